Background: an optimization exercise with open tools, aiming at a short achievable clock period and few clock cycles. Do not read the settings as production practice.
Where RTL was checked, it was by simulation tests only, not by an equivalence proof against the original.
Order is by start time. A run may have started before the one above it ended, and the first run may already hold edits.
The series may have gaps, and a smaller design here may also do less where the tests do not look.
For runs 2, 4 to 10, 12, 17 to 35, 38, 39, 41 to 43, 45 to 47, 50, 54, 55, 59 and 60, only the layout was checked, not whether the RTL still works.
Power is estimated from default activity; no workload was simulated.

[flow/design.v]
module ALU(
  input[31:0] in1,
  input[31:0] in2,
  input[3:0] cmd,
  output reg[31:0] result
);
  parameter [3:0] NOP = 4'bxxxx,
                  ADD = 4'b0000,
                  SUB = 4'b0010,
                  AND = 4'b0100,
                  OR = 4'b0101,
                  NOR = 4'b0110,
                  XOR = 4'b0111,
                  SLA = 4'b1000,
                  SLL = 4'b1000,
                  SRA = 4'b1001,
                  SRL = 4'b1010,
                  ADDI = 4'b0000,
                  SUBI = 4'b0010,
                  LD = 4'b0000,
                  ST = 4'b0000,
                  BEZ = 4'bxxxx,
                  BNE = 4'bxxxx,
                  JMP = 4'bxxxx;
always @(*) begin
  case(cmd)
   ADD: result <= in1 + in2;
   SUB: result <= in1 - in2;
   AND: result <= in1 & in2;
   OR: result <= in1 | in2;
   NOR: result <= ~(in1 | in2);
   XOR: result <= in1 ^ in2;
   SLA: result <= in1 <<< in2;
   SLL: result <= in1 << in2;
   SRA: result <= $signed(in1) >>> in2;
   SRL: result <= in1 >> in2;
   default: result <= 32'b0;
  endcase
end
endmodule
module Addr_Map(
  input[31:0] ALU_result_in,
  output[31:0] mapped_addr
);
assign mapped_addr = ALU_result_in - 32'd1024;
endmodule
module CalcJumpDest (
  input[31:0] val2,
  input[31:0] PC,
  output[31:0] Br_Addr
  );
  assign Br_Addr = val2 * 4 + PC + 4;
endmodule
module ConditionCheck(
  	input[31:0] val1,
    input[31:0] val_src2,
    input[1:0] Br_type,
    output reg Br_taken
  );
parameter [1:0] BEZ = 2'b01,
                BNE = 2'b10,
                JMP = 2'b11,
                IDLE = 2'b00;
always @(val1, val_src2, Br_type) begin
	Br_taken <= 1'b0;
	case (Br_type)
		BEZ: if(val1 == 32'b0) Br_taken <= 1'b1;
		BNE: if(val1 != val_src2) Br_taken <= 1'b1;
		JMP: Br_taken <= 1'b1;
		IDLE: Br_taken <= 1'b0;
  endcase
end
endmodule
module Control_Unit(
	input[5:0] opcode,
	output reg[3:0] Exe_Cmd,
	output reg mem_read,
	output reg mem_write,
	output reg WB_Enable,
	output reg is_immediate,
	output reg [1:0] Branch_Type
);
parameter [5:0] NOP = 6'd0,
					 ADD = 6'd1,
					 SUB = 6'd3,
					 AND = 6'd5,
					 OR = 6'd6,
					 NOR = 6'd7,
					 XOR = 6'd8,
					 SLA = 6'd9,
					 SLL = 6'd10,
					 SRA = 6'd11,
					 SRL = 6'd12,
					 ADDI = 6'd32,
					 SUBI = 6'd33,
					 LD = 6'd36,
					 ST = 6'd37,
					 BEZ = 6'd40,
					 BNE = 6'd41,
					 JMP = 6'd42;
always @(opcode) begin
	{ Exe_Cmd, mem_read, mem_write, WB_Enable, is_immediate, Branch_Type } <= 10'b0;
	case(opcode)
		NOP:  { Exe_Cmd, mem_read, mem_write, WB_Enable, is_immediate, Branch_Type } <= 10'b0000000000;
		ADD:  { Exe_Cmd, mem_read, mem_write, WB_Enable, is_immediate, Branch_Type } <= 10'b0000001000;
		SUB:  { Exe_Cmd, mem_read, mem_write, WB_Enable, is_immediate, Branch_Type } <= 10'b0010001000;
		AND:  { Exe_Cmd, mem_read, mem_write, WB_Enable, is_immediate, Branch_Type } <= 10'b0100001000;
		OR:   { Exe_Cmd, mem_read, mem_write, WB_Enable, is_immediate, Branch_Type } <= 10'b0101001000;
		NOR:  { Exe_Cmd, mem_read, mem_write, WB_Enable, is_immediate, Branch_Type } <= 10'b0110001000;
		XOR:  { Exe_Cmd, mem_read, mem_write, WB_Enable, is_immediate, Branch_Type } <= 10'b0111001000;
		SLA:  { Exe_Cmd, mem_read, mem_write, WB_Enable, is_immediate, Branch_Type } <= 10'b1000001000;
		SLL:  { Exe_Cmd, mem_read, mem_write, WB_Enable, is_immediate, Branch_Type } <= 10'b1000001000;
		SRA:  { Exe_Cmd, mem_read, mem_write, WB_Enable, is_immediate, Branch_Type } <= 10'b1001001000;
		SRL:  { Exe_Cmd, mem_read, mem_write, WB_Enable, is_immediate, Branch_Type } <= 10'b1010001000;
		ADDI: { Exe_Cmd, mem_read, mem_write, WB_Enable, is_immediate, Branch_Type } <= 10'b0000001100;
		SUBI: { Exe_Cmd, mem_read, mem_write, WB_Enable, is_immediate, Branch_Type } <= 10'b0010001100;
		LD:   { Exe_Cmd, mem_read, mem_write, WB_Enable, is_immediate, Branch_Type } <= 10'b0000101100;
		ST:   { Exe_Cmd, mem_read, mem_write, WB_Enable, is_immediate, Branch_Type } <= 10'b0000010100;
		BEZ:  { Exe_Cmd, mem_read, mem_write, WB_Enable, is_immediate, Branch_Type } <= 10'b0000000101;
		BNE:  { Exe_Cmd, mem_read, mem_write, WB_Enable, is_immediate, Branch_Type } <= 10'b0000000110;
		JMP:  { Exe_Cmd, mem_read, mem_write, WB_Enable, is_immediate, Branch_Type } <= 10'b0000000111;
	endcase
end
endmodule
module EXE_Stage(
	input clk,
	input[3:0] EXE_CMD,
	input[31:0] val1,
	input[31:0] val2,
	input[31:0] val_src2,
	input[31:0] PC,
	input[1:0] Br_type,
	input[1:0] sel1,
	input[1:0] sel2,
  input[1:0] sel3,
	input[31:0] MEM_ALU_Result,
	input[31:0] Write_Value,
	output[31:0] ALU_result,
	output[31:0] ST_val,
	output[31:0] Br_Addr,
	output Br_taken
);
wire[31:0] Val1, Val2, Src2_Val;
assign Val1 = (sel1 == 2'b00) ? val1 :
							(sel1 == 2'b01) ? MEM_ALU_Result : Write_Value;
assign Val2 = (sel2 == 2'b00) ? val2 :
 							(sel2 == 2'b01) ? MEM_ALU_Result : Write_Value;
assign Src2_Val = (sel3 == 2'b00) ? val_src2 :
									(sel3 == 2'b01) ? MEM_ALU_Result : Write_Value;
assign ST_val = Src2_Val;
ALU alu( Val1, Val2, EXE_CMD, ALU_result);
ConditionCheck CC( Val1, Src2_Val, Br_type, Br_taken);
CalcJumpDest CJD( Val2, PC, Br_Addr);
endmodule
module EXE_Stage_reg(
	input clk,
	input rst,
	input WB_en_in,
	input MEM_R_EN_in,
	input MEM_W_EN_in,
	input[31:0] PC_in,
	input[31:0] ALU_result_in,
	input[31:0] ST_val_in,
	input[4:0] Dest_in,
	input Freeze,
	output reg WB_en,
	output reg MEM_R_EN,
	output reg MEM_W_EN,
	output reg[31:0] PC,
	output reg[31:0] ALU_result,
	output reg[31:0] ST_val,
	output reg[4:0] Dest
);
always @(posedge clk, posedge rst) begin
	if(rst) begin
		WB_en <= 0;
		MEM_R_EN <= 0;
		MEM_W_EN <= 0;
		PC <= 0;
		ALU_result <= 0;
		ST_val <= 0;
		Dest <= 0;
	end
	else if (Freeze == 0) begin
		WB_en <= WB_en_in;
		MEM_R_EN <= MEM_R_EN_in;
		MEM_W_EN <= MEM_W_EN_in;
		PC <= PC_in;
		ALU_result <= ALU_result_in;
		ST_val <= ST_val_in;
		Dest <= Dest_in;
	end
end
endmodule
module Forward_Unit(
  input [4:0] src1,
  input [4:0] src2,
  input [4:0] Exe_Dest,
  input [4:0] Mem_Dest,
  input Mem_WB_EN,
  input [4:0] WB_Dest,
  input WB_WB_EN,
  input forward_en,
  input is_immediate,
  input MEM_W_EN,
  input [1:0] Branch_Type,
  output reg[1:0] sel1,
  output reg[1:0] sel2,
  output reg[1:0] sel3
);
always @ ( * ) begin
  sel1 <= 2'b00;
  sel2 <= 2'b00;
  sel3 <= 2'b00;
  if(forward_en) begin
    if((src1 == Mem_Dest && Mem_WB_EN && Mem_Dest != 0))
      sel1 <= 2'b01;
    else if (src1 == WB_Dest && WB_WB_EN && WB_Dest != 0)
      sel1 <= 2'b10;
    if (is_immediate == 0) begin
      if ((src2 == Mem_Dest && Mem_WB_EN && Mem_Dest != 0))
        sel2 <= 2'b01;
      else if ((src2 == WB_Dest && WB_WB_EN && WB_Dest != 0))
        sel2 <= 2'b10;
    end
    if((Exe_Dest == Mem_Dest && Mem_WB_EN && Mem_Dest != 0))
      sel3 <= 2'b01;
    else if (Exe_Dest == WB_Dest && WB_WB_EN && WB_Dest != 0)
      sel3 <= 2'b10;
  end
end
endmodule
module Hazard_Detection_Unit(
  input [4:0]src1,
  input [4:0]src2,
  input [4:0]Exe_Dest,
  input Exe_WB_EN,
  input [4:0]Mem_Dest,
  input Mem_WB_EN,
  input is_immediate,
  input MEM_R_EN,
  input MEM_W_EN,
  input [1:0] Branch_Type,
  input forward_en,
  output reg hazard_detected
);
always @ ( * ) begin
  hazard_detected <= 1'b0;
  if(forward_en == 1'b0) begin
    if((src1 == Exe_Dest && Exe_WB_EN && Exe_Dest != 0) || (src1 == Mem_Dest && Mem_WB_EN && Mem_Dest != 0))
      hazard_detected <= 1'b1;
    else if ((src2 == Exe_Dest && (!is_immediate || (is_immediate && (MEM_W_EN || (Branch_Type == 2'b10)))) && Exe_WB_EN && Exe_Dest != 0) || (src2 == Mem_Dest && (!is_immediate || (is_immediate && (MEM_W_EN || (Branch_Type == 2'b10)))) && Mem_WB_EN && Mem_Dest != 0))
      hazard_detected <= 1'b1;
  end
  if (((src2 == Exe_Dest && MEM_R_EN) && Exe_WB_EN && Exe_Dest != 0) || ((src2 == Mem_Dest && MEM_R_EN) && Mem_WB_EN && Mem_Dest != 0))
    hazard_detected <= 1'b1;
  if (((src1 == Exe_Dest && MEM_R_EN) && Exe_WB_EN && Exe_Dest != 0) || ((src1 == Mem_Dest && MEM_R_EN) && Mem_WB_EN && Mem_Dest != 0))
    hazard_detected <= 1'b1;
end
endmodule
module ID_Stage(
	input clk,
	input rst,
	input[31:0] Instruction,
	input WB_Write_Enable,
	input[4:0] WB_Dest,
	input[31:0] WB_Data,
	input Freeze,
	output[4:0] Dest,
	output[31:0] Reg2,
	output[31:0] Val2,
	output[31:0] Val1,
	output[3:0] EXE_CMD,
	output MEM_R_EN,
	output MEM_W_EN,
	output WB_EN,
	output[1:0] Branch_Type,
	output Is_Immediate,
	output MEM_W_EN2,
	output[1:0] Branch_Type2,
	output[4:0] src1,
	output[4:0] src2
);
wire is_immediate;
wire[31:0] reg2;
wire[31:0] sign_extended_immediate;
wire[3:0] exe_cmd;
wire mem_r_en, mem_w_en, wb_en;
wire[1:0] branch_type;
assign Val2 = is_immediate ? sign_extended_immediate : reg2;
assign Dest = is_immediate ? Instruction[20:16] : Instruction[15:11];
assign Reg2 = reg2;
assign EXE_CMD = Freeze ? 0 : exe_cmd;
assign MEM_R_EN = Freeze ? 0 : mem_r_en;
assign MEM_W_EN = Freeze ? 0 : mem_w_en;
assign WB_EN = Freeze ? 0 : wb_en;
assign Branch_Type = Freeze ? 0 : branch_type;
assign Is_Immediate = is_immediate;
assign MEM_W_EN2 = mem_w_en;
assign Branch_Type2 = branch_type;
assign src1 = Instruction[25:21];
assign src2 = Instruction[20:16];
Control_Unit cu(Instruction[31:26], exe_cmd, mem_r_en, mem_w_en, wb_en, is_immediate, branch_type);
Registers_File rf(clk, rst, Instruction[25:21], Instruction[20:16], WB_Dest, WB_Data, WB_Write_Enable, Val1, reg2);
Sign_Extend se(Instruction[15:0], sign_extended_immediate);
endmodule
module ID_Stage_reg(
	input clk,
	input rst,
	input Flush,
	input[4:0] Dest_in,
	input[31:0] Reg2_in,
	input[31:0] Val2_in,
	input[31:0] Val1_in,
	input[31:0] PC_in,
	input[3:0] EXE_CMD_in,
	input MEM_R_EN_in,
	input MEM_W_EN_in,
	input WB_EN_in,
	input[1:0] Branch_Type_in,
	input is_imm_in,
	input[4:0] src1_in,
	input[4:0] src2_in,
	input Freeze,
	output reg[4:0] Dest,
	output reg[31:0] Reg2,
	output reg[31:0] Val2,
	output reg[31:0] Val1,
	output reg[31:0] PC_out,
	output reg[3:0] EXE_CMD,
	output reg MEM_R_EN,
	output reg MEM_W_EN,
	output reg WB_EN,
	output reg[1:0] Branch_Type,
	output reg is_imm,
	output reg[4:0] src1,
	output reg[4:0] src2
);
always @(posedge clk) begin
	if (rst || Flush) begin
		Dest <= 5'b0;
		Reg2 <= 32'b0;
		Val2 <= 32'b0;
		Val1 <= 32'b0;
		PC_out <= 32'b0;
		EXE_CMD <= 4'b0;
		MEM_R_EN <= 1'b0;
		MEM_W_EN <= 1'b0;
		WB_EN <= 1'b0;
		Branch_Type <= 2'b0;
		is_imm <= 1'b0;
		src1 <= 5'b0;
		src2 <= 5'b0;
	end
	else if (Freeze == 0) begin
		Dest <= Dest_in;
		Reg2 <= Reg2_in;
		Val2 <= Val2_in;
		Val1 <= Val1_in;
		PC_out <= PC_in;
		EXE_CMD <= EXE_CMD_in;
		MEM_R_EN <= MEM_R_EN_in;
		MEM_W_EN <= MEM_W_EN_in;
		WB_EN <= WB_EN_in;
		Branch_Type <= Branch_Type_in;
		is_imm <= is_imm_in;
		src1 <= src1_in;
		src2 <= src2_in;
	end
end
endmodule
module IF_Stage(
	input clk,
	input rst,
	input Br_taken,
	input[31:0] Br_Addr,
	input Freeze,
	output[31:0] PC,
	output[31:0] Instruction,
	output[31:0] imem_addr,
	input[31:0] imem_data
);
reg[31:0] pc;
wire[31:0] pc_next;
assign pc_next = rst ? 32'b0 :
                 (Freeze == 0) ? (Br_taken ? Br_Addr : pc + 32'd4) : pc;
always @(posedge clk)begin
	pc <= pc_next;
end
assign PC = pc;
assign imem_addr = pc_next;
assign Instruction = imem_data;
endmodule
module IF_Stage_reg(
	input clk,
	input rst,
	input Flush,
	input[31:0] PC_in,
	input[31:0] Instruction_in,
	input Freeze,
	output reg[31:0] PC,
	output reg[31:0] Instruction
);
always @(posedge clk) begin
	if (rst || Flush) begin
		PC <= 32'b0;
		Instruction <= 32'b0;
	end
	else if (Freeze == 0) begin
		PC <= PC_in;
		Instruction <= Instruction_in;
	end
end
endmodule
module MEM_Stage(
  input clk,
  input rst,
  input MEM_R_EN_in,
  input MEM_W_EN_in,
  input[31:0] ALU_result_in,
  input[31:0] ST_val,
  output[31:0] Mem_read_value,
  output ready,
  input[15:0] SRAM_RDATA,
  output[17:0] SRAM_ADDR,
  output[15:0] SRAM_WDATA,
  output SRAM_WE_N
);
wire[31:0] mapped_addr;
wire[31:0] sram_address;
wire[31:0] sram_wdata;
wire[63:0] sram_rdata;
wire sram_ready, cache_hit;
Addr_Map addr_map(.ALU_result_in(ALU_result_in), .mapped_addr(mapped_addr));
cache_controller cache_ctrl(.clk(clk), .rst(rst), .address(mapped_addr), .wdata(ST_val),
                       .MEM_R_EN(MEM_R_EN_in), .MEM_W_EN(MEM_W_EN_in), .rdata(Mem_read_value),
                       .ready(ready), .cache_hit(cache_hit), .sram_address(sram_address), .sram_wdata(sram_wdata), .sram_rdata(sram_rdata),
                       .sram_ready(sram_ready));
Sram_Controller sram_controller(.clk(clk), .rst(rst), .wr_en(MEM_W_EN_in), .rd_en(MEM_R_EN_in),
                       .address(sram_address), .writeData(sram_wdata), .cache_hit(cache_hit), .readData(sram_rdata),
                       .ready(sram_ready), .SRAM_RDATA(SRAM_RDATA), .SRAM_ADDR(SRAM_ADDR),
                       .SRAM_WDATA(SRAM_WDATA), .SRAM_WE_N(SRAM_WE_N));
endmodule
module MEM_Stage_reg(
	input clk,
	input rst,
	input WB_en_in,
	input MEM_R_EN_in,
	input[31:0] ALU_result_in,
	input[31:0] Mem_read_value_in,
	input[4:0] Dest_in,
	input Freeze,
	output reg WB_en,
	output reg MEM_R_EN,
	output reg[31:0] ALU_result,
	output reg[31:0] Mem_read_value,
	output reg[4:0] Dest
);
always @(posedge clk, posedge rst) begin
	if(rst) begin
		WB_en <= 0;
		MEM_R_EN <= 0;
		ALU_result <= 0;
		Mem_read_value <= 0;
		Dest <= 0;
	end
	else if (Freeze == 0) begin
		WB_en <= WB_en_in;
		MEM_R_EN <= MEM_R_EN_in;
		ALU_result <= ALU_result_in;
		Mem_read_value <= Mem_read_value_in;
		Dest <= Dest_in;
	end
end
endmodule
module Registers_File(
	input clk,
	input rst,
	input[4:0] src1,
	input[4:0] src2,
	input[4:0] dest,
	input[31:0] Write_Val,
	input Write_EN,
	output[31:0] reg1,
	output[31:0] reg2
);
reg[31:0] register[0:31];
integer i;
assign reg1 = register[src1];
assign reg2 = register[src2];
always @(negedge clk, posedge rst) begin
	if (rst)
		for(i = 0; i < 32; i = i + 1)
			register[i] <= 32'b0;
	else if ((Write_EN == 1) & (dest != 0))
		register[dest] <= Write_Val;
end
endmodule
module Sign_Extend(
  input[15:0] a,
  output[31:0] w
);
assign w = a[15] ? {16'b1111111111111111, a} : {16'b0, a};
endmodule
module Sram_Controller(
  input clk,
  input rst,
  input wr_en,
  input rd_en,
  input[31:0] address,
  input[31:0] writeData,
  input cache_hit,
  output[63:0] readData,
  output ready,
  input[15:0] SRAM_RDATA,
  output[17:0] SRAM_ADDR,
  output[15:0] SRAM_WDATA,
  output SRAM_WE_N
  );
reg[2:0] counter;
reg[15:0] DQ;
reg[17:0] ADDR;
reg WE_N;
reg[63:0] rdata;
reg[2:0] counter_d;
reg[15:0] DQ_d;
reg[17:0] ADDR_d;
reg WE_N_d;
assign ready = (counter == 5) ? 1'b1 : 1'b0;
assign readData = (rd_en == 1) ? rdata : 0;
assign SRAM_ADDR = ADDR_d;
assign SRAM_WDATA = DQ_d;
assign SRAM_WE_N = WE_N_d;
always @(*) begin
  counter_d = counter;
  DQ_d = DQ;
  ADDR_d = ADDR;
  WE_N_d = WE_N;
  if(rst) begin
    WE_N_d = 1'b1;
    DQ_d = 16'b0;
    ADDR_d = 18'b0;
    counter_d = 3'd0 ;
  end
  if(rd_en == 1'b1 && cache_hit == 0) begin  
    if(counter == 3'd0)begin
      WE_N_d = 1'b1;
      DQ_d = 16'b0;
      ADDR_d = {address[17:3], 2'b00};
      counter_d = counter + 1;
    end
    else if(counter == 3'd1)begin
      WE_N_d = 1'b1;
      ADDR_d = {address[17:3], 2'b01};
      counter_d = counter + 1;
    end
    else if(counter == 3'd2)begin
      WE_N_d = 1'b1;
      ADDR_d = {address[17:3], 2'b10};
      counter_d = counter + 1;
    end
    else if(counter == 3'd3)begin
      WE_N_d = 1'b1;
      ADDR_d = {address[17:3], 2'b11};
      counter_d = counter + 1;
    end
    else if(counter == 3'd4)begin
      WE_N_d = 1'b1;
      counter_d = counter + 1;
    end
    else if(counter == 3'd5)begin
      WE_N_d = 1'b1;
      counter_d = 0;
    end
  end
  else if(wr_en == 1'b1 && cache_hit == 0) begin  
    if(counter == 3'd0)begin
      WE_N_d = 1'b0;
      DQ_d = writeData[15:0];  
      ADDR_d = {address[17:2], 1'b0};  
      counter_d = counter + 1;
    end
    else if(counter == 3'd1)  begin
      WE_N_d = 1'b0;
      DQ_d = writeData[31:16];  
      ADDR_d = {address[17:2], 1'b1};  
      counter_d = counter + 1;
    end
    else if(counter == 3'd2 || counter == 3'd3 || counter == 3'd4)  begin
      WE_N_d = 1'b1;
      counter_d = counter + 1;
    end
    else if(counter == 3'd5) begin
      WE_N_d = 1'b1;
      counter_d = 0;
    end
  end
end
always@(posedge clk) begin
  counter <= counter_d;
  DQ <= DQ_d;
  ADDR <= ADDR_d;
  WE_N <= WE_N_d;
  if(rd_en == 1'b1 && cache_hit == 0) begin
    if(counter == 3'd1) rdata[15:0] <= SRAM_RDATA;
    else if(counter == 3'd2) rdata[31:16] <= SRAM_RDATA;
    else if(counter == 3'd3) rdata[47:32] <= SRAM_RDATA;
    else if(counter == 3'd4) rdata[63:48] <= SRAM_RDATA;
  end
end
endmodule
module WB_Stage(
  input clk,
  input WB_en_in,
  input MEM_R_EN,
  input[31:0] ALU_result,
  input[31:0] Mem_read_value,
  input[4:0] Dest_in,
  output WB_en,
  output[31:0] Write_value,
  output[4:0] Dest
);
assign WB_en = WB_en_in;
assign Write_value = MEM_R_EN ? Mem_read_value : ALU_result;
assign Dest = Dest_in;
endmodule
module cache_controller(
  input clk,
  input rst,
  input [31:0] address,
  input [31:0] wdata,
  input MEM_R_EN,
  input MEM_W_EN,
  output [31:0] rdata,
  output ready,
  output cache_hit,
  output [31:0] sram_address,
  output [31:0] sram_wdata,
  input [63:0] sram_rdata,
  input sram_ready
);
reg[31:0] data_1h[0:63];
reg[31:0] data_1l[0:63];
reg[63:0] v_1;
reg[8:0] tag_1[0:63];
reg[31:0] data_0h[0:63];
reg[31:0] data_0l[0:63];
reg[63:0] v_0;
reg[8:0] tag_0[0:63];
reg[63:0] LRU;
wire hit, hit0, hit1;
assign hit0 = (address[17:9] == tag_0[address[8:3]]) && v_0[address[8:3]] && MEM_W_EN == 0;
assign hit1 = (address[17:9]  == tag_1[address[8:3]]) && v_1[address[8:3]]  && MEM_W_EN == 0;
assign hit = hit0 || hit1 || (MEM_R_EN == 0 && MEM_W_EN == 0);
assign ready = sram_ready || hit;
assign rdata = (hit0 && address[2] == 1) ? data_0h[address[8:3]] :
               (hit0 && address[2] == 0) ? data_0l[address[8:3]] :
               (hit1 && address[2] == 1) ? data_1h[address[8:3]] :
               (hit1 && address[2] == 0) ? data_1l[address[8:3]] :
               (address[2] == 1) ? sram_rdata[63:32] :
               sram_rdata[31:0];
assign sram_address = address;
assign sram_wdata = wdata;
assign cache_hit = hit;
integer i;
always @(posedge clk, posedge rst) begin
  if (rst) begin
  	 v_0 <= 0;
	 v_1 <= 0;
	 LRU <= 0;
  end
  else begin
    if (MEM_W_EN) begin
      if (tag_0[address[8:3]] == address[17:9] && v_0[address[8:3]] == 1)
        v_0[address[8:3]] <= 0;
      else if (tag_1[address[8:3]] == address[17:9] && v_1[address[8:3]] == 1)
        v_1[address[8:3]] <= 0;
    end
    else if (sram_ready) begin
      if (LRU[address[8:3]] == 0) begin
        v_0[address[8:3]] <= 1;
        tag_0[address[8:3]] <= address[17:9];
        data_0l[address[8:3]] <= sram_rdata[31:0];
        data_0h[address[8:3]] <= sram_rdata[63:32];
      end
      else if (LRU[address[8:3]] == 1) begin
        v_1[address[8:3]] <= 1;
        tag_1[address[8:3]] <= address[17:9];
        data_1l[address[8:3]] <= sram_rdata[31:0];
        data_1h[address[8:3]] <= sram_rdata[63:32];
      end
      LRU[address[8:3]] <= LRU[address[8:3]] + 1;
    end
  end
end
endmodule
module Mips(
	input clk,
	input rst,
	output[31:0] imem_addr,
	input[31:0] imem_data,
	output[17:0] SRAM_ADDR,
	output[15:0] SRAM_WDATA,
	input[15:0] SRAM_RDATA,
	output SRAM_WE_N
);
wire forward_en = 1'b1;
wire[31:0] pc_IF, pc_ID, pc_EXE, pc_MEM;
wire[31:0] pc_EXE1;
wire[31:0] pc_EXE2;
wire[31:0] pc_MEM1;
wire[31:0] pc_MEM2;
wire[31:0] pc_WB1;
wire[31:0] pc_WB2;
wire[31:0] instruction;
wire[31:0] instruction_out;
wire ID_WB_Write_Enable;
wire[4:0] ID_WB_Dest;
wire[31:0] ID_WB_Data;
wire[4:0] ID_Dest, EXE_Dest, MEM_Dest, WB_Dest;
wire[31:0] ID_Reg2, EXE_Reg2;
wire[31:0] ID_Val2, EXE_Val2;
wire[31:0] ID_Val1, EXE_Val1;
wire[3:0] ID_EXE_CMD, EXE_EXE_CMD;
wire ID_MEM_R_EN, EXE_MEM_R_EN, MEM_MEM_R_EN, WB_MEM_R_EN;
wire ID_MEM_W_EN, EXE_MEM_W_EN, MEM_MEM_W_EN;
wire ID_WB_EN, EXE_WB_EN, MEM_WB_EN, WB_WB_en;
wire[1:0] ID_Branch_Type, EXE_Branch_Type;
wire[31:0] EXE_ALU_result, MEM_ALU_result, WB_ALU_result;
wire[31:0] EXE_Br_Addr;
wire EXE_Br_taken;
wire[31:0] ST_val, EXE_ST_val;
wire[31:0] MEM_Mem_read_value, WB_Mem_read_value;
wire Freeze, is_immediate, is_immediate2, mem_w_en, ready;
wire[1:0] branch_type;
wire[1:0] sel1, sel2, sel3;
wire[4:0] ID_src1, ID_src2, EXE_src1, EXE_src2;
IF_Stage IF(.clk(clk), .rst(rst), .Br_taken(EXE_Br_taken) , .Br_Addr(EXE_Br_Addr), .Freeze(Freeze || ~ready),.PC(pc_IF), .Instruction(instruction),
				.imem_addr(imem_addr), .imem_data(imem_data));
IF_Stage_reg IF_reg(.clk(clk), .rst(rst), .Flush(EXE_Br_taken && ready), .PC_in(pc_IF), .Instruction_in(instruction), .Freeze(Freeze || ~ready), .PC(pc_ID), .Instruction(instruction_out));
Hazard_Detection_Unit hazard_detection(.src1(instruction_out[25:21]), .src2(instruction_out[20:16]), .Exe_Dest(EXE_Dest),
																		.Exe_WB_EN(EXE_WB_EN), .Mem_Dest(MEM_Dest), .Mem_WB_EN(MEM_WB_EN),
																		.is_immediate(is_immediate), .MEM_R_EN(EXE_MEM_R_EN), .MEM_W_EN(mem_w_en),
																		.Branch_Type(branch_type), .forward_en(forward_en), .hazard_detected(Freeze));
Forward_Unit forward_unit(.src1(EXE_src1), .src2(EXE_src2), .Exe_Dest(EXE_Dest), .Mem_Dest(MEM_Dest), .Mem_WB_EN(MEM_WB_EN),
													.WB_Dest(WB_Dest), .WB_WB_EN(WB_WB_en), .forward_en(forward_en), .is_immediate(is_immediate2),
													.MEM_W_EN(EXE_MEM_W_EN), .Branch_Type(EXE_Branch_Type),
													.sel1(sel1), .sel2(sel2), .sel3(sel3));
ID_Stage ID(.clk(clk), .rst(rst), .Instruction(instruction_out), .WB_Write_Enable(ID_WB_Write_Enable), .WB_Dest(ID_WB_Dest), .WB_Data(ID_WB_Data), .Freeze(Freeze),
				.Dest(ID_Dest), .Reg2(ID_Reg2), .Val2(ID_Val2), .Val1(ID_Val1), .EXE_CMD(ID_EXE_CMD), .MEM_R_EN(ID_MEM_R_EN), .MEM_W_EN(ID_MEM_W_EN),
				.WB_EN(ID_WB_EN), .Branch_Type(ID_Branch_Type), .Is_Immediate(is_immediate), .MEM_W_EN2(mem_w_en), .Branch_Type2(branch_type),
				.src1(ID_src1), .src2(ID_src2));
ID_Stage_reg ID_reg(.clk(clk), .rst(rst), .Flush(EXE_Br_taken && ready), .Dest_in(ID_Dest), .Reg2_in(ID_Reg2), .Val2_in(ID_Val2), .Val1_in(ID_Val1),
										.PC_in(pc_ID), .EXE_CMD_in(ID_EXE_CMD), .MEM_R_EN_in(ID_MEM_R_EN), .MEM_W_EN_in(ID_MEM_W_EN),
										.WB_EN_in(ID_WB_EN), .Branch_Type_in(ID_Branch_Type), .is_imm_in(is_immediate),
										.src1_in(ID_src1), .src2_in(ID_src2), .Freeze(~ready),
										.Dest(EXE_Dest), .Reg2(EXE_Reg2), .Val2(EXE_Val2), .Val1(EXE_Val1),
										.PC_out(pc_EXE), .EXE_CMD(EXE_EXE_CMD), .MEM_R_EN(EXE_MEM_R_EN), .MEM_W_EN(EXE_MEM_W_EN),
										.WB_EN(EXE_WB_EN), .Branch_Type(EXE_Branch_Type), .is_imm(is_immediate2), .src1(EXE_src1), .src2(EXE_src2));
EXE_Stage EXE(.clk(clk), .EXE_CMD(EXE_EXE_CMD), .val1(EXE_Val1), .val2(EXE_Val2), .val_src2(EXE_Reg2), .PC(pc_EXE),
				.Br_type(EXE_Branch_Type), .sel1(sel1), .sel2(sel2), .sel3(sel3), .MEM_ALU_Result(MEM_ALU_result), .Write_Value(ID_WB_Data),
				.ALU_result(EXE_ALU_result), .ST_val(EXE_ST_val), .Br_Addr(EXE_Br_Addr), .Br_taken(EXE_Br_taken));
EXE_Stage_reg EXE_reg(.clk(clk), .rst(rst), .WB_en_in(EXE_WB_EN),
											.MEM_R_EN_in(EXE_MEM_R_EN), .MEM_W_EN_in(EXE_MEM_W_EN),
											.PC_in(pc_EXE), .ALU_result_in(EXE_ALU_result),
											.ST_val_in(EXE_ST_val), .Dest_in(EXE_Dest), .Freeze(~ready),
											.WB_en(MEM_WB_EN),
											.MEM_R_EN(MEM_MEM_R_EN), .MEM_W_EN(MEM_MEM_W_EN), .PC(pc_MEM),
											.ALU_result(MEM_ALU_result), .ST_val(ST_val), .Dest(MEM_Dest));
MEM_Stage MEM(.clk(clk), .rst(rst), .MEM_R_EN_in(MEM_MEM_R_EN),
							.MEM_W_EN_in(MEM_MEM_W_EN), .ALU_result_in(MEM_ALU_result),
							.ST_val(ST_val), .Mem_read_value(MEM_Mem_read_value),
							.ready(ready), .SRAM_RDATA(SRAM_RDATA), .SRAM_ADDR(SRAM_ADDR),
							.SRAM_WDATA(SRAM_WDATA), .SRAM_WE_N(SRAM_WE_N));
MEM_Stage_reg MEM_reg(.clk(clk), .rst(rst), .WB_en_in(MEM_WB_EN),
										  .MEM_R_EN_in(MEM_MEM_R_EN), .ALU_result_in(MEM_ALU_result),
											.Mem_read_value_in(MEM_Mem_read_value), .Dest_in(MEM_Dest), .Freeze(~ready),
											.WB_en(WB_WB_en), .MEM_R_EN(WB_MEM_R_EN),
											.ALU_result(WB_ALU_result), .Mem_read_value(WB_Mem_read_value),
											.Dest(WB_Dest));
WB_Stage WB(.clk(clk), .WB_en_in(WB_WB_en), .MEM_R_EN(WB_MEM_R_EN),
						.ALU_result(WB_ALU_result), .Mem_read_value(WB_Mem_read_value),
						.Dest_in(WB_Dest), .WB_en(ID_WB_Write_Enable),
						.Write_value(ID_WB_Data), .Dest(ID_WB_Dest));
endmodule
[flow/run.sh]
#!/bin/bash
# synth_recipe.tcl (not shown) runs the flow's synth.tcl, then flattens the netlist and writes it again
# the make line also repeats each setting of config.mk as NAME=value (left out here)
make -C /OpenROAD-flow-scripts/flow DESIGN_CONFIG=/design/flow/config.mk WORK_HOME=/design/flow/orfs CLKGATE_MAP_FILE= SYNTH_SCRIPT=/design/flow/synth_recipe.tcl finish
[flow/config.mk]
export PLATFORM = sky130hd
export DESIGN_NAME = Mips
export DESIGN_NICKNAME = Mips
export VERILOG_FILES = /design/flow/design.v
export SDC_FILE = /design/flow/constraint.sdc
export NUM_CORES = 8
export LEC_CHECK = 0
export CAP_MARGIN = 20
export CORE_MARGIN = 2
export CORE_UTILIZATION = 40
export SLEW_MARGIN = 40
[flow/constraint.sdc]
create_clock -name core_clock -period 15.0 [get_ports {clk}]
set_input_delay 3.0000 -clock core_clock [delete_from_list [all_inputs] [get_ports {clk}]]
set_output_delay 3.0000 -clock core_clock [all_outputs]
set_load 0.01 [all_outputs]
==> results of run 1 <==
[layout make-up]
cell class | instances | area (µm²)
Antenna cell | 210 | 525.5
Clock buffer | 1445 | 30480
Clock inverter | 615 | 6703
Fill cell | 91180 | 573600
Inverter | 116 | 483.0
Multi-Input combinational cell | 14850 | 101000
Sequential cell | 11050 | 322300
Tap cell | 14130 | 17680
Timing Repair Buffer | 1455 | 16050
[critical path, cell delays in order, from the launching register on]
cell	delay, ns
dfrtp_4	0.71
inv_1	0.67
ha_2	0.67
buf_4	0.45
nand3b_1	0.36
nor2_4	0.49
buf_4	0.54
buf_4	0.56
a22oi_1	0.22
and4_1	0.31
a41oi_1	0.49
xnor2_1	0.22
nand4_1	0.12
or4b_1	0.68
buf_6	0.25
a31o_4	0.43
buf_4	0.39
or4_1	0.54
a41oi_1	0.36
clkdlybuf4s50_1	0.62
[synth_stat cells, drive strengths merged (168+ instances only)]
cell type	count	area (µm²)
nand3	551	2758
nor4	225	1444
buf	655	2783
nor3	467	2354
mux2	184	2072
ha	168	2102
edfxtp	9408	282500
a21oi	1059	5330
nand2	1609	6042
o21ai	867	4343
a221oi	464	4070
dfrtp	335	8383
and3	231	1450
a22oi	4323	32450
clkbuf	1444	5421
dfxtp	287	5746
nand4	861	5399
a22o	464	4064
nor2	1322	4972
mux2i	297	2973
dfrtn	1024	25620
[final timing paths]
check | startpoint | to | slack [ns]
max | EXE_reg.ALU_result[3] | imem_addr[24] | 1.48
min | ID.rf.register[0][2] | ID.rf.register[0][2] | 0.35
max reg2reg | MEM_reg.Dest[4] | ID.rf.register[7][16] | 3.91
min reg2reg | ID.rf.register[0][2] | ID.rf.register[0][2] | 0.35
max in group asynchronous | rst | ID.rf.register[7][13] | 3.32
min in group asynchronous | rst | MEM_reg.Dest[4] | 2.59
[sequential cells by signal (all words and copies together), names as in the netlist, 576 cells and up, named ones only]
| register | flops |
|---|---|
| MEM.cache_ctrl.data_1h | 2048 |
| ID.rf.register | 1024 |
| MEM.cache_ctrl.data_0l | 2048 |
| MEM.cache_ctrl.tag_1 | 576 |
| MEM.cache_ctrl.tag_0 | 576 |
| MEM.cache_ctrl.data_0h | 2048 |
| MEM.cache_ctrl.data_1l | 2048 |
[power groups by stage]
stage / logic [µW] / registers [µW] / clock network [µW]
6_report: 24300 / 36100 / 28800
2_1_floorplan: 11200 / 36100 / 0
3_5_place_dp: 22700 / 36700 / 0
4_1_cts: 22800 / 36100 / 28600
5_1_grt: 24200 / 36200 / 29700
3_3_place_gp: 22300 / 36600 / 0
[logic make-up after synthesis]
family | count (synthesis) | synth area share
mux | 576 | 0.01677
buf+inv | 2215 | 0.02017
flops | 11050 | 0.7524
simple gates | 5691 | 0.06401
fa+ha+maj | 170 | 0.005001
compound gates | 8225 | 0.1378
xor+xnor | 190 | 0.003885
[metal layers]
metal / global-route usage / routed length [µm] / vias to the layer above
met5: 0.0005264 / 592 / -
met4: 0.2699 / 196700 / 76
met3: 0.1382 / 359700 / 9323
met2: 0.5295 / 854400 / 36300
met1: 0.4623 / 661300 / 160100
li1: - / - / 114700
[through the flow]
step | hold slack (ns) | instance area (µm²) | util | TNS, ns | setup WS, ns
6_report | 0.3497 | 495300 | 0.4634 | 0 | 1.476
5_1_grt | 0.3639 | 494900 | 0.4630 | 0 | 1.632
4_1_cts | 0.3526 | 493900 | 0.4621 | 0 | 1.723
3_5_place_dp | 0.3510 | 456700 | 0.4273 | 0 | 2.347
3_3_place_gp | 0.3461 | 452600 | 0.4234 | 0 | 2.902
2_1_floorplan | 0.4128 | 428400 | - | -208.82 | -0.2039
==> impl_results.md, run 1 <==
* Syn. warnings at 20
* Routed Antenna Nets at 0
* Net load switching power at between 30000 and 40000 µW
* Slew @ Worst Pin at 1.078 ns
* Avg WL per Cell at 47.23 µm
* Tot Pwr at slightly below 90000 µW
* Clk pwr share at 0.322
* Depth of the worst hold-timing path at 0
* RSZ-0062 raised after global routing: no
* Critical path endpoint category: output port
* Placed insts at 41580
* Core ar. at 1069000 µm²
* Starting density of the core at 0.4007
* Initial antenna violation count at 170
* Startpoint Class: register
* Routed wire length at 2073000 µm
* Reg2reg path depth at 7
* Overall Global Routing Usage at 0.3706
* CTS H-tree lvls at 7
* Cell area after synthesis at 428300 µm²
* Port Buf Inserts at 116
* Synth async-reset ratio at 0.1229
* DR pass1 iterations at 10
* Reg power frac at 0.405
* Fin cells at 43880
* Reg clk slew, reported paths at 0.06 ns
* I/O pin cnt at 117
* CTS tree: built
* HPWL Detailed at 1123000 µm
* DIE HEIGHT at 1039 µm
* Max Buffers Root-to-Sink at 5
* Pwr dens at 180.1 nW/µm²
* Post-CTS sizing at 0
* First-pass GRT wire length at roughly 2700000 µm
* Die area at 1079000 µm²
* Commonest cells after routing, fill and taps aside: edfxtp_1 (9408), a22oi_1 (4321), nand2_1 (1593), clkbuf_16 (1162), a21oi_1 (1048)
* VDD IR-drop max at approximately 0.00022 V
* EDFF count, synth at 9408
* FF+latch count, synth at roughly 11000
* Most common cell after layout, fill and taps aside: edfxtp_1
* Syn_area_per_cell at 15.23 µm²
* Mapped Nets at 28340
* P_leak at around 0.16 µW
* Crit Path Category: register to output port
* Layout cells sized above 1 at 0.1313
* Crit path time final at around 14 ns
* # hold bufs at CTS at 0
* Max Clock Skew at between 0.15 and 0.2 ns
* Post-route clock period utilization at 0.9016
* Drt initial violations at 73470
* Drt via density at between 7 and 8
* Clock Latency Late Sink at between 1 and 1.5 ns
* Crit path DAT at 10.52 ns
* Drt drc at 0
* Final Net Count at 28850
* Post-CTS Setup Inserts at 0
* Top FF cell, synth: edfxtp_1
* Status: complete, no violations
* FP Rows at 380
* Max Fclk at between 70 and 80 MHz
* Pins Over Slew Limit at 0
* Sw frac at 0.3615
* CP Max Fanout at 46
* Final Hold Fails at 0
* Worst Hold Class: register to register
* Synth unique cells at 112
* Comb power frac at 0.273
* Max Cap Violations at 0
* Max_slew headroom at 0.2610
* Inserted Clock Buffers at 1150
* Worst EP required at 12.00 ns
* Die width at 1039 µm
* CTS Sinks at 11050
* GR Overflow Total at 0
* Syn Inst Count at 28120
* Vias at 320500
* Vias in the first global route at 289700
* Final Wtd Congestion at 0.9748
* Area Growth Syn to Fin at 15.63%
* Finish-stage setup viols at 0
* Root Buffer: clkbuf_16
* P_int at 56950 µW
* Largest net degree at the start of global routing at approximately 140
* Sequential area share after synthesis at 0.7524
Testbench counts, summed over its fixed seeds: cycles 117,590.
==> inputs of run 2 (changes only) <==
==> flow/design.v (replaced) <==
module Mips(
	input clk,
	input rst,
	output[31:0] imem_addr,
	input[31:0] imem_data,
	output[17:0] SRAM_ADDR,
	output[15:0] SRAM_WDATA,
	input[15:0] SRAM_RDATA,
	output SRAM_WE_N
);
localparam CIB = 6;               
localparam NCS = 1 << CIB;        
localparam CTB = 16 - CIB;        
localparam SBB = 2;               
localparam SBD = 1 << SBB;        
localparam [2:0] S_IDLE = 3'd0, S_DRAIN = 3'd1, S_ISSHI = 3'd2, S_CAPLO = 3'd3, S_CAPHI = 3'd4;
reg [31:0] pcf;
reg [15:0] btb_v;
reg [25:0] btb_tag [0:15];
reg [29:0] btb_tgt [0:15];
reg [1:0]  btb_ctr [0:15];
reg        v2;
reg [31:0] pc2, seq2;
reg        bh2, pt2;
reg [1:0]  bc2;
reg        vS;
reg [31:0] irS, pcS, seqS;
reg        bhS, ptS;
reg [1:0]  bcS;
reg        vD;
reg [31:0] irD, pcD, seqD;
reg        bhD, ptD;
reg [1:0]  bcD;
reg [31:0] rf [1:31];
reg        vE;
reg [31:0] A_E, B_E, T_E;
reg        aW_E, bW_E, tW_E;
reg [15:0] wE;
reg [4:0]  destE;
reg        weE, ldE, stE, bezE, bneE, jmpE, subE, specE;
reg        cAdd_E, cAnd_E, cOr_E, cNor_E, cXor_E, cSll_E, cSra_E, cSrl_E;
reg        guessE, nzE;
reg [31:0] tgtE, seqE, pcE;
reg        bhE;
reg [1:0]  bcE;
reg [2:0]  mst;
reg [15:0] lo_cap;
reg        bu_v, bu_w;
reg [3:0]  bu_i;
reg [25:0] bu_tag;
reg [29:0] bu_tgt;
reg [1:0]  bu_ctr;
reg        vW;
reg [31:0] dataW;
reg [4:0]  destW;
reg        weW, fillW;
reg [15:0] waW;
reg [NCS-1:0] cval;
reg [CTB-1:0] ctag [0:NCS-1];
reg [31:0]    cdat [0:NCS-1];
reg [15:0] sb_a [0:SBD-1];
reg [31:0] sb_d [0:SBD-1];
reg [SBB-1:0] sb_h, sb_t;
reg [SBB:0]   sb_n;
reg        sb_ph;
reg [17:0] sa;
reg [15:0] sw;
reg        swe_n;
assign imem_addr = pcf;
assign SRAM_ADDR = sa;
assign SRAM_WDATA = sw;
assign SRAM_WE_N = swe_n;
wire [3:0]  fi = pcf[5:2];
wire        bhit = btb_v[fi] && (btb_tag[fi] == pcf[31:6]);
wire [1:0]  bctr = btb_ctr[fi];
wire        bpt = bhit && bctr[1];
wire [31:0] pcf4 = pcf + 32'd4;
wire [31:0] npc = bpt ? {btb_tgt[fi], 2'b00} : pcf4;
wire [5:0] opD = irD[31:26];
wire [4:0] rsD = irD[25:21];
wire [4:0] rtD = irD[20:16];
wire [4:0] rdD = irD[15:11];
wire [31:0] sxD = {{16{irD[15]}}, irD[15:0]};
wire isRD   = (opD == 6'd1) || (opD == 6'd3) || (opD == 6'd5) || (opD == 6'd6) || (opD == 6'd7) ||
              (opD == 6'd8) || (opD == 6'd9) || (opD == 6'd10) || (opD == 6'd11) || (opD == 6'd12);
wire isAddiD = (opD == 6'd32);
wire isSubiD = (opD == 6'd33);
wire isLdD  = (opD == 6'd36);
wire isStD  = (opD == 6'd37);
wire isBezD = (opD == 6'd40);
wire isBneD = (opD == 6'd41);
wire isJmpD = (opD == 6'd42);
wire useB_D = isRD | isBneD;
wire [4:0] destD = isRD ? rdD : rtD;
wire weD = (isRD | isAddiD | isSubiD | isLdD) && (destD != 5'd0);
wire [31:0] tgtD = seqD + {sxD[29:0], 2'b00};
wire [31:0] rfA = (rsD == 5'd0) ? 32'd0 : (vW && weW && destW == rsD) ? dataW : rf[rsD];
wire [31:0] rfB = (rtD == 5'd0) ? 32'd0 : (vW && weW && destW == rtD) ? dataW : rf[rtD];
wire [17:0] ofsD = sxD[17:0] - 18'd1024;
wire [17:0] eaD = rfA[17:0] + ofsD;
wire [15:0] wD = eaD[17:2];
wire hazD = vE && weE && (isLdD || isStD) && rsD == destE;
wire rdD_fire = vD && !ptD && (isJmpD || ((isBezD || isBneD) && irD[15] && !bhD));
wire fAW = vE && weE && destE == rsD;
wire fBW = vE && weE && destE == rtD;
wire [31:0] Af = aW_E ? dataW : A_E;
wire [31:0] Bf = bW_E ? dataW : B_E;
wire [31:0] Tf = tW_E ? dataW : T_E;
wire [31:0] sumE = Af + (subE ? ~Bf : Bf) + {31'd0, subE};
wire big = |Bf[31:5];
wire [4:0] sh = Bf[4:0];
wire [31:0] sllE = big ? 32'd0 : (Af << sh);
wire [31:0] srE = $signed({cSra_E & Af[31], Af}) >>> (big ? 6'd32 : {1'b0, sh});
wire [31:0] aluE = ({32{cAdd_E}} & sumE) |
                   ({32{cAnd_E}} & (Af & Bf)) |
                   ({32{cOr_E}}  & (Af | Bf)) |
                   ({32{cNor_E}} & ~(Af | Bf)) |
                   ({32{cXor_E}} & (Af ^ Bf)) |
                   ({32{cSll_E}} & sllE) |
                   ({32{cSra_E | cSrl_E}} & srE);
wire takenE = jmpE | (bezE & (Af == 32'd0)) | (bneE & (Af != Bf));
wire mispE = vE && (bezE || bneE) && nzE && (takenE != guessE);
wire [31:0] redirE = takenE ? tgtE : seqE;
wire ldEv = vE && ldE;
wire stEv = vE && stE;
wire [CIB-1:0] ciE = wE[CIB-1:0];
wire [CTB-1:0] ctE = wE[15:CIB];
wire chit = cval[ciE] && (ctag[ciE] == ctE);
wire [31:0] cdE = cdat[ciE];
wire sb_full = (sb_n == SBD);
wire sb_empty = (sb_n == 0);
reg sbmatch;
integer k;
always @(*) begin
	sbmatch = 1'b0;
	for (k = 0; k < SBD; k = k + 1)
		if (((k - sb_h) & (SBD - 1)) < sb_n && sb_a[k] == wE) sbmatch = 1'b1;
end
wire ld_done = (mst == S_IDLE && chit) || (mst == S_CAPHI);
wire stallE = (ldEv && !ld_done) || (stEv && sb_full);
wire advE = !stallE;
reg [2:0] mst_n;
reg p_lo, p_hi;
always @(*) begin
	mst_n = mst;
	p_lo = 1'b0;
	p_hi = 1'b0;
	case (mst)
		S_IDLE: if (ldEv && !chit) begin
			if (sbmatch) mst_n = S_DRAIN;
			else if (specE) begin p_hi = 1'b1; mst_n = S_CAPLO; end
			else begin p_lo = 1'b1; mst_n = S_ISSHI; end
		end
		S_DRAIN: if (sb_empty) begin p_lo = 1'b1; mst_n = S_ISSHI; end
		S_ISSHI: begin p_hi = 1'b1; mst_n = S_CAPLO; end
		S_CAPLO: mst_n = S_CAPHI;
		S_CAPHI: mst_n = S_IDLE;
		default: mst_n = S_IDLE;
	endcase
end
wire accD = !vD || (advE && !hazD);
wire fetch_ok = accD || (!vS && !v2);
wire goD = vD && advE && !hazD && !mispE;    
wire spec_go = vD && isLdD && advE && !hazD;
wire sb_go = !(p_lo || p_hi || spec_go) && !sb_empty;
wire sb_deq = sb_go && sb_ph;
wire sb_enq = stEv && !sb_full;
integer i;
always @(posedge clk or posedge rst) begin
	if (rst) begin
		pcf <= 32'd0;
		v2 <= 1'b0;
		vS <= 1'b0;
		vD <= 1'b0;
		ptD <= 1'b0;
	end else begin
		if (mispE) begin
			pcf <= redirE;
			v2 <= 1'b0;
		end else if (rdD_fire) begin
			pcf <= tgtD;
			v2 <= 1'b0;
		end else if (fetch_ok) begin
			pcf <= npc;
			v2 <= 1'b1;
		end else
			v2 <= 1'b0;
		if (mispE || rdD_fire)
			vS <= 1'b0;
		else if (accD)
			vS <= vS & v2;
		else if (v2)
			vS <= 1'b1;
		if (mispE)
			vD <= 1'b0;
		else if (accD) begin
			if (rdD_fire)
				vD <= 1'b0;
			else if (vS) begin
				vD <= 1'b1;
				ptD <= ptS;
			end else begin
				vD <= v2;
				ptD <= pt2;
			end
		end else if (rdD_fire)
			ptD <= 1'b1;
	end
end
always @(posedge clk) begin
	if (fetch_ok) begin
		pc2 <= pcf;
		seq2 <= pcf4;
		bh2 <= bhit;
		bc2 <= bctr;
		pt2 <= bpt;
	end
	if (accD) begin
		if (vS) begin
			irS <= imem_data; pcS <= pc2; seqS <= seq2; bhS <= bh2; bcS <= bc2; ptS <= pt2;
		end
	end else if (v2) begin
		irS <= imem_data; pcS <= pc2; seqS <= seq2; bhS <= bh2; bcS <= bc2; ptS <= pt2;
	end
	if (accD) begin
		if (vS) begin
			irD <= irS; pcD <= pcS; seqD <= seqS; bhD <= bhS; bcD <= bcS;
		end else begin
			irD <= imem_data; pcD <= pc2; seqD <= seq2; bhD <= bh2; bcD <= bc2;
		end
	end
end
always @(posedge clk or posedge rst) begin
	if (rst)
		btb_v <= 16'd0;
	else if (bu_v && bu_w)
		btb_v[bu_i] <= 1'b1;
end
always @(posedge clk) begin
	if (bu_v && bu_w) begin
		btb_tag[bu_i] <= bu_tag;
		btb_tgt[bu_i] <= bu_tgt;
		btb_ctr[bu_i] <= bu_ctr;
	end
end
always @(posedge clk or posedge rst) begin
	if (rst)
		bu_v <= 1'b0;
	else
		bu_v <= vE && (bezE || bneE || jmpE) && advE;
end
always @(posedge clk) begin
	bu_i <= pcE[5:2];
	bu_tag <= pcE[31:6];
	bu_tgt <= tgtE[31:2];
	bu_w <= bhE || takenE;
	bu_ctr <= !bhE ? 2'd2 :
	          takenE ? ((bcE == 2'd3) ? 2'd3 : bcE + 2'd1) :
	                   ((bcE == 2'd0) ? 2'd0 : bcE - 2'd1);
end
always @(posedge clk or posedge rst) begin
	if (rst) begin
		for (i = 1; i < 32; i = i + 1)
			rf[i] <= 32'd0;
	end else if (vW && weW)
		rf[destW] <= dataW;
end
always @(posedge clk or posedge rst) begin
	if (rst) begin
		vE <= 1'b0;
		mst <= S_IDLE;
	end else begin
		if (advE) vE <= goD;
		mst <= mst_n;
	end
end
always @(posedge clk) begin
	if (advE) begin
		A_E <= rfA;
		B_E <= useB_D ? rfB : sxD;
		T_E <= rfB;
		aW_E <= fAW;
		bW_E <= useB_D && fBW;
		tW_E <= fBW;
		wE <= wD;
		destE <= destD;
		weE <= weD;
		ldE <= isLdD;
		stE <= isStD;
		specE <= spec_go;
		bezE <= isBezD;
		bneE <= isBneD;
		jmpE <= isJmpD;
		subE <= (opD == 6'd3) || isSubiD;
		cAdd_E <= (opD == 6'd1) || (opD == 6'd3) || isAddiD || isSubiD;
		cAnd_E <= (opD == 6'd5);
		cOr_E <= (opD == 6'd6);
		cNor_E <= (opD == 6'd7);
		cXor_E <= (opD == 6'd8);
		cSll_E <= (opD == 6'd9) || (opD == 6'd10);
		cSra_E <= (opD == 6'd11);
		cSrl_E <= (opD == 6'd12);
		guessE <= ptD || rdD_fire;
		nzE <= (irD[15:0] != 16'd0);
		tgtE <= tgtD;
		seqE <= seqD;
		pcE <= pcD;
		bhE <= bhD;
		bcE <= bcD;
	end else begin
		A_E <= Af; aW_E <= 1'b0;
		B_E <= Bf; bW_E <= 1'b0;
		T_E <= Tf; tW_E <= 1'b0;
		if (mispE) guessE <= takenE;
	end
	if (mst == S_CAPLO) lo_cap <= SRAM_RDATA;
end
always @(posedge clk or posedge rst) begin
	if (rst)
		vW <= 1'b0;
	else
		vW <= vE && advE;
end
always @(posedge clk) begin
	dataW <= (mst == S_CAPHI) ? {SRAM_RDATA, lo_cap} : ldE ? cdE : aluE;
	destW <= destE;
	weW <= weE;
	fillW <= ldEv && (mst == S_CAPHI);
	waW <= wE;
end
always @(posedge clk or posedge rst) begin
	if (rst)
		cval <= {NCS{1'b0}};
	else begin
		if (fillW) cval[waW[CIB-1:0]] <= 1'b1;
		if (sb_enq) cval[ciE] <= 1'b1;
	end
end
always @(posedge clk) begin
	if (fillW) begin
		ctag[waW[CIB-1:0]] <= waW[15:CIB];
		cdat[waW[CIB-1:0]] <= dataW;
	end
	if (sb_enq) begin
		ctag[ciE] <= ctE;
		cdat[ciE] <= Tf;
	end
end
always @(posedge clk or posedge rst) begin
	if (rst) begin
		sb_h <= {SBB{1'b0}};
		sb_t <= {SBB{1'b0}};
		sb_n <= {(SBB+1){1'b0}};
		sb_ph <= 1'b0;
		swe_n <= 1'b1;
		sa <= 18'd0;
	end else begin
		if (sb_enq) sb_t <= sb_t + 1'b1;
		if (sb_deq) sb_h <= sb_h + 1'b1;
		sb_n <= sb_n + {{SBB{1'b0}}, sb_enq} - {{SBB{1'b0}}, sb_deq};
		if (sb_go) sb_ph <= ~sb_ph;
		swe_n <= !sb_go;
		if (p_lo) sa <= {1'b0, wE, 1'b0};
		else if (p_hi) sa <= {1'b0, wE, 1'b1};
		else if (spec_go) sa <= {1'b0, wD, 1'b0};
		else if (sb_go) sa <= {1'b0, sb_a[sb_h], sb_ph};
	end
end
always @(posedge clk) begin
	if (sb_enq) begin
		sb_a[sb_t] <= wE;
		sb_d[sb_t] <= Tf;
	end
	if (sb_go) sw <= sb_ph ? sb_d[sb_h][31:16] : sb_d[sb_h][15:0];
end
endmodule
==> flow/flow/run.sh (new file) <==
#!/bin/bash
# Standard ORFS layout, with timing repair aimed well below the 15 ns clock:
# repair_timing keeps working until setup slack reaches SETUP_SLACK_MARGIN.
export SETUP_SLACK_MARGIN=10
bash standard.sh > standard.log 2>&1
==> flow/standard.sh (new file) <==
#!/bin/bash
# synth_recipe.tcl (not shown) runs the flow's synth.tcl, then flattens the netlist and writes it again
# the make line also repeats each setting of config.mk as NAME=value (left out here)
make -C /OpenROAD-flow-scripts/flow DESIGN_CONFIG=/design/flow/config.mk WORK_HOME=/design/flow/orfs CLKGATE_MAP_FILE= SYNTH_SCRIPT=/design/flow/synth_recipe.tcl "${@:-finish}"
--- a/flow/config.mk
+++ b/flow/config.mk
@@ -5,6 +5,7 @@
 export SDC_FILE = /design/flow/constraint.sdc
 export NUM_CORES = 8
 export LEC_CHECK = 0
+export ABC_CLOCK_PERIOD_IN_PS = 4500
 export CAP_MARGIN = 20
 export CORE_MARGIN = 2
 export CORE_UTILIZATION = 40
removed: flow/run.sh
==> run 2 against run 1 <==
  * Cell count is 35% lower
  * Power is 27% lower
  * Critical path depth is 3 higher
  * Via count is 42% lower
  * Sequential share of layout area is 13 points lower
  * Register-to-register slack better by 5.7 ns
  * Cell area is 38% lower
  * Wire length is 51% lower
  * Worst hold slack worse by 0.019 ns
  * Synthesized area is 38% lower
  * Critical path type is now register to register
  * Highest routed layer unchanged
==> impl_results.md, run 2 <==
* Seq. cell area at 160400 µm² (-50%)
* Clk pwr share at 0.226 (-0.096)
* RSZ-0062 raised after global routing: yes
* Crit path time final at 5.354 ns (-8.170 ns)
* Max_slew headroom at 0.3124 (+0.05142)
* Core ar. at 658800 µm² (-38%)
* CTS H-tree lvls at 6 (-1)
* Pins Over Slew Limit at 0 (unchanged)
* Met3 Use GR at 0.07903 (-0.05915)
* Mapped Nets at 19880 (-30%)
* Max Fclk at 186.8 MHz (+150%)
* CTS Sinks at 5598 (-49%)
* FP Rows at 298 (-22%)
* Routed Antenna Nets at 0 (unchanged)
* Net load switching power at 25110 µW (-22%)
* Sequential area share after synthesis at 0.6051 (-0.1473)
* Most frequent cell after synthesis: edfxtp_1
* Setup TNS at 0 ns (unchanged)
* Depth of the worst hold-timing path at 0 (unchanged)
* Number of flip-flops under the largest register name at 2048
* Max Buffers Root-to-Sink at 4 (-1)
* Status: complete, no violations
* Cell area after synthesis at 264700 µm² (-38%)
* Synth async-reset ratio at 0.2036 (+0.08070)
* First-pass GRT wire length at 1399000 µm (-48%)
* DIE HEIGHT at 817.5 µm (-21%)
* Startpoint Class: register
* Layout cells sized above 1 at 0.2834 (+0.1521)
* Share of the synthesized area in the top cell type at 0.4804 (-0.1791)
* Finish-stage setup viols at 0 (unchanged)
* CP Max Fanout at 6 (-87%)
* GR Overflow Total at 0 (unchanged)
* Most common cell after layout, fill and taps aside: edfxtp_1
* VDD IR-drop max at 0.0001938 V (-9.9%)
* Pwr dens at 213.3 nW/µm² (+18%)
* Registers with the most flip-flops: cdat (2048), rf (992), ctag (640)
* Crit path DAT at 6.18 ns (-4.34 ns)
* HPWL Detailed at 576300 µm (-49%)
* Port Buf Inserts at 115 (-0.86%)
* Max Clock Skew at 0.08509 ns (-0.1013 ns)
* CP Capture Point: pcE[21]
* Syn Inst Count at 19660 (-30%)
* Syn. warnings at 2 (-90%)
* I/O pin cnt at 117 (unchanged)
* Overall Global Routing Usage at 0.2916 (-0.07900)
* Post-route clock period utilization at 0.3569 (-0.5447)
* Critical path endpoint category: register
* Clock Latency Late Sink at 1.14 ns (-0.17 ns)
* Final Wtd Congestion at 0.9604 (-1.5%)
* Area Growth Syn to Fin at 15.66% (about the same)
* Vias at 185800 (-42%)
* Drt drc at 0 (unchanged)
* Drt via density at 6.503 (-11%)
* DR pass1 iterations at 12 (+2)
* Max Cap Violations at 0 (unchanged)
* Die area at 668300 µm² (-38%)
* Comb. pwr at 26700 µW (+9.9%)
* Synth unique cells at 95 (-15%)
* Commonest cells post-synth: edfxtp_1 (4235), nor2_1 (1779), mux2_2 (1754)
* Top cells by area, synth: edfxtp_1 (48%), dfrtp_1 (11%), mux4_2 (10%), mux2_2 (7.5%), a21oi_1 (3.0%)
* Filler instances at 56670 (-38%)
* Final hold slack at 0.3311 ns (-0.01861 ns)
* RR Endpoint: pcE[21]
* Crit-path max cell delay at 0.55 ns (-0.16 ns)
* Most Used Layer, Global Route: met2
* Largest Register: cdat
* Slew @ Worst Pin at 1.022 ns (-0.05572 ns)
* Top pwr grp: combinational logic
* Avg WL per Cell at 35.53 µm (-25%)
* Reg power frac at 0.365 (-0.040)
* Vias in the first global route at 176700 (-39%)
[run 2: worst max-delay path: cells and delay by family (launching register included)]
| family | cells | cell delay [ns] |
|---|---|---|
| AND/OR/NAND/NOR | 6 | 1.52 |
| multiplexers | 2 | 1.03 |
| buffers and inverters | 13 | 1.82 |
| flip-flops | 1 | 0.44 |
| AO/OA/AOI/OAI | 1 | 0.17 |
[run 2: kinds of logic after synthesis]
family,Yosys count,synth area share
simple gates,3916,0.06257
buf+inv,2293,0.03355
mux,3253,0.1868
other cells,1,0.00001417
flops,5598,0.6051
fa+ha+maj,170,0.008111
xor+xnor,259,0.008570
compound gates,4169,0.09531
[run 2: area by class of cell]
cell class	count	area share
clock inverters	259	0.008325
repair inverters	3	0.00007765
repair buffers	1186	0.04776
diodes	30	0.0002452
multi-input cells	11770	0.3276
clock buffers	812	0.05381
well taps	8700	0.03556
inverters	203	0.002697
flip-flops and latches	5598	0.5239
[run 2: metrics by stage]
step	power [µW]	cell area, µm²	std cells	setup WS [ns]	utilization
global route	67390	306100	28540	9.597	0.4646
detailed placement	46880	277800	27040	6.559	0.4216
floorplan	37810	264800	19660	-3.736	-
CTS	63450	302300	28370	9.656	0.4589
global placement	46350	276100	26990	6.625	0.4191
finish	65300	306100	28560	9.646	0.4647
[run 2: what timing repair did]
item / in CTS / in global routing
endpoints found under the setup margin: 896 / 981
pin swaps: 65 / 103
cloned: 69 / 39
resized for setup: 653 / 375
endpoints found under the hold margin: 0 / 0
buffers inserted: 190 / 98
[run 2: routing by layer]
layer	share of wire	vias to the layer above
met3	0.13	3133
met5	0.00023	-
met2	0.44	13730
met1	0.37	94410
met4	0.061	34
li1	-	74450
==> run 3: too many edits to list; what changed since run 2 <==
flow/design.v: 376 -> 488 lines; modules unchanged: 0
  Mips: edited, 376 -> 488 lines, not shown
==> flow/flow/run.sh (replaced) <==
#!/bin/bash
# Standard ORFS layout (standard.sh), with timing repair aimed well
# below the 15 ns clock: repair_timing keeps working until the setup slack
# reaches SETUP_SLACK_MARGIN (10.5 ns, i.e. a 4.5 ns clock).
export SETUP_SLACK_MARGIN=10.5
bash standard.sh > standard.log 2>&1
==> run 3 against run 2 <==
  * Sequential share of layout area decreased by 0.55 points
  * Critical path type unchanged
  * Via count increased by 18%
  * Register-to-register slack got worse by 0.36 ns
  * Clock power increased by 7%
  * Synthesized cell count increased by 6.7%
  * Utilization increased by 2.0 points
  * Still clean on timing, DRC and antenna
  * Wire length increased by 29%
  * Power increased by 1.6%
==> impl_results.md, run 3 <==
* Status: complete, no violations
* RR Endpoint: cdE[13]
* Drt drc at 0 (unchanged)
* Placed cell areas at 290100 µm² (+4.4%)
* Top cells by area, synth: edfxtp_1 (58%), mux4_2 (6.3%), a21oi_1 (3.9%), mux2_2 (3.5%), dfxtp_1 (3.2%)
* Vias in the first global route at 196800 (+11%)
* Routed Antenna Nets at 0 (unchanged)
* Crit path time final at 5.717 ns (+0.3627 ns)
* Most common cell after layout, fill and taps aside: edfxtp_1
* Final Wtd Congestion at 0.9932 (+3.4%)
* Commonest cells post-synth: edfxtp_1 (5276), nor2_1 (2166), a21oi_1 (2129)
* Post-route cell area at 332000 µm² (+8.4%)
* Number of flip-flops under the largest register name at 2048 (unchanged)
* Port Buf Inserts at 115 (unchanged)
* Layout cells sized above 1 at 0.2613 (-0.02215)
* Critical path endpoint category: register
* Setup Slack @ Placement at 7.643 ns (+1.084 ns)
* Met3 wire length at 227500 µm (+77%)
* CTS Sinks at 5898 (+5.4%)
* Placed insts at 28890 (+6.8%)
* Avg WL per Cell at 42.08 µm (+18%)
* VDD IR-drop max at 0.0001690 V (-13%)
* Max_slew headroom at 0.2767 (-0.03571)
* CP Max Fanout at 7 (+1)
* Max Buffers Root-to-Sink at 4 (unchanged)
* DRT met1 WL at 432700 µm (+16%)
* Drt via density at 7.046 (+8.4%)
* Startpoint Class: register
* WP buf/inv at 7 (-6)
* DR pass1 iterations at 22 (+10)
* Largest Register: cdatF
* Area Growth Syn to Fin at 21.03%
* Tot Pwr at 66340 µW (+1.6%)
* Most frequent cell after synthesis: edfxtp_1
* Max Clock Skew at 0.1313 ns (+0.04625 ns)
* GR Overflow Total at 0 (unchanged)
* Finish-stage setup viols at 0 (unchanged)
* Core ar. at 684300 µm² (+3.9%)
* RSZ-0062 raised after global routing: yes
* CTS H-tree lvls at 6 (unchanged)
* Synth unique cells at 110 (+16%)
* Die area at 692400 µm² (+3.6%)
* Pins Over Slew Limit at 0 (unchanged)
* Synth async-reset ratio at 0.03069 (-0.1730)
* Fin cells at 31180 (+9.2%)
* Levels on crit path at 18 (-18%)
* Registers with the most flip-flops: cdatF (2048), rf (992), ctagF (640)
* Share of the synthesized area in the top cell type at 0.5776 (+0.09717)
* Crit path DAT at 6.72 ns (+0.54 ns)
* Clock Latency Late Sink at 1.19 ns (+0.05 ns)
* FP Rows at 304 (+2.0%)
* Layout Utilization at 0.4851 (+0.02047)
* Routed length on met2 at 519200 µm (+15%)
* Min setup slack post-route at 9.283 ns (-0.3627 ns)
* Most Used Layer, Global Route: met2
* Depth of the worst hold-timing path at 0 (unchanged)
* HPWL Detailed at 709300 µm (+23%)
* Crit-path max cell delay at 0.89 ns (+0.34 ns)
* Max Fclk at 174.9 MHz (-6.3%)
* Post-route clock period utilization at 0.3811 (+0.02418)
* Worst EP required at between 15 and 20 ns
* Cell area after synthesis at 274300 µm² (+3.6%)
* DIE HEIGHT at 832.1 µm (+1.8%)
* I/O pin cnt at 117 (unchanged)
* Overall Global Routing Usage at 0.3582 (+0.06656)
* Slew @ Worst Pin at 1.084 ns (+0.06183 ns)
* Syn Inst Count at 20980 (+6.7%)
* Mapped Nets at 21250 (+6.9%)
* First-pass GRT wire length at 1711000 µm (+22%)
* Max Used Layer: met5
* Sequential area share after synthesis at 0.6263 (+0.02123)
[run 3: how the worst min path moves through the flow]
stage,from,endpoint
2_1_floorplan,pcE[2],bu_i[0]
3_3_place_gp,pcE[19],bu_tag[13]
3_5_place_dp,pcE[13],bu_tag[7]
6_report,pcE[2],bu_i[0]
5_1_grt,pcE[31],bu_tag[25]
4_1_cts,pcE[26],bu_tag[20]
[run 3: layout make-up]
| type | count | area [µm²] |
|---|---|---|
| antenna | 153 | 382.9 |
| clock buffer | 826 | 16970 |
| clock inverter | 309 | 3259 |
| fill | 58130 | 352300 |
| inverter | 250 | 1060 |
| multi-input combinational | 12770 | 102800 |
| sequential | 5898 | 172100 |
| tap | 9027 | 11290 |
| timing repair buffer | 1941 | 24120 |
| timing repair inverter | 3 | 26.28 |
[run 3: report_power, final]
part           internal, µW  switching [µW]  total (µW)
Clock                  8770            6930       15700
Combinational          9270           18300       27600
Sequential            21100            1960       23100
Total                 39200           27200       66300
[run 3: cells by family (layout without fill, tap and decap cells)]
logic type | count (synthesis) | in the layout | share of synthesized area
AO/OA/AOI/OAI | 5242 | 5242 | 0.1208
XOR/XNOR | 345 | 345 | 0.01132
adder cells (fa/ha/maj) | 224 | 224 | 0.01031
buffers and inverters | 2335 | 3329 | 0.03338
flip-flops | 5898 | 5898 | 0.6263
multiplexers | 2356 | 2356 | 0.1251
other | 1 | 154 | 0.00001367
AND/OR/NAND/NOR | 4580 | 4603 | 0.07273
[run 3: repair_timing]
action                                  in CTS  in global routing
pin swaps                                  397                359
endpoints found under the setup margin    3960               1427
resized for setup                         1880                593
setup buffers                              585                240
gates cloned                               116                 34
Testbench counts for the RTL of run 3, summed over its fixed seeds: cycles 66,883.
==> inputs of run 4 (changes only) <==
--- a/flow/design.v
+++ b/flow/design.v
@@ -8,7 +8,7 @@
 	input[15:0] SRAM_RDATA,
 	output SRAM_WE_N
 );
-localparam CIB = 6;               
+localparam CIB = 4;               
 localparam NCS = 1 << CIB;        
 localparam CTB = 16 - CIB;        
 localparam SBB = 2;               
@@ -26,16 +26,19 @@
 reg [1:0]  bc2;
 reg        vS;
 reg [31:0] irS, pcS, seqS;
+reg [9:0]  pdS;
 reg [31:0] opA_S, opB_S;
 reg        bWA_S, bWB_S;
 reg        bhS, ptS;
 reg [1:0]  bcS;
 reg        vD;
 reg [31:0] irD, pcD, seqD;
+reg [9:0]  pdD;
 reg        bhD, ptD;
 reg [1:0]  bcD;
 reg [31:0] opA_D, opB_D;
 reg        bWA_D, bWB_D;   
+reg        eA_r, eB_r;     
 reg [31:0] rf [1:31];
 reg [31:1] rfv;           
 reg        vE;
@@ -60,6 +63,13 @@
 reg [15:0] lbW;
 reg [15:0] lo_cap;
 reg [31:0] dataL;
+localparam PFK = 15;
+reg        pfV;
+reg [3:0]  pfCnt;
+reg [15:0] pfW, pfFA;
+reg        pf_s1, pf_s2, pf_s3, pfDataV, pfCancel;
+reg [15:0] pf_lo;
+reg [31:0] pfData;
 reg        bu_v, bu_w;
 reg [3:0]  bu_i;
 reg [25:0] bu_tag;
@@ -90,6 +100,24 @@
 wire        bpt = bhit && bctr[1];
 wire [31:0] pcf4 = pcf + 32'd4;
 wire [31:0] npc = bpt ? {btb_tgt[fi], 2'b00} : pcf4;
+function [9:0] predec(input [31:0] w);
+	reg [5:0] op;
+	begin
+		op = w[31:26];
+		predec[0] = (op == 6'd1) || (op == 6'd3) || (op == 6'd5) || (op == 6'd6) || (op == 6'd7) ||
+		            (op == 6'd8) || (op == 6'd9) || (op == 6'd10) || (op == 6'd11) || (op == 6'd12);
+		predec[1] = (op == 6'd32);
+		predec[2] = (op == 6'd33);
+		predec[3] = (op == 6'd36);
+		predec[4] = (op == 6'd37);
+		predec[5] = (op == 6'd40);
+		predec[6] = (op == 6'd41);
+		predec[7] = (op == 6'd42);
+		predec[8] = (w[15:0] != 16'd0);
+		predec[9] = (w[25:21] == w[20:16]);
+	end
+endfunction
+wire [9:0] pdN = predec(imem_data);
 wire [4:0] rsN = imem_data[25:21];
 wire [4:0] rtN = imem_data[20:16];
 wire [4:0] rsS = irS[25:21];
@@ -111,15 +139,16 @@
 wire [4:0] rtD = irD[20:16];
 wire [4:0] rdD = irD[15:11];
 wire [31:0] sxD = {{16{irD[15]}}, irD[15:0]};
-wire isRD   = (opD == 6'd1) || (opD == 6'd3) || (opD == 6'd5) || (opD == 6'd6) || (opD == 6'd7) ||
-              (opD == 6'd8) || (opD == 6'd9) || (opD == 6'd10) || (opD == 6'd11) || (opD == 6'd12);
-wire isAddiD = (opD == 6'd32);
-wire isSubiD = (opD == 6'd33);
-wire isLdD  = (opD == 6'd36);
-wire isStD  = (opD == 6'd37);
-wire isBezD = (opD == 6'd40);
-wire isBneD = (opD == 6'd41);
-wire isJmpD = (opD == 6'd42);
+wire isRD    = pdD[0];
+wire isAddiD = pdD[1];
+wire isSubiD = pdD[2];
+wire isLdD   = pdD[3];
+wire isStD   = pdD[4];
+wire isBezD  = pdD[5];
+wire isBneD  = pdD[6];
+wire isJmpD  = pdD[7];
+wire nzD     = pdD[8];      
+wire sameD   = pdD[9];      
 wire useA_D = isRD | isAddiD | isSubiD | isBezD | isBneD;    
 wire useB_D = isRD | isBneD;                                 
 wire [4:0] destD = isRD ? rdD : rtD;
@@ -178,7 +207,15 @@
 wire wn_we = e2w || (lbToW && lbWe);
 wire [4:0] wn_dest = e2w ? destE : lbDest;
 wire cbyS = st_wr && ciE == ciD;
-wire cbyF = fillW && waW[CIB-1:0] == ciD;
+wire fill_we = fillW || pfDataV;
+wire [15:0] fill_a = fillW ? waW : pfFA;
+wire [31:0] fill_d = fillW ? dataW : pfData;
+wire cbyF = fill_we && fill_a[CIB-1:0] == ciD;
+wire [CIB-1:0] pI = rfA[CIB+1:2] ^ sxD[CIB+1:2];
+wire [CIB-1:0] gI = rfA[CIB+1:2] & sxD[CIB+1:2];
+wire c2I = (rfA[1] & sxD[1]) | ((rfA[1] ^ sxD[1]) & rfA[0] & sxD[0]);
+reg [NCS-1:0] selD;
+reg [CIB-1:0] jv, cyI;
 reg           crvR;
 reg [CTB-1:0] crtR;
 reg [31:0]    crdR;
@@ -188,19 +225,35 @@
 	crtR = {CTB{1'b0}};
 	crdR = 32'd0;
 	for (j = 0; j < NCS; j = j + 1) begin
-		crvR = crvR | ((ciD == j) & cval[j]);
-		crtR = crtR | ({CTB{ciD == j}} & ctagF[j*CTB +: CTB]);
-		crdR = crdR | ({32{ciD == j}} & cdatF[j*32 +: 32]);
+		jv = j;
+		cyI = gI | (pI & ~jv);
+		selD[j] = ((pI ^ jv) == {cyI[CIB-2:0], c2I});
+		crvR = crvR | (selD[j] & cval[j]);
+		crtR = crtR | ({CTB{selD[j]}} & ctagF[j*CTB +: CTB]);
+		crdR = crdR | ({32{selD[j]}} & cdatF[j*32 +: 32]);
 	end
 end
 wire          crvD = cbyS | cbyF | crvR;
-wire [CTB-1:0] crtD = cbyS ? ctE : cbyF ? waW[15:CIB] : crtR;
-wire [31:0]   crdD = cbyS ? Tf : cbyF ? dataW : crdR;
+wire [CTB-1:0] crtD = cbyS ? ctE : cbyF ? fill_a[15:CIB] : crtR;
+wire [31:0]   crdD = cbyS ? Tf : cbyF ? fill_d : crdR;
 wire p_hi = (mst == S_ISSHI);
 wire p_new = ldAlloc;
 wire spec_go;
 wire sb_go = !(p_hi || p_new || spec_go) && !sb_empty;
 wire sb_deq = sb_go && sb_ph;
+wire pf_free = !(p_hi || p_new || spec_go || sb_go);
+reg pfSbMatch;
+always @(*) begin
+	pfSbMatch = 1'b0;
+	for (k = 0; k < SBD; k = k + 1)
+		if (((k - sb_h) & (SBD - 1)) < sb_n && sb_a[k] == pfW) pfSbMatch = 1'b1;
+end
+wire pf_idle = !pf_s1 && !pf_s2 && !pf_s3 && !pfDataV;
+wire pf_try = pfV && pfCnt != 4'd0 && pf_idle;
+wire pf_lo_go = pf_try && !pfSbMatch && pf_free;
+wire pf_skip = pf_try && pfSbMatch;
+wire pf_hi_go = pf_s1 && pf_free;
+wire pf_kill = st_wr && wE == pfFA;      
 wire sb_enq = st_wr;
 reg [1:0] mst_n;
 always @(*) begin
@@ -213,16 +266,48 @@
 	if (ldAlloc) mst_n = specE ? S_CAPLO : S_ISSHI;
 end
 wire accD = !vD || (advE && !hazD);
-wire fetch_ok = accD || (!vS && !v2);
+wire fetch_ok = !rst && (accD || (!vS && !v2));
 wire goD = vD && advE && !hazD && !mispE;    
+wire brD = (isBezD || isBneD) && nzD;
+wire bneSame = isBneD && sameD;                       
+wire eA = eA_r;                  
+wire eB = eB_r && isBneD;        
+wire useE = (eA || eB) && !bneSame;
+wire lbHazB = lbV && lbWe && (rsD == lbDest || (isBneD && rtD == lbDest));
+wire eAdd = cAdd_E;
+wire eLog = cAnd_E | cOr_E | cNor_E | cXor_E;
+wire eLd = ldE && chit;
+wire [31:0] xD = isBezD ? 32'd0 : (eA ? rfB : rfA);   
+wire [31:0] bxE = subE ? ~Bf : Bf;
+wire [31:0] ppE = Af ^ bxE;
+wire [31:0] ggE = Af & bxE;
+wire [31:0] cyE = ggE | (ppE & ~xD);
+wire eqAdd = ((ppE ^ xD) == {cyE[30:0], subE});
+wire [31:0] logE = ({32{cAnd_E}} & (Af & Bf)) | ({32{cOr_E}} & (Af | Bf)) |
+                   ({32{cNor_E}} & ~(Af | Bf)) | ({32{cXor_E}} & (Af ^ Bf));
+wire eqLog = (logE == xD);
+wire eqLd = (cdE == xD);
+wire eqE = eAdd ? eqAdd : eLog ? eqLog : eqLd;
+wire eqR = isBezD ? (rfA == 32'd0) : (rfA == rfB);
+wire eqD = bneSame | (useE ? eqE : eqR);
+wire takenD = isBezD ? eqD : !eqD;
+wire resD = brD && goD && !lbHazB && (!useE || eAdd || eLog || eLd);
+wire mispD = resD && (takenD != ptD);
 assign spec_go = vD && isLdD && !hazD && advE && !p_hi && !p_new;
-wire [31:0] pcf_n = mispE ? redirE : rdF_fire ? tgtF : fetch_ok ? npc : pcf;
+wire [31:0] pcf_n = mispE ? redirE : mispD ? (takenD ? tgtD : seqD) : rdF_fire ? tgtF : fetch_ok ? npc : pcf;
 integer i;
+always @(posedge clk)
+	ia_q <= pcf_n;
+wire [4:0] rsNew = vS ? rsS : rsN;
+wire [4:0] rtNew = vS ? rtS : rtN;
 always @(posedge clk) begin
-	if (rst)
-		ia_q <= 32'd0;
-	else
-		ia_q <= pcf_n;
+	if (advE) begin
+		eA_r <= goD && weD && destD == rsNew;
+		eB_r <= goD && weD && destD == rtNew;
+	end else if (accD) begin
+		eA_r <= vE && weE && destE == rsNew;
+		eB_r <= vE && weE && destE == rtNew;
+	end
 end
 always @(posedge clk or posedge rst) begin
 	if (rst) begin
@@ -233,8 +318,8 @@
 		ptD <= 1'b0;
 	end else begin
 		pcf <= pcf_n;
-		v2 <= !mispE && !rdF_fire && fetch_ok;
-		if (mispE)
+		v2 <= !mispE && !mispD && !rdF_fire && fetch_ok;
+		if (mispE || mispD)
 			vS <= 1'b0;
 		else if (accD)
 			vS <= vS & v2;
@@ -243,7 +328,9 @@
 		if (mispE)
 			vD <= 1'b0;
 		else if (accD) begin
-			if (vS) begin
+			if (mispD)
+				vD <= 1'b0;
+			else if (vS) begin
 				vD <= 1'b1;
 				ptD <= ptS;
 			end else begin
@@ -262,7 +349,7 @@
 		pt2 <= bpt;
 	end
 	if ((accD && vS) || (!accD && v2)) begin
-		irS <= imem_data; pcS <= pc2; seqS <= seq2; bhS <= bh2; bcS <= bc2; ptS <= ptF;
+		irS <= imem_data; pdS <= pdN; pcS <= pc2; seqS <= seq2; bhS <= bh2; bcS <= bc2; ptS <= ptF;
 		opA_S <= rdA_N;
 		opB_S <= rdB_N;
 		bWA_S <= wn_we && wn_dest == rsN;
@@ -291,9 +378,9 @@
 	end
 	if (accD) begin
 		if (vS) begin
-			irD <= irS; pcD <= pcS; seqD <= seqS; bhD <= bhS; bcD <= bcS;
+			irD <= irS; pdD <= pdS; pcD <= pcS; seqD <= seqS; bhD <= bhS; bcD <= bcS;
 		end else begin
-			irD <= imem_data; pcD <= pc2; seqD <= seq2; bhD <= bh2; bcD <= bc2;
+			irD <= imem_data; pdD <= pdN; pcD <= pc2; seqD <= seq2; bhD <= bh2; bcD <= bc2;
 		end
 	end
 end
@@ -373,8 +460,8 @@
 		cSll_E <= (opD == 6'd9) || (opD == 6'd10);
 		cSra_E <= (opD == 6'd11);
 		cSrl_E <= (opD == 6'd12);
-		guessE <= ptD;
-		nzE <= (irD[15:0] != 16'd0);
+		guessE <= resD ? takenD : ptD;
+		nzE <= nzD;
 		tgtE <= tgtD;
 		seqE <= seqD;
 		pcE <= pcD;
@@ -440,10 +527,44 @@
 	waW <= lbW;
 end
 always @(posedge clk or posedge rst) begin
+	if (rst) begin
+		pfV <= 1'b0;
+		pf_s1 <= 1'b0;
+		pf_s2 <= 1'b0;
+		pf_s3 <= 1'b0;
+		pfDataV <= 1'b0;
+	end else begin
+		if (ldAlloc) pfV <= 1'b1;
+		pf_s1 <= pf_lo_go;
+		pf_s2 <= pf_hi_go;
+		pf_s3 <= pf_s2;
+		if (pf_s3)
+			pfDataV <= !pfCancel && !pf_kill;
+		else if (!fillW || pf_kill)
+			pfDataV <= 1'b0;
+	end
+end
+always @(posedge clk) begin
+	if (ldAlloc) begin
+		pfW <= wE + 16'd1;
+		pfCnt <= PFK;
+	end else if (pf_hi_go || pf_skip) begin
+		pfW <= pfW + 16'd1;
+		pfCnt <= pfCnt - 4'd1;
+	end
+	if (pf_lo_go) begin
+		pfFA <= pfW;
+		pfCancel <= 1'b0;
+	end else if (pf_kill)
+		pfCancel <= 1'b1;
+	if (pf_s2) pf_lo <= SRAM_RDATA;
+	if (pf_s3) pfData <= {SRAM_RDATA, pf_lo};
+end
+always @(posedge clk or posedge rst) begin
 	if (rst)
 		cval <= {NCS{1'b0}};
 	else begin
-		if (fillW) cval[waW[CIB-1:0]] <= 1'b1;
+		if (fill_we) cval[fill_a[CIB-1:0]] <= 1'b1;
 		if (sb_enq) cval[ciE] <= 1'b1;
 	end
 end
@@ -452,9 +573,9 @@
 		if (sb_enq && ciE == j) begin
 			ctagF[j*CTB +: CTB] <= ctE;
 			cdatF[j*32 +: 32] <= Tf;
-		end else if (fillW && waW[CIB-1:0] == j) begin
-			ctagF[j*CTB +: CTB] <= waW[15:CIB];
-			cdatF[j*32 +: 32] <= dataW;
+		end else if (fill_we && fill_a[CIB-1:0] == j) begin
+			ctagF[j*CTB +: CTB] <= fill_a[15:CIB];
+			cdatF[j*32 +: 32] <= fill_d;
 		end
 	end
 end
@@ -476,6 +597,8 @@
 		else if (p_new) sa <= {1'b0, wE, specE};
 		else if (spec_go) sa <= {1'b0, wD, 1'b0};
 		else if (sb_go) sa <= {1'b0, sb_a[sb_h], sb_ph};
+		else if (pf_lo_go) sa <= {1'b0, pfW, 1'b0};
+		else if (pf_hi_go) sa <= {1'b0, pfFA, 1'b1};
 	end
 end
 always @(posedge clk) begin
==> flow/flow/run.sh (replaced) <==
#!/bin/bash
# Standard ORFS layout (standard.sh), with timing repair aimed well
# below the 15 ns clock: repair_timing keeps working until the setup slack
# reaches SETUP_SLACK_MARGIN (10.6 ns below the 15 ns clock).
export SETUP_SLACK_MARGIN=10.6
bash standard.sh > standard.log 2>&1
==> run 4 against run 3 <==
  * Flip-flop and latch count down 1918
  * Clock skew shrank 0.0044 ns
  * Critical path type unchanged
  * Wire length decreased by 47%
  * Maximum frequency up 18%
  * Largest cell class unchanged
  * Critical path depth is 1 lower
  * Global-route usage down 7.2 points
  * Utilization decreased by 0.90 points
  * Combinational power shrank 73%
  * Non-clock buffer count decreased by 1014
  * Largest power group is now registers
  * Via count is 41% lower
==> impl_results.md, run 4 <==
* Max Used Layer: met5
* Crit-path max cell delay at 0.45 ns (-0.44 ns)
* Multi-input combinational area share at 0.3272 (+0.01763)
* CP Max Fanout at 11 (+4)
* Finish-stage setup viols at 0 (unchanged)
* Area Growth Syn to Fin at 18.68%
* Synth async-reset ratio at 0.03467 (+0.003985)
* DIE HEIGHT at 688.4 µm (-17%)
* Largest family of logic cells by synthesized area: multiplexers
* Port Buf Inserts at 115 (unchanged)
* Clock Latency Late Sink at 1.09 ns (-0.10 ns)
* Num sequential at 3980 (-33%)
* Registers with the most flip-flops: rf (992), cdatF (512), btb_tgt (480)
* Comb power frac at 0.228 (-0.188)
* VDD IR-drop max at 0.0002096 V (+24%)
* Core ar. at 467000 µm² (-32%)
* Setup Slack @ Placement at 7.109 ns (-0.5345 ns)
* Most Used Layer, Global Route: met2
* Clk pwr share at 0.329 (+0.092)
* Pins Over Slew Limit at 0 (unchanged)
* Commonest cells post-synth: edfxtp_1 (3394), nor2_1 (1352), a21oi_1 (1183)
* Number of flip-flops under the largest register name at 992 (-52%)
* Slew @ Worst Pin at 0.9700 ns (-0.1139 ns)
* Buffers excl. clock at 927 (-52%)
* Met3 wire length at 78630 µm (-65%)
* TAP cells at 6198 (-31%)
* DR pass1 iterations at 8 (-64%)
* Top cell category: registers
* Reg power frac at 0.443 (+0.095)
* Multi-input logic area at 72760 µm² (-29%)
* Xor and xnor fraction of the mapped netlist area at 0.02822 (+0.01690)
* Largest Register: rf
* Avg WL per Cell at 34.20 µm (-19%)
* Layout clock buffer count at 557 (-33%)
* Status: complete, no violations
* HPWL Detailed at 403400 µm (-43%)
* Most common cell after layout, fill and taps aside: edfxtp_1
* CTS Sinks at 3980 (-33%)
* Routed length on met2 at 313500 µm (-40%)
* FP Rows at 251 (-17%)
* Sequential area share after synthesis at 0.6103 (-0.01604)
* Max Buffers Root-to-Sink at 4 (unchanged)
* Max Fclk at 206.1 MHz (+18%)
* Seq area share at 0.5153 (-0.003047)
* Seq. cell area at 114600 µm² (-33%)
* Critical path endpoint category: register
* Synth unique cells at 97 (-12%)
* Vias in the first global route at 123400 (-37%)
* Crit path DAT at 5.68 ns (-1.04 ns)
[run 4: cell types whose count changed after synthesis, sizes merged, moves of 99 or more]
| cell | before | now |
|---|---|---|
| a22oi | 763 | 324 |
| nor2 | 2166 | 1352 |
| a222oi | 144 | 2 |
| edfxtp | 5276 | 3394 |
| a21oi | 2129 | 1184 |
| buf | 676 | 276 |
| clkbuf | 1409 | 770 |
| o21ai | 854 | 372 |
| nand3 | 249 | 150 |
| xnor2 | 180 | 324 |
| xor2 | 159 | 277 |
| mux2 | 843 | 191 |
| nand4 | 212 | 108 |
| nand2 | 1229 | 532 |
[run 4: repair_timing]
action	CTS	global route
pin swaps	164	72
setup endpoints to repair	937	606
gates resized for setup	1324	238
hold endpoints to repair	0	0
cloned	92	10
buffers inserted	221	61
[run 4: how the worst min path moves through the flow]
stage | from | end | slack [ns] | depth (start not counted)
finish | pcE[27] | bu_tag[21] | 0.33 | 0
global route | pcE[26] | bu_tag[20] | 0.34 | 0
CTS | pcE[27] | bu_tag[21] | 0.33 | 0
detailed placement | pcE[19] | bu_tag[13] | 0.33 | 0
global placement | pcE[19] | bu_tag[13] | 0.33 | 0
floorplan | pcE[2] | bu_i[0] | 0.32 | 0
[run 4: through the flow]
step | utilization | power (µW) | instance area, µm² | std cells
final | 0.4762 | 32630 | 222400 | 20430
after global routing | 0.4761 | 33490 | 222300 | 20410
after CTS | 0.4721 | 32360 | 220500 | 20340
after detailed placement | 0.4231 | 20930 | 197600 | 19240
after global placement | 0.4216 | 20850 | 196900 | 19230
after floorplan | - | 17970 | 188300 | 13540
[run 4: power by group through the flow]
stage	clock network, µW	logic (µW)	registers, µW
floorplan	0	3840	14100
global placement	0	6180	14700
detailed placement	0	6240	14700
CTS	10800	7130	14400
global route	11200	7760	14500
finish	10700	7430	14500
==> inputs of run 5 (changes only) <==
==> flow/flow/run.sh (replaced) <==
#!/bin/bash
# Standard ORFS layout (standard.sh), with timing repair aimed well
# below the 15 ns clock: repair_timing keeps working until the setup slack
# reaches SETUP_SLACK_MARGIN (10.2 ns below the 15 ns clock).
export SETUP_SLACK_MARGIN=10.2
bash standard.sh > standard.log 2>&1
==> run 5 against run 4 <==
  * Still clean
  * Sequential power is essentially flat
  * Die area did not move
  * Global-route usage shrank 0.65 points
  * Setup slack lost 0.044 ns
  * Synthesized cell count stayed put
  * Highest routed layer unchanged
==> impl_results.md, run 5 <==
* VDD IR-drop max at 0.0001380 V (-34%)
* Startpoint Class: register
* Critical path endpoint category: register
* Fin cells at 20320 (-0.55%)
* FF+latch count, synth at 3980
* Max Fclk at 204.2 MHz (-0.90%)
* Max Cap Violations at 0
* FP Rows at 251 (unchanged)
* Pins Over Slew Limit at 0 (unchanged)
* CP Max Fanout at 8 (-3)
* Most common cell after layout, fill and taps aside: edfxtp_1
* P_leak at approximately 0.076 µW
* Top FF cell, synth: edfxtp_1
* Vias in the first global route at 122300 (-0.87%)
* Clock Latency Late Sink at 1.07 ns (-0.02 ns)
* DR pass1 iterations at 7 (-1)
* Port Buf Inserts at 115 (unchanged)
* Root Buffer: clkbuf_16
* Layout cells sized above 1 at 0.2180
* Final Hold Fails at 0
* Avg WL per Cell at 33.87 µm (-0.95%)
* RSZ-0062 raised after global routing: yes
* Mapped Nets at 13850
* Setup Slack @ Placement at 7.003 ns (-0.1052 ns)
* Finish-stage setup viols at 0 (unchanged)
* Largest Register: rf
* Max Buffers Root-to-Sink at 4 (unchanged)
* CTS Sinks at 3980 (unchanged)
* EDFF count, synth at 3394
* HPWL Detailed at 410500 µm (+1.8%)
* Commonest cells post-synth: edfxtp_1 (3394), nor2_1 (1352), a21oi_1 (1183)
* Share of the synthesized area in the top cell type at 0.5440
* Number of flip-flops under the largest register name at 992 (unchanged)
* Reg clk slew, reported paths at approximately 0.06 ns
* Crit-path max cell delay at 0.46 ns (about the same)
* Post-CTS Setup Inserts at 93 (-58%)
* Commonest cells after routing, fill and taps aside: edfxtp_1 (3394), nor2_1 (1300), a21oi_1 (1170), mux4_2 (856), mux2i_1 (628)
* Top cells by area, synth: edfxtp_1 (54%), mux4_2 (10%), dfxtp_1 (4.8%), mux2i_1 (3.9%), a21oi_1 (3.2%)
* Pwr dens at 146.9 nW/µm²
* Placed insts at 19250 (+0.068%)
* Core ar. at 467000 µm² (unchanged)
* Sequential area share after synthesis at 0.6103 (unchanged)
* GR Overflow Total at 0
* Die area at 473900 µm²
* Drt via density at 6.331
* Post-route cell area at 218900 µm² (-1.6%)
* Placed cell areas at 198000 µm² (+0.18%)
* Status: complete, no violations
* Post-CTS sizing at 639 (-52%)
* Area Growth Syn to Fin at 16.81%
* CP max stage cell: edfxtp_1
* Layout Utilization at 0.4687 (-0.007494)
* Post-route clock period utilization at 0.3265
* I/O pin cnt at around 120
* DIE HEIGHT at 688.4 µm (unchanged)
* Registers with the most flip-flops: rf (992), cdatF (512), btb_tgt (480)
* Crit Path Category: register to register
* Max Clock Skew at 0.1224 ns
* Synth unique cells at 97 (unchanged)
* Slew @ Worst Pin at 0.9483 ns (-0.02169 ns)
* Delay-heaviest family, CP: compound AO/OA/AOI/OAI gates
* Overall Global Routing Usage at 0.2799
* Tot Pwr at 32140 µW (-1.5%)
* WP buf/inv at 4
* Largest net degree at the start of global routing at 90
* Initial antenna violation count at between 50 and 60
* Synth async-reset ratio at 0.03467 (unchanged)
* Final hold slack at 0.3406 ns
* Crit path DAT at 5.81 ns (+0.13 ns)
* Setup TNS at 0 ns
* Worst Hold Class: register to register
run 5: cell counts after synthesis:
Identical to the previous run, type by type.
run 5: power breakdown:
| group | internal, µW | switching (µW) |
|---|---|---|
| registers | 13400 | 962 |
| clock network | 6060 | 4620 |
| logic | 2600 | 4530 |
run 5: logic make-up (layout without fill, tap and decap cells):
logic type / Yosys count / in the layout / synth area share
and+or+nand+nor: 2779 / 2786 / 0.06596
AOI/OAI and AO/OA: 2772 / 2772 / 0.09404
xor gates and xnor gates: 602 / 602 / 0.02822
buffers and inverters: 1357 / 1914 / 0.02870
other: 1 / 20 / 0.00002001
adders and majority gates: 260 / 260 / 0.01887
DFF: 3980 / 3980 / 0.6103
muxes: 1785 / 1787 / 0.1539
run 5: layer usage:
metal,vias to the layer above,track usage,share of wire
met2,8339,0.4346,0.45
met5,-,0,0.00011
met4,12,0.1314,0.055
li1,52810,-,-
met1,65870,0.3789,0.38
met3,1601,0.05592,0.11
run 5: cell type report:
class,count,area [µm²]
well taps,6198,7755
clock buffers,568,11460
fillers,40270,248100
inverters,311,1272
repair buffers,821,9533
flip-flops and latches,3980,114500
multi-input cells,8208,71720
diodes,19,47.55
clock inverters,214,2565
run 5: final timing paths:
check / slack [ns] / from / cells past startpoint / to
setup / recovery: 10.10 / eA_r / 17 / ia_q[29]
hold / removal: 0.34 / pcE[22] / 0 / bu_tag[16]
setup reg to reg: 10.10 / eA_r / 17 / ia_q[29]
hold reg to reg: 0.34 / pcE[22] / 0 / bu_tag[16]
max in group asynchronous: 10.37 / rst / 5 / sb_h[1]
min in group asynchronous: 2.63 / rst / 2 / pcf[31]
==> inputs of run 6 (changes only) <==
--- a/flow/design.v
+++ b/flow/design.v
@@ -28,7 +28,7 @@
 reg [31:0] irS, pcS, seqS;
 reg [9:0]  pdS;
 reg [31:0] opA_S, opB_S;
-reg        bWA_S, bWB_S;
+reg        bWA_S, bWB_S, bW2A_S, bW2B_S;
 reg        bhS, ptS;
 reg [1:0]  bcS;
 reg        vD;
@@ -38,6 +38,7 @@
 reg [1:0]  bcD;
 reg [31:0] opA_D, opB_D;
 reg        bWA_D, bWB_D;   
+reg        bW2A_D, bW2B_D;  
 reg        eA_r, eB_r;     
 reg [31:0] rf [1:31];
 reg [31:1] rfv;           
@@ -76,7 +77,7 @@
 reg [29:0] bu_tgt;
 reg [1:0]  bu_ctr;
 reg        weW, fillW;
-reg [31:0] dataW;
+reg [31:0] dataW, dataW2;
 reg [4:0]  destW;
 reg [15:0] waW;
 reg [NCS-1:0]     cval;
@@ -122,10 +123,12 @@
 wire [4:0] rtN = imem_data[20:16];
 wire [4:0] rsS = irS[25:21];
 wire [4:0] rtS = irS[20:16];
-wire [31:0] rfA_S = bWA_S ? dataW : opA_S;
-wire [31:0] rfB_S = bWB_S ? dataW : opB_S;
-wire [31:0] rdA_N = (rsN == 5'd0) ? 32'd0 : (weW && destW == rsN) ? dataW : rfv[rsN] ? rf[rsN] : 32'd0;
-wire [31:0] rdB_N = (rtN == 5'd0) ? 32'd0 : (weW && destW == rtN) ? dataW : rfv[rtN] ? rf[rtN] : 32'd0;
+wire [31:0] rfA_S = bWA_S ? dataW : bW2A_S ? dataW2 : opA_S;
+wire [31:0] rfB_S = bWB_S ? dataW : bW2B_S ? dataW2 : opB_S;
+wire [31:0] rdA_N = (rsN != 5'd0 && rfv[rsN]) ? rf[rsN] : 32'd0;
+wire [31:0] rdB_N = (rtN != 5'd0 && rfv[rtN]) ? rf[rtN] : 32'd0;
+wire bW2A_N = weW && destW == rsN && rsN != 5'd0;
+wire bW2B_N = weW && destW == rtN && rtN != 5'd0;
 wire [5:0] opF = imem_data[31:26];
 wire isBezF = (opF == 6'd40);
 wire isBneF = (opF == 6'd41);
@@ -154,8 +157,8 @@
 wire [4:0] destD = isRD ? rdD : rtD;
 wire weD = (isRD | isAddiD | isSubiD | isLdD) && (destD != 5'd0);
 wire [31:0] tgtD = seqD + {sxD[29:0], 2'b00};
-wire [31:0] rfA = bWA_D ? dataW : opA_D;
-wire [31:0] rfB = bWB_D ? dataW : opB_D;
+wire [31:0] rfA = bWA_D ? dataW : bW2A_D ? dataW2 : opA_D;
+wire [31:0] rfB = bWB_D ? dataW : bW2B_D ? dataW2 : opB_D;
 wire [17:0] ofsD = sxD[17:0] - 18'd1024;
 wire [17:0] eaD = rfA[17:0] + ofsD;
 wire [15:0] wD = eaD[17:2];
@@ -277,24 +280,32 @@
 wire eAdd = cAdd_E;
 wire eLog = cAnd_E | cOr_E | cNor_E | cXor_E;
 wire eLd = ldE && chit;
-wire [31:0] xD = isBezD ? 32'd0 : (eA ? rfB : rfA);   
 wire [31:0] bxE = subE ? ~Bf : Bf;
 wire [31:0] ppE = Af ^ bxE;
 wire [31:0] ggE = Af & bxE;
-wire [31:0] cyE = ggE | (ppE & ~xD);
-wire eqAdd = ((ppE ^ xD) == {cyE[30:0], subE});
 wire [31:0] logE = ({32{cAnd_E}} & (Af & Bf)) | ({32{cOr_E}} & (Af | Bf)) |
                    ({32{cNor_E}} & ~(Af | Bf)) | ({32{cXor_E}} & (Af ^ Bf));
-wire eqLog = (logE == xD);
-wire eqLd = (cdE == xD);
-wire eqE = eAdd ? eqAdd : eLog ? eqLog : eqLd;
+function eqRes(input [31:0] x, input [31:0] pp, input [31:0] gg, input sub,
+               input [31:0] lg, input [31:0] ld, input isAdd, input isLog);
+	reg [31:0] cy;
+	begin
+		cy = gg | (pp & ~x);
+		eqRes = isAdd ? ((pp ^ x) == {cy[30:0], sub}) :
+		        isLog ? (lg == x) : (ld == x);
+	end
+endfunction
+wire eqE_0 = eqRes(32'd0, ppE, ggE, subE, logE, cdE, eAdd, eLog);
+wire eqE_A = eqRes(rfA, ppE, ggE, subE, logE, cdE, eAdd, eLog);
+wire eqE_B = eqRes(rfB, ppE, ggE, subE, logE, cdE, eAdd, eLog);
+wire eqE = isBezD ? eqE_0 : eA ? eqE_B : eqE_A;
 wire eqR = isBezD ? (rfA == 32'd0) : (rfA == rfB);
 wire eqD = bneSame | (useE ? eqE : eqR);
 wire takenD = isBezD ? eqD : !eqD;
 wire resD = brD && goD && !lbHazB && (!useE || eAdd || eLog || eLd);
 wire mispD = resD && (takenD != ptD);
 assign spec_go = vD && isLdD && !hazD && advE && !p_hi && !p_new;
-wire [31:0] pcf_n = mispE ? redirE : mispD ? (takenD ? tgtD : seqD) : rdF_fire ? tgtF : fetch_ok ? npc : pcf;
+wire [31:0] pcf_n = mispD ? (ptD ? seqD : tgtD) :
+                    mispE ? redirE : rdF_fire ? tgtF : fetch_ok ? npc : pcf;
 integer i;
 always @(posedge clk)
 	ia_q <= pcf_n;
@@ -354,27 +365,37 @@
 		opB_S <= rdB_N;
 		bWA_S <= wn_we && wn_dest == rsN;
 		bWB_S <= wn_we && wn_dest == rtN;
+		bW2A_S <= bW2A_N;
+		bW2B_S <= bW2B_N;
 	end else begin
 		opA_S <= rfA_S;
 		opB_S <= rfB_S;
 		bWA_S <= wn_we && wn_dest == rsS;
 		bWB_S <= wn_we && wn_dest == rtS;
+		bW2A_S <= 1'b0;
+		bW2B_S <= 1'b0;
 	end
 	if (accD && vS) begin
 		opA_D <= rfA_S;
 		opB_D <= rfB_S;
 		bWA_D <= wn_we && wn_dest == rsS;
 		bWB_D <= wn_we && wn_dest == rtS;
+		bW2A_D <= 1'b0;
+		bW2B_D <= 1'b0;
 	end else if (accD) begin
 		opA_D <= rdA_N;
 		opB_D <= rdB_N;
 		bWA_D <= wn_we && wn_dest == rsN;
 		bWB_D <= wn_we && wn_dest == rtN;
+		bW2A_D <= bW2A_N;
+		bW2B_D <= bW2B_N;
 	end else begin
 		opA_D <= rfA;
 		opB_D <= rfB;
 		bWA_D <= wn_we && wn_dest == rsD;
 		bWB_D <= wn_we && wn_dest == rtD;
+		bW2A_D <= 1'b0;
+		bW2B_D <= 1'b0;
 	end
 	if (accD) begin
 		if (vS) begin
@@ -524,6 +545,7 @@
 always @(posedge clk) begin
 	dataW <= e2w ? (ldE ? cdE : aluE) : lbRdy ? dataL : {SRAM_RDATA, lo_cap};
 	destW <= wn_dest;
+	dataW2 <= dataW;
 	waW <= lbW;
 end
 always @(posedge clk or posedge rst) begin
@@ -554,7 +576,7 @@
 	end
 	if (pf_lo_go) begin
 		pfFA <= pfW;
-		pfCancel <= 1'b0;
+		pfCancel <= st_wr && wE == pfW;
 	end else if (pf_kill)
 		pfCancel <= 1'b1;
 	if (pf_s2) pf_lo <= SRAM_RDATA;
==> flow/flow/run.sh (replaced) <==
#!/bin/bash
# Standard ORFS layout (standard.sh), with timing repair aimed well
# below the 15 ns clock: repair_timing keeps working until the setup slack
# reaches SETUP_SLACK_MARGIN (10.6 ns below the 15 ns clock).
export SETUP_SLACK_MARGIN=10.6
bash standard.sh > standard.log 2>&1
==> run 6 against run 5 <==
  * Synthesized area up 0.97%
  * Worst hold slack worse by 0.0024 ns
  * Via count grew 2.5%
  * Critical path type unchanged
  * Power grew 3.3%
  * Clock skew up 0.0051 ns
  * Largest cell class unchanged
  * Maximum frequency shrank 1.4%
  * Critical path depth rose by 3
  * Clock power barely moved
  * Non-clock buffer count increased by 276
  * First-iteration DRC count rose by 5.5%
  * Synthesized cell count grew 1.1%
  * Cell area increased by 3.8%
==> impl_results.md, run 6 <==
* Status: complete, no violations
* Initial antenna violation count at 44 (-14%)
* Synth async-reset ratio at 0.03436 (-0.0003108)
* Worst Hold Class: register to register
* Number of flip-flops under the largest register name at 992 (unchanged)
* Layout Utilization at 0.4824 (+0.01372)
* Commonest cells after routing, fill and taps aside: edfxtp_1 (3395), nor2_1 (1101), a21oi_1 (1087), mux4_2 (804), nand2_1 (679)
* HPWL Detailed at 433600 µm (+5.6%)
* Reg2reg path depth at 20 (+3)
* Share of the synthesized area in the top cell type at 0.5389 (-0.005062)
* Mapped Nets at 14060 (+1.5%)
* Avg WL per Cell at 35.46 µm (+4.7%)
* Met3 Use GR at 0.06621 (+0.01029)
* Setup Slack @ Placement at 7.345 ns (+0.3420 ns)
* Core ar. at 471100 µm² (+0.87%)
* FF-to-FF Start: aW_E
* Max Buffers Root-to-Sink at 4 (unchanged)
* DR pass1 iterations at 8 (+1)
* CP max stage cell: nor4_1
* RR Endpoint: pcf[21]
* Max Used Layer: met5
* Pins Over Slew Limit at 0 (unchanged)
* Area Growth Syn to Fin at 20.12%
* Tot Pwr at 33210 µW (+3.3%)
* Drt via density at 6.337 (about the same)
* Finish-stage setup viols at 0 (unchanged)
* Max Cap Violations at 0 (unchanged)
* I/O pin cnt at 117 (unchanged)
* Crit path launch: aW_E
* Placed insts at 19500 (+1.3%)
* Commonest cells post-synth: edfxtp_1 (3395), nor2_1 (1162), a21oi_1 (1152)
* FP Rows at 252 (+0.40%)
* Die area at 478500 µm² (+0.96%)
* Top cells by area, synth: edfxtp_1 (54%), mux4_2 (9.6%), dfxtp_1 (5.1%), mux2i_1 (3.9%), a21oi_1 (3.0%)
* Largest net degree at the start of global routing at 89 (-1.1%)
* Startpoint Class: register
* Routed length on met2 at 329600 µm (+5.8%)
* Post-CTS Setup Inserts at 248 (+170%)
* Fin cells at 20810 (+2.4%)
* Setup TNS at 0 ns (unchanged)
* Most common cell after layout, fill and taps aside: edfxtp_1
* Registers with the most flip-flops: rf (992), cdatF (512), btb_tgt (480)
* Max Fclk at 201.4 MHz (-1.4%)
* FF-to-FF setup slack at 10.04 ns (-0.07 ns)
* GR Util met1 at 0.3997 (+0.02087)
* Clock Latency Late Sink at 1.08 ns (about the same)
* Crit Path Category: register to register
* FF+latch count, synth at 4016 (+0.90%)
* Placed cell areas at 200300 µm² (+1.2%)
run 6: cell types whose count changed in the layout (fill, tap and decap cells not counted), sizes merged, moves of 42 or more:
cell / before / now
nand2: 534 / 703
nor2b: 78 / 27
nand3: 150 / 247
nor3: 227 / 154
mux4: 856 / 804
mux2: 193 / 332
nor2: 1352 / 1163
nand4: 108 / 150
xnor2: 324 / 435
o21ai: 372 / 448
buf: 683 / 1000
run 6: how the worst min path moves through the flow:
stage	startpoint	to	slack, ns
4_1_cts	pcE[7]	bu_tag[1]	0.33
6_report	pcE[4]	bu_i[2]	0.34
3_5_place_dp	pcE[29]	bu_tag[23]	0.33
5_1_grt	pcE[9]	bu_tag[3]	0.34
2_1_floorplan	pcE[2]	bu_i[0]	0.32
3_3_place_gp	pcE[29]	bu_tag[23]	0.33
run 6: power by group:
part	total (µW)	internal (µW)	switching, µW
registers	14600	13500	1110
clock network	10800	6120	4670
logic	7790	3020	4770
run 6: layout make-up:
cell class / count / area, µm²
tap: 6223 / 7786
clock inverter: 209 / 2345
clock buffer: 588 / 11820
inverter: 265 / 1157
fill: 40360 / 243800
sequential: 4016 / 115300
timing repair buffer: 1097 / 13860
antenna: 16 / 40.04
timing repair inverter: 4 / 35.03
multi-input combinational: 8387 / 74870
run 6: critical path, delay by kind of cell, from the launching register on:
kind | cells | cell delay, ns
flops | 1 | 0.39
simple gates | 5 | 1.29
compound gates | 3 | 0.80
mux | 3 | 0.89
fa+ha+maj | 1 | 0.18
buf+inv | 8 | 1.37
run 6: logic make-up after synthesis:
kind of cell             synth area share
adder cells (fa/ha/maj)           0.02394
multiplexers                       0.1546
buffers and inverters             0.02638
AO/OA/AOI/OAI                     0.08869
flip-flops                         0.6083
XOR/XNOR                          0.03296
AND/OR/NAND/NOR                   0.06513
other                          0.00001982
==> inputs of run 7 (changes only) <==
--- a/flow/config.mk
+++ b/flow/config.mk
@@ -9,4 +9,6 @@
 export CAP_MARGIN = 20
 export CORE_MARGIN = 2
 export CORE_UTILIZATION = 40
+export CTS_CLUSTER_DIAMETER = 60
+export CTS_CLUSTER_SIZE = 24
 export SLEW_MARGIN = 40
==> run 7 against run 6 <==
  * Cell area decreased by 0.43%
  * Critical path depth is 2 lower
  * Combinational power about the same
  * First-iteration DRC count increased by 0.83%
  * Global-route usage fell by 0.052 points
  * Flip-flop and latch count did not move
  * Critical path type unchanged
  * Via count decreased by 0.42%
  * Still clean
  * Setup slack improved by 0.0039 ns
==> impl_results.md, run 7 <==
* Drt via density at 6.340 (about the same)
* Startpoint Class: register
* Number of flip-flops under the largest register name at 992 (unchanged)
* DR pass1 iterations at 6 (-2)
* Comb power frac at 0.239 (+0.004)
* Largest net degree at the start of global routing at 89 (unchanged)
* Post-CTS Setup Inserts at 244 (-1.6%)
* Clock Latency Late Sink at 1.09 ns (about the same)
* CP max stage cell: nor4_2
* Placed insts at 19500 (unchanged)
* Reg power frac at 0.447 (+0.006)
* Largest Register: rf
* Inserted Clock Buffers at 365
* Finish-stage setup viols at 0 (unchanged)
* Commonest cells post-synth: edfxtp_1 (3395), nor2_1 (1162), a21oi_1 (1152)
* Layout Utilization at 0.4803 (-0.002090)
* Final Wtd Congestion at roughly 1
* Net load switching power at 10960 µW (+3.9%)
* P_int at 21720 µW (-4.1%)
* Max Cap Violations at 0 (unchanged)
* Commonest cells after routing, fill and taps aside: edfxtp_1 (3395), nor2_1 (1099), a21oi_1 (1090), mux4_2 (804), nand2_1 (683)
* WP buf/inv at 5 (-3)
* CTS tree: built
* Starting density of the core at 0.4016
* Top cells by area, synth: edfxtp_1 (54%), mux4_2 (9.6%), dfxtp_1 (5.1%), mux2i_1 (3.9%), a21oi_1 (3.0%)
* Max Fclk at 201.6 MHz (about the same)
* Registers with the most flip-flops: rf (992), cdatF (512), btb_tgt (480)
* RR Endpoint: ia_q[31]
* Mapped Nets at 14060 (unchanged)
* Die area at 478500 µm² (unchanged)
* Setup Slack @ Placement at 7.345 ns (unchanged)
* Reg2reg path depth at 18 (-10%)
* P_leak at slightly below 0.08 µW
* FF+latch count, synth at 4016 (unchanged)
* Reg clk slew, reported paths at 0.08 ns
* Worst Hold Class: register to register
* HPWL Detailed at 433600 µm (unchanged)
* Sw frac at 0.3354 (+0.01779)
* VDD IR-drop max at 0.0001253 V
* Share of the synthesized area in the top cell type at 0.5389 (unchanged)
* Avg WL per Cell at 35.57 µm (+0.30%)
* FP Rows at 252 (unchanged)
* Clk pwr share at 0.314 (-0.011)
* # hold bufs at CTS at 0
* Synth async-reset ratio at 0.03436 (unchanged)
* Crit Path Category: register to register
* Most common cell after layout, fill and taps aside: edfxtp_1
* Max Buffers Root-to-Sink at 4 (unchanged)
* Initial antenna violation count at 51 (+16%)
* Syn_area_per_cell at 13.82 µm²
* Hold-critical path endpoint: bu_tag[1]
* Core ar. at 471100 µm² (unchanged)
* CTS H-tree lvls at 5
* Top FF cell, synth: edfxtp_1
* Setup TNS at 0 ns (unchanged)
* Delay-heaviest family, CP: compound AO/OA/AOI/OAI gates
* Fin cells at 20710 (-0.47%)
* Overall Global Routing Usage at 0.2953
* Hold_sp: pcE[7]
* Syn Inst Count at 13690
* Area Growth Syn to Fin at 19.60%
* Pins Over Slew Limit at 0 (unchanged)
* FF-to-FF setup slack at 10.04 ns (about the same)
* Most frequent cell after synthesis: edfxtp_1
* I/O pin cnt at 117 (unchanged)
* Status: complete, no violations
* Crit-path max cell delay at about 0.46 ns
* Levels on crit path at 18 (-10%)
* FF-to-FF Start: dataW[5]
* Crit path launch: dataW[5]
* Post-route clock period utilization at 0.3307
-- run 7: routing by layer --
| layer | global-route usage | wire (µm) | vias up |
|---|---|---|---|
| li1 | - | - | 53690 |
| met1 | 0.3996 | 280900 | 67180 |
| met2 | 0.4521 | 326900 | 8559 |
| met3 | 0.06650 | 85260 | 1824 |
| met4 | 0.1401 | 43340 | 32 |
| met5 | 0.0007001 | 215 | - |
-- run 7: layout make-up --
cell class,instances,area [µm²]
antenna,19,47.55
clock buffer,389,9350
clock inverter,300,3895
fill,40480,244800
inverter,265,1176
multi-input combinational,8387,74570
sequential,4016,115300
tap,6223,7786
timing repair buffer,1104,14080
timing repair inverter,4,35.03
-- run 7: cells by family (layout without fill, tap and decap cells) --
family / count (synthesis) / count (layout) / synth area share
buffers and inverters: 1286 / 2062 / 0.02638
AO/OA/AOI/OAI: 2707 / 2708 / 0.08869
other: 1 / 20 / 0.00001982
multiplexers: 1874 / 1874 / 0.1546
XOR/XNOR: 712 / 712 / 0.03296
adder cells (fa/ha/maj): 321 / 321 / 0.02394
AND/OR/NAND/NOR: 2771 / 2771 / 0.06513
flip-flops: 4016 / 4016 / 0.6083
-- run 7: power groups by stage --
stage          Clock (µW)  Sequential (µW)  Combinational (µW)
6_report            10300            14600                7800
5_1_grt             10800            14700                8100
4_1_cts             10400            14600                7380
3_5_place_dp            0            14800                6590
3_3_place_gp            0            14800                6560
2_1_floorplan           0            14300                3890
-- run 7: stage by stage --
stage / hold WS [ns] / instance area, µm² / power (µW)
6_report: 0.3101 / 226200 / 32680
5_1_grt: 0.3171 / 226200 / 33520
4_1_cts: 0.3054 / 222500 / 32300
3_5_place_dp: 0.3269 / 200300 / 21380
3_3_place_gp: 0.3259 / 199700 / 21340
2_1_floorplan: 0.3233 / 190500 / 18190
==> inputs of run 8 (changes only) <==
==> flow/config.mk (replaced) <==
export PLATFORM = sky130hd
export DESIGN_NAME = Mips
export DESIGN_NICKNAME = Mips
export VERILOG_FILES = /design/flow/design.v
export SDC_FILE = /design/flow/constraint.sdc
export NUM_CORES = 8
export LEC_CHECK = 0
export ABC_CLOCK_PERIOD_IN_PS = 3000
export CAP_MARGIN = 20
export CORE_MARGIN = 2
export CORE_UTILIZATION = 40
export SLEW_MARGIN = 40
==> run 8 against run 7 <==
  * Largest cell class unchanged
  * Still clean
  * Cell area up 0.43%
  * Non-clock buffer count down 7
  * Cell count up 0.47%
  * Wire length up 0.17%
  * Flip-flop and latch count unchanged
  * Setup slack worse by 0.0039 ns
  * Sequential power about the same
  * Clock-buffer cell count up 199
  * First-iteration DRC count down 0.82%
  * Register-to-register slack about the same
==> impl_results.md, run 8 <==
* Inserted Clock Buffers at 427 (+17%)
* FF-to-FF Start: aW_E
* DIE HEIGHT at 691.7 µm
* Clock Latency Late Sink at 1.08 ns (about the same)
* Hold-critical path endpoint: bu_i[2]
* Placed insts at 19500 (unchanged)
* Simple-gate portion of the synthesized area at 0.06513 (unchanged)
* FF+latch count, synth at 4016 (unchanged)
* Setup TNS at 0 ns (unchanged)
* Overall Global Routing Usage at 0.2958 (+0.0005174)
* I/O pin cnt at 117 (unchanged)
* Drt via density at 6.337 (about the same)
* Mapped Nets at 14060 (unchanged)
* Levels on crit path at 20 (+2)
* CTS H-tree lvls at 5 (unchanged)
* Largest net degree at the start of global routing at 89 (unchanged)
* Largest Register: rf
* Layout Utilization at 0.4824 (+0.002090)
* Crit path launch: aW_E
* Setup Slack @ Placement at 7.345 ns (unchanged)
* FF-to-FF setup slack at 10.04 ns (about the same)
* Commonest cells post-synth: edfxtp_1 (3395), nor2_1 (1162), a21oi_1 (1152)
* Max Cap Violations at 0 (unchanged)
* Post-synthesis mux area share at 0.1546 (unchanged)
* Routed wire length at 737800 µm
* Largest family of logic cells by synthesized area: multiplexers
* EDFF count, synth at 3395
* Worst Hold Class: register to register
* RR Endpoint: pcf[21]
* Post-synthesis compound-gate area fraction at 0.08869 (unchanged)
* FP Rows at 252 (unchanged)
* # hold bufs at CTS at 0 (unchanged)
* Die area at 478500 µm² (unchanged)
* Max Fclk at 201.4 MHz (about the same)
* Final hold slack at 0.3382 ns (+0.02812 ns)
* Starting density of the core at 0.4016 (unchanged)
* Core ar. at 471100 µm² (unchanged)
* Post-route cell area at 227200 µm² (+0.43%)
* Share of the synthesized area in the top cell type at 0.5389 (unchanged)
* Status: complete, no violations
* Max Buffers Root-to-Sink at 4 (unchanged)
* Area Growth Syn to Fin at 20.12%
* Placed cell areas at 200300 µm² (unchanged)
* Xor and xnor fraction of the mapped netlist area at 0.03296 (unchanged)
* HPWL Detailed at 433600 µm (unchanged)
* Reg clk slew, reported paths at 0.07 ns (about the same)
* Finish-stage setup viols at 0 (unchanged)
* Final Wtd Congestion at 1.018 (unchanged)
* CP max stage cell: nor4_1
* Hold_sp: pcE[4]
* Delay-heaviest family, CP: buffers and inverters
* Top cells by area, synth: edfxtp_1 (54%), mux4_2 (9.6%), dfxtp_1 (5.1%), mux2i_1 (3.9%), a21oi_1 (3.0%)
* Die width at between 600 and 700 µm
* DR pass1 iterations at 8 (+2)
* Startpoint Class: register
* VDD IR-drop max at 0.0001294 V (+3.2%)
* Post-Synth Adder-Cell Area at 0.02394 (unchanged)
* Avg WL per Cell at 35.46 µm (-0.30%)
* Reg2reg path depth at 20 (+2)
* Syn Inst Count at 13690 (unchanged)
* Initial antenna violation count at 44 (-14%)
* Most common cell after layout, fill and taps aside: edfxtp_1
* Syn_area_per_cell at 13.82 µm² (unchanged)
* Most frequent cell after synthesis: edfxtp_1
* P_leak at 0.07987 µW (+0.62%)
* Pins Over Slew Limit at 0 (unchanged)
* Post-route clock period utilization at 0.3310 (about the same)
* Synth async-reset ratio at 0.03436 (unchanged)
* Top FF cell, synth: edfxtp_1
* Crit-path max cell delay at 0.42 ns (-0.04 ns)
* Tot Pwr at 33210 µW (+1.6%)
==> run 8: cell count changes in the layout (fill, tap and decap cells not counted), moves of 22 or more <==
cell       before  now
clkinv_4       30    8
clkinv_1       19   69
inv_12         25    1
clkbuf_8        2   47
clkinv_8       56    4
clkinv_2       22   58
inv_6          61   21
clkbuf_1       17  111
inv_8          38    1
clkbuf_16     401  454
==> run 8: per-layer routing <==
metal	global-route usage	routed length, µm	vias up
met3	0.06621	84380	1862
met4	0.1371	43000	24
met5	0	264	-
met2	0.4554	329600	8613
met1	0.3997	280600	67540
li1	-	-	53800
==> run 8: logic make-up (layout without fill, tap and decap cells) <==
family                     count (synthesis)  in the layout
DFF                                     4016           4016
and+or+nand+nor                         2771           2771
AOI/OAI and AO/OA                       2707           2708
muxes                                   1874           1874
buffers and inverters                   1286           2163
xor gates and xnor gates                 712            712
adders and majority gates                321            321
other                                      1             17
==> run 8: where the power goes <==
| group | internal (µW) | total, µW | switching (µW) |
|---|---|---|---|
| combinational | 3020 | 7790 | 4770 |
| sequential | 13500 | 14600 | 1110 |
| clock | 6120 | 10800 | 4670 |
==> run 8: cell type report <==
class / count / area, µm² / share of cell area
timing repair buffer: 1097 / 13860 / 0.06099
antenna: 16 / 40.04 / 0.0001762
tap: 6223 / 7786 / 0.03427
multi-input combinational: 8387 / 74870 / 0.3295
inverter: 265 / 1157 / 0.005093
clock inverter: 209 / 2345 / 0.01032
clock buffer: 588 / 11820 / 0.05203
sequential: 4016 / 115300 / 0.5075
timing repair inverter: 4 / 35.03 / 0.0001542
==> run 8: what timing repair did <==
item                                    4_1_cts  5_1_grt
endpoints found under the setup margin      986      587
pin swaps                                    78      127
cloned                                       92       26
setup buffers                               248      119
gates resized for setup                    1374      393
==> inputs of run 9 (changes only) <==
==> flow/design.v: back to that of run 4 <==
==> run 9 against run 8 <==
  * Still clean on timing, DRC and antenna
  * Clock-buffer cell count shrank 31
  * Sequential share of layout area grew 0.78 points
  * Maximum frequency grew 2.3%
  * Power shrank 1.8%
  * Global-route usage shrank 0.94 points
  * Synthesized cell count shrank 1.1%
  * Worst hold slack lost 0.011 ns
  * Wire length shrank 5.3%
  * Non-clock buffer count shrank 170
  * Die area shrank 0.95%
  * Combinational power shrank 4.6%
  * Synthesized area shrank 0.96%
  * Critical path type unchanged
  * Largest cell class unchanged
  * Largest power group unchanged
==> impl_results.md, run 9 <==
* Top FF cell, synth: edfxtp_1
* Max Cap Violations at 0 (unchanged)
* Crit path launch: aW_E
* Largest net degree at the start of global routing at 95 (+6.7%)
* Syn_area_per_cell at 13.84 µm² (+0.15%)
* FP Rows at 251 (-0.40%)
* Die area at 473900 µm² (-0.95%)
* Synth async-reset ratio at 0.03467 (+0.0003108)
* Avg WL per Cell at 34.20 µm (-3.6%)
* Final Wtd Congestion at 1.038 (+2.0%)
* RR Endpoint: ia_q[29]
* Starting density of the core at 0.4012 (about the same)
* DR pass1 iterations at 8 (unchanged)
* Net load switching power at 10250 µW (-2.8%)
* Core ar. at 467000 µm² (-0.86%)
* Post-CTS Setup Inserts at 221 (-11%)
* Reg2reg path depth at 17 (-15%)
* Reg clk slew, reported paths at 0.06 ns (about the same)
* Drt via density at 6.345 (+0.13%)
* Startpoint Class: register
* Comb power frac at 0.228 (-0.007)
* DIE HEIGHT at 688.4 µm (-0.48%)
* Overall Global Routing Usage at 0.2864 (-0.009405)
* Routed wire length at 698700 µm (-5.3%)
* VDD IR-drop max at 0.0002096 V (+62%)
* Worst Hold Class: register to register
* P_leak at 0.07732 µW (-3.2%)
* Status: complete, no violations
* Placed insts at 19240 (-1.3%)
* Initial antenna violation count at 33 (-25%)
* Pins Over Slew Limit at 0 (unchanged)
* Mapped Nets at 13850 (-1.5%)
* Clock Latency Late Sink at 1.09 ns (about the same)
* Inserted Clock Buffers at 415 (-2.8%)
* EDFF count, synth at 3394 (-0.029%)
* Levels on crit path at 17 (-15%)
* Clock net power at 10700 µW (about the same)
* Commonest cells post-synth: edfxtp_1 (3394), nor2_1 (1352), a21oi_1 (1183)
* Tot Pwr at 32630 µW (-1.8%)
* # hold bufs at CTS at 0 (unchanged)
* FF+latch count, synth at 3980 (-0.90%)
* Die width at 688.4 µm (-0.48%)
* Layout Utilization at 0.4762 (-0.006228)
* Reg power frac at 0.443 (+0.002)
* Share of the synthesized area in the top cell type at 0.5440 (+0.005062)
* Most frequent cell after synthesis: edfxtp_1
* CP max stage cell: dfxtp_4
* P_int at 22380 µW (-1.3%)
* Max Buffers Root-to-Sink at 4 (unchanged)
==> run 9: worst min-delay path by stage <==
| stage | startpoint | endpoint | slack (ns) | depth (start not counted) |
|---|---|---|---|---|
| floorplan | pcE[2] | bu_i[0] | 0.32 | 0 |
| CTS | pcE[27] | bu_tag[21] | 0.33 | 0 |
| finish | pcE[27] | bu_tag[21] | 0.33 | 0 |
| global placement | pcE[19] | bu_tag[13] | 0.33 | 0 |
| global route | pcE[26] | bu_tag[20] | 0.34 | 0 |
| detailed placement | pcE[19] | bu_tag[13] | 0.33 | 0 |
==> run 9: routing by layer <==
layer,track usage,share of wire,up-vias
met5,0.007347,0.0012,-
met4,0.1481,0.062,28
met3,0.06555,0.11,1826
met2,0.4417,0.45,8492
met1,0.3786,0.38,66250
li1,-,-,53050
==> run 9: layout make-up <==
cell class | instances | area (µm²) | area share
Sequential cell | 3980 | 114600 | 0.5153
Multi-Input combinational cell | 8208 | 72760 | 0.3272
Tap cell | 6198 | 7755 | 0.03488
Clock inverter | 230 | 2644 | 0.01189
Clock buffer | 557 | 11460 | 0.05154
Inverter | 311 | 1297 | 0.005835
Timing Repair Buffer | 927 | 11800 | 0.05307
Antenna cell | 21 | 52.55 | 0.0002363
==> run 9: kinds of logic (layout without fill, tap and decap cells) <==
| family | count (synthesis) | in the layout | synth area share |
|---|---|---|---|
| flops | 3980 | 3980 | 0.6103 |
| simple gates | 2779 | 2785 | 0.06596 |
| compound gates | 2772 | 2772 | 0.09404 |
| mux | 1785 | 1788 | 0.1539 |
| buf+inv | 1357 | 2025 | 0.02870 |
| xor+xnor | 602 | 602 | 0.02822 |
| fa+ha+maj | 260 | 260 | 0.01887 |
| other cells | 1 | 22 | 0.00002001 |
==> inputs of run 10 (changes only) <==
--- a/flow/design.v
+++ b/flow/design.v
@@ -28,7 +28,7 @@
 reg [31:0] irS, pcS, seqS;
 reg [9:0]  pdS;
 reg [31:0] opA_S, opB_S;
-reg        bWA_S, bWB_S;
+reg        bWA_S, bWB_S, bW2A_S, bW2B_S;
 reg        bhS, ptS;
 reg [1:0]  bcS;
 reg        vD;
@@ -38,6 +38,7 @@
 reg [1:0]  bcD;
 reg [31:0] opA_D, opB_D;
 reg        bWA_D, bWB_D;   
+reg        bW2A_D, bW2B_D;  
 reg        eA_r, eB_r;     
 reg [31:0] rf [1:31];
 reg [31:1] rfv;           
@@ -76,7 +77,7 @@
 reg [29:0] bu_tgt;
 reg [1:0]  bu_ctr;
 reg        weW, fillW;
-reg [31:0] dataW;
+reg [31:0] dataW, dataW2;
 reg [4:0]  destW;
 reg [15:0] waW;
 reg [NCS-1:0]     cval;
@@ -122,10 +123,12 @@
 wire [4:0] rtN = imem_data[20:16];
 wire [4:0] rsS = irS[25:21];
 wire [4:0] rtS = irS[20:16];
-wire [31:0] rfA_S = bWA_S ? dataW : opA_S;
-wire [31:0] rfB_S = bWB_S ? dataW : opB_S;
-wire [31:0] rdA_N = (rsN == 5'd0) ? 32'd0 : (weW && destW == rsN) ? dataW : rfv[rsN] ? rf[rsN] : 32'd0;
-wire [31:0] rdB_N = (rtN == 5'd0) ? 32'd0 : (weW && destW == rtN) ? dataW : rfv[rtN] ? rf[rtN] : 32'd0;
+wire [31:0] rfA_S = bWA_S ? dataW : bW2A_S ? dataW2 : opA_S;
+wire [31:0] rfB_S = bWB_S ? dataW : bW2B_S ? dataW2 : opB_S;
+wire [31:0] rdA_N = (rsN != 5'd0 && rfv[rsN]) ? rf[rsN] : 32'd0;
+wire [31:0] rdB_N = (rtN != 5'd0 && rfv[rtN]) ? rf[rtN] : 32'd0;
+wire bW2A_N = weW && destW == rsN && rsN != 5'd0;
+wire bW2B_N = weW && destW == rtN && rtN != 5'd0;
 wire [5:0] opF = imem_data[31:26];
 wire isBezF = (opF == 6'd40);
 wire isBneF = (opF == 6'd41);
@@ -154,8 +157,8 @@
 wire [4:0] destD = isRD ? rdD : rtD;
 wire weD = (isRD | isAddiD | isSubiD | isLdD) && (destD != 5'd0);
 wire [31:0] tgtD = seqD + {sxD[29:0], 2'b00};
-wire [31:0] rfA = bWA_D ? dataW : opA_D;
-wire [31:0] rfB = bWB_D ? dataW : opB_D;
+wire [31:0] rfA = bWA_D ? dataW : bW2A_D ? dataW2 : opA_D;
+wire [31:0] rfB = bWB_D ? dataW : bW2B_D ? dataW2 : opB_D;
 wire [17:0] ofsD = sxD[17:0] - 18'd1024;
 wire [17:0] eaD = rfA[17:0] + ofsD;
 wire [15:0] wD = eaD[17:2];
@@ -354,27 +357,37 @@
 		opB_S <= rdB_N;
 		bWA_S <= wn_we && wn_dest == rsN;
 		bWB_S <= wn_we && wn_dest == rtN;
+		bW2A_S <= bW2A_N;
+		bW2B_S <= bW2B_N;
 	end else begin
 		opA_S <= rfA_S;
 		opB_S <= rfB_S;
 		bWA_S <= wn_we && wn_dest == rsS;
 		bWB_S <= wn_we && wn_dest == rtS;
+		bW2A_S <= 1'b0;
+		bW2B_S <= 1'b0;
 	end
 	if (accD && vS) begin
 		opA_D <= rfA_S;
 		opB_D <= rfB_S;
 		bWA_D <= wn_we && wn_dest == rsS;
 		bWB_D <= wn_we && wn_dest == rtS;
+		bW2A_D <= 1'b0;
+		bW2B_D <= 1'b0;
 	end else if (accD) begin
 		opA_D <= rdA_N;
 		opB_D <= rdB_N;
 		bWA_D <= wn_we && wn_dest == rsN;
 		bWB_D <= wn_we && wn_dest == rtN;
+		bW2A_D <= bW2A_N;
+		bW2B_D <= bW2B_N;
 	end else begin
 		opA_D <= rfA;
 		opB_D <= rfB;
 		bWA_D <= wn_we && wn_dest == rsD;
 		bWB_D <= wn_we && wn_dest == rtD;
+		bW2A_D <= 1'b0;
+		bW2B_D <= 1'b0;
 	end
 	if (accD) begin
 		if (vS) begin
@@ -524,6 +537,7 @@
 always @(posedge clk) begin
 	dataW <= e2w ? (ldE ? cdE : aluE) : lbRdy ? dataL : {SRAM_RDATA, lo_cap};
 	destW <= wn_dest;
+	dataW2 <= dataW;
 	waW <= lbW;
 end
 always @(posedge clk or posedge rst) begin
@@ -554,7 +568,7 @@
 	end
 	if (pf_lo_go) begin
 		pfFA <= pfW;
-		pfCancel <= 1'b0;
+		pfCancel <= st_wr && wE == pfW;
 	end else if (pf_kill)
 		pfCancel <= 1'b1;
 	if (pf_s2) pf_lo <= SRAM_RDATA;
--- a/flow/config.mk
+++ b/flow/config.mk
@@ -5,7 +5,6 @@
 export SDC_FILE = /design/flow/constraint.sdc
 export NUM_CORES = 8
 export LEC_CHECK = 0
-export ABC_CLOCK_PERIOD_IN_PS = 3000
 export CAP_MARGIN = 20
 export CORE_MARGIN = 2
 export CORE_UTILIZATION = 40
==> run 10 against run 9 <==
  * Still clean on timing, DRC and antenna
  * Critical path depth unchanged
  * Wire length up 4.3%
  * Clock power about the same
  * Flip-flop and latch count up 36
  * Combinational power down 9.2%
  * Synthesized cell count up 1.2%
  * Register-to-register slack worse by 0.05 ns
  * Sequential power about the same
  * First-iteration DRC count up 4.2%
  * Cell count up 2.5%
  * Synthesized area up 0.57%
  * Critical path type is now input port to register
  * Largest cell class unchanged
  * Highest routed layer unchanged
==> impl_results.md, run 10 <==
* Max Cap Violations at 0 (unchanged)
* Worst Hold Class: register to register
* Share of the synthesized area in the top cell type at 0.5410 (-0.002922)
* Pwr dens at between 100 and 150 nW/µm²
* Commonest cells after routing, fill and taps aside: edfxtp_1 (3395), nor2_1 (1168), a21oi_1 (1128), mux4_2 (765), mux2i_1 (709)
* Number of flip-flops under the largest register name at 992
* Setup TNS at 0 ns
* P_leak at 0.07987 µW (+3.3%)
* DIE HEIGHT at 690.3 µm (+0.28%)
* Met3 Use GR at 0.07278 (+0.007235)
* Vias at between 100k and 150k
* Starting density of the core at 0.4008 (about the same)
* GR Overflow Total at 0
* Initial antenna violation count at 48 (+45%)
* Inserted Clock Buffers at 421 (+1.4%)
* Routed wire length at 728500 µm (+4.3%)
* Post-CTS Setup Inserts at 377 (+71%)
* Critical path endpoint category: register
* Max Buffers Root-to-Sink at 4 (unchanged)
* Commonest cells post-synth: edfxtp_1 (3395), nor2_1 (1257), a21oi_1 (1177)
* Startpoint Class: input port
* FF+latch count, synth at 4016 (+0.90%)
* Layout Utilization at 0.4855 (+0.009376)
* Pins Over Slew Limit at 0 (unchanged)
* Top FF cell, synth: edfxtp_1
* Synth async-reset ratio at 0.03436 (-0.0003108)
* Mapped Nets at 14000 (+1.1%)
* Fin cells at 20950
* M2 GR Usage at 0.4361 (-0.005601)
* WP buf/inv at 4
* Root Buffer: clkbuf_16
* Drt initial violations at between 20000 and 25000
* VDD IR-drop max at 0.0001218 V (-42%)
* Die width at 690.3 µm (+0.28%)
* Depth of the worst hold-timing path at 0 (unchanged)
* Levels on crit path at 17 (unchanged)
* Placed insts at 19520 (+1.5%)
* Max Fclk at 195.2 MHz
* Core ar. at 470100 µm² (+0.67%)
* Tot Pwr at 31690 µW (-2.9%)
* EDFF count, synth at 3395 (+0.029%)
* Clock Latency Late Sink at 1.04 ns (-0.05 ns)
* Status: complete, no violations
* Most common cell after layout, fill and taps aside: edfxtp_1
* GR Util met1 at 0.4060 (+0.02739)
* Min setup slack post-route at 9.877 ns
* CP max stage cell: a221o_1
* Area leader, netlist: edfxtp_1
* Overall Global Routing Usage at 0.2940 (+0.007590)
* Final Net Count at around 15000
* # hold bufs at CTS at 0 (unchanged)
* Die area at 476600 µm² (+0.57%)
* Largest net degree at the start of global routing at 89 (-6.3%)
* Setup Slack @ Placement at 7.082 ns
* Post-route clock period utilization at 0.3415
* Most frequent cell after synthesis: edfxtp_1
* Reg2reg path depth at 14 (-3)
* DR pass1 iterations at 6 (-2)
* Most Used Layer, Global Route: met2
* Reg clk slew, reported paths at 0.06 ns (about the same)
* FP Rows at 252 (+0.40%)
* Avg WL per Cell at 34.78 µm (+1.7%)
* Final Wtd Congestion at 0.9899 (-4.7%)
* Layout cells sized above 1 at 0.2592
* Syn_area_per_cell at 13.76 µm² (-0.58%)
* Sequential area share after synthesis at 0.6107
* Post-route cell area at 228300 µm²
* Max Clock Skew at 0.07218 ns
* Final Hold Fails at 0
* Drt via density at 6.360 (+0.23%)
* Delay-heaviest family, CP: compound AO/OA/AOI/OAI gates
run 10: cell count changes after synthesis, moves of 80 or more:
cell and delta:
nand2_1 +198, a22oi_1 -160, mux2i_1 +115, nor2_1 -95, mux4_2 -91, mux2_2 +81
nor3_1 -80
run 10: logic make-up (layout without fill, tap and decap cells):
kind of cell / count (synthesis) / after routing / synth area share
DFF: 4016 / 4016 / 0.6107
xor gates and xnor gates: 624 / 624 / 0.02912
muxes: 1918 / 1918 / 0.1549
other: 1 / 29 / 0.00001990
AOI/OAI and AO/OA: 2806 / 2808 / 0.09425
adders and majority gates: 260 / 260 / 0.01874
buffers and inverters: 1262 / 2255 / 0.02646
and+or+nand+nor: 2806 / 2812 / 0.06584
run 10: power by group:
part	internal [µW]	total [µW]	switching, µW
Clock	6040	10700	4630
Sequential	13300	14300	1010
Combinational	2630	6750	4110
Total	21900	31700	9750
run 10: worst paths after layout:
| check | startpoint | endpoint | slack [ns] |
|---|---|---|---|
| setup / recovery | imem_data[0] | pcf[22] | 9.88 |
| hold / removal | pcE[4] | bu_i[2] | 0.34 |
| setup reg to reg | pcf[3] | pcf[30] | 10.10 |
| hold reg to reg | pcE[4] | bu_i[2] | 0.34 |
| max in group asynchronous | rst | sb_h[0] | 10.82 |
| min in group asynchronous | rst | weW | 3.03 |
run 10: final cells by class:
type / count / area [µm²]
fill: 39980 / 241900
sequential: 4016 / 115300
multi-input combinational: 8423 / 74910
timing repair buffer: 1174 / 14910
clock buffer: 578 / 11710
tap: 6223 / 7786
clock inverter: 212 / 2267
inverter: 285 / 1209
antenna: 28 / 70.07
timing repair inverter: 6 / 63.81
run 10: metal layers:
layer	part of all wire	vias up
li1	-	54250
met1	0.38	67810
met2	0.43	9246
met3	0.13	1884
met4	0.057	26
met5	0.00029	-
==> inputs of run 11 (changes only) <==
--- a/flow/design.v
+++ b/flow/design.v
@@ -19,23 +19,23 @@
 reg [15:0] btb_v;
 reg [25:0] btb_tag [0:15];
 reg [29:0] btb_tgt [0:15];
-reg [1:0]  btb_ctr [0:15];
+reg [2:0]  btb_ctr [0:15];
 reg        v2;
 reg [31:0] pc2, seq2;
 reg        bh2, pt2;
-reg [1:0]  bc2;
+reg [2:0]  bc2;
 reg        vS;
 reg [31:0] irS, pcS, seqS;
 reg [9:0]  pdS;
 reg [31:0] opA_S, opB_S;
 reg        bWA_S, bWB_S, bW2A_S, bW2B_S;
 reg        bhS, ptS;
-reg [1:0]  bcS;
+reg [2:0]  bcS;
 reg        vD;
 reg [31:0] irD, pcD, seqD;
 reg [9:0]  pdD;
 reg        bhD, ptD;
-reg [1:0]  bcD;
+reg [2:0]  bcD;
 reg [31:0] opA_D, opB_D;
 reg        bWA_D, bWB_D;   
 reg        bW2A_D, bW2B_D;  
@@ -57,7 +57,7 @@
 reg        guessE, nzE;
 reg [31:0] tgtE, seqE, pcE;
 reg        bhE;
-reg [1:0]  bcE;
+reg [2:0]  bcE;
 reg [1:0]  mst;
 reg        lbV, lbWe, lbFill, lbRdy;
 reg [4:0]  lbDest;
@@ -75,7 +75,7 @@
 reg [3:0]  bu_i;
 reg [25:0] bu_tag;
 reg [29:0] bu_tgt;
-reg [1:0]  bu_ctr;
+reg [2:0]  bu_ctr;
 reg        weW, fillW;
 reg [31:0] dataW, dataW2;
 reg [4:0]  destW;
@@ -97,8 +97,8 @@
 assign SRAM_WE_N = swe_n;
 wire [3:0]  fi = pcf[5:2];
 wire        bhit = btb_v[fi] && (btb_tag[fi] == pcf[31:6]);
-wire [1:0]  bctr = btb_ctr[fi];
-wire        bpt = bhit && bctr[1];
+wire [2:0]  bctr = btb_ctr[fi];
+wire        bpt = bhit && bctr[2];
 wire [31:0] pcf4 = pcf + 32'd4;
 wire [31:0] npc = bpt ? {btb_tgt[fi], 2'b00} : pcf4;
 function [9:0] predec(input [31:0] w);
@@ -297,7 +297,8 @@
 wire resD = brD && goD && !lbHazB && (!useE || eAdd || eLog || eLd);
 wire mispD = resD && (takenD != ptD);
 assign spec_go = vD && isLdD && !hazD && advE && !p_hi && !p_new;
-wire [31:0] pcf_n = mispE ? redirE : mispD ? (takenD ? tgtD : seqD) : rdF_fire ? tgtF : fetch_ok ? npc : pcf;
+wire [31:0] pcf_n = mispD ? (ptD ? seqD : tgtD) :
+                    mispE ? redirE : rdF_fire ? tgtF : fetch_ok ? npc : pcf;
 integer i;
 always @(posedge clk)
 	ia_q <= pcf_n;
@@ -421,9 +422,9 @@
 	bu_tag <= pcE[31:6];
 	bu_tgt <= tgtE[31:2];
 	bu_w <= bhE || takenE;
-	bu_ctr <= !bhE ? 2'd2 :
-	          takenE ? ((bcE == 2'd3) ? 2'd3 : bcE + 2'd1) :
-	                   ((bcE == 2'd0) ? 2'd0 : bcE - 2'd1);
+	bu_ctr <= !bhE ? 3'd6 :
+	          takenE ? ((bcE == 3'd7) ? 3'd7 : bcE + 3'd1) :
+	                   ((bcE == 3'd0) ? 3'd0 : bcE - 3'd1);
 end
 always @(posedge clk or posedge rst) begin
 	if (rst)
==> run 11 against run 10 <==
  * Clock power hardly changed
  * Sequential power is 3% higher
  * First-iteration DRC count is 9.5% lower
  * Critical path depth is 4 higher
  * Setup slack better by 0.24 ns
  * Worst hold slack better by 0.0021 ns
  * Combinational power is 6.5% higher
  * Synthesized area is 0.28% lower
  * Flip-flop and latch count is 21 higher
  * Highest routed layer unchanged
==> impl_results.md, run 11 <==
* Routed wire length at 685300 µm (-5.9%)
* Simple-gate portion of the synthesized area at 0.06157 (-0.004263)
* Reg2reg path depth at 21 (+7)
* P_leak at 0.07922 µW (-0.81%)
* Startpoint Class: register
* Post-Synth Adder-Cell Area at 0.01902 (+0.0002792)
* Depth of the worst hold-timing path at 0 (unchanged)
* Starting density of the core at 0.4018 (+0.001006)
* Max Buffers Root-to-Sink at 4 (unchanged)
* Max Clock Skew at 0.09675 ns (+0.02456 ns)
* Number of flip-flops under the largest register name at 992 (unchanged)
* Vias at 128700 (-3.4%)
* Non-clock inverter count at 265 (-8.9%)
* Delay-heaviest family, CP: simple AND/OR/NAND/NOR gates
* VDD IR-drop max at 0.0001073 V (-12%)
* # hold bufs at CTS at 0 (unchanged)
* Hold_sp: pcE[2]
* Diodes inserted at 37 (+32%)
* Final Hold Fails at 0 (unchanged)
* RR Endpoint: pcf[31]
* Final Wtd Congestion at 0.9661 (-2.4%)
* Status: complete, no violations
* Top FF cell, synth: edfxtp_1
* FF+latch count, synth at 4037 (+0.52%)
* EDFF count, synth at 3415 (+0.59%)
* Commonest cells after routing, fill and taps aside: edfxtp_1 (3415), nor2_1 (1159), a21oi_1 (1155), mux4_2 (846), nand2_1 (599)
* DIE HEIGHT at 689.4 µm (-0.14%)
* Inserted Clock Buffers at 427 (+1.4%)
* Syn_area_per_cell at 14.00 µm² (+1.7%)
* Crit path launch: bW_E
* Post-route clock period utilization at 0.3256 (-0.01592)
* Layout Utilization at 0.4833 (-0.002233)
* CP max stage cell: nor4_4
* Worst Hold Class: register to register
* Clock Latency Late Sink at 1.04 ns (about the same)
* Die width at 689.4 µm (-0.14%)
* Multi-input combinational area share at 0.3237 (-0.004449)
* Avg WL per Cell at 33.43 µm (-3.9%)
* Synth async-reset ratio at 0.03418 (-0.0001787)
* Pwr dens at 144.7 nW/µm² (+4.2%)
* Seq area share at 0.5130 (+0.007688)
* Signal buffers share of area at 0.06014 (-0.005195)
* Max Fclk at 204.7 MHz (+4.9%)
* Clk cell area share at 0.06321 (+0.001989)
* Layout clock buffer count at 596 (+3.1%)
* Max Cap Violations at 0 (unchanged)
* WP buf/inv at 7 (+3)
* Commonest cells post-synth: edfxtp_1 (3415), a21oi_1 (1228), nor2_1 (1198)
* Num sequential at 4037 (+0.52%)
run 11: how the worst max path moves through the flow:
| stage | endpoint | slack, ns | depth (start not counted) |
|---|---|---|---|
| 2_1_floorplan | pcf[31] | 8.58 | 9 |
| 3_3_place_gp | opB_D[18] | 7.85 | 9 |
| 3_5_place_dp | opA_D[13] | 7.98 | 9 |
| 4_1_cts | SRAM_WE_N | 10.17 | 1 |
| 5_1_grt | pcf[29] | 10.19 | 16 |
| 6_report | pcf[31] | 10.12 | 21 |
run 11: logic make-up after synthesis:
logic type,Yosys count
flip-flops,4037
buffers and inverters,1277
AO/OA/AOI/OAI,2810
XOR/XNOR,618
AND/OR/NAND/NOR,2612
multiplexers,1807
adder cells (fa/ha/maj),263
other,1
run 11: per-stage QoR:
step	setup slack (ns)	power (µW)	area [µm²]	cells
after CTS	10.17	32260	221700	20320
after floorplan	8.579	18020	188900	13430
final	10.12	32710	226000	20500
after detailed placement	7.982	20820	198100	19160
after global routing	10.19	33610	225900	20470
after global placement	7.846	20770	197400	19140
run 11: report_power, final:
| part | switching [µW] | total [µW] | internal, µW |
|---|---|---|---|
| combinational | 4340 | 7190 | 2850 |
| clock | 4610 | 10900 | 6240 |
| sequential | 1130 | 14700 | 13500 |
| total | 10100 | 32700 | 22600 |
run 11: repair_timing:
item / in CTS / in global routing
setup buffers: 266 / 109
resized for setup: 1379 / 492
hold endpoints to repair: 0 / 0
cloned: 88 / 32
endpoints found under the setup margin: 1040 / 788
pin swaps: 111 / 159
run 11: per-layer routing:
metal	vias up	track usage	wire, µm
met5	-	0	65
met4	10	0.1335	40340
met3	1760	0.05673	75190
met2	8121	0.4259	306300
met1	65720	0.3763	263400
li1	53080	-	-
Testbench counts for the RTL of run 11, summed over its fixed seeds: cycles 63,511.
==> inputs of run 12 (changes only) <==
--- a/flow/design.v
+++ b/flow/design.v
@@ -135,7 +135,13 @@
 wire stTakenF = imem_data[15] || (isBezF && rsN == 5'd0) || (isBneF && rsN != rtN);
 wire rdF_fire = v2 && !pt2 && ((opF == 6'd42) ||
                 ((isBezF || isBneF) && stTakenF && !bh2 && imem_data[15:0] != 16'd0));
-wire [31:0] tgtF = seq2 + {{14{imem_data[15]}}, imem_data[15:0], 2'b00};
+wire [16:0] tgtF_lo = {1'b0, seq2[17:2]} + {1'b0, imem_data[15:0]};
+wire [13:0] upF = seq2[31:18];
+wire [13:0] upF_p1 = upF + 14'd1;
+wire [13:0] upF_m1 = upF - 14'd1;
+wire [13:0] tgtF_hi = (tgtF_lo[16] && !imem_data[15]) ? upF_p1 :
+                      (!tgtF_lo[16] && imem_data[15]) ? upF_m1 : upF;
+wire [31:0] tgtF = {tgtF_hi, tgtF_lo[15:0], 2'b00};
 wire ptF = pt2 || rdF_fire;
 wire [5:0] opD = irD[31:26];
 wire [4:0] rsD = irD[25:21];
==> run 12 against run 11 <==
  * Global-route usage is 0.63 points higher
  * Register-to-register slack improved by 0.03 ns
  * Highest routed layer unchanged
  * Largest power group unchanged
  * Still clean on timing, DRC and antenna
  * Cell area fell by 0.64%
==> impl_results.md, run 12 <==
* Status: complete, no violations
* Routed Antenna Nets at 0
* WP buf/inv at 8 (+1)
* Depth of the worst hold-timing path at 0 (unchanged)
* DRT met1 WL at 271600 µm (+3.1%)
* Top cells by area, synth: edfxtp_1 (54%), mux4_2 (9.4%), dfxtp_1 (5.1%), mux2i_1 (4.4%), a21oi_1 (3.0%)
* Vias in the first global route at about 120k
* Comb power frac at 0.373 (+0.153)
* Inserted Clock Buffers at 421 (-1.4%)
* Max Fclk at 196.2 MHz (-4.2%)
* CTS H-tree lvls at 5
* EDFF count, synth at 3415 (unchanged)
* Post-route clock period utilization at 0.3398 (+0.01420)
* Comb. pwr at 16200 µW (+130%)
* Commonest cells after routing, fill and taps aside: edfxtp_1 (3415), nor2_1 (1186), a21oi_1 (1111), mux4_2 (786), mux2i_1 (707)
* Commonest cells post-synth: edfxtp_1 (3415), nor2_1 (1249), a21oi_1 (1150)
* Post-CTS sizing at 1413 (+2.5%)
* Hold_sp: pcE[28]
* # hold bufs at CTS at 0 (unchanged)
* Syn_area_per_cell at 13.88 µm² (-0.80%)
* Vias at 130300 (+1.3%)
* Max Clock Skew at 0.07814 ns (-0.01861 ns)
* Top pwr grp: registers
* M2 GR Usage at 0.4281 (+0.002244)
* FF+latch count, synth at 4037 (unchanged)
* Sequential area share after synthesis at 0.6111
* Max Cap Violations at 0 (unchanged)
* P_leak at 0.07679 µW (-3.1%)
* CP Max Fanout at 6
* Most Used Layer, Global Route: met2
* HPWL Detailed at 411500 µm
* DIE HEIGHT at 692.0 µm (+0.37%)
* Clock Latency Late Sink at 1.03 ns (about the same)
* Synth async-reset ratio at 0.03418 (unchanged)
* Avg WL per Cell at 34.08 µm (+2.0%)
* FF-to-FF Start: bW_E
* Routed wire length at 701000 µm (+2.3%)
* Routed length on met2 at 308200 µm (+0.61%)
* Net load switching power at 16580 µW (+65%)
* Max Used Layer: met5
* Startpoint Class: input port
* Fin cells at 20570 (+0.32%)
* Clk pwr share at 0.246 (-0.086)
* Max_slew headroom at 0.3475
* Crit path launch: imem_data[22]
* CP max stage cell: mux4_2
* Placed insts at 19400 (+1.2%)
* Top FF cell, synth: edfxtp_1
* GR Util met1 at 0.3912 (+0.01491)
* Die width at 692.0 µm (+0.37%)
* Starting density of the core at 0.4019 (about the same)
* P_int at 26880 µW (+19%)
* Most frequent cell after synthesis: edfxtp_1
* Pwr dens at 193.5 nW/µm² (+34%)
* P_seq at 16600 µW (+13%)
* VDD IR-drop max at 0.0001415 V (+32%)
* Final Wtd Congestion at 0.9959 (+3.1%)
* Met3 Use GR at 0.06180 (+0.005074)
* Reg power frac at 0.381 (-0.067)
* Met3 wire length at 81470 µm (+8.4%)
* Number of flip-flops under the largest register name at 992 (unchanged)
* Final Hold Fails at 0 (unchanged)
* Sw frac at 0.3816 (+0.07351)
* Reg clk slew, reported paths at 0.06 ns
* RR Endpoint: pcf[27]
* Worst Hold Class: register to register
* Final Net Count at 14260
* Post-CTS Setup Inserts at 233 (-12%)
* Delay-heaviest family, CP: buffers and inverters
* Reg2reg path depth at 20 (-4.8%)
* Clock net power at 10700 µW (about the same)
==> run 12: cell types whose count changed after synthesis, moves of 51 or more <==
cell	change
a21oi_1	-78
buf_2	+64
mux2_2	+66
mux2i_1	+108
mux4_2	-60
nor2_1	+51
nor3_1	-73
==> run 12: metrics by stage <==
stage / setup WS (ns) / hold WS [ns] / util / cell area (µm²) / power (µW)
2_1_floorplan: 8.279 / 0.3233 / - / 190300 / 24430
3_3_place_gp: 6.958 / 0.3254 / 0.4216 / 198600 / 30190
3_5_place_dp: 7.152 / 0.3269 / 0.4233 / 199400 / 30330
4_1_cts: 10.03 / 0.3336 / 0.4717 / 222200 / 42550
5_1_grt: 9.800 / 0.3359 / 0.4766 / 224500 / 44790
6_report: 9.903 / 0.3301 / 0.4767 / 224500 / 43460
==> run 12: cell families (layout without fill, tap and decap cells) <==
group	Yosys count	in the layout	synth area share
compound gates	2825	2825	0.09498
xor+xnor	606	606	0.02804
fa+ha+maj	250	250	0.01803
buf+inv	1314	2006	0.02855
flops	4037	4037	0.6111
mux	1919	1919	0.1558
other cells	1	17	0.00001981
simple gates	2683	2684	0.06342
==> run 12: how the worst max path moves through the flow <==
stage	to	slack, ns	depth (start not counted)
finish	opA_S[19]	9.90	18
global route	opA_D[5]	9.80	19
CTS	opA_D[26]	10.03	18
detailed placement	opB_D[10]	7.15	12
global placement	opB_D[15]	6.96	12
floorplan	pcf[2]	8.28	8
==> run 12: final cells by class <==
class | instances | area [µm²]
clock buffers | 562 | 11570
clock inverters | 227 | 2436
inverters | 284 | 1217
repair buffers | 929 | 11760
fillers | 40500 | 246500
multi-input cells | 8285 | 73720
repair inverters | 4 | 35.03
flip-flops and latches | 4037 | 116000
diodes | 16 | 40.04
well taps | 6223 | 7786
==> inputs of run 13 (changes only) <==
--- a/flow/design.v
+++ b/flow/design.v
@@ -135,13 +135,7 @@
 wire stTakenF = imem_data[15] || (isBezF && rsN == 5'd0) || (isBneF && rsN != rtN);
 wire rdF_fire = v2 && !pt2 && ((opF == 6'd42) ||
                 ((isBezF || isBneF) && stTakenF && !bh2 && imem_data[15:0] != 16'd0));
-wire [16:0] tgtF_lo = {1'b0, seq2[17:2]} + {1'b0, imem_data[15:0]};
-wire [13:0] upF = seq2[31:18];
-wire [13:0] upF_p1 = upF + 14'd1;
-wire [13:0] upF_m1 = upF - 14'd1;
-wire [13:0] tgtF_hi = (tgtF_lo[16] && !imem_data[15]) ? upF_p1 :
-                      (!tgtF_lo[16] && imem_data[15]) ? upF_m1 : upF;
-wire [31:0] tgtF = {tgtF_hi, tgtF_lo[15:0], 2'b00};
+wire [31:0] tgtF = seq2 + {{14{imem_data[15]}}, imem_data[15:0], 2'b00};
 wire ptF = pt2 || rdF_fire;
 wire [5:0] opD = irD[31:26];
 wire [4:0] rsD = irD[25:21];
==> flow/flow/run.sh (replaced) <==
#!/bin/bash
# Standard ORFS layout (standard.sh), with timing repair aimed well
# below the 15 ns clock: repair_timing keeps working until the setup slack
# reaches SETUP_SLACK_MARGIN (10.8 ns below the 15 ns clock).
export SETUP_SLACK_MARGIN=10.8
bash standard.sh > standard.log 2>&1
==> run 13 against run 12 <==
  * Still clean on timing, DRC and antenna
  * Largest power group unchanged
  * Via count up 0.21%
  * Critical path type is now register to register
  * Maximum frequency up 6.8%
  * Critical endpoint is now ia_q[30]
  * Cell count about the same
==> impl_results.md, run 13 <==
* Final Wtd Congestion at 0.9774 (-1.9%)
* Filler instances at 39130 (-3.4%)
* Post-CTS sizing at 1503 (+6.4%)
* Most frequent cell after synthesis: edfxtp_1
* Most common cell after layout, fill and taps aside: edfxtp_1
* Top cells by area, synth: edfxtp_1 (55%), mux4_2 (10%), dfxtp_1 (5.2%), mux2i_1 (3.8%), a21oi_1 (3.3%)
* Post-synthesis mux area share at 0.1548 (-0.001020)
* P_leak at 0.08039 µW (+4.7%)
* Worst Hold Class: register to register
* Post-route cell area at 229100 µm² (+2.0%)
* Layout cells sized above 1 at 0.2754
* Worst EP required at 15.93 ns
* Pins Over Slew Limit at 0
* Sequential area share after synthesis at 0.6157 (+0.004590)
* Max Clock Skew at 0.1248 ns (+0.04663 ns)
* DIE HEIGHT at 689.4 µm (-0.37%)
* Fin cells at 20560 (-0.024%)
* Clock Latency Late Sink at 1.06 ns (+0.03 ns)
* Final hold slack at 0.3365 ns (+0.006390 ns)
* Max Fclk at 209.6 MHz (+6.8%)
* Largest net degree at the start of global routing at between 100 and 150
* WP buf/inv at 6 (-2)
* Post-route clock period utilization at 0.3180 (-0.02178)
* # hold bufs at CTS at 0 (unchanged)
* Top FF cell, synth: edfxtp_1
* Vias in the first global route at 122700 (-1.0%)
* HPWL Detailed at 390900 µm (-5.0%)
* Synth async-reset ratio at 0.03418 (unchanged)
* Max_slew headroom at 0.3701 (+0.02262)
* VDD IR-drop max at 0.0001128 V (-20%)
* Reg clk slew, reported paths at 0.06 ns (about the same)
* RSZ-0062 raised after global routing: yes
* Post-Synth Adder-Cell Area at 0.01902 (+0.0009878)
* Min setup slack post-route at 10.23 ns (+0.3267 ns)
* Placed cell areas at 198200 µm² (-0.58%)
* CP Max Fanout at 14 (+8)
* Port Buf Inserts at 115
* Commonest cells after routing, fill and taps aside: edfxtp_1 (3415), nor2_1 (1155), a21oi_1 (1140), mux4_2 (848), mux2i_1 (583)
* Placed insts at 19160 (-1.2%)
* Tot Pwr at 33000 µW (-24%)
* Delay-heaviest family, CP: simple AND/OR/NAND/NOR gates
* Syn_area_per_cell at 14.00 µm² (+0.81%)
* Max Cap Violations at 0 (unchanged)
* Die width at 689.4 µm (-0.37%)
* Setup Slack @ Placement at 7.573 ns (+0.4205 ns)
* Synth unique cells at between 90 and 100
* Pwr dens at 144.0 nW/µm² (-26%)
* CTS H-tree lvls at 5 (unchanged)
* Vias at 130600 (+0.21%)
* Number of flip-flops under the largest register name at 992 (unchanged)
* CP max stage cell: or4_4
* Drt drc at 0
* Routed Antenna Nets at 0 (unchanged)
* Largest family of logic cells by synthesized area: multiplexers
* Area Growth Syn to Fin at 21.95%
* Xor and xnor fraction of the mapped netlist area at 0.02888 (+0.0008432)
* Commonest cells post-synth: edfxtp_1 (3415), a21oi_1 (1228), nor2_1 (1198)
* Initial antenna violation count at 41
* Final Net Count at 14290 (+0.16%)
* Post-synthesis compound-gate area fraction at 0.09366 (-0.001318)
* Avg WL per Cell at 34.38 µm (+0.87%)
* Starting density of the core at 0.4018 (about the same)
* Simple-gate portion of the synthesized area at 0.06157 (-0.001841)
* Status: complete, no violations
* Post-CTS Setup Inserts at 287 (+23%)
* CTS tree: built
* Final Hold Fails at 0 (unchanged)
* Inserted Clock Buffers at 423 (+0.48%)
* FF+latch count, synth at 4037 (unchanged)
* Layout Utilization at 0.4900 (+0.01334)
* Startpoint Class: register
## run 13: cell types whose count changed in the layout (fill, tap and decap cells not counted), sizes merged, moves of 26 or more
cell	previous run	this run
a211oi	113	75
mux2	297	231
nor3	99	164
mux2i	832	724
nor2	1249	1198
a21oi	1151	1229
clkbuf	572	622
buf	847	1014
o22ai	66	40
a21o	47	75
mux4	790	852
## run 13: area by class of cell
| class | count | area [µm²] | share of cell area |
|---|---|---|---|
| sequential | 4037 | 115900 | 0.5059 |
| clock inverter | 216 | 2296 | 0.01002 |
| clock buffer | 584 | 11850 | 0.05173 |
| timing repair buffer | 1130 | 15180 | 0.06626 |
| tap | 6198 | 7755 | 0.03384 |
| antenna | 16 | 40.04 | 0.0001747 |
| inverter | 262 | 1132 | 0.004942 |
| multi-input combinational | 8116 | 74930 | 0.3270 |
| timing repair inverter | 3 | 33.78 | 0.0001474 |
## run 13: path summary, 6_finish.rpt
check | to | startpoint | cells past startpoint
max in group asynchronous | pcf[2] | rst | 4
worst min-delay path | bu_tag[24] | pcE[30] | 0
worst min register to register | bu_tag[24] | pcE[30] | 0
worst max-delay path | ia_q[30] | bW2A_D | 18
min in group asynchronous | cval[14] | rst | 3
worst max register to register | ia_q[30] | bW2A_D | 18
## run 13: where the power goes
| part | switching (µW) | total (µW) | internal, µW |
|---|---|---|---|
| clock network | 4620 | 10800 | 6170 |
| registers | 1090 | 14600 | 13500 |
| logic | 4570 | 7590 | 3020 |
## run 13: layer usage
metal  global-route usage  wire, µm
met5                    0        82
met4               0.1443     43710
met3              0.05796     81340
met2               0.4382    315400
met1               0.3860    266400
Testbench counts for the RTL of run 13, summed over its fixed seeds: cycles 63,511.
==> inputs of run 14 (changes only) <==
==> flow/flow/run.sh (replaced) <==
#!/bin/bash
# Standard ORFS layout (standard.sh), with timing repair aimed well
# below the 15 ns clock: repair_timing keeps working until the setup slack
# reaches SETUP_SLACK_MARGIN (10.6 ns below the 15 ns clock).
export SETUP_SLACK_MARGIN=10.6
bash standard.sh > standard.log 2>&1
--- a/flow/config.mk
+++ b/flow/config.mk
@@ -7,5 +7,5 @@
 export LEC_CHECK = 0
 export CAP_MARGIN = 20
 export CORE_MARGIN = 2
-export CORE_UTILIZATION = 40
+export CORE_UTILIZATION = 45
 export SLEW_MARGIN = 40
==> run 14 against run 13 <==
  * Still clean
  * Clock-buffer cell count down 7
  * First-iteration DRC count rose by 0.19%
  * Via count up 1.3%
  * Power grew 0.65%
  * Non-clock buffer count decreased by 3
  * Wire length increased by 5.3%
  * Combinational power rose by 3.4%
  * Cell area decreased by 0.85%
  * Critical path type is now input port to register
  * Highest routed layer unchanged
==> impl_results.md, run 14 <==
* Status: complete, no violations
* Crit path launch: imem_data[0]
* Hold-critical path endpoint: bu_tag[17]
* Number of flip-flops under the largest register name at 992 (unchanged)
* Post-route clock period utilization at 0.3207 (+0.002660)
* Drt drc at 0 (unchanged)
* Area Growth Syn to Fin at 20.92%
* Depth of the worst hold-timing path at 0 (unchanged)
* Delay-heaviest family, CP: compound AO/OA/AOI/OAI gates
* RR Endpoint: pcf[18]
* Synth unique cells at 94 (unchanged)
* Port Buf Inserts at 115 (unchanged)
* P_leak at 0.07972 µW (-0.84%)
* Layout cells sized above 1 at 0.2723 (-0.003118)
* Vias at 132300 (+1.3%)
* DIE HEIGHT at 650.2 µm (-5.7%)
* Worst Hold Class: register to register
* Final Hold Fails at 0 (unchanged)
* Die width at 650.2 µm (-5.7%)
* Setup Slack @ Placement at 7.636 ns (+0.06320 ns)
* Routed Antenna Nets at 0 (unchanged)
* Post-CTS sizing at 1597 (+6.3%)
* Max Clock Skew at 0.08260 ns (-0.04217 ns)
* Min setup slack post-route at 10.19 ns (-0.03990 ns)
* Syn_area_per_cell at 14.00 µm² (unchanged)
* Initial antenna violation count at 45 (+9.8%)
* Layout Utilization at 0.5457 (+0.05571)
* FF+latch count, synth at 4037 (unchanged)
* Most frequent cell after synthesis: edfxtp_1
* Reg clk slew, reported paths at 0.06 ns (about the same)
* Reg2reg path depth at 16 (-2)
* # hold bufs at CTS at 0 (unchanged)
* Worst EP required at 15.85 ns (-0.08 ns)
* Vias in the first global route at 125700 (+2.4%)
* Top FF cell, synth: edfxtp_1
* Levels on crit path at 15 (-3)
* Synth async-reset ratio at 0.03418 (unchanged)
* Final Net Count at 14290 (unchanged)
* Starting density of the core at 0.4513 (+0.04950)
* Pwr dens at 146.2 nW/µm² (+1.5%)
* CP Capture Point: pcf[22]
* Max_slew headroom at 0.3485 (-0.02159)
* Max Cap Violations at 0 (unchanged)
* Hold_sp: pcE[23]
* FF-to-FF Start: aW_E
* Pins Over Slew Limit at 0 (unchanged)
* Clock Latency Late Sink at 1.04 ns (-0.02 ns)
* Final Wtd Congestion at 1.002 (+2.5%)
* Avg WL per Cell at 37.49 µm (+9.1%)
* Largest net degree at the start of global routing at 138 (-6.8%)
* RSZ-0062 raised after global routing: yes
* WP buf/inv at 2 (-4)
* Max Fclk at 207.9 MHz (-0.83%)
* CTS tree: built
* Commonest cells post-synth: edfxtp_1 (3415), a21oi_1 (1228), nor2_1 (1198)
* Placed cell areas at 197500 µm² (-0.36%)
* Most common cell after layout, fill and taps aside: edfxtp_1
* Finish-stage setup viols at 0
* Tot Pwr at 33220 µW (+0.65%)
* Commonest cells after routing, fill and taps aside: edfxtp_1 (3415), nor2_1 (1157), a21oi_1 (1116), mux4_2 (848), nand2_1 (591)
* Fin cells at 19860 (-3.4%)
* Inserted Clock Buffers at 427 (+0.95%)
* VDD IR-drop max at 0.0001094 V (-3.0%)
* CP max stage cell: o31a_1
* Final hold slack at 0.3391 ns (+0.002544 ns)
* Sequential area share after synthesis at 0.6157 (unchanged)
* CTS H-tree lvls at 5 (unchanged)
* Placed insts at 18450 (-3.7%)
* Post-CTS Setup Inserts at 282 (-1.7%)
* CP Max Fanout at 2 (-12)
* Top cells by area, synth: edfxtp_1 (55%), mux4_2 (10%), dfxtp_1 (5.2%), mux2i_1 (3.8%), a21oi_1 (3.3%)
## run 14: cell types whose count changed in the layout (fill, tap and decap cells not counted), sizes merged, moves of 2 or more
cell	delta
dlygate4sd2	+4
inv	-16
buf	+14
bufinv	+2
dlymetal6s2s	-3
bufbuf	-5
diode	+9
clkinv	+4
clkinvlp	+7
clkbuf	-19
## run 14: logic make-up (layout without fill, tap and decap cells)
kind of cell / Yosys count / count (layout) / share of synthesized area
buffers and inverters: 1277 / 2182 / 0.02631
AO/OA/AOI/OAI: 2810 / 2810 / 0.09366
adder cells (fa/ha/maj): 263 / 263 / 0.01902
AND/OR/NAND/NOR: 2612 / 2618 / 0.06157
multiplexers: 1807 / 1807 / 0.1548
other: 1 / 26 / 0.00001996
XOR/XNOR: 618 / 618 / 0.02888
flip-flops: 4037 / 4037 / 0.6157
## run 14: area by class of cell
cell class                 instances  area [µm²]
fill                           33170      189100
sequential                      4037      115900
multi-input combinational       8117       74910
timing repair buffer            1127       14230
clock buffer                     577       11860
tap                             5497        6878
clock inverter                   215        2135
inverter                         262        1182
antenna                           25       62.56
timing repair inverter             1       30.03
## run 14: where the power goes
| part | internal (µW) | switching (µW) | leakage, µW |
|---|---|---|---|
| Clock | 6180 | 4550 | 0.00682 |
| Combinational | 3020 | 4830 | 0.0359 |
| Sequential | 13500 | 1100 | 0.0370 |
## run 14: layer usage
layer / vias up / share of wire / track usage
met5: - / 0.000082 / 0
met4: 10 / 0.073 / 0.1957
met3: 2135 / 0.11 / 0.07181
met2: 9274 / 0.45 / 0.5210
met1: 67660 / 0.37 / 0.4482
li1: 53240 / - / -
==> inputs of run 15 (changes only) <==
==> flow/flow/run.sh (replaced) <==
#!/bin/bash
# Standard ORFS layout (standard.sh), with timing repair aimed well
# below the 15 ns clock: repair_timing keeps working until the setup slack
# reaches SETUP_SLACK_MARGIN (10.8 ns below the 15 ns clock).
export SETUP_SLACK_MARGIN=10.8
bash standard.sh > standard.log 2>&1
--- a/flow/config.mk
+++ b/flow/config.mk
@@ -7,5 +7,7 @@
 export LEC_CHECK = 0
 export CAP_MARGIN = 20
 export CORE_MARGIN = 2
-export CORE_UTILIZATION = 45
+export CORE_UTILIZATION = 40
+export CTS_CLUSTER_DIAMETER = 60
+export CTS_CLUSTER_SIZE = 24
 export SLEW_MARGIN = 40
==> run 15 against run 14 <==
  * Synthesized area is the same
  * Sequential power about the same
  * Die area up 12%
  * Cell count is 3.0% higher
  * Clock skew decreased by 0.0020 ns
  * Sequential share of layout area about the same
  * Global-route usage fell by 5.5 points
  * Largest power group unchanged
  * Clock-buffer cell count is 216 lower
  * Highest routed layer unchanged
  * Synthesized cell count unchanged
  * Clock power fell by 8%
  * Largest cell class unchanged
  * Flip-flop and latch count unchanged
  * First-iteration DRC count down 0.52%
==> impl_results.md, run 15 <==
* RSZ-0062 raised after global routing: yes
* Layout cells sized above 1 at 0.2745 (+0.002142)
* Initial antenna violation count at 41 (-8.9%)
* Layout clock buffer count at 361 (-37%)
* P_leak at 0.07953 µW (-0.24%)
* Final Wtd Congestion at 0.9774 (-2.4%)
* FF+latch count, synth at 4037 (unchanged)
* Post-route clock period utilization at 0.3306 (+0.009907)
* Clock Latency Late Sink at 1.02 ns (-0.02 ns)
* Vias at 130300 (-1.6%)
* Placed cell areas at 198200 µm² (+0.36%)
* Synth unique cells at 94 (unchanged)
* Inserted Clock Buffers at 333 (-22%)
* Final Net Count at 14270 (-0.091%)
* Top FF cell, synth: edfxtp_1
* Reg2reg path depth at 24 (+8)
* FF-to-FF Start: bW_E
* Area Growth Syn to Fin at 21.02% (about the same)
* Sequential area share after synthesis at 0.6157 (unchanged)
* CTS tree: built
* CP Capture Point: ia_q[19]
* P_seq at 14600 µW (about the same)
* Diodes inserted at 12 (-52%)
* Routed Antenna Nets at 0 (unchanged)
* CP Max Fanout at 7 (+5)
* Finish-stage setup viols at 0 (unchanged)
* Most common cell after layout, fill and taps aside: edfxtp_1
* Max Cap Violations at 0 (unchanged)
* Pins Over Slew Limit at 0 (unchanged)
* Crit path launch: bW_E
* Met3 wire length at 82390 µm (+0.76%)
* Reg clk slew, reported paths at 0.09 ns (+0.03 ns)
* Vias in the first global route at 121800 (-3.0%)
* Hold_sp: pcE[27]
* Final Hold Fails at 0 (unchanged)
* Sw frac at 0.3295 (+0.01409)
* DIE HEIGHT at 689.4 µm (+6.0%)
* Clock net power at 9880 µW (-8%)
* Port Buf Inserts at 115 (unchanged)
* Multi-In Gates at 8118 (+0.012%)
* Die width at 689.4 µm (+6.0%)
* Max Used Layer: met5
* Net load switching power at 10560 µW (+0.77%)
* Drt drc at 0 (unchanged)
* Routed length on met2 at 313000 µm (-6.3%)
* Status: complete, no violations
* Non-clock inverter count at 265 (+0.76%)
* Top cell category: registers
* Num sequential at 4037 (unchanged)
## run 15: stage by stage
stage / util / worst slack (ns) / power, µW
floorplan: - / 8.579 / 18030
global placement: 0.4223 / 7.117 / 20780
detailed placement: 0.4239 / 7.573 / 20850
CTS: 0.4754 / 10.27 / 31560
global route: 0.4862 / 10.10 / 32900
finish: 0.4863 / 10.04 / 32040
## run 15: cells by family (layout without fill, tap and decap cells)
kind of cell | count (synthesis) | count (layout) | synth area share
compound gates | 2810 | 2810 | 0.09366
xor+xnor | 618 | 618 | 0.02888
fa+ha+maj | 263 | 263 | 0.01902
buf+inv | 1277 | 2091 | 0.02631
flops | 4037 | 4037 | 0.6157
mux | 1807 | 1807 | 0.1548
other cells | 1 | 13 | 0.00001996
simple gates | 2612 | 2619 | 0.06157
## run 15: repair_timing
| item | 4_1_cts | 5_1_grt |
|---|---|---|
| gates cloned | 110 | 29 |
| pin swaps | 155 | 151 |
| gates resized for setup | 1612 | 531 |
| setup endpoints to repair | 1306 | 888 |
| setup buffers | 336 | 183 |
## run 15: worst max-delay path: stages, from the launching register on
cell and delay (ns):
dfxtp_4 0.35, buf_6 0.12, buf_12 0.12, buf_6 0.11, buf_16 0.16, mux2i_4 0.29
buf_12 0.17, inv_16 0.03, ha_4 0.14, a22oi_2 0.22, nand2_2 0.12, a21oi_4 0.17
xnor2_2 0.10, nor4_4 0.71, and4_1 0.31, and4b_1 0.25, a2bb2oi_4 0.17, buf_12 0.15
xnor3_1 0.26, nand2_4 0.11, buf_12 0.13, buf_8 0.11, buf_16 0.14, buf_12 0.15
mux2i_4 0.24
## run 15: per-layer routing
metal / global-route usage / up-vias
met5: 0 / -
met4: 0.1394 / 20
met3: 0.06065 / 1908
met2: 0.4349 / 8780
met1: 0.3854 / 66360
li1: - / 53190
==> inputs of run 16 (changes only) <==
==> flow/flow/run.sh (replaced) <==
#!/bin/bash
# Standard ORFS layout (standard.sh), with timing repair aimed well
# below the 15 ns clock: repair_timing keeps working until the setup slack
# reaches SETUP_SLACK_MARGIN (11.0 ns below the 15 ns clock).
export SETUP_SLACK_MARGIN=11.0
bash standard.sh > standard.log 2>&1
--- a/flow/config.mk
+++ b/flow/config.mk
@@ -8,6 +8,4 @@
 export CAP_MARGIN = 20
 export CORE_MARGIN = 2
 export CORE_UTILIZATION = 40
-export CTS_CLUSTER_DIAMETER = 60
-export CTS_CLUSTER_SIZE = 24
 export SLEW_MARGIN = 40
==> run 16 against run 15 <==
  * Non-clock buffer count increased by 159
  * Setup slack improved by 0.18 ns
  * Synthesized cell count unchanged
  * Register-to-register slack improved by 0.27 ns
  * Wire length increased by 1.0%
  * Clock skew increased by 0.0049 ns
  * Synthesized area unchanged
  * Highest routed layer unchanged
==> impl_results.md, run 16 <==
* CTS tree: built
* Avg WL per Cell at 34.28 µm
* Levels on crit path at 13 (-46%)
* Most common cell after layout, fill and taps aside: edfxtp_1
* Vias at 132300 (+1.6%)
* Post-CTS sizing at 1813 (+12%)
* Top FF cell, synth: edfxtp_1
* Tot Pwr at 33280 µW (+3.9%)
* Initial antenna violation count at 26 (-37%)
* Area leader, netlist: edfxtp_1
* Status: complete, no violations
* Clock net power at 10800 µW (+9%)
* Post-CTS Setup Inserts at 443 (+32%)
* Die width at 689.4 µm (unchanged)
* Inserted Clock Buffers at 423 (+27%)
* CP Max Fanout at 4 (-3)
* Net load switching power at 10390 µW (-1.6%)
* Crit path DAT at 5.65 ns
* CP max stage cell: dlygate4sd2_1
* P_leak at 0.08170 µW (+2.7%)
* Drt drc at 0 (unchanged)
* Port Buf Inserts at 115 (unchanged)
* Area Growth Syn to Fin at 23.84%
* Pins Over Slew Limit at 0 (unchanged)
* WP buf/inv at 1 (-10)
* Final Wtd Congestion at 0.9851 (+0.79%)
* Synth unique cells at 94 (unchanged)
* Delay-heaviest family, CP: compound AO/OA/AOI/OAI gates
* Xor and xnor fraction of the mapped netlist area at 0.02888 (unchanged)
* Reg2reg path depth at 21 (-13%)
* Final Hold Fails at 0 (unchanged)
* Post-synthesis compound-gate area fraction at 0.09366 (unchanged)
* RSZ-0062 raised after global routing: yes
* Post-route clock period utilization at 0.3184 (-0.01221)
* Reg power frac at 0.438
* Layout cells sized above 1 at 0.2945 (+0.02002)
* Finish-stage setup viols at 0 (unchanged)
* Max Cap Violations at 0 (unchanged)
* Sw frac at 0.3121 (-0.01740)
* Vias in the first global route at 124500 (+2.2%)
* DIE HEIGHT at 689.4 µm (unchanged)
* FF-to-FF setup slack at 10.31 ns
* Die area at 475200 µm²
* Post-synthesis mux area share at 0.1548 (unchanged)
* P_seq at 14600 µW (about the same)
* Crit-path max cell delay at 0.46 ns (-0.25 ns)
* Post-Synth Adder-Cell Area at 0.01902 (unchanged)
* Reg clk slew, reported paths at 0.06 ns (-0.03 ns)
* Sequential area share after synthesis at 0.6157 (unchanged)
==> run 16: cell count changes in the layout (fill, tap and decap cells not counted), sizes merged, moves of 3 or more <==
| cell | before | now |
|---|---|---|
| nand2 | 635 | 638 |
| clkinvlp | 18 | 27 |
| bufbuf | 55 | 41 |
| bufinv | 24 | 40 |
| clkbuf | 390 | 588 |
| buf | 1095 | 1273 |
| nand3 | 112 | 119 |
| clkinv | 100 | 162 |
| inv | 383 | 262 |
==> run 16: final timing paths <==
| path | to | from |
|---|---|---|
| hold / removal | bu_tag[24] | pcE[30] |
| min in group asynchronous | sb_ph | rst |
| max in group asynchronous | sb_h[0] | rst |
| setup / recovery | pcf[22] | imem_data[7] |
| setup reg to reg | pcf[29] | aW_E |
| hold reg to reg | bu_tag[24] | pcE[30] |
==> run 16: stage by stage <==
step | hold WS [ns] | cell area [µm²] | cells | setup slack (ns) | util
finish | 0.3327 | 232700 | 20800 | 10.22 | 0.4976
global route | 0.3405 | 232700 | 20790 | 10.13 | 0.4976
CTS | 0.3346 | 226400 | 20520 | 10.19 | 0.4842
detailed placement | 0.3269 | 198400 | 19160 | 7.346 | 0.4242
global placement | 0.3236 | 197600 | 19140 | 7.283 | 0.4226
floorplan | 0.3233 | 189300 | 13430 | 8.579 | -
==> run 16: layout make-up <==
class,count,area share
diodes,13,0.0001398
flip-flops and latches,4037,0.4982
well taps,6198,0.03333
repair inverters,4,0.0001613
clock buffers,564,0.05028
clock inverters,225,0.01033
inverters,262,0.004963
multi-input cells,8129,0.3260
repair buffers,1364,0.07659
==> run 16: metal layers <==
layer,global-route usage,up-vias,share of wire
met1,0.3876,67560,0.37
met2,0.4404,9017,0.45
met5,0,-,0.000094
met3,0.06438,1955,0.12
met4,0.1419,10,0.061
li1,-,53760,-
==> inputs of run 17 (changes only) <==
--- a/flow/design.v
+++ b/flow/design.v
@@ -20,6 +20,8 @@
 reg [25:0] btb_tag [0:15];
 reg [29:0] btb_tgt [0:15];
 reg [2:0]  btb_ctr [0:15];
+reg [7:0]  btb_dif [0:15];
+reg [15:0] btb_xn;
 reg        v2;
 reg [31:0] pc2, seq2;
 reg        bh2, pt2;
@@ -76,6 +78,8 @@
 reg [25:0] bu_tag;
 reg [29:0] bu_tgt;
 reg [2:0]  bu_ctr;
+reg [7:0]  bu_dif;
+reg        bu_tk, bu_hit, bu_bne;
 reg        weW, fillW;
 reg [31:0] dataW, dataW2;
 reg [4:0]  destW;
@@ -98,7 +102,7 @@
 wire [3:0]  fi = pcf[5:2];
 wire        bhit = btb_v[fi] && (btb_tag[fi] == pcf[31:6]);
 wire [2:0]  bctr = btb_ctr[fi];
-wire        bpt = bhit && bctr[2];
+wire        bpt = bhit && bctr[2] && !btb_xn[fi];
 wire [31:0] pcf4 = pcf + 32'd4;
 wire [31:0] npc = bpt ? {btb_tgt[fi], 2'b00} : pcf4;
 function [9:0] predec(input [31:0] w);
@@ -404,11 +408,20 @@
 	else if (bu_v && bu_w)
 		btb_v[bu_i] <= 1'b1;
 end
+wire [7:0] bu_dif0 = btb_dif[bu_i];
+wire [7:0] bu_next = {bu_dif[6:0], 1'b0} - bu_dif0;    
+always @(posedge clk or posedge rst) begin
+	if (rst)
+		btb_xn <= 16'd0;
+	else if (bu_v && bu_w)
+		btb_xn[bu_i] <= bu_tk && bu_hit && bu_bne && bu_next == 8'd0 && bu_dif != bu_dif0;
+end
 always @(posedge clk) begin
 	if (bu_v && bu_w) begin
 		btb_tag[bu_i] <= bu_tag;
 		btb_tgt[bu_i] <= bu_tgt;
 		btb_ctr[bu_i] <= bu_ctr;
+		btb_dif[bu_i] <= bu_dif;
 	end
 end
 always @(posedge clk or posedge rst) begin
@@ -422,6 +435,10 @@
 	bu_tag <= pcE[31:6];
 	bu_tgt <= tgtE[31:2];
 	bu_w <= bhE || takenE;
+	bu_dif <= Af[7:0] - Bf[7:0];
+	bu_tk <= takenE;
+	bu_hit <= bhE;
+	bu_bne <= bneE;
 	bu_ctr <= !bhE ? 3'd6 :
 	          takenE ? ((bcE == 3'd7) ? 3'd7 : bcE + 3'd1) :
 	                   ((bcE == 3'd0) ? 3'd0 : bcE - 3'd1);
==> flow/flow/run.sh (replaced) <==
#!/bin/bash
# Standard ORFS layout (standard.sh), with timing repair aimed well
# below the 15 ns clock: repair_timing keeps working until the setup slack
# reaches SETUP_SLACK_MARGIN (10.8 ns below the 15 ns clock).
export SETUP_SLACK_MARGIN=10.8
bash standard.sh > standard.log 2>&1
==> run 17 against run 16 <==
  * Maximum frequency fell by 2.7%
  * Sequential power rose by 5%
  * First-iteration DRC count increased by 0.81%
  * Wire length increased by 0.29%
  * Power increased by 4.2%
  * Global-route usage down 1.1 points
  * Via count grew 0.46%
==> impl_results.md, run 17 <==
* Status: complete, no violations
* Layout cells sized above 1 at 0.2568 (-0.03766)
* Port Buf Inserts at 115 (unchanged)
* RSZ-0062 raised after global routing: yes
* Top FF cell, synth: edfxtp_1
* Largest family of logic cells by synthesized area: multiplexers
* CP max stage cell: o41a_1
* Post-synthesis mux area share at 0.1587 (+0.003926)
* DIE HEIGHT at 703.6 µm (+2.1%)
* Cell area after synthesis at 195800 µm²
* Post-synthesis compound-gate area fraction at 0.08949 (-0.004173)
* CP Max Fanout at 4 (unchanged)
* Inserted Clock Buffers at 437 (+3.3%)
* Max Cap Violations at 0 (unchanged)
* Starting density of the core at 0.4021
* Drt via density at 6.266
* Commonest cells post-synth: edfxtp_1 (3543), nor2_1 (1333), a21oi_1 (1210)
* Clock Latency Late Sink at 1.05 ns
* Area Growth Syn to Fin at 19.66%
* Drt drc at 0 (unchanged)
* Initial antenna violation count at 43 (+65%)
* Xor and xnor fraction of the mapped netlist area at 0.02801 (-0.0008710)
* Share of the synthesized area in the top cell type at 0.5435
* Finish-stage setup viols at 0 (unchanged)
* Most common cell after layout, fill and taps aside: edfxtp_1
* Overall Global Routing Usage at 0.2765
* Final Hold Fails at 0 (unchanged)
* Crit-path max cell delay at 0.44 ns (-0.02 ns)
* Crit path DAT at 5.77 ns (+0.12 ns)
* Delay-heaviest family, CP: compound AO/OA/AOI/OAI gates
* Core ar. at slightly below 500000 µm²
* Vias at 132900 (+0.46%)
* Post-route clock period utilization at 0.3273 (+0.008913)
* Mapped Nets at 14300
* Pins Over Slew Limit at 0 (unchanged)
* Post-CTS Setup Inserts at 213 (-52%)
* FF+latch count, synth at 4192
* # hold bufs at CTS at 0
* Die width at 703.6 µm (+2.1%)
* Area leader, netlist: edfxtp_1
* Synth async-reset ratio at 0.03674
* Largest net degree at the start of global routing at 132
* DR pass1 iterations at 6
* Max_slew headroom at 0.2996
* Post-Synth Adder-Cell Area at 0.01907 (+0.00005513)
* Max Fclk at 203.7 MHz
* Reg clk slew, reported paths at 0.06 ns (about the same)
* Startpoint Class: input port
* Syn Inst Count at 13970
* Crit path time final at 4.909 ns
* Synth unique cells at 104 (+11%)
* Max Clock Skew at approximately 0.12 ns
* Registers with the most flip-flops: rf (992), cdatF (512), btb_tgt (480)
* CP dominant cell by count: a211o_1
* CTS tree: built
* Avg WL per Cell at 33.71 µm (-1.7%)
* Routed wire length at between 700000 and 800000 µm
* Sequential area share after synthesis at 0.6138 (-0.001897)
* Worst EP required at between 15 and 20 ns
* Setup Slack @ Placement at 7.798 ns (+0.4517 ns)
* Worst Hold Class: register to register
* Most frequent cell after synthesis: edfxtp_1
* WP buf/inv at 1 (unchanged)
* Die area at 495000 µm² (+4.2%)
* Final Wtd Congestion at 0.9588 (-2.7%)
* Vias in the first global route at 126400 (+1.6%)
* Pwr dens at around 150 nW/µm²
* P_leak at 0.08065 µW (-1.3%)
* Min setup slack post-route at 10.09 ns (-0.1337 ns)
* Final Net Count at 14680
* Post-CTS sizing at 1456 (-20%)
run 17: final timing paths:
check / startpoint / to / slack (ns) / depth (start not counted)
max: imem_data[1] / pcf[31] / 10.09 / 13
min: pcE[24] / bu_tag[18] / 0.33 / 0
max reg2reg: bW_E / pcf[15] / 10.27 / 20
min reg2reg: pcE[24] / bu_tag[18] / 0.33 / 0
max in group asynchronous: rst / sa[12] / 11.08 / 4
min in group asynchronous: rst / pcf[6] / 2.64 / 2
run 17: final cells by class:
| type | count | area (µm²) |
|---|---|---|
| repair buffers | 975 | 13070 |
| well taps | 6450 | 8070 |
| diodes | 21 | 52.55 |
| flip-flops and latches | 4192 | 120400 |
| inverters | 295 | 1197 |
| clock inverters | 252 | 2596 |
| multi-input cells | 8447 | 76790 |
| repair inverters | 3 | 25.02 |
| clock buffers | 578 | 12030 |
| fillers | 41420 | 252600 |
run 17: stage by stage:
step                instances  power, µW  hold WS, ns  utilization  instance area (µm²)
floorplan               13970      19150       0.3233            -               197200
global placement        19870      22200       0.3240       0.4220               205400
detailed placement      19890      22280       0.3269       0.4236               206200
CTS                     21020      34090       0.3393       0.4726               230100
global route            21190      35660       0.3408       0.4810               234200
finish                  21210      34680       0.3337       0.4811               234200
run 17: power by group:
part,switching (µW),internal (µW),leakage [µW]
registers,1330,14100,0.0382
logic,4920,3250,0.0353
clock network,4820,6250,0.00713
run 17: per-layer routing:
metal | share of wire | GRT usage | vias to the layer above
met4 | 0.055 | 0.1217 | 18
met5 | 0.00018 | 0 | -
li1 | - | - | 54880
met1 | 0.39 | 0.3789 | 67670
met3 | 0.11 | 0.05653 | 1744
met2 | 0.45 | 0.4268 | 8605
==> inputs of run 18 (changes only) <==
--- a/flow/design.v
+++ b/flow/design.v
@@ -139,7 +139,13 @@
 wire stTakenF = imem_data[15] || (isBezF && rsN == 5'd0) || (isBneF && rsN != rtN);
 wire rdF_fire = v2 && !pt2 && ((opF == 6'd42) ||
                 ((isBezF || isBneF) && stTakenF && !bh2 && imem_data[15:0] != 16'd0));
-wire [31:0] tgtF = seq2 + {{14{imem_data[15]}}, imem_data[15:0], 2'b00};
+wire [16:0] tgtF_lo = {1'b0, seq2[17:2]} + {1'b0, imem_data[15:0]};
+wire [13:0] upF = seq2[31:18];
+wire [13:0] upF_p1 = upF + 14'd1;
+wire [13:0] upF_m1 = upF - 14'd1;
+wire [13:0] tgtF_hi = (tgtF_lo[16] && !imem_data[15]) ? upF_p1 :
+                      (!tgtF_lo[16] && imem_data[15]) ? upF_m1 : upF;
+wire [31:0] tgtF = {tgtF_hi, tgtF_lo[15:0], 2'b00};
 wire ptF = pt2 || rdF_fire;
 wire [5:0] opD = irD[31:26];
 wire [4:0] rsD = irD[25:21];
==> run 18 against run 17 <==
  * The layout now fails its checks (max-capacitance violations, max-slew violations)
  * Cell count about the same
  * Flip-flop and latch count unchanged
  * Worst hold slack better by 0.0025 ns
  * Sequential power about the same
  * Synthesized area down 0.21%
  * Utilization about the same
  * Setup slack better by 0.052 ns
  * Die area down 0.21%
  * Critical path depth up 3
==> impl_results.md, run 18 <==
* WP buf/inv at 3 (+2)
* FF+latch count, synth at 4192 (unchanged)
* Layout cells sized above 1 at 0.2599 (+0.003086)
* Layout Utilization at 0.4809 (about the same)
* Post-route clock period utilization at 0.3239 (-0.003447)
* Fin cells at 21220 (+0.0094%)
* Largest net degree at the start of global routing at 86 (-35%)
* GR Util met1 at 0.3911 (+0.01220)
* Failing layout criteria: max-capacitance violations, max-slew violations
* Sequential area share after synthesis at 0.6151 (+0.001309)
* Max Fclk at 205.9 MHz (+1.1%)
* Delay-heaviest family, CP: compound AO/OA/AOI/OAI gates
* Final Net Count at 14650 (-0.16%)
* Vias in the first global route at 126700 (+0.20%)
* Reg clk slew, reported paths at 0.06 ns (about the same)
* P_int at 23530 µW (-0.35%)
* CP Max Fanout at 6 (+2)
* Mapped Nets at 14210 (-0.61%)
* Routed wire length at 720000 µm (+0.70%)
* Crit-path max cell delay at 0.36 ns (-0.08 ns)
* Comb power frac at 0.234 (about the same)
* Cell area after synthesis at 195300 µm² (-0.21%)
* Port Buf Inserts at 115 (unchanged)
* Top FF cell, synth: edfxtp_1
* Net load switching power at 10930 µW (-1.3%)
* Pins Over Slew Limit at 7 (+7)
* CTS tree: built
* Drt drc at 0 (unchanged)
* DR pass1 iterations at 9 (+3)
* RSZ-0062 raised after global routing: yes
* Core ar. at 486200 µm² (-0.13%)
* Reg power frac at 0.444 (about the same)
* Final Wtd Congestion at 0.9507 (-0.84%)
* Initial antenna violation count at 67 (+56%)
* Vias at 133400 (+0.38%)
* Share of the synthesized area in the top cell type at 0.5447 (+0.001159)
* Max Clock Skew at 0.1284 ns (+0.01007 ns)
* Starting density of the core at 0.4017 (about the same)
* Sw frac at 0.3172 (-0.002014)
* Synth async-reset ratio at 0.03674 (unchanged)
* Filler instances at 41350 (-0.17%)
* Post-synthesis compound-gate area fraction at 0.08462 (-0.004869)
* Pwr dens at 147.4 nW/µm² (-0.47%)
* Die area at 493900 µm² (-0.21%)
* Clk pwr share at 0.323 (+0.004)
* Post-CTS Setup Inserts at 292 (+37%)
* Xor and xnor fraction of the mapped netlist area at 0.02740 (-0.0006128)
* Max Cap Violations at 1 (+1)
* Tot Pwr at 34460 µW (-0.64%)
* Post-route cell area at 233800 µm² (-0.17%)
* CP max stage cell: a221oi_4
* Inserted Clock Buffers at 435 (-0.46%)
* Min setup slack post-route at 10.14 ns (+0.05170 ns)
* Most Used Layer, Global Route: met2
* # hold bufs at CTS at 0 (unchanged)
* Area leader, netlist: edfxtp_1
* Die width at 702.8 µm (-0.11%)
* M2 GR Usage at 0.4208 (-0.005997)
* Final hold slack at 0.3362 ns (+0.002520 ns)
* Setup Slack @ Placement at 7.466 ns (-0.3316 ns)
* Worst Hold Class: register to register
* Met3 wire length at 85900 µm (+5.4%)
* Crit path time final at 4.858 ns (-0.05170 ns)
* Placed cell areas at 206700 µm² (+0.23%)
* Avg WL per Cell at 33.94 µm (+0.69%)
* Finish-stage setup viols at 0 (unchanged)
* Commonest cells post-synth: edfxtp_1 (3543), nor2_1 (1301), a21oi_1 (1177)
* Routed length on met2 at 316200 µm (-0.84%)
* Placed insts at 19850 (-0.19%)
* Status: complete, but fails checks
* Crit path DAT at 5.73 ns (-0.04 ns)
[run 18: cell count changes after synthesis, moves of 24 or more]
cell | previous run | this run
a22oi_1 | 108 | 193
nand2_1 | 633 | 708
o211ai_1 | 146 | 91
a22o_1 | 172 | 120
a221oi_1 | 212 | 161
xor2_1 | 277 | 229
nor3b_1 | 11 | 50
o21ai_0 | 419 | 380
buf_1 | 166 | 201
a21oi_1 | 1210 | 1177
xnor2_1 | 349 | 382
nor2_1 | 1333 | 1301
mux4_2 | 899 | 929
mux2_2 | 278 | 254
[run 18: path summary, 6_finish.rpt]
kind / from / end / slack [ns] / cells after the start
worst max-delay path: imem_data[0] / pcf[31] / 10.14 / 16
worst min-delay path: pcE[4] / bu_i[2] / 0.34 / 0
worst max register to register: dataW[21] / ia_q[22] / 10.23 / 17
worst min register to register: pcE[4] / bu_i[2] / 0.34 / 0
max in group asynchronous: rst / pf_s2 / 11.12 / 4
min in group asynchronous: rst / rfv[12] / 2.57 / 3
[run 18: area by class of cell]
cell class              count  area, µm²  area share
flip-flops and latches   4192     120400      0.5150
multi-input cells        8382      76440      0.3269
repair buffers           1040      13140     0.05619
clock buffers             577      11850     0.05067
well taps                6450       8070     0.03451
clock inverters           239       2629     0.01124
inverters                 285       1164    0.004976
diodes                     48      120.1   0.0005137
repair inverters            2      17.52  0.00007491
[run 18: power groups by stage]
stage	logic [µW]	clock network (µW)	registers, µW
floorplan	4080	0	14800
global placement	6490	0	15500
detailed placement	6550	0	15500
CTS	7530	11200	15200
global route	8390	11700	15300
finish	8060	11100	15300
==> inputs of run 19 (changes only) <==
==> flow/flow/run.sh (replaced) <==
#!/bin/bash
# Standard ORFS layout (standard.sh), with timing repair aimed well
# below the 15 ns clock: repair_timing keeps working until the setup slack
# reaches SETUP_SLACK_MARGIN (10.6 ns below the 15 ns clock).
export SETUP_SLACK_MARGIN=10.6
bash standard.sh > standard.log 2>&1
==> run 19 against run 18 <==
  * The run now finishes clean
  * Via count decreased by 1.3%
  * Utilization decreased by 0.24 points
  * Sequential share of layout area increased by 0.26 points
  * Maximum frequency about the same
  * First-iteration DRC count decreased by 8.0%
  * Wire length decreased by 2.4%
  * Register-to-register slack got worse by 0.03 ns
  * Synthesized cell count unchanged
==> impl_results.md, run 19 <==
* Synth async-reset ratio at 0.03674 (unchanged)
* WP buf/inv at 4 (+1)
* Inserted Clock Buffers at 439 (+0.92%)
* Reg2reg path depth at 14 (-3)
* Reg power frac at 0.447 (+0.003)
* Depth of the worst hold-timing path at 0 (unchanged)
* FF-to-FF Start: pcf[3]
* Most Used Layer, Global Route: met2
* Crit path DAT at 5.80 ns (+0.07 ns)
* Post-route clock period utilization at 0.3239 (unchanged)
* Final Wtd Congestion at 0.9569 (+0.65%)
* Max Clock Skew at 0.08404 ns (-0.04440 ns)
* Hold-critical path endpoint: bu_tag[6]
* Max Fclk at 205.9 MHz (about the same)
* Met3 wire length at 79160 µm (-7.8%)
* Port Buf Inserts at 115 (unchanged)
* Final hold slack at 0.3334 ns (-0.002790 ns)
* Layout Utilization at 0.4785 (-0.002427)
* CTS tree: built
* Finish-stage setup viols at 0 (unchanged)
* Clock net power at 11300 µW (about the same)
* Die width at 702.8 µm (unchanged)
* Vias in the first global route at 125100 (-1.3%)
* Starting density of the core at 0.4017 (unchanged)
* Vias at 131700 (-1.3%)
* Layout cells sized above 1 at 0.2495 (-0.01043)
* Net load switching power at 10700 µW (-2.1%)
* Reg clk slew, reported paths at 0.06 ns (about the same)
* Initial antenna violation count at 53 (-21%)
* Routed wire length at 703000 µm (-2.4%)
* Commonest cells post-synth: edfxtp_1 (3543), nor2_1 (1301), a21oi_1 (1177)
* Hold_sp: pcE[12]
* Routed length on met2 at 313000 µm (-1.0%)
* Sw frac at 0.3124 (-0.004827)
* Core ar. at 486200 µm² (unchanged)
* RSZ-0062 raised after global routing: yes
* FF+latch count, synth at 4192 (unchanged)
* Multi-input logic area at 75610 µm² (-1.1%)
* Clk pwr share at 0.329 (+0.006)
* Max Cap Violations at 0 (-1)
* Pwr dens at 147.3 nW/µm² (about the same)
* CP max stage cell: fa_2
* Die area at 493900 µm² (unchanged)
* P_int at 23560 µW (+0.14%)
* Crit-path max cell delay at 0.36 ns (about the same)
* Delay-heaviest family, CP: compound AO/OA/AOI/OAI gates
* Seq. cell area at 120400 µm² (about the same)
* Status: complete, no violations
* Filler instances at 41370 (+0.039%)
* Number of flip-flops under the largest register name at ~990
* Setup Slack @ Placement at 7.537 ns (+0.07146 ns)
* Comb. pwr at 7670 µW (-4.8%)
* FF-to-FF setup slack at 10.20 ns (-0.03 ns)
* Area leader, netlist: edfxtp_1
* Share of the synthesized area in the top cell type at 0.5447 (unchanged)
* Avg WL per Cell at 33.31 µm (-1.9%)
* Crit path time final at 4.858 ns (unchanged)
* Mapped Nets at 14210 (unchanged)
* P_seq at 15300 µW (about the same)
* Top FF cell, synth: edfxtp_1
* Sequential area share after synthesis at 0.6151 (unchanged)
* Worst Hold Class: register to register
* Min setup slack post-route at 10.14 ns (unchanged)
* RR Endpoint: pcf[31]
* M2 GR Usage at 0.4169 (-0.003858)
* CP Max Fanout at 7 (+1)
* Drt drc at 0 (unchanged)
* Top pwr grp: registers
* Cell area after synthesis at 195300 µm² (unchanged)
* Comb power frac at 0.224 (-0.010)
* Largest net degree at the start of global routing at 73 (-15%)
## run 19: changes by cell type in the layout (fill, tap and decap cells not counted), sizes merged, moves of 4 or more
cell / change
clkinv: -6
clkdlybuf4s15: -6
clkbuf: +16
buf: -91
dlygate4sd2: +7
inv: -5
diode: -21
bufinv: +4
## run 19: cell families (layout without fill, tap and decap cells)
family	Yosys count	count (layout)	synth area share
AOI/OAI and AO/OA	2653	2653	0.08462
xor gates and xnor gates	611	611	0.02740
adders and majority gates	264	264	0.01841
buffers and inverters	1324	2060	0.02601
DFF	4192	4192	0.6151
muxes	1975	1975	0.1626
other	1	28	0.00001920
and+or+nand+nor	2875	2875	0.06582
## run 19: layout make-up
type	count	share of cell area
clock buffers	587	0.05179
well taps	6450	0.03469
multi-input cells	8379	0.3250
repair inverters	3	0.0001129
diodes	27	0.0002904
flip-flops and latches	4192	0.5175
clock inverters	229	0.01163
inverters	285	0.005103
repair buffers	956	0.05389
## run 19: what timing repair did
item	in CTS	in global routing
hold buffers	0	0
endpoints found under the setup margin	903	504
gates resized for setup	1166	414
buffers inserted	168	132
gates cloned	76	33
pin swaps	55	96
## run 19: stage by stage
stage,cells,cell area (µm²),power (µW)
finish,21110,232700,34260
global route,21100,232600,35200
CTS,20910,228600,33770
detailed placement,19850,206600,21960
global placement,19830,205700,21870
floorplan,13900,197000,18870
## run 19: worst max-delay path by stage
stage               endpoint          start  cells past startpoint  slack, ns
3_5_place_dp       opB_D[24]  imem_data[16]                      9       7.54
6_report            ia_q[21]   imem_data[0]                     17      10.14
4_1_cts             ia_q[31]   imem_data[0]                     16      10.22
5_1_grt             ia_q[22]   imem_data[0]                     18       9.99
2_1_floorplan  btb_ctr[6][0]        bu_i[2]                      4       8.49
3_3_place_gp       opA_D[23]  imem_data[21]                     10       7.20
==> inputs of run 20 (changes only) <==
--- a/flow/design.v
+++ b/flow/design.v
@@ -30,6 +30,7 @@
 reg [31:0] irS, pcS, seqS;
 reg [9:0]  pdS;
 reg [31:0] opA_S, opB_S;
+reg        srcF_S;         
 reg        bWA_S, bWB_S, bW2A_S, bW2B_S;
 reg        bhS, ptS;
 reg [2:0]  bcS;
@@ -39,6 +40,8 @@
 reg        bhD, ptD;
 reg [2:0]  bcD;
 reg [31:0] opA_D, opB_D;
+reg        srcF_D;         
+reg [31:0] opA_F, opB_F;   
 reg        bWA_D, bWB_D;   
 reg        bW2A_D, bW2B_D;  
 reg        eA_r, eB_r;     
@@ -127,8 +130,8 @@
 wire [4:0] rtN = imem_data[20:16];
 wire [4:0] rsS = irS[25:21];
 wire [4:0] rtS = irS[20:16];
-wire [31:0] rfA_S = bWA_S ? dataW : bW2A_S ? dataW2 : opA_S;
-wire [31:0] rfB_S = bWB_S ? dataW : bW2B_S ? dataW2 : opB_S;
+wire [31:0] rfA_S = bWA_S ? dataW : bW2A_S ? dataW2 : srcF_S ? opA_F : opA_S;
+wire [31:0] rfB_S = bWB_S ? dataW : bW2B_S ? dataW2 : srcF_S ? opB_F : opB_S;
 wire [31:0] rdA_N = (rsN != 5'd0 && rfv[rsN]) ? rf[rsN] : 32'd0;
 wire [31:0] rdB_N = (rtN != 5'd0 && rfv[rtN]) ? rf[rtN] : 32'd0;
 wire bW2A_N = weW && destW == rsN && rsN != 5'd0;
@@ -167,8 +170,8 @@
 wire [4:0] destD = isRD ? rdD : rtD;
 wire weD = (isRD | isAddiD | isSubiD | isLdD) && (destD != 5'd0);
 wire [31:0] tgtD = seqD + {sxD[29:0], 2'b00};
-wire [31:0] rfA = bWA_D ? dataW : bW2A_D ? dataW2 : opA_D;
-wire [31:0] rfB = bWB_D ? dataW : bW2B_D ? dataW2 : opB_D;
+wire [31:0] rfA = bWA_D ? dataW : bW2A_D ? dataW2 : srcF_D ? opA_F : opA_D;
+wire [31:0] rfB = bWB_D ? dataW : bW2B_D ? dataW2 : srcF_D ? opB_F : opB_D;
 wire [17:0] ofsD = sxD[17:0] - 18'd1024;
 wire [17:0] eaD = rfA[17:0] + ofsD;
 wire [15:0] wD = eaD[17:2];
@@ -362,17 +365,19 @@
 		bc2 <= bctr;
 		pt2 <= bpt;
 	end
+	opA_F <= rdA_N;
+	opB_F <= rdB_N;
+	opA_S <= rfA_S;
+	opB_S <= rfB_S;
 	if ((accD && vS) || (!accD && v2)) begin
 		irS <= imem_data; pdS <= pdN; pcS <= pc2; seqS <= seq2; bhS <= bh2; bcS <= bc2; ptS <= ptF;
-		opA_S <= rdA_N;
-		opB_S <= rdB_N;
+		srcF_S <= 1'b1;
 		bWA_S <= wn_we && wn_dest == rsN;
 		bWB_S <= wn_we && wn_dest == rtN;
 		bW2A_S <= bW2A_N;
 		bW2B_S <= bW2B_N;
 	end else begin
-		opA_S <= rfA_S;
-		opB_S <= rfB_S;
+		srcF_S <= 1'b0;
 		bWA_S <= wn_we && wn_dest == rsS;
 		bWB_S <= wn_we && wn_dest == rtS;
 		bW2A_S <= 1'b0;
@@ -381,13 +386,13 @@
 	if (accD && vS) begin
 		opA_D <= rfA_S;
 		opB_D <= rfB_S;
+		srcF_D <= 1'b0;
 		bWA_D <= wn_we && wn_dest == rsS;
 		bWB_D <= wn_we && wn_dest == rtS;
 		bW2A_D <= 1'b0;
 		bW2B_D <= 1'b0;
 	end else if (accD) begin
-		opA_D <= rdA_N;
-		opB_D <= rdB_N;
+		srcF_D <= 1'b1;
 		bWA_D <= wn_we && wn_dest == rsN;
 		bWB_D <= wn_we && wn_dest == rtN;
 		bW2A_D <= bW2A_N;
@@ -395,6 +400,7 @@
 	end else begin
 		opA_D <= rfA;
 		opB_D <= rfB;
+		srcF_D <= 1'b0;
 		bWA_D <= wn_we && wn_dest == rsD;
 		bWB_D <= wn_we && wn_dest == rtD;
 		bW2A_D <= 1'b0;
==> run 20 against run 19 <==
  * Utilization shrank 0.33 points
  * Power is 1.0% higher
  * Worst hold slack better by 0.0054 ns
  * Die area is 1.7% higher
  * Synthesized area rose by 1.7%
  * Critical endpoint is now pcf[30]
==> impl_results.md, run 20 <==
* Sw frac at 0.3147 (+0.002311)
* Core ar. at 494200 µm² (+1.6%)
* Crit path time final at 4.932 ns (+0.07460 ns)
* # hold bufs at CTS at 0 (unchanged)
* Filler instances at 42610 (+3.0%)
* Routed wire length at 731400 µm (+4.0%)
* Max Cap Violations at 0 (unchanged)
* Status: complete, no violations
* I/O pin cnt at 117
* Net load switching power at 10890 µW (+1.8%)
* Crit-path max cell delay at 0.38 ns (+0.02 ns)
* Cell area after synthesis at 198700 µm² (+1.7%)
* Post-synthesis compound-gate area fraction at 0.09336 (+0.008735)
* Clk pwr share at 0.330 (about the same)
* Avg WL per Cell at 33.48 µm (+0.51%)
* Placed insts at 20600 (+3.7%)
* CP Max Fanout at 5 (-2)
* Number of flip-flops under the largest register name at 992 (unchanged)
* P_int at 23720 µW (+0.66%)
* Commonest cells post-synth: edfxtp_1 (3607), nor2_1 (1548), a21oi_1 (1362)
* Simple-gate portion of the synthesized area at 0.06609 (+0.0002678)
* Max Fclk at 202.7 MHz (-1.5%)
* Post-route cell area at 234900 µm² (+0.95%)
* Top FF cell, synth: edfxtp_1
* Finish-stage setup viols at 0 (unchanged)
* Starting density of the core at 0.4020 (about the same)
* Pwr dens at 147.3 nW/µm² (about the same)
* Max Clock Skew at 0.1482 ns (+0.06411 ns)
* Inserted Clock Buffers at 445 (+1.4%)
* Setup Slack @ Placement at 7.984 ns (+0.4463 ns)
* CTS tree: built
* Drt drc at 0 (unchanged)
* Fin cells at 21850 (+3.5%)
* Routed length on met2 at 324600 µm (+3.7%)
* Largest net degree at the start of global routing at 72 (-1.4%)
* Vias at 137200 (+4.2%)
* Layout cells sized above 1 at 0.2326 (-0.01692)
* M2 GR Usage at 0.4283 (+0.01138)
* Largest family of logic cells by synthesized area: multiplexers
* Area leader, netlist: edfxtp_1
* Post-Synth Adder-Cell Area at 0.01810 (-0.0003108)
* Sequential area share after synthesis at 0.6146 (about the same)
* Final Wtd Congestion at 1.035 (+8.2%)
* Commonest cells after routing, fill and taps aside: edfxtp_1 (3607), nor2_1 (1452), a21oi_1 (1310), mux4_2 (795), mux2i_1 (761)
* RSZ-0062 raised after global routing: yes
* Placed cell areas at 209900 µm² (+1.6%)
* Drt via density at 6.278
* Max Buffers Root-to-Sink at 4
* Tot Pwr at 34610 µW (+1.0%)
* Port Buf Inserts at 115 (unchanged)
* Post-route clock period utilization at 0.3288 (+0.004973)
* Share of the synthesized area in the top cell type at 0.5451 (about the same)
* Layout Utilization at 0.4753 (-0.003254)
* Initial antenna violation count at 39 (-26%)
* CP max stage cell: or3_4
* Crit path DAT at 5.83 ns (+0.03 ns)
* Comb power frac at 0.222 (-0.002)
* Reg clk slew, reported paths at 0.06 ns (about the same)
* Mapped Nets at 14760 (+3.8%)
* Post-synthesis mux area share at 0.1537 (-0.008942)
* Min setup slack post-route at 10.07 ns (-0.07460 ns)
* Worst Hold Class: register to register
* FF+latch count, synth at 4258 (+1.6%)
* Synth async-reset ratio at 0.03617 (-0.0005694)
* Met3 Use GR at 0.05432
* Met3 wire length at 82970 µm (+4.8%)
* Synth unique cells at 98
* Die area at 502400 µm² (+1.7%)
* Reg power frac at 0.447 (about the same)
* Xor and xnor fraction of the mapped netlist area at 0.02753 (+0.0001357)
* Final hold slack at 0.3388 ns (+0.005393 ns)
[run 20: power by group through the flow]
stage | sequential (µW) | combinational [µW] | clock, µW
final | 15500 | 7690 | 11400
after global placement | 15700 | 6720 | 0
after global routing | 15500 | 8020 | 12000
after floorplan | 15200 | 4010 | 0
after CTS | 15400 | 7260 | 11500
after detailed placement | 15700 | 6780 | 0
[run 20: repair_timing]
item                        CTS  global route
hold endpoints to repair      0             0
gates resized for setup    1135           365
cloned                       54            24
pin swaps                   109            83
setup buffers               166           145
setup endpoints to repair   994           492
[run 20: worst max-delay path: cells and delay by family]
| kind | cells | cell delay [ns] |
|---|---|---|
| simple gates | 2 | 0.43 |
| xor+xnor | 1 | 0.12 |
| fa+ha+maj | 2 | 0.38 |
| mux | 1 | 0.23 |
| compound gates | 7 | 1.49 |
| buf+inv | 2 | 0.16 |
[run 20: layout make-up]
type	count	area [µm²]	share of cell area
Clock buffer	648	12820	0.05457
Sequential cell	4258	122300	0.5209
Tap cell	6630	8295	0.03532
Timing Repair inverter	3	33.78	0.0001438
Multi-Input combinational cell	8833	76620	0.3262
Clock inverter	191	2238	0.009530
Inverter	307	1310	0.005577
Antenna cell	17	42.54	0.0001811
Timing Repair Buffer	961	11180	0.04761
[run 20: final timing paths]
check | start | to | slack [ns] | depth (start not counted)
min | pcE[17] | bu_tag[11] | 0.34 | 0
min reg2reg | pcE[17] | bu_tag[11] | 0.34 | 0
max | imem_data[0] | pcf[30] | 10.07 | 15
min in group asynchronous | rst | pcf[16] | 2.58 | 2
max in group asynchronous | rst | pf_s3 | 10.86 | 5
max reg2reg | srcF_D | pcf[12] | 10.09 | 20
==> inputs of run 21 (changes only) <==
==> flow/flow/run.sh (replaced) <==
#!/bin/bash
# Standard ORFS layout (standard.sh), with timing repair aimed well
# below the 15 ns clock: repair_timing keeps working until the setup slack
# reaches SETUP_SLACK_MARGIN (10.8 ns below the 15 ns clock).
export SETUP_SLACK_MARGIN=10.8
bash standard.sh > standard.log 2>&1
==> run 21 against run 20 <==
  * Power increased by 0.64%
  * Critical path type is now register to register
  * Still clean on timing, DRC and antenna
  * Highest routed layer unchanged
  * Cell area increased by 1.7%
  * Critical path depth increased by 4
  * Worst hold slack got worse by 0.0046 ns
==> impl_results.md, run 21 <==
* Status: complete, no violations
* Die area at 502400 µm² (unchanged)
* Pins Over Slew Limit at 0
* Synth async-reset ratio at 0.03617 (unchanged)
* Cell area after synthesis at 198700 µm² (unchanged)
* Mapped Nets at 14760 (unchanged)
* Crit path DAT at 5.92 ns (+0.09 ns)
* Reg clk slew, reported paths at 0.07 ns (about the same)
* Reg power frac at 0.443 (-0.004)
* I/O pin cnt at 117 (unchanged)
* RSZ-0062 raised after global routing: yes
* Depth of the worst hold-timing path at 0 (unchanged)
* Pwr dens at 145.8 nW/µm² (-1.0%)
* Max Cap Violations at 0 (unchanged)
* Syn_area_per_cell at 13.76 µm²
* Post-route cell area at 238900 µm² (+1.7%)
* Drt drc at 0 (unchanged)
* Port Buf Inserts at 115 (unchanged)
* Avg WL per Cell at 34.04 µm (+1.7%)
* EDFF count, synth at 3607
* P_int at 23780 µW (+0.29%)
* Routed wire length at 751200 µm (+2.7%)
* Top cells by area, synth: edfxtp_1 (55%), mux4_2 (9.0%), dfxtp_1 (5.0%), mux2i_1 (4.5%), a21oi_1 (3.4%)
* Vias in the first global route at 130500
* Fin cells at 22070 (+0.99%)
* Commonest cells after routing, fill and taps aside: edfxtp_1 (3607), nor2_1 (1434), a21oi_1 (1297), mux4_2 (795), mux2i_1 (746)
* Largest net degree at the start of global routing at 92 (+28%)
* Tot Pwr at 34830 µW (+0.64%)
* Commonest cells post-synth: edfxtp_1 (3607), nor2_1 (1548), a21oi_1 (1362)
* Share of the synthesized area in the top cell type at 0.5451 (unchanged)
* Core ar. at 494200 µm² (unchanged)
* Max Buffers Root-to-Sink at 4 (unchanged)
* Placed insts at 20630 (+0.17%)
* Initial antenna violation count at 40 (+2.6%)
* Post-route clock period utilization at 0.3353 (+0.006466)
* Final Wtd Congestion at 1.004 (-3.0%)
* Startpoint Class: register
* Layout Utilization at 0.4833 (+0.008055)
* Sw frac at 0.3171 (+0.002409)
* Starting density of the core at 0.4020 (unchanged)
* Worst Hold Class: register to register
* Area leader, netlist: edfxtp_1
* RR Endpoint: pcf[13]
* Crit path time final at 5.029 ns (+0.09699 ns)
* Min setup slack post-route at 9.971 ns (-0.09699 ns)
* Drt via density at 6.291 (+0.19%)
* Crit path launch: aW_E
* FP Rows at 258
* FF-to-FF Start: aW_E
* Number of flip-flops under the largest register name at 992 (unchanged)
* Setup Slack @ Placement at 7.591 ns (-0.3925 ns)
* Layout cells sized above 1 at 0.2508 (+0.01823)
* Net load switching power at 11040 µW (+1.4%)
* Placed cell areas at 210200 µm² (+0.16%)
* Final hold slack at 0.3342 ns (-0.004586 ns)
* Inserted Clock Buffers at 445 (unchanged)
* Clk pwr share at 0.327 (-0.003)
* # hold bufs at CTS at 0 (unchanged)
* Max Fclk at 198.8 MHz (-1.9%)
* Hold-critical path endpoint: bu_tag[14]
* CP Capture Point: pcf[13]
* Synth unique cells at 98 (unchanged)
* Top FF cell, synth: edfxtp_1
* Sequential area share after synthesis at 0.6146 (unchanged)
* Max Clock Skew at 0.1628 ns (+0.01460 ns)
* CP Max Fanout at 8 (+3)
* FF-to-FF setup slack at 9.97 ns (-0.12 ns)
* Reg2reg path depth at 19 (-5.0%)
* FF+latch count, synth at 4258 (unchanged)
* Hold_sp: pcE[20]
* CTS tree: built
[run 21: cell counts after synthesis]
Identical to the previous run, type by type.
[run 21: power groups by stage]
stage               Clock, µW  Combinational (µW)  Sequential [µW]
floorplan                   0                4030            15200
global placement            0                6790            15600
detailed placement          0                6860            15600
CTS                     11500                7490            15400
global route            11900                8350            15500
finish                  11400                8030            15400
[run 21: area by class of cell]
type                       instances  area [µm²]
timing repair buffer            1170       14530
clock buffer                     603       12360
fill                           42110      255400
tap                             6630        8295
sequential                      4258      122300
timing repair inverter             1       16.27
clock inverter                   244        2616
antenna                           19       47.55
multi-input combinational       8833       77390
inverter                         307        1274
[run 21: critical path, stage by stage (launching register included)]
cell	delay, ns
dfxtp_4	0.37
buf_12	0.12
buf_4	0.14
mux2i_1	0.18
buf_4	0.26
inv_1	0.29
ha_1	0.28
a22oi_1	0.14
nand2_1	0.21
a21oi_2	0.36
xor2_1	0.31
nand4_1	0.19
nor4_4	0.41
a31oi_4	0.24
or3_4	0.40
a21oi_4	0.18
buf_12	0.14
buf_12	0.10
buf_16	0.16
mux2_4	0.32
[run 21: timing repair]
item                                    in CTS  in global routing
gates cloned                                79                 49
buffers inserted                           256                177
pin swaps                                  139                147
resized for setup                         1320                482
endpoints found under the setup margin    1080                819
[run 21: cells by family after synthesis]
logic type      share of synthesized area
simple gates                      0.06609
mux                                0.1537
buf+inv                           0.02663
compound gates                    0.09336
flops                              0.6146
xor+xnor                          0.02753
fa+ha+maj                         0.01810
other cells                    0.00001887
[run 21: per-layer routing]
| metal | track usage | part of all wire |
|---|---|---|
| met1 | 0.3801 | 0.38 |
| met2 | 0.4411 | 0.45 |
| met3 | 0.06048 | 0.11 |
| met4 | 0.1364 | 0.061 |
| met5 | 0 | 0.000081 |
==> inputs of run 22 (changes only) <==
--- a/flow/design.v
+++ b/flow/design.v
@@ -140,15 +140,16 @@
 wire isBezF = (opF == 6'd40);
 wire isBneF = (opF == 6'd41);
 wire stTakenF = imem_data[15] || (isBezF && rsN == 5'd0) || (isBneF && rsN != rtN);
-wire rdF_fire = v2 && !pt2 && ((opF == 6'd42) ||
+wire shortF = (imem_data[15:7] == 9'h000) || (imem_data[15:7] == 9'h1FF);
+wire rdF_fire = v2 && !pt2 && shortF && ((opF == 6'd42) ||
                 ((isBezF || isBneF) && stTakenF && !bh2 && imem_data[15:0] != 16'd0));
-wire [16:0] tgtF_lo = {1'b0, seq2[17:2]} + {1'b0, imem_data[15:0]};
-wire [13:0] upF = seq2[31:18];
-wire [13:0] upF_p1 = upF + 14'd1;
-wire [13:0] upF_m1 = upF - 14'd1;
-wire [13:0] tgtF_hi = (tgtF_lo[16] && !imem_data[15]) ? upF_p1 :
-                      (!tgtF_lo[16] && imem_data[15]) ? upF_m1 : upF;
-wire [31:0] tgtF = {tgtF_hi, tgtF_lo[15:0], 2'b00};
+wire [8:0]  tgtF_lo = {1'b0, seq2[9:2]} + {1'b0, imem_data[7:0]};
+wire [21:0] upF = seq2[31:10];
+wire [21:0] upF_p1 = upF + 22'd1;
+wire [21:0] upF_m1 = upF - 22'd1;
+wire [21:0] tgtF_hi = (tgtF_lo[8] && !imem_data[15]) ? upF_p1 :
+                      (!tgtF_lo[8] && imem_data[15]) ? upF_m1 : upF;
+wire [31:0] tgtF = {tgtF_hi, tgtF_lo[7:0], 2'b00};
 wire ptF = pt2 || rdF_fire;
 wire [5:0] opD = irD[31:26];
 wire [4:0] rsD = irD[25:21];
@@ -306,8 +307,9 @@
 wire eqE = eAdd ? eqAdd : eLog ? eqLog : eqLd;
 wire eqR = isBezD ? (rfA == 32'd0) : (rfA == rfB);
 wire eqD = bneSame | (useE ? eqE : eqR);
-wire takenD = isBezD ? eqD : !eqD;
-wire resD = brD && goD && !lbHazB && (!useE || eAdd || eLog || eLd);
+wire takenD = isJmpD | (isBezD ? eqD : !eqD);
+wire resD = goD && ((brD && !lbHazB && (!useE || eAdd || eLog || eLd)) ||
+                    isJmpD);    
 wire mispD = resD && (takenD != ptD);
 assign spec_go = vD && isLdD && !hazD && advE && !p_hi && !p_new;
 wire [31:0] pcf_n = mispD ? (ptD ? seqD : tgtD) :
==> flow/flow/run.sh (replaced) <==
#!/bin/bash
# Standard ORFS layout (standard.sh), with timing repair aimed well
# below the 15 ns clock: repair_timing keeps working until the setup slack
# reaches SETUP_SLACK_MARGIN (10.6 ns below the 15 ns clock).
export SETUP_SLACK_MARGIN=10.6
bash standard.sh > standard.log 2>&1
==> run 22 against run 21 <==
  * Synthesized cell count shrank 0.67%
  * Via count shrank 0.63%
  * Flip-flop and latch count unchanged
  * Cell count is 1.0% lower
  * Die area down 0.42%
  * Critical path type unchanged
  * Critical endpoint is now ia_q[17]
  * Largest cell class unchanged
  * Largest power group is now combinational logic
==> impl_results.md, run 22 <==
* Final Wtd Congestion at 1.007 (+0.28%)
* Die area at 500300 µm² (-0.42%)
* Top FF cell, synth: edfxtp_1
* DRT met1 WL at 287600 µm (+1.8%)
* Status: complete, no violations
* GR Util met1 at 0.3896 (+0.009502)
* Number of flip-flops under the largest register name at 992 (unchanged)
* Avg WL per Cell at 34.51 µm (+1.4%)
* CP max stage cell: or4_4
* Post-CTS Setup Inserts at 297 (+16%)
* CP dominant cell by count: buf_12
* Worst path cell trace: buf_12 > buf_4 > mux2i_4 > inv_1 > ha_1 > a22oi_1 > nand2_1 > a21o_1 > xnor2_1 > or4_1 > o211ai_1 > o2111a_1 > a31oi_4 > or4_4 > a21oi_2 > nand3b_1 > buf_12 > buf_16 > buf_12 > mux2i_4
* Post-route clock period utilization at 0.3534 (+0.01811)
* FF-to-FF setup slack at 9.70 ns (-0.27 ns)
* Post-Synth Adder-Cell Area at 0.01772 (-0.0003795)
* Pins Over Slew Limit at 0 (unchanged)
* Reg2reg path depth at 20 (+1)
* Share of the synthesized area in the top cell type at 0.5474 (+0.002282)
* Routed length on met2 at 339100 µm (+0.75%)
* Pwr dens at 202.4 nW/µm² (+39%)
* Filler instances at 42050 (-0.15%)
* RSZ-0062 raised after global routing: yes
* FP Rows at 258 (unchanged)
* Reg power frac at 0.357 (-0.086)
* FF+latch count, synth at 4258 (unchanged)
* Syn_area_per_cell at 13.79 µm² (+0.26%)
* RR Endpoint: ia_q[17]
* Synth unique cells at 90 (-8.2%)
* Routed wire length at 753400 µm (+0.30%)
* Cell area after synthesis at 197900 µm² (-0.42%)
* Max Cap Violations at 0 (unchanged)
* Post-CTS sizing at 1362 (+3.2%)
* Worst Hold Class: register to register
* Area leader, netlist: edfxtp_1
* Largest net degree at the start of global routing at 110 (+20%)
* Commonest cells after routing, fill and taps aside: edfxtp_1 (3607), nor2_1 (1457), a21oi_1 (1263), mux4_2 (849), mux2i_1 (647)
* Largest family of logic cells by synthesized area: multiplexers
* Startpoint Class: register
* Delay-heaviest family, CP: compound AO/OA/AOI/OAI gates
* FF-to-FF Start: aW_E
* Placed insts at 20380 (-1.2%)
* Met3 wire length at 81980 µm (-4.4%)
* CP Max Fanout at 8 (unchanged)
* Clk pwr share at 0.234 (-0.093)
* Post-synthesis compound-gate area fraction at 0.09151 (-0.001848)
* Xor and xnor fraction of the mapped netlist area at 0.02793 (+0.0003998)
* Reg clk slew, reported paths at 0.06 ns (about the same)
* Vias in the first global route at 130400 (-0.091%)
* Commonest cells post-synth: edfxtp_1 (3607), nor2_1 (1557), a21oi_1 (1329)
-- run 22: power by group through the flow --
| stage | logic [µW] | registers (µW) | clock network (µW) |
|---|---|---|---|
| global route | 20300 | 17300 | 11800 |
| CTS | 18300 | 17100 | 11300 |
| global placement | 15600 | 17300 | 0 |
| detailed placement | 15700 | 17300 | 0 |
| floorplan | 9490 | 16600 | 0 |
| finish | 19700 | 17200 | 11200 |
-- run 22: cell type report --
cell class,count,area [µm²],share of cell area
Timing Repair Buffer,1151,14820,0.06240
Clock inverter,193,2082,0.008768
Sequential cell,4258,122400,0.5153
Antenna cell,42,105.1,0.0004426
Clock buffer,656,12580,0.05299
Tap cell,6500,8133,0.03425
Multi-Input combinational cell,8755,76240,0.3211
Inverter,278,1132,0.004769
Timing Repair inverter,1,5.005,0.00002108
-- run 22: per-stage QoR --
| stage | area, µm² | hold WS (ns) | utilization | total power (µW) | setup WS [ns] |
|---|---|---|---|---|---|
| floorplan | 199200 | 0.3233 | - | 26090 | 8.579 |
| global placement | 207900 | 0.3234 | 0.4216 | 32900 | 7.738 |
| detailed placement | 208800 | 0.3269 | 0.4233 | 33000 | 7.717 |
| CTS | 233500 | 0.3381 | 0.4735 | 46680 | 9.838 |
| global route | 237400 | 0.3479 | 0.4813 | 49330 | 9.734 |
| finish | 237400 | 0.3362 | 0.4814 | 48070 | 9.699 |
-- run 22: worst max-delay path by stage --
stage	from	to	cells past startpoint
2_1_floorplan	sb_h[1]	bcS[0]	16
3_3_place_gp	imem_data[23]	opA_F[24]	10
3_5_place_dp	imem_data[23]	opA_F[10]	10
4_1_cts	aW_E	ia_q[12]	17
5_1_grt	bW_E	pcf[7]	18
6_report	aW_E	ia_q[17]	20
==> inputs of run 23 (changes only) <==
==> flow/flow/run.sh (replaced) <==
#!/bin/bash
# Standard ORFS layout (standard.sh), with timing repair aimed well
# below the 15 ns clock: repair_timing keeps working until the setup slack
# reaches SETUP_SLACK_MARGIN (10.8 ns below the 15 ns clock).
export SETUP_SLACK_MARGIN=10.8
bash standard.sh > standard.log 2>&1
==> run 23 against run 22 <==
  * Still clean on timing, DRC and antenna
  * Critical path depth increased by 1
  * Die area unchanged
  * Combinational power about the same
  * Power increased by 0.87%
  * Global-route usage increased by 0.21 points
  * Wire length increased by 1.0%
  * Critical path type unchanged
==> impl_results.md, run 23 <==
* RR Endpoint: ia_q[10]
* Drt initial violations at 21420
* Crit path time final at 5.274 ns
* Top FF cell, synth: edfxtp_1
* Max Cap Violations at 0 (unchanged)
* I/O pin cnt at 117
* Inserted Clock Buffers at around 440
* Synth async-reset ratio at 0.03617
* Vias in the first global route at 131000 (+0.42%)
* Simple-gate portion of the synthesized area at 0.06931
* CTS Sinks at roughly 4300
* Crit path launch: srcF_D
* CP max stage cell: fa_1
* Syn_area_per_cell at 13.79 µm² (unchanged)
* Routed wire length at 761300 µm (+1.0%)
* Number of flip-flops under the largest register name at 992 (unchanged)
* Multi-input logic area at 76610 µm² (+0.48%)
* Share of the synthesized area in the top cell type at 0.5474 (unchanged)
* Reg power frac at 0.356 (about the same)
* Max Fclk at approximately 190 MHz
* Commonest cells after routing, fill and taps aside: edfxtp_1 (3607), nor2_1 (1424), a21oi_1 (1242), mux4_2 (849), mux2i_1 (647)
* Commonest cells post-synth: edfxtp_1 (3607), nor2_1 (1557), a21oi_1 (1329)
* Post-route cell area at 240000 µm² (+1.1%)
* Max Clock Skew at 0.1563 ns
* Layout Utilization at 0.4865 (+0.005106)
* P_leak at 0.08491 µW
* Status: complete, no violations
* Critical path endpoint category: register
* Die area at 500300 µm² (unchanged)
* Seq. cell area at 122400 µm² (about the same)
* Final Wtd Congestion at 0.9880 (-1.9%)
* RSZ-0062 raised after global routing: yes
* Root Buffer: clkbuf_16
* Xor and xnor fraction of the mapped netlist area at 0.02793 (unchanged)
* Post-route clock period utilization at 0.3516 (-0.001783)
* Tot Pwr at 48490 µW (+0.87%)
* Area leader, netlist: edfxtp_1
* Placed cell areas at 208900 µm² (about the same)
* Reg2reg path depth at 21 (+5.0%)
* Startpoint Class: register
* Sw frac at 0.3917
* Crit-path max cell delay at 0.57 ns
* Levels on crit path at 21 (+5.0%)
* Initial antenna violation count at between 60 and 70
* Delay-heaviest family, CP: simple AND/OR/NAND/NOR gates
* FF-to-FF setup slack at 9.73 ns (+0.03 ns)
* Drt drc at 0
* FF+latch count, synth at 4258 (unchanged)
* Pwr dens at 202.1 nW/µm² (-0.19%)
* Worst path cell trace: buf_6 > buf_16 > mux2i_1 > nor2_1 > a21oi_2 > a211oi_2 > buf_4 > fa_1 > xor2_1 > nand4_1 > nor4_2 > nand2_1 > o21ai_2 > a31oi_4 > or4_4 > a21oi_2 > nand3b_1 > buf_12 > buf_12 > buf_16 > mux2i_4
* Post-Synth Adder-Cell Area at 0.01772 (unchanged)
* CP Capture Point: ia_q[10]
* Avg WL per Cell at 34.71 µm (+0.58%)
* FP Rows at 258 (unchanged)
* Cell area after synthesis at 197900 µm² (unchanged)
* Clk pwr share at 0.233 (about the same)
* Synth unique cells at 90 (unchanged)
* CTS H-tree lvls at 5
* Hold-critical path endpoint: bcE[2]
* Final hold slack at 0.2882 ns (-0.04794 ns)
* Largest net degree at the start of global routing at 94 (-15%)
* Sequential area share after synthesis at 0.6172
* FF-to-FF Start: srcF_D
* Syn Inst Count at 14350
* CP Max Fanout at 13 (+5)
* Post-synthesis compound-gate area fraction at 0.09151 (unchanged)
* Filler instances at 41900 (-0.35%)
* Reg clk slew, reported paths at 0.06 ns (about the same)
* Largest family of logic cells by synthesized area: multiplexers
* Pins Over Slew Limit at 0 (unchanged)
* Worst Hold Class: register to register
## run 23: cell types whose count changed in the layout (fill, tap and decap cells not counted), sizes merged, moves of 5 or more
cell	previous run	this run
buf	1048	1144
clkbuf	683	634
bufinv	31	36
clkdlybuf4s50	23	18
clkinvlp	24	31
clkdlybuf4s15	3	8
clkinv	135	175
inv	282	271
bufbuf	39	50
## run 23: power by group through the flow
stage	registers (µW)	logic [µW]	clock network, µW
2_1_floorplan	16600	9510	0
4_1_cts	17200	18400	11400
5_1_grt	17400	20600	11800
3_5_place_dp	17400	15600	0
6_report	17200	19900	11300
3_3_place_gp	17400	15500	0
## run 23: metal layers
metal | global-route usage | up-vias | wire length [µm]
li1 | - | 56690 | -
met1 | 0.3886 | 70980 | 288300
met2 | 0.4488 | 9175 | 340100
met3 | 0.06674 | 2164 | 85860
met4 | 0.1473 | 34 | 46820
met5 | 0 | - | 220
## run 23: area by class of cell
cell class / count / share of cell area
Antenna cell: 46 / 0.0004797
Tap cell: 6500 / 0.03389
Clock inverter: 231 / 0.01081
Sequential cell: 4258 / 0.5100
Multi-Input combinational cell: 8754 / 0.3192
Clock buffer: 609 / 0.05119
Timing Repair Buffer: 1255 / 0.06924
Timing Repair inverter: 4 / 0.0001356
Inverter: 278 / 0.005005
## run 23: stage by stage
stage                     setup slack (ns)  cells
after floorplan                      8.579  14350
after global placement               7.431  20360
after detailed placement             7.765  20390
after CTS                            9.959  21680
after global routing                 9.767  21910
final                                9.726  21940
## run 23: repair_timing
item,4_1_cts,5_1_grt
hold buffers,0,0
pin swaps,205,212
resized for setup,1566,459
setup buffers,321,178
gates cloned,123,30
setup endpoints to repair,1245,759
==> inputs of run 24 (changes only) <==
==> flow/flow/run.sh (replaced) <==
#!/bin/bash
# Standard ORFS layout (standard.sh) with two changes to timing repair:
#  - repair_timing keeps working until the setup slack reaches
#    SETUP_SLACK_MARGIN (10.6 ns below the 15 ns clock);
#  - resizing may pick any drive strength of a cell, not only one of the
#    same width (MATCH_CELL_FOOTPRINT=0; the platform default is 1).
export SETUP_SLACK_MARGIN=10.6
bash standard.sh MATCH_CELL_FOOTPRINT=0 finish > standard.log 2>&1
==> run 24 against run 23 <==
  * Setup slack improved by 0.23 ns
  * Still clean on timing, DRC and antenna
  * Clock power about the same
  * Largest power group unchanged
  * Utilization fell by 0.91 points
  * Highest routed layer unchanged
==> impl_results.md, run 24 <==
* Crit path time final at 5.043 ns (-0.2317 ns)
* CTS Sinks at 4258 (unchanged)
* Max Clock Skew at 0.1419 ns (-0.01442 ns)
* Critical path endpoint category: register
* Status: complete, no violations
* Commonest cells post-synth: edfxtp_1 (3607), nor2_1 (1557), a21oi_1 (1329)
* DRT met1 WL at 288300 µm (about the same)
* Routed length on met2 at 334600 µm (-1.6%)
* CP max stage cell: fa_1
* Final Wtd Congestion at 1.006 (+1.8%)
* Layout clock buffer count at 601 (-1.3%)
* Largest net degree at the start of global routing at 149 (+59%)
* Syn Inst Count at 14350 (unchanged)
* Seq area share at 0.5196 (+0.009615)
* Multi-input combinational area share at 0.3205 (+0.001226)
* Syn_area_per_cell at 13.79 µm² (unchanged)
* Max Fclk at 198.3 MHz (+4.6%)
* Startpoint Class: register
* Fin cells at 21730 (-0.92%)
* Clk cell area share at 0.06338 (+0.001371)
* GR Util met1 at 0.3919 (+0.003338)
* FF+latch count, synth at 4258 (unchanged)
* Area leader, netlist: edfxtp_1
* Reg power frac at 0.362 (+0.006)
* Pins Over Slew Limit at 0 (unchanged)
* Avg WL per Cell at 34.35 µm (-1.0%)
* Initial antenna violation count at 43 (-36%)
* Max Used Layer: met5
* Reg clk slew, reported paths at 0.07 ns (about the same)
* Synth unique cells at 90 (unchanged)
* Sequential area share after synthesis at 0.6172 (unchanged)
* Synth async-reset ratio at 0.03617 (unchanged)
* Inserted Clock Buffers at 444 (+0.23%)
* Final hold slack at 0.3405 ns (+0.05227 ns)
* Post-route clock period utilization at 0.3362 (-0.01545)
* Commonest cells after routing, fill and taps aside: edfxtp_1 (3607), nor2_1 (1456), a21oi_1 (1239), mux4_2 (849), mux2i_1 (649)
* Routed wire length at 746600 µm (-1.9%)
* Non-clock inverter count at 281 (-0.35%)
* CP Max Fanout at 35 (+22)
* Top cell category: registers
* Buffers excl. clock at 1079 (-14%)
* I/O pin cnt at 117 (unchanged)
* Filler instances at 42470 (+1.3%)
* FP Rows at 258 (unchanged)
* Top FF cell, synth: edfxtp_1
* Multi-In Gates at 8758 (+0.046%)
* Worst Hold Class: register to register
* Multi-input logic area at 75460 µm² (-1.5%)
* Number of flip-flops under the largest register name at 992 (unchanged)
## run 24: changes by cell type in the layout (fill, tap and decap cells not counted), moves of 25 or more
cell       previous run  this run
buf_4               603       539
buf_6               212       167
buf_16              126        49
a221oi_2            112        21
diode_2              46        21
a221oi_1             75       170
bufbuf_16            50         0
buf_12              150       118
clkbuf_16           471       553
nor2_1             1424      1456
## run 24: timing repair
action,4_1_cts,5_1_grt
setup endpoints to repair,1116,870
setup buffers,253,110
cloned,91,37
resized for setup,1213,388
hold buffers,0,0
pin swaps,108,80
## run 24: worst paths after layout
kind                         from       end  cells after the start
max in group asynchronous     rst    sa[14]                      5
setup reg to reg            bWA_D  ia_q[24]                     21
hold reg to reg            pcE[3]   bu_i[1]                      0
hold / removal             pcE[3]   bu_i[1]                      0
setup / recovery            bWA_D  ia_q[24]                     21
min in group asynchronous     rst   pcf[22]                      2
## run 24: cell families (layout without fill, tap and decap cells)
| group | after synthesis | count (layout) | share of synthesized area |
|---|---|---|---|
| flops | 4258 | 4258 | 0.6172 |
| simple gates | 3088 | 3096 | 0.06931 |
| compound gates | 2911 | 2911 | 0.09151 |
| mux | 1862 | 1862 | 0.1495 |
| buf+inv | 1337 | 2197 | 0.02682 |
| xor+xnor | 631 | 631 | 0.02793 |
| fa+ha+maj | 257 | 257 | 0.01772 |
| other cells | 1 | 22 | 0.00001895 |
## run 24: power by group through the flow
stage / Sequential [µW] / Combinational [µW] / Clock [µW]
6_report: 17100 / 18900 / 11300
5_1_grt: 17300 / 19600 / 11900
4_1_cts: 17100 / 17600 / 11400
3_5_place_dp: 17300 / 15700 / 0
3_3_place_gp: 17300 / 15600 / 0
2_1_floorplan: 16600 / 9510 / 0
==> inputs of run 25 (changes only) <==
==> flow/flow/run.sh (replaced) <==
#!/bin/bash
# Standard ORFS layout (standard.sh) with two changes to timing repair:
#  - repair_timing keeps working until the setup slack reaches
#    SETUP_SLACK_MARGIN (10.8 ns below the 15 ns clock);
#  - resizing may pick any drive strength of a cell, not only one of the
#    same width (MATCH_CELL_FOOTPRINT=0; the platform default is 1).
export SETUP_SLACK_MARGIN=10.8
bash standard.sh MATCH_CELL_FOOTPRINT=0 finish > standard.log 2>&1
==> run 25 against run 24 <==
  * Still clean on timing, DRC and antenna
  * Sequential power is essentially flat
  * Sequential share of layout area is 1.5 points lower
  * Cell area increased by 3.0%
  * Clock-buffer cell count up 14
  * Cell count is 1.5% higher
  * Die area did not move
  * Wire length increased by 2.3%
  * Critical path type unchanged
==> impl_results.md, run 25 <==
* Commonest cells after routing, fill and taps aside: edfxtp_1 (3607), nor2_1 (1386), a21oi_1 (1176), mux4_2 (849), mux2i_1 (643)
* VDD IR-drop max at 0.0001489 V
* Startpoint Class: register
* Pins Over Slew Limit at 0 (unchanged)
* # hold bufs at CTS at 0 (unchanged)
* Routed wire length at 763900 µm (+2.3%)
* Worst EP required at about 16 ns
* Top cell category: registers
* Status: complete, no violations
* Starting density of the core at 0.4011
* Layout Utilization at 0.4918
* FP Rows at 258 (unchanged)
* Post-route clock period utilization at 0.3536 (+0.01743)
* Number of flip-flops under the largest register name at 992 (unchanged)
* Avg WL per Cell at 34.63 µm (+0.81%)
* CTS H-tree lvls at 5
* CTS Sinks at 4258 (unchanged)
* Filler instances at 41450 (-2.4%)
* Max Buffers Root-to-Sink at 4
* Clk cell area share at 0.06305 (-0.0003283)
* Drt initial violations at 21030
* Crit Path Category: register to register
* Mapped Nets at 14650
* Vias at between 100k and 150k
* Reg clk slew, reported paths at 0.07 ns (about the same)
* Post-CTS Setup Inserts at 385 (+52%)
* Signal buffers share of area at 0.07335
* Crit path DAT at 6.32 ns
* Drt via density at 6.312
* Layout clock buffer count at 615 (+2.3%)
* Syn Inst Count at 14350 (unchanged)
* Multi-input combinational area share at 0.3203 (about the same)
* I/O pin cnt at 117 (unchanged)
* Inserted Clock Buffers at 444 (unchanged)
* Final Net Count at 15440
* DR pass1 iterations at 6
* Post-CTS sizing at 1501 (+24%)
* Top FF cell, synth: edfxtp_1
* Buffers excl. clock at 1389 (+29%)
* CP Max Fanout at 12 (-66%)
* Die width at 707.3 µm
* Seq area share at 0.5043 (-0.01529)
* EDFF count, synth at roughly 3600
* Sequential area share after synthesis at 0.6172 (unchanged)
* Multi-input logic area at 77700 µm² (+3.0%)
* Crit path time final at 5.304 ns (+0.2614 ns)
* Final hold slack at 0.2598 ns (-0.08072 ns)
* Clock Latency Late Sink at 1.12 ns
* Commonest cells post-synth: edfxtp_1 (3607), nor2_1 (1557), a21oi_1 (1329)
* Max Fclk at 188.5 MHz (-4.9%)
* GR Overflow Total at 0
* Core ar. at 493300 µm²
* Placed insts at between 20000 and 25000
* Max Clock Skew at 0.1946 ns (+0.05271 ns)
* Critical path endpoint category: register
* Num sequential at around 4300
* Syn_area_per_cell at 13.79 µm² (unchanged)
* Finish-stage setup viols at 0
* Final Wtd Congestion at 0.9895 (-1.6%)
* P_leak at 0.08600 µW
* Area leader, netlist: edfxtp_1
* Synth unique cells at 90 (unchanged)
* Largest net degree at the start of global routing at 74 (-50%)
* Worst Hold Class: register to register
* FF+latch count, synth at 4258 (unchanged)
* Fin cells at 22060 (+1.5%)
* Share of the synthesized area in the top cell type at 0.5474
* Synth async-reset ratio at 0.03617 (unchanged)
* Initial antenna violation count at 43 (unchanged)
* Non-clock inverter count at 284 (+1.1%)
* Multi-In Gates at 8760 (+0.023%)
[run 25: logic make-up after synthesis]
| group | Yosys count | synth area share |
|---|---|---|
| flip-flops | 4258 | 0.6172 |
| AND/OR/NAND/NOR | 3088 | 0.06931 |
| AO/OA/AOI/OAI | 2911 | 0.09151 |
| multiplexers | 1862 | 0.1495 |
| buffers and inverters | 1337 | 0.02682 |
| XOR/XNOR | 631 | 0.02793 |
| adder cells (fa/ha/maj) | 257 | 0.01772 |
| other | 1 | 0.00001895 |
[run 25: worst max-delay path: stages, from the launching register on]
cell	delay (ns)
dfxtp_4	0.52
buf_6	0.15
clkbuf_16	0.18
mux2_2	0.39
mux2_2	0.32
mux2i_2	0.63
o22a_1	0.20
o21ai_0	0.10
nor4_1	0.36
nand4_1	0.26
o31a_1	0.53
or4_4	0.57
a21oi_2	0.12
nand3b_1	0.13
buf_6	0.14
buf_12	0.15
clkbuf_16	0.23
mux2i_4	0.25
[run 25: worst paths after layout]
path / slack [ns] / to / startpoint / cells after the start
min in group asynchronous: 2.36 / pcf[3] / rst / 2
max reg2reg: 9.70 / pcf[4] / srcF_D / 17
min reg2reg: 0.26 / bu_tag[17] / pcE[23] / 0
max in group asynchronous: 10.93 / sb_h[0] / rst / 4
max: 9.70 / pcf[4] / srcF_D / 17
min: 0.26 / bu_tag[17] / pcE[23] / 0
[run 25: metal layers]
layer	global-route usage	vias to the layer above	part of all wire
li1	-	56960	-
met1	0.3880	71070	0.38
met2	0.4462	9203	0.45
met3	0.06869	1977	0.12
met4	0.1406	24	0.059
met5	0	-	0.00020
[run 25: report_power, final]
part	internal, µW	switching, µW
sequential	15500	1740
clock	6570	4950
combinational	7740	12400
==> inputs of run 26 (changes only) <==
--- a/flow/design.v
+++ b/flow/design.v
@@ -307,13 +307,13 @@
 wire eqE = eAdd ? eqAdd : eLog ? eqLog : eqLd;
 wire eqR = isBezD ? (rfA == 32'd0) : (rfA == rfB);
 wire eqD = bneSame | (useE ? eqE : eqR);
-wire takenD = isJmpD | (isBezD ? eqD : !eqD);
-wire resD = goD && ((brD && !lbHazB && (!useE || eAdd || eLog || eLd)) ||
-                    isJmpD);    
+wire takenD = isBezD ? eqD : !eqD;
+wire resD = brD && goD && !lbHazB && (!useE || eAdd || eLog || eLd);
+wire rdD_fire = vD && isJmpD && !ptD;
 wire mispD = resD && (takenD != ptD);
 assign spec_go = vD && isLdD && !hazD && advE && !p_hi && !p_new;
 wire [31:0] pcf_n = mispD ? (ptD ? seqD : tgtD) :
-                    mispE ? redirE : rdF_fire ? tgtF : fetch_ok ? npc : pcf;
+                    mispE ? redirE : rdD_fire ? tgtD : rdF_fire ? tgtF : fetch_ok ? npc : pcf;
 integer i;
 always @(posedge clk)
 	ia_q <= pcf_n;
@@ -337,8 +337,8 @@
 		ptD <= 1'b0;
 	end else begin
 		pcf <= pcf_n;
-		v2 <= !mispE && !mispD && !rdF_fire && fetch_ok;
-		if (mispE || mispD)
+		v2 <= !mispE && !mispD && !rdD_fire && !rdF_fire && fetch_ok;
+		if (mispE || mispD || rdD_fire)
 			vS <= 1'b0;
 		else if (accD)
 			vS <= vS & v2;
@@ -347,7 +347,7 @@
 		if (mispE)
 			vD <= 1'b0;
 		else if (accD) begin
-			if (mispD)
+			if (mispD || rdD_fire)
 				vD <= 1'b0;
 			else if (vS) begin
 				vD <= 1'b1;
@@ -356,7 +356,8 @@
 				vD <= v2;
 				ptD <= ptF;
 			end
-		end
+		end else if (rdD_fire)
+			ptD <= 1'b1;
 	end
 end
 always @(posedge clk) begin
==> flow/flow/run.sh (replaced) <==
#!/bin/bash
# Standard ORFS layout (standard.sh), with timing repair aimed well
# below the 15 ns clock: repair_timing keeps working until the setup slack
# reaches SETUP_SLACK_MARGIN (10.6 ns below the 15 ns clock).
export SETUP_SLACK_MARGIN=10.6
bash standard.sh > standard.log 2>&1
==> run 26 against run 25 <==
  * Still clean on timing, DRC and antenna
  * Sequential share of layout area grew 1.0 points
  * Clock power is essentially flat
  * Combinational power shrank 56%
  * Via count grew 0.17%
  * Clock skew shrank 0.024 ns
  * Cell count is essentially flat
  * Maximum frequency grew 5.5%
  * Power shrank 27%
  * Utilization shrank 1.3 points
  * Die area grew 0.91%
  * Critical path type unchanged
  * Largest power group is now registers
  * Highest routed layer unchanged
==> impl_results.md, run 26 <==
* Delay-heaviest family, CP: compound AO/OA/AOI/OAI gates
* P_leak at 0.08339 µW (-3.0%)
* Reg power frac at 0.428 (+0.076)
* Top pwr grp: registers
* Number of flip-flops under the largest register name at 992 (unchanged)
* Comb power frac at 0.246 (-0.167)
* Simple-gate portion of the synthesized area at 0.06953 (+0.0002283)
* Largest net degree at the start of global routing at 170 (+130%)
* Core ar. at 497400 µm² (+0.85%)
* EDFF count, synth at 3607 (unchanged)
* Synth async-reset ratio at 0.03617 (unchanged)
* Reg clk slew, reported paths at 0.06 ns (about the same)
* Vias at 139500 (+0.17%)
* Filler instances at 42670 (+3.0%)
* Pins Over Slew Limit at 0 (unchanged)
* Crit-path max cell delay at 0.79 ns (+0.16 ns)
* CP Max Fanout at 7 (-5)
* Sequential area share after synthesis at 0.6116 (-0.005612)
* Startpoint Class: register
* Mapped Nets at 14800 (+1.0%)
* Max Buffers Root-to-Sink at 4 (unchanged)
* Syn_area_per_cell at 13.78 µm² (-0.13%)
* Routed wire length at 763900 µm (about the same)
* CP max stage cell: o21a_1
* P_seq at 15300 µW (-11%)
* VDD IR-drop max at 0.0001433 V (-3.8%)
* Worst Hold Class: register to register
* Share of the synthesized area in the top cell type at 0.5424 (-0.004977)
* Final hold slack at 0.3244 ns (+0.06457 ns)
* # hold bufs at CTS at 0 (unchanged)
* Post-route clock period utilization at 0.3351 (-0.01847)
* Initial antenna violation count at 58 (+35%)
* Status: complete, no violations
* Post-synthesis mux area share at 0.1528 (+0.003259)
* Layout Utilization at 0.4783 (-0.01346)
* Final Net Count at 15260 (-1.2%)
* DR pass1 iterations at 8 (+2)
* Max Fclk at 198.9 MHz (+5.5%)
* Inserted Clock Buffers at 447 (+0.68%)
* Crit Path Category: register to register
* CTS Sinks at 4258 (unchanged)
* Clock net power at 11700 µW (about the same)
* Drt initial violations at 20460 (-2.7%)
* Largest family of logic cells by synthesized area: multiplexers
* Avg WL per Cell at 34.66 µm (about the same)
* P_int at 24350 µW (-18%)
* Clock Latency Late Sink at 1.10 ns (-0.02 ns)
* Synth unique cells at 115 (+28%)
* Area leader, netlist: edfxtp_1
==> run 26: changes by cell type in the layout (fill, tap and decap cells not counted), moves of 56 or more <==
| cell | delta |
|---|---|
| a21oi_1 | +93 |
| a21oi_2 | -95 |
| a221oi_2 | -63 |
| a22oi_1 | +100 |
| buf_12 | -62 |
| buf_4 | -80 |
| buf_6 | -95 |
| clkbuf_16 | -116 |
| inv_1 | +56 |
| mux2i_1 | +102 |
| nand2_1 | -109 |
| o21ai_1 | -72 |
==> run 26: final cells by class <==
class,count,area share
multi-input combinational,8851,0.3251
timing repair inverter,2,0.00005785
inverter,336,0.005916
timing repair buffer,1060,0.05456
clock buffer,598,0.05148
clock inverter,247,0.01324
antenna,31,0.0003260
tap,6655,0.03500
sequential,4258,0.5143
==> run 26: final timing paths <==
check	start	to	slack [ns]	depth (start not counted)
setup / recovery	srcF_D	ia_q[6]	9.97	17
hold / removal	tgtE[28]	bu_tgt[26]	0.32	0
setup reg to reg	srcF_D	ia_q[6]	9.97	17
hold reg to reg	tgtE[28]	bu_tgt[26]	0.32	0
max in group asynchronous	rst	pcf[4]	10.79	4
min in group asynchronous	rst	pf_s3	2.51	2
==> run 26: stage by stage <==
step	instance area, µm²	std cells
final	237900	22040
after global routing	237900	22010
after CTS	235100	21880
after detailed placement	210500	20670
after global placement	209700	20650
after floorplan	200900	14500
==> run 26: metal layers <==
metal / up-vias / wire length (µm) / GRT usage
met5: - / 234 / 0
met4: 38 / 45760 / 0.1414
met3: 1967 / 91570 / 0.07435
met2: 9311 / 335800 / 0.4409
met1: 71090 / 290500 / 0.3893
li1: 57060 / - / -
==> run 26: timing repair <==
action | in CTS | in global routing
resized for setup | 1380 | 237
buffers inserted | 286 | 94
cloned | 76 | 30
setup endpoints to repair | 1093 | 373
pin swaps | 133 | 102
==> inputs of run 27 (changes only) <==
==> flow/flow/run.sh (replaced) <==
#!/bin/bash
# Standard ORFS layout (standard.sh) with two changes to timing repair:
#  - repair_timing keeps working until the setup slack reaches
#    SETUP_SLACK_MARGIN (10.6 ns below the 15 ns clock);
#  - resizing may pick any drive strength of a cell, not only one of the
#    same width (MATCH_CELL_FOOTPRINT=0; the platform default is 1).
export SETUP_SLACK_MARGIN=10.6
bash standard.sh MATCH_CELL_FOOTPRINT=0 finish > standard.log 2>&1
==> run 27 against run 26 <==
  * Clock skew fell by 0.060 ns
  * Largest power group unchanged
  * Cell count grew 0.29%
  * Setup slack improved by 0.029 ns
  * Power is 0.62% lower
  * Non-clock buffer count grew 65
  * Clock power about the same
  * Sequential share of layout area is essentially flat
  * Combinational power shrank 0.8%
  * Largest cell class unchanged
  * Synthesized area is the same
==> impl_results.md, run 27 <==
* Status: complete, no violations
* Synth async-reset ratio at 0.03617 (unchanged)
* Avg WL per Cell at 35.24 µm (+1.7%)
* Clock Latency Late Sink at 1.08 ns (-0.02 ns)
* Drt initial violations at 21100 (+3.1%)
* Reg2reg path depth at 19 (+2)
* FF-to-FF setup slack at 10.00 ns (+0.03 ns)
* Filler instances at 42550 (-0.28%)
* Post-route clock period utilization at 0.3332 (-0.001912)
* Multi-input combinational area share at 0.3237 (-0.001431)
* Drt via density at 6.346
* Number of flip-flops under the largest register name at 992 (unchanged)
* Met3 Use GR at 0.07574 (+0.001383)
* Routed wire length at 779000 µm (+2.0%)
* P_int at 24100 µW (-1.1%)
* FF-to-FF Start: eA_r
* Diodes inserted at 29 (-6.5%)
* Routed length on met2 at 342000 µm (+1.9%)
* Comb power frac at 0.246 (about the same)
* Area leader, netlist: edfxtp_1
* TAP cells at 6655 (unchanged)
* Hold-critical path endpoint: bu_i[1]
* Placed cell areas at 210900 µm² (+0.19%)
* Multi-In Gates at 8851 (unchanged)
* Inserted Clock Buffers at 447 (unchanged)
* DR pass1 iterations at 8 (unchanged)
* Max Fclk at 200.1 MHz (+0.57%)
* Most Used Layer, Global Route: met2
* Worst Hold Class: register to register
* Top cell category: registers
* Placed insts at 20690 (+0.11%)
* Non-clock inverter count at 338 (unchanged)
* Max Buffers Root-to-Sink at 4 (unchanged)
* Core ar. at 497400 µm² (unchanged)
* Max Used Layer: met5
* DRT met1 WL at 295400 µm (+1.7%)
* CTS Sinks at 4258 (unchanged)
* VDD IR-drop max at 0.0001283 V (-10%)
* Signal buffers share of area at 0.05749 (+0.002929)
* # hold bufs at CTS at 0 (unchanged)
* Seq area share at 0.5142 (about the same)
* Reg clk slew, reported paths at 0.07 ns (about the same)
* Sequential area share after synthesis at 0.6116 (unchanged)
* Depth of the worst hold-timing path at 0 (unchanged)
* Syn_area_per_cell at 13.78 µm² (unchanged)
* Hold_sp: pcE[3]
* Fin cells at 22100 (+0.29%)
* Final Hold Fails at 0
* Final hold slack at 0.3405 ns (+0.01613 ns)
* Layout clock buffer count at 641 (+7.2%)
* Layout Utilization at 0.4784 (about the same)
* Crit Path Category: register to register
* Pins Over Slew Limit at 0 (unchanged)
* CP Max Fanout at 10 (+3)
* Max Cap Violations at 0
* Share of the synthesized area in the top cell type at 0.5424 (unchanged)
* Initial antenna violation count at 59 (+1.7%)
* Routed Antenna Nets at 0
* Post-route cell area at 238000 µm² (about the same)
* Buffers excl. clock at 1125 (+6.1%)
* Synth unique cells at 115 (unchanged)
* Clk cell area share at 0.06353 (-0.001185)
* Final Net Count at 15330 (+0.43%)
* EDFF count, synth at 3607 (unchanged)
* Vias at 140300 (+0.58%)
* Reg power frac at 0.431 (+0.003)
* Startpoint Class: register
* GR Util met1 at 0.3945 (+0.005157)
* Num sequential at 4258 (unchanged)
* Mapped Nets at 14800 (unchanged)
* Largest net degree at the start of global routing at 142 (-16%)
run 27: worst max path at each step:
stage,start,to,slack [ns]
after floorplan,imem_data[0],pcf[27],9.45
after global placement,imem_data[16],opB_F[24],7.19
after detailed placement,sb_h[1],pcS[13],7.68
after CTS,imem_data[0],ia_q[27],10.18
after global routing,eA_r,pcf[14],9.93
final,eA_r,ia_q[15],10.00
run 27: worst max-delay path, cell delays in order, from the launching register on:
cell,delay (ns)
edfxtp_1,0.44
buf_6,0.18
buf_4,0.17
clkbuf_16,0.19
nor2_1,0.35
a221o_1,0.39
nor2_1,0.12
fa_1,0.62
xor2_2,0.22
nand4_1,0.23
nor4_2,0.33
a21oi_1,0.10
inv_1,0.13
a21oi_4,0.06
o211ai_4,0.26
buf_12,0.17
mux2i_4,0.27
buf_12,0.16
buf_12,0.15
mux2_4,0.31
run 27: what timing repair did:
item | 4_1_cts | 5_1_grt
resized for setup | 1162 | 391
gates cloned | 72 | 47
setup buffers | 240 | 170
setup endpoints to repair | 1064 | 383
pin swaps | 96 | 157
run 27: cell families (layout without fill, tap and decap cells):
group | Yosys count | in the layout | share of synthesized area
AOI/OAI and AO/OA | 2967 | 2967 | 0.09356
xor gates and xnor gates | 614 | 614 | 0.02697
adders and majority gates | 256 | 256 | 0.01751
buffers and inverters | 1397 | 2310 | 0.02807
DFF | 4258 | 4258 | 0.6116
muxes | 1963 | 1963 | 0.1528
other | 1 | 30 | 0.00001878
and+or+nand+nor | 3039 | 3050 | 0.06953
run 27: power by group through the flow:
stage / clock network (µW) / logic (µW) / registers (µW)
after CTS: 11600 / 8200 / 15300
after floorplan: 0 / 4520 / 15000
after global routing: 12000 / 9060 / 15400
after detailed placement: 0 / 7450 / 15500
after global placement: 0 / 7410 / 15500
final: 11500 / 8740 / 15300
==> inputs of run 28 (changes only) <==
--- a/flow/design.v
+++ b/flow/design.v
@@ -49,7 +49,6 @@
 reg [31:1] rfv;           
 reg        vE;
 reg [31:0] A_E, B_E, T_E;
-reg        aW_E, bW_E, tW_E;
 reg [4:0]  rsE, rtE;
 reg        uA_E, uB_E, uT_E;
 reg [15:0] wE;
@@ -179,9 +178,9 @@
 wire [CIB-1:0] ciD = wD[CIB-1:0];
 wire hazD = (isLdD || isStD) &&
             ((vE && weE && rsD == destE) || (lbV && lbWe && rsD == lbDest));
-wire [31:0] Af = aW_E ? dataW : A_E;
-wire [31:0] Bf = bW_E ? dataW : B_E;
-wire [31:0] Tf = tW_E ? dataW : T_E;
+wire [31:0] Af = A_E;
+wire [31:0] Bf = B_E;
+wire [31:0] Tf = T_E;
 wire [31:0] sumE = Af + (subE ? ~Bf : Bf) + {31'd0, subE};
 wire big = |Bf[31:5];
 wire [4:0] sh = Bf[4:0];
@@ -223,6 +222,7 @@
 wire lbToW = lbV && (lbRdy || capNow) && !e2w;
 wire wn_we = e2w || (lbToW && lbWe);
 wire [4:0] wn_dest = e2w ? destE : lbDest;
+wire [31:0] wn_data = e2w ? (ldE ? cdE : aluE) : lbRdy ? dataL : {SRAM_RDATA, lo_cap};
 wire cbyS = st_wr && ciE == ciD;
 wire fill_we = fillW || pfDataV;
 wire [15:0] fill_a = fillW ? waW : pfFA;
@@ -476,12 +476,9 @@
 end
 always @(posedge clk) begin
 	if (advE) begin
-		A_E <= rfA;
-		B_E <= useB_D ? rfB : sxD;
-		T_E <= rfB;
-		aW_E <= wn_we && wn_dest == rsD;
-		bW_E <= useB_D && wn_we && wn_dest == rtD;
-		tW_E <= wn_we && wn_dest == rtD;
+		A_E <= (wn_we && wn_dest == rsD) ? wn_data : rfA;
+		B_E <= !useB_D ? sxD : (wn_we && wn_dest == rtD) ? wn_data : rfB;
+		T_E <= (wn_we && wn_dest == rtD) ? wn_data : rfB;
 		rsE <= rsD;
 		rtE <= rtD;
 		uA_E <= useA_D;
@@ -514,12 +511,9 @@
 		bhE <= bhD;
 		bcE <= bcD;
 	end else begin
-		A_E <= Af;
-		B_E <= Bf;
-		T_E <= Tf;
-		aW_E <= wn_we && wn_dest == rsE;
-		bW_E <= uB_E && wn_we && wn_dest == rtE;
-		tW_E <= wn_we && wn_dest == rtE;
+		if (wn_we && wn_dest == rsE) A_E <= wn_data;
+		if (uB_E && wn_we && wn_dest == rtE) B_E <= wn_data;
+		if (wn_we && wn_dest == rtE) T_E <= wn_data;
 		specE <= 1'b0;
 		heldMiss <= ldMiss;
 		if (mispE) guessE <= takenE;
@@ -568,7 +562,7 @@
 	end
 end
 always @(posedge clk) begin
-	dataW <= e2w ? (ldE ? cdE : aluE) : lbRdy ? dataL : {SRAM_RDATA, lo_cap};
+	dataW <= wn_data;
 	destW <= wn_dest;
 	dataW2 <= dataW;
 	waW <= lbW;
==> run 28 against run 27 <==
  * Via count is 0.84% lower
  * Utilization rose by 0.19 points
  * Clock skew is 0.0027 ns lower
  * Cell count fell by 0.91%
  * Maximum frequency hardly changed
  * Non-clock buffer count up 70
  * Sequential share of layout area up 0.50 points
  * Critical path type unchanged
  * Highest routed layer unchanged
==> impl_results.md, run 28 <==
* Met3 wire length at 88250 µm
* Simple-gate portion of the synthesized area at 0.06626 (-0.003271)
* Syn_area_per_cell at 13.93 µm² (+1.1%)
* Crit-path max cell delay at 0.72 ns (+0.10 ns)
* Mapped Nets at 14570 (-1.5%)
* CP Max Fanout at 14 (+4)
* Sw frac at 0.3194
* I/O pin cnt at 117
* Levels on crit path at 16 (-3)
* Drt initial violations at 22080 (+4.7%)
* Avg WL per Cell at 35.27 µm (about the same)
* Post-synthesis compound-gate area fraction at 0.09483 (+0.001271)
* CTS Sinks at 4255 (-0.070%)
* Final Hold Fails at 0 (unchanged)
* Post-CTS Setup Inserts at 299 (+25%)
* Seq area share at 0.5191 (+0.004990)
* DRT met1 WL at 299700 µm (+1.5%)
* Drt via density at 6.351 (about the same)
* Share of the synthesized area in the top cell type at 0.5593 (+0.01687)
* # hold bufs at CTS at 0 (unchanged)
* Worst path cell trace: buf_6 > clkbuf_16 > mux2_2 > mux2i_1 > o21ai_1 > xor2_1 > nor4_1 > o211ai_1 > nor4bb_1 > o21a_1 > a211oi_4 > buf_12 > clkbuf_16 > a21o_4 > a222oi_1 > o31a_1
* Post-route clock period utilization at 0.3329 (about the same)
* Reg power frac at 0.446 (+0.015)
* Routed length on met2 at 338400 µm (-1.1%)
* Core ar. at 494200 µm² (-0.65%)
* Area leader, netlist: edfxtp_1
* Depth of the worst hold-timing path at 0 (unchanged)
* Post-Synth Adder-Cell Area at 0.01758 (+0.00007647)
* Clock Latency Late Sink at 1.09 ns (about the same)
* Non-clock inverter count at 338 (unchanged)
* Worst Hold Class: register to register
* DR pass1 iterations at 8 (unchanged)
* Vias at 139100 (-0.84%)
* WP buf/inv at 4 (-3)
* Pins Over Slew Limit at 0 (unchanged)
* Delay-heaviest family, CP: compound AO/OA/AOI/OAI gates
* CP max stage cell: o21ai_1
* TAP cells at 6630 (-0.38%)
* Multi-input combinational area share at 0.3171 (-0.006589)
* Largest family of logic cells by synthesized area: multiplexers
* Max Buffers Root-to-Sink at 4 (unchanged)
* Post-route cell area at 237400 µm² (-0.24%)
* Clk cell area share at 0.06273 (-0.0008041)
* EDFF count, synth at 3703 (+2.7%)
* Final Net Count at 15150 (-1.1%)
* Post-synthesis mux area share at 0.1466 (-0.006149)
* Startpoint Class: register
* VDD IR-drop max at 0.0001106 V (-14%)
* Initial antenna violation count at 47 (-20%)
* Overall Global Routing Usage at 0.2932
* Top cell category: registers
* Crit Path Category: register to register
* Max Fclk at 200.2 MHz (about the same)
* Comb power frac at 0.228 (-0.018)
* Diodes inserted at 31 (+6.9%)
* Xor and xnor fraction of the mapped netlist area at 0.02811 (+0.001137)
* Synth async-reset ratio at 0.03619 (about the same)
* Reg clk slew, reported paths at 0.06 ns (about the same)
* Signal buffers share of area at 0.05987 (+0.002385)
* Placed cell areas at 209300 µm² (-0.76%)
* Sequential area share after synthesis at 0.6188 (+0.007202)
* Number of flip-flops under the largest register name at 992 (unchanged)
* Status: complete, no violations
* Multi-In Gates at 8614 (-2.7%)
* Multi-input logic area at 75290 µm²
* Max Used Layer: met5
* Largest net degree at the start of global routing at 108 (-24%)
* Post-CTS sizing at 1313 (+13%)
* Max Cap Violations at 0 (unchanged)
* Buffers excl. clock at 1195 (+6.2%)
* Filler instances at 42310 (-0.56%)
==> run 28: cell count changes after synthesis, moves of 59 or more <==
cell / before / now
dfxtp_1: 497 / 398
edfxtp_1: 3607 / 3703
mux2i_1: 853 / 751
a21oi_1: 1319 / 1155
nor2_1: 1512 / 1340
o21ai_0: 358 / 417
==> run 28: power by group through the flow <==
stage          clock network (µW)  registers [µW]  logic (µW)
2_1_floorplan                   0           15200        3910
3_3_place_gp                    0           15700        6690
3_5_place_dp                    0           15700        6760
4_1_cts                     11400           15500        7390
5_1_grt                     11900           15600        8220
6_report                    11300           15500        7940
==> run 28: routing by layer <==
| layer | track usage | vias up |
|---|---|---|
| met5 | 0 | - |
| met2 | 0.4403 | 9503 |
| met4 | 0.1366 | 22 |
| met3 | 0.05870 | 1985 |
| li1 | - | 56450 |
| met1 | 0.4099 | 71130 |
==> run 28: worst paths after layout <==
path | start | to
max | srcF_D | ia_q[13]
min | pcE[6] | bu_tag[0]
max reg2reg | srcF_D | ia_q[13]
min reg2reg | pcE[6] | bu_tag[0]
max in group asynchronous | rst | rfv[22]
min in group asynchronous | rst | pcf[28]
==> run 28: stage by stage <==
| stage | util | cells | hold WS [ns] | worst slack, ns | total power (µW) |
|---|---|---|---|---|---|
| after global placement | 0.4219 | 20380 | 0.3245 | 6.607 | 22430 |
| after global routing | 0.4802 | 21880 | 0.3451 | 9.950 | 35650 |
| after floorplan | - | 14270 | 0.3233 | 7.922 | 19090 |
| after detailed placement | 0.4235 | 20400 | 0.3268 | 7.100 | 22490 |
| final | 0.4804 | 21900 | 0.3364 | 10.01 | 34770 |
| after CTS | 0.4704 | 21620 | 0.3378 | 10.02 | 34280 |
==> inputs of run 29 (changes only) <==
==> flow/flow/run.sh (replaced) <==
#!/bin/bash
# Standard ORFS layout (standard.sh), with timing repair aimed well
# below the 15 ns clock: repair_timing keeps working until the setup slack
# reaches SETUP_SLACK_MARGIN (10.6 ns below the 15 ns clock).
export SETUP_SLACK_MARGIN=10.6
bash standard.sh > standard.log 2>&1
==> run 29 against run 28 <==
  * Power increased by 0.25%
  * Largest cell class unchanged
  * Die area unchanged
  * Clock-buffer cell count up 9
  * Via count down 0.26%
  * Critical endpoint unchanged
  * Still clean on timing, DRC and antenna
  * Sequential power is essentially flat
  * Cell area shrank 0.48%
  * Critical path type unchanged
  * Maximum frequency shrank 5.6%
  * Flip-flop and latch count unchanged
  * Clock power about the same
  * Cell count down 0.53%
==> impl_results.md, run 29 <==
* Share of the synthesized area in the top cell type at 0.5593 (unchanged)
* Worst Hold Class: register to register
* Initial antenna violation count at 51 (+8.5%)
* Crit-path max cell delay at 0.69 ns (-0.03 ns)
* Min setup slack post-route at 9.712 ns (-0.2941 ns)
* WP buf/inv at 4 (unchanged)
* Layout Utilization at 0.4781 (-0.002304)
* Max Fclk at 189.1 MHz (-5.6%)
* VDD IR-drop max at 0.0001389 V (+26%)
* Final hold slack at 0.3386 ns (+0.002168 ns)
* Reg clk slew, reported paths at 0.06 ns (about the same)
* Worst path cell trace: buf_12 > clkinvlp_4 > ha_1 > nor4_4 > nand4_1 > o21a_1 > nor3_4 > buf_12 > xnor2_1 > and3_1 > buf_6 > nor2_1 > a21o_4 > a222oi_1 > o31a_1
* Drt via density at 6.368 (+0.27%)
* Die area at approximately 500000 µm²
* Mapped Nets at 14570 (unchanged)
* FF-to-FF Start: A_E[26]
* Area leader, netlist: edfxtp_1
* Final Hold Fails at 0 (unchanged)
* Synth async-reset ratio at 0.03619 (unchanged)
* Core ar. at 494200 µm² (unchanged)
* Sequential area share after synthesis at 0.6188 (unchanged)
* Post-route clock period utilization at 0.3525 (+0.01960)
* Placed insts at 20410 (+0.015%)
* Number of flip-flops under the largest register name at 992 (unchanged)
* CP Max Fanout at 29 (+15)
* Crit path launch: A_E[26]
* Status: complete, no violations
* Area Growth Syn to Fin at 18.84%
* Largest net degree at the start of global routing at 112 (+3.7%)
* Fin cells at 21790 (-0.53%)
* Post-CTS Setup Inserts at 270 (-9.7%)
* Final Net Count at 15040 (-0.73%)
* Placed cell areas at 209400 µm² (about the same)
* # hold bufs at CTS at 0 (unchanged)
* Max Cap Violations at 0 (unchanged)
* Syn_area_per_cell at 13.93 µm² (unchanged)
* Post-CTS sizing at 1283 (-2.3%)
* Crit Path Category: register to register
* Tot Pwr at 34860 µW (+0.25%)
* Delay-heaviest family, CP: simple AND/OR/NAND/NOR gates
* Drt initial violations at 21410 (-3.0%)
* Clock Latency Late Sink at 1.06 ns (-0.03 ns)
* Max Buffers Root-to-Sink at 4 (unchanged)
* CP dominant cell by count: buf_12
* DR pass1 iterations at 9 (+1)
* Vias at 138700 (-0.26%)
* Startpoint Class: register
* Overall Global Routing Usage at 0.2873 (-0.005868)
* Post-route cell area at 236300 µm² (-0.48%)
run 29: cell counts after synthesis:
Identical to the previous run, type by type.
run 29: final cells by class:
class / count / area [µm²]
clock buffer: 604 / 12540
multi-input combinational: 8617 / 74970
inverter: 338 / 1388
tap: 6630 / 8295
antenna: 18 / 45.04
timing repair buffer: 1078 / 12930
timing repair inverter: 1 / 5.005
clock inverter: 244 / 2841
fill: 42300 / 257900
sequential: 4255 / 123200
run 29: worst paths after layout:
kind,cells after the start,endpoint
max in group asynchronous,4,fillW
min,0,bu_tag[0]
min in group asynchronous,2,sb_h[0]
max reg2reg,15,ia_q[13]
max,15,ia_q[13]
min reg2reg,0,bu_tag[0]
run 29: kinds of logic (layout without fill, tap and decap cells):
| group | Yosys count | after routing | share of synthesized area |
|---|---|---|---|
| adder cells (fa/ha/maj) | 256 | 256 | 0.01758 |
| XOR/XNOR | 638 | 638 | 0.02811 |
| buffers and inverters | 1411 | 2265 | 0.02780 |
| multiplexers | 1869 | 1876 | 0.1466 |
| other | 1 | 19 | 0.00001886 |
| AND/OR/NAND/NOR | 2875 | 2882 | 0.06626 |
| AO/OA/AOI/OAI | 2963 | 2964 | 0.09483 |
| flip-flops | 4255 | 4255 | 0.6188 |
run 29: where the power goes:
group | leakage (µW) | switching (µW) | internal (µW)
sequential | 0.0393 | 1230 | 14300
combinational | 0.0370 | 4850 | 2840
clock | 0.00749 | 4940 | 6670
total | 0.0838 | 11000 | 23800
run 29: layer usage:
layer / global-route usage / vias to the layer above / wire length, µm / share of wire
met2: 0.4338 / 9539 / 331200 / 0.44
met1: 0.3965 / 70930 / 291100 / 0.39
met3: 0.06805 / 2000 / 88960 / 0.12
li1: - / 56210 / - / -
met4: 0.1240 / 38 / 40190 / 0.053
met5: 0.001634 / - / 397 / 0.00053
==> inputs of run 30 (changes only) <==
--- a/flow/design.v
+++ b/flow/design.v
@@ -294,7 +294,7 @@
 wire eAdd = cAdd_E;
 wire eLog = cAnd_E | cOr_E | cNor_E | cXor_E;
 wire eLd = ldE && chit;
-wire [31:0] xD = isBezD ? 32'd0 : (eA ? rfB : rfA);   
+wire [31:0] xD = eA ? rfB : rfA;    
 wire [31:0] bxE = subE ? ~Bf : Bf;
 wire [31:0] ppE = Af ^ bxE;
 wire [31:0] ggE = Af & bxE;
@@ -304,7 +304,10 @@
                    ({32{cNor_E}} & ~(Af | Bf)) | ({32{cXor_E}} & (Af ^ Bf));
 wire eqLog = (logE == xD);
 wire eqLd = (cdE == xD);
-wire eqE = eAdd ? eqAdd : eLog ? eqLog : eqLd;
+wire eqE_x = eAdd ? eqAdd : eLog ? eqLog : eqLd;
+wire eqAdd0 = (ppE == {ggE[30:0], subE});
+wire eqE_0 = eAdd ? eqAdd0 : eLog ? (logE == 32'd0) : (cdE == 32'd0);
+wire eqE = isBezD ? eqE_0 : eqE_x;
 wire eqR = isBezD ? (rfA == 32'd0) : (rfA == rfB);
 wire eqD = bneSame | (useE ? eqE : eqR);
 wire takenD = isBezD ? eqD : !eqD;
==> run 30 against run 29 <==
  * Setup slack improved by 0.43 ns
  * Critical path depth is 14 lower
  * Utilization shrank 0.12 points
  * Critical path type is now register to output port
  * Global-route usage hardly changed
  * Register-to-register slack better by 0.56 ns
  * Synthesized cell count fell by 0.50%
  * Synthesized area grew 0.46%
  * First-iteration DRC count fell by 0.61%
  * Critical endpoint is now SRAM_WE_N
  * Maximum frequency increased by 8.8%
==> impl_results.md, run 30 <==
* Max Fclk at 205.7 MHz (+8.8%)
* Area leader, netlist: edfxtp_1
* Post-route clock period utilization at 0.3240 (-0.02850)
* Crit path time final at 4.860 ns
* Tot Pwr at 33800 µW (-3.0%)
* CP Max Fanout at 1 (-97%)
* Hold-critical path endpoint: waW[13]
* Top cells by area, synth: edfxtp_1 (56%), mux4_2 (9.2%), dfxtp_1 (4.0%), mux2i_1 (3.7%), a21oi_1 (2.8%)
* Final Net Count at 15010 (-0.21%)
* Most frequent cell after synthesis: edfxtp_1
* Worst path cell trace: buf_6
* Finish-stage setup viols at 0
* Area Growth Syn to Fin at 18.76% (about the same)
* Max Buffers Root-to-Sink at 4 (unchanged)
* RR Endpoint: pcf[21]
* Syn_area_per_cell at 14.07 µm² (+0.97%)
* Crit path DAT at roughly 1.9 ns
* Post-CTS Setup Inserts at 259 (-4.1%)
* FP Rows at between 200 and 300
* Crit path launch: swe_n
* Share of the synthesized area in the top cell type at 0.5567 (-0.002579)
* FF-to-FF Start: A_E[29]
* Drt initial violations at 21280 (-0.61%)
* Filler instances at 42600 (+0.72%)
* Overall Global Routing Usage at 0.2868 (-0.0004903)
* Final Wtd Congestion at between 1 and 1.5
* DR pass1 iterations at 8 (-1)
* Synth async-reset ratio at 0.03619 (unchanged)
* Registers with the most flip-flops: rf (992), cdatF (512), btb_tgt (480)
* M2 GR Usage at 0.4353 (+0.001448)
* Initial antenna violation count at 50 (-2.0%)
* Drt drc at 0
* Setup TNS at 0 ns
* Post-CTS sizing at 1247 (-2.8%)
* Fin cells at 21750 (-0.15%)
* Startpoint Class: register
* DIE HEIGHT at about 710 µm
* VDD IR-drop max at 0.0001197 V (-14%)
* CP Capture Point: SRAM_WE_N
* Status: complete, no violations
* Drt via density at 6.336 (-0.50%)
* Met3 Use GR at 0.06724 (-0.0008075)
* Crit-path max cell delay at 0.64 ns (-0.05 ns)
* Max Cap Violations at 0 (unchanged)
* First-pass GRT wire length at 1031000 µm
* Depth of the worst hold-timing path at 0 (unchanged)
* Die area at 505000 µm² (+0.46%)
* Avg WL per Cell at 34.73 µm
* Final Hold Fails at 0 (unchanged)
* Core ar. at 497400 µm² (+0.65%)
* Largest net degree at the start of global routing at 66 (-41%)
* CTS Sinks at 4255
* Reg2reg path depth at 13 (-2)
* GR Util met1 at 0.3898 (-0.006688)
* Clock Latency Late Sink at 1.11 ns (+0.05 ns)
* Delay-heaviest family, CP: flip-flops
* Sequential area share after synthesis at 0.6159 (-0.002853)
* Final hold slack at 0.3186 ns (-0.01997 ns)
* Number of flip-flops under the largest register name at 992 (unchanged)
* Levels on crit path at 1 (-14)
* Mapped Nets at 14530 (-0.29%)
* Commonest cells post-synth: edfxtp_1 (3703), nor2_1 (1291), a21oi_1 (1113)
* # hold bufs at CTS at 0 (unchanged)
* Max Clock Skew at 0.1419 ns
* Worst Hold Class: register to register
* Crit Path Category: register to output port
* Vias at 137800 (-0.65%)
* Placed insts at 20350 (-0.29%)
* WP buf/inv at 1 (-3)
* Most Used Layer, Global Route: met2
* Reg clk slew, reported paths at 0.06 ns (about the same)
==> run 30: cell count changes after synthesis, moves of 48 or more <==
cell      previous run  this run
a221oi_1           172       227
a22oi_1            285       193
clkbuf_1           766       828
o22ai_1            152       104
nor2_1            1340      1291
a22o_1             110       169
==> run 30: stage by stage <==
stage	utilization	setup WS [ns]	instance area (µm²)
3_5_place_dp	0.4228	7.646	210300
3_3_place_gp	0.4215	7.506	209600
2_1_floorplan	-	8.296	200900
6_report	0.4768	10.14	237200
5_1_grt	0.4768	10.12	237200
4_1_cts	0.4683	10.03	233000
==> run 30: kinds of logic after synthesis <==
family,Yosys count,synth area share
flops,4255,0.6159
compound gates,2961,0.09705
simple gates,2803,0.06401
mux,1858,0.1462
buf+inv,1397,0.02839
xor+xnor,637,0.02797
fa+ha+maj,285,0.02041
other cells,1,0.00001878
==> run 30: area by class of cell <==
cell class	instances	area, µm²	share of cell area
repair buffers	1108	12750	0.05375
clock inverters	235	2700	0.01138
flip-flops and latches	4255	123300	0.5197
clock buffers	608	12450	0.05247
inverters	302	1244	0.005243
repair inverters	1	5.005	0.00002110
diodes	24	60.06	0.0002532
multi-input cells	8564	76400	0.3221
well taps	6655	8327	0.03510
==> run 30: routing by layer <==
layer / wire length (µm) / vias up / share of wire
met5: 139 / - / 0.00018
met4: 43540 / 22 / 0.058
met3: 89250 / 1903 / 0.12
met2: 334400 / 9387 / 0.44
met1: 288100 / 70300 / 0.38
li1: - / 56210 / -
==> run 30: power breakdown <==
group	switching [µW]	internal (µW)	leakage (µW)	total [µW]
clock network	4920	6550	0.00736	11500
logic	4430	2650	0.0369	7080
registers	1160	14100	0.0393	15200
==> inputs of run 31 (changes only) <==
==> flow/flow/run.sh (replaced) <==
#!/bin/bash
# Standard ORFS layout (standard.sh) with two changes to timing repair:
#  - repair_timing keeps working until the setup slack reaches
#    SETUP_SLACK_MARGIN (10.6 ns below the 15 ns clock);
#  - resizing may pick any drive strength of a cell, not only one of the
#    same width (MATCH_CELL_FOOTPRINT=0; the platform default is 1).
export SETUP_SLACK_MARGIN=10.6
bash standard.sh MATCH_CELL_FOOTPRINT=0 finish > standard.log 2>&1
==> run 31 against run 30 <==
  * Maximum frequency shrank 0.70%
  * Sequential power is essentially flat
  * Clock power is essentially flat
  * Cell area shrank 0.22%
  * Utilization shrank 0.10 points
  * Setup slack lost 0.034 ns
  * Power grew 0.35%
  * Die area is the same
  * Via count shrank 0.84%
  * Global-route usage shrank 0.11 points
==> impl_results.md, run 31 <==
* Met3 Use GR at 0.05811 (-0.009139)
* Overall Global Routing Usage at 0.2857 (-0.001053)
* Clock Latency Late Sink at 1.09 ns (-0.02 ns)
* Startpoint Class: register
* Share of the synthesized area in the top cell type at 0.5567 (unchanged)
* Final Net Count at 14960 (-0.33%)
* Delay-heaviest family, CP: compound AO/OA/AOI/OAI gates
* Worst path cell trace: buf_12 > buf_12 > buf_6 > mux2_2 > o22a_1 > o221a_4 > fa_2 > xor2_2 > nand4_1 > nor4_2 > nand2_1 > o21ai_1 > a31oi_1 > a221oi_2 > buf_6 > mux2_8 > buf_4 > a211oi_4 > a31oi_4
* Number of flip-flops under the largest register name at 992 (unchanged)
* Simple-gate portion of the synthesized area at 0.06401 (unchanged)
* Crit-path max cell delay at 0.61 ns (-0.03 ns)
* WP buf/inv at 5 (+4)
* Commonest cells post-synth: edfxtp_1 (3703), nor2_1 (1291), a21oi_1 (1113)
* Post-route clock period utilization at 0.3263 (+0.002267)
* Syn_area_per_cell at 14.07 µm² (unchanged)
* Area leader, netlist: edfxtp_1
* Post-synthesis mux area share at 0.1462 (unchanged)
* Crit Path Category: register to register
* DIE HEIGHT at 710.6 µm (unchanged)
* P_int at 23370 µW (+0.35%)
* Comb power frac at 0.206 (-0.004)
* GR Util met1 at 0.3962 (+0.006377)
* # hold bufs at CTS at 0 (unchanged)
* Crit path launch: srcF_D
* Synth async-reset ratio at 0.03619 (unchanged)
* Largest family of logic cells by synthesized area: multiplexers
* Max Buffers Root-to-Sink at 4 (unchanged)
* DR pass1 iterations at 9 (+1)
* Tot Pwr at 33920 µW (+0.35%)
* Net load switching power at 10550 µW (+0.37%)
* Area Growth Syn to Fin at 18.50%
* Mapped Nets at 14530 (unchanged)
* FF-to-FF Start: srcF_D
* Final Wtd Congestion at 1.015 (+0.44%)
* Drt via density at 6.298 (-0.60%)
* First-pass GRT wire length at 1027000 µm (-0.37%)
* Hold-critical path endpoint: bu_tag[4]
* Top cells by area, synth: edfxtp_1 (56%), mux4_2 (9.2%), dfxtp_1 (4.0%), mux2i_1 (3.7%), a21oi_1 (2.8%)
* Finish-stage setup viols at 0 (unchanged)
* Setup Slack @ Placement at 7.684 ns (+0.03793 ns)
* Xor and xnor fraction of the mapped netlist area at 0.02797 (unchanged)
* Most Used Layer, Global Route: met2
* Depth of the worst hold-timing path at 0 (unchanged)
* Post-CTS sizing at 1243 (-0.32%)
* Status: complete, no violations
* Vias at 136700 (-0.84%)
* Post-Synth Adder-Cell Area at 0.02041 (unchanged)
* Drt drc at 0 (unchanged)
* Sw frac at 0.3110 (about the same)
-- run 31: layer usage --
layer | vias up | share of wire
li1 | 56140 | -
met1 | 69810 | 0.39
met2 | 8928 | 0.44
met3 | 1778 | 0.11
met4 | 14 | 0.058
met5 | - | 0.00011
-- run 31: power groups by stage --
| stage | Clock [µW] | Combinational (µW) | Sequential [µW] |
|---|---|---|---|
| CTS | 11800 | 6610 | 15200 |
| finish | 11700 | 6990 | 15200 |
| detailed placement | 0 | 6120 | 15400 |
| global route | 12300 | 7270 | 15300 |
| global placement | 0 | 6050 | 15400 |
| floorplan | 0 | 3610 | 14900 |
-- run 31: worst reg2reg max path, stage by stage (launching register included) --
cell      delay, ns
dfxtp_4        0.38
buf_12         0.13
buf_12         0.11
buf_6          0.14
mux2_2         0.38
o22a_1         0.26
o221a_4        0.15
fa_2           0.61
xor2_2         0.26
nand4_1        0.20
nor4_2         0.36
nand2_1        0.09
o21ai_1        0.12
a31oi_1        0.08
a221oi_2       0.28
buf_6          0.25
mux2_8         0.49
buf_4          0.17
a211oi_4       0.18
a31oi_4        0.07
-- run 31: final cells by class --
| cell class | count | area [µm²] |
|---|---|---|
| Fill cell | 42550 | 260800 |
| Sequential cell | 4255 | 123300 |
| Multi-Input combinational cell | 8562 | 76060 |
| Clock buffer | 574 | 12240 |
| Timing Repair Buffer | 1055 | 12150 |
| Tap cell | 6655 | 8327 |
| Clock inverter | 277 | 3332 |
| Inverter | 302 | 1252 |
| Antenna cell | 18 | 45.04 |
| Timing Repair inverter | 2 | 15.01 |
-- run 31: stage by stage --
stage,std cells,area (µm²)
after floorplan,14200,200700
after global placement,20330,209700
after detailed placement,20370,210700
after CTS,21520,233400
after global routing,21690,236600
final,21700,236700
==> inputs of run 32 (changes only) <==
==> flow/flow/run.sh (replaced) <==
#!/bin/bash
# Standard ORFS layout (standard.sh), with timing repair aimed well
# below the 15 ns clock: repair_timing keeps working until the setup slack
# reaches SETUP_SLACK_MARGIN (10.8 ns below the 15 ns clock).
export SETUP_SLACK_MARGIN=10.8
bash standard.sh > standard.log 2>&1
==> run 32 against run 31 <==
  * Clock-buffer cell count rose by 47
  * Largest power group unchanged
  * Maximum frequency shrank 0.35%
  * Critical path depth decreased by 18
  * First-iteration DRC count rose by 10%
  * Global-route usage increased by 0.60 points
==> impl_results.md, run 32 <==
* Delay-heaviest family, CP: flip-flops
* Vias at 139900 (+2.3%)
* Worst path cell trace: buf_6
* CTS Sinks at 4255
* Crit path launch: swe_n
* Layout Utilization at 0.4848
* Depth of the worst hold-timing path at 0 (unchanged)
* Synth async-reset ratio at 0.03619 (unchanged)
* Seq. cell area at 123300 µm² (about the same)
* Drt via density at 6.389 (+1.4%)
* Initial antenna violation count at 54
* CP max stage cell: dfstp_2
* Registers with the most flip-flops: rf (992), cdatF (512), btb_tgt (480)
* Most frequent cell after synthesis: edfxtp_1
* Routed Antenna Nets at 0
* Area leader, netlist: edfxtp_1
* Inserted Clock Buffers at 443
* Reg clk slew, reported paths at about 0.060 ns
* Most common cell after layout, fill and taps aside: edfxtp_1
* Commonest cells post-synth: edfxtp_1 (3703), nor2_1 (1291), a21oi_1 (1113)
* Status: complete, no violations
* Max Fclk at 203.6 MHz
* Overall Global Routing Usage at 0.2918 (+0.006033)
* Crit-path max cell delay at 0.71 ns (+0.10 ns)
* Syn Inst Count at around 14000
* Multi-input logic area at 78140 µm² (+2.7%)
* Commonest cells after routing, fill and taps aside: edfxtp_1 (3703), nor2_1 (1187), a21oi_1 (1053), mux4_2 (816), mux2i_1 (688)
* GR Overflow Total at 0
* Share of the synthesized area in the top cell type at 0.5567 (unchanged)
* Comb power frac at 0.219 (+0.013)
* HPWL Detailed at between 400000 and 500000 µm
* Syn. warnings at 1
* Drt drc at 0 (unchanged)
* Setup Slack @ Placement at 7.705 ns (+0.02045 ns)
* Fin cells at 21890 (+0.88%)
* Final Net Count at 15160 (+1.3%)
* CTS H-tree lvls at 5
* Post-CTS sizing at 1493 (+20%)
* # hold bufs at CTS at 0 (unchanged)
* WP buf/inv at 1 (-4)
* Finish-stage setup viols at 0 (unchanged)
* FF-to-FF Start: subE
* Mapped Nets at 14530 (unchanged)
* Number of flip-flops under the largest register name at 992 (unchanged)
* Post-route cell area at 241100 µm² (+1.9%)
* Startpoint Class: register
* FP Rows at 259
* Core ar. at between 400000 and 500000 µm²
* Reg power frac at 0.448
* FF+latch count, synth at 4255
* First-pass GRT wire length at 1046000 µm (+1.9%)
* Net load switching power at 10670 µW (+1.2%)
* Filler instances at 42140 (-0.96%)
* Top cells by area, synth: edfxtp_1 (56%), mux4_2 (9.2%), dfxtp_1 (4.0%), mux2i_1 (3.7%), a21oi_1 (2.8%)
* Crit Path Category: register to output port
* DR pass1 iterations at 9 (unchanged)
* Area Growth Syn to Fin at 20.73%
* Placed cell areas at 210600 µm² (about the same)
* Tot Pwr at 33890 µW (about the same)
* Sw frac at 0.3150 (+0.003932)
* DIE HEIGHT at 710.6 µm (unchanged)
* Cell area after synthesis at between 150000 and 200000 µm²
* Syn_area_per_cell at 14.07 µm² (unchanged)
* Clock Latency Late Sink at 1.09 ns (about the same)
* Die area at approximately 500000 µm²
* Post-route clock period utilization at 0.3274 (+0.001133)
* P_int at 23210 µW (-0.66%)
* Max Buffers Root-to-Sink at 4 (unchanged)
* Placed insts at 20360 (-0.039%)
* Worst Hold Class: register to register
* Final Wtd Congestion at 1.016 (about the same)
==> run 32: final cells by class <==
cell class,count,share of cell area
Timing Repair inverter,1,0.00002075
Sequential cell,4255,0.5112
Clock buffer,621,0.05123
Multi-Input combinational cell,8564,0.3240
Tap cell,6655,0.03453
Clock inverter,220,0.01004
Antenna cell,19,0.0001972
Timing Repair Buffer,1253,0.06360
Inverter,302,0.005173
==> run 32: worst paths after layout <==
path / to / slack [ns]
worst min-delay path: waW[4] / 0.31
worst max register to register: pcf[19] / 10.21
min in group asynchronous: pcf[5] / 2.51
worst max-delay path: SRAM_WE_N / 10.09
worst min register to register: waW[4] / 0.31
max in group asynchronous: sb_h[1] / 11.03
==> run 32: power groups by stage <==
stage / Clock (µW) / Sequential [µW] / Combinational, µW
2_1_floorplan: 0 / 14900 / 3620
3_3_place_gp: 0 / 15400 / 6100
3_5_place_dp: 0 / 15400 / 6170
4_1_cts: 11400 / 15100 / 6820
5_1_grt: 11800 / 15200 / 7670
6_report: 11300 / 15200 / 7430
==> run 32: per-layer routing <==
layer | global-route usage | wire length (µm) | vias up
met5 | 0 | 87 | -
met4 | 0.1450 | 51040 | 14
met3 | 0.06276 | 91610 | 2188
met2 | 0.4428 | 342500 | 9731
met1 | 0.3977 | 294100 | 71420
li1 | - | - | 56520
==> run 32: cell families (layout without fill, tap and decap cells) <==
logic type / Yosys count / in the layout / synth area share
simple gates: 2803 / 2813 / 0.06401
other cells: 1 / 20 / 0.00001878
fa+ha+maj: 285 / 285 / 0.02041
compound gates: 2961 / 2963 / 0.09705
buf+inv: 1397 / 2397 / 0.02839
xor+xnor: 637 / 637 / 0.02797
flops: 4255 / 4255 / 0.6159
mux: 1858 / 1865 / 0.1462
==> inputs of run 33 (changes only) <==
--- a/flow/design.v
+++ b/flow/design.v
@@ -315,8 +315,15 @@
 wire rdD_fire = vD && isJmpD && !ptD;
 wire mispD = resD && (takenD != ptD);
 assign spec_go = vD && isLdD && !hazD && advE && !p_hi && !p_new;
-wire [31:0] pcf_n = mispD ? (ptD ? seqD : tgtD) :
-                    mispE ? redirE : rdD_fire ? tgtD : rdF_fire ? tgtF : fetch_ok ? npc : pcf;
+wire s_mD = mispD;
+wire s_mE = mispE;
+wire s_rD = rdD_fire && !mispE;
+wire s_rF = rdF_fire && !mispE && !mispD && !rdD_fire;
+wire s_nx = fetch_ok && !mispE && !mispD && !rdD_fire && !rdF_fire;
+wire s_hd = !(s_mD || s_mE || s_rD || s_rF || s_nx);
+wire [31:0] pcf_n = ({32{s_mD}} & (ptD ? seqD : tgtD)) | ({32{s_mE}} & redirE) |
+                    ({32{s_rD}} & tgtD) | ({32{s_rF}} & tgtF) |
+                    ({32{s_nx}} & npc) | ({32{s_hd}} & pcf);
 integer i;
 always @(posedge clk)
 	ia_q <= pcf_n;
@@ -629,23 +636,22 @@
 		sb_t <= {SBB{1'b0}};
 		sb_n <= {(SBB+1){1'b0}};
 		sb_ph <= 1'b0;
-		swe_n <= 1'b1;
-		sa <= 18'd0;
 	end else begin
 		if (sb_enq) sb_t <= sb_t + 1'b1;
 		if (sb_deq) sb_h <= sb_h + 1'b1;
 		sb_n <= sb_n + {{SBB{1'b0}}, sb_enq} - {{SBB{1'b0}}, sb_deq};
 		if (sb_go) sb_ph <= ~sb_ph;
-		swe_n <= !sb_go;
-		if (p_hi) sa <= {1'b0, lbW, 1'b1};
-		else if (p_new) sa <= {1'b0, wE, specE};
-		else if (spec_go) sa <= {1'b0, wD, 1'b0};
-		else if (sb_go) sa <= {1'b0, sb_a[sb_h], sb_ph};
-		else if (pf_lo_go) sa <= {1'b0, pfW, 1'b0};
-		else if (pf_hi_go) sa <= {1'b0, pfFA, 1'b1};
 	end
 end
 always @(posedge clk) begin
+	swe_n <= rst || !sb_go;
+	sa <= p_hi ? {1'b0, lbW, 1'b1} :
+	      p_new ? {1'b0, wE, specE} :
+	      spec_go ? {1'b0, wD, 1'b0} :
+	      sb_go ? {1'b0, sb_a[sb_h], sb_ph} :
+	      pf_lo_go ? {1'b0, pfW, 1'b0} : {1'b0, pfFA, 1'b1};
+end
+always @(posedge clk) begin
 	if (sb_enq) begin
 		sb_a[sb_t] <= wE;
 		sb_d[sb_t] <= Tf;
==> flow/flow/run.sh (replaced) <==
#!/bin/bash
# Standard ORFS layout (standard.sh), with timing repair aimed well
# below the 15 ns clock: repair_timing keeps working until the setup slack
# reaches SETUP_SLACK_MARGIN (10.6 ns below the 15 ns clock).
export SETUP_SLACK_MARGIN=10.6
bash standard.sh > standard.log 2>&1
==> run 33 against run 32 <==
  * Critical path depth grew 16
  * Combinational power rose by 0.5%
  * Non-clock buffer count down 266
  * Via count down 4.5%
  * Cell count fell by 3.3%
  * Largest power group unchanged
  * Worst hold slack improved by 0.027 ns
  * Critical path type is now input port to register
==> impl_results.md, run 33 <==
* Setup Slack @ Placement at 7.304 ns (-0.4012 ns)
* Reg power frac at 0.450 (+0.002)
* Sw frac at 0.3111 (-0.003892)
* Finish-stage setup viols at 0 (unchanged)
* FF-to-FF Start: srcF_D
* Layout Utilization at 0.4766 (-0.008196)
* Min setup slack post-route at 9.547 ns
* P_leak at around 0.082 µW
* Share of the synthesized area in the top cell type at 0.5622 (+0.005466)
* FP Rows at 258 (-0.39%)
* VDD IR-drop max at 0.0001244 V
* Initial antenna violation count at 60 (+11%)
* Syn_area_per_cell at 14.29 µm² (+1.6%)
* Final Net Count at 14570 (-3.9%)
* Worst Hold Class: register to register
* Placed insts at 19870 (-2.4%)
* Fin cells at 21170 (-3.3%)
* Final Wtd Congestion at 1.013 (-0.31%)
* Registers with the most flip-flops: rf (992), cdatF (512), btb_tgt (480)
* Most common cell after layout, fill and taps aside: edfxtp_1
* First-pass GRT wire length at 997300 µm (-4.7%)
* P_int at 23920 µW (+3.0%)
* M2 GR Usage at 0.4274 (-0.01535)
* Top cells by area, synth: edfxtp_1 (56%), mux4_2 (11%), dfxtp_1 (4.2%), mux2i_1 (2.8%), a21oi_1 (2.8%)
* Post-CTS sizing at 1099 (-26%)
* Depth of the worst hold-timing path at 0 (unchanged)
* Mapped Nets at 14170 (-2.5%)
* Cell area after synthesis at 197800 µm² (-0.97%)
* CTS H-tree lvls at 5 (unchanged)
* CTS Sinks at 4255 (unchanged)
* Comb power frac at 0.215 (-0.004)
* Syn Inst Count at 13840 (-2.5%)
* CP Capture Point: pcf[28]
* Met3 Use GR at 0.06227 (-0.0004930)
* Final hold slack at about 0.34 ns
* GR Util met1 at 0.3904 (-0.007288)
* Commonest cells post-synth: edfxtp_1 (3703), nor2_1 (1256), a21oi_1 (1107)
* RR Endpoint: pcf[22]
* Hold_sp: pcE[16]
* DR pass1 iterations at 6 (-3)
* HPWL Detailed at 437400 µm (-2.2%)
* # hold bufs at CTS at 0 (unchanged)
* Drt drc at 0 (unchanged)
* Drt via density at 6.311 (-1.2%)
* Clock Latency Late Sink at 1.13 ns (+0.04 ns)
* DIE HEIGHT at 707.2 µm (-0.48%)
* Syn. warnings at 1 (unchanged)
* Number of flip-flops under the largest register name at 992 (unchanged)
* Max Clock Skew at 0.1729 ns
* Core ar. at 493300 µm² (-0.84%)
* Inserted Clock Buffers at 450 (+1.6%)
* Routed Antenna Nets at 0 (unchanged)
* Vias at 133600 (-4.5%)
* Max Fclk at 183.4 MHz (-9.9%)
* Most frequent cell after synthesis: edfxtp_1
* Net load switching power at 10800 µW (+1.2%)
* Hold-critical path endpoint: bu_tag[10]
* Post-route clock period utilization at 0.3635 (+0.03609)
* Status: complete, no violations
* Reg clk slew, reported paths at 0.06 ns (about the same)
* Area leader, netlist: edfxtp_1
* FF-to-FF setup slack at 9.93 ns (-0.28 ns)
* Commonest cells after routing, fill and taps aside: edfxtp_1 (3703), nor2_1 (1179), a21oi_1 (1079), mux4_2 (942), nand2_1 (546)
* Max Buffers Root-to-Sink at 4 (unchanged)
* Crit path launch: imem_data[0]
* Die area at 500100 µm² (-0.97%)
* Synth async-reset ratio at 0.03196 (-0.004230)
* Overall Global Routing Usage at 0.2798 (-0.01201)
* FF+latch count, synth at 4255 (unchanged)
* Post-route cell area at 235100 µm² (-2.5%)
* Crit Path Category: input port to register
## run 33: worst max-delay path: stages
cell and delay [ns]:
buf_8 0.10, ha_4 0.16, fa_2 0.39, a21o_1 0.19
a21oi_2 0.21, o21bai_4 0.10, a2111oi_4 0.28, buf_4 0.20
buf_6 0.11, o2111ai_4 0.14, or4_4 0.54, or4_4 0.45
o21ai_4 0.08, xnor2_2 0.14, o32ai_2 0.09, a21oi_1 0.12
nand3_1 0.11
## run 33: per-layer routing
metal	up-vias	share of wire
met5	-	0.00045
met4	28	0.046
met3	1527	0.11
met2	8440	0.45
met1	69060	0.39
li1	54560	-
## run 33: power by group through the flow
stage	Sequential [µW]	Clock, µW	Combinational [µW]
after floorplan	15200	0	3810
after global placement	15900	0	6370
after detailed placement	15800	0	6470
after CTS	15600	11700	7010
after global routing	15700	12200	7760
final	15600	11600	7470
## run 33: logic make-up (layout without fill, tap and decap cells)
family,after synthesis,count (layout),share of synthesized area
other,1,34,0.00001896
muxes,1798,1798,0.1525
xor gates and xnor gates,636,636,0.02816
DFF,4255,4255,0.6215
adders and majority gates,285,285,0.02061
and+or+nand+nor,2755,2756,0.06315
buffers and inverters,1385,2183,0.02677
AOI/OAI and AO/OA,2722,2723,0.08726
## run 33: area by class of cell
class                           count  area (µm²)  share of cell area
Clock buffer                      602       12590             0.05354
Timing Repair inverter              2       17.52          0.00007452
Tap cell                         6500        8133             0.03460
Timing Repair Buffer              987       12300             0.05233
Clock inverter                    252        2899             0.01233
Multi-Input combinational cell   8199       74530              0.3171
Inverter                          340        1375            0.005850
Sequential cell                  4255      123100              0.5238
Antenna cell                       33       82.58           0.0003513
==> inputs of run 34 (changes only) <==
==> flow/flow/run.sh (replaced) <==
#!/bin/bash
# Standard ORFS layout (standard.sh), with timing repair aimed well
# below the 15 ns clock: repair_timing keeps working until the setup slack
# reaches SETUP_SLACK_MARGIN (10.8 ns below the 15 ns clock).
export SETUP_SLACK_MARGIN=10.8
bash standard.sh > standard.log 2>&1
==> run 34 against run 33 <==
  * Still clean
  * Synthesized area is the same
  * Clock-buffer cell count grew 14
  * Via count grew 3.3%
  * Power grew 1.0%
  * Non-clock buffer count grew 403
  * Worst hold slack lost 0.0069 ns
  * Register-to-register slack lost 0.13 ns
  * Clock power is essentially flat
  * First-iteration DRC count grew 11%
  * Sequential share of layout area shrank 1.7 points
  * Wire length grew 5.9%
  * Utilization grew 1.6 points
  * Critical endpoint is now pcf[26]
  * Largest power group unchanged
  * Highest routed layer unchanged
==> impl_results.md, run 34 <==
* Depth of the worst hold-timing path at 0 (unchanged)
* Commonest cells after routing, fill and taps aside: edfxtp_1 (3703), nor2_1 (1150), a21oi_1 (1035), mux4_2 (942), buf_4 (662)
* Max Used Layer: met5
* Top cells by area, synth: edfxtp_1 (56%), mux4_2 (11%), dfxtp_1 (4.2%), mux2i_1 (2.8%), a21oi_1 (2.8%)
* Syn. warnings at 1 (unchanged)
* Post-route clock period utilization at 0.3536 (-0.009911)
* Routed length on met2 at 343300 µm (+4.6%)
* Mapped Nets at 14170 (unchanged)
* Max Fclk at 188.5 MHz (+2.8%)
* Crit Path Category: input port to register
* Reg clk slew, reported paths at 0.07 ns (about the same)
* Status: complete, no violations
* DIE HEIGHT at 707.2 µm (unchanged)
* Max Buffers Root-to-Sink at 4 (unchanged)
* Routed Antenna Nets at 0 (unchanged)
* Syn_area_per_cell at 14.29 µm² (unchanged)
* GR Util met1 at 0.4005 (+0.01015)
* Final hold slack at 0.3302 ns (-0.006895 ns)
* Die area at 500100 µm² (unchanged)
* Levels on crit path at 14 (-3)
* Number of flip-flops under the largest register name at 992 (unchanged)
* Drt via density at 6.405 (+1.5%)
* P_int at 24050 µW (+0.56%)
* First-pass GRT wire length at 1037000 µm (+4.0%)
* Delay-heaviest family, CP: compound AO/OA/AOI/OAI gates
* Area leader, netlist: edfxtp_1
* Sw frac at 0.3142 (+0.003167)
* WP buf/inv at 1 (-2)
* Reg power frac at 0.444 (-0.006)
* Top pwr grp: registers
* CTS Sinks at 4255 (unchanged)
* Core ar. at 493300 µm² (unchanged)
* FF+latch count, synth at 4255 (unchanged)
* Commonest cells post-synth: edfxtp_1 (3703), nor2_1 (1256), a21oi_1 (1107)
* Initial antenna violation count at 42 (-30%)
* P_leak at 0.08518 µW (+3.6%)
* Min setup slack post-route at 9.696 ns (+0.1487 ns)
* Drt drc at 0 (unchanged)
* Max Clock Skew at 0.1018 ns (-0.07116 ns)
* Final Net Count at 14980 (+2.8%)
* P_seq at 15600 µW (about the same)
* Layout Utilization at 0.4924 (+0.01586)
* Clock net power at 11300 µW (about the same)
* Finish-stage setup viols at 0 (unchanged)
* Worst path cell trace: buf_8 > ha_4 > fa_2 > a21o_1 > a21oi_2 > o21bai_2 > a2111oi_4 > o2111ai_2 > or4_4 > or3_4 > o21ai_2 > xnor2_1 > o21ai_1 > a2111o_1
* M2 GR Usage at 0.4463 (+0.01886)
* Comb power frac at 0.235 (+0.020)
* Final Wtd Congestion at 1.002 (-1.1%)
* Syn Inst Count at 13840 (unchanged)
==> run 34: changes by cell type in the layout (fill, tap and decap cells not counted), moves of 43 or more <==
cell / change
mux2i_1: -63
buf_4: +177
a21oi_1: -44
buf_6: +111
buf_16: +46
a221oi_1: -48
o21ai_0: -48
a221oi_2: +43
buf_12: +61
==> run 34: cell type report <==
type,count,area (µm²),area share
sequential,4255,123100,0.5070
multi-input combinational,8209,77180,0.3177
timing repair buffer,1390,18160,0.07479
clock buffer,616,12490,0.05142
tap,6500,8133,0.03348
clock inverter,226,2266,0.009329
inverter,340,1439,0.005924
antenna,19,47.55,0.0001957
timing repair inverter,2,27.53,0.0001133
==> run 34: worst reg2reg max path, delay by kind of cell (launching register included) <==
kind | cells | cell delay, ns
AOI/OAI and AO/OA | 6 | 1.75
xor gates and xnor gates | 1 | 0.12
adders and majority gates | 1 | 0.41
buffers and inverters | 5 | 0.75
DFF | 1 | 0.64
muxes | 1 | 0.28
and+or+nand+nor | 4 | 1.13
==> run 34: worst paths after layout <==
path / slack, ns / from / end
setup / recovery: 9.70 / imem_data[0] / pcf[26]
hold / removal: 0.33 / pcE[15] / bu_tag[9]
setup reg to reg: 9.80 / B_E[5] / ia_q[17]
hold reg to reg: 0.33 / pcE[15] / bu_tag[9]
max in group asynchronous: 10.99 / rst / vS
min in group asynchronous: 2.80 / rst / cval[4]
==> run 34: cell families after synthesis <==
kind of cell             count (synthesis)
AO/OA/AOI/OAI                         2722
XOR/XNOR                               636
adder cells (fa/ha/maj)                285
buffers and inverters                 1385
flip-flops                            4255
multiplexers                          1798
other                                    1
AND/OR/NAND/NOR                       2755
==> run 34: what timing repair did <==
action	in CTS	in global routing
setup endpoints to repair	1625	810
gates cloned	117	56
pin swaps	215	334
resized for setup	1575	743
setup buffers	375	270
hold buffers	0	0
==> inputs of run 35 (changes only) <==
--- a/flow/design.v
+++ b/flow/design.v
@@ -24,6 +24,7 @@
 reg [15:0] btb_xn;
 reg        v2;
 reg [31:0] pc2, seq2;
+reg [21:0] seq2_p1, seq2_m1;    
 reg        bh2, pt2;
 reg [2:0]  bc2;
 reg        vS;
@@ -144,8 +145,8 @@
                 ((isBezF || isBneF) && stTakenF && !bh2 && imem_data[15:0] != 16'd0));
 wire [8:0]  tgtF_lo = {1'b0, seq2[9:2]} + {1'b0, imem_data[7:0]};
 wire [21:0] upF = seq2[31:10];
-wire [21:0] upF_p1 = upF + 22'd1;
-wire [21:0] upF_m1 = upF - 22'd1;
+wire [21:0] upF_p1 = seq2_p1;
+wire [21:0] upF_m1 = seq2_m1;
 wire [21:0] tgtF_hi = (tgtF_lo[8] && !imem_data[15]) ? upF_p1 :
                       (!tgtF_lo[8] && imem_data[15]) ? upF_m1 : upF;
 wire [31:0] tgtF = {tgtF_hi, tgtF_lo[7:0], 2'b00};
@@ -295,18 +296,25 @@
 wire eLog = cAnd_E | cOr_E | cNor_E | cXor_E;
 wire eLd = ldE && chit;
 wire [31:0] xD = eA ? rfB : rfA;    
-wire [31:0] bxE = subE ? ~Bf : Bf;
-wire [31:0] ppE = Af ^ bxE;
-wire [31:0] ggE = Af & bxE;
-wire [31:0] cyE = ggE | (ppE & ~xD);
-wire eqAdd = ((ppE ^ xD) == {cyE[30:0], subE});
-wire [31:0] logE = ({32{cAnd_E}} & (Af & Bf)) | ({32{cOr_E}} & (Af | Bf)) |
-                   ({32{cNor_E}} & ~(Af | Bf)) | ({32{cXor_E}} & (Af ^ Bf));
-wire eqLog = (logE == xD);
-wire eqLd = (cdE == xD);
-wire eqE_x = eAdd ? eqAdd : eLog ? eqLog : eqLd;
-wire eqAdd0 = (ppE == {ggE[30:0], subE});
-wire eqE_0 = eAdd ? eqAdd0 : eLog ? (logE == 32'd0) : (cdE == 32'd0);
+function sumEq(input [31:0] a, input [31:0] b, input cin, input [31:0] x);
+	reg [31:0] p, cy;
+	begin
+		p = a ^ b;
+		cy = (a & b) | (p & ~x);
+		sumEq = ((p ^ x) == {cy[30:0], cin});
+	end
+endfunction
+wire [31:0] andE = Af & Bf;
+wire [31:0] orE = Af | Bf;
+wire [31:0] xorE = Af ^ Bf;
+wire eqAddX = sumEq(Af, Bf, 1'b0, xD);
+wire eqSubX = sumEq(Af, ~Bf, 1'b1, xD);
+wire eqAdd0 = sumEq(Af, Bf, 1'b0, 32'd0);
+wire eqSub0 = sumEq(Af, ~Bf, 1'b1, 32'd0);
+wire eqLogX = cAnd_E ? (andE == xD) : cOr_E ? (orE == xD) : cNor_E ? (orE == ~xD) : (xorE == xD);
+wire eqLog0 = cAnd_E ? (andE == 32'd0) : cOr_E ? (orE == 32'd0) : cNor_E ? (&orE) : (xorE == 32'd0);
+wire eqE_x = eAdd ? (subE ? eqSubX : eqAddX) : eLog ? eqLogX : (cdE == xD);
+wire eqE_0 = eAdd ? (subE ? eqSub0 : eqAdd0) : eLog ? eqLog0 : (cdE == 32'd0);
 wire eqE = isBezD ? eqE_0 : eqE_x;
 wire eqR = isBezD ? (rfA == 32'd0) : (rfA == rfB);
 wire eqD = bneSame | (useE ? eqE : eqR);
@@ -315,15 +323,8 @@
 wire rdD_fire = vD && isJmpD && !ptD;
 wire mispD = resD && (takenD != ptD);
 assign spec_go = vD && isLdD && !hazD && advE && !p_hi && !p_new;
-wire s_mD = mispD;
-wire s_mE = mispE;
-wire s_rD = rdD_fire && !mispE;
-wire s_rF = rdF_fire && !mispE && !mispD && !rdD_fire;
-wire s_nx = fetch_ok && !mispE && !mispD && !rdD_fire && !rdF_fire;
-wire s_hd = !(s_mD || s_mE || s_rD || s_rF || s_nx);
-wire [31:0] pcf_n = ({32{s_mD}} & (ptD ? seqD : tgtD)) | ({32{s_mE}} & redirE) |
-                    ({32{s_rD}} & tgtD) | ({32{s_rF}} & tgtF) |
-                    ({32{s_nx}} & npc) | ({32{s_hd}} & pcf);
+wire [31:0] pcf_n = mispD ? (ptD ? seqD : tgtD) :
+                    mispE ? redirE : rdD_fire ? tgtD : rdF_fire ? tgtF : fetch_ok ? npc : pcf;
 integer i;
 always @(posedge clk)
 	ia_q <= pcf_n;
@@ -374,6 +375,8 @@
 	if (fetch_ok) begin
 		pc2 <= pcf;
 		seq2 <= pcf4;
+		seq2_p1 <= pcf4[31:10] + 22'd1;
+		seq2_m1 <= pcf4[31:10] - 22'd1;
 		bh2 <= bhit;
 		bc2 <= bctr;
 		pt2 <= bpt;
==> flow/flow/run.sh (replaced) <==
#!/bin/bash
# Standard ORFS layout (standard.sh), with timing repair aimed well
# below the 15 ns clock: repair_timing keeps working until the setup slack
# reaches SETUP_SLACK_MARGIN (10.6 ns below the 15 ns clock).
export SETUP_SLACK_MARGIN=10.6
bash standard.sh > standard.log 2>&1
==> run 35 against run 34 <==
  * Non-clock buffer count is 297 lower
  * Via count is 0.11% lower
  * Register-to-register slack lost 0.17 ns
  * Critical path depth increased by 8
==> impl_results.md, run 35 <==
* Overall Global Routing Usage at 0.2870
* Final Wtd Congestion at 0.9702 (-3.2%)
* RR Endpoint: ia_q[19]
* Root Buffer: clkbuf_16
* Comb power frac at 0.229 (-0.006)
* Crit path launch: srcF_D
* Final Net Count at 15030 (+0.35%)
* P_int at 24140 µW (+0.38%)
* Max Clock Skew at 0.1152 ns (+0.01346 ns)
* Critical path endpoint category: register
* Inserted Clock Buffers at 449
* RSZ-0062 raised after global routing: yes
* Levels on crit path at 22 (+8)
* Sw frac at 0.3148 (+0.0005537)
* Worst Hold Class: register to register
* Net load switching power at 11090 µW
* Final hold slack at 0.3381 ns (+0.007900 ns)
* Clock net power at 11400 µW (about the same)
* Crit Path Category: register to register
* Synth async-reset ratio at 0.03164
* Reg clk slew, reported paths at 0.06 ns (about the same)
* P_seq at 15700 µW (about the same)
* Synth unique cells at 116
* Worst EP required at roughly 16 ns
* Die area at 509400 µm² (+1.9%)
* Area leader, netlist: edfxtp_1
* Core ar. at 501600 µm² (+1.7%)
* Placed cell areas at 213000 µm²
* Mapped Nets at 14530 (+2.5%)
* CTS Sinks at 4298 (+1.0%)
* Tot Pwr at between 30000 and 40000 µW
* Worst path cell trace: buf_12 > buf_4 > mux2i_1 > nand2_1 > o21ai_2 > buf_6 > inv_1 > fa_2 > xnor2_1 > nor4_2 > nand4_1 > nor4_2 > a221oi_1 > o211a_1 > or4_4 > and4b_4 > nor2_4 > buf_12 > buf_4 > buf_16 > o311ai_1 > o21ai_1
* Routed Antenna Nets at 0 (unchanged)
* Top pwr grp: registers
* Syn_area_per_cell at 14.23 µm² (-0.48%)
* CP Capture Point: ia_q[19]
* CTS tree: built
* Routed wire length at 769100 µm
* Cell area after synthesis at 201500 µm²
* Max Cap Violations at 0
* Top cells by area, synth: edfxtp_1 (56%), mux4_2 (10%), dfxtp_1 (4.1%), mux2i_1 (2.9%), a21oi_1 (2.8%)
* FF-to-FF Start: srcF_D
* Largest net degree at the start of global routing at 111
* FF+latch count, synth at 4298 (+1.0%)
* Setup TNS at 0 ns
* Finish-stage setup viols at 0 (unchanged)
* DIE HEIGHT at 713.8 µm (+0.93%)
* Xor and xnor fraction of the mapped netlist area at 0.03463
* CP Max Fanout at 7
* FF-to-FF setup slack at 9.63 ns (-0.17 ns)
* Drt drc at 0 (unchanged)
* Delay-heaviest family, CP: simple AND/OR/NAND/NOR gates
* Max Fclk at 186.1 MHz (-1.3%)
* Startpoint Class: register
* Number of flip-flops under the largest register name at 992 (unchanged)
* P_leak at 0.08321 µW (-2.3%)
* First-pass GRT wire length at 1038000 µm (about the same)
* Syn. warnings at 1 (unchanged)
* Vias at 137900
* Max Buffers Root-to-Sink at 4 (unchanged)
* Status: complete, no violations
* Commonest cells post-synth: edfxtp_1 (3746), nor2_1 (1276), a21oi_1 (1136)
* Syn Inst Count at 14170 (+2.4%)
* Initial antenna violation count at 38 (-9.5%)
* DR pass1 iterations at 7
* Crit-path max cell delay at approximately 0.63 ns
* Post-route clock period utilization at 0.3582 (+0.004613)
* Reg power frac at 0.447 (+0.003)
* Drt via density at 6.337 (-1.1%)
* WP buf/inv at 7 (+6)
* Commonest cells after routing, fill and taps aside: edfxtp_1 (3746), nor2_1 (1206), a21oi_1 (1084), mux4_2 (901), buf_4 (617)
## run 35: cell types whose count changed after synthesis, sizes merged, moves of 35 or more
| cell | change |
|---|---|
| a22oi | -151 |
| xnor2 | +129 |
| a221oi | +105 |
| a22o | +80 |
| buf | +69 |
| inv | -67 |
| clkbuf | -61 |
| nor4 | +49 |
| edfxtp | +43 |
| mux4 | -41 |
| nor3 | +35 |
## run 35: cell type report
type	instances	area [µm²]
Timing Repair Buffer	1093	12770
Timing Repair inverter	3	33.78
Clock buffer	623	12510
Antenna cell	18	45.04
Tap cell	6681	8359
Clock inverter	228	2530
Multi-Input combinational cell	8541	76240
Sequential cell	4298	124400
Inverter	278	1144
Fill cell	43090	263600
## run 35: worst min-delay path by stage
stage | start | end | slack (ns) | cells past startpoint
after floorplan | pcE[2] | bu_i[0] | 0.32 | 0
after global placement | pcE[26] | bu_tag[20] | 0.33 | 0
after detailed placement | pcE[7] | bu_tag[1] | 0.33 | 0
after CTS | lbW[12] | waW[12] | 0.34 | 0
after global routing | pcE[27] | bu_tag[21] | 0.35 | 0
final | pcE[7] | bu_tag[1] | 0.34 | 0
## run 35: through the flow
stage	instances	util	worst slack, ns
final	21760	0.4746	9.627
after global routing	21750	0.4745	9.616
after CTS	21520	0.4656	9.657
after detailed placement	20440	0.4246	7.742
after global placement	20410	0.4229	7.489
after floorplan	14170	-	9.509
## run 35: layer usage
layer | track usage | share of wire | wire [µm]
met1 | 0.3806 | 0.37 | 286700
met2 | 0.4496 | 0.45 | 346700
met3 | 0.06182 | 0.11 | 87250
met4 | 0.1393 | 0.063 | 48310
met5 | 0 | 0.00032 | 248
## run 35: what timing repair did
item,4_1_cts,5_1_grt
buffers inserted,187,159
resized for setup,905,396
hold buffers,0,0
cloned,49,51
setup endpoints to repair,1204,750
pin swaps,74,117
==> inputs of run 36 (changes only) <==
--- a/flow/design.v
+++ b/flow/design.v
@@ -296,25 +296,18 @@
 wire eLog = cAnd_E | cOr_E | cNor_E | cXor_E;
 wire eLd = ldE && chit;
 wire [31:0] xD = eA ? rfB : rfA;    
-function sumEq(input [31:0] a, input [31:0] b, input cin, input [31:0] x);
-	reg [31:0] p, cy;
-	begin
-		p = a ^ b;
-		cy = (a & b) | (p & ~x);
-		sumEq = ((p ^ x) == {cy[30:0], cin});
-	end
-endfunction
-wire [31:0] andE = Af & Bf;
-wire [31:0] orE = Af | Bf;
-wire [31:0] xorE = Af ^ Bf;
-wire eqAddX = sumEq(Af, Bf, 1'b0, xD);
-wire eqSubX = sumEq(Af, ~Bf, 1'b1, xD);
-wire eqAdd0 = sumEq(Af, Bf, 1'b0, 32'd0);
-wire eqSub0 = sumEq(Af, ~Bf, 1'b1, 32'd0);
-wire eqLogX = cAnd_E ? (andE == xD) : cOr_E ? (orE == xD) : cNor_E ? (orE == ~xD) : (xorE == xD);
-wire eqLog0 = cAnd_E ? (andE == 32'd0) : cOr_E ? (orE == 32'd0) : cNor_E ? (&orE) : (xorE == 32'd0);
-wire eqE_x = eAdd ? (subE ? eqSubX : eqAddX) : eLog ? eqLogX : (cdE == xD);
-wire eqE_0 = eAdd ? (subE ? eqSub0 : eqAdd0) : eLog ? eqLog0 : (cdE == 32'd0);
+wire [31:0] bxE = subE ? ~Bf : Bf;
+wire [31:0] ppE = Af ^ bxE;
+wire [31:0] ggE = Af & bxE;
+wire [31:0] cyE = ggE | (ppE & ~xD);
+wire eqAdd = ((ppE ^ xD) == {cyE[30:0], subE});
+wire [31:0] logE = ({32{cAnd_E}} & (Af & Bf)) | ({32{cOr_E}} & (Af | Bf)) |
+                   ({32{cNor_E}} & ~(Af | Bf)) | ({32{cXor_E}} & (Af ^ Bf));
+wire eqLog = (logE == xD);
+wire eqLd = (cdE == xD);
+wire eqE_x = eAdd ? eqAdd : eLog ? eqLog : eqLd;
+wire eqAdd0 = (ppE == {ggE[30:0], subE});
+wire eqE_0 = eAdd ? eqAdd0 : eLog ? (logE == 32'd0) : (cdE == 32'd0);
 wire eqE = isBezD ? eqE_0 : eqE_x;
 wire eqR = isBezD ? (rfA == 32'd0) : (rfA == rfB);
 wire eqD = bneSame | (useE ? eqE : eqR);
==> run 36 against run 35 <==
  * Synthesized cell count is 0.70% higher
  * Global-route usage increased by 0.27 points
  * Cell area increased by 0.96%
  * Die area shrank 0.20%
  * Clock-buffer cell count decreased by 21
  * Worst hold slack about the same
  * Flip-flop and latch count is the same
  * Setup slack improved by 0.61 ns
  * Sequential power is essentially flat
  * Register-to-register slack better by 0.61 ns
  * Synthesized area down 0.20%
  * Highest routed layer unchanged
==> impl_results.md, run 36 <==
* Post-route clock period utilization at 0.3176 (-0.04065)
* Max Clock Skew at 0.1244 ns (+0.009204 ns)
* # hold bufs at CTS at 0 (unchanged)
* Met3 wire length at 86370 µm (-1.0%)
* FF+latch count, synth at 4298 (unchanged)
* Final Net Count at 15160 (+0.84%)
* Layout Utilization at 0.4797 (+0.005169)
* DIE HEIGHT at 713.0 µm (about the same)
* Commonest cells after routing, fill and taps aside: edfxtp_1 (3746), nor2_1 (1320), a21oi_1 (1155), mux4_2 (866), mux2i_1 (689)
* Final hold slack at 0.3381 ns (-0.00008400 ns)
* Max Cap Violations at 0 (unchanged)
* Routed length on met2 at 338600 µm (-2.3%)
* First-pass GRT wire length at 1048000 µm (+1.0%)
* Mapped Nets at 14600 (+0.47%)
* Critical path endpoint category: register
* RSZ-0062 raised after global routing: yes
* Inserted Clock Buffers at 443 (-1.3%)
* CTS Sinks at 4298 (unchanged)
* Crit-path max cell delay at 0.46 ns (-0.17 ns)
* Placed insts at 20470 (+0.16%)
* Crit Path Category: register to register
* Worst EP required at 15.98 ns (+0.03 ns)
* Core ar. at 501000 µm² (-0.13%)
* Max Fclk at 209.9 MHz (+13%)
* Overall Global Routing Usage at 0.2897 (+0.002722)
* Syn. warnings at 1 (unchanged)
* DRT met1 WL at 297900 µm (+3.9%)
* Status: complete, no violations
* Syn Inst Count at 14260 (+0.70%)
* Routed Antenna Nets at 0 (unchanged)
* Routed wire length at 768100 µm (-0.13%)
* Max Used Layer: met5
* Delay-heaviest family, CP: simple AND/OR/NAND/NOR gates
* P_leak at 0.08471 µW (+1.8%)
* Setup TNS at 0 ns (unchanged)
* Largest net degree at the start of global routing at 96 (-14%)
* Finish-stage setup viols at 0 (unchanged)
* Tot Pwr at 35610 µW (+1.1%)
* Final Wtd Congestion at 0.9980 (+2.9%)
* Synth async-reset ratio at 0.03164 (unchanged)
* CP Max Fanout at 17 (+10)
* Multi-input logic area at 76650 µm² (+0.54%)
* Filler instances at 42720 (-0.86%)
* Worst path cell trace: buf_4 > buf_12 > xor2_4 > ha_1 > fa_1 > nor4_4 > nand3_1 > nor4_2 > o31ai_2 > nor4_1 > nand4_1 > buf_6 > a211oi_4 > or2_4 > buf_12 > buf_12 > mux2i_2
* CTS tree: built
* Syn_area_per_cell at 14.10 µm² (-0.89%)
* Root Buffer: clkbuf_16
* WP buf/inv at 5 (-2)
* Min setup slack post-route at 10.24 ns (+0.6097 ns)
## run 36: cell count changes after synthesis, moves of 63 or more
cell / delta
a21oi_1: +90
a22oi_1: +140
nor2_1: +125
buf_1: -63
xor2_1: -93
a22o_1: -63
mux2i_1: +176
## run 36: cell families (layout without fill, tap and decap cells)
logic type / Yosys count / after routing / synth area share
other: 1 / 31 / 0.00001865
buffers and inverters: 1394 / 2342 / 0.02845
AND/OR/NAND/NOR: 2913 / 2916 / 0.06564
adder cells (fa/ha/maj): 286 / 286 / 0.02033
multiplexers: 1926 / 1926 / 0.1520
XOR/XNOR: 660 / 660 / 0.02875
flip-flops: 4298 / 4298 / 0.6177
AO/OA/AOI/OAI: 2786 / 2786 / 0.08714
## run 36: path summary, 6_finish.rpt
kind,startpoint,end,slack (ns),depth (start not counted)
max in group asynchronous,rst,weW,11.04,6
worst min register to register,pcE[8],bu_tag[2],0.34,0
worst min-delay path,pcE[8],bu_tag[2],0.34,0
worst max-delay path,subE,ia_q[6],10.24,17
worst max register to register,subE,ia_q[6],10.24,17
min in group asynchronous,rst,pcf[20],2.48,3
## run 36: power breakdown
group          switching (µW)  internal (µW)  total, µW
Combinational            5230           3290       8520
Clock                    4920           6310      11200
Sequential               1300          14600      15900
Total                   11400          24200      35600
## run 36: timing repair
action	4_1_cts	5_1_grt
buffers inserted	292	167
pin swaps	137	109
setup endpoints to repair	1933	1030
cloned	89	34
resized for setup	1392	338
## run 36: area by class of cell
cell class | instances | area share
multi-input combinational | 8575 | 0.3189
clock buffer | 602 | 0.05105
tap | 6681 | 0.03478
inverter | 331 | 0.005664
sequential | 4298 | 0.5179
timing repair buffer | 1169 | 0.06103
timing repair inverter | 4 | 0.0001302
antenna | 30 | 0.0003124
clock inverter | 236 | 0.01017
Testbench counts for the RTL of run 36, summed over its fixed seeds: cycles 62,400.
==> inputs of run 37 (changes only) <==
==> flow/flow/run.sh (replaced) <==
#!/bin/bash
# Standard ORFS layout (standard.sh) with two changes to timing repair:
#  - repair_timing keeps working until the setup slack reaches
#    SETUP_SLACK_MARGIN (10.6 ns below the 15 ns clock);
#  - resizing may pick any drive strength of a cell, not only one of the
#    same width (MATCH_CELL_FOOTPRINT=0; the platform default is 1).
export SETUP_SLACK_MARGIN=10.6
bash standard.sh MATCH_CELL_FOOTPRINT=0 finish > standard.log 2>&1
==> run 37 against run 36 <==
  * Setup slack got worse by 0.030 ns
  * Die area is the same
  * Power grew 1.3%
  * Cell area grew 0.60%
  * Still clean on timing, DRC and antenna
  * Clock power barely moved
  * Wire length increased by 2.3%
  * Sequential share of layout area down 0.31 points
  * Global-route usage is 0.75 points higher
  * Register-to-register slack is essentially flat
  * Combinational power grew 2%
==> impl_results.md, run 37 <==
* Status: complete, no violations
* Core ar. at 501000 µm² (unchanged)
* CP Max Fanout at 6 (-11)
* Worst EP required at 15.94 ns (-0.04 ns)
* First-pass GRT wire length at 1068000 µm (+1.9%)
* Root Buffer: clkbuf_16
* Tot Pwr at 36090 µW (+1.3%)
* Post-CTS sizing at 1514 (+8.8%)
* Inserted Clock Buffers at 448 (+1.1%)
* Sw frac at 0.3222 (+0.0006757)
* Post-route clock period utilization at 0.3196 (+0.001987)
* Layout Utilization at 0.4826 (+0.002890)
* Worst path cell trace: buf_8 > ha_4 > inv_2 > fa_2 > nor2b_1 > o21ai_1 > a21boi_1 > o21ai_1 > nand2_1 > a31oi_4 > buf_6 > clkbuf_16 > buf_12 > mux2i_1 > a21oi_1 > a221o_1 > a21oi_2 > mux2i_1
* DIE HEIGHT at 713.0 µm (unchanged)
* CTS tree: built
* Finish-stage setup viols at 0 (unchanged)
* CTS H-tree lvls at 5
* Net load switching power at 11630 µW (+1.6%)
* Crit-path max cell delay at 0.34 ns (-0.12 ns)
* Critical path endpoint category: register
* Final hold slack at 0.3136 ns (-0.02448 ns)
* CTS Sinks at 4298 (unchanged)
* # hold bufs at CTS at 0 (unchanged)
* Largest Register: rf
* Final Wtd Congestion at 0.9954 (-0.26%)
* Routed wire length at 786100 µm (+2.3%)
* Delay-heaviest family, CP: compound AO/OA/AOI/OAI gates
* Min setup slack post-route at 10.21 ns (-0.02980 ns)
* Placed insts at 20460 (-0.059%)
* Largest net degree at the start of global routing at 104 (+8.3%)
* Syn. warnings at 1 (unchanged)
* Comb power frac at 0.240 (about the same)
* Final Net Count at 15210 (+0.37%)
* Synth async-reset ratio at 0.03164 (unchanged)
* Max Fclk at 208.6 MHz (-0.62%)
* WP buf/inv at 5 (unchanged)
* Routed Antenna Nets at 0 (unchanged)
* Layout cells sized above 1 at 0.2620
* P_int at 24460 µW (+1.2%)
* Top FF cell, synth: edfxtp_1
* Syn Inst Count at 14260 (unchanged)
* Fin cells at 21980
* Mapped Nets at 14600 (unchanged)
* Clk pwr share at 0.320 (+0.005)
* RSZ-0062 raised after global routing: yes
* Overall Global Routing Usage at 0.2971 (+0.007451)
* Max Clock Skew at 0.1389 ns (+0.01447 ns)
* Crit Path Category: input port to register
* Setup TNS at 0 ns (unchanged)
## run 37: worst paths after layout
kind / startpoint / to / slack [ns] / cells past startpoint
min in group asynchronous: rst / pcf[4] / 2.51 / 3
setup / recovery: imem_data[0] / pcf[16] / 10.21 / 18
max in group asynchronous: rst / pf_s3 / 11.14 / 5
hold / removal: pcE[31] / bu_tag[25] / 0.31 / 0
setup reg to reg: subE / pcf[27] / 10.23 / 18
hold reg to reg: pcE[31] / bu_tag[25] / 0.31 / 0
## run 37: power by group through the flow
stage	Sequential [µW]	Clock [µW]	Combinational [µW]
after global placement	16100	0	6990
after CTS	15800	11600	8120
after detailed placement	16100	0	7040
after floorplan	15400	0	4260
final	15900	11500	8670
after global routing	15900	12100	8970
## run 37: cell families after synthesis
group | after synthesis | share of synthesized area
adder cells (fa/ha/maj) | 286 | 0.02033
AND/OR/NAND/NOR | 2913 | 0.06564
flip-flops | 4298 | 0.6177
multiplexers | 1926 | 0.1520
XOR/XNOR | 660 | 0.02875
AO/OA/AOI/OAI | 2786 | 0.08714
other | 1 | 0.00001865
buffers and inverters | 1394 | 0.02845
## run 37: per-layer routing
| metal | wire, µm | GRT usage | up-vias |
|---|---|---|---|
| met1 | 299200 | 0.4053 | 71080 |
| met5 | 190 | 0 | - |
| li1 | - | - | 56440 |
| met2 | 343600 | 0.4440 | 9553 |
| met4 | 49770 | 0.1535 | 32 |
| met3 | 93370 | 0.06978 | 2038 |
## run 37: cell type report
class / count / area (µm²)
inverters: 331 / 1381
fillers: 42630 / 259200
multi-input cells: 8586 / 77530
clock inverters: 206 / 2487
diodes: 23 / 57.56
well taps: 6681 / 8359
flip-flops and latches: 4298 / 124500
repair inverters: 2 / 22.52
clock buffers: 641 / 12760
repair buffers: 1211 / 14720
==> inputs of run 38 (changes only) <==
--- a/flow/design.v
+++ b/flow/design.v
@@ -223,7 +223,14 @@
 wire lbToW = lbV && (lbRdy || capNow) && !e2w;
 wire wn_we = e2w || (lbToW && lbWe);
 wire [4:0] wn_dest = e2w ? destE : lbDest;
-wire [31:0] wn_data = e2w ? (ldE ? cdE : aluE) : lbRdy ? dataL : {SRAM_RDATA, lo_cap};
+wire [31:0] resE = ldE ? cdE : aluE;
+wire [31:0] lbData = lbRdy ? dataL : {SRAM_RDATA, lo_cap};
+wire [31:0] wn_data = e2w ? resE : lbData;
+wire lbToW_a = lbV && (lbRdy || capNow) && !(vE && weE && !ldMiss);
+wire fA_E = eA_r && !ldMiss;
+wire fB_E = eB_r && !ldMiss;
+wire fA_L = lbToW_a && lbWe && lbDest == rsD;
+wire fB_L = lbToW_a && lbWe && lbDest == rtD;
 wire cbyS = st_wr && ciE == ciD;
 wire fill_we = fillW || pfDataV;
 wire [15:0] fill_a = fillW ? waW : pfFA;
@@ -296,18 +303,25 @@
 wire eLog = cAnd_E | cOr_E | cNor_E | cXor_E;
 wire eLd = ldE && chit;
 wire [31:0] xD = eA ? rfB : rfA;    
-wire [31:0] bxE = subE ? ~Bf : Bf;
-wire [31:0] ppE = Af ^ bxE;
-wire [31:0] ggE = Af & bxE;
-wire [31:0] cyE = ggE | (ppE & ~xD);
-wire eqAdd = ((ppE ^ xD) == {cyE[30:0], subE});
-wire [31:0] logE = ({32{cAnd_E}} & (Af & Bf)) | ({32{cOr_E}} & (Af | Bf)) |
-                   ({32{cNor_E}} & ~(Af | Bf)) | ({32{cXor_E}} & (Af ^ Bf));
-wire eqLog = (logE == xD);
-wire eqLd = (cdE == xD);
-wire eqE_x = eAdd ? eqAdd : eLog ? eqLog : eqLd;
-wire eqAdd0 = (ppE == {ggE[30:0], subE});
-wire eqE_0 = eAdd ? eqAdd0 : eLog ? (logE == 32'd0) : (cdE == 32'd0);
+function sumEq(input [31:0] a, input [31:0] b, input cin, input [31:0] x);
+	reg [31:0] p, cy;
+	begin
+		p = a ^ b;
+		cy = (a & b) | (p & ~x);
+		sumEq = ((p ^ x) == {cy[30:0], cin});
+	end
+endfunction
+wire [31:0] andE = Af & Bf;
+wire [31:0] orE = Af | Bf;
+wire [31:0] xorE = Af ^ Bf;
+wire eqAddX = sumEq(Af, Bf, 1'b0, xD);
+wire eqSubX = sumEq(Af, ~Bf, 1'b1, xD);
+wire eqAdd0 = sumEq(Af, Bf, 1'b0, 32'd0);
+wire eqSub0 = sumEq(Af, ~Bf, 1'b1, 32'd0);
+wire eqLogX = cAnd_E ? (andE == xD) : cOr_E ? (orE == xD) : cNor_E ? (orE == ~xD) : (xorE == xD);
+wire eqLog0 = cAnd_E ? (andE == 32'd0) : cOr_E ? (orE == 32'd0) : cNor_E ? (&orE) : (xorE == 32'd0);
+wire eqE_x = eAdd ? (subE ? eqSubX : eqAddX) : eLog ? eqLogX : (cdE == xD);
+wire eqE_0 = eAdd ? (subE ? eqSub0 : eqAdd0) : eLog ? eqLog0 : (cdE == 32'd0);
 wire eqE = isBezD ? eqE_0 : eqE_x;
 wire eqR = isBezD ? (rfA == 32'd0) : (rfA == rfB);
 wire eqD = bneSame | (useE ? eqE : eqR);
@@ -482,9 +496,9 @@
 end
 always @(posedge clk) begin
 	if (advE) begin
-		A_E <= (wn_we && wn_dest == rsD) ? wn_data : rfA;
-		B_E <= !useB_D ? sxD : (wn_we && wn_dest == rtD) ? wn_data : rfB;
-		T_E <= (wn_we && wn_dest == rtD) ? wn_data : rfB;
+		A_E <= fA_E ? resE : fA_L ? lbData : rfA;
+		B_E <= !useB_D ? sxD : fB_E ? resE : fB_L ? lbData : rfB;
+		T_E <= fB_E ? resE : fB_L ? lbData : rfB;
 		rsE <= rsD;
 		rtE <= rtD;
 		uA_E <= useA_D;
==> flow/flow/run.sh (replaced) <==
#!/bin/bash
# Standard ORFS layout (standard.sh), with timing repair aimed well
# below the 15 ns clock: repair_timing keeps working until the setup slack
# reaches SETUP_SLACK_MARGIN (10.6 ns below the 15 ns clock).
export SETUP_SLACK_MARGIN=10.6
bash standard.sh > standard.log 2>&1
==> run 38 against run 37 <==
  * Still clean on timing, DRC and antenna
  * Sequential power about the same
  * Clock-buffer cell count up 18
  * Largest power group unchanged
  * Setup slack lost 0.60 ns
  * Critical path type is now register to register
  * Via count grew 4.6%
==> impl_results.md, run 38 <==
* Multi-input logic area at 81350 µm² (+4.9%)
* Top cell category: registers
* Largest net degree at the start of global routing at 100 (-3.8%)
* Largest Register: rf
* Synth async-reset ratio at 0.03164 (unchanged)
* Critical path endpoint category: register
* Non-clock inverter count at 328 (-1.5%)
* TAP cells at 6757 (+1.1%)
* Reg2reg path depth at 20 (+2)
* Layout cells sized above 1 at 0.2541 (-0.007912)
* Worst EP required at 15.89 ns (-0.05 ns)
* Tot Pwr at 36290 µW (+0.57%)
* Placed cell areas at between 200000 and 250000 µm²
* CTS tree: built
* Inserted Clock Buffers at 448 (unchanged)
* Num sequential at 4298 (unchanged)
* Setup TNS at 0 ns (unchanged)
* Syn Inst Count at 14930 (+4.7%)
* Die width at slightly above 700 µm
* Routed Antenna Nets at 0 (unchanged)
* Layout clock buffer count at 659 (+2.8%)
* Routed wire length at 814900 µm (+3.7%)
* Multi-In Gates at 9173 (+6.8%)
* Post-CTS sizing at 1216 (-20%)
* Hold_sp: pcE[12]
* Number of flip-flops under the largest register name at about 1000
* Clk cell area share at 0.06188 (-0.001165)
* Post-route clock period utilization at 0.3596 (+0.04002)
* GR Util met1 at 0.4037 (-0.001553)
* CTS Sinks at 4298 (unchanged)
* First-pass GRT wire length at 1104000 µm (+3.4%)
* Mapped Nets at 15300 (+4.8%)
* Depth of the worst hold-timing path at 0 (unchanged)
* RR Endpoint: ia_q[27]
* Finish-stage setup viols at 0 (unchanged)
* Multi-input combinational area share at 0.3316 (+0.01091)
* CTS H-tree lvls at 5 (unchanged)
* Area leader, netlist: edfxtp_1
* FF-to-FF Start: srcF_D
* Root Buffer: clkbuf_16
* Placed insts at 21190 (+3.6%)
* M2 GR Usage at 0.4541 (+0.01005)
* Filler instances at 43850 (+2.9%)
* Buffers excl. clock at 1202 (-0.74%)
* Signal buffers share of area at 0.05845 (-0.002424)
* Crit Path Category: register to register
* Routed length on met2 at 358600 µm (+4.4%)
* Status: complete, no violations
* Drt initial violations at 23090
* Diodes inserted at 41 (+78%)
* Core ar. at 512400 µm² (+2.3%)
* CP Max Fanout at 8 (+2)
* Max Clock Skew at 0.1215 ns (-0.01745 ns)
* # hold bufs at CTS at 0 (unchanged)
* Syn. warnings at 1 (unchanged)
* Fin cells at 22650 (+3.1%)
* Layout Utilization at 0.4789 (-0.003723)
* Final Net Count at 15820 (+4.0%)
* Final Wtd Congestion at 1.016 (+2.1%)
* Hold-critical path endpoint: bu_tag[6]
* Seq area share at 0.5072 (-0.007618)
* Seq. cell area at 124400 µm² (about the same)
* Overall Global Routing Usage at 0.3003 (+0.003198)
* Most Used Layer, Global Route: met2
* Max Fclk at 185.4 MHz (-11%)
* Max Used Layer: met5
* RSZ-0062 raised after global routing: yes
* Min setup slack post-route at 9.606 ns (-0.6003 ns)
* DIE HEIGHT at 720.6 µm (+1.1%)
* Final hold slack at 0.3389 ns (+0.02531 ns)
* Met3 Use GR at 0.08021 (+0.01043)
## run 38: cell count changes after synthesis, moves of 40 or more
cell,delta
xor2_1,+85
clkbuf_1,+73
nor2_1,+48
mux2i_1,-90
buf_2,-40
o22ai_1,+43
mux2_2,-64
nor3_1,+44
nand2_1,+78
mux4_2,+46
buf_1,+68
nor4_1,+62
## run 38: worst max-delay path, stage by stage (launching register included)
cell and delay, ns:
dfxtp_4 0.45, buf_16 0.17, buf_12 0.12, mux2i_2 0.49, and2_1 0.27, nor3_1 0.08, buf_4 0.18, fa_2 0.63
xor2_2 0.30, nand4_1 0.19, nor4_2 0.36, nand4_1 0.14, o2bb2ai_2 0.17, or4b_4 0.16, nand3b_1 0.14, a311oi_4 0.39
a2111oi_4 0.10, buf_4 0.17, a21oi_2 0.25, nor2_1 0.10, a311oi_2 0.32
## run 38: worst max-delay path by stage
stage                        from        end  slack (ns)  cells past startpoint
floorplan                 sb_h[0]     bcS[0]        8.21                     19
global placement    imem_data[16]  opB_F[20]        7.33                      8
detailed placement  imem_data[16]    pcf[30]        7.82                     14
CTS                       B_E[27]    pcf[26]        9.74                     18
global route                 eA_r    pcf[21]        9.60                     22
finish                     srcF_D   ia_q[27]        9.61                     20
## run 38: where the power goes
group          switching, µW  internal, µW
combinational           5470          3340
sequential              1400         14600
clock                   4930          6590
total                  11800         24500
## run 38: logic make-up (layout without fill, tap and decap cells)
kind of cell             after synthesis  in the layout  synth area share
flip-flops                          4298           4298            0.6048
AND/OR/NAND/NOR                     3270           3272           0.07355
AO/OA/AOI/OAI                       3007           3008           0.09386
multiplexers                        1810           1811            0.1453
buffers and inverters               1464           2382           0.02792
XOR/XNOR                             764            764           0.03271
adder cells (fa/ha/maj)              317            317           0.02187
other                                  1             42        0.00001826
==> inputs of run 39 (changes only) <==
--- a/flow/design.v
+++ b/flow/design.v
@@ -303,25 +303,18 @@
 wire eLog = cAnd_E | cOr_E | cNor_E | cXor_E;
 wire eLd = ldE && chit;
 wire [31:0] xD = eA ? rfB : rfA;    
-function sumEq(input [31:0] a, input [31:0] b, input cin, input [31:0] x);
-	reg [31:0] p, cy;
-	begin
-		p = a ^ b;
-		cy = (a & b) | (p & ~x);
-		sumEq = ((p ^ x) == {cy[30:0], cin});
-	end
-endfunction
-wire [31:0] andE = Af & Bf;
-wire [31:0] orE = Af | Bf;
-wire [31:0] xorE = Af ^ Bf;
-wire eqAddX = sumEq(Af, Bf, 1'b0, xD);
-wire eqSubX = sumEq(Af, ~Bf, 1'b1, xD);
-wire eqAdd0 = sumEq(Af, Bf, 1'b0, 32'd0);
-wire eqSub0 = sumEq(Af, ~Bf, 1'b1, 32'd0);
-wire eqLogX = cAnd_E ? (andE == xD) : cOr_E ? (orE == xD) : cNor_E ? (orE == ~xD) : (xorE == xD);
-wire eqLog0 = cAnd_E ? (andE == 32'd0) : cOr_E ? (orE == 32'd0) : cNor_E ? (&orE) : (xorE == 32'd0);
-wire eqE_x = eAdd ? (subE ? eqSubX : eqAddX) : eLog ? eqLogX : (cdE == xD);
-wire eqE_0 = eAdd ? (subE ? eqSub0 : eqAdd0) : eLog ? eqLog0 : (cdE == 32'd0);
+wire [31:0] bxE = subE ? ~Bf : Bf;
+wire [31:0] ppE = Af ^ bxE;
+wire [31:0] ggE = Af & bxE;
+wire [31:0] cyE = ggE | (ppE & ~xD);
+wire eqAdd = ((ppE ^ xD) == {cyE[30:0], subE});
+wire [31:0] logE = ({32{cAnd_E}} & (Af & Bf)) | ({32{cOr_E}} & (Af | Bf)) |
+                   ({32{cNor_E}} & ~(Af | Bf)) | ({32{cXor_E}} & (Af ^ Bf));
+wire eqLog = (logE == xD);
+wire eqLd = (cdE == xD);
+wire eqE_x = eAdd ? eqAdd : eLog ? eqLog : eqLd;
+wire eqAdd0 = (ppE == {ggE[30:0], subE});
+wire eqE_0 = eAdd ? eqAdd0 : eLog ? (logE == 32'd0) : (cdE == 32'd0);
 wire eqE = isBezD ? eqE_0 : eqE_x;
 wire eqR = isBezD ? (rfA == 32'd0) : (rfA == rfB);
 wire eqD = bneSame | (useE ? eqE : eqR);
==> run 39 against run 38 <==
  * Still clean
  * Utilization up 0.14 points
  * Maximum frequency up 8.0%
  * Cell count down 1.5%
  * Cell area down 1.1%
  * Critical path depth down 2
  * Critical path type is now input port to register
  * Largest cell class unchanged
==> impl_results.md, run 39 <==
* Status: complete, no violations
* Placed insts at 20850 (-1.6%)
* Num sequential at 4298 (unchanged)
* DIE HEIGHT at 716.0 µm (-0.63%)
* Routed wire length at 797500 µm (-2.1%)
* Post-route cell area at 242600 µm²
* Depth of the worst hold-timing path at 0 (unchanged)
* Final Wtd Congestion at 1.026 (+0.94%)
* Buffers excl. clock at 1199 (-0.25%)
* Hold-critical path endpoint: bu_tag[6]
* Registers with the most flip-flops: rf (992), cdatF (512), btb_tgt (480)
* Crit Path Category: input port to register
* Mapped Nets at 14970 (-2.2%)
* Root Buffer: clkbuf_16
* Placed cell areas at 214100 µm² (-1.2%)
* Multi-input combinational area share at 0.3229 (-0.008662)
* Drt via density at 6.371
* Port Buf Inserts at 115
* Max Clock Skew at 0.1237 ns (+0.002256 ns)
* First-pass GRT wire length at 1077000 µm (-2.4%)
* # hold bufs at CTS at 0 (unchanged)
* Top cell category: registers
* Clk cell area share at 0.06340 (+0.001523)
* RR Endpoint: pcf[30]
* Seq. cell area at 124500 µm² (about the same)
* Largest net degree at the start of global routing at 90 (-10%)
* Diodes inserted at 34 (-17%)
* Core ar. at 505200 µm² (-1.4%)
* Reg clk slew, reported paths at 0.06 ns
* Overall Global Routing Usage at 0.2975 (-0.002841)
* Reg2reg path depth at 14 (-30%)
* CTS tree: built
* Layout cells sized above 1 at 0.2489 (-0.005224)
* Syn. warnings at 1 (unchanged)
* Largest Register: rf
* Max Fclk at 200.3 MHz (+8.0%)
* Multi-input logic area at 78340 µm² (-3.7%)
* Die width at 716.0 µm (-0.63%)
* Signal buffers share of area at 0.05953 (+0.001082)
* Layout Utilization at 0.4803 (+0.001373)
* Setup TNS at 0 ns (unchanged)
* Filler instances at 42980 (-2.0%)
* TAP cells at 6706 (-0.75%)
* Layout clock buffer count at 583 (-12%)
* Max_slew headroom at 0.3033
* Final Net Count at 15510 (-2.0%)
* Finish-stage setup viols at 0 (unchanged)
* RSZ-0062 raised after global routing: yes
* Synth async-reset ratio at 0.03164 (unchanged)
* Number of flip-flops under the largest register name at 992 (unchanged)
* GR Overflow Total at 0
* Fin cells at 22310 (-1.5%)
* Min setup slack post-route at 10.01 ns (+0.4015 ns)
* CP Capture Point: ia_q[26]
* Final hold slack at 0.3262 ns (-0.01272 ns)
* Syn Inst Count at 14630 (-2.0%)
* Inserted Clock Buffers at 446 (-0.45%)
* CTS H-tree lvls at 5 (unchanged)
* Tot Pwr at 49920 µW (+38%)
* Non-clock inverter count at 354 (+7.9%)
* Critical path endpoint category: register
* Post-route clock period utilization at 0.3328 (-0.02677)
* Area leader, netlist: edfxtp_1
* Multi-In Gates at 8875 (-3.2%)
* Routed Antenna Nets at 0 (unchanged)
* FF-to-FF Start: A_E[27]
* Crit path launch: imem_data[21]
* Seq area share at 0.5130 (+0.005853)
* CP Max Fanout at 6 (-2)
* Hold_sp: pcE[12]
* Worst EP required at 15.92 ns (+0.03 ns)
-- run 39: cell types whose count changed after synthesis, sizes merged, moves of 30 or more --
cell	delta
mux2i	+128
xnor2	-94
mux4	-62
nand4	-60
a22o	+59
nor4	-51
mux2	+46
o21bai	-46
o21ai	+45
nand2	-44
nor2	-39
a22oi	-33
ha	-30
-- run 39: metal layers --
metal | part of all wire | vias up | wire length, µm | global-route usage
met2 | 0.44 | 9846 | 349600 | 0.4481
met1 | 0.38 | 72330 | 303100 | 0.4029
li1 | - | 57820 | - | -
met3 | 0.12 | 2126 | 93520 | 0.07071
met5 | 0.00017 | - | 138 | 0
met4 | 0.064 | 22 | 51130 | 0.1505
-- run 39: cells by family (layout without fill, tap and decap cells) --
group	count (synthesis)	count (layout)	synth area share
compound gates	2971	2972	0.09373
simple gates	3043	3052	0.06806
flops	4298	4298	0.6126
buf+inv	1469	2398	0.02868
mux	1922	1922	0.1490
other cells	1	35	0.00001849
xor+xnor	643	643	0.02777
fa+ha+maj	285	285	0.02010
-- run 39: power breakdown --
part           total, µW  internal [µW]  switching, µW
clock network      11700           6780           4930
registers          17900          15700           2160
logic              20300           7490          12800
-- run 39: critical path, cell delays in order --
cell      delay [ns]
buf_16          0.13
clkinv_8        0.05
ha_4            0.11
nor3b_4         0.18
nor2b_4         0.23
nand2_2         0.09
a311oi_4        0.60
buf_4           0.25
o221ai_4        0.11
buf_12          0.16
buf_12          0.13
buf_12          0.12
nand2_8         0.09
buf_4           0.12
buf_6           0.10
buf_6           0.10
o22ai_2         0.07
mux2i_1         0.24
-- run 39: repair_timing --
action	in CTS	in global routing
pin swaps	132	162
gates resized for setup	1274	433
endpoints found under the setup margin	1447	897
setup buffers	244	216
cloned	66	41
==> inputs of run 40 (changes only) <==
--- a/flow/design.v
+++ b/flow/design.v
@@ -223,14 +223,7 @@
 wire lbToW = lbV && (lbRdy || capNow) && !e2w;
 wire wn_we = e2w || (lbToW && lbWe);
 wire [4:0] wn_dest = e2w ? destE : lbDest;
-wire [31:0] resE = ldE ? cdE : aluE;
-wire [31:0] lbData = lbRdy ? dataL : {SRAM_RDATA, lo_cap};
-wire [31:0] wn_data = e2w ? resE : lbData;
-wire lbToW_a = lbV && (lbRdy || capNow) && !(vE && weE && !ldMiss);
-wire fA_E = eA_r && !ldMiss;
-wire fB_E = eB_r && !ldMiss;
-wire fA_L = lbToW_a && lbWe && lbDest == rsD;
-wire fB_L = lbToW_a && lbWe && lbDest == rtD;
+wire [31:0] wn_data = e2w ? (ldE ? cdE : aluE) : lbRdy ? dataL : {SRAM_RDATA, lo_cap};
 wire cbyS = st_wr && ciE == ciD;
 wire fill_we = fillW || pfDataV;
 wire [15:0] fill_a = fillW ? waW : pfFA;
@@ -489,9 +482,9 @@
 end
 always @(posedge clk) begin
 	if (advE) begin
-		A_E <= fA_E ? resE : fA_L ? lbData : rfA;
-		B_E <= !useB_D ? sxD : fB_E ? resE : fB_L ? lbData : rfB;
-		T_E <= fB_E ? resE : fB_L ? lbData : rfB;
+		A_E <= (wn_we && wn_dest == rsD) ? wn_data : rfA;
+		B_E <= !useB_D ? sxD : (wn_we && wn_dest == rtD) ? wn_data : rfB;
+		T_E <= (wn_we && wn_dest == rtD) ? wn_data : rfB;
 		rsE <= rsD;
 		rtE <= rtD;
 		uA_E <= useA_D;
==> flow/flow/run.sh (replaced) <==
#!/bin/bash
# Standard ORFS layout (standard.sh), with timing repair aimed well
# below the 15 ns clock: repair_timing keeps working until the setup slack
# reaches SETUP_SLACK_MARGIN (10.8 ns below the 15 ns clock).
export SETUP_SLACK_MARGIN=10.8
bash standard.sh > standard.log 2>&1
==> run 40 against run 39 <==
  * Via count fell by 0.94%
  * Synthesized cell count fell by 2.5%
  * Cell count fell by 1.1%
  * Largest power group is now registers
==> impl_results.md, run 40 <==
* Depth of the worst hold-timing path at 0 (unchanged)
* Simple-gate portion of the synthesized area at 0.06564 (-0.002419)
* Hold_sp: pcE[13]
* EDFF count, synth at approximately 3700
* Routed Antenna Nets at 0 (unchanged)
* CP Max Fanout at 8 (+2)
* Inserted Clock Buffers at 445 (-0.22%)
* Clock net power at 11400 µW (about the same)
* Max Clock Skew at 0.1278 ns (+0.004045 ns)
* Crit Path Category: register to register
* RSZ-0062 raised after global routing: yes
* Delay-heaviest family, CP: simple AND/OR/NAND/NOR gates
* Port Buf Inserts at 115 (unchanged)
* Net load switching power at 11740 µW (-41%)
* Top pwr grp: registers
* Status: complete, no violations
* Largest Register: rf
* Clock Latency Late Sink at 1.13 ns
* GR Overflow Total at 0 (unchanged)
* Post-synthesis mux area share at 0.1520 (+0.002929)
* Worst path cell trace: buf_12 > buf_12 > buf_16 > mux2_2 > mux2i_1 > nor2_1 > a21oi_1 > o211ai_1 > or4_1 > nor4_2 > nand4_1 > a31o_4 > and4_4 > or2_4 > buf_12 > buf_12 > buf_16 > mux2i_4
* Final Net Count at 15300 (-1.3%)
* Levels on crit path at 18 (unchanged)
* CP Capture Point: pcf[2]
* Seq. cell area at 124500 µm² (about the same)
* Post-route clock period utilization at 0.3305 (-0.002320)
* Post-synthesis compound-gate area fraction at 0.08714 (-0.006592)
* Sw frac at 0.3241 (-0.07486)
* P_seq at 16000 µW (-11%)
* Final Wtd Congestion at 1.007 (-1.8%)
* CP dominant cell by count: buf_12
* Finish-stage setup viols at 0 (unchanged)
* Xor and xnor fraction of the mapped netlist area at 0.02875 (+0.0009720)
* RR Endpoint: pcf[2]
* # hold bufs at CTS at 0 (unchanged)
* Max Fclk at 201.7 MHz (+0.70%)
* Multi-input logic area at 78650 µm² (+0.39%)
* Comb power frac at 0.245 (-0.162)
* First-pass GRT wire length at 1071000 µm (-0.56%)
* Layout cells sized above 1 at 0.2766 (+0.02778)
* Registers with the most flip-flops: rf (992), cdatF (512), btb_tgt (480)
* Reg clk slew, reported paths at 0.06 ns (about the same)
* CP max stage cell: or4_1
* CTS H-tree lvls at 5 (unchanged)
* Critical path endpoint category: register
* WP buf/inv at 6 (-3)
* Layout Utilization at 0.4893 (+0.008998)
* Overall Global Routing Usage at 0.2978 (about the same)
* Max_slew headroom at 0.3430 (+0.03969)
* Mapped Nets at 14600 (-2.5%)
* Syn. warnings at 1 (unchanged)
* CTS tree: built
* Number of flip-flops under the largest register name at 992 (unchanged)
* Routed wire length at 788400 µm (-1.1%)
* Area leader, netlist: edfxtp_1
* Largest family of logic cells by synthesized area: multiplexers
* Filler instances at 42290 (-1.6%)
* Reg2reg path depth at 18 (+4)
* Max Used Layer: met5
* Met3 wire length at 95680 µm (+2.3%)
* Root Buffer: clkbuf_16
* Comb. pwr at 8860 µW (-56%)
* Synth async-reset ratio at 0.03164 (unchanged)
* Reg power frac at 0.441 (+0.082)
* Crit path launch: srcF_D
* Die width at 713.0 µm (-0.41%)
* Hold-critical path endpoint: bu_tag[7]
* Setup TNS at 0 ns (unchanged)
* P_int at 24490 µW (-18%)
* Worst EP required at 15.98 ns (+0.06 ns)
* Routed length on met2 at 346500 µm (-0.88%)
## run 40: metrics by stage
step	setup slack [ns]	hold WS (ns)	cell area, µm²	total power, µW	std cells
after global placement	7.525	0.3246	210900	23090	20440
after global routing	10.12	0.3395	245100	37090	22050
after floorplan	8.196	0.3233	202500	19710	14260
final	10.04	0.3333	245100	36230	22070
after CTS	10.30	0.3380	240600	35560	21880
after detailed placement	7.529	0.3259	211900	23150	20470
## run 40: per-layer routing
metal | vias up | global-route usage
met2 | 9828 | 0.4490
met3 | 2380 | 0.07520
met5 | - | 0
met1 | 71900 | 0.3965
met4 | 40 | 0.1600
li1 | 56660 | -
## run 40: final cells by class
| cell class | instances | area share |
|---|---|---|
| sequential | 4298 | 0.5079 |
| tap | 6681 | 0.03410 |
| timing repair buffer | 1299 | 0.07027 |
| inverter | 331 | 0.005666 |
| timing repair inverter | 4 | 0.0001378 |
| clock buffer | 565 | 0.04838 |
| antenna | 22 | 0.0002246 |
| multi-input combinational | 8586 | 0.3209 |
| clock inverter | 280 | 0.01245 |
## run 40: what timing repair did
item                                    4_1_cts  5_1_grt
buffers inserted                            428      128
endpoints found under the setup margin     2291      923
pin swaps                                   225      205
resized for setup                          1749      539
cloned                                      136       25
## run 40: worst reg2reg max path, cell delays in order (launching register included)
cell and delay [ns]:
dfxtp_4 0.42, buf_12 0.17, buf_12 0.15, buf_16 0.14
mux2_2 0.38, mux2i_1 0.33, nor2_1 0.16, a21oi_1 0.26
o211ai_1 0.12, or4_1 0.55, nor4_2 0.20, nand4_1 0.39
a31o_4 0.46, and4_4 0.22, or2_4 0.26, buf_12 0.16
buf_12 0.14, buf_16 0.15, mux2i_4 0.18
Testbench counts for the RTL of run 40, summed over its fixed seeds: cycles 62,400.
==> inputs of run 41 (changes only) <==
--- a/flow/design.v
+++ b/flow/design.v
@@ -15,7 +15,6 @@
 localparam SBD = 1 << SBB;        
 localparam [1:0] S_IDLE = 2'd0, S_ISSHI = 2'd1, S_CAPLO = 2'd2, S_CAPHI = 2'd3;
 reg [31:0] pcf;
-reg [31:0] ia_q;          
 reg [15:0] btb_v;
 reg [25:0] btb_tag [0:15];
 reg [29:0] btb_tgt [0:15];
@@ -98,7 +97,7 @@
 reg [17:0] sa;
 reg [15:0] sw;
 reg        swe_n;
-assign imem_addr = ia_q;
+assign imem_addr = pcf;
 assign SRAM_ADDR = sa;
 assign SRAM_WDATA = sw;
 assign SRAM_WE_N = swe_n;
@@ -319,8 +318,6 @@
 wire [31:0] pcf_n = mispD ? (ptD ? seqD : tgtD) :
                     mispE ? redirE : rdD_fire ? tgtD : rdF_fire ? tgtF : fetch_ok ? npc : pcf;
 integer i;
-always @(posedge clk)
-	ia_q <= pcf_n;
 wire [4:0] rsNew = vS ? rsS : rsN;
 wire [4:0] rtNew = vS ? rtS : rtN;
 always @(posedge clk) begin
==> flow/flow/run.sh (replaced) <==
#!/bin/bash
# Standard ORFS layout (standard.sh), with timing repair aimed well
# below the 15 ns clock: repair_timing keeps working until the setup slack
# reaches SETUP_SLACK_MARGIN (10.6 ns below the 15 ns clock).
export SETUP_SLACK_MARGIN=10.6
bash standard.sh > standard.log 2>&1
==> run 41 against run 40 <==
  * Flip-flop and latch count down 32
  * Critical endpoint is now pcf[21]
  * Synthesized cell count increased by 0.22%
  * Sequential share of layout area grew 0.33 points
==> impl_results.md, run 41 <==
* Final Wtd Congestion at 1.031 (+2.3%)
* GR Overflow Total at 0 (unchanged)
* Setup Slack @ Placement at 6.950 ns (-0.5786 ns)
* Max_slew headroom at 0.3591 (+0.01607)
* Number of flip-flops under the largest register name at 992 (unchanged)
* CP max stage cell: fa_2
* Seq. cell area at 123700 µm² (-0.61%)
* Crit path time final at 4.997 ns
* Largest Register: rf
* Crit Path Category: input port to register
* Max Fclk at 200.1 MHz (-0.79%)
* Largest family of logic cells by synthesized area: multiplexers
* Port Buf Inserts at 115 (unchanged)
* RR Endpoint: pcf[26]
* Syn. warnings at 1 (unchanged)
* CP Max Fanout at 4 (-4)
* RSZ-0062 raised after global routing: yes
* Root Buffer: clkbuf_16
* Max Buffers Root-to-Sink at 4
* Simple-gate portion of the synthesized area at 0.06589 (+0.0002442)
* Layout cells sized above 1 at 0.2598 (-0.01687)
* CTS tree: built
* CTS H-tree lvls at 5 (unchanged)
* Area leader, netlist: edfxtp_1
* Pins Over Slew Limit at 0
* Synth async-reset ratio at 0.03188 (+0.0002374)
* Critical path endpoint category: register
* Multi-input logic area at 77390 µm² (-1.6%)
* Die width at 712.4 µm (about the same)
* Depth of the worst hold-timing path at 0 (unchanged)
* Xor and xnor fraction of the mapped netlist area at 0.02849 (-0.0002558)
* Post-CTS Setup Inserts at 340 (-21%)
* Crit path launch: imem_data[0]
* EDFF count, synth at 3746 (unchanged)
* Inserted Clock Buffers at 455 (+2.2%)
* Hold-critical path endpoint: bu_tag[13]
* Syn_area_per_cell at 14.04 µm²
* Final Net Count at 15290 (-0.059%)
* Pwr dens at 153.0 nW/µm²
* FP Rows at 260
* Overall Global Routing Usage at 0.2921 (-0.005676)
* Finish-stage setup viols at 0 (unchanged)
* Routed wire length at 773900 µm (-1.8%)
* Filler instances at 42250 (-0.085%)
* Post-CTS sizing at 1406 (-20%)
* Final Hold Fails at 0
* WP buf/inv at 5 (-1)
* Min setup slack post-route at 10.00 ns (-0.03970 ns)
* Status: complete, no violations
* Layout Utilization at 0.4834 (-0.005822)
* Hold_sp: pcE[19]
* First-pass GRT wire length at 1055000 µm (-1.5%)
* # hold bufs at CTS at 0 (unchanged)
* Post-synthesis mux area share at 0.1477 (-0.004269)
* Placed insts at 20520 (+0.25%)
* Worst path cell trace: buf_12 > ha_4 > inv_2 > fa_2 > nor2b_2 > o21ai_2 > a21boi_2 > o21ai_2 > a21o_4 > buf_12 > buf_16 > buf_4 > and3_1 > a211oi_1 > a311o_1 > a31oi_2 > o221ai_1 > o21a_1 > o31ai_2
* Reg2reg path depth at 17 (-1)
* Post-route clock period utilization at 0.3331 (+0.002647)
* Mapped Nets at 14630 (+0.21%)
* Max Clock Skew at 0.08586 ns (-0.04190 ns)
* Clock Latency Late Sink at 1.08 ns (-0.05 ns)
* Worst EP required at 15.95 ns (-0.03 ns)
* Fin cells at 22070 (+0.018%)
* Post-synthesis compound-gate area fraction at 0.09332 (+0.006184)
* Routed Antenna Nets at 0 (unchanged)
* Drt initial violations at approximately 21000
* Setup TNS at 0 ns (unchanged)
* Reg clk slew, reported paths at 0.06 ns (about the same)
* Registers with the most flip-flops: rf (992), cdatF (512), btb_tgt (480)
* Delay-heaviest family, CP: compound AO/OA/AOI/OAI gates
* Levels on crit path at 19 (+1)
==> run 41: cell types whose count changed in the layout (fill, tap and decap cells not counted), moves of 44 or more <==
| cell | before | now |
|---|---|---|
| a21oi_2 | 91 | 36 |
| a221oi_1 | 100 | 162 |
| a22o_1 | 108 | 190 |
| a22oi_1 | 243 | 75 |
| buf_12 | 167 | 123 |
| nand2_1 | 515 | 591 |
| nor2_4 | 128 | 72 |
| xnor2_1 | 332 | 288 |
| xor2_1 | 250 | 316 |
==> run 41: per-stage QoR <==
| stage | hold slack [ns] | area (µm²) | power [µW] |
|---|---|---|---|
| 2_1_floorplan | 0.3233 | 201700 | 19920 |
| 3_3_place_gp | 0.3232 | 210900 | 23430 |
| 3_5_place_dp | 0.3269 | 211900 | 23530 |
| 4_1_cts | 0.3023 | 237200 | 36340 |
| 5_1_grt | 0.3070 | 242000 | 37960 |
| 6_report | 0.3051 | 242000 | 37030 |
==> run 41: final cells by class <==
cell class	instances	area share
flip-flops and latches	4266	0.5112
multi-input cells	8589	0.3197
repair buffers	1275	0.06397
clock buffers	628	0.05246
well taps	6681	0.03454
clock inverters	233	0.01163
inverters	368	0.006115
diodes	29	0.0002998
repair inverters	1	0.00003619
==> run 41: routing by layer <==
metal / share of wire / GRT usage / up-vias
met3: 0.12 / 0.06938 / 2111
li1: - / - / 56840
met4: 0.063 / 0.1483 / 32
met1: 0.38 / 0.3966 / 71360
met2: 0.44 / 0.4388 / 9519
met5: 0.00025 / 0 / -
==> run 41: where the power goes <==
group / switching (µW) / internal, µW
Clock: 4940 / 6830
Combinational: 5970 / 3780
Sequential: 1060 / 14400
==> inputs of run 42 (changes only) <==
--- a/flow/design.v
+++ b/flow/design.v
@@ -15,6 +15,7 @@
 localparam SBD = 1 << SBB;        
 localparam [1:0] S_IDLE = 2'd0, S_ISSHI = 2'd1, S_CAPLO = 2'd2, S_CAPHI = 2'd3;
 reg [31:0] pcf;
+reg [31:0] ia_q;          
 reg [15:0] btb_v;
 reg [25:0] btb_tag [0:15];
 reg [29:0] btb_tgt [0:15];
@@ -43,6 +44,8 @@
 reg        srcF_D;         
 reg [31:0] opA_F, opB_F;   
 reg        bWA_D, bWB_D;   
+reg        mrd;            
+reg [31:0] mrdTgt;
 reg        bW2A_D, bW2B_D;  
 reg        eA_r, eB_r;     
 reg [31:0] rf [1:31];
@@ -97,7 +100,7 @@
 reg [17:0] sa;
 reg [15:0] sw;
 reg        swe_n;
-assign imem_addr = pcf;
+assign imem_addr = ia_q;
 assign SRAM_ADDR = sa;
 assign SRAM_WDATA = sw;
 assign SRAM_WE_N = swe_n;
@@ -284,7 +287,7 @@
 end
 wire accD = !vD || (advE && !hazD);
 wire fetch_ok = !rst && (accD || (!vS && !v2));
-wire goD = vD && advE && !hazD && !mispE;    
+wire goD = vD && advE && !hazD && !mispE && !mrd;    
 wire brD = (isBezD || isBneD) && nzD;
 wire bneSame = isBneD && sameD;                       
 wire eA = eA_r;                  
@@ -305,19 +308,22 @@
 wire eqLog = (logE == xD);
 wire eqLd = (cdE == xD);
 wire eqE_x = eAdd ? eqAdd : eLog ? eqLog : eqLd;
-wire eqAdd0 = (ppE == {ggE[30:0], subE});
+wire [31:0] cyE0 = ggE | ppE;
+wire eqAdd0 = (ppE == {cyE0[30:0], subE});
 wire eqE_0 = eAdd ? eqAdd0 : eLog ? (logE == 32'd0) : (cdE == 32'd0);
 wire eqE = isBezD ? eqE_0 : eqE_x;
 wire eqR = isBezD ? (rfA == 32'd0) : (rfA == rfB);
 wire eqD = bneSame | (useE ? eqE : eqR);
 wire takenD = isBezD ? eqD : !eqD;
 wire resD = brD && goD && !lbHazB && (!useE || eAdd || eLog || eLd);
-wire rdD_fire = vD && isJmpD && !ptD;
+wire rdD_fire = vD && isJmpD && !ptD && !mrd;
 wire mispD = resD && (takenD != ptD);
-assign spec_go = vD && isLdD && !hazD && advE && !p_hi && !p_new;
-wire [31:0] pcf_n = mispD ? (ptD ? seqD : tgtD) :
-                    mispE ? redirE : rdD_fire ? tgtD : rdF_fire ? tgtF : fetch_ok ? npc : pcf;
+assign spec_go = vD && isLdD && !hazD && advE && !mrd && !p_hi && !p_new;
+wire [31:0] pcf_n = mispE ? redirE : mrd ? mrdTgt :
+                    rdD_fire ? tgtD : rdF_fire ? tgtF : fetch_ok ? npc : pcf;
 integer i;
+always @(posedge clk)
+	ia_q <= pcf_n;
 wire [4:0] rsNew = vS ? rsS : rsN;
 wire [4:0] rtNew = vS ? rtS : rtN;
 always @(posedge clk) begin
@@ -332,23 +338,25 @@
 always @(posedge clk or posedge rst) begin
 	if (rst) begin
 		pcf <= 32'd0;
+		mrd <= 1'b0;
 		v2 <= 1'b0;
 		vS <= 1'b0;
 		vD <= 1'b0;
 		ptD <= 1'b0;
 	end else begin
 		pcf <= pcf_n;
-		v2 <= !mispE && !mispD && !rdD_fire && !rdF_fire && fetch_ok;
-		if (mispE || mispD || rdD_fire)
+		mrd <= mispD;
+		v2 <= !mispE && !mrd && !rdD_fire && !rdF_fire && fetch_ok;
+		if (mispE || mrd || rdD_fire)
 			vS <= 1'b0;
 		else if (accD)
 			vS <= vS & v2;
 		else if (v2)
 			vS <= 1'b1;
-		if (mispE)
+		if (mispE || mrd)
 			vD <= 1'b0;
 		else if (accD) begin
-			if (mispD || rdD_fire)
+			if (rdD_fire)
 				vD <= 1'b0;
 			else if (vS) begin
 				vD <= 1'b1;
@@ -362,6 +370,7 @@
 	end
 end
 always @(posedge clk) begin
+	mrdTgt <= ptD ? seqD : tgtD;
 	if (fetch_ok) begin
 		pc2 <= pcf;
 		seq2 <= pcf4;
==> run 42 against run 41 <==
  * Still clean on timing, DRC and antenna
  * Sequential power barely moved
  * Cell count is 2.4% lower
  * Maximum frequency increased by 5.6%
  * Utilization fell by 1.0 points
  * Wire length down 7.2%
  * Sequential share of layout area increased by 2.0 points
  * Power shrank 5.4%
  * Critical endpoint is now pcf[8]
==> impl_results.md, run 42 <==
* Status: complete, no violations
* Share of the synthesized area in the top cell type at 0.5632
* Routed Antenna Nets at 0 (unchanged)
* Max Buffers Root-to-Sink at 4 (unchanged)
* EDFF count, synth at 3746 (unchanged)
* # hold bufs at CTS at 0 (unchanged)
* Reg2reg path depth at 14 (-3)
* Mapped Nets at 14440 (-1.3%)
* Hold-critical path endpoint: waW[8]
* Syn. warnings at 1 (unchanged)
* Drt initial violations at 19580 (-8.0%)
* CP max stage cell: nor4_4
* Post-CTS sizing at 1085 (-23%)
* Root Buffer: clkbuf_16
* Port Buf Inserts at 115 (unchanged)
* Pwr dens at 148.8 nW/µm² (-2.8%)
* Simple-gate portion of the synthesized area at 0.06488 (-0.001005)
* Max_slew headroom at 0.3014 (-0.05762)
* Post-synthesis compound-gate area fraction at 0.08578 (-0.007543)
* DIE HEIGHT at just over 700 µm
* Overall Global Routing Usage at 0.2732 (-0.01895)
* Area leader, netlist: edfxtp_1
* Inserted Clock Buffers at 447 (-1.8%)
* Crit Path Category: input port to register
* Largest family of logic cells by synthesized area: multiplexers
* Critical path endpoint category: register
* Largest Register: rf
* Avg WL per Cell at 33.33 µm
* RSZ-0062 raised after global routing: yes
* Final Wtd Congestion at 0.9965 (-3.3%)
* Routed wire length at 718100 µm (-7.2%)
* Xor and xnor fraction of the mapped netlist area at 0.02997 (+0.001479)
* Most frequent cell after synthesis: edfxtp_1
* First-pass GRT wire length at 987100 µm (-6.5%)
* FP Rows at 259 (-0.38%)
* Clock Latency Late Sink at 1.05 ns (-0.03 ns)
* Synth async-reset ratio at 0.03163 (-0.0002476)
* Pins Over Slew Limit at 0 (unchanged)
* Post-synthesis mux area share at 0.1480 (+0.0003011)
* Final hold slack at 0.3335 ns (+0.02832 ns)
* Syn Inst Count at 14100
* Max Cap Violations at 0
* Die width at 710.6 µm (-0.25%)
* CTS Sinks at 4331
* Post-route clock period utilization at 0.3156 (-0.01758)
* Worst EP required at 15.95 ns (about the same)
* Final Net Count at 14820 (-3.1%)
* RR Endpoint: pcf[30]
* Max Fclk at 211.3 MHz (+5.6%)
* Syn_area_per_cell at 14.16 µm² (+0.85%)
* Crit path time final at 4.733 ns (-0.2637 ns)
* CTS tree: built
* Setup TNS at 0 ns (unchanged)
* Depth of the worst hold-timing path at 0 (unchanged)
* Final Hold Fails at 0 (unchanged)
* Crit path launch: imem_data[15]
* Crit-path max cell delay at roughly 0.63 ns
* Max Clock Skew at 0.08372 ns (-0.002149 ns)
* Number of flip-flops under the largest register name at 992 (unchanged)
* Finish-stage setup viols at 0 (unchanged)
* Post-CTS Setup Inserts at 161 (-53%)
* Worst path cell trace: buf_12 > buf_12 > nor4_4 > nand4_1 > and3b_2 > o221ai_4 > buf_6 > buf_12 > buf_16 > nor3b_2 > a21oi_1 > o311ai_1 > a22oi_1
* Worst Hold Class: register to register
* CTS H-tree lvls at 5 (unchanged)
* Reg clk slew, reported paths at 0.07 ns (about the same)
* GR Overflow Total at 0 (unchanged)
* Layout cells sized above 1 at 0.2341 (-0.02567)
* Area Growth Syn to Fin at 17.90%
* Filler instances at 42660 (+0.97%)
* Hold_sp: lbW[8]
* CP Max Fanout at 6 (+2)
run 42: final cells by class:
| cell class | count | area, µm² | share of cell area |
|---|---|---|---|
| Antenna cell | 5 | 12.51 | 0.00005314 |
| Inverter | 315 | 1292 | 0.005489 |
| Tap cell | 6655 | 8327 | 0.03536 |
| Multi-Input combinational cell | 8430 | 73940 | 0.3140 |
| Timing Repair inverter | 4 | 31.28 | 0.0001328 |
| Sequential cell | 4331 | 125100 | 0.5312 |
| Clock buffer | 602 | 12690 | 0.05390 |
| Timing Repair Buffer | 957 | 11460 | 0.04865 |
| Clock inverter | 244 | 2643 | 0.01122 |
run 42: routing by layer:
layer  share of wire  vias up  global-route usage
li1                -    55280                   -
met1            0.40    68890              0.3852
met2            0.45     8276              0.4170
met3            0.11     1604             0.05422
met4           0.048       20              0.1065
met5         0.00018        -                   0
run 42: stage by stage:
stage          instances  instance area (µm²)  total power [µW]  setup slack [ns]    util
6_report           21540               235500             35040             10.27  0.4734
2_1_floorplan      14100               200800             19260             8.430       -
5_1_grt            21540               235500             36010             10.20  0.4734
3_5_place_dp       20330               211000             22510             8.197  0.4242
4_1_cts            21390               231900             34650             10.35  0.4662
3_3_place_gp       20300               210100             22440             8.019  0.4223
run 42: power by group:
group | switching, µW | total (µW) | internal [µW] | leakage [µW]
Sequential | 1020 | 15500 | 14500 | 0.0400
Combinational | 4920 | 7870 | 2950 | 0.0350
Clock | 4920 | 11700 | 6730 | 0.00755
run 42: critical path, delay by kind of cell:
| kind | cells | cell delay, ns |
|---|---|---|
| AO/OA/AOI/OAI | 4 | 0.77 |
| AND/OR/NAND/NOR | 4 | 1.24 |
| buffers and inverters | 5 | 0.67 |
==> inputs of run 43 (changes only) <==
--- a/flow/design.v
+++ b/flow/design.v
@@ -143,8 +143,9 @@
 wire isBneF = (opF == 6'd41);
 wire stTakenF = imem_data[15] || (isBezF && rsN == 5'd0) || (isBneF && rsN != rtN);
 wire shortF = (imem_data[15:7] == 9'h000) || (imem_data[15:7] == 9'h1FF);
+wire nzShortF = (|imem_data[7:0]) || imem_data[15];
 wire rdF_fire = v2 && !pt2 && shortF && ((opF == 6'd42) ||
-                ((isBezF || isBneF) && stTakenF && !bh2 && imem_data[15:0] != 16'd0));
+                ((isBezF || isBneF) && stTakenF && !bh2 && nzShortF));
 wire [8:0]  tgtF_lo = {1'b0, seq2[9:2]} + {1'b0, imem_data[7:0]};
 wire [21:0] upF = seq2[31:10];
 wire [21:0] upF_p1 = seq2_p1;
@@ -319,8 +320,9 @@
 wire rdD_fire = vD && isJmpD && !ptD && !mrd;
 wire mispD = resD && (takenD != ptD);
 assign spec_go = vD && isLdD && !hazD && advE && !mrd && !p_hi && !p_new;
-wire [31:0] pcf_n = mispE ? redirE : mrd ? mrdTgt :
-                    rdD_fire ? tgtD : rdF_fire ? tgtF : fetch_ok ? npc : pcf;
+wire rdF_eff = rdF_fire && !mispE && !mrd && !rdD_fire;
+wire [31:0] pcf_n = rdF_eff ? tgtF :
+                    mispE ? redirE : mrd ? mrdTgt : rdD_fire ? tgtD : fetch_ok ? npc : pcf;
 integer i;
 always @(posedge clk)
 	ia_q <= pcf_n;
==> run 43 against run 42 <==
  * Clock-buffer cell count up 39
  * Sequential power hardly changed
  * Wire length rose by 4.2%
  * Cell count increased by 1.7%
  * Power up 1.8%
  * Largest cell class unchanged
  * Combinational power increased by 4.6%
  * Still clean on timing, DRC and antenna
  * Setup slack improved by 0.10 ns
  * Worst hold slack lost 0.045 ns
  * First-iteration DRC count shrank 4.6%
==> impl_results.md, run 43 <==
* Reg2reg path depth at 15 (+1)
* P_int at 24520 µW (+1.4%)
* Root Buffer: clkbuf_16
* Layout cells sized above 1 at 0.2318 (-0.002316)
* Most frequent cell after synthesis: edfxtp_1
* CP Max Fanout at 4 (-2)
* Max Fclk at 215.9 MHz (+2.2%)
* WP buf/inv at 3 (-2)
* Area Growth Syn to Fin at 17.52%
* Min setup slack post-route at 10.37 ns (+0.1022 ns)
* RSZ-0062 raised after global routing: yes
* GR Overflow Total at 0 (unchanged)
* Status: complete, no violations
* Post-route cell area at 237200 µm² (+0.75%)
* Share of the synthesized area in the top cell type at 0.5572 (-0.005962)
* Syn Inst Count at 14420 (+2.2%)
* Syn_area_per_cell at 14.00 µm² (-1.1%)
* Simple-gate portion of the synthesized area at 0.06871 (+0.003825)
* Setup TNS at 0 ns (unchanged)
* Post-synthesis mux area share at 0.1495 (+0.001489)
* Max_slew headroom at 0.3306 (+0.02914)
* # hold bufs at CTS at 0 (unchanged)
* Reg clk slew, reported paths at 0.06 ns (about the same)
* Critical path endpoint category: register
* Tot Pwr at 35660 µW (+1.8%)
* Mapped Nets at 14750 (+2.2%)
* Post-CTS Setup Inserts at 157 (-2.5%)
* Clock Latency Late Sink at 1.08 ns (+0.03 ns)
* Multi-input logic area at 74980 µm² (+1.4%)
* Setup Slack @ Placement at 7.683 ns (-0.5143 ns)
* Fin cells at 21920 (+1.7%)
* Depth of the worst hold-timing path at 0 (unchanged)
* Crit path time final at 4.631 ns (-0.1022 ns)
* Filler instances at 43130 (+1.1%)
* Overall Global Routing Usage at 0.2809 (+0.007717)
* Hold-critical path endpoint: bu_tag[2]
* Synth async-reset ratio at 0.03163 (unchanged)
* Seq. cell area at 125100 µm² (about the same)
* First-pass GRT wire length at 1022000 µm (+3.5%)
* Final Hold Fails at 0 (unchanged)
* CP max stage cell: o32a_1
* Post-CTS sizing at 1063 (-2.0%)
* Reg power frac at 0.443 (about the same)
* Finish-stage setup viols at 0 (unchanged)
* Routed wire length at 748200 µm (+4.2%)
* Delay-heaviest family, CP: compound AO/OA/AOI/OAI gates
* Hold_sp: pcE[8]
* Post-route clock period utilization at 0.3087 (-0.006813)
* Largest Register: rf
[run 43: worst max path at each step]
stage / depth (start not counted) / from / endpoint / slack, ns
final: 15 / imem_data[0] / pcf[30] / 10.37
after global routing: 15 / irD[0] / pcf[30] / 10.27
after CTS: 1 / ia_q[25] / imem_addr[25] / 10.36
after detailed placement: 8 / imem_data[21] / opA_F[18] / 7.68
after global placement: 8 / imem_data[21] / opA_F[29] / 7.44
after floorplan: 17 / imem_data[21] / pcf[14] / 9.12
[run 43: worst register-to-register path: stages (launching register included)]
cell and delay, ns:
edfxtp_1 0.32, buf_4 0.31, ha_1 0.34, inv_1 0.08, fa_1 0.41, nor2b_1 0.18, o2111ai_1 0.18, a31oi_1 0.58
a21oi_2 0.24, o21ai_0 0.44, o41ai_2 0.19, or4b_2 0.22, o311ai_0 0.15, buf_4 0.20, a221o_1 0.30, o32a_1 0.37
[run 43: final cells by class]
cell class | count | area share
antenna | 34 | 0.0003586
clock buffer | 641 | 0.05392
clock inverter | 226 | 0.01073
inverter | 333 | 0.005849
multi-input combinational | 8679 | 0.3160
sequential | 4331 | 0.5274
tap | 6681 | 0.03524
timing repair buffer | 988 | 0.05041
timing repair inverter | 2 | 0.00007384
[run 43: metal layers]
metal  vias up  global-route usage  wire length (µm)
li1      56420                   -                 -
met1     69950              0.3686            284200
met2      8151              0.4465            343900
met3      1786             0.06170             77890
met4        26              0.1290             41610
met5         -                   0               525
[run 43: power by group through the flow]
stage	Combinational [µW]	Sequential (µW)	Clock, µW
floorplan	4360	15500	0
global placement	7060	16000	0
detailed placement	7140	16000	0
CTS	7870	15800	11700
global route	8570	15900	12200
finish	8230	15800	11600
==> inputs of run 44 (changes only) <==
--- a/flow/design.v
+++ b/flow/design.v
@@ -44,8 +44,6 @@
 reg        srcF_D;         
 reg [31:0] opA_F, opB_F;   
 reg        bWA_D, bWB_D;   
-reg        mrd;            
-reg [31:0] mrdTgt;
 reg        bW2A_D, bW2B_D;  
 reg        eA_r, eB_r;     
 reg [31:0] rf [1:31];
@@ -143,9 +141,8 @@
 wire isBneF = (opF == 6'd41);
 wire stTakenF = imem_data[15] || (isBezF && rsN == 5'd0) || (isBneF && rsN != rtN);
 wire shortF = (imem_data[15:7] == 9'h000) || (imem_data[15:7] == 9'h1FF);
-wire nzShortF = (|imem_data[7:0]) || imem_data[15];
 wire rdF_fire = v2 && !pt2 && shortF && ((opF == 6'd42) ||
-                ((isBezF || isBneF) && stTakenF && !bh2 && nzShortF));
+                ((isBezF || isBneF) && stTakenF && !bh2 && imem_data[15:0] != 16'd0));
 wire [8:0]  tgtF_lo = {1'b0, seq2[9:2]} + {1'b0, imem_data[7:0]};
 wire [21:0] upF = seq2[31:10];
 wire [21:0] upF_p1 = seq2_p1;
@@ -288,7 +285,7 @@
 end
 wire accD = !vD || (advE && !hazD);
 wire fetch_ok = !rst && (accD || (!vS && !v2));
-wire goD = vD && advE && !hazD && !mispE && !mrd;    
+wire goD = vD && advE && !hazD && !mispE;    
 wire brD = (isBezD || isBneD) && nzD;
 wire bneSame = isBneD && sameD;                       
 wire eA = eA_r;                  
@@ -317,12 +314,11 @@
 wire eqD = bneSame | (useE ? eqE : eqR);
 wire takenD = isBezD ? eqD : !eqD;
 wire resD = brD && goD && !lbHazB && (!useE || eAdd || eLog || eLd);
-wire rdD_fire = vD && isJmpD && !ptD && !mrd;
+wire rdD_fire = vD && isJmpD && !ptD;
 wire mispD = resD && (takenD != ptD);
-assign spec_go = vD && isLdD && !hazD && advE && !mrd && !p_hi && !p_new;
-wire rdF_eff = rdF_fire && !mispE && !mrd && !rdD_fire;
-wire [31:0] pcf_n = rdF_eff ? tgtF :
-                    mispE ? redirE : mrd ? mrdTgt : rdD_fire ? tgtD : fetch_ok ? npc : pcf;
+assign spec_go = vD && isLdD && !hazD && advE && !p_hi && !p_new;
+wire [31:0] pcf_n = mispD ? (ptD ? seqD : tgtD) :
+                    mispE ? redirE : rdD_fire ? tgtD : rdF_fire ? tgtF : fetch_ok ? npc : pcf;
 integer i;
 always @(posedge clk)
 	ia_q <= pcf_n;
@@ -340,25 +336,23 @@
 always @(posedge clk or posedge rst) begin
 	if (rst) begin
 		pcf <= 32'd0;
-		mrd <= 1'b0;
 		v2 <= 1'b0;
 		vS <= 1'b0;
 		vD <= 1'b0;
 		ptD <= 1'b0;
 	end else begin
 		pcf <= pcf_n;
-		mrd <= mispD;
-		v2 <= !mispE && !mrd && !rdD_fire && !rdF_fire && fetch_ok;
-		if (mispE || mrd || rdD_fire)
+		v2 <= !mispE && !mispD && !rdD_fire && !rdF_fire && fetch_ok;
+		if (mispE || mispD || rdD_fire)
 			vS <= 1'b0;
 		else if (accD)
 			vS <= vS & v2;
 		else if (v2)
 			vS <= 1'b1;
-		if (mispE || mrd)
+		if (mispE)
 			vD <= 1'b0;
 		else if (accD) begin
-			if (rdD_fire)
+			if (mispD || rdD_fire)
 				vD <= 1'b0;
 			else if (vS) begin
 				vD <= 1'b1;
@@ -372,7 +366,6 @@
 	end
 end
 always @(posedge clk) begin
-	mrdTgt <= ptD ? seqD : tgtD;
 	if (fetch_ok) begin
 		pc2 <= pcf;
 		seq2 <= pcf4;
==> run 44 against run 43 <==
  * Still clean on timing, DRC and antenna
  * Register-to-register slack got worse by 0.03 ns
  * Flip-flop and latch count decreased by 33
  * Critical path depth increased by 1
  * Synthesized area increased by 0.14%
  * First-iteration DRC count increased by 14%
  * Worst hold slack improved by 0.044 ns
  * Power increased by 2.5%
  * Largest power group unchanged
==> impl_results.md, run 44 <==
* Status: complete, no violations
* Largest net degree at the start of global routing at 85
* Max Used Layer: met5
* Crit path time final at 4.692 ns (+0.06080 ns)
* Layout cells sized above 1 at 0.2470 (+0.01521)
* Crit path launch: imem_data[0]
* DRT met1 WL at 303600 µm (+6.8%)
* Largest Register: rf
* Reg2reg path depth at 18 (+3)
* Most common cell after layout, fill and taps aside: edfxtp_1
* Max Fclk at 213.1 MHz (-1.3%)
* Depth of the worst hold-timing path at 0 (unchanged)
* CTS Sinks at 4298
* P_leak at 0.08438 µW
* Area Growth Syn to Fin at 18.79%
* Syn Inst Count at 14540 (+0.81%)
* Routed wire length at 779400 µm (+4.2%)
* Synth async-reset ratio at 0.03164 (about the same)
* Delay-heaviest family, CP: compound AO/OA/AOI/OAI gates
* First-pass GRT wire length at 1061000 µm (+3.9%)
* Setup TNS at 0 ns (unchanged)
* Critical path endpoint category: register
* Setup Slack @ Placement at 7.757 ns (+0.07406 ns)
* Reg power frac at 0.431 (-0.012)
* Mapped Nets at 14870 (+0.80%)
* Most frequent cell after synthesis: edfxtp_1
* Routed length on met2 at 340000 µm (-1.1%)
* Hold-critical path endpoint: bu_tag[6]
* Levels on crit path at 16 (+1)
* Max Buffers Root-to-Sink at 4
* Worst path cell trace: buf_8 > ha_4 > inv_2 > fa_2 > nor2b_1 > o21ai_2 > a21boi_2 > o21ai_4 > a21o_4 > nand2_4 > buf_4 > a211oi_2 > a31oi_1 > a221oi_2 > o21ai_1 > mux2_4
* Syn_area_per_cell at 13.91 µm² (-0.67%)
* Reg clk slew, reported paths at 0.06 ns (about the same)
* Hold_sp: pcE[12]
* Met3 Use GR at 0.07150 (+0.009796)
* Met3 wire length at 93930 µm (+21%)
* Max_slew headroom at 0.3539 (+0.02335)
* P_int at 24580 µW (+0.23%)
* CP Max Fanout at 9 (+5)
* RSZ-0062 raised after global routing: yes
* Share of the synthesized area in the top cell type at 0.5565 (-0.0007657)
* Clock Latency Late Sink at 1.09 ns (about the same)
* CP max stage cell: a21o_4
* Min setup slack post-route at 10.31 ns (-0.06080 ns)
* Most Used Layer, Global Route: met2
* Finish-stage setup viols at 0 (unchanged)
* GR Util met1 at 0.4056 (+0.03691)
* Post-route clock period utilization at 0.3128 (+0.004053)
* Fin cells at 22110 (+0.89%)
* GR Overflow Total at 0 (unchanged)
* Root Buffer: clkbuf_16
* Worst EP required at approximately 16 ns
* Max Cap Violations at 0
* FF-to-FF Start: A_E[24]
* CP Capture Point: pcf[14]
* Starting density of the core at 0.4009
* Registers with the most flip-flops: rf (992), cdatF (512), btb_tgt (480)
* Max Clock Skew at around 0.13 ns
* # hold bufs at CTS at 0 (unchanged)
* Tot Pwr at 36530 µW (+2.5%)
* DR pass1 iterations at 7
* CTS tree: built
* Overall Global Routing Usage at 0.2926 (+0.01169)
* WP buf/inv at 3 (unchanged)
* VDD IR-drop max at 0.0001152 V
* M2 GR Usage at 0.4372 (-0.009370)
* Post-route cell area at 240100 µm² (+1.2%)
* Final Hold Fails at 0 (unchanged)
* Worst Hold Class: register to register
* Cell area after synthesis at a little over 200000 µm²
* Sw frac at 0.3272
run 44: cell count changes in the layout (fill, tap and decap cells not counted), moves of 36 or more:
| cell | delta |
|---|---|
| a21oi_1 | +66 |
| a221oi_1 | +95 |
| a22o_1 | +165 |
| a22oi_1 | -295 |
| buf_4 | +44 |
| buf_6 | +47 |
| mux2_2 | -36 |
| mux2i_1 | -92 |
| nand2_1 | -121 |
| xnor2_1 | -147 |
| xor2_1 | +116 |
run 44: area by class of cell:
type / instances / area, µm²
Timing Repair Buffer: 1069 / 12830
Sequential cell: 4298 / 124400
Clock buffer: 652 / 12900
Timing Repair inverter: 1 / 11.26
Inverter: 377 / 1584
Clock inverter: 201 / 2193
Fill cell: 43350 / 264100
Antenna cell: 35 / 87.58
Multi-Input combinational cell: 8771 / 77680
Tap cell: 6706 / 8391
run 44: logic make-up (layout without fill, tap and decap cells):
| logic type | after synthesis | in the layout | share of synthesized area |
|---|---|---|---|
| other cells | 1 | 36 | 0.00001855 |
| mux | 1826 | 1826 | 0.1438 |
| buf+inv | 1481 | 2300 | 0.02933 |
| xor+xnor | 648 | 648 | 0.02808 |
| fa+ha+maj | 289 | 289 | 0.01931 |
| compound gates | 3053 | 3055 | 0.09858 |
| flops | 4298 | 4298 | 0.6145 |
| simple gates | 2939 | 2952 | 0.06642 |
run 44: repair_timing:
item                        CTS  global route
resized for setup          1262           364
cloned                       75            31
pin swaps                   157            93
setup endpoints to repair  1544           654
buffers inserted            242           132
run 44: power by group through the flow:
stage	logic (µW)	registers, µW	clock network (µW)
3_3_place_gp	7780	16000	0
6_report	9330	15800	11400
2_1_floorplan	4820	15400	0
3_5_place_dp	7850	16000	0
5_1_grt	9700	15800	12000
4_1_cts	8820	15700	11500
Testbench counts for the RTL of run 44, summed over its fixed seeds: cycles 62,400.
==> inputs of run 45 (changes only) <==
--- a/flow/design.v
+++ b/flow/design.v
@@ -141,8 +141,9 @@
 wire isBneF = (opF == 6'd41);
 wire stTakenF = imem_data[15] || (isBezF && rsN == 5'd0) || (isBneF && rsN != rtN);
 wire shortF = (imem_data[15:7] == 9'h000) || (imem_data[15:7] == 9'h1FF);
+wire nzShortF = (|imem_data[7:0]) || imem_data[15];
 wire rdF_fire = v2 && !pt2 && shortF && ((opF == 6'd42) ||
-                ((isBezF || isBneF) && stTakenF && !bh2 && imem_data[15:0] != 16'd0));
+                ((isBezF || isBneF) && stTakenF && !bh2 && nzShortF));
 wire [8:0]  tgtF_lo = {1'b0, seq2[9:2]} + {1'b0, imem_data[7:0]};
 wire [21:0] upF = seq2[31:10];
 wire [21:0] upF_p1 = seq2_p1;
@@ -317,8 +318,9 @@
 wire rdD_fire = vD && isJmpD && !ptD;
 wire mispD = resD && (takenD != ptD);
 assign spec_go = vD && isLdD && !hazD && advE && !p_hi && !p_new;
-wire [31:0] pcf_n = mispD ? (ptD ? seqD : tgtD) :
-                    mispE ? redirE : rdD_fire ? tgtD : rdF_fire ? tgtF : fetch_ok ? npc : pcf;
+wire rdF_eff = rdF_fire && !mispE && !mispD && !rdD_fire;
+wire [31:0] pcf_n = rdF_eff ? tgtF : mispD ? (ptD ? seqD : tgtD) :
+                    mispE ? redirE : rdD_fire ? tgtD : fetch_ok ? npc : pcf;
 integer i;
 always @(posedge clk)
 	ia_q <= pcf_n;
==> run 45 against run 44 <==
  * Still clean on timing, DRC and antenna
  * Global-route usage is 0.31 points lower
  * Wire length shrank 0.84%
  * Non-clock buffer count up 80
  * Die area about the same
  * Flip-flop and latch count did not move
  * Clock power increased by 4%
  * Critical path depth unchanged
  * Synthesized area barely moved
  * Synthesized cell count decreased by 1.5%
  * Worst hold slack better by 0.0081 ns
  * Maximum frequency fell by 4.4%
  * Highest routed layer unchanged
==> impl_results.md, run 45 <==
* Final Hold Fails at 0 (unchanged)
* P_seq at 15700 µW (about the same)
* CTS tree: built
* Post-route clock period utilization at 0.3271 (+0.01430)
* Max Buffers Root-to-Sink at 4 (unchanged)
* Hold-critical path endpoint: waW[10]
* Hold_sp: lbW[10]
* Max_slew headroom at 0.3416 (-0.01232)
* Post-Synth Adder-Cell Area at 0.01929 (-0.00001958)
* Worst Hold Class: register to register
* Crit path time final at 4.906 ns (+0.2145 ns)
* Crit path launch: cAnd_E
* FF-to-FF Start: cAnd_E
* Reg power frac at 0.444 (+0.013)
* First-pass GRT wire length at 1049000 µm (-1.2%)
* VDD IR-drop max at 0.0001287 V (+12%)
* Xor and xnor fraction of the mapped netlist area at 0.02793 (-0.0001479)
* Seq. cell area at 124400 µm² (about the same)
* Post-synthesis compound-gate area fraction at 0.08878 (-0.009804)
* Max Clock Skew at 0.1050 ns (-0.02966 ns)
* Root Buffer: clkbuf_16
* RSZ-0062 raised after global routing: yes
* Multi-input logic area at 77640 µm² (about the same)
* Diodes inserted at 28 (-20%)
* Non-clock inverter count at 388 (+2.6%)
* Worst EP required at 15.94 ns (-0.03 ns)
* DRT met1 WL at 298000 µm (-1.8%)
* Commonest cells after routing, fill and taps aside: edfxtp_1 (3746), nor2_1 (1183), a21oi_1 (1044), mux4_2 (950), buf_4 (602)
* Layout clock buffer count at 609 (-6.6%)
* P_leak at 0.08537 µW (+1.2%)
* Largest Register: rf
* Post-synthesis mux area share at 0.1533 (+0.009535)
* Status: complete, no violations
* TAP cells at 6681 (-0.37%)
* GR Overflow Total at 0 (unchanged)
* Reg2reg path depth at 16 (-2)
* CP Max Fanout at 43 (+34)
* Core ar. at 502300 µm²
* Clock net power at 11900 µW (+4%)
* Reg clk slew, reported paths at 0.06 ns (about the same)
* Finish-stage setup viols at 0 (unchanged)
* Syn_area_per_cell at 14.11 µm² (+1.5%)
* Share of the synthesized area in the top cell type at 0.5570 (about the same)
* GR Util met1 at 0.4000 (-0.005555)
* Max Fclk at 203.8 MHz (-4.4%)
* Met3 wire length at 93700 µm (-0.25%)
* Critical path endpoint category: register
* Seq area share at 0.5138 (-0.004412)
* Overall Global Routing Usage at 0.2895 (-0.003117)
* Sw frac at 0.3108 (-0.01641)
* CP Capture Point: ia_q[6]
* Layout cells sized above 1 at 0.2653 (+0.01829)
* Starting density of the core at 0.4021 (+0.001176)
* Area leader, netlist: edfxtp_1
* Simple-gate portion of the synthesized area at 0.06678 (+0.0003579)
* Met3 Use GR at 0.06990 (-0.001600)
* Most frequent cell after synthesis: edfxtp_1
* Area Growth Syn to Fin at 19.92%
* M2 GR Usage at 0.4368 (about the same)
* Largest family of logic cells by synthesized area: multiplexers
* Depth of the worst hold-timing path at 0 (unchanged)
* Multi-input combinational area share at 0.3206 (-0.002922)
* Most common cell after layout, fill and taps aside: edfxtp_1
* Comb. pwr at 7780 µW (-17%)
* Max Used Layer: met5
* Top cell category: registers
* Filler instances at 42720 (-1.5%)
* Cell area after synthesis at 202000 µm² (about the same)
* Mapped Nets at 14650 (-1.5%)
* Syn Inst Count at 14310 (-1.5%)
* Top pwr grp: registers
## run 45: changes by cell type in the layout (fill, tap and decap cells not counted), moves of 91 or more
cell      before   now
a22oi_1      136   274
mux4_2       830   950
a221oi_1     207    93
a22o_1       184    79
mux2i_1      632   538
a21oi_1     1135  1044
## run 45: worst max-delay path, cell delays in order, from the launching register on
cell	delay, ns
edfxtp_1	0.43
buf_12	0.19
or4_1	0.57
buf_8	0.19
buf_12	0.19
o21ai_0	0.47
xor2_1	0.33
o2111ai_1	0.22
nor4_1	0.37
a31oi_2	0.17
a211oi_4	0.22
buf_12	0.17
mux2i_4	0.28
buf_12	0.16
buf_16	0.13
or4b_4	0.48
o221ai_4	0.08
## run 45: what timing repair did
| item | 4_1_cts | 5_1_grt |
|---|---|---|
| gates resized for setup | 1413 | 455 |
| hold endpoints to repair | 0 | 0 |
| endpoints found under the setup margin | 1713 | 654 |
| hold buffers | 0 | 0 |
| pin swaps | 145 | 142 |
| buffers inserted | 273 | 193 |
| cloned | 87 | 31 |
## run 45: through the flow
| stage | hold slack, ns | instances | cell area, µm² | power, µW | worst slack, ns |
|---|---|---|---|---|---|
| final | 0.3397 | 21940 | 242200 | 35320 | 10.09 |
| after global placement | 0.3240 | 20440 | 211700 | 22420 | 7.792 |
| after global routing | 0.3480 | 21920 | 242100 | 36170 | 10.10 |
| after CTS | 0.3346 | 21660 | 237300 | 34870 | 10.32 |
| after detailed placement | 0.3269 | 20460 | 212400 | 22460 | 7.761 |
| after floorplan | 0.3233 | 14310 | 203000 | 19300 | 9.441 |
==> inputs of run 46 (changes only) <==
--- a/flow/design.v
+++ b/flow/design.v
@@ -24,7 +24,7 @@
 reg [15:0] btb_xn;
 reg        v2;
 reg [31:0] pc2, seq2;
-reg [21:0] seq2_p1, seq2_m1;    
+reg [23:0] seq2_p1, seq2_m1;    
 reg        bh2, pt2;
 reg [2:0]  bc2;
 reg        vS;
@@ -140,17 +140,17 @@
 wire isBezF = (opF == 6'd40);
 wire isBneF = (opF == 6'd41);
 wire stTakenF = imem_data[15] || (isBezF && rsN == 5'd0) || (isBneF && rsN != rtN);
-wire shortF = (imem_data[15:7] == 9'h000) || (imem_data[15:7] == 9'h1FF);
-wire nzShortF = (|imem_data[7:0]) || imem_data[15];
+wire shortF = (imem_data[15:5] == 11'h000) || (imem_data[15:5] == 11'h7FF);
+wire nzShortF = (|imem_data[5:0]) || imem_data[15];
 wire rdF_fire = v2 && !pt2 && shortF && ((opF == 6'd42) ||
                 ((isBezF || isBneF) && stTakenF && !bh2 && nzShortF));
-wire [8:0]  tgtF_lo = {1'b0, seq2[9:2]} + {1'b0, imem_data[7:0]};
-wire [21:0] upF = seq2[31:10];
-wire [21:0] upF_p1 = seq2_p1;
-wire [21:0] upF_m1 = seq2_m1;
-wire [21:0] tgtF_hi = (tgtF_lo[8] && !imem_data[15]) ? upF_p1 :
-                      (!tgtF_lo[8] && imem_data[15]) ? upF_m1 : upF;
-wire [31:0] tgtF = {tgtF_hi, tgtF_lo[7:0], 2'b00};
+wire [6:0]  tgtF_lo = {1'b0, seq2[7:2]} + {1'b0, imem_data[5:0]};
+wire [23:0] upF = seq2[31:8];
+wire [23:0] upF_p1 = seq2_p1;
+wire [23:0] upF_m1 = seq2_m1;
+wire [23:0] tgtF_hi = (tgtF_lo[6] && !imem_data[15]) ? upF_p1 :
+                      (!tgtF_lo[6] && imem_data[15]) ? upF_m1 : upF;
+wire [31:0] tgtF = {tgtF_hi, tgtF_lo[5:0], 2'b00};
 wire ptF = pt2 || rdF_fire;
 wire [5:0] opD = irD[31:26];
 wire [4:0] rsD = irD[25:21];
@@ -371,8 +371,8 @@
 	if (fetch_ok) begin
 		pc2 <= pcf;
 		seq2 <= pcf4;
-		seq2_p1 <= pcf4[31:10] + 22'd1;
-		seq2_m1 <= pcf4[31:10] - 22'd1;
+		seq2_p1 <= pcf4[31:8] + 24'd1;
+		seq2_m1 <= pcf4[31:8] - 24'd1;
 		bh2 <= bhit;
 		bc2 <= bctr;
 		pt2 <= bpt;
==> run 46 against run 45 <==
  * Critical path depth rose by 3
  * Non-clock buffer count up 48
  * Register-to-register slack worse by 0.24 ns
  * Clock-buffer cell count rose by 3
  * Wire length rose by 2.2%
  * Critical endpoint is now ia_q[2]
==> impl_results.md, run 46 <==
* FF-to-FF Start: subE
* Delay-heaviest family, CP: simple AND/OR/NAND/NOR gates
* Hold-critical path endpoint: bu_i[1]
* Largest Register: rf
* Root Buffer: clkbuf_16
* Overall Global Routing Usage at 0.2927 (+0.003258)
* Post-CTS sizing at 1390 (-1.6%)
* Top pwr grp: registers
* Cell area after synthesis at 203000 µm² (+0.49%)
* Crit-path max cell delay at 0.64 ns (+0.07 ns)
* Comb. pwr at 8110 µW (+4.2%)
* Post-route cell area at 243400 µm² (+0.52%)
* Hold_sp: pcE[3]
* Syn_area_per_cell at 13.88 µm² (-1.6%)
* Largest family of logic cells by synthesized area: multiplexers
* Area leader, netlist: edfxtp_1
* Depth of the worst hold-timing path at 0 (unchanged)
* Commonest cells after routing, fill and taps aside: edfxtp_1 (3750), nor2_1 (1309), a21oi_1 (1143), mux4_2 (945), nand2_1 (677)
* First-pass GRT wire length at 1064000 µm (+1.5%)
* Final Hold Fails at 0 (unchanged)
* Crit path time final at 5.150 ns (+0.2435 ns)
* RSZ-0062 raised after global routing: yes
* Met3 Use GR at 0.08367 (+0.01377)
* Worst path cell trace: buf_12 > xor2_1 > inv_1 > ha_1 > xnor2_1 > nor4_1 > nand4_1 > nor4_1 > a21oi_1 > o31ai_1 > nand3_2 > and2_4 > a21oi_4 > o311ai_4 > buf_4 > buf_6 > buf_12 > buf_16 > o21a_1
* Post-synthesis mux area share at 0.1483 (-0.005001)
* Status: complete, no violations
* Worst Hold Class: register to register
* Worst EP required at 15.92 ns (-0.02 ns)
* # hold bufs at CTS at 0 (unchanged)
* WP buf/inv at 6 (unchanged)
* Post-Synth Adder-Cell Area at 0.01895 (-0.0003414)
* Most frequent cell after synthesis: edfxtp_1
* Max Clock Skew at 0.1282 ns (+0.02325 ns)
* Xor and xnor fraction of the mapped netlist area at 0.02852 (+0.0005964)
* Clock net power at 11400 µW (-4%)
* Reg2reg path depth at 19 (+3)
* CTS tree: built
* Area Growth Syn to Fin at 19.95% (about the same)
* P_leak at 0.08545 µW (about the same)
* P_seq at 15300 µW (-3%)
* Layout cells sized above 1 at 0.2512 (-0.01409)
* Post-route clock period utilization at 0.3433 (+0.01623)
* M2 GR Usage at 0.4292 (-0.007545)
* Reg clk slew, reported paths at 0.06 ns (about the same)
* Simple-gate portion of the synthesized area at 0.07175 (+0.004974)
* Share of the synthesized area in the top cell type at 0.5548 (-0.002145)
* Reg power frac at 0.439 (-0.005)
* VDD IR-drop max at 0.0001314 V (+2.1%)
* Max Fclk at 194.2 MHz (-4.7%)
[run 46: cell count changes after synthesis, moves of 24 or more]
| cell | change |
|---|---|
| a21oi_1 | +107 |
| a221oi_1 | +30 |
| a22oi_1 | -41 |
| buf_1 | +55 |
| clkbuf_1 | -24 |
| mux2_2 | -78 |
| nand2_1 | +156 |
| nor2_1 | +127 |
| nor4_1 | -27 |
| o22ai_1 | -71 |
| xnor2_1 | +124 |
| xor2_1 | -107 |
[run 46: how the worst max path moves through the flow]
stage,from,endpoint,slack (ns),cells after the start
after floorplan,sb_h[0],bcS[0],8.51,19
after global placement,rst,pcf[24],7.42,11
after detailed placement,rst,pcf[24],7.63,11
after CTS,srcF_D,pcf[5],10.11,22
after global routing,srcF_D,ia_q[2],9.78,23
final,subE,ia_q[2],9.85,19
[run 46: layout make-up]
class                           instances  area [µm²]
Antenna cell                           49       122.6
Fill cell                           42880      261700
Sequential cell                      4302      124600
Clock inverter                        226        2537
Timing Repair inverter                  2       17.52
Timing Repair Buffer                 1197       15500
Tap cell                             6706        8391
Inverter                              378        1599
Multi-Input combinational cell       8845       78410
Clock buffer                          612       12290
[run 46: per-stage QoR]
step	utilization	hold WS [ns]	setup WS, ns	instances	power (µW)
after floorplan	-	0.3233	8.505	14620	19090
final	0.4819	0.3394	9.850	22320	34720
after global placement	0.4214	0.3244	7.425	20770	21970
after detailed placement	0.4231	0.3268	7.628	20810	22020
after CTS	0.4732	0.3392	10.11	22060	34150
after global routing	0.4817	0.3459	9.781	22280	35530
[run 46: layer usage]
metal,vias to the layer above,part of all wire
met1,73020,0.38
met2,10620,0.43
met3,2241,0.14
li1,57670,-
met4,36,0.062
met5,-,0.00036
==> inputs of run 47 (changes only) <==
--- a/flow/design.v
+++ b/flow/design.v
@@ -44,6 +44,8 @@
 reg        srcF_D;         
 reg [31:0] opA_F, opB_F;   
 reg        bWA_D, bWB_D;   
+reg        mrd;            
+reg [31:0] mrdTgt;
 reg        bW2A_D, bW2B_D;  
 reg        eA_r, eB_r;     
 reg [31:0] rf [1:31];
@@ -286,7 +288,7 @@
 end
 wire accD = !vD || (advE && !hazD);
 wire fetch_ok = !rst && (accD || (!vS && !v2));
-wire goD = vD && advE && !hazD && !mispE;    
+wire goD = vD && advE && !hazD && !mispE && !mrd;    
 wire brD = (isBezD || isBneD) && nzD;
 wire bneSame = isBneD && sameD;                       
 wire eA = eA_r;                  
@@ -315,12 +317,12 @@
 wire eqD = bneSame | (useE ? eqE : eqR);
 wire takenD = isBezD ? eqD : !eqD;
 wire resD = brD && goD && !lbHazB && (!useE || eAdd || eLog || eLd);
-wire rdD_fire = vD && isJmpD && !ptD;
+wire rdD_fire = vD && isJmpD && !ptD && !mrd;
 wire mispD = resD && (takenD != ptD);
-assign spec_go = vD && isLdD && !hazD && advE && !p_hi && !p_new;
-wire rdF_eff = rdF_fire && !mispE && !mispD && !rdD_fire;
-wire [31:0] pcf_n = rdF_eff ? tgtF : mispD ? (ptD ? seqD : tgtD) :
-                    mispE ? redirE : rdD_fire ? tgtD : fetch_ok ? npc : pcf;
+assign spec_go = vD && isLdD && !hazD && advE && !mrd && !p_hi && !p_new;
+wire rdF_eff = rdF_fire && !mispE && !mrd && !rdD_fire;
+wire [31:0] pcf_n = rdF_eff ? tgtF :
+                    mispE ? redirE : mrd ? mrdTgt : rdD_fire ? tgtD : fetch_ok ? npc : pcf;
 integer i;
 always @(posedge clk)
 	ia_q <= pcf_n;
@@ -338,23 +340,25 @@
 always @(posedge clk or posedge rst) begin
 	if (rst) begin
 		pcf <= 32'd0;
+		mrd <= 1'b0;
 		v2 <= 1'b0;
 		vS <= 1'b0;
 		vD <= 1'b0;
 		ptD <= 1'b0;
 	end else begin
 		pcf <= pcf_n;
-		v2 <= !mispE && !mispD && !rdD_fire && !rdF_fire && fetch_ok;
-		if (mispE || mispD || rdD_fire)
+		mrd <= mispD;
+		v2 <= !mispE && !mrd && !rdD_fire && !rdF_fire && fetch_ok;
+		if (mispE || mrd || rdD_fire)
 			vS <= 1'b0;
 		else if (accD)
 			vS <= vS & v2;
 		else if (v2)
 			vS <= 1'b1;
-		if (mispE)
+		if (mispE || mrd)
 			vD <= 1'b0;
 		else if (accD) begin
-			if (mispD || rdD_fire)
+			if (rdD_fire)
 				vD <= 1'b0;
 			else if (vS) begin
 				vD <= 1'b1;
@@ -368,6 +372,7 @@
 	end
 end
 always @(posedge clk) begin
+	mrdTgt <= ptD ? seqD : tgtD;
 	if (fetch_ok) begin
 		pc2 <= pcf;
 		seq2 <= pcf4;
==> run 47 against run 46 <==
  * Cell area fell by 3.0%
  * Global-route usage decreased by 1.5 points
  * Die area down 0.93%
  * Sequential power is 16% higher
  * Setup slack improved by 0.51 ns
  * Worst hold slack better by 0.0016 ns
  * Critical endpoint is now imem_addr[25]
  * Sequential share of layout area is 1.8 points higher
==> impl_results.md, run 47 <==
* Final Net Count at 14980
* Levels on crit path at 1 (-18)
* Seq. cell area at 125200 µm² (+0.52%)
* Routed length on met2 at 338500 µm (+0.70%)
* Max Clock Skew at 0.1044 ns (-0.02384 ns)
* Filler instances at 43040 (+0.38%)
* Area leader, netlist: edfxtp_1
* Multi-In Gates at 8580 (-3.0%)
* Multi-input combinational area share at 0.3172 (-0.004832)
* Met3 wire length at 78300 µm (-27%)
* M2 GR Usage at 0.4413 (+0.01207)
* First-pass GRT wire length at 1009000 µm (-5.2%)
* Crit path time final at 4.636 ns (-0.5138 ns)
* Overall Global Routing Usage at 0.2779 (-0.01481)
* Worst path cell trace: buf_6
* Pwr dens at around 200 nW/µm²
* Max Cap Violations at 0
* Most Used Layer, Global Route: met2
* Diodes inserted at 24 (-51%)
* TAP cells at 6681 (-0.37%)
* Reg2reg path depth at 17 (-2)
* Max Fclk at 215.7 MHz (+11%)
* Layout clock buffer count at 630 (+2.9%)
* FF-to-FF Start: A_E[21]
* Num sequential at 4335 (+0.77%)
* Worst Hold Class: register to register
* Crit-path max cell delay at 0.46 ns (-0.18 ns)
* Non-clock inverter count at 308 (-19%)
* CP Capture Point: imem_addr[25]
* Multi-input logic area at 74950 µm² (-4.4%)
* Seq area share at 0.5300 (+0.01831)
* Cell area after synthesis at 201100 µm² (-0.93%)
* Registers with the most flip-flops: rf (992), cdatF (512), btb_tgt (480)
* P_seq at 17700 µW (+16%)
* # hold bufs at CTS at 0 (unchanged)
* Clock Latency Late Sink at 1.07 ns
* Area Growth Syn to Fin at 17.50%
* FF-to-FF setup slack at 10.45 ns
* Commonest cells after routing, fill and taps aside: edfxtp_1 (3750), nor2_1 (1301), a21oi_1 (1106), mux4_2 (916), nand2_1 (684)
* Comb. pwr at 18200 µW (+120%)
* Clk cell area share at 0.06142 (+0.0005198)
* Post-route cell area at 236300 µm² (-3.0%)
* Signal buffers share of area at 0.04986 (-0.01382)
* CTS tree: built
* Delay-heaviest family, CP: flip-flops
* Syn_area_per_cell at 14.08 µm² (+1.5%)
* Final Hold Fails at 0 (unchanged)
* CTS H-tree lvls at 5
* VDD IR-drop max at 0.0001656 V (+26%)
* Layout cells sized above 1 at 0.2374 (-0.01376)
* Buffers excl. clock at 977 (-18%)
* Tot Pwr at 47030 µW (+35%)
* Reg power frac at 0.376 (-0.063)
* Max Used Layer: met5
* WP buf/inv at 1 (-5)
* Top cell category: registers
* Worst EP required at 12.00 ns (-3.92 ns)
* Root Buffer: clkbuf_16
* Largest Register: rf
* DRT met1 WL at 276900 µm (-6.5%)
* Crit path launch: ia_q[25]
* Top pwr grp: combinational logic
* Status: complete, no violations
* Reg clk slew, reported paths at 0.06 ns (about the same)
* Post-route clock period utilization at 0.3091 (-0.03425)
* Met3 Use GR at 0.06095 (-0.02272)
* Share of the synthesized area in the top cell type at 0.5601 (+0.005234)
* RSZ-0062 raised after global routing: yes
* P_leak at 0.08241 µW (-3.6%)
* CP max stage cell: dfxtp_4
* Finish-stage setup viols at 0
==> run 47: changes by cell type after synthesis, sizes merged, moves of 52 or more <==
cell	change
a21oi	-61
nand3	+52
mux2	+66
xor2	+118
xnor2	-112
inv	-77
nand4	-59
==> run 47: how the worst min path moves through the flow <==
stage / from / endpoint / slack [ns] / depth (start not counted)
2_1_floorplan: pcE[2] / bu_i[0] / 0.32 / 0
4_1_cts: pcE[13] / bu_tag[7] / 0.34 / 0
3_5_place_dp: pcE[25] / bu_tag[19] / 0.33 / 0
3_3_place_gp: pcE[16] / bu_tag[10] / 0.33 / 0
5_1_grt: pcE[21] / bu_tag[15] / 0.35 / 0
6_report: pcE[4] / bu_i[2] / 0.34 / 0
==> run 47: cells by family (layout without fill, tap and decap cells) <==
group,Yosys count,in the layout,synth area share
AOI/OAI and AO/OA,2720,2723,0.08478
xor gates and xnor gates,667,667,0.02909
DFF,4335,4335,0.6217
muxes,1839,1839,0.1505
buffers and inverters,1369,2125,0.02699
adders and majority gates,284,284,0.01913
and+or+nand+nor,3061,3066,0.06777
other,1,25,0.00001865
==> run 47: repair_timing <==
action,CTS,global route
cloned,54,27
pin swaps,71,132
setup buffers,172,120
endpoints found under the setup margin,1708,944
resized for setup,1084,414
==> run 47: per-stage QoR <==
stage / hold slack (ns) / util / instances / setup WS, ns
6_report: 0.3409 / 0.4716 / 21750 / 10.36
5_1_grt: 0.3494 / 0.4715 / 21730 / 10.33
3_3_place_gp: 0.3259 / 0.4214 / 20460 / 7.131
2_1_floorplan: 0.3233 / - / 14280 / 8.129
4_1_cts: 0.3405 / 0.4647 / 21570 / 10.28
3_5_place_dp: 0.3269 / 0.4236 / 20500 / 7.205
==> inputs of run 48 (changes only) <==
==> flow/design.v: back to that of run 44 <==
--- a/flow/config.mk
+++ b/flow/config.mk
@@ -7,5 +7,5 @@
 export LEC_CHECK = 0
 export CAP_MARGIN = 20
 export CORE_MARGIN = 2
-export CORE_UTILIZATION = 40
+export CORE_UTILIZATION = 45
 export SLEW_MARGIN = 40
==> run 48 against run 47 <==
  * Sequential share of layout area decreased by 0.76 points
  * Maximum frequency decreased by 3.1%
  * Power decreased by 22%
  * Clock-buffer cell count decreased by 22
  * Register-to-register slack got worse by 0.10 ns
==> impl_results.md, run 48 <==
* FF-to-FF setup slack at 10.35 ns (-0.10 ns)
* Cell area after synthesis at 202100 µm² (+0.54%)
* Reg power frac at 0.432 (+0.056)
* P_leak at 0.08394 µW (+1.9%)
* Registers with the most flip-flops: rf (992), cdatF (512), btb_tgt (480)
* CP Capture Point: pcf[14]
* Largest Register: rf
* Reg clk slew, reported paths at 0.06 ns (about the same)
* Area Growth Syn to Fin at 17.90%
* Crit path launch: imem_data[2]
* DRT met1 WL at 298700 µm (+7.9%)
* Hold-critical path endpoint: bu_tag[8]
* Crit Path Category: input port to register
* Levels on crit path at 14 (+13)
* GR Overflow Total at 0
* Hold_sp: pcE[14]
* Status: complete, no violations
* Met3 wire length at 92210 µm (+18%)
* Final Hold Fails at 0 (unchanged)
* Core ar. at between 400000 and 500000 µm²
* M2 GR Usage at 0.4949 (+0.05358)
* Clock Latency Late Sink at 1.06 ns (about the same)
* Depth of the worst hold-timing path at 0 (unchanged)
* P_seq at 15900 µW (-10%)
* Worst Hold Class: register to register
* Max Clock Skew at 0.1013 ns (-0.003049 ns)
* CTS tree: built
* P_int at 24760 µW
* Worst path cell trace: clkdlybuf4s15_2 > ha_4 > nor2b_2 > o21ai_2 > a21boi_2 > o21ai_4 > a21o_4 > buf_4 > nand2_4 > nand2_1 > a31oi_1 > a221oi_2 > o21ai_1 > mux2_4
* Pwr dens at 154.5 nW/µm² (-22%)
* Commonest cells after routing, fill and taps aside: edfxtp_1 (3746), nor2_1 (1220), a21oi_1 (1111), mux4_2 (830), mux2i_1 (656)
* Area leader, netlist: edfxtp_1
* Final Net Count at 15290 (+2.1%)
* Number of flip-flops under the largest register name at roughly 990
* Most Used Layer, Global Route: met2
* RSZ-0062 raised after global routing: yes
* First-pass GRT wire length at 1066000 µm (+5.6%)
* Comb power frac at 0.251
* Startpoint Class: input port
* CP max stage cell: a21o_4
* Root Buffer: clkbuf_16
* VDD IR-drop max at 0.0001141 V (-31%)
* Met3 Use GR at 0.07414 (+0.01318)
* Finish-stage setup viols at 0 (unchanged)
* Worst EP required at 15.87 ns (+3.87 ns)
* Post-route clock period utilization at 0.3191 (+0.01000)
* Initial antenna violation count at 64
* FP Rows at 246
* WP buf/inv at 2 (+1)
* CTS H-tree lvls at 5 (unchanged)
* Clk pwr share at 0.317
* Crit path time final at 4.786 ns (+0.1500 ns)
* Layout cells sized above 1 at 0.2478 (+0.01038)
* Drt initial violations at 21720
* Routed length on met2 at 341400 µm (+0.85%)
* Reg2reg path depth at 15 (-2)
* Max Cap Violations at 0 (unchanged)
* Comb. pwr at 9230 µW (-49%)
* Max Fclk at 208.9 MHz (-3.1%)
* Syn_area_per_cell at 13.91 µm² (-1.3%)
* Top pwr grp: registers
* Critical path endpoint category: register
* FF-to-FF Start: pcf[3]
* Crit-path max cell delay at 0.33 ns (-0.13 ns)
* Delay-heaviest family, CP: compound AO/OA/AOI/OAI gates
* Overall Global Routing Usage at 0.3330 (+0.05512)
* Final Wtd Congestion at 1.027
* Max Used Layer: met5
* Synth unique cells at roughly 110
* Tot Pwr at 36830 µW (-22%)
* Share of the synthesized area in the top cell type at 0.5565 (-0.003596)
## run 48: cell type report
type | count | area [µm²] | area share
Antenna cell | 53 | 132.6 | 0.0005565
Clock buffer | 608 | 12580 | 0.05277
Clock inverter | 243 | 2796 | 0.01173
Inverter | 377 | 1605 | 0.006736
Multi-Input combinational cell | 8769 | 77340 | 0.3245
Sequential cell | 4298 | 124500 | 0.5224
Tap cell | 5952 | 7447 | 0.03125
Timing Repair Buffer | 1053 | 11910 | 0.04997
Timing Repair inverter | 2 | 15.01 | 0.00006300
## run 48: through the flow
step | hold WS [ns] | cells | utilization | setup WS, ns | instance area, µm²
6_report | 0.3209 | 21360 | 0.5318 | 10.21 | 238300
5_1_grt | 0.3425 | 21320 | 0.5316 | 10.14 | 238200
4_1_cts | 0.3417 | 21110 | 0.5224 | 10.30 | 234100
3_5_place_dp | 0.3269 | 19990 | 0.4739 | 7.731 | 212400
3_3_place_gp | 0.3237 | 19960 | 0.4719 | 7.730 | 211500
2_1_floorplan | 0.3233 | 14540 | - | 9.372 | 203400
## run 48: cell families after synthesis
family / Yosys count / synth area share
compound gates: 3053 / 0.09858
simple gates: 2939 / 0.06642
xor+xnor: 648 / 0.02808
buf+inv: 1481 / 0.02933
fa+ha+maj: 289 / 0.01931
mux: 1826 / 0.1438
other cells: 1 / 0.00001855
flops: 4298 / 0.6145
## run 48: what timing repair did
| action | in CTS | in global routing |
|---|---|---|
| setup buffers | 224 | 150 |
| hold buffers | 0 | 0 |
| gates cloned | 43 | 19 |
| gates resized for setup | 1175 | 428 |
| pin swaps | 113 | 124 |
| setup endpoints to repair | 1706 | 893 |
Testbench counts for the RTL of run 48, summed over its fixed seeds: cycles 62,400.
==> inputs of run 49 (changes only) <==
==> flow/flow/run.sh (replaced) <==
#!/bin/bash
# Standard ORFS layout (standard.sh), with timing repair aimed well
# below the 15 ns clock: repair_timing keeps working until the setup slack
# reaches SETUP_SLACK_MARGIN (11.0 ns below the 15 ns clock).
export SETUP_SLACK_MARGIN=11.0
bash standard.sh > standard.log 2>&1
--- a/flow/config.mk
+++ b/flow/config.mk
@@ -7,5 +7,5 @@
 export LEC_CHECK = 0
 export CAP_MARGIN = 20
 export CORE_MARGIN = 2
-export CORE_UTILIZATION = 45
+export CORE_UTILIZATION = 40
 export SLEW_MARGIN = 40
==> run 49 against run 48 <==
  * Still clean
  * Flip-flop and latch count stayed put
  * Synthesized cell count unchanged
  * Clock-buffer cell count shrank 43
  * Cell area increased by 5.0%
  * Die area increased by 12%
  * Via count up 3.8%
  * Largest cell class unchanged
==> impl_results.md, run 49 <==
* Status: complete, no violations
* Post-Synth Adder-Cell Area at 0.01931 (unchanged)
* Setup Slack @ Placement at 7.647 ns (-0.08422 ns)
* DR pass1 iterations at 9
* Max Fclk at 211.5 MHz (+1.2%)
* Area Growth Syn to Fin at 23.82%
* Largest family of logic cells by synthesized area: multiplexers
* Overall Global Routing Usage at 0.3093 (-0.02374)
* Tot Pwr at 37790 µW (+2.6%)
* Layout Utilization at 0.4964 (-0.03538)
* GR Overflow Total at 0 (unchanged)
* Root Buffer: clkbuf_16
* Worst Hold Class: register to register
* VDD IR-drop max at 0.0001308 V (+15%)
* Worst EP required at 12.00 ns (-3.87 ns)
* Comb power frac at 0.275 (+0.024)
* Synth unique cells at 113 (unchanged)
* Post-route clock period utilization at 0.3152 (-0.003867)
* Max Used Layer: met5
* Core ar. at 504200 µm² (+13%)
* FP Rows at 261 (+6.1%)
* Share of the synthesized area in the top cell type at 0.5565 (unchanged)
* Routed length on met2 at 360200 µm (+5.5%)
* Largest Register: rf
* Simple-gate portion of the synthesized area at 0.06642 (unchanged)
* Sequential area share after synthesis at 0.6145
* Registers with the most flip-flops: rf (992), cdatF (512), btb_tgt (480)
* Finish-stage setup viols at 0 (unchanged)
* Final Hold Fails at 0 (unchanged)
* Number of flip-flops under the largest register name at 992 (unchanged)
* Worst path cell trace: buf_6
* Layout cells sized above 1 at 0.3005 (+0.05265)
* Final Net Count at 15750 (+3.0%)
* DRT met1 WL at 304400 µm (+1.9%)
* Starting density of the core at 0.4009
* Crit Path Category: register to output port
* Reg power frac at 0.419 (-0.013)
* # hold bufs at CTS at 0 (unchanged)
* Placed cell areas at 213200 µm² (+0.39%)
* Vias in the first global route at about 140k
* CP max stage cell: dfxtp_4
* Crit-path max cell delay at 0.47 ns (+0.14 ns)
* Post-synthesis mux area share at 0.1438 (unchanged)
* Min setup slack post-route at 10.27 ns (+0.05800 ns)
* Reg clk slew, reported paths at 0.07 ns (about the same)
* Avg WL per Cell at 36.68 µm
* Cell area after synthesis at 202100 µm² (unchanged)
* Startpoint Class: register
* Most Used Layer, Global Route: met2
* P_leak at 0.08839 µW (+5.3%)
* Clk pwr share at 0.306 (-0.011)
* Final hold slack at 0.2810 ns (-0.03991 ns)
* Fin cells at 22540 (+5.6%)
* Xor and xnor fraction of the mapped netlist area at 0.02808 (unchanged)
* Initial antenna violation count at 73 (+14%)
* P_int at 25180 µW (+1.7%)
* Final Wtd Congestion at 1.025 (-0.24%)
* Met3 wire length at 101900 µm (+10%)
* Critical path endpoint category: output port
* First-pass GRT wire length at 1114000 µm (+4.5%)
* Delay-heaviest family, CP: flip-flops
* Max Cap Violations at 0 (unchanged)
* Post-route cell area at 250300 µm² (+5.0%)
* Drt initial violations at 23070 (+6.2%)
* WP buf/inv at 1 (-1)
* Commonest cells after routing, fill and taps aside: edfxtp_1 (3746), nor2_1 (1184), a21oi_1 (1073), mux4_2 (830), buf_4 (787)
* Area leader, netlist: edfxtp_1
* CTS tree: built
* Clock Latency Late Sink at 1.11 ns (+0.05 ns)
* Met3 Use GR at 0.07586 (+0.001722)
* M2 GR Usage at 0.4648 (-0.03009)
-- run 49: cell counts after synthesis --
Identical to the previous run, type by type.
-- run 49: what timing repair did --
action / in CTS / in global routing
gates resized for setup: 2002 / 712
endpoints found under the setup margin: 2520 / 1323
gates cloned: 151 / 37
setup buffers: 516 / 233
pin swaps: 325 / 370
hold endpoints to repair: 0 / 0
-- run 49: power groups by stage --
| stage | clock [µW] | sequential (µW) | combinational (µW) |
|---|---|---|---|
| after floorplan | 0 | 15400 | 4850 |
| after global placement | 0 | 16000 | 7940 |
| after detailed placement | 0 | 16000 | 7990 |
| after CTS | 11600 | 15800 | 9530 |
| after global routing | 12100 | 15900 | 10700 |
| final | 11500 | 15800 | 10400 |
-- run 49: path summary, 6_finish.rpt --
| kind | start | to | slack (ns) | cells past startpoint |
|---|---|---|---|---|
| min in group asynchronous | rst | pcf[24] | 2.67 | 3 |
| max reg2reg | pcf[2] | ia_q[24] | 10.46 | 16 |
| max | ia_q[27] | imem_addr[27] | 10.27 | 1 |
| min | lbW[11] | waW[11] | 0.28 | 0 |
| min reg2reg | lbW[11] | waW[11] | 0.28 | 0 |
| max in group asynchronous | rst | weW | 11.41 | 4 |
-- run 49: final cells by class --
cell class | instances | area [µm²] | share of cell area
Timing Repair Buffer | 1505 | 19120 | 0.07637
Clock inverter | 273 | 3029 | 0.01210
Timing Repair inverter | 6 | 48.80 | 0.0001950
Multi-Input combinational cell | 8778 | 81550 | 0.3258
Inverter | 377 | 1613 | 0.006443
Antenna cell | 35 | 87.58 | 0.0003499
Clock buffer | 565 | 12000 | 0.04793
Sequential cell | 4298 | 124500 | 0.4973
Tap cell | 6706 | 8391 | 0.03352
==> inputs of run 50 (changes only) <==
==> flow/design.v: back to that of run 47 <==
==> flow/flow/run.sh (replaced) <==
#!/bin/bash
# Standard ORFS layout (standard.sh), with timing repair aimed well
# below the 15 ns clock: repair_timing keeps working until the setup slack
# reaches SETUP_SLACK_MARGIN (10.8 ns below the 15 ns clock).
export SETUP_SLACK_MARGIN=10.8
bash standard.sh > standard.log 2>&1
==> run 50 against run 49 <==
  * Via count down 5.0%
  * First-iteration DRC count down 9.2%
  * Combinational power up 85%
  * Clock skew down 0.041 ns
  * Maximum frequency down 2.9%
  * Cell count down 2.1%
  * Clock-buffer cell count up 72
  * Non-clock buffer count down 247
  * Power up 28%
  * Critical endpoint is now A_E[21]
  * Largest power group is now combinational logic
==> impl_results.md, run 50 <==
* Reg power frac at 0.367 (-0.052)
* Tot Pwr at 48550 µW (+28%)
* Max Cap Violations at 0 (unchanged)
* Layout Utilization at 0.4845 (-0.01189)
* P_leak at 0.08534 µW (-3.5%)
* Finish-stage setup viols at 0 (unchanged)
* Crit-path max cell delay at 0.62 ns (+0.15 ns)
* Max Fclk at 205.3 MHz (-2.9%)
* DRT met1 WL at 276600 µm (-9.1%)
* Hold_sp: pcE[25]
* Post-route clock period utilization at 0.3247 (+0.009473)
* Delay-heaviest family, CP: simple AND/OR/NAND/NOR gates
* CP Capture Point: A_E[21]
* Clock Latency Late Sink at 1.06 ns (-0.05 ns)
* Initial antenna violation count at 45 (-38%)
* Vias in the first global route at 130400 (-4.2%)
* Clock net power at 11600 µW (about the same)
* Registers with the most flip-flops: rf (992), cdatF (512), btb_tgt (480)
* Number of flip-flops under the largest register name at 992 (unchanged)
* Area Growth Syn to Fin at 20.73%
* Largest Register: rf
* Max Used Layer: met5
* Final Net Count at 15280 (-3.0%)
* Crit Path Category: register to register
* Synth unique cells at 98 (-13%)
* First-pass GRT wire length at 1027000 µm (-7.8%)
* Root Buffer: clkbuf_16
* Commonest cells after routing, fill and taps aside: edfxtp_1 (3750), nor2_1 (1233), a21oi_1 (1086), mux4_2 (916), nand2_1 (646)
* Startpoint Class: register
* GR Overflow Total at 0 (unchanged)
* Starting density of the core at 0.4013 (+0.0004245)
* Status: complete, no violations
* Most Used Layer, Global Route: met2
* DR pass1 iterations at 13 (+4)
* Met3 wire length at 87670 µm (-14%)
* Routed length on met2 at 343700 µm (-4.6%)
* P_seq at 17800 µW (+13%)
* Hold-critical path endpoint: bu_tag[19]
* CTS Sinks at 4335
* Share of the synthesized area in the top cell type at 0.5601 (+0.003596)
* Worst path cell trace: buf_12 > xor2_4 > nor4_4 > nand4_1 > buf_6 > nand2_4 > or3b_4 > buf_6 > buf_6 > mux2i_4 > buf_6 > a222oi_1 > nand2_2 > nand2_8 > buf_12 > buf_16 > mux2_4
* Overall Global Routing Usage at 0.2837 (-0.02555)
* CP max stage cell: nand4_1
* FP Rows at 260 (-0.38%)
* Final hold slack at 0.3262 ns (+0.04518 ns)
* Comb. pwr at 19200 µW (+85%)
* Top pwr grp: combinational logic
* Levels on crit path at 17 (+16)
* Reg2reg path depth at 17 (+1)
* Depth of the worst hold-timing path at 0 (unchanged)
* Final Hold Fails at 0 (unchanged)
* Fin cells at 22060 (-2.1%)
* WP buf/inv at 7 (+6)
* Core ar. at 501000 µm² (-0.64%)
* Comb power frac at 0.395 (+0.120)
* RR Endpoint: A_E[21]
* FF-to-FF Start: wE[8]
* Worst Hold Class: register to register
* Area leader, netlist: edfxtp_1
* Met3 Use GR at 0.06903 (-0.006828)
* FF-to-FF setup slack at 10.13 ns (-0.33 ns)
* Cell area after synthesis at 201100 µm² (-0.54%)
* Sequential area share after synthesis at 0.6217 (+0.007220)
* Crit path launch: wE[8]
* Final Wtd Congestion at 0.9909 (-3.3%)
* Critical path endpoint category: register
* Clk pwr share at 0.238 (-0.068)
* Worst EP required at 15.79 ns (+3.79 ns)
* P_int at 29840 µW (+19%)
* Layout cells sized above 1 at 0.2683 (-0.03221)
* Drt initial violations at 20950 (-9.2%)
run 50: cell count changes after synthesis, sizes merged, moves of 32 or more:
cell,delta
a221oi,-111
a22oi,+129
inv,-72
mux4,+86
a21oi,-54
o21ai,-47
nand4,-36
a22o,-94
buf,-52
mux2i,-82
nor2,+58
nand3,+85
dfxtp,+32
nand2,+86
run 50: cell type report:
type                            instances  area (µm²)  share of cell area
Sequential cell                      4335      125200              0.5159
Multi-Input combinational cell       8582       76410              0.3148
Timing Repair Buffer                 1258       16120             0.06643
Clock buffer                          637       12910             0.05320
Tap cell                             6681        8359             0.03444
Clock inverter                        227        2262            0.009319
Inverter                              305        1277            0.005263
Timing Repair inverter                  7       93.84           0.0003866
Antenna cell                           30       75.07           0.0003093
run 50: per-stage QoR:
step	setup WS (ns)	area (µm²)
after CTS	10.31	237400
after floorplan	8.129	202000
after detailed placement	8.221	212000
after global routing	10.22	242700
after global placement	7.390	211100
final	10.13	242700
run 50: kinds of logic (layout without fill, tap and decap cells):
kind of cell / after synthesis / count (layout) / share of synthesized area
AOI/OAI and AO/OA: 2720 / 2723 / 0.08478
xor gates and xnor gates: 667 / 667 / 0.02909
adders and majority gates: 284 / 284 / 0.01913
buffers and inverters: 1369 / 2434 / 0.02699
DFF: 4335 / 4335 / 0.6217
muxes: 1839 / 1839 / 0.1505
other: 1 / 31 / 0.00001865
and+or+nand+nor: 3061 / 3068 / 0.06777
run 50: repair_timing:
item,4_1_cts,5_1_grt
pin swaps,193,164
buffers inserted,322,188
endpoints found under the hold margin,0,0
gates cloned,106,56
setup endpoints to repair,2128,1601
resized for setup,1495,558
==> inputs of run 51 (changes only) <==
==> flow/design.v: back to that of run 44 <==
==> run 51 against run 50 <==
  * Cell area increased by 1.4%
  * Global-route usage rose by 1.9 points
  * Die area grew 0.54%
  * Utilization is 0.38 points higher
  * Clock skew rose by 0.031 ns
  * Synthesized area grew 0.54%
  * Clock power is essentially flat
  * Worst hold slack got worse by 0.014 ns
  * Cell count increased by 1.3%
  * Register-to-register slack improved by 0.24 ns
  * Sequential share of layout area fell by 1.0 points
  * Still clean
  * Non-clock buffer count is 54 higher
==> impl_results.md, run 51 <==
* RR Endpoint: pcf[27]
* Initial antenna violation count at 57 (+27%)
* Xor and xnor fraction of the mapped netlist area at 0.02808 (-0.001016)
* CP max stage cell: dfxtp_4
* Depth of the worst hold-timing path at 0 (unchanged)
* Status: complete, no violations
* Post-synthesis mux area share at 0.1438 (-0.006749)
* Startpoint Class: register
* Post-Synth Adder-Cell Area at 0.01931 (+0.0001822)
* Post-route cell area at 246200 µm² (+1.4%)
* Finish-stage setup viols at 0 (unchanged)
* Max Fclk at 212.7 MHz (+3.6%)
* Layout cells sized above 1 at 0.2837 (+0.01546)
* P_leak at 0.08682 µW (+1.7%)
* GR Overflow Total at 0 (unchanged)
* Routed Antenna Nets at 0
* Registers with the most flip-flops: rf (992), cdatF (512), btb_tgt (480)
* Layout Utilization at 0.4883 (+0.003797)
* Largest family of logic cells by synthesized area: multiplexers
* Crit path launch: ia_q[27]
* Final Hold Fails at 0 (unchanged)
* VDD IR-drop max at 0.0001406 V
* WP buf/inv at 1 (-6)
* Drt initial violations at 22980 (+9.7%)
* # hold bufs at CTS at 0
* Cell area after synthesis at 202100 µm² (+0.54%)
* Crit Path Category: register to output port
* FP Rows at 261 (+0.38%)
* Largest Register: rf
* Drt via density at 6.432
* Vias in the first global route at 133400 (+2.3%)
* Delay-heaviest family, CP: flip-flops
* Hold_sp: lbW[7]
* Core ar. at 504200 µm² (+0.65%)
* Final Wtd Congestion at 1.016 (+2.6%)
* Commonest cells after routing, fill and taps aside: edfxtp_1 (3746), nor2_1 (1186), a21oi_1 (1093), mux4_2 (830), buf_4 (691)
* Number of flip-flops under the largest register name at 992 (unchanged)
* Crit-path max cell delay at 0.47 ns (-0.15 ns)
* Share of the synthesized area in the top cell type at 0.5565 (-0.003596)
* Simple-gate portion of the synthesized area at 0.06642 (-0.001347)
* Fin cells at 22340 (+1.3%)
* Post-synthesis compound-gate area fraction at 0.09858 (+0.01381)
* Worst path cell trace: buf_6
* Overall Global Routing Usage at 0.3030 (+0.01927)
* Synth unique cells at 113 (+15%)
* DR pass1 iterations at 9 (-4)
* CTS tree: built
* Top FF cell, synth: edfxtp_1
* Port Buf Inserts at approximately 120
* Placed cell areas at 213300 µm² (+0.64%)
* CTS Sinks at 4298 (-0.85%)
* Root Buffer: clkbuf_16
* Starting density of the core at 0.4009 (-0.0004245)
* Final Net Count at 15550 (+1.8%)
* Reg2reg path depth at 14 (-3)
* Hold-critical path endpoint: waW[7]
* Worst Hold Class: register to register
* Sequential area share after synthesis at 0.6145 (-0.007220)
* First-pass GRT wire length at 1091000 µm (+6.2%)
* Area Growth Syn to Fin at 21.80%
* Post-route clock period utilization at 0.3134 (-0.01125)
* Critical path endpoint category: output port
* Area leader, netlist: edfxtp_1
* CTS H-tree lvls at 5
* Clock Latency Late Sink at 1.09 ns (+0.03 ns)
* FF-to-FF Start: cOr_E
* Worst EP required at 12.00 ns (-3.79 ns)
* Max_slew headroom at 0.2893
* EDFF count, synth at 3746
* FF-to-FF setup slack at 10.37 ns (+0.24 ns)
* Max Cap Violations at 0 (unchanged)
[run 51: cell type report]
cell class	instances	area, µm²	share of cell area
diodes	28	70.07	0.0002846
clock buffers	629	12430	0.05050
clock inverters	208	2252	0.009147
inverters	377	1627	0.006606
multi-input cells	8777	80520	0.3270
flip-flops and latches	4298	124500	0.5055
well taps	6706	8391	0.03408
repair buffers	1312	16410	0.06664
repair inverters	6	51.30	0.0002083
[run 51: how the worst max path moves through the flow]
stage,to,cells after the start,slack [ns]
floorplan,opA_F[1],16,9.37
global placement,opA_F[29],8,7.40
detailed placement,opB_F[16],8,7.51
CTS,imem_addr[27],1,10.21
global route,imem_addr[27],1,10.24
finish,imem_addr[27],1,10.30
[run 51: repair_timing]
action / 4_1_cts / 5_1_grt
gates resized for setup: 1733 / 739
pin swaps: 228 / 296
setup endpoints to repair: 1895 / 1417
gates cloned: 122 / 36
buffers inserted: 380 / 193
[run 51: through the flow]
stage	total power (µW)	setup slack (ns)	hold WS, ns
finish	37140	10.30	0.3127
CTS	36310	10.21	0.3082
floorplan	20210	9.367	0.3233
global route	38000	10.24	0.3268
detailed placement	23970	7.514	0.3269
global placement	23910	7.403	0.3243
[run 51: where the power goes]
group / internal, µW / switching [µW]
Combinational: 3910 / 6130
Clock: 6350 / 4910
Sequential: 14500 / 1330
[run 51: per-layer routing]
metal  vias to the layer above  part of all wire  track usage
met5                         -           0.00037            0
met4                        48             0.070       0.1628
met3                      2279              0.12      0.07270
met2                     10320              0.44       0.4550
met1                     73270              0.37       0.4074
li1                      57790                 -            -
[run 51: logic make-up (layout without fill, tap and decap cells)]
family          after synthesis  in the layout
buf+inv                    1481           2532
mux                        1826           1826
fa+ha+maj                   289            289
flops                      4298           4298
other cells                   1             29
simple gates               2939           2956
xor+xnor                    648            648
compound gates             3053           3057
Testbench counts for the RTL of run 51, summed over its fixed seeds: cycles 62,400.
==> inputs of run 52 (changes only) <==
--- a/flow/design.v
+++ b/flow/design.v
@@ -24,7 +24,6 @@
 reg [15:0] btb_xn;
 reg        v2;
 reg [31:0] pc2, seq2;
-reg [21:0] seq2_p1, seq2_m1;    
 reg        bh2, pt2;
 reg [2:0]  bc2;
 reg        vS;
@@ -33,12 +32,12 @@
 reg [31:0] opA_S, opB_S;
 reg        srcF_S;         
 reg        bWA_S, bWB_S, bW2A_S, bW2B_S;
-reg        bhS, ptS;
+reg        bhS, ptS, rdfS;
 reg [2:0]  bcS;
 reg        vD;
 reg [31:0] irD, pcD, seqD;
 reg [9:0]  pdD;
-reg        bhD, ptD;
+reg        bhD, ptD, rdfD;    
 reg [2:0]  bcD;
 reg [31:0] opA_D, opB_D;
 reg        srcF_D;         
@@ -141,15 +140,11 @@
 wire isBneF = (opF == 6'd41);
 wire stTakenF = imem_data[15] || (isBezF && rsN == 5'd0) || (isBneF && rsN != rtN);
 wire shortF = (imem_data[15:7] == 9'h000) || (imem_data[15:7] == 9'h1FF);
+wire nzShortF = (|imem_data[7:0]) || imem_data[15];
 wire rdF_fire = v2 && !pt2 && shortF && ((opF == 6'd42) ||
-                ((isBezF || isBneF) && stTakenF && !bh2 && imem_data[15:0] != 16'd0));
-wire [8:0]  tgtF_lo = {1'b0, seq2[9:2]} + {1'b0, imem_data[7:0]};
-wire [21:0] upF = seq2[31:10];
-wire [21:0] upF_p1 = seq2_p1;
-wire [21:0] upF_m1 = seq2_m1;
-wire [21:0] tgtF_hi = (tgtF_lo[8] && !imem_data[15]) ? upF_p1 :
-                      (!tgtF_lo[8] && imem_data[15]) ? upF_m1 : upF;
-wire [31:0] tgtF = {tgtF_hi, tgtF_lo[7:0], 2'b00};
+                ((isBezF || isBneF) && stTakenF && !bh2 && nzShortF));
+wire [7:0]  tgtF_lo = seq2[9:2] + imem_data[7:0];
+wire [31:0] tgtF = {seq2[31:10], tgtF_lo, 2'b00};
 wire ptF = pt2 || rdF_fire;
 wire [5:0] opD = irD[31:26];
 wire [4:0] rsD = irD[25:21];
@@ -315,10 +310,12 @@
 wire takenD = isBezD ? eqD : !eqD;
 wire resD = brD && goD && !lbHazB && (!useE || eAdd || eLog || eLd);
 wire rdD_fire = vD && isJmpD && !ptD;
+wire tfix = vD && rdfD && (tgtD[31:10] != seqD[31:10]);
+wire rdD_any = rdD_fire || tfix;
 wire mispD = resD && (takenD != ptD);
 assign spec_go = vD && isLdD && !hazD && advE && !p_hi && !p_new;
 wire [31:0] pcf_n = mispD ? (ptD ? seqD : tgtD) :
-                    mispE ? redirE : rdD_fire ? tgtD : rdF_fire ? tgtF : fetch_ok ? npc : pcf;
+                    mispE ? redirE : rdD_any ? tgtD : rdF_fire ? tgtF : fetch_ok ? npc : pcf;
 integer i;
 always @(posedge clk)
 	ia_q <= pcf_n;
@@ -340,10 +337,11 @@
 		vS <= 1'b0;
 		vD <= 1'b0;
 		ptD <= 1'b0;
+		rdfD <= 1'b0;
 	end else begin
 		pcf <= pcf_n;
-		v2 <= !mispE && !mispD && !rdD_fire && !rdF_fire && fetch_ok;
-		if (mispE || mispD || rdD_fire)
+		v2 <= !mispE && !mispD && !rdD_any && !rdF_fire && fetch_ok;
+		if (mispE || mispD || rdD_any)
 			vS <= 1'b0;
 		else if (accD)
 			vS <= vS & v2;
@@ -352,25 +350,29 @@
 		if (mispE)
 			vD <= 1'b0;
 		else if (accD) begin
-			if (mispD || rdD_fire)
+			if (mispD || rdD_any)
 				vD <= 1'b0;
 			else if (vS) begin
 				vD <= 1'b1;
 				ptD <= ptS;
+				rdfD <= rdfS;
 			end else begin
 				vD <= v2;
 				ptD <= ptF;
+				rdfD <= rdF_fire;
 			end
-		end else if (rdD_fire)
-			ptD <= 1'b1;
+		end else begin
+			if (rdD_fire)
+				ptD <= 1'b1;
+			if (tfix)
+				rdfD <= 1'b0;
+		end
 	end
 end
 always @(posedge clk) begin
 	if (fetch_ok) begin
 		pc2 <= pcf;
 		seq2 <= pcf4;
-		seq2_p1 <= pcf4[31:10] + 22'd1;
-		seq2_m1 <= pcf4[31:10] - 22'd1;
 		bh2 <= bhit;
 		bc2 <= bctr;
 		pt2 <= bpt;
@@ -380,7 +382,7 @@
 	opA_S <= rfA_S;
 	opB_S <= rfB_S;
 	if ((accD && vS) || (!accD && v2)) begin
-		irS <= imem_data; pdS <= pdN; pcS <= pc2; seqS <= seq2; bhS <= bh2; bcS <= bc2; ptS <= ptF;
+		irS <= imem_data; pdS <= pdN; pcS <= pc2; seqS <= seq2; bhS <= bh2; bcS <= bc2; ptS <= ptF; rdfS <= rdF_fire;
 		srcF_S <= 1'b1;
 		bWA_S <= wn_we && wn_dest == rsN;
 		bWB_S <= wn_we && wn_dest == rtN;
==> run 52 against run 51 <==
  * Still clean on timing, DRC and antenna
  * Clock skew down 0.013 ns
  * Non-clock buffer count grew 80
  * Utilization grew 0.31 points
  * Power down 0.95%
  * Maximum frequency down 0.11%
  * Critical endpoint is now ia_q[5]
  * Highest routed layer unchanged
==> impl_results.md, run 52 <==
* Worst path cell trace: buf_8 > nor3_1 > nand2_1 > o211a_4 > fa_1 > xor2_1 > nand4_1 > nor3_2 > nand4_1 > o21ai_1 > a32o_2 > buf_6 > nor2_4 > a21o_4 > buf_12 > a221o_1
* Cell area after synthesis at 200300 µm² (-0.90%)
* P_int at 24800 µW (about the same)
* Tot Pwr at 36780 µW (-0.95%)
* Final hold slack at 0.3389 ns (+0.02621 ns)
* Post-synthesis compound-gate area fraction at 0.09169 (-0.006896)
* Max Cap Violations at 0 (unchanged)
* CTS Sinks at 4257 (-0.95%)
* Max Fclk at 212.5 MHz (-0.11%)
* FP Rows at 259 (-0.77%)
* Min setup slack post-route at 10.29 ns (-0.005300 ns)
* Met3 wire length at 96500 µm (-2.0%)
* Finish-stage setup viols at 0 (unchanged)
* Status: complete, no violations
* CTS tree: built
* Commonest cells after routing, fill and taps aside: edfxtp_1 (3704), nor2_1 (1216), a21oi_1 (1084), mux4_2 (908), buf_4 (709)
* Max Clock Skew at 0.1036 ns
* Final Wtd Congestion at 1.015 (about the same)
* Crit-path max cell delay at 0.72 ns (+0.25 ns)
* Crit Path Category: register to register
* EDFF count, synth at 3704 (-1.1%)
* Post-synthesis mux area share at 0.1524 (+0.008627)
* Post-CTS Setup Inserts at 302 (-21%)
* Placed insts at 20480
* Sw frac at 0.3259 (-0.007048)
* Largest Register: rf
* Comb power frac at 0.256 (-0.014)
* VDD IR-drop max at 0.0001203 V (-14%)
* Worst Hold Class: register to register
* Largest family of logic cells by synthesized area: multiplexers
* Routed Antenna Nets at 0 (unchanged)
* Synth unique cells at 110 (-2.7%)
* Final Hold Fails at 0 (unchanged)
* Vias in the first global route at 132000 (-1.1%)
* Post-Synth Adder-Cell Area at 0.01925 (-0.00006257)
* Clock Latency Late Sink at 1.10 ns (about the same)
* Port Buf Inserts at 115 (unchanged)
* Clk pwr share at 0.318 (+0.015)
* Area Growth Syn to Fin at 22.19%
* Setup TNS at 0 ns
* CTS H-tree lvls at 5 (unchanged)
* Sequential area share after synthesis at 0.6139 (about the same)
* Routed length on met2 at 351900 µm (-0.45%)
* # hold bufs at CTS at 0 (unchanged)
* Delay-heaviest family, CP: simple AND/OR/NAND/NOR gates
* Drt initial violations at 23070 (+0.41%)
* Core ar. at 498100 µm² (-1.2%)
* Reg power frac at 0.425 (about the same)
* P_leak at 0.08680 µW (about the same)
* Placed cell areas at 211300 µm² (-0.94%)
* Number of flip-flops under the largest register name at 992 (unchanged)
* Net load switching power at 11990 µW (-3.0%)
* WP buf/inv at 3 (+2)
* Simple-gate portion of the synthesized area at 0.06598 (-0.0004357)
* Max Used Layer: met5
* Root Buffer: clkbuf_16
* DRT met1 WL at 306500 µm (+1.4%)
* Critical path endpoint category: register
* CP max stage cell: nor3_1
* Overall Global Routing Usage at 0.2976 (-0.005440)
* GR Overflow Total at 0 (unchanged)
* Drt via density at 6.394 (-0.60%)
* Max_slew headroom at 0.3455 (+0.05622)
* Startpoint Class: register
* Post-CTS sizing at 1433 (-17%)
* Layout cells sized above 1 at 0.2801 (-0.003602)
* Top FF cell, synth: edfxtp_1
* Setup Slack @ Placement at 7.949 ns (+0.4347 ns)
* Share of the synthesized area in the top cell type at 0.5552 (-0.001260)
* DR pass1 iterations at 16 (+7)
* Initial antenna violation count at 63 (+11%)
==> run 52: final cells by class <==
class                   instances  area, µm²  area share
clock buffers                 616      12560     0.05132
flip-flops and latches       4257     123200      0.5033
well taps                    6655       8327     0.03402
repair buffers               1392      17670     0.07218
inverters                     380       1618    0.006609
repair inverters                2      20.02  0.00008178
multi-input cells            8583      78450      0.3205
clock inverters               235       2850     0.01164
diodes                         32      80.08   0.0003271
==> run 52: worst paths after layout <==
kind	to	slack, ns	cells after the start	from
setup / recovery	ia_q[5]	10.29	16	bWA_D
hold / removal	bu_tag[18]	0.34	0	pcE[24]
setup reg to reg	ia_q[5]	10.29	16	bWA_D
hold reg to reg	bu_tag[18]	0.34	0	pcE[24]
max in group asynchronous	pcf[4]	11.10	5	rst
min in group asynchronous	btb_v[9]	2.36	3	rst
==> run 52: power by group through the flow <==
stage	clock network, µW	registers, µW	logic [µW]
2_1_floorplan	0	15300	4450
3_3_place_gp	0	15900	7420
3_5_place_dp	0	15900	7550
4_1_cts	11800	15600	8530
5_1_grt	12200	15700	9720
6_report	11700	15600	9430
==> run 52: per-layer routing <==
| metal | track usage | vias to the layer above |
|---|---|---|
| met2 | 0.4507 | 9984 |
| met3 | 0.06944 | 2077 |
| met4 | 0.1308 | 38 |
| met1 | 0.4098 | 72550 |
| met5 | 0 | - |
| li1 | - | 56990 |
==> run 52: logic make-up (layout without fill, tap and decap cells) <==
group	after synthesis	after routing
adder cells (fa/ha/maj)	285	285
buffers and inverters	1464	2625
AO/OA/AOI/OAI	2877	2878
multiplexers	1879	1879
XOR/XNOR	635	635
AND/OR/NAND/NOR	2899	2905
other	1	33
flip-flops	4257	4257
Testbench counts for the RTL of run 52, summed over its fixed seeds: cycles 62,410.
==> inputs of run 53 (changes only) <==
==> flow/flow/run.sh (replaced) <==
#!/bin/bash
# Standard ORFS layout (standard.sh), with timing repair aimed well
# below the 15 ns clock: repair_timing keeps working until the setup slack
# reaches SETUP_SLACK_MARGIN (10.6 ns below the 15 ns clock).
export SETUP_SLACK_MARGIN=10.6
bash standard.sh > standard.log 2>&1
==> run 53 against run 52 <==
  * Still clean
  * First-iteration DRC count is 12% lower
  * Synthesized area stayed put
  * Cell count is 1.4% lower
  * Utilization is 1.1 points lower
  * Cell area is 2.3% lower
  * Combinational power is 5.8% lower
  * Clock skew hardly changed
  * Worst hold slack worse by 0.0031 ns
==> impl_results.md, run 53 <==
* Status: complete, no violations
* Cell area after synthesis at 200300 µm² (unchanged)
* Post-synthesis compound-gate area fraction at 0.09169 (unchanged)
* Vias in the first global route at 129500 (-1.9%)
* Simple-gate portion of the synthesized area at 0.06598 (unchanged)
* Root Buffer: clkbuf_16
* Overall Global Routing Usage at 0.2855 (-0.01208)
* Drt initial violations at 20240 (-12%)
* CTS Sinks at 4257 (unchanged)
* CP max stage cell: dfxtp_4
* CTS H-tree lvls at 5 (unchanged)
* Post-route clock period utilization at 0.3102
* Share of the synthesized area in the top cell type at 0.5552 (unchanged)
* Avg WL per Cell at between 30 and 40 µm
* Syn Inst Count at 14300
* Clock Latency Late Sink at 1.07 ns (-0.03 ns)
* Area Growth Syn to Fin at 19.36%
* Number of flip-flops under the largest register name at 992 (unchanged)
* Synth unique cells at 110 (unchanged)
* DR pass1 iterations at 7 (-9)
* Core ar. at 498100 µm² (unchanged)
* Sequential area share after synthesis at 0.6139 (unchanged)
* Hold_sp: pcE[22]
* Post-Synth Adder-Cell Area at 0.01925 (unchanged)
* Critical path endpoint category: output port
* CTS tree: built
* Initial antenna violation count at 70 (+11%)
* Max Clock Skew at 0.1038 ns (+0.0001830 ns)
* Layout cells sized above 1 at 0.2558 (-0.02435)
* FF+latch count, synth at 4257
* Top cells by area, synth: edfxtp_1 (56%), mux4_2 (10%), dfxtp_1 (4.2%), mux2i_1 (3.5%), a21oi_1 (2.9%)
* Crit path launch: ia_q[9]
* EDFF count, synth at 3704 (unchanged)
* Final Hold Fails at 0 (unchanged)
* Delay-heaviest family, CP: flip-flops
* Drt via density at 6.305 (-1.4%)
* Xor and xnor fraction of the mapped netlist area at 0.02790
* Top FF cell, synth: edfxtp_1
* Tot Pwr at 36140 µW (-1.8%)
* # hold bufs at CTS at 0 (unchanged)
* P_leak at 0.08412 µW (-3.1%)
* Post-route cell area at 239100 µm²
* Largest Register: rf
* Most common cell after layout, fill and taps aside: edfxtp_1
* Crit-path max cell delay at 0.45 ns (-0.27 ns)
* Startpoint Class: register
* Crit path DAT at 1.65 ns
* FP Rows at 259 (unchanged)
* Final Wtd Congestion at 1.043 (+2.8%)
* WP buf/inv at 1 (-2)
* VDD IR-drop max at 0.0001277 V (+6.2%)
* Synth async-reset ratio at 0.03218
* Crit Path Category: register to output port
* Post-synthesis mux area share at 0.1524 (unchanged)
* GR Overflow Total at 0 (unchanged)
* Worst Hold Class: register to register
* Routed Antenna Nets at 0 (unchanged)
* Max_slew headroom at 0.3325 (-0.01300)
* Drt drc at 0
* FF-to-FF Start: pcf[5]
* Largest family of logic cells by synthesized area: multiplexers
* Max Cap Violations at 0 (unchanged)
* Worst path cell trace: buf_6
* Finish-stage setup viols at 0 (unchanged)
* Die width at 711.7 µm
* Commonest cells after routing, fill and taps aside: edfxtp_1 (3704), nor2_1 (1220), a21oi_1 (1094), mux4_2 (908), mux2i_1 (637)
* Placed cell areas at 210900 µm² (-0.18%)
* RSZ-0062 raised after global routing: yes
* Port Buf Inserts at 115 (unchanged)
* Setup TNS at 0 ns (unchanged)
* Max Fclk at 214.9 MHz (+1.2%)
==> run 53: cell counts after synthesis <==
Identical to the previous run, type by type.
==> run 53: final cells by class <==
cell class,count,area [µm²],area share
clock buffers,616,12510,0.05232
inverters,380,1672,0.006991
diodes,29,72.57,0.0003035
clock inverters,227,2775,0.01161
flip-flops and latches,4257,123200,0.5153
repair buffers,1096,13220,0.05528
well taps,6655,8327,0.03482
repair inverters,6,57.56,0.0002407
multi-input cells,8584,77280,0.3232
==> run 53: through the flow <==
step                      hold slack, ns  std cells  utilization  worst slack (ns)
after floorplan                   0.3233      14300            -             8.553
after global placement            0.3247      20430       0.4222             7.668
after detailed placement          0.3293      20460       0.4235             7.680
after CTS                         0.3289      21630       0.4709             10.27
after global routing              0.3401      21820       0.4799             10.32
final                             0.3358      21850       0.4801             10.35
==> run 53: timing repair <==
action,in CTS,in global routing
setup endpoints to repair,1508,598
buffers inserted,252,158
gates resized for setup,1305,531
pin swaps,135,140
gates cloned,72,28
==> run 53: path summary, 6_finish.rpt <==
| kind | to | slack (ns) | cells after the start |
|---|---|---|---|
| hold reg to reg | bu_tag[16] | 0.34 | 0 |
| setup / recovery | imem_addr[9] | 10.35 | 1 |
| setup reg to reg | pcf[31] | 10.43 | 13 |
| min in group asynchronous | btb_v[15] | 2.32 | 3 |
| max in group asynchronous | pcf[2] | 11.21 | 5 |
| hold / removal | bu_tag[16] | 0.34 | 0 |
==> run 53: routing by layer <==
metal  track usage  wire [µm]
met1        0.3916     292400
met2        0.4334     334300
met3       0.06813      89000
met4        0.1247      40420
met5             0        283
==> run 53: where the power goes <==
part / switching (µW) / internal (µW) / total, µW / leakage (µW)
clock network: 4890 / 6690 / 11600 / 0.00743
registers: 1280 / 14400 / 15700 / 0.0392
logic: 5450 / 3440 / 8880 / 0.0375
==> inputs of run 54 (changes only) <==
--- a/flow/design.v
+++ b/flow/design.v
@@ -102,9 +102,17 @@
 assign SRAM_WDATA = sw;
 assign SRAM_WE_N = swe_n;
 wire [3:0]  fi = pcf[5:2];
-wire        bhit = btb_v[fi] && (btb_tag[fi] == pcf[31:6]);
+reg [15:0] bhitE, bptE;
+integer bi;
+always @(*) begin
+	for (bi = 0; bi < 16; bi = bi + 1) begin
+		bhitE[bi] = btb_v[bi] && (btb_tag[bi] == pcf[31:6]);
+		bptE[bi] = bhitE[bi] && btb_ctr[bi][2] && !btb_xn[bi];
+	end
+end
+wire        bhit = bhitE[fi];
 wire [2:0]  bctr = btb_ctr[fi];
-wire        bpt = bhit && bctr[2] && !btb_xn[fi];
+wire        bpt = bptE[fi];
 wire [31:0] pcf4 = pcf + 32'd4;
 wire [31:0] npc = bpt ? {btb_tgt[fi], 2'b00} : pcf4;
 function [9:0] predec(input [31:0] w);
==> run 54 against run 53 <==
  * Clock skew decreased by 0.0015 ns
  * Cell count increased by 0.54%
  * Critical path depth increased by 15
  * Clock power about the same
  * Cell area decreased by 0.54%
  * Register-to-register slack got worse by 0.35 ns
  * Combinational power increased by 35%
==> impl_results.md, run 54 <==
* Synth async-reset ratio at 0.03218 (unchanged)
* Post-Synth Adder-Cell Area at 0.01913 (-0.0001214)
* DR pass1 iterations at 8 (+1)
* CTS tree: built
* Crit-path max cell delay at 0.53 ns (+0.08 ns)
* Commonest cells after routing, fill and taps aside: edfxtp_1 (3704), nor2_1 (1274), a21oi_1 (1111), mux4_2 (825), xnor2_1 (675)
* Max Fclk at 203.1 MHz (-5.5%)
* Max Cap Violations at 0 (unchanged)
* Status: complete, no violations
* Synth unique cells at 101 (-8.2%)
* Number of flip-flops under the largest register name at 992 (unchanged)
* Clock net power at 11400 µW (about the same)
* Root Buffer: clkbuf_16
* Die width at 711.9 µm (about the same)
* Delay-heaviest family, CP: buffers and inverters
* VDD IR-drop max at 0.0001138 V (-11%)
* Crit path launch: subE
* P_int at 25710 µW (+4.9%)
* Hold_sp: pcE[21]
* Initial antenna violation count at 66 (-5.7%)
* Finish-stage setup viols at 0 (unchanged)
* Largest Register: rf
* Largest family of logic cells by synthesized area: multiplexers
* Top FF cell, synth: edfxtp_1
* Net load switching power at 13980 µW (+20%)
* P_leak at 0.08297 µW (-1.4%)
* Crit Path Category: register to register
* Share of the synthesized area in the top cell type at 0.5549 (about the same)
* Final hold slack at 0.3337 ns (-0.002141 ns)
* Clock Latency Late Sink at 1.07 ns (about the same)
* P_seq at 16300 µW (+4%)
* Sequential area share after synthesis at 0.6136 (about the same)
* Simple-gate portion of the synthesized area at 0.06925 (+0.003265)
* Max Clock Skew at 0.1023 ns (-0.001486 ns)
* Most common cell after layout, fill and taps aside: edfxtp_1
* Crit path DAT at 5.91 ns (+4.26 ns)
* Sw frac at 0.3522 (+0.03072)
* CTS H-tree lvls at 5 (unchanged)
* CP max stage cell: ha_1
* Final Hold Fails at 0 (unchanged)
* Depth of the worst hold-timing path at 0 (unchanged)
* RSZ-0062 raised after global routing: yes
* Drt via density at 6.285 (-0.31%)
* Max_slew headroom at 0.3571 (+0.02459)
* Final Wtd Congestion at 1.029 (-1.4%)
* Top cells by area, synth: edfxtp_1 (55%), mux4_2 (9.3%), dfxtp_1 (4.2%), xnor2_1 (3.0%), a21oi_1 (2.9%)
* Port Buf Inserts at 115 (unchanged)
* Reg2reg path depth at 16 (+3)
* GR Overflow Total at 0 (unchanged)
* Xor and xnor fraction of the mapped netlist area at 0.04678 (+0.01888)
* Core ar. at 498400 µm² (about the same)
* Syn Inst Count at 14490 (+1.4%)
* Drt drc at 0 (unchanged)
* WP buf/inv at 5 (+4)
* Setup Slack @ Placement at 7.514 ns (-0.1668 ns)
* Post-synthesis mux area share at 0.1357 (-0.01667)
* Top pwr grp: registers
* RR Endpoint: ia_q[23]
* FP Rows at 259 (unchanged)
* Overall Global Routing Usage at 0.2912 (+0.005691)
* Area Growth Syn to Fin at 18.66%
* Routed Antenna Nets at 0 (unchanged)
* FF-to-FF Start: subE
* Cell area after synthesis at 200400 µm² (about the same)
* Critical path endpoint category: register
* FF+latch count, synth at 4257 (unchanged)
* Clk pwr share at 0.288 (-0.033)
* Multi-input logic area at 77480 µm² (+0.26%)
* EDFF count, synth at 3704 (unchanged)
* Drt initial violations at 21250 (+5.0%)
* Avg WL per Cell at 34.88 µm (+0.77%)
==> run 54: cell type report <==
type	instances	share of cell area
Multi-Input combinational cell	8828	0.3258
Sequential cell	4257	0.5181
Clock buffer	610	0.05251
Timing Repair inverter	1	0.00008418
Antenna cell	29	0.0003051
Tap cell	6655	0.03501
Clock inverter	238	0.01071
Inverter	308	0.005414
Timing Repair Buffer	1043	0.05212
==> run 54: worst max path at each step <==
| stage | to | cells after the start |
|---|---|---|
| global route | pcf[1] | 19 |
| CTS | pcf[0] | 18 |
| finish | ia_q[23] | 16 |
| detailed placement | pcf[23] | 16 |
| global placement | pcf[23] | 16 |
| floorplan | opA_F[10] | 13 |
==> run 54: through the flow <==
step	instance area [µm²]	util	std cells	total power (µW)
after floorplan	201700	-	14490	21990
after global placement	210900	0.4231	20630	26850
after detailed placement	212000	0.4254	20670	26930
after CTS	234800	0.4711	21800	39080
after global routing	237800	0.4770	21940	40760
final	237800	0.4772	21970	39690
==> run 54: logic make-up (layout without fill, tap and decap cells) <==
kind of cell | after synthesis | in the layout
flip-flops | 4257 | 4257
AND/OR/NAND/NOR | 3030 | 3033
AO/OA/AOI/OAI | 2797 | 2798
multiplexers | 1652 | 1652
buffers and inverters | 1411 | 2200
XOR/XNOR | 1061 | 1061
adder cells (fa/ha/maj) | 283 | 283
other | 1 | 30
==> run 54: routing by layer <==
layer,vias up,global-route usage,routed length (µm)
li1,56520,-,-
met1,70800,0.4121,307100
met2,8903,0.4283,330600
met3,1818,0.06525,86410
met4,38,0.1327,41980
met5,-,0,232
==> run 54: timing repair <==
action                     4_1_cts  5_1_grt
setup endpoints to repair     1767      639
buffers inserted               233      104
cloned                          55       14
resized for setup             1325      323
pin swaps                      113       88
==> inputs of run 55 (changes only) <==
==> flow/flow/run.sh (replaced) <==
#!/bin/bash
# Standard ORFS layout (standard.sh), with timing repair aimed well
# below the 15 ns clock: repair_timing keeps working until the setup slack
# reaches SETUP_SLACK_MARGIN (10.8 ns below the 15 ns clock).
export SETUP_SLACK_MARGIN=10.8
bash standard.sh > standard.log 2>&1
==> run 55 against run 54 <==
  * Still clean
  * Clock-buffer cell count decreased by 9
  * Critical path depth increased by 1
  * Cell area increased by 3.5%
  * Clock power increased by 4%
  * Synthesized area unchanged
  * Wire length increased by 3.1%
  * Non-clock buffer count increased by 299
  * Register-to-register slack improved by 0.05 ns
  * Synthesized cell count unchanged
  * Worst hold slack got worse by 0.0096 ns
  * Largest power group unchanged
==> impl_results.md, run 55 <==
* Overall Global Routing Usage at 0.2981 (+0.006901)
* Top cells by area, synth: edfxtp_1 (55%), mux4_2 (9.3%), dfxtp_1 (4.2%), xnor2_1 (3.0%), a21oi_1 (2.9%)
* Largest family of logic cells by synthesized area: multiplexers
* Syn_area_per_cell at between 10 and 15 µm²
* Max Clock Skew at 0.1257 ns (+0.02341 ns)
* Final hold slack at 0.3241 ns (-0.009631 ns)
* CTS tree: built
* Crit path launch: srcF_D
* Initial antenna violation count at 80 (+21%)
* Max Buffers Root-to-Sink at 4
* Layout Utilization at 0.4939 (+0.01672)
* Commonest cells after routing, fill and taps aside: edfxtp_1 (3704), nor2_1 (1227), a21oi_1 (1073), mux4_2 (825), buf_4 (679)
* Delay-heaviest family, CP: compound AO/OA/AOI/OAI gates
* Most common cell after layout, fill and taps aside: edfxtp_1
* FF-to-FF Start: srcF_D
* Levels on crit path at 17 (+1)
* Setup Slack @ Placement at 7.667 ns (+0.1534 ns)
* P_int at 26520 µW (+3.2%)
* Xor and xnor fraction of the mapped netlist area at 0.04678 (unchanged)
* Synth async-reset ratio at 0.03218 (unchanged)
* Placed insts at 20670 (-0.0048%)
* Largest Register: rf
* Slew @ Worst Pin at roughly 0.95 ns
* CTS H-tree lvls at 5 (unchanged)
* CP Capture Point: pcf[23]
* Final Wtd Congestion at 1.030 (+0.12%)
* Routed Antenna Nets at 0 (unchanged)
* Top pwr grp: registers
* Drt via density at 6.349 (+1.0%)
* Placed cell areas at 212200 µm² (about the same)
* WP buf/inv at 5 (unchanged)
* Die width at 711.9 µm (unchanged)
* Clock net power at 11900 µW (+4%)
* Status: complete, no violations
* FF+latch count, synth at 4257 (unchanged)
* Post-Synth Adder-Cell Area at 0.01913 (unchanged)
* Number of flip-flops under the largest register name at 992 (unchanged)
* Avg WL per Cell at 35.45 µm (+1.6%)
* FP Rows at 259 (unchanged)
* Post-synthesis mux area share at 0.1357 (unchanged)
* RR Endpoint: pcf[23]
* Reg2reg path depth at 17 (+1)
* Port Buf Inserts at 115 (unchanged)
* P_leak at 0.08630 µW (+4.0%)
* Max Fclk at 205.2 MHz (+1.0%)
* VDD IR-drop max at 0.0001201 V (+5.5%)
* Synth unique cells at 101 (unchanged)
* Drt drc at 0 (unchanged)
* Tot Pwr at 40940 µW (+3.2%)
* Max Cap Violations at 0 (unchanged)
* Critical path endpoint category: register
* Simple-gate portion of the synthesized area at 0.06925 (unchanged)
* Multi-input logic area at 80260 µm² (+3.6%)
* Area leader, netlist: edfxtp_1
* RSZ-0062 raised after global routing: yes
* GR Overflow Total at 0 (unchanged)
* Crit-path max cell delay at 0.52 ns (about the same)
* Crit Path Category: register to register
* Area Growth Syn to Fin at 22.82%
* Final Hold Fails at 0 (unchanged)
* EDFF count, synth at 3704 (unchanged)
* DR pass1 iterations at 8 (unchanged)
* Core ar. at 498400 µm² (unchanged)
* P_seq at 16400 µW (about the same)
* Pins Over Slew Limit at 0
* Sw frac at 0.3523 (about the same)
* Syn Inst Count at 14490 (unchanged)
* Post-route cell area at 246200 µm² (+3.5%)
* Cell area after synthesis at 200400 µm² (unchanged)
* Share of the synthesized area in the top cell type at 0.5549 (unchanged)
* Clk pwr share at 0.290 (+0.002)
==> run 55: cell count changes in the layout (fill, tap and decap cells not counted), sizes merged, moves of 2 or more <==
cell and change:
buf +278, bufbuf +17, bufinv +15, clkinvlp +9, nand3 +7, dlygate4sd2 -5, inv -5, clkinv +3
diode +3, dlymetal6s2s -3, clkbuf +2
==> run 55: cell type report <==
type                       count  share of cell area
tap                         6655             0.03383
timing repair buffer        1342             0.06952
clock buffer                 601             0.05098
multi-input combinational   8838              0.3260
antenna                       32           0.0003253
sequential                  4257              0.5007
inverter                     308            0.005413
clock inverter               260             0.01310
timing repair inverter         1          0.00008133
==> run 55: worst min path at each step <==
stage,startpoint,endpoint,cells past startpoint
finish,pcE[12],bu_tag[6],0
CTS,pcE[13],bu_tag[7],0
global placement,pcE[14],bu_tag[8],0
detailed placement,pcE[16],bu_tag[10],0
floorplan,pcE[2],bu_i[0],0
global route,pcE[13],bu_tag[7],0
==> run 55: layer usage <==
| layer | routed length (µm) | track usage | vias up | share of wire |
|---|---|---|---|---|
| met5 | 384 | 0 | - | 0.00049 |
| met1 | 306200 | 0.4105 | 72140 | 0.39 |
| met3 | 97610 | 0.07646 | 2123 | 0.12 |
| met2 | 341100 | 0.4406 | 10040 | 0.43 |
| li1 | - | - | 57190 | - |
| met4 | 45020 | 0.1433 | 50 | 0.057 |
==> run 55: what timing repair did <==
item / 4_1_cts / 5_1_grt
cloned: 113 / 21
hold endpoints to repair: 0 / 0
hold buffers: 0 / 0
buffers inserted: 387 / 193
resized for setup: 1789 / 630
setup endpoints to repair: 2030 / 662
pin swaps: 229 / 259
==> inputs of run 56 (changes only) <==
--- a/flow/design.v
+++ b/flow/design.v
@@ -102,17 +102,9 @@
 assign SRAM_WDATA = sw;
 assign SRAM_WE_N = swe_n;
 wire [3:0]  fi = pcf[5:2];
-reg [15:0] bhitE, bptE;
-integer bi;
-always @(*) begin
-	for (bi = 0; bi < 16; bi = bi + 1) begin
-		bhitE[bi] = btb_v[bi] && (btb_tag[bi] == pcf[31:6]);
-		bptE[bi] = bhitE[bi] && btb_ctr[bi][2] && !btb_xn[bi];
-	end
-end
-wire        bhit = bhitE[fi];
+wire        bhit = btb_v[fi] && (btb_tag[fi] == pcf[31:6]);
 wire [2:0]  bctr = btb_ctr[fi];
-wire        bpt = bptE[fi];
+wire        bpt = bhit && bctr[2] && !btb_xn[fi];
 wire [31:0] pcf4 = pcf + 32'd4;
 wire [31:0] npc = bpt ? {btb_tgt[fi], 2'b00} : pcf4;
 function [9:0] predec(input [31:0] w);
==> flow/flow/run.sh (replaced) <==
#!/bin/bash
# Standard ORFS layout (standard.sh), with timing repair aimed well
# below the 15 ns clock: repair_timing keeps working until the setup slack
# reaches SETUP_SLACK_MARGIN (10.7 ns below the 15 ns clock).
export SETUP_SLACK_MARGIN=10.7
bash standard.sh > standard.log 2>&1
==> run 56 against run 55 <==
  * Still clean on timing, DRC and antenna
  * Combinational power down 28%
  * First-iteration DRC count shrank 4.4%
  * Cell count decreased by 1.6%
  * Utilization down 1.1 points
  * Sequential power shrank 4%
  * Power is 12% lower
  * Flip-flop and latch count did not move
  * Critical path depth fell by 16
  * Synthesized area barely moved
  * Synthesized cell count is 1.3% lower
  * Via count is 1.7% lower
  * Clock-buffer cell count increased by 31
  * Highest routed layer unchanged
==> impl_results.md, run 56 <==
* CTS H-tree lvls at 5 (unchanged)
* Slew @ Worst Pin at 0.9423 ns (-0.01085 ns)
* Most common cell after layout, fill and taps aside: edfxtp_1
* Drt via density at 6.339 (-0.17%)
* Share of the synthesized area in the top cell type at 0.5552 (about the same)
* Max Cap Violations at 0 (unchanged)
* Initial antenna violation count at 63 (-21%)
* Top cells by area, synth: edfxtp_1 (56%), mux4_2 (10%), dfxtp_1 (4.2%), mux2i_1 (3.5%), a21oi_1 (2.9%)
* Area leader, netlist: edfxtp_1
* Sequential area share after synthesis at 0.6139
* Status: complete, no violations
* Number of flip-flops under the largest register name at 992 (unchanged)
* Vias at 139100
* FF+latch count, synth at 4257 (unchanged)
* Critical path endpoint category: output port
* Post-route cell area at 240700 µm² (-2.2%)
* GR Overflow Total at 0 (unchanged)
* Syn_area_per_cell at 14.01 µm² (+1.3%)
* Layout Utilization at 0.4833 (-0.01058)
* Max_slew headroom at 0.3660
* CP max stage cell: dfxtp_4
* Tot Pwr at 36150 µW (-12%)
* Placed insts at 20440 (-1.1%)
* CTS tree: built
* Root Buffer: clkbuf_16
* Routed Antenna Nets at 0 (unchanged)
* P_int at 24350 µW (-8.2%)
* Drt drc at 0 (unchanged)
* Final hold slack at 0.3336 ns (+0.009577 ns)
* Port Buf Inserts at 115 (unchanged)
* Max Clock Skew at 0.1313 ns (+0.005600 ns)
* Max Buffers Root-to-Sink at 4 (unchanged)
* # hold bufs at CTS at 0 (unchanged)
* Min setup slack post-route at between 10 and 15 ns
* Setup Slack @ Placement at 7.590 ns (-0.07730 ns)
* P_leak at 0.08488 µW (-1.6%)
* Delay-heaviest family, CP: flip-flops
* Clk pwr share at 0.315 (+0.025)
* Synth async-reset ratio at 0.03218 (unchanged)
* Area Growth Syn to Fin at 20.16%
* Commonest cells after routing, fill and taps aside: edfxtp_1 (3704), nor2_1 (1219), a21oi_1 (1086), mux4_2 (908), buf_4 (639)
* VDD IR-drop max at 0.0001255 V (+4.5%)
* HPWL Detailed at between 400000 and 500000 µm
* Crit path DAT at 1.68 ns
* Starting density of the core at 0.4022
* Pwr dens at 150.2 nW/µm²
* Vias in the first global route at 129600
* Largest Register: rf
* Layout cells sized above 1 at 0.2616
* RSZ-0062 raised after global routing: yes
* Final Hold Fails at 0 (unchanged)
* Sw frac at 0.3264 (-0.02584)
* Die area at 506500 µm²
* Cell area after synthesis at 200300 µm² (about the same)
* Synth unique cells at 110 (+8.9%)
* Avg WL per Cell at 35.42 µm (about the same)
* Max Fclk at 213.7 MHz (+4.1%)
* Placed cell areas at 210900 µm² (-0.60%)
* Syn Inst Count at 14300 (-1.3%)
* DR pass1 iterations at 6 (-2)
* Core ar. at 498100 µm² (about the same)
* FP Rows at 259 (unchanged)
* WP buf/inv at 1 (-4)
* EDFF count, synth at 3704 (unchanged)
* Pins Over Slew Limit at 0 (unchanged)
* Crit Path Category: register to output port
* Crit-path max cell delay at 0.45 ns (-0.07 ns)
* Crit path time final at 4.680 ns
* Final Wtd Congestion at 1.013 (-1.7%)
* Die width at 711.7 µm (about the same)
* Overall Global Routing Usage at 0.2908 (-0.007229)
-- run 56: power by group through the flow --
stage          combinational [µW]  sequential (µW)  clock [µW]
2_1_floorplan                4450            15300           0
3_3_place_gp                 7430            15900           0
3_5_place_dp                 7480            15900           0
4_1_cts                      8390            15700       11500
5_1_grt                      9430            15700       11900
6_report                     9100            15700       11400
-- run 56: timing repair --
action	CTS	global route
cloned	85	47
gates resized for setup	1364	606
buffers inserted	250	234
endpoints found under the setup margin	1457	590
pin swaps	93	168
-- run 56: per-layer routing --
layer,wire length (µm),share of wire,GRT usage
met1,302400,0.39,0.4058
met2,342900,0.44,0.4424
met3,90590,0.12,0.06376
met4,40990,0.053,0.1175
met5,592,0.00076,0
-- run 56: worst paths after layout --
| kind | to | depth (start not counted) | start | slack (ns) |
|---|---|---|---|---|
| min reg2reg | bu_tag[15] | 0 | pcE[21] | 0.33 |
| min in group asynchronous | btb_xn[4] | 3 | rst | 2.44 |
| max | imem_addr[2] | 1 | ia_q[2] | 10.32 |
| max reg2reg | ia_q[20] | 19 | eA_r | 10.41 |
| max in group asynchronous | weW | 5 | rst | 11.11 |
| min | bu_tag[15] | 0 | pcE[21] | 0.33 |
-- run 56: kinds of logic after synthesis --
group | synth area share
buffers and inverters | 0.02889
AOI/OAI and AO/OA | 0.09169
xor gates and xnor gates | 0.02790
DFF | 0.6139
and+or+nand+nor | 0.06598
adders and majority gates | 0.01925
other | 0.00001872
muxes | 0.1524
-- run 56: area by class of cell --
class	count	area (µm²)
antenna	34	85.08
inverter	380	1649
multi-input combinational	8581	77460
sequential	4257	123200
timing repair buffer	1193	15010
clock inverter	212	2441
timing repair inverter	4	40.04
tap	6655	8327
fill	42360	257400
clock buffer	632	12510
Testbench counts for the RTL of run 56, summed over its fixed seeds: cycles 62,410.
==> inputs of run 57 (changes only) <==
==> flow/flow/run.sh (replaced) <==
#!/bin/bash
# Standard ORFS layout (standard.sh) with two changes to timing repair:
#  - repair_timing keeps working until the setup slack reaches
#    SETUP_SLACK_MARGIN (10.7 ns below the 15 ns clock);
#  - resizing may pick any drive strength of a cell, not only one of the
#    same width (MATCH_CELL_FOOTPRINT=0; the platform default is 1).
export SETUP_SLACK_MARGIN=10.7
bash standard.sh MATCH_CELL_FOOTPRINT=0 finish > standard.log 2>&1
==> run 57 against run 56 <==
  * Still clean on timing, DRC and antenna
  * First-iteration DRC count fell by 1.2%
  * Flip-flop and latch count did not move
  * Critical path depth rose by 15
  * Sequential share of layout area up 0.065 points
  * Cell count grew 0.12%
  * Cell area shrank 0.12%
  * Via count up 0.43%
  * Utilization decreased by 0.057 points
  * Sequential power about the same
  * Die area stayed put
  * Maximum frequency fell by 0.44%
  * Largest cell class unchanged
==> impl_results.md, run 57 <==
* Status: complete, no violations
* Drt via density at 6.358 (+0.30%)
* Delay-heaviest family, CP: compound AO/OA/AOI/OAI gates
* Max Cap Violations at 0 (unchanged)
* # hold bufs at CTS at 0 (unchanged)
* Crit Path Category: register to register
* Core ar. at 498100 µm² (unchanged)
* WP buf/inv at 5 (+4)
* Root Buffer: clkbuf_16
* Synth unique cells at 110 (unchanged)
* Die area at 506500 µm² (unchanged)
* Max Buffers Root-to-Sink at 4 (unchanged)
* Initial antenna violation count at 70 (+11%)
* Routed Antenna Nets at 0 (unchanged)
* Max Clock Skew at 0.1028 ns (-0.02854 ns)
* HPWL Detailed at 463700 µm (+0.22%)
* Reg2reg path depth at 16 (-3)
* Slew @ Worst Pin at 0.9761 ns (+0.03385 ns)
* Vias at 139700 (+0.43%)
* RSZ-0062 raised after global routing: yes
* VDD IR-drop max at 0.0001203 V (-4.2%)
* Port Buf Inserts at 115 (unchanged)
* Max_slew headroom at 0.3472 (-0.01879)
* Avg WL per Cell at 35.48 µm (+0.15%)
* Largest Register: rf
* Syn Inst Count at 14300 (unchanged)
* FP Rows at 259 (unchanged)
* CTS H-tree lvls at 5 (unchanged)
* Setup Slack @ Placement at 7.209 ns (-0.3810 ns)
* FF-to-FF Start: A_E[30]
* Max Fclk at 212.7 MHz (-0.44%)
* Final Wtd Congestion at 0.9972 (-1.5%)
* Top cells by area, synth: edfxtp_1 (56%), mux4_2 (10%), dfxtp_1 (4.2%), mux2i_1 (3.5%), a21oi_1 (2.9%)
* Share of the synthesized area in the top cell type at 0.5552 (unchanged)
* Cell area after synthesis at 200300 µm² (unchanged)
* GR Overflow Total at 0 (unchanged)
* CTS tree: built
* Placed cell areas at 211300 µm² (+0.18%)
* FF-to-FF setup slack at 10.30 ns (-0.11 ns)
* Vias in the first global route at 130600 (+0.79%)
* Starting density of the core at 0.4022 (unchanged)
* Drt drc at 0 (unchanged)
* Crit path time final at 4.701 ns (+0.02050 ns)
* Layout Utilization at 0.4827 (-0.0005700)
* Min setup slack post-route at 10.30 ns (-0.02050 ns)
* DR pass1 iterations at 7 (+1)
* Commonest cells after routing, fill and taps aside: edfxtp_1 (3704), nor2_1 (1221), a21oi_1 (1094), mux4_2 (908), buf_4 (649)
* Syn_area_per_cell at 14.01 µm² (unchanged)
* Crit-path max cell delay at 0.48 ns (+0.03 ns)
run 57: cell counts after synthesis:
Identical to the previous run, type by type.
run 57: worst max-delay path by stage:
| stage | cells past startpoint | startpoint | end |
|---|---|---|---|
| detailed placement | 9 | imem_data[21] | opA_F[21] |
| global placement | 9 | imem_data[21] | opA_F[21] |
| floorplan | 10 | rst | pcf[29] |
| CTS | 1 | ia_q[9] | imem_addr[9] |
| global route | 1 | ia_q[3] | imem_addr[3] |
| finish | 16 | A_E[30] | pcf[20] |
run 57: area by class of cell:
class,count,area (µm²)
Tap cell,6655,8327
Clock buffer,612,12410
Multi-Input combinational cell,8580,77180
Timing Repair inverter,5,52.55
Clock inverter,220,2426
Antenna cell,34,85.08
Sequential cell,4257,123200
Timing Repair Buffer,1232,15090
Inverter,380,1657
Fill cell,42560,257600
run 57: cells by family after synthesis:
logic type | synth area share
compound gates | 0.09169
buf+inv | 0.02889
flops | 0.6139
mux | 0.1524
other cells | 0.00001872
xor+xnor | 0.02790
fa+ha+maj | 0.01925
simple gates | 0.06598
run 57: power by group:
group	switching [µW]	internal, µW
Clock	4930	6370
Sequential	1270	14400
Combinational	5550	3450
Total	11700	24200
run 57: per-layer routing:
| layer | GRT usage | vias to the layer above | share of wire |
|---|---|---|---|
| met5 | 0 | - | 0.00036 |
| met1 | 0.4074 | 71720 | 0.39 |
| met4 | 0.1254 | 40 | 0.053 |
| li1 | - | 56610 | - |
| met2 | 0.4512 | 9507 | 0.45 |
| met3 | 0.05956 | 1841 | 0.11 |
run 57: repair_timing:
action	4_1_cts	5_1_grt
gates cloned	101	35
pin swaps	97	148
setup endpoints to repair	1573	780
resized for setup	1399	552
buffers inserted	259	216
endpoints found under the hold margin	0	0
==> inputs of run 58 (changes only) <==
==> flow/flow/run.sh (replaced) <==
#!/bin/bash
# Standard ORFS layout (standard.sh), with timing repair aimed well
# below the 15 ns clock: repair_timing keeps working until the setup slack
# reaches SETUP_SLACK_MARGIN (10.7 ns below the 15 ns clock).
export SETUP_SLACK_MARGIN=10.7
bash standard.sh > standard.log 2>&1
--- a/flow/config.mk
+++ b/flow/config.mk
@@ -8,4 +8,5 @@
 export CAP_MARGIN = 20
 export CORE_MARGIN = 2
 export CORE_UTILIZATION = 40
+export PLACE_DENSITY = 0.65
 export SLEW_MARGIN = 40
==> run 58 against run 57 <==
  * Utilization fell by 0.29 points
  * Clock power about the same
  * Highest routed layer unchanged
  * Synthesized area is the same
  * Setup slack worse by 0.065 ns
==> impl_results.md, run 58 <==
* CTS H-tree lvls at 5 (unchanged)
* Post-synthesis compound-gate area fraction at 0.09169 (unchanged)
* Vias in the first global route at 131300 (+0.53%)
* Routed wire length at 755800 µm
* Post-synthesis mux area share at 0.1524 (unchanged)
* Simple-gate portion of the synthesized area at 0.06598 (unchanged)
* HPWL Detailed at 451300 µm (-2.7%)
* Commonest cells after routing, fill and taps aside: edfxtp_1 (3704), nor2_1 (1241), a21oi_1 (1089), mux4_2 (908), mux2i_1 (627)
* DRT met1 WL at 282000 µm (-6.9%)
* Drt drc at 0 (unchanged)
* Most Used Layer, Global Route: met2
* GR Overflow Total at 0 (unchanged)
* FF+latch count, synth at around 4300
* Comb. pwr at 8800 µW (-2%)
* Post-CTS sizing at 1275 (-8.9%)
* Synth unique cells at 110 (unchanged)
* Max Used Layer: met5
* DR pass1 iterations at 9 (+2)
* Net load switching power at 11570 µW (-1.4%)
* Top pwr grp: registers
* GR Util met1 at 0.3803 (-0.02716)
* Top cells by area, synth: edfxtp_1 (56%), mux4_2 (10%), dfxtp_1 (4.2%), mux2i_1 (3.5%), a21oi_1 (2.9%)
* P_int at 24310 µW (+0.38%)
* Max_slew headroom at 0.09034 (-0.2569)
* Status: complete, no violations
* Layout Utilization at 0.4798 (-0.002914)
* Placed cell areas at 211100 µm² (about the same)
* Share of the synthesized area in the top cell type at 0.5552 (unchanged)
* Die area at 506500 µm² (unchanged)
* Routed length on met2 at 332900 µm (-4.1%)
* Slew @ Worst Pin at 1.362 ns (+0.3856 ns)
* Syn Inst Count at 14300 (unchanged)
* Port Buf Inserts at 115 (unchanged)
* Post-Synth Adder-Cell Area at 0.01925 (unchanged)
* Crit Path Category: register to register
* Root Buffer: clkbuf_16
* Largest family of logic cells by synthesized area: multiplexers
* Drt via density at 6.363 (about the same)
* Area leader, netlist: edfxtp_1
* Initial antenna violation count at 65 (-7.1%)
* Drt initial violations at 21600
* Met3 wire length at 96630 µm (+9.5%)
* Routed Antenna Nets at 0 (unchanged)
* Met3 Use GR at 0.07586 (+0.01629)
* Xor and xnor fraction of the mapped netlist area at 0.02790 (unchanged)
* Cell area after synthesis at 200300 µm² (unchanged)
* P_seq at 15700 µW (about the same)
* RSZ-0062 raised after global routing: yes
* Comb power frac at 0.245 (-0.005)
* Vias at 139100 (-0.42%)
* Largest Register: rf
* Max Cap Violations at 0 (unchanged)
* Final Wtd Congestion at 1.023 (+2.6%)
* Reg power frac at 0.436 (about the same)
* M2 GR Usage at 0.4305 (-0.02070)
* Max Buffers Root-to-Sink at 4 (unchanged)
* Crit path time final at 4.766 ns (+0.06490 ns)
* # hold bufs at CTS at 0 (unchanged)
* CTS tree: built
* Core ar. at 498100 µm² (unchanged)
* Clk pwr share at 0.318 (+0.004)
* Clock net power at 11400 µW (about the same)
* Mapped Nets at 14630
* Max Fclk at 209.8 MHz (-1.4%)
* FP Rows at 259 (unchanged)
* Sw frac at 0.3225 (-0.004016)
* Starting density of the core at 0.4022 (unchanged)
* Avg WL per Cell at 34.57 µm (-2.6%)
* Setup Slack @ Placement at 7.840 ns (+0.6316 ns)
* Post-CTS Setup Inserts at 232 (-10%)
* Max Clock Skew at 0.1004 ns (-0.002406 ns)
==> run 58: cell types whose count changed in the layout (fill, tap and decap cells not counted), sizes merged, moves of 10 or more <==
cell and change:
buf -74, bufbuf +44, bufinv +21, clkbuf -122, dlygate4sd2 +14, dlymetal6s2s -15, inv +10
==> run 58: path summary, 6_finish.rpt <==
kind	from	end	slack, ns	cells past startpoint
max in group asynchronous	rst	sb_h[1]	10.93	5
min in group asynchronous	rst	pcf[19]	2.64	3
worst min register to register	pcE[5]	bu_i[3]	0.33	0
worst min-delay path	pcE[5]	bu_i[3]	0.33	0
worst max register to register	srcF_D	pcf[23]	10.23	18
worst max-delay path	srcF_D	pcf[23]	10.23	18
==> run 58: critical path, stage by stage, from the launching register on <==
cell and delay [ns]:
dfxtp_4 0.40, buf_6 0.13, buf_16 0.14, buf_12 0.15, buf_4 0.12, mux2_1 0.39, mux2_2 0.30, nor2_2 0.33
o22ai_1 0.14, o31a_1 0.26, a211oi_1 0.63, nand4_1 0.31, o21ai_4 0.24, buf_12 0.15, nor2_4 0.06, a21o_4 0.25
buf_12 0.15, clkbuf_16 0.17, a221o_1 0.34
==> run 58: layout make-up <==
cell class	count	area, µm²
fillers	42240	259100
flip-flops and latches	4257	123200
multi-input cells	8580	76820
repair buffers	1116	13900
clock buffers	578	11900
well taps	6655	8327
clock inverters	252	3077
inverters	380	1607
diodes	40	100.1
repair inverters	5	51.30
==> run 58: logic make-up (layout without fill, tap and decap cells) <==
kind of cell	Yosys count	in the layout
compound gates	2877	2878
xor+xnor	635	635
fa+ha+maj	285	285
buf+inv	1464	2331
flops	4257	4257
mux	1879	1879
other cells	1	41
simple gates	2899	2902
==> inputs of run 59 (changes only) <==
--- a/flow/design.v
+++ b/flow/design.v
@@ -290,17 +290,16 @@
 wire eAdd = cAdd_E;
 wire eLog = cAnd_E | cOr_E | cNor_E | cXor_E;
 wire eLd = ldE && chit;
-wire [31:0] xD = eA ? rfB : rfA;    
 wire [31:0] bxE = subE ? ~Bf : Bf;
 wire [31:0] ppE = Af ^ bxE;
 wire [31:0] ggE = Af & bxE;
-wire [31:0] cyE = ggE | (ppE & ~xD);
-wire eqAdd = ((ppE ^ xD) == {cyE[30:0], subE});
+wire [31:0] cyA = ggE | (ppE & ~rfA);
+wire [31:0] cyB = ggE | (ppE & ~rfB);
 wire [31:0] logE = ({32{cAnd_E}} & (Af & Bf)) | ({32{cOr_E}} & (Af | Bf)) |
                    ({32{cNor_E}} & ~(Af | Bf)) | ({32{cXor_E}} & (Af ^ Bf));
-wire eqLog = (logE == xD);
-wire eqLd = (cdE == xD);
-wire eqE_x = eAdd ? eqAdd : eLog ? eqLog : eqLd;
+wire eqE_A = eAdd ? ((ppE ^ rfA) == {cyA[30:0], subE}) : eLog ? (logE == rfA) : (cdE == rfA);
+wire eqE_B = eAdd ? ((ppE ^ rfB) == {cyB[30:0], subE}) : eLog ? (logE == rfB) : (cdE == rfB);
+wire eqE_x = eA ? eqE_B : eqE_A;
 wire [31:0] cyE0 = ggE | ppE;
 wire eqAdd0 = (ppE == {cyE0[30:0], subE});
 wire eqE_0 = eAdd ? eqAdd0 : eLog ? (logE == 32'd0) : (cdE == 32'd0);
==> flow/flow/run.sh (replaced) <==
#!/bin/bash
# Standard ORFS layout (standard.sh), with timing repair aimed well
# below the 15 ns clock: repair_timing keeps working until the setup slack
# reaches SETUP_SLACK_MARGIN (10.6 ns below the 15 ns clock).
export SETUP_SLACK_MARGIN=10.6
bash standard.sh > standard.log 2>&1
--- a/flow/config.mk
+++ b/flow/config.mk
@@ -8,5 +8,4 @@
 export CAP_MARGIN = 20
 export CORE_MARGIN = 2
 export CORE_UTILIZATION = 40
-export PLACE_DENSITY = 0.65
 export SLEW_MARGIN = 40
==> run 59 against run 58 <==
  * Still clean on timing, DRC and antenna
  * Power fell by 2.1%
  * Utilization fell by 0.14 points
  * Cell count rose by 0.45%
  * First-iteration DRC count rose by 5.8%
  * Clock-buffer cell count rose by 48
  * Critical path depth rose by 1
  * Setup slack got worse by 0.33 ns
  * Die area rose by 0.61%
  * Global-route usage rose by 0.82 points
  * Flip-flop and latch count did not move
  * Cell area rose by 0.41%
  * Critical endpoint is now ia_q[28]
  * Largest power group unchanged
  * Highest routed layer unchanged
==> impl_results.md, run 59 <==
* Largest family of logic cells by synthesized area: multiplexers
* CTS H-tree lvls at 5 (unchanged)
* Root Buffer: clkbuf_16
* P_int at 23880 µW (-1.8%)
* Simple-gate portion of the synthesized area at 0.07056 (+0.004573)
* FF+latch count, synth at 4257 (unchanged)
* Clk pwr share at 0.323 (+0.005)
* Crit path time final at 5.094 ns (+0.3280 ns)
* Port Buf Inserts at 115 (unchanged)
* FP Rows at 260 (+0.39%)
* Seq. cell area at 123200 µm² (about the same)
* Crit Path Category: register to register
* Top cells by area, synth: edfxtp_1 (55%), mux4_2 (10%), dfxtp_1 (4.1%), mux2i_1 (3.0%), a21oi_1 (2.5%)
* Max Cap Violations at 0 (unchanged)
* Vias at 140000 (+0.62%)
* # hold bufs at CTS at 0 (unchanged)
* Max_slew headroom at 0.1424 (+0.05207)
* Delay-heaviest family, CP: simple AND/OR/NAND/NOR gates
* CP max stage cell: or3b_4
* Synth unique cells at 103 (-6.4%)
* Cell area after synthesis at 201600 µm² (+0.61%)
* Status: complete, no violations
* Starting density of the core at 0.4018 (-0.0004142)
* Comb power frac at 0.238 (-0.007)
* Mapped Nets at 14720 (+0.60%)
* First-pass GRT wire length at about 1100000 µm
* Crit-path max cell delay at 0.50 ns (-0.13 ns)
* Vias in the first global route at 130900 (-0.37%)
* Sw frac at 0.3203 (-0.002155)
* Largest Register: rf
* Drt drc at 0 (unchanged)
* Initial antenna violation count at 51 (-22%)
* CP dominant cell by count: buf_12
* Post-CTS Setup Inserts at 271 (+17%)
* CTS tree: built
* DR pass1 iterations at 8 (-1)
* Drt via density at 6.374 (+0.17%)
* HPWL Detailed at 465200 µm (+3.1%)
* Final Wtd Congestion at 1.028 (+0.48%)
* Routed wire length at 780000 µm (+3.2%)
* Post-synthesis compound-gate area fraction at 0.08996 (-0.001728)
* Post-CTS sizing at 1264 (-0.86%)
* Syn Inst Count at 14350 (+0.40%)
* Post-synthesis mux area share at 0.1491 (-0.003250)
* WP buf/inv at 6 (-1)
* Multi-input logic area at 78250 µm² (+1.9%)
* RSZ-0062 raised after global routing: yes
* Avg WL per Cell at 35.52 µm (+2.7%)
* GR Overflow Total at 0 (unchanged)
==> run 59: metal layers <==
layer / vias to the layer above / track usage / share of wire
met1: 71650 / 0.4070 / 0.38
met4: 34 / 0.1295 / 0.055
li1: 56700 / - / -
met3: 1832 / 0.06110 / 0.12
met5: - / 0 / 0.00030
met2: 9759 / 0.4416 / 0.44
==> run 59: through the flow <==
stage,hold WS (ns),util,area (µm²),setup slack (ns)
after floorplan,0.3233,-,202400,9.219
after global placement,0.3238,0.4218,211600,6.773
after detailed placement,0.3269,0.4237,212600,7.060
after CTS,0.3153,0.4699,235700,10.08
after global routing,0.3379,0.4783,239900,9.895
final,0.3169,0.4784,240000,9.906
==> run 59: power by group through the flow <==
stage / combinational (µW) / sequential, µW / clock [µW]
3_5_place_dp: 7140 / 15600 / 0
3_3_place_gp: 7070 / 15600 / 0
6_report: 8370 / 15400 / 11400
4_1_cts: 7860 / 15400 / 11400
5_1_grt: 8670 / 15400 / 11900
2_1_floorplan: 4270 / 15100 / 0
==> run 59: final timing paths <==
check / end / cells past startpoint / start
min: waW[11] / 0 / lbW[11]
min in group asynchronous: weW / 3 / rst
max: ia_q[28] / 19 / bW2A_D
max in group asynchronous: btb_v[8] / 5 / rst
max reg2reg: ia_q[28] / 19 / bW2A_D
min reg2reg: waW[11] / 0 / lbW[11]
==> run 59: area by class of cell <==
class                           count  area share
Clock buffer                      626     0.05236
Timing Repair Buffer             1112     0.05648
Multi-Input combinational cell   8688      0.3261
Inverter                          351    0.006361
Clock inverter                    219     0.01010
Timing Repair inverter              4   0.0001877
Sequential cell                  4257      0.5134
Tap cell                         6681     0.03483
Antenna cell                       23   0.0002398
==> inputs of run 60 (changes only) <==
==> flow/flow/run.sh (replaced) <==
#!/bin/bash
# Standard ORFS layout (standard.sh), with timing repair aimed well
# below the 15 ns clock: repair_timing keeps working until the setup slack
# reaches SETUP_SLACK_MARGIN (10.7 ns below the 15 ns clock).
export SETUP_SLACK_MARGIN=10.7
bash standard.sh > standard.log 2>&1
==> run 60 against run 59 <==
  * Still clean
  * Clock-buffer cell count grew 1
  * Setup slack lost 0.14 ns
  * Critical path depth shrank 4
  * Global-route usage grew 0.49 points
  * First-iteration DRC count shrank 3.7%
  * Sequential power is essentially flat
  * Worst hold slack gained 0.016 ns
  * Wire length grew 0.84%
  * Via count grew 0.72%
  * Non-clock buffer count grew 130
  * Utilization grew 0.79 points
  * Maximum frequency shrank 2.6%
  * Critical endpoint is now ia_q[4]
  * Largest power group unchanged
  * Highest routed layer unchanged
==> impl_results.md, run 60 <==
* Post-route cell area at 243900 µm² (+1.6%)
* Drt via density at 6.379 (about the same)
* Fin cells at 22100
* Min setup slack post-route at 9.768 ns (-0.1380 ns)
* Drt initial violations at 22020
* Port Buf Inserts at 115 (unchanged)
* Routed wire length at 786600 µm (+0.84%)
* # hold bufs at CTS at 0 (unchanged)
* Critical path endpoint category: register
* Layout cells sized above 1 at 0.2736
* DR pass1 iterations at 8 (unchanged)
* Top cells by area, synth: edfxtp_1 (55%), mux4_2 (10%), dfxtp_1 (4.1%), mux2i_1 (3.0%), a21oi_1 (2.5%)
* Root Buffer: clkbuf_16
* Setup TNS at 0 ns
* Die width at 713.8 µm
* Synth async-reset ratio at 0.03218
* FF+latch count, synth at 4257 (unchanged)
* Initial antenna violation count at 58 (+14%)
* Drt drc at 0 (unchanged)
* Commonest cells after routing, fill and taps aside: edfxtp_1 (3704), nor2_1 (1108), a21oi_1 (995), mux4_2 (908), buf_4 (609)
* Status: complete, no violations
* WP buf/inv at 3 (-3)
* Clock Latency Late Sink at 1.06 ns
* Max Buffers Root-to-Sink at 4
* Cell area after synthesis at 201600 µm² (unchanged)
* Final Wtd Congestion at 1.021 (-0.71%)
* GR Overflow Total at 0 (unchanged)
* Registers with the most flip-flops: rf (992), cdatF (512), btb_tgt (480)
* CP max stage cell: o22ai_1
* Share of the synthesized area in the top cell type at 0.5518
* Vias in the first global route at 131600 (+0.57%)
* Filler instances at between 40000 and 50000
* Vias at 141000 (+0.72%)
* First-pass GRT wire length at 1068000 µm (+1.4%)
* Finish-stage setup viols at 0
* Setup Slack @ Placement at 6.895 ns (-0.1641 ns)
* Largest Register: rf
* Final hold slack at 0.3326 ns (+0.01576 ns)
* Most common cell after layout, fill and taps aside: edfxtp_1
* Avg WL per Cell at 35.59 µm (+0.20%)
* CTS H-tree lvls at 5 (unchanged)
* Synth unique cells at 103 (unchanged)
* Final Hold Fails at 0
* Post-route clock period utilization at 0.3488
* Commonest cells post-synth: edfxtp_1 (3704), nor2_1 (1247), a21oi_1 (1022)
* Placed cell areas at 212500 µm² (about the same)
* Delay-heaviest family, CP: compound AO/OA/AOI/OAI gates
* Max Cap Violations at 0 (unchanged)
* FP Rows at 260 (unchanged)
* I/O pin cnt at 117
* Largest net degree at the start of global routing at 92
* Tot Pwr at ~36000 µW
* Crit path time final at 5.232 ns (+0.1380 ns)
* Max_slew headroom at 0.05408 (-0.08833)
* Starting density of the core at 0.4018 (unchanged)
* Mapped Nets at 14720 (unchanged)
* Syn_area_per_cell at roughly 14 µm²
* CP Max Fanout at 7
* Crit-path max cell delay at 0.55 ns (+0.05 ns)
* HPWL Detailed at 463900 µm (-0.27%)
* Routed Antenna Nets at 0
* CTS tree: built
* Max Fclk at 191.1 MHz
* Syn Inst Count at 14350 (unchanged)
* FF-to-FF setup slack at about 9.8 ns
* Max Clock Skew at 0.09554 ns
* Reg clk slew, reported paths at 0.06 ns
* Crit Path Category: register to register
* RSZ-0062 raised after global routing: yes
* Layout Utilization at 0.4862 (+0.007854)
* Area leader, netlist: edfxtp_1
run 60: changes by cell type in the layout (fill, tap and decap cells not counted), sizes merged, moves of 5 or more:
cell	previous run	this run
buf	997	1133
bufinv	31	42
clkinvlp	50	41
dlygate4sd2	17	10
dlymetal6s2s	0	5
run 60: final timing paths:
kind	from	to	cells past startpoint
setup / recovery	A_E[29]	ia_q[4]	15
max in group asynchronous	rst	btb_v[3]	5
setup reg to reg	A_E[29]	ia_q[4]	15
hold reg to reg	pcE[10]	bu_tag[4]	0
hold / removal	pcE[10]	bu_tag[4]	0
min in group asynchronous	rst	rfv[25]	2
run 60: cells by family after synthesis:
family / synth area share
xor gates and xnor gates: 0.03048
other: 0.00001861
AOI/OAI and AO/OA: 0.08996
and+or+nand+nor: 0.07056
DFF: 0.6102
buffers and inverters: 0.02751
adders and majority gates: 0.02216
muxes: 0.1491
run 60: cell type report:
class,count,area (µm²),area share
sequential,4257,123200,0.5051
multi-input combinational,8692,79680,0.3267
timing repair buffer,1242,15860,0.06504
clock buffer,627,12630,0.05177
tap,6681,8359,0.03427
clock inverter,224,2626,0.01077
inverter,351,1485,0.006089
antenna,26,65.06,0.0002667
timing repair inverter,2,16.27,0.00006669
run 60: per-layer routing:
metal	share of wire	global-route usage
met1	0.38	0.4070
met2	0.44	0.4457
met3	0.12	0.07125
met4	0.059	0.1403
met5	0.00033	0
run 60: timing repair:
action | CTS | global route
buffers inserted | 353 | 166
endpoints found under the hold margin | 0 | 0
pin swaps | 192 | 229
endpoints found under the setup margin | 1831 | 1332
gates cloned | 107 | 29
resized for setup | 1642 | 586
run 60: report_power, final:
group          switching, µW  internal, µW  total (µW)
clock                   4910          6630       11500
sequential              1200         14200       15400
combinational           5270          3380        8650
==> inputs of run 61 (changes only) <==
--- a/flow/design.v
+++ b/flow/design.v
@@ -290,16 +290,17 @@
 wire eAdd = cAdd_E;
 wire eLog = cAnd_E | cOr_E | cNor_E | cXor_E;
 wire eLd = ldE && chit;
+wire [31:0] xD = eA ? rfB : rfA;    
 wire [31:0] bxE = subE ? ~Bf : Bf;
 wire [31:0] ppE = Af ^ bxE;
 wire [31:0] ggE = Af & bxE;
-wire [31:0] cyA = ggE | (ppE & ~rfA);
-wire [31:0] cyB = ggE | (ppE & ~rfB);
+wire [31:0] cyE = ggE | (ppE & ~xD);
+wire eqAdd = ((ppE ^ xD) == {cyE[30:0], subE});
 wire [31:0] logE = ({32{cAnd_E}} & (Af & Bf)) | ({32{cOr_E}} & (Af | Bf)) |
                    ({32{cNor_E}} & ~(Af | Bf)) | ({32{cXor_E}} & (Af ^ Bf));
-wire eqE_A = eAdd ? ((ppE ^ rfA) == {cyA[30:0], subE}) : eLog ? (logE == rfA) : (cdE == rfA);
-wire eqE_B = eAdd ? ((ppE ^ rfB) == {cyB[30:0], subE}) : eLog ? (logE == rfB) : (cdE == rfB);
-wire eqE_x = eA ? eqE_B : eqE_A;
+wire eqLog = (logE == xD);
+wire eqLd = (cdE == xD);
+wire eqE_x = eAdd ? eqAdd : eLog ? eqLog : eqLd;
 wire [31:0] cyE0 = ggE | ppE;
 wire eqAdd0 = (ppE == {cyE0[30:0], subE});
 wire eqE_0 = eAdd ? eqAdd0 : eLog ? (logE == 32'd0) : (cdE == 32'd0);
==> flow/flow/run.sh (replaced) <==
#!/bin/bash
# Standard ORFS layout (standard.sh), with timing repair aimed well
# below the 15 ns clock: repair_timing keeps working until the setup slack
# reaches SETUP_SLACK_MARGIN (10.75 ns below the 15 ns clock).
export SETUP_SLACK_MARGIN=10.75
bash standard.sh > standard.log 2>&1
==> run 61 against run 60 <==
  * Still clean on timing, DRC and antenna
  * Global-route usage is 0.43 points lower
  * Synthesized cell count is 0.40% lower
  * Worst hold slack worse by 0.0050 ns
  * Wire length is 0.67% lower
  * Critical path depth is 2 higher
  * Power is 1.1% higher
  * Cell count is 0.71% lower
  * Setup slack better by 0.42 ns
  * Sequential power hardly changed
  * Register-to-register slack better by 0.42 ns
  * First-iteration DRC count is 0.54% higher
  * Highest routed layer unchanged
==> impl_results.md, run 61 <==
* Status: complete, no violations
* Max Cap Violations at 0 (unchanged)
* Net load switching power at 11720 µW (+3.0%)
* Crit path launch: srcF_D
* Synth async-reset ratio at 0.03218 (unchanged)
* P_int at 24300 µW (+0.24%)
* P_seq at 15700 µW (about the same)
* Synth unique cells at 110 (+6.8%)
* Final Hold Fails at 0 (unchanged)
* Layout cells sized above 1 at 0.2618 (-0.01176)
* Vias in the first global route at 130500 (-0.85%)
* Routed wire length at 781300 µm (-0.67%)
* Die width at 711.7 µm (-0.30%)
* Critical path endpoint category: register
* FP Rows at 259 (-0.38%)
* Drt drc at 0 (unchanged)
* Most Used Layer, Global Route: met2
* Avg WL per Cell at 35.60 µm (about the same)
* Clock Latency Late Sink at 1.07 ns (about the same)
* Registers with the most flip-flops: rf (992), cdatF (512), btb_tgt (480)
* Clk pwr share at 0.313 (-0.011)
* CTS H-tree lvls at 5 (unchanged)
* Non-clock inverter count at 382 (+8.2%)
* First-pass GRT wire length at 1054000 µm (-1.3%)
* Root Buffer: clkbuf_16
* Max_slew headroom at 0.3325 (+0.2784)
* CP Capture Point: ia_q[6]
* Hold-critical path endpoint: bu_i[3]
* Comb. pwr at 9030 µW (+4.4%)
* Final Wtd Congestion at 1.020 (about the same)
* TAP cells at 6655 (-0.39%)
* Initial antenna violation count at 84 (+45%)
* CP Max Fanout at 9 (+2)
* Share of the synthesized area in the top cell type at 0.5552 (+0.003360)
* Sw frac at 0.3254 (+0.005827)
* CP max stage cell: nor4bb_1
* Starting density of the core at 0.4022 (+0.0004142)
* Filler instances at 42350 (-0.58%)
* Multi-input combinational area share at 0.3223 (-0.004385)
* Cell area after synthesis at 200300 µm² (-0.61%)
* Finish-stage setup viols at 0 (unchanged)
* Drt via density at 6.370 (-0.14%)
* Seq. cell area at 123200 µm² (about the same)
* Syn_area_per_cell at 14.01 µm² (-0.21%)
* Max Clock Skew at 0.09224 ns (-0.003294 ns)
* Num sequential at 4257 (unchanged)
* Met3 wire length at 92540 µm (-3.0%)
* Port Buf Inserts at 115 (unchanged)
* HPWL Detailed at 461100 µm (-0.61%)
[run 61: changes by cell type after synthesis, sizes merged, moves of 61 or more]
cell / previous run / this run
nor2b: 156 / 91
nand2: 645 / 575
a22oi: 244 / 183
nor2: 1249 / 1357
mux2i: 603 / 709
a21oi: 1022 / 1146
[run 61: per-stage QoR]
step / cells / cell area (µm²) / util / worst slack (ns) / total power (µW)
after detailed placement: 20480 / 211300 / 0.4241 / 7.265 / 23320
after global placement: 20440 / 210300 / 0.4223 / 7.226 / 23250
final: 21940 / 240700 / 0.4833 / 10.19 / 36020
after global routing: 21910 / 240600 / 0.4831 / 10.17 / 36900
after CTS: 21660 / 235300 / 0.4724 / 10.29 / 35300
after floorplan: 14300 / 201200 / - / 8.553 / 19720
[run 61: what timing repair did]
action | CTS | global route
gates resized for setup | 1393 | 589
pin swaps | 112 | 232
setup endpoints to repair | 1757 | 834
gates cloned | 90 | 42
setup buffers | 242 | 194
endpoints found under the hold margin | 0 | 0
[run 61: worst register-to-register path, cell delays in order, from the launching register on]
cell and delay, ns:
dfxtp_4 0.36, buf_12 0.15, buf_8 0.13, mux2_2 0.37
mux2i_2 0.36, and2_1 0.43, a2bb2oi_1 0.19, nor4bb_1 0.59
a41oi_1 0.35, nand3_1 0.26, o21ai_4 0.09, buf_12 0.15
o211a_4 0.25, buf_6 0.12, a21o_4 0.23, buf_6 0.13
buf_12 0.14, a221o_1 0.38
[run 61: logic make-up after synthesis]
kind of cell | count (synthesis) | synth area share
flip-flops | 4257 | 0.6139
AND/OR/NAND/NOR | 2899 | 0.06598
AO/OA/AOI/OAI | 2877 | 0.09169
multiplexers | 1879 | 0.1524
buffers and inverters | 1464 | 0.02889
XOR/XNOR | 635 | 0.02790
adder cells (fa/ha/maj) | 285 | 0.01925
other | 1 | 0.00001872
Testbench counts for the RTL of run 61, summed over its fixed seeds: cycles 62,410.
==> inputs of run 62 (changes only) <==
==> flow/flow/run.sh (replaced) <==
#!/bin/bash
# Standard ORFS layout (standard.sh), with timing repair aimed well
# below the 15 ns clock: repair_timing keeps working until the setup slack
# reaches SETUP_SLACK_MARGIN (10.7 ns below the 15 ns clock).
export SETUP_SLACK_MARGIN=10.7
bash standard.sh > standard.log 2>&1
--- a/flow/config.mk
+++ b/flow/config.mk
@@ -7,5 +7,5 @@
 export LEC_CHECK = 0
 export CAP_MARGIN = 20
 export CORE_MARGIN = 2
-export CORE_UTILIZATION = 40
+export CORE_UTILIZATION = 42
 export SLEW_MARGIN = 40
==> run 62 against run 61 <==
  * The layout now fails its checks (max-capacitance violations, max-slew violations)
  * Combinational power rose by 2.7%
  * Global-route usage rose by 2.0 points
  * Maximum frequency rose by 2.3%
  * Utilization rose by 2.4 points
  * Setup slack improved by 0.11 ns
  * Worst hold slack improved by 0.013 ns
  * Cell area rose by 0.11%
  * Critical path depth fell by 4
  * Critical path type is now input port to register
  * Largest cell class unchanged
==> impl_results.md, run 62 <==
* FF-to-FF Start: srcF_D
* Layout Utilization at 0.5075 (+0.02422)
* Pins Over Slew Limit at 7
* Placed insts at 20050 (-2.1%)
* Port Buf Inserts at 115 (unchanged)
* Placed cell areas at 210700 µm² (-0.27%)
* Status: complete, but fails checks
* TAP cells at 6247 (-6.1%)
* Vias in the first global route at 130500 (-0.025%)
* Critical path endpoint category: register
* Crit path launch: imem_data[4]
* Simple-gate portion of the synthesized area at 0.06598 (unchanged)
* CP Max Fanout at 6 (-3)
* Filler instances at 39500 (-6.7%)
* Initial antenna violation count at 62 (-26%)
* Layout clock buffer count at 616
* Largest family of logic cells by synthesized area: multiplexers
* Xor and xnor fraction of the mapped netlist area at 0.02790 (unchanged)
* Number of flip-flops under the largest register name at ~990
* Syn Inst Count at 14300
* Die width at 694.6 µm (-2.4%)
* FP Rows at 253 (-2.3%)
* Layout cells sized above 1 at 0.2654 (+0.003535)
* CP max stage cell: or4_4
* Hold_sp: pcE[4]
* Max Clock Skew at 0.1132 ns (+0.02097 ns)
* HPWL Detailed at 465100 µm (+0.86%)
* I/O pin cnt at 117
* Routed wire length at 782100 µm (about the same)
* Post-synthesis mux area share at 0.1524 (unchanged)
* Tot Pwr at 36210 µW (+0.54%)
* Root Buffer: clkbuf_16
* Hold-critical path endpoint: bu_i[2]
* Post-Synth Adder-Cell Area at 0.01925 (unchanged)
* Non-clock inverter count at 385 (+0.79%)
* Share of the synthesized area in the top cell type at 0.5552 (unchanged)
* Post-synthesis compound-gate area fraction at 0.09169 (unchanged)
* Starting density of the core at 0.4219 (+0.01970)
* Avg WL per Cell at 36.27 µm (+1.9%)
* Max_slew headroom at -0.008144 (-0.3407)
* Final Wtd Congestion at 1.010 (-0.97%)
* Commonest cells after routing, fill and taps aside: edfxtp_1 (3704), nor2_1 (1252), a21oi_1 (1078), mux4_2 (908), buf_4 (665)
* Fin cells at 21560 (-1.7%)
* Setup Slack @ Placement at 7.465 ns (+0.1994 ns)
* Finish-stage setup viols at 0 (unchanged)
* Clock Latency Late Sink at 1.07 ns (about the same)
* Startpoint Class: input port
* Post-route cell area at 241000 µm² (+0.11%)
* Registers with the most flip-flops: rf (992), cdatF (512), btb_tgt (480)
* Drt drc at 0 (unchanged)
* Area Growth Syn to Fin at 20.28%
* Cell area after synthesis at 200300 µm² (unchanged)
* First-pass GRT wire length at 1062000 µm (+0.75%)
* P_leak at roughly 0.085 µW
* CTS H-tree lvls at 5 (unchanged)
* Max Cap Violations at 1 (+1)
* Core ar. at between 400000 and 500000 µm²
* Seq. cell area at 123200 µm² (about the same)
* EDFF count, synth at 3704
* Most frequent cell after synthesis: edfxtp_1
* Multi-input combinational area share at 0.3229 (+0.0005882)
* WP buf/inv at 5
* Min setup slack post-route at 10.30 ns (+0.1094 ns)
* Synth async-reset ratio at 0.03218 (unchanged)
* CP dominant cell by count: buf_12
* Final Hold Fails at 0 (unchanged)
* Num sequential at 4257 (unchanged)
* Drt via density at 6.465 (+1.5%)
* Syn_area_per_cell at 14.01 µm² (unchanged)
* Failing layout criteria: max-capacitance violations, max-slew violations
* Synth unique cells at 110 (unchanged)
-- run 62: cell count changes in the layout (fill, tap and decap cells not counted), sizes merged, moves of 12 or more --
| cell | delta |
|---|---|
| clkbuf | -50 |
| buf | +49 |
| bufbuf | +16 |
| clkinv | +14 |
| diode | -12 |
-- run 62: worst reg2reg max path, stage by stage (launching register included) --
cell     delay (ns)
dfxtp_4        0.40
buf_6          0.12
buf_12         0.13
buf_16         0.16
buf_12         0.16
mux2i_4        0.31
a21oi_4        0.11
buf_4          0.15
a22oi_1        0.33
o22ai_1        0.14
or4_1          0.58
nor4_2         0.34
nand4_1        0.19
o21ai_4        0.19
buf_12         0.15
buf_4          0.12
nor2_4         0.05
a21o_4         0.27
buf_6          0.16
buf_16         0.15
a221o_1        0.34
-- run 62: kinds of logic after synthesis --
logic type,after synthesis
simple gates,2899
buf+inv,1464
xor+xnor,635
mux,1879
flops,4257
fa+ha+maj,285
compound gates,2877
other cells,1
-- run 62: how the worst max path moves through the flow --
stage | to
floorplan | pcf[29]
global placement | opB_F[25]
detailed placement | opB_F[30]
CTS | imem_addr[3]
global route | ia_q[12]
finish | ia_q[12]
-- run 62: per-layer routing --
metal,global-route usage,vias up,share of wire
met2,0.4680,9382,0.44
met3,0.06738,1840,0.12
met1,0.4403,71490,0.39
met4,0.1313,36,0.054
li1,-,56650,-
met5,0,-,0.00033
-- run 62: report_power, final --
| part | switching, µW | internal, µW |
|---|---|---|
| clock network | 4910 | 6360 |
| registers | 1290 | 14400 |
| logic | 5630 | 3630 |
| total | 11800 | 24400 |
-- run 62: repair_timing --
action,CTS,global route
resized for setup,1637,370
cloned,110,20
setup endpoints to repair,1743,844
setup buffers,355,157
pin swaps,170,173
hold buffers,0,0
==> inputs of run 63 (changes only) <==
--- a/flow/config.mk
+++ b/flow/config.mk
@@ -7,5 +7,7 @@
 export LEC_CHECK = 0
 export CAP_MARGIN = 20
 export CORE_MARGIN = 2
-export CORE_UTILIZATION = 42
+export CORE_UTILIZATION = 40
+export CTS_CLUSTER_DIAMETER = 80
+export CTS_CLUSTER_SIZE = 20
 export SLEW_MARGIN = 40
==> run 63 against run 62 <==
  * Register-to-register slack got worse by 0.06 ns
  * Now clean on timing, DRC and antenna
  * First-iteration DRC count fell by 12%
  * Clock skew fell by 0.043 ns
  * Sequential share of layout area rose by 1.7 points
  * Clock power fell by 28%
  * Cell area fell by 3.2%
==> impl_results.md, run 63 <==
* Syn. warnings at 1
* Max_slew headroom at 0.3650 (+0.3732)
* Synth async-reset ratio at 0.03218 (unchanged)
* Core ar. at 498100 µm² (+4.9%)
* Drt drc at 0 (unchanged)
* Syn Inst Count at 14300 (unchanged)
* EDFF count, synth at 3704 (unchanged)
* Root Buffer: clkbuf_16
* CTS H-tree lvls at 5 (unchanged)
* Layout cells sized above 1 at 0.2415 (-0.02388)
* Post-CTS sizing at 1442 (-12%)
* Starting density of the core at 0.4022 (-0.01970)
* Sw frac at 0.3404 (+0.01376)
* Die width at 711.7 µm (+2.5%)
* Clock net power at 8090 µW (-28%)
* Final Hold Fails at 0 (unchanged)
* WP buf/inv at 5 (unchanged)
* Net load switching power at 11130 µW (-5.9%)
* Share of the synthesized area in the top cell type at 0.5552 (unchanged)
* # hold bufs at CTS at 0 (unchanged)
* CP Max Fanout at 11 (+5)
* Avg WL per Cell at 35.51 µm (-2.1%)
* Comb power frac at 0.274 (+0.018)
* P_int at 21560 µW (-12%)
* Startpoint Class: register
* Comb. pwr at 8950 µW (-3.5%)
* Pins Over Slew Limit at 0 (-7)
* Number of flip-flops under the largest register name at 992 (unchanged)
* Max Clock Skew at 0.07021 ns (-0.04300 ns)
* FF+latch count, synth at between 4000 and 5000
* P_seq at 15700 µW (about the same)
* Routed wire length at 764300 µm (-2.3%)
* Clock Latency Late Sink at 1.01 ns (-0.06 ns)
* Most frequent cell after synthesis: edfxtp_1
* Finish-stage setup viols at 0 (unchanged)
* Critical path endpoint category: register
* Vias in the first global route at 128100 (-1.8%)
* CP max stage cell: a2111o_1
* Crit path launch: A_E[2]
* HPWL Detailed at 462700 µm (-0.51%)
* Filler instances at 43030 (+9.0%)
* Top pwr grp: registers
* Port Buf Inserts at 115 (unchanged)
* Syn_area_per_cell at 14.01 µm² (unchanged)
* Drt via density at 6.360 (-1.6%)
* Initial antenna violation count at 61 (-1.6%)
* Layout Utilization at 0.4683 (-0.03919)
* Registers with the most flip-flops: rf (992), cdatF (512), btb_tgt (480)
* Cell area after synthesis at 200300 µm² (unchanged)
* DR pass1 iterations at 9
* Crit path time final at 4.709 ns
* FF-to-FF Start: A_E[2]
* Synth unique cells at 110 (unchanged)
* Crit Path Category: register to register
* Seq. cell area at 123200 µm² (about the same)
* First-pass GRT wire length at 1041000 µm (-2.0%)
* Post-CTS Setup Inserts at 294 (-17%)
* Reg power frac at 0.479 (+0.046)
* Commonest cells after routing, fill and taps aside: edfxtp_1 (3704), nor2_1 (1222), a21oi_1 (1086), mux4_2 (908), mux2i_1 (615)
* I/O pin cnt at 117 (unchanged)
* CP dominant cell by count: buf_4
* FP Rows at 259 (+2.4%)
* Max Fclk at 212.4 MHz
* Final Wtd Congestion at 1.013 (+0.26%)
* Area Growth Syn to Fin at 16.43%
* Mapped Nets at 14630
* Hold_sp: pcE[21]
* Status: complete, no violations
* Max Cap Violations at 0 (-1)
* Worst path cell trace: buf_4 > inv_1 > ha_1 > nor4_2 > nand3_1 > a2111o_1 > nor4_4 > o31ai_4 > nand3_2 > o21ai_4 > buf_12 > o211a_4 > buf_4 > a21o_4 > clkbuf_16 > a221o_1
* Clk pwr share at 0.247 (-0.064)
## run 63: cell counts after synthesis
No cell type changed its count.
## run 63: stage by stage
step	setup WS, ns	instances	cell area (µm²)	total power, µW
3_3_place_gp	7.401	20420	210200	23360
3_5_place_dp	7.590	20440	210900	23410
6_report	10.29	21520	233300	32690
5_1_grt	10.26	21490	233200	33580
4_1_cts	10.34	21320	229300	32160
2_1_floorplan	8.553	14300	201200	19720
## run 63: cells by family after synthesis
| group | after synthesis | share of synthesized area |
|---|---|---|
| multiplexers | 1879 | 0.1524 |
| other | 1 | 0.00001872 |
| AO/OA/AOI/OAI | 2877 | 0.09169 |
| XOR/XNOR | 635 | 0.02790 |
| adder cells (fa/ha/maj) | 285 | 0.01925 |
| buffers and inverters | 1464 | 0.02889 |
| flip-flops | 4257 | 0.6139 |
| AND/OR/NAND/NOR | 2899 | 0.06598 |
## run 63: per-layer routing
metal / GRT usage / up-vias / part of all wire
met2: 0.4426 / 8788 / 0.45
met3: 0.06022 / 1564 / 0.11
li1: - / 55930 / -
met1: 0.4057 / 70560 / 0.39
met5: 0 / - / 0.00054
met4: 0.1110 / 34 / 0.048
## run 63: cell type report
type,count,area share
Clock inverter,75,0.004431
Timing Repair inverter,3,0.0001126
Antenna cell,33,0.0003540
Multi-Input combinational cell,8580,0.3316
Inverter,380,0.006882
Sequential cell,4257,0.5282
Timing Repair Buffer,1110,0.05948
Tap cell,6655,0.03570
Clock buffer,428,0.03323
## run 63: final timing paths
path | cells after the start | end | slack (ns)
max in group asynchronous | 5 | vS | 10.97
hold reg to reg | 0 | bu_tag[15] | 0.34
min in group asynchronous | 3 | btb_xn[4] | 2.51
setup / recovery | 16 | pcf[22] | 10.29
setup reg to reg | 16 | pcf[22] | 10.29
hold / removal | 0 | bu_tag[15] | 0.34
==> inputs of run 64 (changes only) <==
--- a/flow/config.mk
+++ b/flow/config.mk
@@ -8,6 +8,5 @@
 export CAP_MARGIN = 20
 export CORE_MARGIN = 2
 export CORE_UTILIZATION = 40
-export CTS_CLUSTER_DIAMETER = 80
-export CTS_CLUSTER_SIZE = 20
+export GPL_ROUTABILITY_DRIVEN = 0
 export SLEW_MARGIN = 40
==> run 64 against run 63 <==
  * Sequential power about the same
  * Via count increased by 1.4%
  * Setup slack gained 0.050 ns
  * Wire length is 2.6% lower
  * Worst hold slack lost 0.012 ns
  * Still clean on timing, DRC and antenna
  * Non-clock buffer count fell by 8
  * Critical path type is now register to output port
  * Synthesized cell count unchanged
==> impl_results.md, run 64 <==
* FP Rows at 259 (unchanged)
* Clk cell area share at 0.06255 (+0.02489)
* Levels on crit path at 1 (-15)
* Synth async-reset ratio at 0.03218 (unchanged)
* FF-to-FF Start: A_E[28]
* Crit path launch: ia_q[19]
* I/O pin cnt at 117 (unchanged)
* Non-clock inverter count at 383 (unchanged)
* Clock Latency Late Sink at 1.10 ns (+0.09 ns)
* Synth unique cells at 110 (unchanged)
* Post-synthesis mux area share at 0.1524 (unchanged)
* # hold bufs at CTS at 0 (unchanged)
* Vias in the first global route at 130400 (+1.8%)
* Pins Over Slew Limit at 0 (unchanged)
* Layout clock buffer count at 631 (+47%)
* CTS H-tree lvls at 5 (unchanged)
* Drt drc at 0 (unchanged)
* Avg WL per Cell at 34.07 µm (-4.1%)
* Critical path endpoint category: output port
* Max Clock Skew at 0.1368 ns (+0.06662 ns)
* Startpoint Class: register
* Routed length on met2 at 318100 µm (-6.7%)
* Initial antenna violation count at 58 (-4.9%)
* Xor and xnor fraction of the mapped netlist area at 0.02790 (unchanged)
* Reg2reg path depth at 16 (unchanged)
* FF+latch count, synth at 4257 (unchanged)
* Core ar. at 498100 µm² (unchanged)
* Status: complete, no violations
* Port Buf Inserts at 115 (unchanged)
* Max Fclk at 214.6 MHz (+1.1%)
* Max_slew headroom at 0.2034 (-0.1616)
* Final Hold Fails at 0 (unchanged)
* HPWL Detailed at 434700 µm (-6.1%)
* Most Used Layer, Global Route: met2
* CP Max Fanout at 1 (-10)
* Top cell category: registers
* Syn. warnings at 1 (unchanged)
* Num sequential at 4257 (unchanged)
* Post-Synth Adder-Cell Area at 0.01925 (unchanged)
* DR pass1 iterations at 15 (+6)
* M2 GR Usage at 0.4113 (-0.03135)
* Syn_area_per_cell at 14.01 µm² (unchanged)
* Largest family of logic cells by synthesized area: multiplexers
* Mapped Nets at 14630 (unchanged)
* RR Endpoint: ia_q[5]
* Registers with the most flip-flops: rf (992), cdatF (512), btb_tgt (480)
* Post-synthesis compound-gate area fraction at 0.09169 (unchanged)
* Seq area share at 0.5153 (-0.01291)
* Seq. cell area at 123200 µm² (about the same)
* Finish-stage setup viols at 0 (unchanged)
* WP buf/inv at 1 (-4)
* Number of flip-flops under the largest register name at 992 (unchanged)
* Routed wire length at 744700 µm (-2.6%)
* Drt via density at 6.353 (-0.12%)
* Max Used Layer: met5
* Area Growth Syn to Fin at 19.35%
* Cell area after synthesis at 200300 µm² (unchanged)
* Commonest cells after routing, fill and taps aside: edfxtp_1 (3704), nor2_1 (1222), a21oi_1 (1088), mux4_2 (908), mux2i_1 (625)
* Share of the synthesized area in the top cell type at 0.5552 (unchanged)
* Crit Path Category: register to output port
* Syn Inst Count at 14300 (unchanged)
* Multi-input combinational area share at 0.3227 (-0.008886)
* Worst path cell trace: buf_6
* Crit path time final at 4.659 ns (-0.04970 ns)
* Most frequent cell after synthesis: edfxtp_1
* Post-CTS sizing at 1380 (-4.3%)
* Starting density of the core at 0.4022 (unchanged)
* Max Cap Violations at 0 (unchanged)
* Post-CTS Setup Inserts at 280 (-4.8%)
* FF-to-FF setup slack at 10.41 ns (+0.12 ns)
* Buffers excl. clock at 1102 (-0.72%)
## run 64: changes by cell type in the layout (fill, tap and decap cells not counted), moves of 17 or more
| cell | delta |
|---|---|
| clkbuf_8 | +64 |
| clkbuf_1 | -18 |
| clkinv_1 | +46 |
| clkbuf_16 | +155 |
| bufinv_16 | +30 |
| mux2i_2 | -17 |
| clkinv_2 | +70 |
## run 64: logic make-up after synthesis
| family | after synthesis |
|---|---|
| xor gates and xnor gates | 635 |
| AOI/OAI and AO/OA | 2877 |
| muxes | 1879 |
| buffers and inverters | 1464 |
| other | 1 |
| adders and majority gates | 285 |
| and+or+nand+nor | 2899 |
| DFF | 4257 |
## run 64: per-stage QoR
| stage | util | instance area (µm²) | hold slack, ns | setup WS (ns) |
|---|---|---|---|---|
| 3_5_place_dp | 0.4232 | 210800 | 0.3269 | 7.293 |
| 2_1_floorplan | - | 201200 | 0.3233 | 8.553 |
| 3_3_place_gp | 0.4216 | 210000 | 0.3260 | 7.010 |
| 4_1_cts | 0.4718 | 235000 | 0.3406 | 10.30 |
| 5_1_grt | 0.4799 | 239000 | 0.3420 | 10.31 |
| 6_report | 0.4800 | 239100 | 0.3287 | 10.34 |
## run 64: worst min path at each step
stage / startpoint / end / slack [ns] / cells after the start
floorplan: pcE[2] / bu_i[0] / 0.32 / 0
global placement: pcE[16] / bu_tag[10] / 0.33 / 0
detailed placement: pcE[18] / bu_tag[12] / 0.33 / 0
global route: pcE[12] / bu_tag[6] / 0.34 / 0
CTS: pcE[12] / bu_tag[6] / 0.34 / 0
finish: pcE[28] / bu_tag[22] / 0.33 / 0
## run 64: report_power, final
part	leakage [µW]	switching, µW	total, µW	internal (µW)
registers	0.0392	1290	15700	14400
clock network	0.00727	4890	11300	6430
logic	0.0377	5420	8870	3450

re-timing with driven ports:
The flow's constraints put no driver on any port. The routed layouts listed below were extracted and timed again, unchanged, in two steps. Step 1: set_driving_cell puts a clkbuf_16 on clk and a buf_2 on each other input, an assumption about the parent block. Step 2 adds t to the input delays and takes it off the output delays; t is the mean of the earliest and latest rising clock arrival at the registers after step 1. Input paths then give back, and output paths get back, about the clock's delay inside the block. Slacks: ideal / step 1 / step 2; pairs: ideal / step 1.
| run | t, ns | setup slack, ns | worst setup path after step 2 | pins driven straight from the clock port |
|---|---|---|---|---|
| run 2 | 1.223 | 9.646 / 9.646 / 9.265 | input, reset recovery | 1 |
| run 3 | 1.242 | 9.283 / 9.283 / 8.655 | input to register | 1 |
| run 4 | 1.141 | 10.147 / 9.965 / 8.824 | input to register | 1 |
| run 5 | 1.131 | 10.103 / 9.886 / 8.755 | input to register | 1 |
| run 6 | 1.147 | 10.035 / 10.035 / 9.001 | input to register | 1 |
| run 7 | 1.151 | 10.039 / 10.039 / 9.026 | input to register | 1 |
| run 8 | 1.147 | 10.035 / 10.035 / 9.001 | input to register | 1 |
| run 9 | 1.141 | 10.147 / 9.965 / 8.824 | input to register | 1 |
| run 10 | 1.123 | 9.877 / 9.950 / 8.828 | input to register | 1 |
| run 11 | 1.111 | 10.116 / 10.115 / 9.073 | input to register | 1 |
| run 12 | 1.097 | 9.903 / 9.774 / 8.677 | input to register | 1 |
| run 13 | 1.120 | 10.230 / 10.114 / 9.047 | input to register | 1 |
| run 14 | 1.115 | 10.190 / 10.145 / 9.060 | input to register | 1 |
| run 15 | 1.109 | 10.041 / 10.041 / 9.051 | input to register | 1 |
| run 16 | 1.128 | 10.224 / 10.171 / 9.048 | input to register | 1 |
| run 17 | 1.108 | 10.090 / 9.964 / 8.856 | input to register | 1 |
| run 18 | 1.133 | 10.142 / 10.022 / 8.889 | input to register | 1 |
| run 19 | 1.109 | 10.142 / 10.153 / 9.045 | input to register | 1 |
| run 20 | 1.155 | 10.068 / 10.093 / 8.998 | input to register | 1 |
| run 21 | 1.188 | 9.971 / 9.971 / 8.871 | input to register | 1 |
| run 22 | 1.171 | 9.699 / 9.699 / 8.574 | input to register | 1 |
| run 23 | 1.169 | 9.726 / 9.726 / 8.767 | input to register | 1 |
| run 24 | 1.139 | 9.957 / 9.957 / 8.973 | input to register | 1 |
| run 25 | 1.155 | 9.696 / 9.696 / 8.828 | input to register | 1 |
| run 26 | 1.138 | 9.973 / 9.973 / 9.034 | input to register | 1 |
| run 27 | 1.151 | 10.002 / 10.002 / 9.038 | input to register | 1 |
| run 28 | 1.159 | 10.006 / 9.957 / 8.873 | input to register | 1 |
| run 29 | 1.138 | 9.712 / 9.712 / 8.913 | input to register | 1 |
| run 30 | 1.163 | 10.140 / 10.015 / 9.156 | input to register | 1 |
| run 31 | 1.147 | 10.106 / 10.106 / 9.125 | input to register | 1 |
| run 32 | 1.159 | 10.089 / 9.965 / 9.098 | input to register | 1 |
| run 33 | 1.168 | 9.547 / 9.621 / 8.453 | input to register | 1 |
| run 34 | 1.153 | 9.696 / 9.743 / 8.590 | input to register | 1 |
| run 35 | 1.143 | 9.627 / 9.627 / 8.763 | input to register | 1 |
| run 36 | 1.153 | 10.237 / 10.192 / 9.106 | input to register | 1 |
| run 37 | 1.153 | 10.207 / 10.208 / 9.067 | input to register | 1 |
| run 38 | 1.136 | 9.606 / 9.606 / 8.702 | input to register | 1 |
| run 39 | 1.131 | 10.008 / 9.948 / 8.818 | input to register | 1 |
| run 40 | 1.165 | 10.043 / 10.043 / 9.089 | input to register | 1 |
| run 41 | 1.162 | 10.003 / 9.902 / 8.743 | input to register | 1 |
| run 42 | 1.129 | 10.267 / 10.298 / 9.212 | input to register | 1 |
| run 43 | 1.145 | 10.369 / 10.301 / 9.213 | input to register | 1 |
| run 44 | 1.136 | 10.308 / 10.245 / 9.181 | input to register | 1 |
| run 45 | 1.123 | 10.094 / 10.094 / 9.140 | input to register | 1 |
| run 46 | 1.180 | 9.850 / 9.850 / 8.915 | input to register | 1 |
| run 47 | 1.137 | 10.364 / 10.242 / 9.157 | input to register | 1 |
| run 48 | 1.134 | 10.214 / 10.233 / 9.163 | input to register | 1 |
| run 49 | 1.185 | 10.272 / 10.135 / 9.209 | input to register | 1 |
| run 50 | 1.141 | 10.130 / 10.130 / 9.180 | input to register | 1 |
| run 51 | 1.155 | 10.298 / 10.181 / 9.251 | input to register | 1 |
| run 52 | 1.167 | 10.293 / 10.185 / 9.018 | input to register | 1 |
| run 53 | 1.145 | 10.347 / 10.222 / 9.176 | input to register | 1 |
| run 54 | 1.131 | 10.077 / 10.076 / 8.945 | input to register | 1 |
| run 55 | 1.147 | 10.126 / 10.126 / 9.069 | input to register | 1 |
| run 56 | 1.159 | 10.320 / 10.193 / 9.218 | input to register | 1 |
| run 57 | 1.159 | 10.299 / 10.193 / 9.198 | input to register | 1 |
| run 58 | 1.149 | 10.234 / 10.234 / 9.095 | input to register | 1 |
| run 59 | 1.143 | 9.906 / 9.906 / 8.803 | input to register | 1 |
| run 60 | 1.149 | 9.768 / 9.768 / 8.922 | input to register | 1 |
| run 61 | 1.147 | 10.189 / 10.189 / 9.112 | input to register | 1 |
| run 62 | 1.144 | 10.298 / 10.185 / 9.113 | input to register | 1 |
| run 63 | 1.099 | 10.291 / 10.284 / 9.204 | input to register | 1 |
| run 64 | 1.165 | 10.341 / 10.210 / 9.116 | input to register | 1 |
The setup slack of run 5, which loses most, moves by -0.217 ns with the drivers and by -1.348 ns with both steps. The worst setup slack also covers recovery checks on asynchronous resets.
